Context: an optimization exercise on an open-source flow, tuned for small area, a short achievable clock period and few clock cycles per item. The choices shown serve that exercise and are no tape-out recipe.
At most, simulation tests tie the RTL to the original design; equivalence was not proved.
Runs are listed by start time; runs that overlapped did not see each other's results, and the first one shown may already differ from the original design.
Some runs may be left out. An edit can pass the tests and still lose a function that they never use.
No functional check of the RTL was part of runs 9, 10 and 23.
The clock input has no modelled driver; a real chip could not lean on it and would need a root buffer or a full tree.

===== flow/config.mk =====
export PLATFORM = sky130hd
export DESIGN_NAME = fc_layer
export DESIGN_NICKNAME = fc_layer
export VERILOG_FILES = /design/flow/design.v
export SDC_FILE = /design/flow/constraint.sdc
export NUM_CORES = 4
export LEC_CHECK = 0
export CAP_MARGIN = 20
export CORE_MARGIN = 2
export CORE_UTILIZATION = 25
export PLACE_DENSITY = 0.35
export SLEW_MARGIN = 20
export SYNTH_MEMORY_MAX_BITS = 16384

===== flow/constraint.sdc =====
create_clock -name core_clock -period 15.0 [get_ports {clk}]
set_input_delay 3.0000 -clock core_clock [delete_from_list [all_inputs] [get_ports {clk}]]
set_output_delay 3.0000 -clock core_clock [all_outputs]
set_load 0.01 [all_outputs]

===== flow/design.v =====
`timescale 1ns / 1ps
module fc_layer #(
    parameter IN_SIZE = 75,
    parameter OUT_SIZE = 10,
    parameter DATA_WIDTH = 16
)(
    input  wire clk,
    input  wire reset_n,
    input  wire start_fc,
    input  wire data_valid,
    input  wire signed [DATA_WIDTH-1:0] map_in_serial,
    input  wire signed [DATA_WIDTH-1:0] weight_serial,
    input  wire signed [DATA_WIDTH-1:0] bias_serial,
    output reg finish_fc,
    output reg signed [DATA_WIDTH-1:0] predict_out,
    output reg predict_out_valid
);
    localparam IDLE = 2'd0, LD_X = 2'd1, LD_W = 2'd2, LD_B = 2'd3;
    reg [1:0] phase;
    reg [6:0] cnt_i;      
    reg [3:0] cnt_o;      
    reg ring_en;          
    reg ring_ld;          
    reg en;               
    reg first;            
    reg lastp;            
    reg push;             
    reg bv;               
    reg b9;               
    reg [15:0] d;         
    reg [15:0] w;         
    always @(posedge clk or negedge reset_n) begin
        if (!reset_n) begin
            phase <= IDLE;
            cnt_i <= 7'd0;
            cnt_o <= 4'd0;
            ring_en <= 1'b0;
            ring_ld <= 1'b0;
            en <= 1'b0;
            first <= 1'b0;
            lastp <= 1'b0;
            push <= 1'b0;
            bv <= 1'b0;
            b9 <= 1'b0;
            predict_out_valid <= 1'b0;
            finish_fc <= 1'b0;
        end else begin
            ring_en <= data_valid && (phase == LD_X || phase == LD_W);
            ring_ld <= (phase == LD_X);
            en <= data_valid && (phase == LD_W);
            first <= data_valid && (phase == LD_W) && (cnt_i == 7'd0);
            lastp <= data_valid && (phase == LD_W) && (cnt_i == IN_SIZE-1) && (cnt_o != OUT_SIZE-1);
            push <= lastp;
            bv <= data_valid && (phase == LD_B);
            b9 <= (cnt_o == OUT_SIZE-1);
            predict_out_valid <= bv;
            finish_fc <= bv && b9;
            if (start_fc) begin
                phase <= LD_X;
                cnt_i <= 7'd0;
                cnt_o <= 4'd0;
            end else if (data_valid) begin
                case (phase)
                    LD_X: begin
                        if (cnt_i == IN_SIZE-1) begin
                            cnt_i <= 7'd0;
                            phase <= LD_W;
                        end else
                            cnt_i <= cnt_i + 7'd1;
                    end
                    LD_W: begin
                        if (cnt_i == IN_SIZE-1) begin
                            cnt_i <= 7'd0;
                            if (cnt_o == OUT_SIZE-1) begin
                                cnt_o <= 4'd0;
                                phase <= LD_B;
                            end else
                                cnt_o <= cnt_o + 4'd1;
                        end else
                            cnt_i <= cnt_i + 7'd1;
                    end
                    LD_B: begin
                        if (cnt_o == OUT_SIZE-1) begin
                            cnt_o <= 4'd0;
                            phase <= IDLE;
                        end else
                            cnt_o <= cnt_o + 4'd1;
                    end
                    default: ;
                endcase
            end
        end
    end
    always @(posedge clk) begin
        d <= (phase == LD_X) ? map_in_serial : bias_serial;
        w <= (data_valid && phase == LD_W) ? weight_serial : 16'd0;
    end
    reg [16*IN_SIZE-1:0] ring;
    wire [15:0] x = ring[15:0];
    always @(posedge clk)
        if (ring_en)
            ring <= {ring_ld ? d : x, ring[16*IN_SIZE-1:16]};
    reg [28:0] acc_s, acc_c;
    wire [28:0] as_ = first ? 29'd4915200 : acc_s;
    wire [28:0] ac_ = first ? 29'd0 : acc_c;
    wire pp1;
    wire pp2;
    wire pp3;
    wire pp4;
    wire pp5;
    wire pp6;
    wire pp7;
    wire pp8;
    wire pp9;
    wire pp10;
    wire pp11;
    wire pp12;
    wire pp13;
    wire pp14;
    wire pp15;
    wire pp16;
    wire pp17;
    wire pp18;
    wire pp19;
    wire pp20;
    wire pp21;
    wire pp22;
    wire pp23;
    wire pp24;
    wire pp25;
    wire pp26;
    wire pp27;
    wire pp28;
    wire pp29;
    wire pp30;
    wire pp31;
    wire pp32;
    wire pp33;
    wire pp34;
    wire pp35;
    wire pp36;
    wire pp37;
    wire pp38;
    wire pp39;
    wire pp40;
    wire pp41;
    wire pp42;
    wire pp43;
    wire pp44;
    wire pp45;
    wire pp46;
    wire pp47;
    wire pp48;
    wire pp49;
    wire pp50;
    wire pp51;
    wire pp52;
    wire pp53;
    wire pp54;
    wire pp55;
    wire pp56;
    wire pp57;
    wire pp58;
    wire pp59;
    wire pp60;
    wire pp61;
    wire pp62;
    wire pp63;
    wire pp64;
    wire pp65;
    wire pp66;
    wire pp67;
    wire pp68;
    wire pp69;
    wire pp70;
    wire pp71;
    wire pp72;
    wire pp73;
    wire pp74;
    wire pp75;
    wire pp76;
    wire pp77;
    wire pp78;
    wire pp79;
    wire pp80;
    wire pp81;
    wire pp82;
    wire pp83;
    wire pp84;
    wire pp85;
    wire pp86;
    wire pp87;
    wire pp88;
    wire pp89;
    wire pp90;
    wire pp91;
    wire pp92;
    wire pp93;
    wire pp94;
    wire pp95;
    wire pp96;
    wire pp97;
    wire pp98;
    wire pp99;
    wire pp100;
    wire pp101;
    wire pp102;
    wire pp103;
    wire pp104;
    wire pp105;
    wire pp106;
    wire pp107;
    wire pp108;
    wire pp109;
    wire pp110;
    wire pp111;
    wire pp112;
    wire pp113;
    wire pp114;
    wire pp115;
    wire pp116;
    wire pp117;
    wire pp118;
    wire pp119;
    wire pp120;
    wire pp121;
    wire pp122;
    wire pp123;
    wire pp124;
    wire pp125;
    wire pp126;
    wire pp127;
    wire pp128;
    wire pp129;
    wire pp130;
    wire pp131;
    wire pp132;
    wire pp133;
    wire pp134;
    wire pp135;
    wire pp136;
    wire pp137;
    wire pp138;
    wire pp139;
    wire pp140;
    wire pp141;
    wire pp142;
    wire pp143;
    wire pp144;
    wire pp145;
    wire pp146;
    wire pp147;
    wire pp148;
    wire pp149;
    wire pp150;
    wire pp151;
    wire pp152;
    wire pp153;
    wire pp154;
    wire pp155;
    wire pp156;
    wire pp157;
    wire pp158;
    wire pp159;
    wire pp160;
    wire pp161;
    wire pp162;
    wire pp163;
    wire pp164;
    wire pp165;
    wire pp166;
    wire pp167;
    wire pp168;
    wire pp169;
    wire pp170;
    wire pp171;
    wire pp172;
    wire pp173;
    wire pp174;
    wire pp175;
    wire pp176;
    wire pp177;
    wire pp178;
    wire pp179;
    wire pp180;
    wire pp181;
    wire pp182;
    wire pp183;
    wire pp184;
    wire pp185;
    wire pp186;
    wire pp187;
    wire pp188;
    wire pp189;
    wire pp190;
    wire pp191;
    wire pp192;
    wire pp193;
    wire pp194;
    wire pp195;
    wire pp196;
    wire pp197;
    wire pp198;
    wire pp199;
    wire pp200;
    wire pp201;
    wire pp202;
    wire pp203;
    wire pp204;
    wire pp205;
    wire pp206;
    wire pp207;
    wire pp208;
    wire pp209;
    wire pp210;
    wire pp211;
    wire pp212;
    wire pp213;
    wire pp214;
    wire pp215;
    wire pp216;
    wire pp217;
    wire pp218;
    wire pp219;
    wire pp220;
    wire pp221;
    wire pp222;
    wire pp223;
    wire pp224;
    wire pp225;
    wire pp226;
    wire pp227;
    wire pp228;
    wire pp229;
    wire pp230;
    wire pp231;
    wire pp232;
    wire pp233;
    wire pp234;
    wire pp235;
    wire pp236;
    wire pp237;
    wire pp238;
    wire pp239;
    wire pp240;
    wire pp241;
    wire pp242;
    wire pp243;
    wire pp244;
    wire pp245;
    wire pp246;
    wire pp247;
    wire pp248;
    wire pp249;
    wire pp250;
    wire pp251;
    wire pp252;
    wire pp253;
    wire s254;
    wire c255;
    wire s256;
    wire c257;
    wire s258;
    wire c259;
    wire s260;
    wire c261;
    wire s262;
    wire c263;
    wire s264;
    wire c265;
    wire s266;
    wire c267;
    wire s268;
    wire c269;
    wire s270;
    wire c271;
    wire s272;
    wire c273;
    wire s274;
    wire c275;
    wire s276;
    wire c277;
    wire s278;
    wire c279;
    wire s280;
    wire c281;
    wire s282;
    wire c283;
    wire s284;
    wire c285;
    wire s286;
    wire c287;
    wire s288;
    wire c289;
    wire s290;
    wire c291;
    wire s292;
    wire c293;
    wire s294;
    wire c295;
    wire s296;
    wire c297;
    wire s298;
    wire c299;
    wire s300;
    wire c301;
    wire s302;
    wire c303;
    wire s304;
    wire c305;
    wire s306;
    wire c307;
    wire s308;
    wire c309;
    wire s310;
    wire c311;
    wire s312;
    wire c313;
    wire s314;
    wire c315;
    wire s316;
    wire c317;
    wire s318;
    wire c319;
    wire s320;
    wire c321;
    wire s322;
    wire c323;
    wire s324;
    wire c325;
    wire s326;
    wire c327;
    wire s328;
    wire c329;
    wire s330;
    wire c331;
    wire s332;
    wire c333;
    wire s334;
    wire c335;
    wire s336;
    wire c337;
    wire s338;
    wire c339;
    wire s340;
    wire c341;
    wire s342;
    wire c343;
    wire s344;
    wire c345;
    wire s346;
    wire c347;
    wire s348;
    wire c349;
    wire s350;
    wire c351;
    wire s352;
    wire c353;
    wire s354;
    wire c355;
    wire s356;
    wire c357;
    wire s358;
    wire c359;
    wire s360;
    wire c361;
    wire s362;
    wire c363;
    wire s364;
    wire c365;
    wire s366;
    wire c367;
    wire s368;
    wire c369;
    wire s370;
    wire c371;
    wire s372;
    wire c373;
    wire s374;
    wire c375;
    wire s376;
    wire c377;
    wire s378;
    wire c379;
    wire s380;
    wire c381;
    wire s382;
    wire c383;
    wire s384;
    wire c385;
    wire s386;
    wire c387;
    wire s388;
    wire c389;
    wire s390;
    wire c391;
    wire s392;
    wire c393;
    wire s394;
    wire c395;
    wire s396;
    wire c397;
    wire s398;
    wire c399;
    wire s400;
    wire c401;
    wire s402;
    wire c403;
    wire s404;
    wire c405;
    wire s406;
    wire c407;
    wire s408;
    wire c409;
    wire s410;
    wire c411;
    wire s412;
    wire c413;
    wire s414;
    wire c415;
    wire s416;
    wire c417;
    wire s418;
    wire c419;
    wire s420;
    wire c421;
    wire s422;
    wire c423;
    wire s424;
    wire c425;
    wire s426;
    wire c427;
    wire s428;
    wire c429;
    wire s430;
    wire c431;
    wire s432;
    wire c433;
    wire s434;
    wire c435;
    wire s436;
    wire c437;
    wire s438;
    wire c439;
    wire s440;
    wire c441;
    wire s442;
    wire c443;
    wire s444;
    wire c445;
    wire s446;
    wire c447;
    wire s448;
    wire c449;
    wire s450;
    wire c451;
    wire s452;
    wire c453;
    wire s454;
    wire c455;
    wire s456;
    wire c457;
    wire s458;
    wire c459;
    wire s460;
    wire c461;
    wire s462;
    wire c463;
    wire s464;
    wire c465;
    wire s466;
    wire c467;
    wire s468;
    wire c469;
    wire s470;
    wire c471;
    wire s472;
    wire c473;
    wire s474;
    wire c475;
    wire s476;
    wire c477;
    wire s478;
    wire c479;
    wire s480;
    wire c481;
    wire s482;
    wire c483;
    wire s484;
    wire c485;
    wire s486;
    wire c487;
    wire s488;
    wire c489;
    wire s490;
    wire c491;
    wire s492;
    wire c493;
    wire s494;
    wire c495;
    wire s496;
    wire c497;
    wire s498;
    wire c499;
    wire s500;
    wire c501;
    wire s502;
    wire c503;
    wire s504;
    wire c505;
    wire s506;
    wire c507;
    wire s508;
    wire c509;
    wire s510;
    wire c511;
    wire s512;
    wire c513;
    wire s514;
    wire c515;
    wire s516;
    wire c517;
    wire s518;
    wire c519;
    wire s520;
    wire c521;
    wire s522;
    wire c523;
    wire s524;
    wire c525;
    wire s526;
    wire c527;
    wire s528;
    wire c529;
    wire s530;
    wire c531;
    wire s532;
    wire c533;
    wire s534;
    wire c535;
    wire s536;
    wire c537;
    wire s538;
    wire c539;
    wire s540;
    wire c541;
    wire s542;
    wire c543;
    wire s544;
    wire c545;
    wire s546;
    wire c547;
    wire s548;
    wire c549;
    wire s550;
    wire c551;
    wire s552;
    wire c553;
    wire s554;
    wire c555;
    wire s556;
    wire c557;
    wire s558;
    wire c559;
    wire s560;
    wire c561;
    wire s562;
    wire c563;
    wire s564;
    wire c565;
    wire s566;
    wire c567;
    wire s568;
    wire c569;
    wire s570;
    wire c571;
    wire s572;
    wire c573;
    wire s574;
    wire c575;
    wire s576;
    wire c577;
    wire s578;
    wire c579;
    wire s580;
    wire c581;
    wire s582;
    wire c583;
    wire s584;
    wire c585;
    wire s586;
    wire c587;
    wire s588;
    wire c589;
    wire s590;
    wire c591;
    wire s592;
    wire c593;
    wire s594;
    wire c595;
    wire s596;
    wire c597;
    wire s598;
    wire c599;
    wire s600;
    wire c601;
    wire s602;
    wire c603;
    wire s604;
    wire c605;
    wire s606;
    wire c607;
    wire s608;
    wire c609;
    wire s610;
    wire c611;
    wire s612;
    wire c613;
    wire s614;
    wire c615;
    wire s616;
    wire c617;
    wire s618;
    wire c619;
    wire s620;
    wire c621;
    wire s622;
    wire c623;
    wire s624;
    wire c625;
    wire s626;
    wire c627;
    wire s628;
    wire c629;
    wire s630;
    wire c631;
    wire s632;
    wire c633;
    wire s634;
    wire c635;
    wire s636;
    wire c637;
    wire s638;
    wire c639;
    wire s640;
    wire c641;
    wire s642;
    wire c643;
    wire s644;
    wire c645;
    wire s646;
    wire c647;
    wire s648;
    wire c649;
    wire s650;
    wire c651;
    wire s652;
    wire c653;
    wire s654;
    wire c655;
    wire s656;
    wire c657;
    wire s658;
    wire c659;
    wire s660;
    wire c661;
    wire s662;
    wire c663;
    wire s664;
    wire c665;
    wire s666;
    wire c667;
    wire s668;
    wire c669;
    wire s670;
    wire c671;
    wire s672;
    wire c673;
    wire s674;
    wire c675;
    wire s676;
    wire c677;
    wire s678;
    wire c679;
    wire s680;
    wire c681;
    wire s682;
    wire c683;
    wire s684;
    wire c685;
    wire s686;
    wire c687;
    wire s688;
    wire c689;
    wire s690;
    wire c691;
    wire s692;
    wire c693;
    wire s694;
    wire c695;
    wire s696;
    wire c697;
    wire s698;
    wire c699;
    wire s700;
    wire c701;
    wire s702;
    wire c703;
    wire s704;
    wire c705;
    wire s706;
    wire c707;
    wire s708;
    wire c709;
    wire s710;
    wire c711;
    wire s712;
    wire c713;
    wire s714;
    wire c715;
    wire s716;
    wire c717;
    wire s718;
    wire c719;
    wire s720;
    wire c721;
    wire s722;
    wire c723;
    wire s724;
    wire c725;
    wire s726;
    wire c727;
    wire s728;
    wire c729;
    wire s730;
    wire c731;
    wire s732;
    wire c733;
    wire s734;
    wire c735;
    wire s736;
    wire c737;
    wire s738;
    wire c739;
    wire s740;
    wire c741;
    wire s742;
    wire c743;
    wire s744;
    wire c745;
    wire s746;
    wire c747;
    wire s748;
    wire c749;
    wire s750;
    wire c751;
    wire s752;
    wire c753;
    wire s754;
    wire c755;
    wire s756;
    wire c757;
    wire s758;
    wire c759;
    wire s760;
    wire c761;
    wire s762;
    wire c763;
    wire s764;
    wire c765;
    wire s766;
    wire c767;
    wire s768;
    wire c769;
    wire s770;
    wire c771;
    wire s772;
    wire c773;
    wire s774;
    wire c775;
    wire s776;
    wire c777;
    wire s778;
    wire c779;
    wire s780;
    wire c781;
    wire s782;
    wire c783;
    wire s784;
    wire c785;
    assign pp1 = (x[0] & w[0]);
    assign pp2 = (x[0] & w[1]);
    assign pp3 = (x[0] & w[2]);
    assign pp4 = (x[0] & w[3]);
    assign pp5 = (x[0] & w[4]);
    assign pp6 = (x[0] & w[5]);
    assign pp7 = (x[0] & w[6]);
    assign pp8 = (x[0] & w[7]);
    assign pp9 = (x[0] & w[8]);
    assign pp10 = (x[0] & w[9]);
    assign pp11 = (x[0] & w[10]);
    assign pp12 = (x[0] & w[11]);
    assign pp13 = (x[0] & w[12]);
    assign pp14 = (x[0] & w[13]);
    assign pp15 = (x[0] & w[14]);
    assign pp16 = (en & ~(x[0] & w[15]));
    assign pp17 = (x[1] & w[0]);
    assign pp18 = (x[1] & w[1]);
    assign pp19 = (x[1] & w[2]);
    assign pp20 = (x[1] & w[3]);
    assign pp21 = (x[1] & w[4]);
    assign pp22 = (x[1] & w[5]);
    assign pp23 = (x[1] & w[6]);
    assign pp24 = (x[1] & w[7]);
    assign pp25 = (x[1] & w[8]);
    assign pp26 = (x[1] & w[9]);
    assign pp27 = (x[1] & w[10]);
    assign pp28 = (x[1] & w[11]);
    assign pp29 = (x[1] & w[12]);
    assign pp30 = (x[1] & w[13]);
    assign pp31 = (x[1] & w[14]);
    assign pp32 = (en & ~(x[1] & w[15]));
    assign pp33 = (x[2] & w[0]);
    assign pp34 = (x[2] & w[1]);
    assign pp35 = (x[2] & w[2]);
    assign pp36 = (x[2] & w[3]);
    assign pp37 = (x[2] & w[4]);
    assign pp38 = (x[2] & w[5]);
    assign pp39 = (x[2] & w[6]);
    assign pp40 = (x[2] & w[7]);
    assign pp41 = (x[2] & w[8]);
    assign pp42 = (x[2] & w[9]);
    assign pp43 = (x[2] & w[10]);
    assign pp44 = (x[2] & w[11]);
    assign pp45 = (x[2] & w[12]);
    assign pp46 = (x[2] & w[13]);
    assign pp47 = (x[2] & w[14]);
    assign pp48 = (en & ~(x[2] & w[15]));
    assign pp49 = (x[3] & w[0]);
    assign pp50 = (x[3] & w[1]);
    assign pp51 = (x[3] & w[2]);
    assign pp52 = (x[3] & w[3]);
    assign pp53 = (x[3] & w[4]);
    assign pp54 = (x[3] & w[5]);
    assign pp55 = (x[3] & w[6]);
    assign pp56 = (x[3] & w[7]);
    assign pp57 = (x[3] & w[8]);
    assign pp58 = (x[3] & w[9]);
    assign pp59 = (x[3] & w[10]);
    assign pp60 = (x[3] & w[11]);
    assign pp61 = (x[3] & w[12]);
    assign pp62 = (x[3] & w[13]);
    assign pp63 = (x[3] & w[14]);
    assign pp64 = (en & ~(x[3] & w[15]));
    assign pp65 = (x[4] & w[0]);
    assign pp66 = (x[4] & w[1]);
    assign pp67 = (x[4] & w[2]);
    assign pp68 = (x[4] & w[3]);
    assign pp69 = (x[4] & w[4]);
    assign pp70 = (x[4] & w[5]);
    assign pp71 = (x[4] & w[6]);
    assign pp72 = (x[4] & w[7]);
    assign pp73 = (x[4] & w[8]);
    assign pp74 = (x[4] & w[9]);
    assign pp75 = (x[4] & w[10]);
    assign pp76 = (x[4] & w[11]);
    assign pp77 = (x[4] & w[12]);
    assign pp78 = (x[4] & w[13]);
    assign pp79 = (x[4] & w[14]);
    assign pp80 = (en & ~(x[4] & w[15]));
    assign pp81 = (x[5] & w[0]);
    assign pp82 = (x[5] & w[1]);
    assign pp83 = (x[5] & w[2]);
    assign pp84 = (x[5] & w[3]);
    assign pp85 = (x[5] & w[4]);
    assign pp86 = (x[5] & w[5]);
    assign pp87 = (x[5] & w[6]);
    assign pp88 = (x[5] & w[7]);
    assign pp89 = (x[5] & w[8]);
    assign pp90 = (x[5] & w[9]);
    assign pp91 = (x[5] & w[10]);
    assign pp92 = (x[5] & w[11]);
    assign pp93 = (x[5] & w[12]);
    assign pp94 = (x[5] & w[13]);
    assign pp95 = (x[5] & w[14]);
    assign pp96 = (en & ~(x[5] & w[15]));
    assign pp97 = (x[6] & w[0]);
    assign pp98 = (x[6] & w[1]);
    assign pp99 = (x[6] & w[2]);
    assign pp100 = (x[6] & w[3]);
    assign pp101 = (x[6] & w[4]);
    assign pp102 = (x[6] & w[5]);
    assign pp103 = (x[6] & w[6]);
    assign pp104 = (x[6] & w[7]);
    assign pp105 = (x[6] & w[8]);
    assign pp106 = (x[6] & w[9]);
    assign pp107 = (x[6] & w[10]);
    assign pp108 = (x[6] & w[11]);
    assign pp109 = (x[6] & w[12]);
    assign pp110 = (x[6] & w[13]);
    assign pp111 = (x[6] & w[14]);
    assign pp112 = (en & ~(x[6] & w[15]));
    assign pp113 = (x[7] & w[0]);
    assign pp114 = (x[7] & w[1]);
    assign pp115 = (x[7] & w[2]);
    assign pp116 = (x[7] & w[3]);
    assign pp117 = (x[7] & w[4]);
    assign pp118 = (x[7] & w[5]);
    assign pp119 = (x[7] & w[6]);
    assign pp120 = (x[7] & w[7]);
    assign pp121 = (x[7] & w[8]);
    assign pp122 = (x[7] & w[9]);
    assign pp123 = (x[7] & w[10]);
    assign pp124 = (x[7] & w[11]);
    assign pp125 = (x[7] & w[12]);
    assign pp126 = (x[7] & w[13]);
    assign pp127 = (x[7] & w[14]);
    assign pp128 = (en & ~(x[7] & w[15]));
    assign pp129 = (x[8] & w[0]);
    assign pp130 = (x[8] & w[1]);
    assign pp131 = (x[8] & w[2]);
    assign pp132 = (x[8] & w[3]);
    assign pp133 = (x[8] & w[4]);
    assign pp134 = (x[8] & w[5]);
    assign pp135 = (x[8] & w[6]);
    assign pp136 = (x[8] & w[7]);
    assign pp137 = (x[8] & w[8]);
    assign pp138 = (x[8] & w[9]);
    assign pp139 = (x[8] & w[10]);
    assign pp140 = (x[8] & w[11]);
    assign pp141 = (x[8] & w[12]);
    assign pp142 = (x[8] & w[13]);
    assign pp143 = (x[8] & w[14]);
    assign pp144 = (en & ~(x[8] & w[15]));
    assign pp145 = (x[9] & w[0]);
    assign pp146 = (x[9] & w[1]);
    assign pp147 = (x[9] & w[2]);
    assign pp148 = (x[9] & w[3]);
    assign pp149 = (x[9] & w[4]);
    assign pp150 = (x[9] & w[5]);
    assign pp151 = (x[9] & w[6]);
    assign pp152 = (x[9] & w[7]);
    assign pp153 = (x[9] & w[8]);
    assign pp154 = (x[9] & w[9]);
    assign pp155 = (x[9] & w[10]);
    assign pp156 = (x[9] & w[11]);
    assign pp157 = (x[9] & w[12]);
    assign pp158 = (x[9] & w[13]);
    assign pp159 = (x[9] & w[14]);
    assign pp160 = (en & ~(x[9] & w[15]));
    assign pp161 = (x[10] & w[0]);
    assign pp162 = (x[10] & w[1]);
    assign pp163 = (x[10] & w[2]);
    assign pp164 = (x[10] & w[3]);
    assign pp165 = (x[10] & w[4]);
    assign pp166 = (x[10] & w[5]);
    assign pp167 = (x[10] & w[6]);
    assign pp168 = (x[10] & w[7]);
    assign pp169 = (x[10] & w[8]);
    assign pp170 = (x[10] & w[9]);
    assign pp171 = (x[10] & w[10]);
    assign pp172 = (x[10] & w[11]);
    assign pp173 = (x[10] & w[12]);
    assign pp174 = (x[10] & w[13]);
    assign pp175 = (x[10] & w[14]);
    assign pp176 = (en & ~(x[10] & w[15]));
    assign pp177 = (x[11] & w[0]);
    assign pp178 = (x[11] & w[1]);
    assign pp179 = (x[11] & w[2]);
    assign pp180 = (x[11] & w[3]);
    assign pp181 = (x[11] & w[4]);
    assign pp182 = (x[11] & w[5]);
    assign pp183 = (x[11] & w[6]);
    assign pp184 = (x[11] & w[7]);
    assign pp185 = (x[11] & w[8]);
    assign pp186 = (x[11] & w[9]);
    assign pp187 = (x[11] & w[10]);
    assign pp188 = (x[11] & w[11]);
    assign pp189 = (x[11] & w[12]);
    assign pp190 = (x[11] & w[13]);
    assign pp191 = (x[11] & w[14]);
    assign pp192 = (en & ~(x[11] & w[15]));
    assign pp193 = (x[12] & w[0]);
    assign pp194 = (x[12] & w[1]);
    assign pp195 = (x[12] & w[2]);
    assign pp196 = (x[12] & w[3]);
    assign pp197 = (x[12] & w[4]);
    assign pp198 = (x[12] & w[5]);
    assign pp199 = (x[12] & w[6]);
    assign pp200 = (x[12] & w[7]);
    assign pp201 = (x[12] & w[8]);
    assign pp202 = (x[12] & w[9]);
    assign pp203 = (x[12] & w[10]);
    assign pp204 = (x[12] & w[11]);
    assign pp205 = (x[12] & w[12]);
    assign pp206 = (x[12] & w[13]);
    assign pp207 = (x[12] & w[14]);
    assign pp208 = (en & ~(x[12] & w[15]));
    assign pp209 = (x[13] & w[0]);
    assign pp210 = (x[13] & w[1]);
    assign pp211 = (x[13] & w[2]);
    assign pp212 = (x[13] & w[3]);
    assign pp213 = (x[13] & w[4]);
    assign pp214 = (x[13] & w[5]);
    assign pp215 = (x[13] & w[6]);
    assign pp216 = (x[13] & w[7]);
    assign pp217 = (x[13] & w[8]);
    assign pp218 = (x[13] & w[9]);
    assign pp219 = (x[13] & w[10]);
    assign pp220 = (x[13] & w[11]);
    assign pp221 = (x[13] & w[12]);
    assign pp222 = (x[13] & w[13]);
    assign pp223 = (x[13] & w[14]);
    assign pp224 = (en & ~(x[13] & w[15]));
    assign pp225 = (x[14] & w[0]);
    assign pp226 = (x[14] & w[1]);
    assign pp227 = (x[14] & w[2]);
    assign pp228 = (x[14] & w[3]);
    assign pp229 = (x[14] & w[4]);
    assign pp230 = (x[14] & w[5]);
    assign pp231 = (x[14] & w[6]);
    assign pp232 = (x[14] & w[7]);
    assign pp233 = (x[14] & w[8]);
    assign pp234 = (x[14] & w[9]);
    assign pp235 = (x[14] & w[10]);
    assign pp236 = (x[14] & w[11]);
    assign pp237 = (x[14] & w[12]);
    assign pp238 = (x[14] & w[13]);
    assign pp239 = (x[14] & w[14]);
    assign pp240 = (en & ~(x[15] & w[0]));
    assign pp241 = (en & ~(x[15] & w[1]));
    assign pp242 = (en & ~(x[15] & w[2]));
    assign pp243 = (en & ~(x[15] & w[3]));
    assign pp244 = (en & ~(x[15] & w[4]));
    assign pp245 = (en & ~(x[15] & w[5]));
    assign pp246 = (en & ~(x[15] & w[6]));
    assign pp247 = (en & ~(x[15] & w[7]));
    assign pp248 = (en & ~(x[15] & w[8]));
    assign pp249 = (en & ~(x[15] & w[9]));
    assign pp250 = (en & ~(x[15] & w[10]));
    assign pp251 = (en & ~(x[15] & w[11]));
    assign pp252 = (en & ~(x[15] & w[12]));
    assign pp253 = (en & ~(x[15] & w[13]));
    assign s254 = pp12 ^ pp27;
    assign c255 = pp12 & pp27;
    assign s256 = pp13 ^ pp28 ^ pp43;
    assign c257 = (pp13 & pp28) | (pp13 & pp43) | (pp28 & pp43);
    assign s258 = pp58 ^ pp73;
    assign c259 = pp58 & pp73;
    assign s260 = pp14 ^ pp29 ^ pp44;
    assign c261 = (pp14 & pp29) | (pp14 & pp44) | (pp29 & pp44);
    assign s262 = pp59 ^ pp74 ^ pp89;
    assign c263 = (pp59 & pp74) | (pp59 & pp89) | (pp74 & pp89);
    assign s264 = pp104 ^ pp119;
    assign c265 = pp104 & pp119;
    assign s266 = pp15 ^ pp30 ^ pp45;
    assign c267 = (pp15 & pp30) | (pp15 & pp45) | (pp30 & pp45);
    assign s268 = pp60 ^ pp75 ^ pp90;
    assign c269 = (pp60 & pp75) | (pp60 & pp90) | (pp75 & pp90);
    assign s270 = pp105 ^ pp120 ^ pp135;
    assign c271 = (pp105 & pp120) | (pp105 & pp135) | (pp120 & pp135);
    assign s272 = pp150 ^ pp165;
    assign c273 = pp150 & pp165;
    assign s274 = pp16 ^ pp31 ^ pp46;
    assign c275 = (pp16 & pp31) | (pp16 & pp46) | (pp31 & pp46);
    assign s276 = pp61 ^ pp76 ^ pp91;
    assign c277 = (pp61 & pp76) | (pp61 & pp91) | (pp76 & pp91);
    assign s278 = pp106 ^ pp121 ^ pp136;
    assign c279 = (pp106 & pp121) | (pp106 & pp136) | (pp121 & pp136);
    assign s280 = pp151 ^ pp166 ^ pp181;
    assign c281 = (pp151 & pp166) | (pp151 & pp181) | (pp166 & pp181);
    assign s282 = pp196 ^ pp211;
    assign c283 = pp196 & pp211;
    assign s284 = pp32 ^ pp47 ^ pp62;
    assign c285 = (pp32 & pp47) | (pp32 & pp62) | (pp47 & pp62);
    assign s286 = pp77 ^ pp92 ^ pp107;
    assign c287 = (pp77 & pp92) | (pp77 & pp107) | (pp92 & pp107);
    assign s288 = pp122 ^ pp137 ^ pp152;
    assign c289 = (pp122 & pp137) | (pp122 & pp152) | (pp137 & pp152);
    assign s290 = pp167 ^ pp182 ^ pp197;
    assign c291 = (pp167 & pp182) | (pp167 & pp197) | (pp182 & pp197);
    assign s292 = pp212 ^ pp227;
    assign c293 = pp212 & pp227;
    assign s294 = pp48 ^ pp63 ^ pp78;
    assign c295 = (pp48 & pp63) | (pp48 & pp78) | (pp63 & pp78);
    assign s296 = pp93 ^ pp108 ^ pp123;
    assign c297 = (pp93 & pp108) | (pp93 & pp123) | (pp108 & pp123);
    assign s298 = pp138 ^ pp153 ^ pp168;
    assign c299 = (pp138 & pp153) | (pp138 & pp168) | (pp153 & pp168);
    assign s300 = pp183 ^ pp198 ^ pp213;
    assign c301 = (pp183 & pp198) | (pp183 & pp213) | (pp198 & pp213);
    assign s302 = pp64 ^ pp79 ^ pp94;
    assign c303 = (pp64 & pp79) | (pp64 & pp94) | (pp79 & pp94);
    assign s304 = pp109 ^ pp124 ^ pp139;
    assign c305 = (pp109 & pp124) | (pp109 & pp139) | (pp124 & pp139);
    assign s306 = pp154 ^ pp169 ^ pp184;
    assign c307 = (pp154 & pp169) | (pp154 & pp184) | (pp169 & pp184);
    assign s308 = pp80 ^ pp95 ^ pp110;
    assign c309 = (pp80 & pp95) | (pp80 & pp110) | (pp95 & pp110);
    assign s310 = pp125 ^ pp140 ^ pp155;
    assign c311 = (pp125 & pp140) | (pp125 & pp155) | (pp140 & pp155);
    assign s312 = pp96 ^ pp111 ^ pp126;
    assign c313 = (pp96 & pp111) | (pp96 & pp126) | (pp111 & pp126);
    assign s314 = pp8 ^ pp23;
    assign c315 = pp8 & pp23;
    assign s316 = pp9 ^ pp24 ^ pp39;
    assign c317 = (pp9 & pp24) | (pp9 & pp39) | (pp24 & pp39);
    assign s318 = pp54 ^ pp69;
    assign c319 = pp54 & pp69;
    assign s320 = pp10 ^ pp25 ^ pp40;
    assign c321 = (pp10 & pp25) | (pp10 & pp40) | (pp25 & pp40);
    assign s322 = pp55 ^ pp70 ^ pp85;
    assign c323 = (pp55 & pp70) | (pp55 & pp85) | (pp70 & pp85);
    assign s324 = pp100 ^ pp115;
    assign c325 = pp100 & pp115;
    assign s326 = pp11 ^ pp26 ^ pp41;
    assign c327 = (pp11 & pp26) | (pp11 & pp41) | (pp26 & pp41);
    assign s328 = pp56 ^ pp71 ^ pp86;
    assign c329 = (pp56 & pp71) | (pp56 & pp86) | (pp71 & pp86);
    assign s330 = pp101 ^ pp116 ^ pp131;
    assign c331 = (pp101 & pp116) | (pp101 & pp131) | (pp116 & pp131);
    assign s332 = pp146 ^ pp161;
    assign c333 = pp146 & pp161;
    assign s334 = s254 ^ pp42 ^ pp57;
    assign c335 = (s254 & pp42) | (s254 & pp57) | (pp42 & pp57);
    assign s336 = pp72 ^ pp87 ^ pp102;
    assign c337 = (pp72 & pp87) | (pp72 & pp102) | (pp87 & pp102);
    assign s338 = pp117 ^ pp132 ^ pp147;
    assign c339 = (pp117 & pp132) | (pp117 & pp147) | (pp132 & pp147);
    assign s340 = pp162 ^ pp177 ^ as_[11];
    assign c341 = (pp162 & pp177) | (pp162 & as_[11]) | (pp177 & as_[11]);
    assign s342 = c255 ^ s256 ^ s258;
    assign c343 = (c255 & s256) | (c255 & s258) | (s256 & s258);
    assign s344 = pp88 ^ pp103 ^ pp118;
    assign c345 = (pp88 & pp103) | (pp88 & pp118) | (pp103 & pp118);
    assign s346 = pp133 ^ pp148 ^ pp163;
    assign c347 = (pp133 & pp148) | (pp133 & pp163) | (pp148 & pp163);
    assign s348 = pp178 ^ pp193 ^ as_[12];
    assign c349 = (pp178 & pp193) | (pp178 & as_[12]) | (pp193 & as_[12]);
    assign s350 = c257 ^ c259 ^ s260;
    assign c351 = (c257 & c259) | (c257 & s260) | (c259 & s260);
    assign s352 = s262 ^ s264 ^ pp134;
    assign c353 = (s262 & s264) | (s262 & pp134) | (s264 & pp134);
    assign s354 = pp149 ^ pp164 ^ pp179;
    assign c355 = (pp149 & pp164) | (pp149 & pp179) | (pp164 & pp179);
    assign s356 = pp194 ^ pp209 ^ as_[13];
    assign c357 = (pp194 & pp209) | (pp194 & as_[13]) | (pp209 & as_[13]);
    assign s358 = c261 ^ c263 ^ c265;
    assign c359 = (c261 & c263) | (c261 & c265) | (c263 & c265);
    assign s360 = s266 ^ s268 ^ s270;
    assign c361 = (s266 & s268) | (s266 & s270) | (s268 & s270);
    assign s362 = s272 ^ pp180 ^ pp195;
    assign c363 = (s272 & pp180) | (s272 & pp195) | (pp180 & pp195);
    assign s364 = pp210 ^ pp225 ^ as_[14];
    assign c365 = (pp210 & pp225) | (pp210 & as_[14]) | (pp225 & as_[14]);
    assign s366 = c267 ^ c269 ^ c271;
    assign c367 = (c267 & c269) | (c267 & c271) | (c269 & c271);
    assign s368 = c273 ^ s274 ^ s276;
    assign c369 = (c273 & s274) | (c273 & s276) | (s274 & s276);
    assign s370 = s278 ^ s280 ^ s282;
    assign c371 = (s278 & s280) | (s278 & s282) | (s280 & s282);
    assign s372 = pp226 ^ pp240 ^ as_[15];
    assign c373 = (pp226 & pp240) | (pp226 & as_[15]) | (pp240 & as_[15]);
    assign s374 = c275 ^ c277 ^ c279;
    assign c375 = (c275 & c277) | (c275 & c279) | (c277 & c279);
    assign s376 = c281 ^ c283 ^ s284;
    assign c377 = (c281 & c283) | (c281 & s284) | (c283 & s284);
    assign s378 = s286 ^ s288 ^ s290;
    assign c379 = (s286 & s288) | (s286 & s290) | (s288 & s290);
    assign s380 = s292 ^ pp241 ^ as_[16];
    assign c381 = (s292 & pp241) | (s292 & as_[16]) | (pp241 & as_[16]);
    assign s382 = c285 ^ c287 ^ c289;
    assign c383 = (c285 & c287) | (c285 & c289) | (c287 & c289);
    assign s384 = c291 ^ c293 ^ s294;
    assign c385 = (c291 & c293) | (c291 & s294) | (c293 & s294);
    assign s386 = s296 ^ s298 ^ s300;
    assign c387 = (s296 & s298) | (s296 & s300) | (s298 & s300);
    assign s388 = pp228 ^ pp242 ^ as_[17];
    assign c389 = (pp228 & pp242) | (pp228 & as_[17]) | (pp242 & as_[17]);
    assign s390 = c295 ^ c297 ^ c299;
    assign c391 = (c295 & c297) | (c295 & c299) | (c297 & c299);
    assign s392 = c301 ^ s302 ^ s304;
    assign c393 = (c301 & s302) | (c301 & s304) | (s302 & s304);
    assign s394 = s306 ^ pp199 ^ pp214;
    assign c395 = (s306 & pp199) | (s306 & pp214) | (pp199 & pp214);
    assign s396 = pp229 ^ pp243 ^ as_[18];
    assign c397 = (pp229 & pp243) | (pp229 & as_[18]) | (pp243 & as_[18]);
    assign s398 = c303 ^ c305 ^ c307;
    assign c399 = (c303 & c305) | (c303 & c307) | (c305 & c307);
    assign s400 = s308 ^ s310 ^ pp170;
    assign c401 = (s308 & s310) | (s308 & pp170) | (s310 & pp170);
    assign s402 = pp185 ^ pp200 ^ pp215;
    assign c403 = (pp185 & pp200) | (pp185 & pp215) | (pp200 & pp215);
    assign s404 = pp230 ^ pp244 ^ as_[19];
    assign c405 = (pp230 & pp244) | (pp230 & as_[19]) | (pp244 & as_[19]);
    assign s406 = c309 ^ c311 ^ s312;
    assign c407 = (c309 & c311) | (c309 & s312) | (c311 & s312);
    assign s408 = pp141 ^ pp156 ^ pp171;
    assign c409 = (pp141 & pp156) | (pp141 & pp171) | (pp156 & pp171);
    assign s410 = pp186 ^ pp201 ^ pp216;
    assign c411 = (pp186 & pp201) | (pp186 & pp216) | (pp201 & pp216);
    assign s412 = pp231 ^ pp245 ^ as_[20];
    assign c413 = (pp231 & pp245) | (pp231 & as_[20]) | (pp245 & as_[20]);
    assign s414 = c313 ^ pp112 ^ pp127;
    assign c415 = (c313 & pp112) | (c313 & pp127) | (pp112 & pp127);
    assign s416 = pp142 ^ pp157 ^ pp172;
    assign c417 = (pp142 & pp157) | (pp142 & pp172) | (pp157 & pp172);
    assign s418 = pp187 ^ pp202 ^ pp217;
    assign c419 = (pp187 & pp202) | (pp187 & pp217) | (pp202 & pp217);
    assign s420 = pp232 ^ pp246 ^ as_[21];
    assign c421 = (pp232 & pp246) | (pp232 & as_[21]) | (pp246 & as_[21]);
    assign s422 = pp128 ^ pp143 ^ pp158;
    assign c423 = (pp128 & pp143) | (pp128 & pp158) | (pp143 & pp158);
    assign s424 = pp173 ^ pp188 ^ pp203;
    assign c425 = (pp173 & pp188) | (pp173 & pp203) | (pp188 & pp203);
    assign s426 = pp218 ^ pp233 ^ pp247;
    assign c427 = (pp218 & pp233) | (pp218 & pp247) | (pp233 & pp247);
    assign s428 = pp144 ^ pp159 ^ pp174;
    assign c429 = (pp144 & pp159) | (pp144 & pp174) | (pp159 & pp174);
    assign s430 = pp189 ^ pp204 ^ pp219;
    assign c431 = (pp189 & pp204) | (pp189 & pp219) | (pp204 & pp219);
    assign s432 = pp160 ^ pp175 ^ pp190;
    assign c433 = (pp160 & pp175) | (pp160 & pp190) | (pp175 & pp190);
    assign s434 = pp5 ^ pp20;
    assign c435 = pp5 & pp20;
    assign s436 = pp6 ^ pp21 ^ pp36;
    assign c437 = (pp6 & pp21) | (pp6 & pp36) | (pp21 & pp36);
    assign s438 = pp51 ^ pp66;
    assign c439 = pp51 & pp66;
    assign s440 = pp7 ^ pp22 ^ pp37;
    assign c441 = (pp7 & pp22) | (pp7 & pp37) | (pp22 & pp37);
    assign s442 = pp52 ^ pp67 ^ pp82;
    assign c443 = (pp52 & pp67) | (pp52 & pp82) | (pp67 & pp82);
    assign s444 = pp97 ^ as_[6];
    assign c445 = pp97 & as_[6];
    assign s446 = s314 ^ pp38 ^ pp53;
    assign c447 = (s314 & pp38) | (s314 & pp53) | (pp38 & pp53);
    assign s448 = pp68 ^ pp83 ^ pp98;
    assign c449 = (pp68 & pp83) | (pp68 & pp98) | (pp83 & pp98);
    assign s450 = pp113 ^ as_[7] ^ ac_[7];
    assign c451 = (pp113 & as_[7]) | (pp113 & ac_[7]) | (as_[7] & ac_[7]);
    assign s452 = c315 ^ s316 ^ s318;
    assign c453 = (c315 & s316) | (c315 & s318) | (s316 & s318);
    assign s454 = pp84 ^ pp99 ^ pp114;
    assign c455 = (pp84 & pp99) | (pp84 & pp114) | (pp99 & pp114);
    assign s456 = pp129 ^ as_[8] ^ ac_[8];
    assign c457 = (pp129 & as_[8]) | (pp129 & ac_[8]) | (as_[8] & ac_[8]);
    assign s458 = c317 ^ c319 ^ s320;
    assign c459 = (c317 & c319) | (c317 & s320) | (c319 & s320);
    assign s460 = s322 ^ s324 ^ pp130;
    assign c461 = (s322 & s324) | (s322 & pp130) | (s324 & pp130);
    assign s462 = pp145 ^ as_[9] ^ ac_[9];
    assign c463 = (pp145 & as_[9]) | (pp145 & ac_[9]) | (as_[9] & ac_[9]);
    assign s464 = c321 ^ c323 ^ c325;
    assign c465 = (c321 & c323) | (c321 & c325) | (c323 & c325);
    assign s466 = s326 ^ s328 ^ s330;
    assign c467 = (s326 & s328) | (s326 & s330) | (s328 & s330);
    assign s468 = s332 ^ as_[10] ^ ac_[10];
    assign c469 = (s332 & as_[10]) | (s332 & ac_[10]) | (as_[10] & ac_[10]);
    assign s470 = c327 ^ c329 ^ c331;
    assign c471 = (c327 & c329) | (c327 & c331) | (c329 & c331);
    assign s472 = c333 ^ s334 ^ s336;
    assign c473 = (c333 & s334) | (c333 & s336) | (s334 & s336);
    assign s474 = s338 ^ s340 ^ ac_[11];
    assign c475 = (s338 & s340) | (s338 & ac_[11]) | (s340 & ac_[11]);
    assign s476 = c335 ^ c337 ^ c339;
    assign c477 = (c335 & c337) | (c335 & c339) | (c337 & c339);
    assign s478 = c341 ^ s342 ^ s344;
    assign c479 = (c341 & s342) | (c341 & s344) | (s342 & s344);
    assign s480 = s346 ^ s348 ^ ac_[12];
    assign c481 = (s346 & s348) | (s346 & ac_[12]) | (s348 & ac_[12]);
    assign s482 = c343 ^ c345 ^ c347;
    assign c483 = (c343 & c345) | (c343 & c347) | (c345 & c347);
    assign s484 = c349 ^ s350 ^ s352;
    assign c485 = (c349 & s350) | (c349 & s352) | (s350 & s352);
    assign s486 = s354 ^ s356 ^ ac_[13];
    assign c487 = (s354 & s356) | (s354 & ac_[13]) | (s356 & ac_[13]);
    assign s488 = c351 ^ c353 ^ c355;
    assign c489 = (c351 & c353) | (c351 & c355) | (c353 & c355);
    assign s490 = c357 ^ s358 ^ s360;
    assign c491 = (c357 & s358) | (c357 & s360) | (s358 & s360);
    assign s492 = s362 ^ s364 ^ ac_[14];
    assign c493 = (s362 & s364) | (s362 & ac_[14]) | (s364 & ac_[14]);
    assign s494 = c359 ^ c361 ^ c363;
    assign c495 = (c359 & c361) | (c359 & c363) | (c361 & c363);
    assign s496 = c365 ^ s366 ^ s368;
    assign c497 = (c365 & s366) | (c365 & s368) | (s366 & s368);
    assign s498 = s370 ^ s372 ^ ac_[15];
    assign c499 = (s370 & s372) | (s370 & ac_[15]) | (s372 & ac_[15]);
    assign s500 = c367 ^ c369 ^ c371;
    assign c501 = (c367 & c369) | (c367 & c371) | (c369 & c371);
    assign s502 = c373 ^ s374 ^ s376;
    assign c503 = (c373 & s374) | (c373 & s376) | (s374 & s376);
    assign s504 = s378 ^ s380 ^ ac_[16];
    assign c505 = (s378 & s380) | (s378 & ac_[16]) | (s380 & ac_[16]);
    assign s506 = c375 ^ c377 ^ c379;
    assign c507 = (c375 & c377) | (c375 & c379) | (c377 & c379);
    assign s508 = c381 ^ s382 ^ s384;
    assign c509 = (c381 & s382) | (c381 & s384) | (s382 & s384);
    assign s510 = s386 ^ s388 ^ ac_[17];
    assign c511 = (s386 & s388) | (s386 & ac_[17]) | (s388 & ac_[17]);
    assign s512 = c383 ^ c385 ^ c387;
    assign c513 = (c383 & c385) | (c383 & c387) | (c385 & c387);
    assign s514 = c389 ^ s390 ^ s392;
    assign c515 = (c389 & s390) | (c389 & s392) | (s390 & s392);
    assign s516 = s394 ^ s396 ^ ac_[18];
    assign c517 = (s394 & s396) | (s394 & ac_[18]) | (s396 & ac_[18]);
    assign s518 = c391 ^ c393 ^ c395;
    assign c519 = (c391 & c393) | (c391 & c395) | (c393 & c395);
    assign s520 = c397 ^ s398 ^ s400;
    assign c521 = (c397 & s398) | (c397 & s400) | (s398 & s400);
    assign s522 = s402 ^ s404 ^ ac_[19];
    assign c523 = (s402 & s404) | (s402 & ac_[19]) | (s404 & ac_[19]);
    assign s524 = c399 ^ c401 ^ c403;
    assign c525 = (c399 & c401) | (c399 & c403) | (c401 & c403);
    assign s526 = c405 ^ s406 ^ s408;
    assign c527 = (c405 & s406) | (c405 & s408) | (s406 & s408);
    assign s528 = s410 ^ s412 ^ ac_[20];
    assign c529 = (s410 & s412) | (s410 & ac_[20]) | (s412 & ac_[20]);
    assign s530 = c407 ^ c409 ^ c411;
    assign c531 = (c407 & c409) | (c407 & c411) | (c409 & c411);
    assign s532 = c413 ^ s414 ^ s416;
    assign c533 = (c413 & s414) | (c413 & s416) | (s414 & s416);
    assign s534 = s418 ^ s420 ^ ac_[21];
    assign c535 = (s418 & s420) | (s418 & ac_[21]) | (s420 & ac_[21]);
    assign s536 = c415 ^ c417 ^ c419;
    assign c537 = (c415 & c417) | (c415 & c419) | (c417 & c419);
    assign s538 = c421 ^ s422 ^ s424;
    assign c539 = (c421 & s422) | (c421 & s424) | (s422 & s424);
    assign s540 = s426 ^ as_[22] ^ ac_[22];
    assign c541 = (s426 & as_[22]) | (s426 & ac_[22]) | (as_[22] & ac_[22]);
    assign s542 = c423 ^ c425 ^ c427;
    assign c543 = (c423 & c425) | (c423 & c427) | (c425 & c427);
    assign s544 = s428 ^ s430 ^ pp234;
    assign c545 = (s428 & s430) | (s428 & pp234) | (s430 & pp234);
    assign s546 = pp248 ^ as_[23] ^ ac_[23];
    assign c547 = (pp248 & as_[23]) | (pp248 & ac_[23]) | (as_[23] & ac_[23]);
    assign s548 = c429 ^ c431 ^ s432;
    assign c549 = (c429 & c431) | (c429 & s432) | (c431 & s432);
    assign s550 = pp205 ^ pp220 ^ pp235;
    assign c551 = (pp205 & pp220) | (pp205 & pp235) | (pp220 & pp235);
    assign s552 = pp249 ^ as_[24] ^ ac_[24];
    assign c553 = (pp249 & as_[24]) | (pp249 & ac_[24]) | (as_[24] & ac_[24]);
    assign s554 = c433 ^ pp176 ^ pp191;
    assign c555 = (c433 & pp176) | (c433 & pp191) | (pp176 & pp191);
    assign s556 = pp206 ^ pp221 ^ pp236;
    assign c557 = (pp206 & pp221) | (pp206 & pp236) | (pp221 & pp236);
    assign s558 = pp250 ^ as_[25] ^ ac_[25];
    assign c559 = (pp250 & as_[25]) | (pp250 & ac_[25]) | (as_[25] & ac_[25]);
    assign s560 = pp192 ^ pp207 ^ pp222;
    assign c561 = (pp192 & pp207) | (pp192 & pp222) | (pp207 & pp222);
    assign s562 = pp237 ^ pp251 ^ as_[26];
    assign c563 = (pp237 & pp251) | (pp237 & as_[26]) | (pp251 & as_[26]);
    assign s564 = pp208 ^ pp223 ^ pp238;
    assign c565 = (pp208 & pp223) | (pp208 & pp238) | (pp223 & pp238);
    assign s566 = pp3 ^ pp18;
    assign c567 = pp3 & pp18;
    assign s568 = pp4 ^ pp19 ^ pp34;
    assign c569 = (pp4 & pp19) | (pp4 & pp34) | (pp19 & pp34);
    assign s570 = pp49 ^ as_[3];
    assign c571 = pp49 & as_[3];
    assign s572 = s434 ^ pp35 ^ pp50;
    assign c573 = (s434 & pp35) | (s434 & pp50) | (pp35 & pp50);
    assign s574 = pp65 ^ as_[4] ^ ac_[4];
    assign c575 = (pp65 & as_[4]) | (pp65 & ac_[4]) | (as_[4] & ac_[4]);
    assign s576 = c435 ^ s436 ^ s438;
    assign c577 = (c435 & s436) | (c435 & s438) | (s436 & s438);
    assign s578 = pp81 ^ as_[5] ^ ac_[5];
    assign c579 = (pp81 & as_[5]) | (pp81 & ac_[5]) | (as_[5] & ac_[5]);
    assign s580 = c437 ^ c439 ^ s440;
    assign c581 = (c437 & c439) | (c437 & s440) | (c439 & s440);
    assign s582 = s442 ^ s444 ^ ac_[6];
    assign c583 = (s442 & s444) | (s442 & ac_[6]) | (s444 & ac_[6]);
    assign s584 = c441 ^ c443 ^ c445;
    assign c585 = (c441 & c443) | (c441 & c445) | (c443 & c445);
    assign s586 = s446 ^ s448 ^ s450;
    assign c587 = (s446 & s448) | (s446 & s450) | (s448 & s450);
    assign s588 = c447 ^ c449 ^ c451;
    assign c589 = (c447 & c449) | (c447 & c451) | (c449 & c451);
    assign s590 = s452 ^ s454 ^ s456;
    assign c591 = (s452 & s454) | (s452 & s456) | (s454 & s456);
    assign s592 = c453 ^ c455 ^ c457;
    assign c593 = (c453 & c455) | (c453 & c457) | (c455 & c457);
    assign s594 = s458 ^ s460 ^ s462;
    assign c595 = (s458 & s460) | (s458 & s462) | (s460 & s462);
    assign s596 = c459 ^ c461 ^ c463;
    assign c597 = (c459 & c461) | (c459 & c463) | (c461 & c463);
    assign s598 = s464 ^ s466 ^ s468;
    assign c599 = (s464 & s466) | (s464 & s468) | (s466 & s468);
    assign s600 = c465 ^ c467 ^ c469;
    assign c601 = (c465 & c467) | (c465 & c469) | (c467 & c469);
    assign s602 = s470 ^ s472 ^ s474;
    assign c603 = (s470 & s472) | (s470 & s474) | (s472 & s474);
    assign s604 = c471 ^ c473 ^ c475;
    assign c605 = (c471 & c473) | (c471 & c475) | (c473 & c475);
    assign s606 = s476 ^ s478 ^ s480;
    assign c607 = (s476 & s478) | (s476 & s480) | (s478 & s480);
    assign s608 = c477 ^ c479 ^ c481;
    assign c609 = (c477 & c479) | (c477 & c481) | (c479 & c481);
    assign s610 = s482 ^ s484 ^ s486;
    assign c611 = (s482 & s484) | (s482 & s486) | (s484 & s486);
    assign s612 = c483 ^ c485 ^ c487;
    assign c613 = (c483 & c485) | (c483 & c487) | (c485 & c487);
    assign s614 = s488 ^ s490 ^ s492;
    assign c615 = (s488 & s490) | (s488 & s492) | (s490 & s492);
    assign s616 = c489 ^ c491 ^ c493;
    assign c617 = (c489 & c491) | (c489 & c493) | (c491 & c493);
    assign s618 = s494 ^ s496 ^ s498;
    assign c619 = (s494 & s496) | (s494 & s498) | (s496 & s498);
    assign s620 = c495 ^ c497 ^ c499;
    assign c621 = (c495 & c497) | (c495 & c499) | (c497 & c499);
    assign s622 = s500 ^ s502 ^ s504;
    assign c623 = (s500 & s502) | (s500 & s504) | (s502 & s504);
    assign s624 = c501 ^ c503 ^ c505;
    assign c625 = (c501 & c503) | (c501 & c505) | (c503 & c505);
    assign s626 = s506 ^ s508 ^ s510;
    assign c627 = (s506 & s508) | (s506 & s510) | (s508 & s510);
    assign s628 = c507 ^ c509 ^ c511;
    assign c629 = (c507 & c509) | (c507 & c511) | (c509 & c511);
    assign s630 = s512 ^ s514 ^ s516;
    assign c631 = (s512 & s514) | (s512 & s516) | (s514 & s516);
    assign s632 = c513 ^ c515 ^ c517;
    assign c633 = (c513 & c515) | (c513 & c517) | (c515 & c517);
    assign s634 = s518 ^ s520 ^ s522;
    assign c635 = (s518 & s520) | (s518 & s522) | (s520 & s522);
    assign s636 = c519 ^ c521 ^ c523;
    assign c637 = (c519 & c521) | (c519 & c523) | (c521 & c523);
    assign s638 = s524 ^ s526 ^ s528;
    assign c639 = (s524 & s526) | (s524 & s528) | (s526 & s528);
    assign s640 = c525 ^ c527 ^ c529;
    assign c641 = (c525 & c527) | (c525 & c529) | (c527 & c529);
    assign s642 = s530 ^ s532 ^ s534;
    assign c643 = (s530 & s532) | (s530 & s534) | (s532 & s534);
    assign s644 = c531 ^ c533 ^ c535;
    assign c645 = (c531 & c533) | (c531 & c535) | (c533 & c535);
    assign s646 = s536 ^ s538 ^ s540;
    assign c647 = (s536 & s538) | (s536 & s540) | (s538 & s540);
    assign s648 = c537 ^ c539 ^ c541;
    assign c649 = (c537 & c539) | (c537 & c541) | (c539 & c541);
    assign s650 = s542 ^ s544 ^ s546;
    assign c651 = (s542 & s544) | (s542 & s546) | (s544 & s546);
    assign s652 = c543 ^ c545 ^ c547;
    assign c653 = (c543 & c545) | (c543 & c547) | (c545 & c547);
    assign s654 = s548 ^ s550 ^ s552;
    assign c655 = (s548 & s550) | (s548 & s552) | (s550 & s552);
    assign s656 = c549 ^ c551 ^ c553;
    assign c657 = (c549 & c551) | (c549 & c553) | (c551 & c553);
    assign s658 = s554 ^ s556 ^ s558;
    assign c659 = (s554 & s556) | (s554 & s558) | (s556 & s558);
    assign s660 = c555 ^ c557 ^ c559;
    assign c661 = (c555 & c557) | (c555 & c559) | (c557 & c559);
    assign s662 = s560 ^ s562 ^ ac_[26];
    assign c663 = (s560 & s562) | (s560 & ac_[26]) | (s562 & ac_[26]);
    assign s664 = c561 ^ c563 ^ s564;
    assign c665 = (c561 & c563) | (c561 & s564) | (c563 & s564);
    assign s666 = pp252 ^ as_[27] ^ ac_[27];
    assign c667 = (pp252 & as_[27]) | (pp252 & ac_[27]) | (as_[27] & ac_[27]);
    assign s668 = c565 ^ pp224 ^ pp239;
    assign c669 = (c565 & pp224) | (c565 & pp239) | (pp224 & pp239);
    assign s670 = pp253 ^ as_[28] ^ ac_[28];
    assign c671 = (pp253 & as_[28]) | (pp253 & ac_[28]) | (as_[28] & ac_[28]);
    assign s672 = pp2 ^ pp17;
    assign c673 = pp2 & pp17;
    assign s674 = s566 ^ pp33 ^ as_[2];
    assign c675 = (s566 & pp33) | (s566 & as_[2]) | (pp33 & as_[2]);
    assign s676 = c567 ^ s568 ^ s570;
    assign c677 = (c567 & s568) | (c567 & s570) | (s568 & s570);
    assign s678 = c569 ^ c571 ^ s572;
    assign c679 = (c569 & c571) | (c569 & s572) | (c571 & s572);
    assign s680 = c573 ^ c575 ^ s576;
    assign c681 = (c573 & c575) | (c573 & s576) | (c575 & s576);
    assign s682 = c577 ^ c579 ^ s580;
    assign c683 = (c577 & c579) | (c577 & s580) | (c579 & s580);
    assign s684 = c581 ^ c583 ^ s584;
    assign c685 = (c581 & c583) | (c581 & s584) | (c583 & s584);
    assign s686 = c585 ^ c587 ^ s588;
    assign c687 = (c585 & c587) | (c585 & s588) | (c587 & s588);
    assign s688 = c589 ^ c591 ^ s592;
    assign c689 = (c589 & c591) | (c589 & s592) | (c591 & s592);
    assign s690 = c593 ^ c595 ^ s596;
    assign c691 = (c593 & c595) | (c593 & s596) | (c595 & s596);
    assign s692 = c597 ^ c599 ^ s600;
    assign c693 = (c597 & c599) | (c597 & s600) | (c599 & s600);
    assign s694 = c601 ^ c603 ^ s604;
    assign c695 = (c601 & c603) | (c601 & s604) | (c603 & s604);
    assign s696 = c605 ^ c607 ^ s608;
    assign c697 = (c605 & c607) | (c605 & s608) | (c607 & s608);
    assign s698 = c609 ^ c611 ^ s612;
    assign c699 = (c609 & c611) | (c609 & s612) | (c611 & s612);
    assign s700 = c613 ^ c615 ^ s616;
    assign c701 = (c613 & c615) | (c613 & s616) | (c615 & s616);
    assign s702 = c617 ^ c619 ^ s620;
    assign c703 = (c617 & c619) | (c617 & s620) | (c619 & s620);
    assign s704 = c621 ^ c623 ^ s624;
    assign c705 = (c621 & c623) | (c621 & s624) | (c623 & s624);
    assign s706 = c625 ^ c627 ^ s628;
    assign c707 = (c625 & c627) | (c625 & s628) | (c627 & s628);
    assign s708 = c629 ^ c631 ^ s632;
    assign c709 = (c629 & c631) | (c629 & s632) | (c631 & s632);
    assign s710 = c633 ^ c635 ^ s636;
    assign c711 = (c633 & c635) | (c633 & s636) | (c635 & s636);
    assign s712 = c637 ^ c639 ^ s640;
    assign c713 = (c637 & c639) | (c637 & s640) | (c639 & s640);
    assign s714 = c641 ^ c643 ^ s644;
    assign c715 = (c641 & c643) | (c641 & s644) | (c643 & s644);
    assign s716 = c645 ^ c647 ^ s648;
    assign c717 = (c645 & c647) | (c645 & s648) | (c647 & s648);
    assign s718 = c649 ^ c651 ^ s652;
    assign c719 = (c649 & c651) | (c649 & s652) | (c651 & s652);
    assign s720 = c653 ^ c655 ^ s656;
    assign c721 = (c653 & c655) | (c653 & s656) | (c655 & s656);
    assign s722 = c657 ^ c659 ^ s660;
    assign c723 = (c657 & c659) | (c657 & s660) | (c659 & s660);
    assign s724 = c661 ^ c663 ^ s664;
    assign c725 = (c661 & c663) | (c661 & s664) | (c663 & s664);
    assign s726 = c665 ^ c667 ^ s668;
    assign c727 = (c665 & c667) | (c665 & s668) | (c667 & s668);
    assign s728 = pp1 ^ as_[0];
    assign c729 = pp1 & as_[0];
    assign s730 = s672 ^ as_[1] ^ ac_[1];
    assign c731 = (s672 & as_[1]) | (s672 & ac_[1]) | (as_[1] & ac_[1]);
    assign s732 = c673 ^ s674 ^ ac_[2];
    assign c733 = (c673 & s674) | (c673 & ac_[2]) | (s674 & ac_[2]);
    assign s734 = c675 ^ s676 ^ ac_[3];
    assign c735 = (c675 & s676) | (c675 & ac_[3]) | (s676 & ac_[3]);
    assign s736 = c677 ^ s678 ^ s574;
    assign c737 = (c677 & s678) | (c677 & s574) | (s678 & s574);
    assign s738 = c679 ^ s680 ^ s578;
    assign c739 = (c679 & s680) | (c679 & s578) | (s680 & s578);
    assign s740 = c681 ^ s682 ^ s582;
    assign c741 = (c681 & s682) | (c681 & s582) | (s682 & s582);
    assign s742 = c683 ^ s684 ^ s586;
    assign c743 = (c683 & s684) | (c683 & s586) | (s684 & s586);
    assign s744 = c685 ^ s686 ^ s590;
    assign c745 = (c685 & s686) | (c685 & s590) | (s686 & s590);
    assign s746 = c687 ^ s688 ^ s594;
    assign c747 = (c687 & s688) | (c687 & s594) | (s688 & s594);
    assign s748 = c689 ^ s690 ^ s598;
    assign c749 = (c689 & s690) | (c689 & s598) | (s690 & s598);
    assign s750 = c691 ^ s692 ^ s602;
    assign c751 = (c691 & s692) | (c691 & s602) | (s692 & s602);
    assign s752 = c693 ^ s694 ^ s606;
    assign c753 = (c693 & s694) | (c693 & s606) | (s694 & s606);
    assign s754 = c695 ^ s696 ^ s610;
    assign c755 = (c695 & s696) | (c695 & s610) | (s696 & s610);
    assign s756 = c697 ^ s698 ^ s614;
    assign c757 = (c697 & s698) | (c697 & s614) | (s698 & s614);
    assign s758 = c699 ^ s700 ^ s618;
    assign c759 = (c699 & s700) | (c699 & s618) | (s700 & s618);
    assign s760 = c701 ^ s702 ^ s622;
    assign c761 = (c701 & s702) | (c701 & s622) | (s702 & s622);
    assign s762 = c703 ^ s704 ^ s626;
    assign c763 = (c703 & s704) | (c703 & s626) | (s704 & s626);
    assign s764 = c705 ^ s706 ^ s630;
    assign c765 = (c705 & s706) | (c705 & s630) | (s706 & s630);
    assign s766 = c707 ^ s708 ^ s634;
    assign c767 = (c707 & s708) | (c707 & s634) | (s708 & s634);
    assign s768 = c709 ^ s710 ^ s638;
    assign c769 = (c709 & s710) | (c709 & s638) | (s710 & s638);
    assign s770 = c711 ^ s712 ^ s642;
    assign c771 = (c711 & s712) | (c711 & s642) | (s712 & s642);
    assign s772 = c713 ^ s714 ^ s646;
    assign c773 = (c713 & s714) | (c713 & s646) | (s714 & s646);
    assign s774 = c715 ^ s716 ^ s650;
    assign c775 = (c715 & s716) | (c715 & s650) | (s716 & s650);
    assign s776 = c717 ^ s718 ^ s654;
    assign c777 = (c717 & s718) | (c717 & s654) | (s718 & s654);
    assign s778 = c719 ^ s720 ^ s658;
    assign c779 = (c719 & s720) | (c719 & s658) | (s720 & s658);
    assign s780 = c721 ^ s722 ^ s662;
    assign c781 = (c721 & s722) | (c721 & s662) | (s722 & s662);
    assign s782 = c723 ^ s724 ^ s666;
    assign c783 = (c723 & s724) | (c723 & s666) | (s724 & s666);
    assign s784 = c725 ^ s726 ^ s670;
    assign c785 = (c725 & s726) | (c725 & s670) | (s726 & s670);
    always @(posedge clk) begin
        acc_s <= {c783, c781, c779, c777, c775, c773, c771, c769, c767, c765, c763, c761, c759, c757, c755, c753, c751, c749, c747, c745, c743, c741, c739, c737, c735, c733, c731, c729, s728};
        acc_c <= {s784, s782, s780, s778, s776, s774, s772, s770, s768, s766, s764, s762, s760, s758, s756, s754, s752, s750, s748, s746, s744, s742, s740, s738, s736, s734, s732, s730, ac_[0]};
    end
    wire [28:0] sum = acc_s + acc_c;
    reg [16*(OUT_SIZE-1)-1:0] psum;
    always @(posedge clk)
        if (push || (bv && !b9))
            psum <= {sum[28:13], psum[16*(OUT_SIZE-1)-1:16]};
    always @(posedge clk)
        predict_out <= (b9 ? sum[28:13] : psum[15:0]) + d;
endmodule

===== flow/run.sh =====
#!/bin/bash
# synth_recipe.tcl (not shown) runs the flow's synth.tcl, then flattens the netlist and writes it again
# the make line also repeats each setting of config.mk as NAME=value (left out here)
make -C /OpenROAD-flow-scripts/flow DESIGN_CONFIG=/design/flow/config.mk WORK_HOME=/design/flow/orfs CLKGATE_MAP_FILE= SYNTH_SCRIPT=/design/flow/synth_recipe.tcl finish

==> results of run 1 <==
[Yosys cell counts (all sizes together), types with 20 or more instances]
cell / instances / area share
nor2b: 42 / 0.0049
xnor2: 23 / 0.0037
mux2: 45 / 0.0094
dfrtp: 23 / 0.011
ha: 67 / 0.015
a21oi: 42 / 0.0039
nor2: 27 / 0.0019
inv: 276 / 0.019
edfxtp: 1344 / 0.75
clkbuf: 51 / 0.0035
fa: 246 / 0.091
nand2: 115 / 0.0080
and3: 20 / 0.0023
and2: 159 / 0.018
dfxtp: 105 / 0.039
[state kept, by name, indices dropped and copies added, names as in the netlist, 2 cells and up]
register and count:
acc_c 28, acc_s 29, cnt_i 7, cnt_o 4, d 16, phase 2, predict_out 16, psum 144
ring 1200, w 16
[how the worst max path moves through the flow]
| stage | start | end | slack, ns | cells past startpoint |
|---|---|---|---|---|
| 2_1_floorplan | ring_en | ring[0] | 0.59 | 0 |
| 4_1_cts | predict_out[15] | predict_out[15] | 9.95 | 1 |
| 6_report | acc_s[5] | predict_out[15] | 10.13 | 18 |
| 3_5_place_dp | data_valid | cnt_o[2] | 9.84 | 4 |
| 3_3_place_gp | data_valid | cnt_i[2] | 9.92 | 7 |
| 5_1_grt | acc_c[5] | predict_out[14] | 9.74 | 18 |
[metrics by stage]
| stage | hold WS [ns] | setup slack, ns | cells |
|---|---|---|---|
| after floorplan | 0.331 | 0.591 | 2758 |
| after global placement | 0.400 | 9.92 | 5637 |
| after detailed placement | 0.405 | 9.84 | 5641 |
| after CTS | 0.384 | 9.95 | 5931 |
| after global routing | 0.387 | 9.74 | 5933 |
| final | 0.386 | 10.13 | 5934 |
[worst max-delay path: stages, from the launching register on]
cell	delay (ns)
dfxtp_1	0.31
ha_1	0.30
a21o_1	0.21
a211o_1	0.33
o221a_2	0.26
o21ai_0	0.27
nor2b_1	0.22
o21ai_0	0.12
xnor2_1	0.50
mux2_2	0.27
ha_1	0.14
a211oi_1	0.10
o211ai_1	0.33
nand2_1	0.18
a211o_1	0.33
o21ai_0	0.31
xor2_1	0.26
o21ai_0	0.12
o22ai_1	0.21
[per-layer routing]
metal | wire length [um] | track usage | up-vias | share of wire
met5 | 0 | 0 | - | 0
met2 | 44500 | 0.139 | 402 | 0.42
met3 | 4230 | 0.0210 | 198 | 0.040
li1 | - | - | 10265 | -
met4 | 3030 | 0.0355 | 0 | 0.029
met1 | 53100 | 0.142 | 12106 | 0.51
[area by class of cell]
type,count,share of cell area
well taps,2838,0.0558
multi-input cells,956,0.154
inverters,276,0.0163
flip-flops and latches,1472,0.676
diodes,1,0.0000393
clock inverters,86,0.0141
repair buffers,101,0.0164
clock buffers,204,0.0668
[cell families (layout without fill, tap and decap cells)]
group           count (synthesis)  count (layout)  synth area share
simple gates                  431             431            0.0430
buf+inv                       330             667            0.0229
fa+ha+maj                     313             313             0.107
compound gates                126             126            0.0158
flops                        1472            1472             0.796
xor+xnor                       38              38           0.00615
other cells                     0               1                 0
mux                            48              48           0.00992
==> results by group, run 1 <==
Synthesis
  – Post-synth EDFFs: 1344
  – Most used DFF post-synth: edfxtp_1
  – Post-Syn Area: 0.0541 mm^2
  – Seq/Total Area, Yosys: 0.796
  – Syn_nets: 3123
  – Synth Instances: 2758
  – Post-synthesis register bit count: 1472
  – YS warnings: 1
  – Synth cell types: 55
  – Post-synth ARST share: 0.0156
  – Syn_area_per_cell: 19.6 um^2

CTS
  – Clock root cell: clkbuf_16
  – H-tree levels: 4
  – Clk buf depth: 3
  – Worst-skew pair later-pin latency: 0.79 ns
  – Clk pin slew, worst setup/hold paths: 0.06 ns
  – Clk sink count: 1472
  – CTS Buf Count: 161
  – CTS resizes: 0
  – Post-CTS Setup Bufs: 0
  – Post-CTS Hold Buffers: 0
  – CTS tree: built

Floorplanning
  – Initial Util: 0.252
  – Num rows: 170
  – Die area: 0.220 mm^2
  – I/O pin total: 70
  – Die height: 469 um
  – Die width: 469 um
  – Placeable Area: 0.215 mm^2

Timing
  – Worst-Margin Slew: 1.23 ns
  – Final Hold Viols: 0
  – Slew margin rel.: 0.181
  – Tcrit/Tclk final: 0.325
  – RSZ-0062 raised after global routing: no
  – Finish-stage setup viols: 0
  – Min cycle time layout: 4.87 ns
  – FMAX: 0.205 GHz
  – Max-slew violation count: 0
  – Clk_skew: 0.0375 ns
  – Setup TNS: 0 ns

Final layout
  – Area of the multi-input gates: 0.00982 mm^2
  – Final nets: 3333
  – Design area: 0.0637 mm^2
  – Storage cell area: 0.0430 mm^2
  – Share of layout cells above drive strength 1: 0.102
  – Most common cell after layout, fill and taps aside: edfxtp_1
  – Commonest non-fill, non-tap cells in the layout: edfxtp_1 (1344), inv_1 (276), fa_1 (246), clkbuf_16 (164), and2_1 (159)
  – Fillers: 21037
  – Post-layout util: 0.296
  – Synth-to-layout area growth: 17.7%

Run
  – MaxCap Viol Count: 0

GRT
  – First-pass GRT wire length: 160 mm
  – Antenna violations before repair: 8
  – GRT overflow: 0
  – Vias in the first global route: 24821
  – GRT Total Usage: 0.0964
  – Pin count of the biggest net entering global routing: 176

Outcome
  – Status: finished clean

Placed design
  – Hpwl dp: 59.4 mm
  – Routability cong.: 0.764
  – Area after DPL: 0.0584 mm^2
  – Number of buffers added on ports: 69

Route
  – Post-DRT Antenna Nets: 0
  – DRT Pass-1 Iters: 5
  – WL final: 105 mm
  – DRT iter0 DRCs: 1869
  – Total DRC errors in the routed layout: 0
  – Vias per std cell: 3.87
  – Drt wl/cell: 17.7 um
  – Vias: 22971

Worst setup path
  – FF-to-FF End: predict_out[15]
  – Crit. End Element: flop
  – Crit path kind: reg2reg
  – Worst endpoint data arrival time: 5.55 ns
  – CP Max Fanout: 3
  – Worst r2r src: acc_s[5]
  – Register-to-Register Path Depth: 18
  – R2r setup slk: 10.13 ns
  – Startpoint types: flop
  – Crit path required time: 15.68 ns

Worst hold path
  – Worst Hold End: psum[103]
  – Worst Hold Launch: psum[119]
  – Hold Path Depth: 0
  – Hold crit path type: reg2reg
Testbench counts, summed over its fixed seeds: cycles 53,568, images 64.
Power of run 1 is not shown: the default activity estimate is doubtful for this run.
==> inputs of run 2 (changes only) <==
--- a/flow/config.mk
+++ b/flow/config.mk
@@ -7,6 +7,7 @@
 export LEC_CHECK = 0
+export ABC_CLOCK_PERIOD_IN_PS = 4000
 export CAP_MARGIN = 20
 export CORE_MARGIN = 2
-export CORE_UTILIZATION = 25
-export PLACE_DENSITY = 0.35
+export CORE_UTILIZATION = 50
+export PLACE_DENSITY = 0.6
 export SLEW_MARGIN = 20
==> run 2 against run 1 <==
Cell area shrank 3.8%. Still clean. Routed wire length shrank 21%. Critical path type unchanged. Global-route usage grew 5.7 points. Cell count shrank 25%.
==> results by group, run 2 <==
Outcome
  – Status: finished clean

Synthesis
  – Cell taking the most area after synthesis: edfxtp_1
  – Post-synthesis register bit count: 1472 (unchanged)
  – Synth top area share: 0.746 (unchanged)
  – Post-Syn Area: 0.0541 mm^2 (unchanged)
  – Post-synth EDFFs: 1344 (unchanged)
  – YS warnings: 1 (unchanged)
  – Top cells by area, synth: edfxtp_1 (75%), fa_1 (9.1%), dfxtp_1 (3.9%)
  – Seq/Total Area, Yosys: 0.796 (unchanged)
  – Most used DFF post-synth: edfxtp_1
  – Post-synth ARST share: 0.0156 (unchanged)
  – Syn_area_per_cell: 19.6 um^2 (unchanged)
  – Syn_nets: 3123 (unchanged)
  – Top post-synthesis cells by count: edfxtp_1 (1344), inv_1 (276), fa_1 (246)
  – Synth Instances: 2758 (unchanged)
  – Synth cell types: 55 (unchanged)
  – Cell with the most instances after synthesis: edfxtp_1

Timing
  – Clk_skew: 0.0332 ns (-0.00423 ns)
  – Setup TNS: 0 ns (unchanged)
  – Tcrit/Tclk final: 0.316 (-0.00911)
  – FMAX: 0.211 GHz (+2.9%)
  – Slew margin rel.: 0.267 (+0.0858)
  – Max-slew violation count: 0 (unchanged)
  – Final Hold Viols: 0 (unchanged)
  – RSZ-0062 raised after global routing: no
  – Min cycle time layout: 4.74 ns (-0.137 ns)
  – Worst-Margin Slew: 1.10 ns (-0.127 ns)
  – Finish-stage setup viols: 0 (unchanged)

CTS
  – Clock root cell: clkbuf_16
  – Clk sink count: 1472 (unchanged)
  – CTS resizes: 0 (unchanged)
  – Clk buf depth: 3 (unchanged)
  – Post-CTS Setup Bufs: 0 (unchanged)
  – Worst-skew pair later-pin latency: 0.74 ns (-0.05 ns)
  – CTS Buf Count: 146 (-9.3%)
  – CTS tree: built
  – Clk pin slew, worst setup/hold paths: 0.06 ns (about the same)
  – Post-CTS Hold Buffers: 0 (unchanged)
  – H-tree levels: 4 (unchanged)

Final layout
  – Commonest non-fill, non-tap cells in the layout: edfxtp_1 (1344), inv_1 (276), fa_1 (246), and2_1 (159), clkbuf_16 (149)
  – Most common cell after layout, fill and taps aside: edfxtp_1
  – Largest reg by FF count: ring
  – Largest registers: ring (1200), psum (144), acc_s (29)
  – Share of layout cells above drive strength 1: 0.0907 (-0.0110)
  – Fillers: 7949 (-62%)
  – Max reg flops: 1200 (unchanged)
  – Synth-to-layout area growth: 13.2%
  – Final nets: 3302 (-0.93%)
  – Inserted Diodes: 0 (-1)

Worst setup path
  – CP Max Fanout: 5 (+2)
  – Register-to-Register Path Depth: 18 (unchanged)
  – Crit path required time: 15.65 ns (-0.03 ns)
  – Worst endpoint data arrival time: 5.39 ns (-0.16 ns)
  – Worst r2r src: acc_s[5]
  – Startpoint types: flop
  – Crit. End Element: flop
  – R2r setup slk: 10.26 ns (+0.14 ns)
  – Crit path kind: reg2reg
  – FF-to-FF End: predict_out[15]

GRT
  – First-pass GRT wire length: 133 mm (-17%)
  – GRT Total Usage: 0.154 (+0.0572)
  – Antenna violations before repair: 7 (-1)
  – Pin count of the biggest net entering global routing: 221 (+26%)
  – Vias in the first global route: 23828 (-4.0%)
  – GRT overflow: 0 (unchanged)

Floorplanning
  – I/O pin total: 70 (unchanged)
  – Placeable Area: 0.107 mm^2 (-50%)
  – Die width: 333 um (-29%)
  – Die height: 333 um (-29%)
  – Die area: 0.111 mm^2 (-50%)
  – Num rows: 120 (-29%)
  – Initial Util: 0.505 (+0.253)

Placed design
  – Hpwl dp: 47.9 mm (-19%)
  – Routability cong.: 0.839 (+9.8%)
  – Number of buffers added on ports: 69 (unchanged)

Run
  – MaxCap Viol Count: 0 (unchanged)

Route
  – DRT Pass-1 Iters: 5 (unchanged)
  – Drt wl/cell: 18.6 um (+5.0%)
  – WL final: 82.7 mm (-21%)
  – Vias: 22667 (-1.3%)
  – DRT iter0 DRCs: 1791 (-4.2%)
  – Total DRC errors in the routed layout: 0 (unchanged)
  – Post-DRT Antenna Nets: 0 (unchanged)
  – Vias per std cell: 5.09 (+31%)

Worst hold path
  – Hold Path Depth: 0 (unchanged)
  – Worst Hold End: ring[101]
  – Worst Hold Launch: ring[117]
  – Hold crit path type: reg2reg
run 2: cell counts after synthesis:
Identical to the previous run, type by type.
run 2: worst max-delay path, stage by stage (launching register included):
cell      delay, ns
dfxtp_1        0.31
ha_1           0.30
a21o_1         0.18
a211o_1        0.32
o221ai_2       0.23
nand4_2        0.26
a31oi_4        0.39
o21ai_2        0.13
xor2_1         0.16
mux2_2         0.28
ha_1           0.35
and3_1         0.20
a221o_1        0.37
nor4_1         0.27
a211o_1        0.18
o21ai_0        0.21
xor2_1         0.21
a21o_1         0.18
o22ai_1        0.12
run 2: routing by layer:
layer	track usage	share of wire	wire length (um)
met5	0	0.00015	12
met4	0.0569	0.027	2240
met3	0.0345	0.052	4310
met2	0.218	0.44	36200
met1	0.234	0.48	39900
run 2: area by class of cell:
class,count,area (um^2),share of cell area
Clock inverter,81,757,0.0124
Timing Repair Buffer,85,900,0.0147
Tap cell,1403,1760,0.0287
Inverter,276,1040,0.0169
Multi-Input combinational cell,956,9820,0.160
Clock buffer,183,3900,0.0637
Sequential cell,1472,43000,0.703
run 2: how the worst max path moves through the flow:
stage                    start               to  slack [ns]  depth (start not counted)
floorplan              ring_en          ring[0]        0.59                          0
global placement    data_valid         cnt_o[2]        9.91                          4
detailed placement  data_valid         cnt_i[2]        9.74                          7
CTS                   acc_s[5]  predict_out[15]       10.22                         18
global route          acc_s[5]  predict_out[15]        9.91                         18
finish                acc_s[5]  predict_out[15]       10.26                         18
run 2: kinds of logic (layout without fill, tap and decap cells):
family                   after synthesis  count (layout)  share of synthesized area
AO/OA/AOI/OAI                        126             126                     0.0158
XOR/XNOR                              38              38                    0.00615
adder cells (fa/ha/maj)              313             313                      0.107
buffers and inverters                330             625                     0.0229
flip-flops                          1472            1472                      0.796
multiplexers                          48              48                    0.00992
AND/OR/NAND/NOR                      431             431                     0.0430
run 2: through the flow:
| step | instance area, um^2 | hold WS (ns) | utilization | setup WS [ns] | std cells |
|---|---|---|---|---|---|
| after floorplan | 54100 | 0.331 | - | 0.591 | 2758 |
| after global placement | 56500 | 0.393 | 0.527 | 9.91 | 4190 |
| after detailed placement | 56500 | 0.377 | 0.527 | 9.74 | 4190 |
| after CTS | 61100 | 0.406 | 0.570 | 10.22 | 4454 |
| after global routing | 61200 | 0.411 | 0.571 | 9.91 | 4456 |
| final | 61200 | 0.405 | 0.571 | 10.26 | 4456 |
Power of run 2 is not shown: the default activity estimate is doubtful for this run.
==> inputs of run 3 (changes only) <==
==> flow/flow/run.sh (new file) <==
#!/bin/bash
# Standard ORFS layout; the resizer is asked to aim below the clock period
# (setup margin), synthesis maps for a shorter period. Constraints unchanged.
set -euo pipefail
bash standard.sh SETUP_SLACK_MARGIN=10.8 ABC_CLOCK_PERIOD_IN_PS=4000 finish > standard_flow.log 2>&1
==> flow/standard.sh (new file) <==
#!/bin/bash
# synth_recipe.tcl (not shown) runs the flow's synth.tcl, then flattens the netlist and writes it again
# the make line also repeats each setting of config.mk as NAME=value (left out here)
make -C /OpenROAD-flow-scripts/flow DESIGN_CONFIG=/design/flow/config.mk WORK_HOME=/design/flow/orfs CLKGATE_MAP_FILE= SYNTH_SCRIPT=/design/flow/synth_recipe.tcl "${@:-finish}"
--- a/flow/config.mk
+++ b/flow/config.mk
@@ -7,3 +7,2 @@
 export LEC_CHECK = 0
-export ABC_CLOCK_PERIOD_IN_PS = 4000
 export CAP_MARGIN = 20
removed: flow/run.sh
==> run 3 against run 2 <==
Non-clock buffer count increased by 63. Global-route usage increased by 0.30 points. Routed wire length increased by 3.2%. First-iteration DRC count increased by 4.9%. Count of clock-buffer cells in the layout decreased by 4. Cell count increased by 1.5%. Critical endpoint is now predict_out_valid. Synthesized cell count unchanged. Die area unchanged. Core utilization increased by 0.90 points. Via count increased by 1.2%. Fmax increased by 12%. Setup slack improved by 0.51 ns.
==> results by group, run 3 <==
Outcome
  – Status: finished clean

Final layout
  – Largest reg by FF count: ring
  – Most common cell after layout, fill and taps aside: edfxtp_1
  – Commonest non-fill, non-tap cells in the layout: edfxtp_1 (1344), inv_1 (276), fa_1 (246), and2_1 (159), clkbuf_16 (150)
  – Synth-to-layout area growth: 14.9%
  – Largest registers: ring (1200), psum (144), acc_s (29)
  – Share of layout cells above drive strength 1: 0.139 (+0.0482)
  – Max reg flops: 1200 (unchanged)
  – Final nets: 3365 (+1.9%)

Worst setup path
  – Crit path largest cell delay: 0.38 ns (about the same)
  – CP max stage cell: dfrtp_1
  – CP Max Fanout: 1 (-4)
  – Worst endpoint data arrival time: 1.22 ns (-4.17 ns)
  – Cell family with most CP delay: flip-flops
  – Startpoint types: flop
  – Crit. End Element: primary output
  – Register-to-Register Path Depth: 18 (unchanged)
  – Crit. path cell count: 1 (-17)
  – Crit path required time: 12.00 ns (-3.65 ns)
  – Buf/Inv on CP: 1 (+1)
  – Worst path cell trace: buf_6
  – Crit path kind: reg2out

Synthesis
  – Post-Syn Area: 0.0541 mm^2 (unchanged)
  – Syn_area_per_cell: 19.6 um^2 (unchanged)
  – Synth cell types: 55 (unchanged)
  – YS warnings: 1 (unchanged)
  – Synth Instances: 2758 (unchanged)
  – Synth top area share: 0.746 (unchanged)
  – Most used DFF post-synth: edfxtp_1
  – Post-synth EDFFs: 1344 (unchanged)
  – Top post-synthesis cells by count: edfxtp_1 (1344), inv_1 (276), fa_1 (246)
  – Post-synth ARST share: 0.0156 (unchanged)
  – Cell with the most instances after synthesis: edfxtp_1
  – Cell taking the most area after synthesis: edfxtp_1
  – Top cells by area, synth: edfxtp_1 (75%), fa_1 (9.1%), dfxtp_1 (3.9%)
  – Seq/Total Area, Yosys: 0.796 (unchanged)
  – Post-synthesis register bit count: 1472 (unchanged)
  – Syn_nets: 3123 (unchanged)

Route
  – Vias per std cell: 5.07 (-0.29%)
  – Post-DRT Antenna Nets: 0 (unchanged)
  – Vias: 22932 (+1.2%)
  – DRT Pass-1 Iters: 5 (unchanged)
  – WL final: 85.4 mm (+3.2%)
  – DRT iter0 DRCs: 1879 (+4.9%)
  – Total DRC errors in the routed layout: 0 (unchanged)
  – Drt wl/cell: 18.9 um (+1.7%)

GRT
  – Grt met3 use: 0.0340 (-0.000525)
  – First-pass GRT wire length: 135 mm (+1.8%)
  – Met2 usage: 0.221 (+0.00346)
  – GRT Total Usage: 0.157 (+0.00299)
  – GRT overflow: 0 (unchanged)
  – GRT met1 Usage: 0.241 (+0.00646)
  – Antenna violations before repair: 4 (-3)
  – Vias in the first global route: 24125 (+1.2%)
  – Top Usage Layer GRT: met1
  – Pin count of the biggest net entering global routing: 219 (-0.90%)

Timing
  – Final Hold Viols: 0 (unchanged)
  – Finish-stage setup viols: 0 (unchanged)
  – Min cycle time layout: 4.22 ns (-0.513 ns)
  – Setup TNS: 0 ns (unchanged)
  – Tcrit/Tclk final: 0.282 (-0.0342)
  – FMAX: 0.237 GHz (+12%)
  – Clk_skew: 0.0212 ns (-0.0120 ns)
  – Slew margin rel.: 0.314 (+0.0468)
  – Max-slew violation count: 0 (unchanged)
  – Worst-Margin Slew: 1.03 ns (-0.0702 ns)
  – RSZ-0062 raised after global routing: yes

CTS
  – Clock root cell: clkbuf_16
  – Clk buf depth: 3 (unchanged)
  – Clk sink count: 1472 (unchanged)
  – CTS Buf Count: 146 (unchanged)
  – H-tree levels: 4 (unchanged)
  – Clk pin slew, worst setup/hold paths: 0.06 ns (about the same)
  – Worst-skew pair later-pin latency: 0.73 ns (about the same)
  – CTS tree: built

Placed design
  – Routability cong.: 0.828 (-1.4%)
  – Number of buffers added on ports: 69 (unchanged)
  – Hpwl dp: 48.2 mm (+0.73%)

Floorplanning
  – I/O pin total: 70 (unchanged)
  – Die height: 333 um (unchanged)
  – Initial Util: 0.505 (unchanged)
  – Num rows: 120 (unchanged)
  – Die width: 333 um (unchanged)
  – Placeable Area: 0.107 mm^2 (unchanged)
  – Die area: 0.111 mm^2 (unchanged)

Worst hold path
  – Hold crit path type: reg2reg
  – Hold Path Depth: 0 (unchanged)

Run
  – MaxCap Viol Count: 0 (unchanged)
run 3: cell counts after synthesis:
Identical to the previous run, type by type.
run 3: final timing paths:
check,from,end,slack (ns)
max,predict_out_valid,predict_out_valid,10.78
min,lastp,push,0.35
max reg2reg,acc_s[5],predict_out[15],10.78
min reg2reg,lastp,push,0.35
max in group asynchronous,reset_n,ring_en,12.35
min in group asynchronous,reset_n,cnt_o[3],2.25
run 3: metrics by stage:
| stage | hold slack [ns] | instances | utilization | area [um^2] | setup slack [ns] |
|---|---|---|---|---|---|
| after detailed placement | 0.343 | 4191 | 0.527 | 56500 | 9.75 |
| after CTS | 0.357 | 4502 | 0.576 | 61800 | 10.55 |
| after floorplan | 0.331 | 2758 | - | 54100 | 6.18 |
| after global routing | 0.370 | 4520 | 0.580 | 62200 | 10.58 |
| after global placement | 0.346 | 4191 | 0.527 | 56500 | 9.78 |
| final | 0.354 | 4521 | 0.580 | 62200 | 10.78 |
run 3: kinds of logic after synthesis:
logic type / count (synthesis) / share of synthesized area
compound gates: 126 / 0.0158
xor+xnor: 38 / 0.00615
fa+ha+maj: 313 / 0.107
buf+inv: 330 / 0.0229
flops: 1472 / 0.796
mux: 48 / 0.00992
simple gates: 431 / 0.0430
run 3: final cells by class:
cell class	instances	area [um^2]
fillers	7917	45000
clock buffers	179	3860
well taps	1403	1760
diodes	1	2.50
inverters	276	1040
flip-flops and latches	1472	43100
clock inverters	86	885
repair buffers	148	1420
multi-input cells	956	10100
run 3: repair_timing:
item,CTS,global route
endpoints found under the setup margin,59,53
hold buffers,0,0
gates resized for setup,135,45
setup buffers,46,15
cloned,0,0
pin swaps,24,22
run 3: metal layers:
metal  share of wire  vias to the layer above
met1            0.48                    11901
li1                -                    10327
met3           0.055                      172
met2            0.44                      532
met5               0                        -
met4           0.026                        0
Power of run 3 is not shown: the default activity estimate is doubtful for this run.
==> inputs of run 4 (changes only) <==
==> flow/design.v (replaced) <==
`timescale 1ns / 1ps
module fc_layer #(
    parameter IN_SIZE = 75,
    parameter OUT_SIZE = 10,
    parameter DATA_WIDTH = 16
)(
    input  wire clk,
    input  wire reset_n,
    input  wire start_fc,
    input  wire data_valid,
    input  wire signed [DATA_WIDTH-1:0] map_in_serial,
    input  wire signed [DATA_WIDTH-1:0] weight_serial,
    input  wire signed [DATA_WIDTH-1:0] bias_serial,
    output reg finish_fc,
    output reg signed [DATA_WIDTH-1:0] predict_out,
    output reg predict_out_valid
);
    localparam IDLE = 2'd0, LD_X = 2'd1, LD_W = 2'd2, LD_B = 2'd3;
    reg [1:0] phase;
    reg [6:0] cnt_i;      
    reg [3:0] cnt_o;      
    reg ring_en;          
    reg ring_ld;          
    reg en;               
    reg first;            
    reg lastp;            
    reg push;             
    reg push2;            
    reg bv;               
    reg b9;               
    reg [15:0] d;         
    reg [7:0] neg, one, two;
    always @(posedge clk or negedge reset_n) begin
        if (!reset_n) begin
            phase <= IDLE;
            cnt_i <= 7'd0;
            cnt_o <= 4'd0;
            ring_en <= 1'b0;
            ring_ld <= 1'b0;
            en <= 1'b0;
            first <= 1'b0;
            lastp <= 1'b0;
            push <= 1'b0;
            push2 <= 1'b0;
            bv <= 1'b0;
            b9 <= 1'b0;
            predict_out_valid <= 1'b0;
            finish_fc <= 1'b0;
        end else begin
            ring_en <= data_valid && (phase == LD_X || phase == LD_W);
            ring_ld <= (phase == LD_X);
            en <= data_valid && (phase == LD_W);
            first <= data_valid && (phase == LD_W) && (cnt_i == 7'd0);
            lastp <= data_valid && (phase == LD_W) && (cnt_i == IN_SIZE-1) && (cnt_o != OUT_SIZE-1);
            push <= lastp;
            push2 <= push;
            bv <= data_valid && (phase == LD_B);
            b9 <= (cnt_o == OUT_SIZE-1);
            predict_out_valid <= bv;
            finish_fc <= bv && b9;
            if (start_fc) begin
                phase <= LD_X;
                cnt_i <= 7'd0;
                cnt_o <= 4'd0;
            end else if (data_valid) begin
                case (phase)
                    LD_X: begin
                        if (cnt_i == IN_SIZE-1) begin
                            cnt_i <= 7'd0;
                            phase <= LD_W;
                        end else
                            cnt_i <= cnt_i + 7'd1;
                    end
                    LD_W: begin
                        if (cnt_i == IN_SIZE-1) begin
                            cnt_i <= 7'd0;
                            if (cnt_o == OUT_SIZE-1) begin
                                cnt_o <= 4'd0;
                                phase <= LD_B;
                            end else
                                cnt_o <= cnt_o + 4'd1;
                        end else
                            cnt_i <= cnt_i + 7'd1;
                    end
                    LD_B: begin
                        if (cnt_o == OUT_SIZE-1) begin
                            cnt_o <= 4'd0;
                            phase <= IDLE;
                        end else
                            cnt_o <= cnt_o + 4'd1;
                    end
                    default: ;
                endcase
            end
        end
    end
    always @(posedge clk) begin
        d <= (phase == LD_X) ? map_in_serial : bias_serial;
    end
    wire [15:0] wv = (data_valid && phase == LD_W) ? weight_serial : 16'd0;
    wire [16:0] wx = {wv, 1'b0};
    integer b;
    always @(posedge clk)
        for (b = 0; b < 8; b = b + 1) begin
            neg[b] <= wx[2*b+2];
            one[b] <= wx[2*b+1] ^ wx[2*b];
            two[b] <= (wx[2*b+2] & ~wx[2*b+1] & ~wx[2*b]) | (~wx[2*b+2] & wx[2*b+1] & wx[2*b]);
        end
    reg [16*IN_SIZE-1:0] ring;
    wire [15:0] x = ring[15:0];
    always @(posedge clk)
        if (ring_en)
            ring <= {ring_ld ? d : x, ring[16*IN_SIZE-1:16]};
    reg [28:0] acc_s, acc_c;
    wire [28:0] as_ = first ? 29'd1638400 : acc_s;
    wire [28:0] ac_ = first ? 29'd0 : acc_c;
    wire pp1;
    wire pp2;
    wire pp3;
    wire pp4;
    wire pp5;
    wire pp6;
    wire pp7;
    wire pp8;
    wire pp9;
    wire pp10;
    wire pp11;
    wire pp12;
    wire pp13;
    wire pp14;
    wire pp15;
    wire pp16;
    wire pp17;
    wire pp18;
    wire pp19;
    wire pp20;
    wire pp21;
    wire pp22;
    wire pp23;
    wire pp24;
    wire pp25;
    wire pp26;
    wire pp27;
    wire pp28;
    wire pp29;
    wire pp30;
    wire pp31;
    wire pp32;
    wire pp33;
    wire pp34;
    wire pp35;
    wire pp36;
    wire pp37;
    wire pp38;
    wire pp39;
    wire pp40;
    wire pp41;
    wire pp42;
    wire pp43;
    wire pp44;
    wire pp45;
    wire pp46;
    wire pp47;
    wire pp48;
    wire pp49;
    wire pp50;
    wire pp51;
    wire pp52;
    wire pp53;
    wire pp54;
    wire pp55;
    wire pp56;
    wire pp57;
    wire pp58;
    wire pp59;
    wire pp60;
    wire pp61;
    wire pp62;
    wire pp63;
    wire pp64;
    wire pp65;
    wire pp66;
    wire pp67;
    wire pp68;
    wire pp69;
    wire pp70;
    wire pp71;
    wire pp72;
    wire pp73;
    wire pp74;
    wire pp75;
    wire pp76;
    wire pp77;
    wire pp78;
    wire pp79;
    wire pp80;
    wire pp81;
    wire pp82;
    wire pp83;
    wire pp84;
    wire pp85;
    wire pp86;
    wire pp87;
    wire pp88;
    wire pp89;
    wire pp90;
    wire pp91;
    wire pp92;
    wire pp93;
    wire pp94;
    wire pp95;
    wire pp96;
    wire pp97;
    wire pp98;
    wire pp99;
    wire pp100;
    wire pp101;
    wire pp102;
    wire pp103;
    wire pp104;
    wire pp105;
    wire pp106;
    wire pp107;
    wire pp108;
    wire pp109;
    wire pp110;
    wire pp111;
    wire pp112;
    wire pp113;
    wire pp114;
    wire pp115;
    wire pp116;
    wire pp117;
    wire pp118;
    wire pp119;
    wire pp120;
    wire pp121;
    wire pp122;
    wire pp123;
    wire pp124;
    wire pp125;
    wire pp126;
    wire pp127;
    wire pp128;
    wire pp129;
    wire pp130;
    wire pp131;
    wire pp132;
    wire pp133;
    wire pp134;
    wire s135;
    wire c136;
    wire s137;
    wire c138;
    wire s139;
    wire c140;
    wire s141;
    wire c142;
    wire s143;
    wire c144;
    wire s145;
    wire c146;
    wire s147;
    wire c148;
    wire s149;
    wire c150;
    wire s151;
    wire c152;
    wire s153;
    wire c154;
    wire s155;
    wire c156;
    wire s157;
    wire c158;
    wire s159;
    wire c160;
    wire s161;
    wire c162;
    wire s163;
    wire c164;
    wire s165;
    wire c166;
    wire s167;
    wire c168;
    wire s169;
    wire c170;
    wire s171;
    wire c172;
    wire s173;
    wire c174;
    wire s175;
    wire c176;
    wire s177;
    wire c178;
    wire s179;
    wire c180;
    wire s181;
    wire c182;
    wire s183;
    wire c184;
    wire s185;
    wire c186;
    wire s187;
    wire c188;
    wire s189;
    wire c190;
    wire s191;
    wire c192;
    wire s193;
    wire c194;
    wire s195;
    wire c196;
    wire s197;
    wire c198;
    wire s199;
    wire c200;
    wire s201;
    wire c202;
    wire s203;
    wire c204;
    wire s205;
    wire c206;
    wire s207;
    wire c208;
    wire s209;
    wire c210;
    wire s211;
    wire c212;
    wire s213;
    wire c214;
    wire s215;
    wire c216;
    wire s217;
    wire c218;
    wire s219;
    wire c220;
    wire s221;
    wire c222;
    wire s223;
    wire c224;
    wire s225;
    wire c226;
    wire s227;
    wire c228;
    wire s229;
    wire c230;
    wire s231;
    wire c232;
    wire s233;
    wire c234;
    wire s235;
    wire c236;
    wire s237;
    wire c238;
    wire s239;
    wire c240;
    wire s241;
    wire c242;
    wire s243;
    wire c244;
    wire s245;
    wire c246;
    wire s247;
    wire c248;
    wire s249;
    wire c250;
    wire s251;
    wire c252;
    wire s253;
    wire c254;
    wire s255;
    wire c256;
    wire s257;
    wire c258;
    wire s259;
    wire c260;
    wire s261;
    wire c262;
    wire s263;
    wire c264;
    wire s265;
    wire c266;
    wire s267;
    wire c268;
    wire s269;
    wire c270;
    wire s271;
    wire c272;
    wire s273;
    wire c274;
    wire s275;
    wire c276;
    wire s277;
    wire c278;
    wire s279;
    wire c280;
    wire s281;
    wire c282;
    wire s283;
    wire c284;
    wire s285;
    wire c286;
    wire s287;
    wire c288;
    wire s289;
    wire c290;
    wire s291;
    wire c292;
    wire s293;
    wire c294;
    wire s295;
    wire c296;
    wire s297;
    wire c298;
    wire s299;
    wire c300;
    wire s301;
    wire c302;
    wire s303;
    wire c304;
    wire s305;
    wire c306;
    wire s307;
    wire c308;
    wire s309;
    wire c310;
    wire s311;
    wire c312;
    wire s313;
    wire c314;
    wire s315;
    wire c316;
    wire s317;
    wire c318;
    wire s319;
    wire c320;
    wire s321;
    wire c322;
    wire s323;
    wire c324;
    wire s325;
    wire c326;
    wire s327;
    wire c328;
    wire s329;
    wire c330;
    wire s331;
    wire c332;
    wire s333;
    wire c334;
    wire s335;
    wire c336;
    wire s337;
    wire c338;
    wire s339;
    wire c340;
    wire s341;
    wire c342;
    wire s343;
    wire c344;
    wire s345;
    wire c346;
    wire s347;
    wire c348;
    wire s349;
    wire c350;
    wire s351;
    wire c352;
    wire s353;
    wire c354;
    wire s355;
    wire c356;
    wire s357;
    wire c358;
    wire s359;
    wire c360;
    wire s361;
    wire c362;
    wire s363;
    wire c364;
    wire s365;
    wire c366;
    wire s367;
    wire c368;
    wire s369;
    wire c370;
    wire s371;
    wire c372;
    wire s373;
    wire c374;
    wire s375;
    wire c376;
    wire s377;
    wire c378;
    wire s379;
    wire c380;
    wire s381;
    wire c382;
    wire s383;
    wire c384;
    wire s385;
    wire c386;
    wire s387;
    wire c388;
    wire s389;
    wire c390;
    wire s391;
    wire c392;
    wire s393;
    wire c394;
    wire s395;
    wire c396;
    wire s397;
    wire c398;
    wire s399;
    wire c400;
    wire s401;
    wire c402;
    wire s403;
    wire c404;
    wire s405;
    wire c406;
    wire s407;
    wire c408;
    wire s409;
    wire c410;
    wire s411;
    wire c412;
    wire s413;
    wire c414;
    wire s415;
    wire c416;
    wire s417;
    wire c418;
    wire s419;
    wire c420;
    wire s421;
    wire c422;
    wire s423;
    wire c424;
    wire s425;
    wire c426;
    wire s427;
    wire c428;
    wire s429;
    wire c430;
    wire s431;
    wire c432;
    wire s433;
    wire c434;
    wire s435;
    wire c436;
    wire s437;
    wire c438;
    wire s439;
    wire c440;
    wire s441;
    wire c442;
    wire s443;
    wire c444;
    wire s445;
    wire c446;
    wire s447;
    wire c448;
    wire s449;
    wire c450;
    wire s451;
    wire c452;
    wire s453;
    wire c454;
    wire s455;
    wire c456;
    wire s457;
    wire c458;
    wire s459;
    wire c460;
    assign pp1 = ((one[0] & x[0])) ^ neg[0];
    assign pp2 = ((one[0] & x[1]) | (two[0] & x[0])) ^ neg[0];
    assign pp3 = ((one[0] & x[2]) | (two[0] & x[1])) ^ neg[0];
    assign pp4 = ((one[0] & x[3]) | (two[0] & x[2])) ^ neg[0];
    assign pp5 = ((one[0] & x[4]) | (two[0] & x[3])) ^ neg[0];
    assign pp6 = ((one[0] & x[5]) | (two[0] & x[4])) ^ neg[0];
    assign pp7 = ((one[0] & x[6]) | (two[0] & x[5])) ^ neg[0];
    assign pp8 = ((one[0] & x[7]) | (two[0] & x[6])) ^ neg[0];
    assign pp9 = ((one[0] & x[8]) | (two[0] & x[7])) ^ neg[0];
    assign pp10 = ((one[0] & x[9]) | (two[0] & x[8])) ^ neg[0];
    assign pp11 = ((one[0] & x[10]) | (two[0] & x[9])) ^ neg[0];
    assign pp12 = ((one[0] & x[11]) | (two[0] & x[10])) ^ neg[0];
    assign pp13 = ((one[0] & x[12]) | (two[0] & x[11])) ^ neg[0];
    assign pp14 = ((one[0] & x[13]) | (two[0] & x[12])) ^ neg[0];
    assign pp15 = ((one[0] & x[14]) | (two[0] & x[13])) ^ neg[0];
    assign pp16 = ((one[0] & x[15]) | (two[0] & x[14])) ^ neg[0];
    assign pp17 = en & ~(((one[0] & x[15]) | (two[0] & x[15])) ^ neg[0]);
    assign pp18 = ((one[1] & x[0])) ^ neg[1];
    assign pp19 = ((one[1] & x[1]) | (two[1] & x[0])) ^ neg[1];
    assign pp20 = ((one[1] & x[2]) | (two[1] & x[1])) ^ neg[1];
    assign pp21 = ((one[1] & x[3]) | (two[1] & x[2])) ^ neg[1];
    assign pp22 = ((one[1] & x[4]) | (two[1] & x[3])) ^ neg[1];
    assign pp23 = ((one[1] & x[5]) | (two[1] & x[4])) ^ neg[1];
    assign pp24 = ((one[1] & x[6]) | (two[1] & x[5])) ^ neg[1];
    assign pp25 = ((one[1] & x[7]) | (two[1] & x[6])) ^ neg[1];
    assign pp26 = ((one[1] & x[8]) | (two[1] & x[7])) ^ neg[1];
    assign pp27 = ((one[1] & x[9]) | (two[1] & x[8])) ^ neg[1];
    assign pp28 = ((one[1] & x[10]) | (two[1] & x[9])) ^ neg[1];
    assign pp29 = ((one[1] & x[11]) | (two[1] & x[10])) ^ neg[1];
    assign pp30 = ((one[1] & x[12]) | (two[1] & x[11])) ^ neg[1];
    assign pp31 = ((one[1] & x[13]) | (two[1] & x[12])) ^ neg[1];
    assign pp32 = ((one[1] & x[14]) | (two[1] & x[13])) ^ neg[1];
    assign pp33 = ((one[1] & x[15]) | (two[1] & x[14])) ^ neg[1];
    assign pp34 = en & ~(((one[1] & x[15]) | (two[1] & x[15])) ^ neg[1]);
    assign pp35 = ((one[2] & x[0])) ^ neg[2];
    assign pp36 = ((one[2] & x[1]) | (two[2] & x[0])) ^ neg[2];
    assign pp37 = ((one[2] & x[2]) | (two[2] & x[1])) ^ neg[2];
    assign pp38 = ((one[2] & x[3]) | (two[2] & x[2])) ^ neg[2];
    assign pp39 = ((one[2] & x[4]) | (two[2] & x[3])) ^ neg[2];
    assign pp40 = ((one[2] & x[5]) | (two[2] & x[4])) ^ neg[2];
    assign pp41 = ((one[2] & x[6]) | (two[2] & x[5])) ^ neg[2];
    assign pp42 = ((one[2] & x[7]) | (two[2] & x[6])) ^ neg[2];
    assign pp43 = ((one[2] & x[8]) | (two[2] & x[7])) ^ neg[2];
    assign pp44 = ((one[2] & x[9]) | (two[2] & x[8])) ^ neg[2];
    assign pp45 = ((one[2] & x[10]) | (two[2] & x[9])) ^ neg[2];
    assign pp46 = ((one[2] & x[11]) | (two[2] & x[10])) ^ neg[2];
    assign pp47 = ((one[2] & x[12]) | (two[2] & x[11])) ^ neg[2];
    assign pp48 = ((one[2] & x[13]) | (two[2] & x[12])) ^ neg[2];
    assign pp49 = ((one[2] & x[14]) | (two[2] & x[13])) ^ neg[2];
    assign pp50 = ((one[2] & x[15]) | (two[2] & x[14])) ^ neg[2];
    assign pp51 = en & ~(((one[2] & x[15]) | (two[2] & x[15])) ^ neg[2]);
    assign pp52 = ((one[3] & x[0])) ^ neg[3];
    assign pp53 = ((one[3] & x[1]) | (two[3] & x[0])) ^ neg[3];
    assign pp54 = ((one[3] & x[2]) | (two[3] & x[1])) ^ neg[3];
    assign pp55 = ((one[3] & x[3]) | (two[3] & x[2])) ^ neg[3];
    assign pp56 = ((one[3] & x[4]) | (two[3] & x[3])) ^ neg[3];
    assign pp57 = ((one[3] & x[5]) | (two[3] & x[4])) ^ neg[3];
    assign pp58 = ((one[3] & x[6]) | (two[3] & x[5])) ^ neg[3];
    assign pp59 = ((one[3] & x[7]) | (two[3] & x[6])) ^ neg[3];
    assign pp60 = ((one[3] & x[8]) | (two[3] & x[7])) ^ neg[3];
    assign pp61 = ((one[3] & x[9]) | (two[3] & x[8])) ^ neg[3];
    assign pp62 = ((one[3] & x[10]) | (two[3] & x[9])) ^ neg[3];
    assign pp63 = ((one[3] & x[11]) | (two[3] & x[10])) ^ neg[3];
    assign pp64 = ((one[3] & x[12]) | (two[3] & x[11])) ^ neg[3];
    assign pp65 = ((one[3] & x[13]) | (two[3] & x[12])) ^ neg[3];
    assign pp66 = ((one[3] & x[14]) | (two[3] & x[13])) ^ neg[3];
    assign pp67 = ((one[3] & x[15]) | (two[3] & x[14])) ^ neg[3];
    assign pp68 = en & ~(((one[3] & x[15]) | (two[3] & x[15])) ^ neg[3]);
    assign pp69 = ((one[4] & x[0])) ^ neg[4];
    assign pp70 = ((one[4] & x[1]) | (two[4] & x[0])) ^ neg[4];
    assign pp71 = ((one[4] & x[2]) | (two[4] & x[1])) ^ neg[4];
    assign pp72 = ((one[4] & x[3]) | (two[4] & x[2])) ^ neg[4];
    assign pp73 = ((one[4] & x[4]) | (two[4] & x[3])) ^ neg[4];
    assign pp74 = ((one[4] & x[5]) | (two[4] & x[4])) ^ neg[4];
    assign pp75 = ((one[4] & x[6]) | (two[4] & x[5])) ^ neg[4];
    assign pp76 = ((one[4] & x[7]) | (two[4] & x[6])) ^ neg[4];
    assign pp77 = ((one[4] & x[8]) | (two[4] & x[7])) ^ neg[4];
    assign pp78 = ((one[4] & x[9]) | (two[4] & x[8])) ^ neg[4];
    assign pp79 = ((one[4] & x[10]) | (two[4] & x[9])) ^ neg[4];
    assign pp80 = ((one[4] & x[11]) | (two[4] & x[10])) ^ neg[4];
    assign pp81 = ((one[4] & x[12]) | (two[4] & x[11])) ^ neg[4];
    assign pp82 = ((one[4] & x[13]) | (two[4] & x[12])) ^ neg[4];
    assign pp83 = ((one[4] & x[14]) | (two[4] & x[13])) ^ neg[4];
    assign pp84 = ((one[4] & x[15]) | (two[4] & x[14])) ^ neg[4];
    assign pp85 = en & ~(((one[4] & x[15]) | (two[4] & x[15])) ^ neg[4]);
    assign pp86 = ((one[5] & x[0])) ^ neg[5];
    assign pp87 = ((one[5] & x[1]) | (two[5] & x[0])) ^ neg[5];
    assign pp88 = ((one[5] & x[2]) | (two[5] & x[1])) ^ neg[5];
    assign pp89 = ((one[5] & x[3]) | (two[5] & x[2])) ^ neg[5];
    assign pp90 = ((one[5] & x[4]) | (two[5] & x[3])) ^ neg[5];
    assign pp91 = ((one[5] & x[5]) | (two[5] & x[4])) ^ neg[5];
    assign pp92 = ((one[5] & x[6]) | (two[5] & x[5])) ^ neg[5];
    assign pp93 = ((one[5] & x[7]) | (two[5] & x[6])) ^ neg[5];
    assign pp94 = ((one[5] & x[8]) | (two[5] & x[7])) ^ neg[5];
    assign pp95 = ((one[5] & x[9]) | (two[5] & x[8])) ^ neg[5];
    assign pp96 = ((one[5] & x[10]) | (two[5] & x[9])) ^ neg[5];
    assign pp97 = ((one[5] & x[11]) | (two[5] & x[10])) ^ neg[5];
    assign pp98 = ((one[5] & x[12]) | (two[5] & x[11])) ^ neg[5];
    assign pp99 = ((one[5] & x[13]) | (two[5] & x[12])) ^ neg[5];
    assign pp100 = ((one[5] & x[14]) | (two[5] & x[13])) ^ neg[5];
    assign pp101 = ((one[5] & x[15]) | (two[5] & x[14])) ^ neg[5];
    assign pp102 = en & ~(((one[5] & x[15]) | (two[5] & x[15])) ^ neg[5]);
    assign pp103 = ((one[6] & x[0])) ^ neg[6];
    assign pp104 = ((one[6] & x[1]) | (two[6] & x[0])) ^ neg[6];
    assign pp105 = ((one[6] & x[2]) | (two[6] & x[1])) ^ neg[6];
    assign pp106 = ((one[6] & x[3]) | (two[6] & x[2])) ^ neg[6];
    assign pp107 = ((one[6] & x[4]) | (two[6] & x[3])) ^ neg[6];
    assign pp108 = ((one[6] & x[5]) | (two[6] & x[4])) ^ neg[6];
    assign pp109 = ((one[6] & x[6]) | (two[6] & x[5])) ^ neg[6];
    assign pp110 = ((one[6] & x[7]) | (two[6] & x[6])) ^ neg[6];
    assign pp111 = ((one[6] & x[8]) | (two[6] & x[7])) ^ neg[6];
    assign pp112 = ((one[6] & x[9]) | (two[6] & x[8])) ^ neg[6];
    assign pp113 = ((one[6] & x[10]) | (two[6] & x[9])) ^ neg[6];
    assign pp114 = ((one[6] & x[11]) | (two[6] & x[10])) ^ neg[6];
    assign pp115 = ((one[6] & x[12]) | (two[6] & x[11])) ^ neg[6];
    assign pp116 = ((one[6] & x[13]) | (two[6] & x[12])) ^ neg[6];
    assign pp117 = ((one[6] & x[14]) | (two[6] & x[13])) ^ neg[6];
    assign pp118 = ((one[6] & x[15]) | (two[6] & x[14])) ^ neg[6];
    assign pp119 = en & ~(((one[6] & x[15]) | (two[6] & x[15])) ^ neg[6]);
    assign pp120 = ((one[7] & x[0])) ^ neg[7];
    assign pp121 = ((one[7] & x[1]) | (two[7] & x[0])) ^ neg[7];
    assign pp122 = ((one[7] & x[2]) | (two[7] & x[1])) ^ neg[7];
    assign pp123 = ((one[7] & x[3]) | (two[7] & x[2])) ^ neg[7];
    assign pp124 = ((one[7] & x[4]) | (two[7] & x[3])) ^ neg[7];
    assign pp125 = ((one[7] & x[5]) | (two[7] & x[4])) ^ neg[7];
    assign pp126 = ((one[7] & x[6]) | (two[7] & x[5])) ^ neg[7];
    assign pp127 = ((one[7] & x[7]) | (two[7] & x[6])) ^ neg[7];
    assign pp128 = ((one[7] & x[8]) | (two[7] & x[7])) ^ neg[7];
    assign pp129 = ((one[7] & x[9]) | (two[7] & x[8])) ^ neg[7];
    assign pp130 = ((one[7] & x[10]) | (two[7] & x[9])) ^ neg[7];
    assign pp131 = ((one[7] & x[11]) | (two[7] & x[10])) ^ neg[7];
    assign pp132 = ((one[7] & x[12]) | (two[7] & x[11])) ^ neg[7];
    assign pp133 = ((one[7] & x[13]) | (two[7] & x[12])) ^ neg[7];
    assign pp134 = ((one[7] & x[14]) | (two[7] & x[13])) ^ neg[7];
    assign s135 = pp13 ^ pp28;
    assign c136 = pp13 & pp28;
    assign s137 = pp14 ^ pp29;
    assign c138 = pp14 & pp29;
    assign s139 = pp15 ^ pp30 ^ pp45;
    assign c140 = (pp15 & pp30) | (pp15 & pp45) | (pp30 & pp45);
    assign s141 = pp60 ^ pp75;
    assign c142 = pp60 & pp75;
    assign s143 = pp16 ^ pp31 ^ pp46;
    assign c144 = (pp16 & pp31) | (pp16 & pp46) | (pp31 & pp46);
    assign s145 = pp61 ^ pp76;
    assign c146 = pp61 & pp76;
    assign s147 = pp17 ^ pp32 ^ pp47;
    assign c148 = (pp17 & pp32) | (pp17 & pp47) | (pp32 & pp47);
    assign s149 = pp62 ^ pp77;
    assign c150 = pp62 & pp77;
    assign s151 = pp33 ^ pp48 ^ pp63;
    assign c152 = (pp33 & pp48) | (pp33 & pp63) | (pp48 & pp63);
    assign s153 = pp34 ^ pp49;
    assign c154 = pp34 & pp49;
    assign s155 = pp7 ^ pp22;
    assign c156 = pp7 & pp22;
    assign s157 = pp8 ^ pp23;
    assign c158 = pp8 & pp23;
    assign s159 = pp9 ^ pp24 ^ pp39;
    assign c160 = (pp9 & pp24) | (pp9 & pp39) | (pp24 & pp39);
    assign s161 = pp54 ^ pp69;
    assign c162 = pp54 & pp69;
    assign s163 = pp10 ^ pp25 ^ pp40;
    assign c164 = (pp10 & pp25) | (pp10 & pp40) | (pp25 & pp40);
    assign s165 = pp55 ^ pp70;
    assign c166 = pp55 & pp70;
    assign s167 = pp11 ^ pp26 ^ pp41;
    assign c168 = (pp11 & pp26) | (pp11 & pp41) | (pp26 & pp41);
    assign s169 = pp56 ^ pp71 ^ pp86;
    assign c170 = (pp56 & pp71) | (pp56 & pp86) | (pp71 & pp86);
    assign s171 = neg[5] ^ as_[10];
    assign c172 = neg[5] & as_[10];
    assign s173 = pp12 ^ pp27 ^ pp42;
    assign c174 = (pp12 & pp27) | (pp12 & pp42) | (pp27 & pp42);
    assign s175 = pp57 ^ pp72 ^ pp87;
    assign c176 = (pp57 & pp72) | (pp57 & pp87) | (pp72 & pp87);
    assign s177 = as_[11] ^ ac_[11];
    assign c178 = as_[11] & ac_[11];
    assign s179 = s135 ^ pp43 ^ pp58;
    assign c180 = (s135 & pp43) | (s135 & pp58) | (pp43 & pp58);
    assign s181 = pp73 ^ pp88 ^ pp103;
    assign c182 = (pp73 & pp88) | (pp73 & pp103) | (pp88 & pp103);
    assign s183 = neg[6] ^ as_[12] ^ ac_[12];
    assign c184 = (neg[6] & as_[12]) | (neg[6] & ac_[12]) | (as_[12] & ac_[12]);
    assign s185 = c136 ^ s137 ^ pp44;
    assign c186 = (c136 & s137) | (c136 & pp44) | (s137 & pp44);
    assign s187 = pp59 ^ pp74 ^ pp89;
    assign c188 = (pp59 & pp74) | (pp59 & pp89) | (pp74 & pp89);
    assign s189 = pp104 ^ as_[13] ^ ac_[13];
    assign c190 = (pp104 & as_[13]) | (pp104 & ac_[13]) | (as_[13] & ac_[13]);
    assign s191 = c138 ^ s139 ^ s141;
    assign c192 = (c138 & s139) | (c138 & s141) | (s139 & s141);
    assign s193 = pp90 ^ pp105 ^ pp120;
    assign c194 = (pp90 & pp105) | (pp90 & pp120) | (pp105 & pp120);
    assign s195 = neg[7] ^ as_[14] ^ ac_[14];
    assign c196 = (neg[7] & as_[14]) | (neg[7] & ac_[14]) | (as_[14] & ac_[14]);
    assign s197 = c140 ^ c142 ^ s143;
    assign c198 = (c140 & c142) | (c140 & s143) | (c142 & s143);
    assign s199 = s145 ^ pp91 ^ pp106;
    assign c200 = (s145 & pp91) | (s145 & pp106) | (pp91 & pp106);
    assign s201 = pp121 ^ as_[15] ^ ac_[15];
    assign c202 = (pp121 & as_[15]) | (pp121 & ac_[15]) | (as_[15] & ac_[15]);
    assign s203 = c144 ^ c146 ^ s147;
    assign c204 = (c144 & c146) | (c144 & s147) | (c146 & s147);
    assign s205 = s149 ^ pp92 ^ pp107;
    assign c206 = (s149 & pp92) | (s149 & pp107) | (pp92 & pp107);
    assign s207 = pp122 ^ as_[16] ^ ac_[16];
    assign c208 = (pp122 & as_[16]) | (pp122 & ac_[16]) | (as_[16] & ac_[16]);
    assign s209 = c148 ^ c150 ^ s151;
    assign c210 = (c148 & c150) | (c148 & s151) | (c150 & s151);
    assign s211 = pp78 ^ pp93 ^ pp108;
    assign c212 = (pp78 & pp93) | (pp78 & pp108) | (pp93 & pp108);
    assign s213 = pp123 ^ as_[17] ^ ac_[17];
    assign c214 = (pp123 & as_[17]) | (pp123 & ac_[17]) | (as_[17] & ac_[17]);
    assign s215 = c152 ^ s153 ^ pp64;
    assign c216 = (c152 & s153) | (c152 & pp64) | (s153 & pp64);
    assign s217 = pp79 ^ pp94 ^ pp109;
    assign c218 = (pp79 & pp94) | (pp79 & pp109) | (pp94 & pp109);
    assign s219 = pp124 ^ as_[18] ^ ac_[18];
    assign c220 = (pp124 & as_[18]) | (pp124 & ac_[18]) | (as_[18] & ac_[18]);
    assign s221 = c154 ^ pp50 ^ pp65;
    assign c222 = (c154 & pp50) | (c154 & pp65) | (pp50 & pp65);
    assign s223 = pp80 ^ pp95 ^ pp110;
    assign c224 = (pp80 & pp95) | (pp80 & pp110) | (pp95 & pp110);
    assign s225 = pp125 ^ as_[19] ^ ac_[19];
    assign c226 = (pp125 & as_[19]) | (pp125 & ac_[19]) | (as_[19] & ac_[19]);
    assign s227 = pp51 ^ pp66 ^ pp81;
    assign c228 = (pp51 & pp66) | (pp51 & pp81) | (pp66 & pp81);
    assign s229 = pp96 ^ pp111 ^ pp126;
    assign c230 = (pp96 & pp111) | (pp96 & pp126) | (pp111 & pp126);
    assign s231 = as_[20] ^ ac_[20];
    assign c232 = as_[20] & ac_[20];
    assign s233 = pp67 ^ pp82 ^ pp97;
    assign c234 = (pp67 & pp82) | (pp67 & pp97) | (pp82 & pp97);
    assign s235 = pp112 ^ pp127 ^ as_[21];
    assign c236 = (pp112 & pp127) | (pp112 & as_[21]) | (pp127 & as_[21]);
    assign s237 = pp68 ^ pp83 ^ pp98;
    assign c238 = (pp68 & pp83) | (pp68 & pp98) | (pp83 & pp98);
    assign s239 = pp113 ^ pp128;
    assign c240 = pp113 & pp128;
    assign s241 = pp84 ^ pp99 ^ pp114;
    assign c242 = (pp84 & pp99) | (pp84 & pp114) | (pp99 & pp114);
    assign s243 = pp85 ^ pp100;
    assign c244 = pp85 & pp100;
    assign s245 = pp3 ^ pp18;
    assign c246 = pp3 & pp18;
    assign s247 = pp4 ^ pp19;
    assign c248 = pp4 & pp19;
    assign s249 = pp5 ^ pp20 ^ pp35;
    assign c250 = (pp5 & pp20) | (pp5 & pp35) | (pp20 & pp35);
    assign s251 = neg[2] ^ as_[4];
    assign c252 = neg[2] & as_[4];
    assign s253 = pp6 ^ pp21 ^ pp36;
    assign c254 = (pp6 & pp21) | (pp6 & pp36) | (pp21 & pp36);
    assign s255 = as_[5] ^ ac_[5];
    assign c256 = as_[5] & ac_[5];
    assign s257 = s155 ^ pp37 ^ pp52;
    assign c258 = (s155 & pp37) | (s155 & pp52) | (pp37 & pp52);
    assign s259 = neg[3] ^ as_[6] ^ ac_[6];
    assign c260 = (neg[3] & as_[6]) | (neg[3] & ac_[6]) | (as_[6] & ac_[6]);
    assign s261 = c156 ^ s157 ^ pp38;
    assign c262 = (c156 & s157) | (c156 & pp38) | (s157 & pp38);
    assign s263 = pp53 ^ as_[7] ^ ac_[7];
    assign c264 = (pp53 & as_[7]) | (pp53 & ac_[7]) | (as_[7] & ac_[7]);
    assign s265 = c158 ^ s159 ^ s161;
    assign c266 = (c158 & s159) | (c158 & s161) | (s159 & s161);
    assign s267 = neg[4] ^ as_[8] ^ ac_[8];
    assign c268 = (neg[4] & as_[8]) | (neg[4] & ac_[8]) | (as_[8] & ac_[8]);
    assign s269 = c160 ^ c162 ^ s163;
    assign c270 = (c160 & c162) | (c160 & s163) | (c162 & s163);
    assign s271 = s165 ^ as_[9] ^ ac_[9];
    assign c272 = (s165 & as_[9]) | (s165 & ac_[9]) | (as_[9] & ac_[9]);
    assign s273 = c164 ^ c166 ^ s167;
    assign c274 = (c164 & c166) | (c164 & s167) | (c166 & s167);
    assign s275 = s169 ^ s171 ^ ac_[10];
    assign c276 = (s169 & s171) | (s169 & ac_[10]) | (s171 & ac_[10]);
    assign s277 = c168 ^ c170 ^ c172;
    assign c278 = (c168 & c170) | (c168 & c172) | (c170 & c172);
    assign s279 = s173 ^ s175 ^ s177;
    assign c280 = (s173 & s175) | (s173 & s177) | (s175 & s177);
    assign s281 = c174 ^ c176 ^ c178;
    assign c282 = (c174 & c176) | (c174 & c178) | (c176 & c178);
    assign s283 = s179 ^ s181 ^ s183;
    assign c284 = (s179 & s181) | (s179 & s183) | (s181 & s183);
    assign s285 = c180 ^ c182 ^ c184;
    assign c286 = (c180 & c182) | (c180 & c184) | (c182 & c184);
    assign s287 = s185 ^ s187 ^ s189;
    assign c288 = (s185 & s187) | (s185 & s189) | (s187 & s189);
    assign s289 = c186 ^ c188 ^ c190;
    assign c290 = (c186 & c188) | (c186 & c190) | (c188 & c190);
    assign s291 = s191 ^ s193 ^ s195;
    assign c292 = (s191 & s193) | (s191 & s195) | (s193 & s195);
    assign s293 = c192 ^ c194 ^ c196;
    assign c294 = (c192 & c194) | (c192 & c196) | (c194 & c196);
    assign s295 = s197 ^ s199 ^ s201;
    assign c296 = (s197 & s199) | (s197 & s201) | (s199 & s201);
    assign s297 = c198 ^ c200 ^ c202;
    assign c298 = (c198 & c200) | (c198 & c202) | (c200 & c202);
    assign s299 = s203 ^ s205 ^ s207;
    assign c300 = (s203 & s205) | (s203 & s207) | (s205 & s207);
    assign s301 = c204 ^ c206 ^ c208;
    assign c302 = (c204 & c206) | (c204 & c208) | (c206 & c208);
    assign s303 = s209 ^ s211 ^ s213;
    assign c304 = (s209 & s211) | (s209 & s213) | (s211 & s213);
    assign s305 = c210 ^ c212 ^ c214;
    assign c306 = (c210 & c212) | (c210 & c214) | (c212 & c214);
    assign s307 = s215 ^ s217 ^ s219;
    assign c308 = (s215 & s217) | (s215 & s219) | (s217 & s219);
    assign s309 = c216 ^ c218 ^ c220;
    assign c310 = (c216 & c218) | (c216 & c220) | (c218 & c220);
    assign s311 = s221 ^ s223 ^ s225;
    assign c312 = (s221 & s223) | (s221 & s225) | (s223 & s225);
    assign s313 = c222 ^ c224 ^ c226;
    assign c314 = (c222 & c224) | (c222 & c226) | (c224 & c226);
    assign s315 = s227 ^ s229 ^ s231;
    assign c316 = (s227 & s229) | (s227 & s231) | (s229 & s231);
    assign s317 = c228 ^ c230 ^ c232;
    assign c318 = (c228 & c230) | (c228 & c232) | (c230 & c232);
    assign s319 = s233 ^ s235 ^ ac_[21];
    assign c320 = (s233 & s235) | (s233 & ac_[21]) | (s235 & ac_[21]);
    assign s321 = c234 ^ c236 ^ s237;
    assign c322 = (c234 & c236) | (c234 & s237) | (c236 & s237);
    assign s323 = s239 ^ as_[22] ^ ac_[22];
    assign c324 = (s239 & as_[22]) | (s239 & ac_[22]) | (as_[22] & ac_[22]);
    assign s325 = c238 ^ c240 ^ s241;
    assign c326 = (c238 & c240) | (c238 & s241) | (c240 & s241);
    assign s327 = pp129 ^ as_[23] ^ ac_[23];
    assign c328 = (pp129 & as_[23]) | (pp129 & ac_[23]) | (as_[23] & ac_[23]);
    assign s329 = c242 ^ s243 ^ pp115;
    assign c330 = (c242 & s243) | (c242 & pp115) | (s243 & pp115);
    assign s331 = pp130 ^ as_[24] ^ ac_[24];
    assign c332 = (pp130 & as_[24]) | (pp130 & ac_[24]) | (as_[24] & ac_[24]);
    assign s333 = c244 ^ pp101 ^ pp116;
    assign c334 = (c244 & pp101) | (c244 & pp116) | (pp101 & pp116);
    assign s335 = pp131 ^ as_[25] ^ ac_[25];
    assign c336 = (pp131 & as_[25]) | (pp131 & ac_[25]) | (as_[25] & ac_[25]);
    assign s337 = pp102 ^ pp117 ^ pp132;
    assign c338 = (pp102 & pp117) | (pp102 & pp132) | (pp117 & pp132);
    assign s339 = as_[26] ^ ac_[26];
    assign c340 = as_[26] & ac_[26];
    assign s341 = pp118 ^ pp133 ^ as_[27];
    assign c342 = (pp118 & pp133) | (pp118 & as_[27]) | (pp133 & as_[27]);
    assign s343 = pp119 ^ pp134;
    assign c344 = pp119 & pp134;
    assign s345 = pp1 ^ neg[0];
    assign c346 = pp1 & neg[0];
    assign s347 = pp2 ^ as_[1];
    assign c348 = pp2 & as_[1];
    assign s349 = s245 ^ neg[1] ^ as_[2];
    assign c350 = (s245 & neg[1]) | (s245 & as_[2]) | (neg[1] & as_[2]);
    assign s351 = c246 ^ s247 ^ as_[3];
    assign c352 = (c246 & s247) | (c246 & as_[3]) | (s247 & as_[3]);
    assign s353 = c248 ^ s249 ^ s251;
    assign c354 = (c248 & s249) | (c248 & s251) | (s249 & s251);
    assign s355 = c250 ^ c252 ^ s253;
    assign c356 = (c250 & c252) | (c250 & s253) | (c252 & s253);
    assign s357 = c254 ^ c256 ^ s257;
    assign c358 = (c254 & c256) | (c254 & s257) | (c256 & s257);
    assign s359 = c258 ^ c260 ^ s261;
    assign c360 = (c258 & c260) | (c258 & s261) | (c260 & s261);
    assign s361 = c262 ^ c264 ^ s265;
    assign c362 = (c262 & c264) | (c262 & s265) | (c264 & s265);
    assign s363 = c266 ^ c268 ^ s269;
    assign c364 = (c266 & c268) | (c266 & s269) | (c268 & s269);
    assign s365 = c270 ^ c272 ^ s273;
    assign c366 = (c270 & c272) | (c270 & s273) | (c272 & s273);
    assign s367 = c274 ^ c276 ^ s277;
    assign c368 = (c274 & c276) | (c274 & s277) | (c276 & s277);
    assign s369 = c278 ^ c280 ^ s281;
    assign c370 = (c278 & c280) | (c278 & s281) | (c280 & s281);
    assign s371 = c282 ^ c284 ^ s285;
    assign c372 = (c282 & c284) | (c282 & s285) | (c284 & s285);
    assign s373 = c286 ^ c288 ^ s289;
    assign c374 = (c286 & c288) | (c286 & s289) | (c288 & s289);
    assign s375 = c290 ^ c292 ^ s293;
    assign c376 = (c290 & c292) | (c290 & s293) | (c292 & s293);
    assign s377 = c294 ^ c296 ^ s297;
    assign c378 = (c294 & c296) | (c294 & s297) | (c296 & s297);
    assign s379 = c298 ^ c300 ^ s301;
    assign c380 = (c298 & c300) | (c298 & s301) | (c300 & s301);
    assign s381 = c302 ^ c304 ^ s305;
    assign c382 = (c302 & c304) | (c302 & s305) | (c304 & s305);
    assign s383 = c306 ^ c308 ^ s309;
    assign c384 = (c306 & c308) | (c306 & s309) | (c308 & s309);
    assign s385 = c310 ^ c312 ^ s313;
    assign c386 = (c310 & c312) | (c310 & s313) | (c312 & s313);
    assign s387 = c314 ^ c316 ^ s317;
    assign c388 = (c314 & c316) | (c314 & s317) | (c316 & s317);
    assign s389 = c318 ^ c320 ^ s321;
    assign c390 = (c318 & c320) | (c318 & s321) | (c320 & s321);
    assign s391 = c322 ^ c324 ^ s325;
    assign c392 = (c322 & c324) | (c322 & s325) | (c324 & s325);
    assign s393 = c326 ^ c328 ^ s329;
    assign c394 = (c326 & c328) | (c326 & s329) | (c328 & s329);
    assign s395 = c330 ^ c332 ^ s333;
    assign c396 = (c330 & c332) | (c330 & s333) | (c332 & s333);
    assign s397 = c334 ^ c336 ^ s337;
    assign c398 = (c334 & c336) | (c334 & s337) | (c336 & s337);
    assign s399 = c338 ^ c340 ^ s341;
    assign c400 = (c338 & c340) | (c338 & s341) | (c340 & s341);
    assign s401 = c342 ^ s343 ^ as_[28];
    assign c402 = (c342 & s343) | (c342 & as_[28]) | (s343 & as_[28]);
    assign s403 = s345 ^ as_[0];
    assign c404 = s345 & as_[0];
    assign s405 = c346 ^ s347 ^ ac_[1];
    assign c406 = (c346 & s347) | (c346 & ac_[1]) | (s347 & ac_[1]);
    assign s407 = c348 ^ s349 ^ ac_[2];
    assign c408 = (c348 & s349) | (c348 & ac_[2]) | (s349 & ac_[2]);
    assign s409 = c350 ^ s351 ^ ac_[3];
    assign c410 = (c350 & s351) | (c350 & ac_[3]) | (s351 & ac_[3]);
    assign s411 = c352 ^ s353 ^ ac_[4];
    assign c412 = (c352 & s353) | (c352 & ac_[4]) | (s353 & ac_[4]);
    assign s413 = c354 ^ s355 ^ s255;
    assign c414 = (c354 & s355) | (c354 & s255) | (s355 & s255);
    assign s415 = c356 ^ s357 ^ s259;
    assign c416 = (c356 & s357) | (c356 & s259) | (s357 & s259);
    assign s417 = c358 ^ s359 ^ s263;
    assign c418 = (c358 & s359) | (c358 & s263) | (s359 & s263);
    assign s419 = c360 ^ s361 ^ s267;
    assign c420 = (c360 & s361) | (c360 & s267) | (s361 & s267);
    assign s421 = c362 ^ s363 ^ s271;
    assign c422 = (c362 & s363) | (c362 & s271) | (s363 & s271);
    assign s423 = c364 ^ s365 ^ s275;
    assign c424 = (c364 & s365) | (c364 & s275) | (s365 & s275);
    assign s425 = c366 ^ s367 ^ s279;
    assign c426 = (c366 & s367) | (c366 & s279) | (s367 & s279);
    assign s427 = c368 ^ s369 ^ s283;
    assign c428 = (c368 & s369) | (c368 & s283) | (s369 & s283);
    assign s429 = c370 ^ s371 ^ s287;
    assign c430 = (c370 & s371) | (c370 & s287) | (s371 & s287);
    assign s431 = c372 ^ s373 ^ s291;
    assign c432 = (c372 & s373) | (c372 & s291) | (s373 & s291);
    assign s433 = c374 ^ s375 ^ s295;
    assign c434 = (c374 & s375) | (c374 & s295) | (s375 & s295);
    assign s435 = c376 ^ s377 ^ s299;
    assign c436 = (c376 & s377) | (c376 & s299) | (s377 & s299);
    assign s437 = c378 ^ s379 ^ s303;
    assign c438 = (c378 & s379) | (c378 & s303) | (s379 & s303);
    assign s439 = c380 ^ s381 ^ s307;
    assign c440 = (c380 & s381) | (c380 & s307) | (s381 & s307);
    assign s441 = c382 ^ s383 ^ s311;
    assign c442 = (c382 & s383) | (c382 & s311) | (s383 & s311);
    assign s443 = c384 ^ s385 ^ s315;
    assign c444 = (c384 & s385) | (c384 & s315) | (s385 & s315);
    assign s445 = c386 ^ s387 ^ s319;
    assign c446 = (c386 & s387) | (c386 & s319) | (s387 & s319);
    assign s447 = c388 ^ s389 ^ s323;
    assign c448 = (c388 & s389) | (c388 & s323) | (s389 & s323);
    assign s449 = c390 ^ s391 ^ s327;
    assign c450 = (c390 & s391) | (c390 & s327) | (s391 & s327);
    assign s451 = c392 ^ s393 ^ s331;
    assign c452 = (c392 & s393) | (c392 & s331) | (s393 & s331);
    assign s453 = c394 ^ s395 ^ s335;
    assign c454 = (c394 & s395) | (c394 & s335) | (s395 & s335);
    assign s455 = c396 ^ s397 ^ s339;
    assign c456 = (c396 & s397) | (c396 & s339) | (s397 & s339);
    assign s457 = c398 ^ s399 ^ ac_[27];
    assign c458 = (c398 & s399) | (c398 & ac_[27]) | (s399 & ac_[27]);
    assign s459 = c400 ^ s401 ^ ac_[28];
    assign c460 = (c400 & s401) | (c400 & ac_[28]) | (s401 & ac_[28]);
    always @(posedge clk) begin
        acc_s <= {c458, c456, c454, c452, c450, c448, c446, c444, c442, c440, c438, c436, c434, c432, c430, c428, c426, c424, c422, c420, c418, c416, c414, c412, c410, c408, c406, c404, s403};
        acc_c <= {s459, s457, s455, s453, s451, s449, s447, s445, s443, s441, s439, s437, s435, s433, s431, s429, s427, s425, s423, s421, s419, s417, s415, s413, s411, s409, s407, s405, ac_[0]};
    end
    wire [28:0] sum = acc_s + acc_c;
    reg [15:0] sum_r;     
    always @(posedge clk)
        sum_r <= sum[28:13];
    reg [16*(OUT_SIZE-1)-1:0] psum;
    always @(posedge clk)
        if (push2 || (bv && !b9))
            psum <= {sum_r, psum[16*(OUT_SIZE-1)-1:16]};
    always @(posedge clk)
        predict_out <= (b9 ? sum_r : psum[15:0]) + d;
endmodule
==> flow/flow/run.sh (replaced) <==
#!/bin/bash
# Standard ORFS layout (standard.sh, unchanged synthesis and steps).
# Only difference: the resizer's repair_timing is asked for a setup margin,
# so it works on paths well below the 15 ns period, and ABC maps for a
# shorter period. The SDC (period, I/O delays, loads) is not changed.
set -euo pipefail
bash standard.sh SETUP_SLACK_MARGIN=11.0 ABC_CLOCK_PERIOD_IN_PS=3800 finish > standard_flow.log 2>&1
==> run 4 against run 3 <==
Hold slack better by 0.0095 ns. Via count is 2.6% lower. Critical path depth stayed put. Global-route usage hardly changed. Count of clock-buffer cells in the layout is 14 higher. Sequential cell count is 25 higher.
==> results by group, run 4 <==
Timing
  – Final Hold Viols: 0 (unchanged)
  – Min cycle time layout: 4.24 ns (+0.0159 ns)
  – Slew margin rel.: 0.285 (-0.0282)
  – Hold_ws: 0.364 ns (+0.00951 ns)
  – Setup TNS: 0 ns (unchanged)
  – Clk_skew: 0.0258 ns (+0.00464 ns)
  – Worst-Margin Slew: 1.07 ns (+0.0424 ns)
  – Max-slew violation count: 0 (unchanged)
  – Tcrit/Tclk final: 0.283 (+0.00106)
  – Finish-stage setup viols: 0 (unchanged)
  – FMAX: 0.236 GHz (-0.38%)
  – RSZ-0062 raised after global routing: yes

Synthesis
  – Seq/Total Area, Yosys: 0.821 (+0.0250)
  – Synth top area share: 0.761 (+0.0145)
  – Syn_nets: 2895 (-7.3%)
  – Cell with the most instances after synthesis: edfxtp_1
  – Top cells by area, synth: edfxtp_1 (76%), fa_1 (5.2%), dfxtp_1 (4.9%)
  – Most used DFF post-synth: edfxtp_1
  – Post-synth EDFFs: 1344 (unchanged)
  – Synth Instances: 2634 (-4.5%)
  – Cell taking the most area after synthesis: edfxtp_1
  – YS warnings: 1 (unchanged)
  – Syn_area_per_cell: 20.1 um^2 (+2.7%)
  – Synth cell types: 60 (+9.1%)
  – Top post-synthesis cells by count: edfxtp_1 (1344), inv_1 (157), fa_1 (138)
  – Post-Syn Area: 0.0531 mm^2 (-1.9%)
  – Post-synthesis register bit count: 1497 (+1.7%)
  – Post-synth ARST share: 0.0160 (+0.000407)

Route
  – Post-DRT Antenna Nets: 0 (unchanged)
  – Vias per std cell: 5.18 (+2.1%)
  – WL final: 83.3 mm (-2.4%)
  – DRT iter0 DRCs: 1896 (+0.90%)
  – Total DRC errors in the routed layout: 0 (unchanged)
  – Vias: 22330 (-2.6%)
  – DRT Pass-1 Iters: 5 (unchanged)
  – Drt wl/cell: 19.3 um (+2.3%)

CTS
  – Clk sink count: 1497 (+1.7%)
  – Worst-skew pair later-pin latency: 0.75 ns (+0.02 ns)
  – Post-CTS Hold Buffers: 0 (unchanged)
  – H-tree levels: 4 (unchanged)
  – CTS Buf Count: 148 (+1.4%)
  – CTS tree: built
  – Clk buf depth: 3 (unchanged)
  – Clk pin slew, worst setup/hold paths: 0.06 ns (about the same)
  – Clock root cell: clkbuf_16

Placed design
  – Hpwl dp: 45.1 mm (-6.6%)
  – Routability cong.: 0.855 (+3.3%)
  – Number of buffers added on ports: 69 (unchanged)

Final layout
  – Commonest non-fill, non-tap cells in the layout: edfxtp_1 (1344), inv_1 (157), clkbuf_16 (151), fa_1 (138), a22oi_1 (120)
  – Fillers: 7676 (-3.0%)
  – Largest registers: ring (1200), psum (144), acc_s (29)
  – Synth-to-layout area growth: 13.6%
  – Final nets: 3068 (-8.8%)
  – Most common cell after layout, fill and taps aside: edfxtp_1
  – Inserted Diodes: 0 (-1)
  – Largest reg by FF count: ring
  – Share of layout cells above drive strength 1: 0.123 (-0.0163)
  – Max reg flops: 1200 (unchanged)

GRT
  – GRT overflow: 0 (unchanged)
  – GRT met1 Usage: 0.233 (-0.00775)
  – GRT Total Usage: 0.157 (about the same)
  – Vias in the first global route: 23261 (-3.6%)
  – Top Usage Layer GRT: met1
  – First-pass GRT wire length: 132 mm (-2.6%)
  – Met2 usage: 0.226 (+0.00482)
  – Grt met3 use: 0.0370 (+0.00300)
  – Pin count of the biggest net entering global routing: 206 (-5.9%)
  – Antenna violations before repair: 2 (-2)

Floorplanning
  – I/O pin total: 70 (unchanged)
  – Die height: 330 um (-0.95%)
  – Die area: 0.109 mm^2 (-1.9%)
  – Initial Util: 0.504 (-0.000529)
  – Num rows: 119 (-0.83%)
  – Die width: 330 um (-0.95%)
  – Placeable Area: 0.105 mm^2 (-1.8%)

Outcome
  – Status: finished clean

Worst setup path
  – CP max stage cell: dfrtp_1
  – Worst endpoint data arrival time: 1.24 ns (+0.02 ns)
  – CP Max Fanout: 1 (unchanged)
  – Crit. End Element: primary output
  – Startpoint types: flop
  – Crit path largest cell delay: 0.36 ns (-0.02 ns)
  – Crit path kind: reg2out
  – Crit path required time: 12.00 ns (about the same)
  – Worst path cell trace: buf_2
  – Cell family with most CP delay: flip-flops
  – Buf/Inv on CP: 1 (unchanged)

Run
  – MaxCap Viol Count: 0 (unchanged)

Worst hold path
  – Hold crit path type: reg2reg
## run 4: cell count changes after synthesis, sizes merged, moves of 32 or more
cell    before  now
xor2        15   59
clkbuf      51   83
xnor2       23  113
inv        276  157
nand2      115   41
a22oi        0  120
and2       159    9
fa         246  138
## run 4: per-layer routing
metal,vias up,wire [um],part of all wire
li1,10117,-,-
met1,11534,40300,0.48
met2,492,36600,0.44
met3,185,4080,0.049
met4,2,2240,0.027
met5,-,13,0.00016
## run 4: cell type report
class | instances | area (um^2) | area share
Clock buffer | 193 | 3980 | 0.0660
Tap cell | 1391 | 1740 | 0.0289
Timing Repair Buffer | 113 | 1040 | 0.0172
Inverter | 157 | 589 | 0.00978
Sequential cell | 1497 | 43600 | 0.723
Clock inverter | 69 | 772 | 0.0128
Multi-Input combinational cell | 890 | 8600 | 0.143
## run 4: path summary, 6_finish.rpt
check | slack [ns] | end | depth (start not counted) | from
setup / recovery | 10.76 | predict_out_valid | 1 | predict_out_valid
hold / removal | 0.36 | push2 | 0 | push
setup reg to reg | 11.15 | acc_c[17] | 9 | ring[8]
hold reg to reg | 0.36 | push2 | 0 | push
max in group asynchronous | 12.34 | ring_en | 1 | reset_n
min in group asynchronous | 2.24 | finish_fc | 1 | reset_n
## run 4: through the flow
step           setup WS, ns  instance area (um^2)  std cells  utilization
3_5_place_dp          10.11                 55400       4027        0.526
2_1_floorplan          6.18                 53100       2634            -
6_report              10.76                 60300       4310        0.573
3_3_place_gp          10.14                 55400       4027        0.526
5_1_grt               10.69                 60300       4310        0.573
4_1_cts               10.69                 60200       4301        0.571
## run 4: kinds of logic after synthesis
| group | after synthesis | share of synthesized area |
|---|---|---|
| compound gates | 234 | 0.0317 |
| xor+xnor | 172 | 0.0284 |
| fa+ha+maj | 209 | 0.0688 |
| buf+inv | 247 | 0.0175 |
| flops | 1497 | 0.821 |
| mux | 53 | 0.0112 |
| simple gates | 222 | 0.0217 |
## run 4: what timing repair did
item,in CTS,in global routing
endpoints found under the setup margin,106,111
gates resized for setup,89,23
setup buffers,12,9
Testbench counts for the RTL of run 4, summed over its fixed seeds: cycles 53,568, images 64.
Power of run 4 is not shown: the default activity estimate is doubtful for this run.
==> inputs of run 5 (changes only) <==
--- a/flow/config.mk
+++ b/flow/config.mk
@@ -10,2 +10,4 @@
 export CORE_UTILIZATION = 50
+export CTS_CLUSTER_DIAMETER = 100
+export CTS_CLUSTER_SIZE = 30
 export PLACE_DENSITY = 0.6
==> run 5 against run 4 <==
Die area stayed put. Global-route usage fell by 0.82 points. Cell area decreased by 4.9%. Routed wire length shrank 3.8%. Largest cell class unchanged. Sequential share of layout area rose by 3.8 points.
==> results by group, run 5 <==
Route
  – Total DRC errors in the routed layout: 0 (unchanged)
  – Drt wl/cell: 19.4 um (+0.22%)
  – Vias: 21626 (-3.2%)
  – WL final: 80.1 mm (-3.8%)
  – DRT Pass-1 Iters: 5 (unchanged)
  – Post-DRT Antenna Nets: 0 (unchanged)
  – DRT iter0 DRCs: 1803 (-4.9%)
  – Vias per std cell: 5.23 (+0.92%)

Timing
  – Min cycle time layout: 4.24 ns (+0.00470 ns)
  – Tcrit/Tclk final: 0.283 (+0.000313)
  – Worst-Margin Slew: 1.11 ns (+0.0379 ns)
  – Setup TNS: 0 ns (unchanged)
  – Max-slew violation count: 0 (unchanged)
  – Final Hold Viols: 0 (unchanged)
  – Clk_skew: 0.0483 ns (+0.0225 ns)
  – FMAX: 0.236 GHz (-0.11%)
  – RSZ-0062 raised after global routing: yes
  – Slew margin rel.: 0.260 (-0.0252)
  – Hold_ws: 0.364 ns (+0.000330 ns)
  – Finish-stage setup viols: 0 (unchanged)

Synthesis
  – Synth top area share: 0.761 (unchanged)
  – Post-synth ARST share: 0.0160 (unchanged)
  – Post-Syn Area: 0.0531 mm^2 (unchanged)
  – Syn_area_per_cell: 20.1 um^2 (unchanged)
  – Synth cell types: 60 (unchanged)
  – Top cells by area, synth: edfxtp_1 (76%), fa_1 (5.2%), dfxtp_1 (4.9%)
  – Syn_nets: 2895 (unchanged)
  – Seq/Total Area, Yosys: 0.821 (unchanged)
  – Top post-synthesis cells by count: edfxtp_1 (1344), inv_1 (157), fa_1 (138)
  – Cell taking the most area after synthesis: edfxtp_1
  – Synth Instances: 2634 (unchanged)
  – Post-synthesis register bit count: 1497 (unchanged)
  – Cell with the most instances after synthesis: edfxtp_1
  – YS warnings: 1 (unchanged)
  – Post-synth EDFFs: 1344 (unchanged)
  – Most used DFF post-synth: edfxtp_1

Worst setup path
  – Worst r2r src: ring[8]
  – Cell family with most CP delay: flip-flops
  – Worst endpoint data arrival time: 1.24 ns (about the same)
  – Crit path required time: 12.00 ns (about the same)
  – Crit path largest cell delay: 0.39 ns (+0.03 ns)
  – Buf/Inv on CP: 1 (unchanged)
  – Register-to-Register Path Depth: 9 (unchanged)
  – FF-to-FF End: acc_c[17]
  – CP max stage cell: dfrtp_1
  – Crit. End Element: primary output
  – Worst path cell trace: buf_2
  – R2r setup slk: 11.14 ns (about the same)
  – Startpoint types: flop
  – Crit path kind: reg2out
  – CP Max Fanout: 1 (unchanged)

Floorplanning
  – Die height: 330 um (unchanged)
  – Die width: 330 um (unchanged)
  – Die area: 0.109 mm^2 (unchanged)
  – Num rows: 119 (unchanged)
  – Placeable Area: 0.105 mm^2 (unchanged)
  – I/O pin total: 70 (unchanged)
  – Initial Util: 0.504 (unchanged)

Final layout
  – Post-layout util: 0.544 (-0.0283)
  – Fillers: 7933 (+3.3%)
  – Finished Layout Cells: 4136 (-4.0%)
  – Largest registers: ring (1200), psum (144), acc_s (29)
  – Area of the multi-input gates: 0.00860 mm^2 (unchanged)
  – Final nets: 2979 (-2.9%)
  – Commonest non-fill, non-tap cells in the layout: edfxtp_1 (1344), inv_1 (157), fa_1 (138), a22oi_1 (120), xnor2_1 (113)
  – Most common cell after layout, fill and taps aside: edfxtp_1
  – Largest reg by FF count: ring
  – Synth-to-layout area growth: 8.02%
  – Inserted Diodes: 0 (unchanged)
  – Share of layout cells above drive strength 1: 0.0827 (-0.0399)
  – Storage cell area: 0.0436 mm^2 (about the same)
  – Max reg flops: 1200 (unchanged)

Worst hold path
  – Hold crit path type: reg2reg
  – Worst Hold Launch: push
  – Worst Hold End: push2
  – Hold Path Depth: 0 (unchanged)

GRT
  – GRT Total Usage: 0.148 (-0.00820)
  – Pin count of the biggest net entering global routing: 206 (unchanged)
  – Vias in the first global route: 21930 (-5.7%)
  – First-pass GRT wire length: 126 mm (-4.2%)
  – Antenna violations before repair: 2 (unchanged)
  – GRT overflow: 0 (unchanged)

Outcome
  – Status: finished clean

CTS
  – CTS Buf Count: 59 (-60%)
  – CTS tree: built
  – Clk pin slew, worst setup/hold paths: 0.11 ns (+0.05 ns)
  – Clk sink count: 1497 (unchanged)
  – Clk buf depth: 3 (unchanged)
  – Clock root cell: clkbuf_16
  – Worst-skew pair later-pin latency: 0.72 ns (-0.03 ns)
  – H-tree levels: 2 (-2)
  – Post-CTS Hold Buffers: 0 (unchanged)

Placed design
  – Routability cong.: 0.855 (unchanged)
  – Post-Place Cells: 4027 (unchanged)
  – Hpwl dp: 45.1 mm (unchanged)
  – Number of buffers added on ports: 69 (unchanged)

Run
  – MaxCap Viol Count: 0 (unchanged)
==> run 5: cell counts after synthesis <==
Identical to the previous run, type by type.
==> run 5: worst max-delay path by stage <==
stage | from | to | slack, ns | cells past startpoint
final | predict_out_valid | predict_out_valid | 10.76 | 1
after floorplan | ring_en | ring[0] | 6.18 | 0
after CTS | predict_out_valid | predict_out_valid | 10.69 | 1
after global placement | data_valid | cnt_i[6] | 10.14 | 6
after global routing | predict_out_valid | predict_out_valid | 10.69 | 1
after detailed placement | data_valid | first | 10.11 | 4
==> run 5: metal layers <==
metal,vias to the layer above,track usage,share of wire
li1,9845,-,-
met1,11309,0.229,0.49
met2,353,0.220,0.45
met3,117,0.0270,0.042
met4,2,0.0373,0.020
met5,-,0,0.00016
==> run 5: kinds of logic (layout without fill, tap and decap cells) <==
group	count (synthesis)	after routing	share of synthesized area
flip-flops	1497	1497	0.821
AND/OR/NAND/NOR	222	222	0.0217
XOR/XNOR	172	172	0.0284
buffers and inverters	247	358	0.0175
multiplexers	53	53	0.0112
AO/OA/AOI/OAI	234	234	0.0317
adder cells (fa/ha/maj)	209	209	0.0688
==> run 5: area by class of cell <==
cell class / count / share of cell area
inverter: 157 / 0.0103
sequential: 1497 / 0.760
clock inverter: 12 / 0.00358
multi-input combinational: 890 / 0.150
timing repair buffer: 113 / 0.0182
clock buffer: 76 / 0.0272
tap: 1391 / 0.0304
==> run 5: stage by stage <==
stage	worst slack [ns]	instance area, um^2
6_report	10.76	57300
5_1_grt	10.69	57300
4_1_cts	10.69	57200
3_5_place_dp	10.11	55400
3_3_place_gp	10.14	55400
2_1_floorplan	6.18	53100
==> run 5: repair_timing <==
item,in CTS,in global routing
gates resized for setup,94,20
setup buffers,12,9
pin swaps,0,0
setup endpoints to repair,108,55
Power of run 5 is not shown: the default activity estimate is doubtful for this run.
==> inputs of run 6 (changes only) <==
--- a/flow/config.mk
+++ b/flow/config.mk
@@ -10,4 +10,4 @@
 export CORE_UTILIZATION = 50
-export CTS_CLUSTER_DIAMETER = 100
-export CTS_CLUSTER_SIZE = 30
+export CTS_CLUSTER_DIAMETER = 60
+export CTS_CLUSTER_SIZE = 25
 export PLACE_DENSITY = 0.6
==> run 6 against run 5 <==
Setup slack better by 0.042 ns. Routed wire length grew 1.4%. Hold slack improved by 0.011 ns. Synthesized area did not move. Cell area up 3.6%. Die area unchanged. Critical path depth is the same. Non-clock buffer count unchanged. Core utilization rose by 1.9 points. Via count increased by 2.0%. Synthesized cell count did not move. Critical endpoint unchanged.
==> results by group, run 6 <==
Worst setup path
  – Crit path required time: 12.00 ns (about the same)
  – CP max stage cell: dfrtp_1
  – Worst path cell trace: buf_2
  – CP Max Fanout: 1 (unchanged)
  – Crit path kind: reg2out
  – Crit path largest cell delay: 0.37 ns (-0.02 ns)
  – Startpoint types: flop
  – Crit. End Element: primary output
  – Buf/Inv on CP: 1 (unchanged)
  – Worst endpoint data arrival time: 1.20 ns (-0.04 ns)
  – Cell family with most CP delay: flip-flops

Route
  – Total DRC errors in the routed layout: 0 (unchanged)
  – WL final: 81.2 mm (+1.4%)
  – DRT iter0 DRCs: 2035 (+13%)
  – Drt wl/cell: 19.1 um (-1.3%)
  – Post-DRT Antenna Nets: 0 (unchanged)
  – Vias: 22054 (+2.0%)
  – Vias per std cell: 5.19 (-0.71%)
  – DRT Pass-1 Iters: 5 (unchanged)

Final layout
  – Largest registers: ring (1200), psum (144), acc_s (29)
  – Fillers: 7757 (-2.2%)
  – Commonest non-fill, non-tap cells in the layout: edfxtp_1 (1344), inv_1 (157), fa_1 (138), a22oi_1 (120), xnor2_1 (113)
  – Synth-to-layout area growth: 11.9%
  – Final nets: 3026 (+1.6%)
  – Most common cell after layout, fill and taps aside: edfxtp_1
  – Largest reg by FF count: ring
  – Max reg flops: 1200 (unchanged)
  – Share of layout cells above drive strength 1: 0.120 (+0.0371)

Synthesis
  – Cell taking the most area after synthesis: edfxtp_1
  – Syn_nets: 2895 (unchanged)
  – Synth cell types: 60 (unchanged)
  – Top post-synthesis cells by count: edfxtp_1 (1344), inv_1 (157), fa_1 (138)
  – Most used DFF post-synth: edfxtp_1
  – Syn_area_per_cell: 20.1 um^2 (unchanged)
  – Synth top area share: 0.761 (unchanged)
  – Post-synthesis register bit count: 1497 (unchanged)
  – Post-synth EDFFs: 1344 (unchanged)
  – YS warnings: 1 (unchanged)
  – Cell with the most instances after synthesis: edfxtp_1
  – Post-Syn Area: 0.0531 mm^2 (unchanged)
  – Post-synth ARST share: 0.0160 (unchanged)
  – Synth Instances: 2634 (unchanged)
  – Seq/Total Area, Yosys: 0.821 (unchanged)
  – Top cells by area, synth: edfxtp_1 (76%), fa_1 (5.2%), dfxtp_1 (4.9%)

Floorplanning
  – Initial Util: 0.504 (unchanged)
  – Die area: 0.109 mm^2 (unchanged)
  – Num rows: 119 (unchanged)
  – I/O pin total: 70 (unchanged)
  – Placeable Area: 0.105 mm^2 (unchanged)
  – Die height: 330 um (unchanged)
  – Die width: 330 um (unchanged)

Timing
  – FMAX: 0.238 GHz (+1.0%)
  – Worst-Margin Slew: 1.07 ns (-0.0425 ns)
  – Final Hold Viols: 0 (unchanged)
  – Tcrit/Tclk final: 0.280 (-0.00283)
  – Max-slew violation count: 0 (unchanged)
  – Finish-stage setup viols: 0 (unchanged)
  – Setup TNS: 0 ns (unchanged)
  – Hold_ws: 0.375 ns (+0.0106 ns)
  – Clk_skew: 0.0311 ns (-0.0172 ns)
  – Slew margin rel.: 0.288 (+0.0284)
  – RSZ-0062 raised after global routing: yes
  – Min cycle time layout: 4.20 ns (-0.0424 ns)

Placed design
  – Number of buffers added on ports: 69 (unchanged)
  – Routability cong.: 0.855 (unchanged)
  – Hpwl dp: 45.1 mm (unchanged)

CTS
  – Clock root cell: clkbuf_16
  – Clk buf depth: 3 (unchanged)
  – Worst-skew pair later-pin latency: 0.71 ns (about the same)
  – H-tree levels: 3 (+1)
  – CTS Buf Count: 106 (+80%)
  – Clk sink count: 1497 (unchanged)
  – CTS tree: built
  – Post-CTS Hold Buffers: 0 (unchanged)
  – Clk pin slew, worst setup/hold paths: 0.06 ns (-0.05 ns)

GRT
  – Antenna violations before repair: 2 (unchanged)
  – First-pass GRT wire length: 128 mm (+1.6%)
  – Pin count of the biggest net entering global routing: 206 (unchanged)
  – GRT overflow: 0 (unchanged)
  – GRT Total Usage: 0.151 (+0.00262)
  – Vias in the first global route: 22452 (+2.4%)

Outcome
  – Status: finished clean

Worst hold path
  – Hold crit path type: reg2reg

Run
  – MaxCap Viol Count: 0 (unchanged)
==> run 6: cells by family after synthesis <==
logic type	share of synthesized area
mux	0.0112
compound gates	0.0317
fa+ha+maj	0.0688
buf+inv	0.0175
xor+xnor	0.0284
simple gates	0.0217
flops	0.821
==> run 6: final timing paths <==
| check | start | endpoint | slack [ns] | cells after the start |
|---|---|---|---|---|
| worst max-delay path | predict_out_valid | predict_out_valid | 10.80 | 1 |
| worst min-delay path | push | push2 | 0.37 | 0 |
| worst max register to register | ring[8] | acc_c[17] | 11.12 | 9 |
| worst min register to register | push | push2 | 0.37 | 0 |
| max in group asynchronous | reset_n | ring_en | 12.30 | 1 |
| min in group asynchronous | reset_n | finish_fc | 2.28 | 1 |
==> run 6: final cells by class <==
class	count	area [um^2]	area share
clock inverters	88	1130	0.0191
diodes	1	2.50	0.0000422
repair buffers	113	1040	0.0175
well taps	1391	1740	0.0293
flip-flops and latches	1497	43600	0.734
inverters	157	589	0.00993
multi-input cells	890	8600	0.145
clock buffers	111	2680	0.0452
==> run 6: metal layers <==
layer | global-route usage | up-vias | share of wire | routed length (um)
met3 | 0.0310 | 156 | 0.045 | 3660
li1 | - | 10032 | - | -
met4 | 0.0463 | 4 | 0.026 | 2110
met1 | 0.231 | 11444 | 0.49 | 39700
met2 | 0.220 | 418 | 0.44 | 35700
met5 | 0 | - | 0.00033 | 27
==> run 6: metrics by stage <==
step                      instances  area, um^2   util  setup WS (ns)
after floorplan                2634       53100      -           6.18
after global placement         4027       55400  0.526          10.14
after detailed placement       4027       55400  0.526          10.11
after CTS                      4238       59200  0.563          10.74
after global routing           4247       59300  0.564          10.73
final                          4248       59400  0.564          10.80
==> run 6: timing repair <==
action / 4_1_cts / 5_1_grt
gates resized for setup: 89 / 23
endpoints found under the hold margin: 0 / 0
setup endpoints to repair: 110 / 115
buffers inserted: 12 / 9
Power of run 6 is not shown: the default activity estimate is doubtful for this run.
==> inputs of run 7 (changes only) <==
--- a/flow/design.v
+++ b/flow/design.v
@@ -21,4 +21,2 @@
     reg [3:0] cnt_o;      
-    reg ring_en;          
-    reg ring_ld;          
     reg en;               
@@ -28,5 +26,6 @@
     reg push2;            
-    reg bv;               
-    reg b9;               
-    reg [15:0] d;         
+    wire ld_x = data_valid && (phase == LD_X);
+    wire ld_w = data_valid && (phase == LD_W);
+    wire ld_b = data_valid && (phase == LD_B);
+    wire last_b = (cnt_o == OUT_SIZE-1);
     reg [7:0] neg, one, two;
@@ -37,4 +36,2 @@
             cnt_o <= 4'd0;
-            ring_en <= 1'b0;
-            ring_ld <= 1'b0;
             en <= 1'b0;
@@ -44,4 +41,2 @@
             push2 <= 1'b0;
-            bv <= 1'b0;
-            b9 <= 1'b0;
             predict_out_valid <= 1'b0;
@@ -49,13 +44,9 @@
         end else begin
-            ring_en <= data_valid && (phase == LD_X || phase == LD_W);
-            ring_ld <= (phase == LD_X);
-            en <= data_valid && (phase == LD_W);
-            first <= data_valid && (phase == LD_W) && (cnt_i == 7'd0);
-            lastp <= data_valid && (phase == LD_W) && (cnt_i == IN_SIZE-1) && (cnt_o != OUT_SIZE-1);
+            en <= ld_w;
+            first <= ld_w && (cnt_i == 7'd0);
+            lastp <= ld_w && (cnt_i == IN_SIZE-1) && (cnt_o != OUT_SIZE-1);
             push <= lastp;
             push2 <= push;
-            bv <= data_valid && (phase == LD_B);
-            b9 <= (cnt_o == OUT_SIZE-1);
-            predict_out_valid <= bv;
-            finish_fc <= bv && b9;
+            predict_out_valid <= ld_b;
+            finish_fc <= ld_b && last_b;
             if (start_fc) begin
@@ -96,6 +87,3 @@
     end
-    always @(posedge clk) begin
-        d <= (phase == LD_X) ? map_in_serial : bias_serial;
-    end
-    wire [15:0] wv = (data_valid && phase == LD_W) ? weight_serial : 16'd0;
+    wire [15:0] wv = ld_w ? weight_serial : 16'd0;
     wire [16:0] wx = {wv, 1'b0};
@@ -109,6 +97,6 @@
     reg [16*IN_SIZE-1:0] ring;
-    wire [15:0] x = ring[15:0];
+    wire [15:0] x = ring[16*IN_SIZE-1:16*IN_SIZE-16];
     always @(posedge clk)
-        if (ring_en)
-            ring <= {ring_ld ? d : x, ring[16*IN_SIZE-1:16]};
+        if (ld_x || ld_w)
+            ring <= {ld_x ? map_in_serial : ring[15:0], ring[16*IN_SIZE-1:16]};
     reg [28:0] acc_s, acc_c;
@@ -1046,6 +1034,6 @@
     always @(posedge clk)
-        if (push2 || (bv && !b9))
+        if (push2 || (ld_b && !last_b))
             psum <= {sum_r, psum[16*(OUT_SIZE-1)-1:16]};
     always @(posedge clk)
-        predict_out <= (b9 ? sum_r : psum[15:0]) + d;
+        predict_out <= (last_b ? sum_r : psum[15:0]) + bias_serial;
 endmodule
--- a/flow/config.mk
+++ b/flow/config.mk
@@ -10,4 +10,4 @@
 export CORE_UTILIZATION = 50
-export CTS_CLUSTER_DIAMETER = 60
-export CTS_CLUSTER_SIZE = 25
+export CTS_CLUSTER_DIAMETER = 100
+export CTS_CLUSTER_SIZE = 30
 export PLACE_DENSITY = 0.6
==> run 7 against run 6 <==
Register-to-register slack gained 0.05 ns. Count of clock-buffer cells in the layout shrank 25. Global-route usage rose by 0.24 points. Via count is 0.16% lower. Core utilization decreased by 0.19 points.
==> results by group, run 7 <==
Route
  – Vias per std cell: 5.26 (+1.3%)
  – Vias: 22019 (-0.16%)
  – Drt wl/cell: 19.9 um (+4.2%)
  – WL final: 83.4 mm (+2.7%)
  – DRT iter0 DRCs: 1930 (-5.2%)
  – DRT Pass-1 Iters: 5 (unchanged)
  – Total DRC errors in the routed layout: 0 (unchanged)
  – Post-DRT Antenna Nets: 0 (unchanged)

Final layout
  – Synth-to-layout area growth: 11.3%
  – Largest registers: ring (1200), psum (144), acc_s (29)
  – Fillers: 7658 (-1.3%)
  – Final nets: 3029 (+0.099%)
  – Max reg flops: 1200 (unchanged)
  – Commonest non-fill, non-tap cells in the layout: edfxtp_1 (1344), inv_1 (156), fa_1 (137), a22oi_1 (120), xnor2_1 (115)
  – Most common cell after layout, fill and taps aside: edfxtp_1
  – Largest reg by FF count: ring
  – Share of layout cells above drive strength 1: 0.102 (-0.0181)

Worst setup path
  – Crit path largest cell delay: 0.42 ns (+0.05 ns)
  – Crit path required time: 12.00 ns (about the same)
  – CP max stage cell: dfrtp_1
  – Register-to-Register Path Depth: 9 (unchanged)
  – CP Max Fanout: 1 (unchanged)
  – Startpoint types: flop
  – Worst path cell trace: buf_6
  – Cell family with most CP delay: flip-flops
  – Crit path kind: reg2out
  – Buf/Inv on CP: 1 (unchanged)
  – Crit. End Element: primary output
  – Worst endpoint data arrival time: 1.24 ns (+0.04 ns)
  – Crit. path cell count: 1 (unchanged)

Synthesis
  – Most used DFF post-synth: edfxtp_1
  – Largest family of logic cells by synthesized area: adder cells
  – Xor/xnor share of the synthesized area: 0.0292 (+0.000846)
  – Cell taking the most area after synthesis: edfxtp_1
  – Post-synthesis register bit count: 1477 (-1.3%)
  – Post-Syn Area: 0.0524 mm^2 (-1.2%)
  – Compound-gate portion of the synthesized area: 0.0316 (-0.000187)
  – Syn_area_per_cell: 20.0 um^2 (-0.63%)
  – Synth top area share: 0.770 (+0.00924)
  – Top post-synthesis cells by count: edfxtp_1 (1344), inv_1 (156), fa_1 (138)
  – Seq/Total Area, Yosys: 0.823 (+0.00195)
  – Top cells by area, synth: edfxtp_1 (77%), fa_1 (5.3%), dfxtp_1 (4.3%)
  – Simple-gate share of the synthesized area: 0.0256 (+0.00384)
  – YS warnings: 1 (unchanged)
  – Adder-Cell Fraction of Synth Area: 0.0697 (+0.000836)
  – Post-synth EDFFs: 1344 (unchanged)
  – Synth cell types: 66 (+10%)
  – Mux cell area share after synthesis: 0.00401 (-0.00714)
  – Cell with the most instances after synthesis: edfxtp_1
  – Syn_nets: 2880 (-0.52%)
  – Synth Instances: 2619 (-0.57%)
  – Post-synth ARST share: 0.0135 (-0.00249)

Floorplanning
  – I/O pin total: 70 (unchanged)
  – Num rows: 118 (-0.84%)
  – Die area: 0.107 mm^2 (-1.2%)
  – Die height: 328 um (-0.60%)
  – Die width: 328 um (-0.60%)
  – Initial Util: 0.505 (+0.00103)
  – Placeable Area: 0.104 mm^2 (-1.4%)

CTS
  – Clk buf depth: 3 (unchanged)
  – CTS Buf Count: 57 (-46%)
  – Worst-skew pair later-pin latency: 0.70 ns (about the same)
  – Post-CTS Hold Buffers: 0 (unchanged)
  – Clk pin slew, worst setup/hold paths: 0.12 ns (+0.06 ns)
  – Clk sink count: 1477 (-1.3%)
  – H-tree levels: 2 (-1)
  – Clock root cell: clkbuf_16
  – CTS tree: built

Timing
  – Min cycle time layout: 4.24 ns (+0.0375 ns)
  – FMAX: 0.236 GHz (-0.88%)
  – RSZ-0062 raised after global routing: yes
  – Clk_skew: 0.0343 ns (+0.00319 ns)
  – Slew margin rel.: 0.245 (-0.0434)
  – Setup TNS: 0 ns (unchanged)
  – Final Hold Viols: 0 (unchanged)
  – Max-slew violation count: 0 (unchanged)
  – Worst-Margin Slew: 1.13 ns (+0.0651 ns)
  – Tcrit/Tclk final: 0.283 (+0.00250)
  – Finish-stage setup viols: 0 (unchanged)

GRT
  – First-pass GRT wire length: 128 mm (about the same)
  – Antenna violations before repair: 2 (unchanged)
  – GRT overflow: 0 (unchanged)
  – Pin count of the biggest net entering global routing: 100 (-51%)
  – Vias in the first global route: 22227 (-1.0%)
  – GRT Total Usage: 0.153 (+0.00239)

Placed design
  – Hpwl dp: 44.9 mm (-0.42%)
  – Number of buffers added on ports: 69 (unchanged)
  – Routability cong.: 0.802 (-6.2%)

Run
  – MaxCap Viol Count: 0 (unchanged)

Worst hold path
  – Hold Path Depth: 0 (unchanged)
  – Hold crit path type: reg2reg

Outcome
  – Status: finished clean
## run 7: changes by cell type in the layout (fill, tap and decap cells not counted), sizes merged, moves of 15 or more
cell / delta
buf: +42
clkbuf: -15
dfxtp: -16
clkinv: -33
inv: -34
nand2: +47
mux2: -33
## run 7: logic make-up after synthesis
group                    after synthesis
flip-flops                          1477
multiplexers                          19
buffers and inverters                240
adder cells (fa/ha/maj)              209
XOR/XNOR                             175
AND/OR/NAND/NOR                      268
AO/OA/AOI/OAI                        231
## run 7: layer usage
layer  routed length, um  track usage  share of wire  vias to the layer above
met3                3300       0.0203          0.040                      108
met5                   0            0              0                        -
li1                    -            -              -                     9928
met1               41000        0.238           0.49                    11559
met2               37300        0.230           0.45                      424
met4                1840       0.0443          0.022                        0
## run 7: area by class of cell
type,instances,area [um^2],area share
Tap cell,1380,1730,0.0296
Antenna cell,3,7.51,0.000129
Timing Repair Buffer,171,2460,0.0422
Inverter,156,586,0.0100
Sequential cell,1477,43200,0.740
Clock inverter,9,139,0.00238
Multi-Input combinational cell,905,8690,0.149
Clock buffer,86,1560,0.0267
## run 7: per-stage QoR
stage	area, um^2	std cells	hold WS, ns	utilization	worst slack (ns)
floorplan	52500	2619	0.331	-	-6.53
CTS	57800	4158	0.382	0.557	10.69
detailed placement	54800	4013	0.344	0.528	7.64
global route	58300	4186	0.386	0.562	10.69
finish	58300	4187	0.377	0.562	10.76
global placement	54800	4013	0.333	0.528	7.83
## run 7: repair_timing
item / CTS / global route
pin swaps: 18 / 15
cloned: 25 / 15
setup endpoints to repair: 1387 / 758
setup buffers: 25 / 10
gates resized for setup: 193 / 43
## run 7: final timing paths
check / start / end / slack [ns]
worst max-delay path: predict_out_valid / predict_out_valid / 10.76
worst min-delay path: push / push2 / 0.38
worst max register to register: two[3] / acc_c[18] / 11.17
worst min register to register: push / push2 / 0.38
max in group asynchronous: reset_n / first / 12.38
min in group asynchronous: reset_n / lastp / 2.26
Testbench counts for the RTL of run 7, summed over its fixed seeds: cycles 53,504, images 64.
Power of run 7 is not shown: the default activity estimate is doubtful for this run.
==> inputs of run 8 (changes only) <==
--- a/flow/config.mk
+++ b/flow/config.mk
@@ -10,2 +10,3 @@
 export CORE_UTILIZATION = 50
+export CTS_BUF_LIST = sky130_fd_sc_hd__clkbuf_8 sky130_fd_sc_hd__clkbuf_16
 export CTS_CLUSTER_DIAMETER = 100
==> run 8 against run 7 <==
Core utilization decreased by 0.23 points. Count of clock-buffer cells in the layout decreased by 28. Setup slack got worse by 0.0022 ns. Non-clock buffer count decreased by 16. Die area unchanged. Highest routed layer unchanged.
==> results by group, run 8 <==
Worst hold path
  – Hold crit path type: reg2reg
  – Worst Hold Launch: push
  – Hold Path Depth: 0 (unchanged)

CTS
  – Clk sink count: 1477 (unchanged)
  – Worst-skew pair later-pin latency: 0.70 ns (about the same)
  – Clock root cell: clkbuf_16
  – Post-CTS Hold Buffers: 0 (unchanged)
  – CTS Buf Count: 57 (unchanged)
  – CTS tree: built
  – H-tree levels: 2 (unchanged)
  – Clk pin slew, worst setup/hold paths: 0.12 ns (about the same)
  – Clk buf depth: 3 (unchanged)

Timing
  – RSZ-0062 raised after global routing: yes
  – Worst setup margin: 10.76 ns (-0.00220 ns)
  – Slew margin rel.: 0.252 (+0.00677)
  – Clk_skew: 0.0392 ns (+0.00487 ns)
  – Final Hold Viols: 0 (unchanged)
  – Tcrit/Tclk final: 0.283 (about the same)
  – Max-slew violation count: 0 (unchanged)
  – Min cycle time layout: 4.24 ns (+0.00220 ns)
  – FMAX: 0.236 GHz (about the same)
  – Finish-stage setup viols: 0 (unchanged)
  – Hold_ws: 0.377 ns (-0.000166 ns)
  – Worst-Margin Slew: 1.12 ns (-0.0117 ns)

Route
  – Post-DRT Antenna Nets: 0 (unchanged)
  – DRT iter0 DRCs: 1886 (-2.3%)
  – DRT Pass-1 Iters: 5 (unchanged)
  – WL final: 82.4 mm (-1.3%)
  – Vias per std cell: 5.23 (-0.48%)
  – Vias: 21835 (-0.84%)
  – Total DRC errors in the routed layout: 0 (unchanged)
  – Drt wl/cell: 19.7 um (-0.91%)

Worst setup path
  – Register-to-Register Path Depth: 9 (unchanged)
  – Crit. End Element: primary output
  – Worst path cell trace: buf_6
  – Startpoint types: flop
  – Crit path largest cell delay: 0.42 ns (about the same)
  – Crit path kind: reg2out
  – CP Max Fanout: 1 (unchanged)
  – CP max stage cell: dfrtp_1
  – Crit path launch: predict_out_valid
  – Worst endpoint data arrival time: 1.24 ns (about the same)
  – Buf/Inv on CP: 1 (unchanged)
  – Crit. path cell count: 1 (unchanged)
  – Worst r2r src: one[4]
  – Cell family with most CP delay: flip-flops
  – Crit path required time: 12.00 ns (about the same)

Synthesis
  – Synth top area share: 0.770 (unchanged)
  – Syn_nets: 2880 (unchanged)
  – Cell with the most instances after synthesis: edfxtp_1
  – YS warnings: 1 (unchanged)
  – Post-synth ARST share: 0.0135 (unchanged)
  – Top cells by area, synth: edfxtp_1 (77%), fa_1 (5.3%), dfxtp_1 (4.3%)
  – Cell taking the most area after synthesis: edfxtp_1
  – Synth cell types: 66 (unchanged)
  – Post-Syn Area: 0.0524 mm^2 (unchanged)
  – Syn_area_per_cell: 20.0 um^2 (unchanged)
  – Synth Instances: 2619 (unchanged)
  – Post-synth EDFFs: 1344 (unchanged)
  – Top post-synthesis cells by count: edfxtp_1 (1344), inv_1 (156), fa_1 (138)
  – Seq/Total Area, Yosys: 0.823 (unchanged)
  – Post-synthesis register bit count: 1477 (unchanged)
  – Most used DFF post-synth: edfxtp_1

Final layout
  – Largest registers: ring (1200), psum (144), acc_s (29)
  – Share of layout cells above drive strength 1: 0.0965 (-0.00516)
  – Commonest non-fill, non-tap cells in the layout: edfxtp_1 (1344), inv_1 (184), fa_1 (137), a22oi_1 (120), xnor2_1 (115)
  – Synth-to-layout area growth: 10.8%
  – Largest reg by FF count: ring
  – Final nets: 3013 (-0.53%)
  – Most common cell after layout, fill and taps aside: edfxtp_1
  – Max reg flops: 1200 (unchanged)

Placed design
  – Pre-CTS setup slack: 7.64 ns (unchanged)
  – Routability cong.: 0.802 (unchanged)
  – Hpwl dp: 44.9 mm (unchanged)
  – Number of buffers added on ports: 69 (unchanged)

Outcome
  – Status: finished clean

GRT
  – First-pass GRT wire length: 128 mm (-0.17%)
  – Vias in the first global route: 22204 (-0.10%)
  – Antenna violations before repair: 3 (+1)
  – Pin count of the biggest net entering global routing: 99 (-1.0%)
  – GRT overflow: 0 (unchanged)
  – GRT Total Usage: 0.153 (-0.000216)

Run
  – MaxCap Viol Count: 0 (unchanged)

Floorplanning
  – Die height: 328 um (unchanged)
  – Initial Util: 0.505 (unchanged)
  – I/O pin total: 70 (unchanged)
  – Num rows: 118 (unchanged)
  – Placeable Area: 0.104 mm^2 (unchanged)
  – Die width: 328 um (unchanged)
  – Die area: 0.107 mm^2 (unchanged)
run 8: cell type report:
| class | instances | area (um^2) |
|---|---|---|
| fill | 7683 | 45700 |
| sequential | 1477 | 43200 |
| multi-input combinational | 905 | 8690 |
| timing repair buffer | 155 | 2220 |
| tap | 1380 | 1730 |
| clock buffer | 58 | 1450 |
| inverter | 156 | 586 |
| clock inverter | 37 | 244 |
| antenna | 4 | 10.0 |
run 8: logic make-up after synthesis:
group,synth area share
AOI/OAI and AO/OA,0.0316
xor gates and xnor gates,0.0292
adders and majority gates,0.0697
buffers and inverters,0.0174
DFF,0.823
muxes,0.00401
and+or+nand+nor,0.0256
run 8: path summary, 6_finish.rpt:
check,end,slack (ns)
worst max-delay path,predict_out_valid,10.76
worst min-delay path,push2,0.38
worst max register to register,acc_c[16],11.16
worst min register to register,push2,0.38
max in group asynchronous,first,12.38
min in group asynchronous,lastp,2.26
run 8: stage by stage:
stage               TNS (ns)  area [um^2]  instances  utilization
floorplan           -7840.46        52500       2619            -
global placement           0        54800       4013        0.528
detailed placement         0        54800       4013        0.528
CTS                        0        57800       4155        0.557
global route               0        58100       4170        0.560
finish                     0        58100       4172        0.560
run 8: repair_timing:
item,CTS,global route
setup endpoints to repair,1387,349
pin swaps,18,15
cloned,28,3
resized for setup,197,33
hold endpoints to repair,0,0
buffers inserted,19,9
run 8: worst reg2reg max path: stages (launching register included):
cell and delay, ns:
dfxtp_1 0.94, a22oi_1 0.24, xnor2_1 0.19, ha_1 0.33
fa_1 0.42, fa_1 0.52, inv_1 0.06, fa_1 0.54
inv_1 0.06, fa_1 0.46
run 8: metal layers:
layer | vias to the layer above | share of wire | GRT usage
li1 | 9896 | - | -
met1 | 11472 | 0.49 | 0.236
met2 | 363 | 0.45 | 0.231
met3 | 104 | 0.038 | 0.0203
met4 | 0 | 0.022 | 0.0444
met5 | - | 0 | 0
Power of run 8 is not shown: the default activity estimate is doubtful for this run.
==> inputs of run 9 (changes only) <==
--- a/flow/design.v
+++ b/flow/design.v
@@ -21,2 +21,4 @@
     reg [3:0] cnt_o;      
+    reg ring_en;          
+    reg ring_ld;          
     reg en;               
@@ -26,4 +28,3 @@
     reg push2;            
-    wire ld_x = data_valid && (phase == LD_X);
-    wire ld_w = data_valid && (phase == LD_W);
+    reg [15:0] d;         
     wire ld_b = data_valid && (phase == LD_B);
@@ -36,2 +37,4 @@
             cnt_o <= 4'd0;
+            ring_en <= 1'b0;
+            ring_ld <= 1'b0;
             en <= 1'b0;
@@ -44,5 +47,7 @@
         end else begin
-            en <= ld_w;
-            first <= ld_w && (cnt_i == 7'd0);
-            lastp <= ld_w && (cnt_i == IN_SIZE-1) && (cnt_o != OUT_SIZE-1);
+            ring_en <= data_valid && (phase == LD_X || phase == LD_W);
+            ring_ld <= (phase == LD_X);
+            en <= data_valid && (phase == LD_W);
+            first <= data_valid && (phase == LD_W) && (cnt_i == 7'd0);
+            lastp <= data_valid && (phase == LD_W) && (cnt_i == IN_SIZE-1) && (cnt_o != OUT_SIZE-1);
             push <= lastp;
@@ -87,3 +92,6 @@
     end
-    wire [15:0] wv = ld_w ? weight_serial : 16'd0;
+    always @(posedge clk) begin
+        d <= map_in_serial;
+    end
+    wire [15:0] wv = (data_valid && phase == LD_W) ? weight_serial : 16'd0;
     wire [16:0] wx = {wv, 1'b0};
@@ -97,6 +105,6 @@
     reg [16*IN_SIZE-1:0] ring;
-    wire [15:0] x = ring[16*IN_SIZE-1:16*IN_SIZE-16];
+    wire [15:0] x = ring[15:0];
     always @(posedge clk)
-        if (ld_x || ld_w)
-            ring <= {ld_x ? map_in_serial : ring[15:0], ring[16*IN_SIZE-1:16]};
+        if (ring_en)
+            ring <= {ring_ld ? d : x, ring[16*IN_SIZE-1:16]};
     reg [28:0] acc_s, acc_c;
--- a/flow/config.mk
+++ b/flow/config.mk
@@ -10,3 +10,2 @@
 export CORE_UTILIZATION = 50
-export CTS_BUF_LIST = sky130_fd_sc_hd__clkbuf_8 sky130_fd_sc_hd__clkbuf_16
 export CTS_CLUSTER_DIAMETER = 100
==> run 9 against run 8 <==
Register-to-register slack about the same. Global-route usage down 0.74 points. Setup slack worse by 0.21 ns. Synthesized cell count up 1.9%. Synthesized area up 0.79%. Fmax down 4.8%. Hold slack worse by 0.017 ns. Largest cell class unchanged.
==> results by group, run 9 <==
Placed design
  – Post-Place Cells: 4060 (+1.2%)
  – Number of buffers added on ports: 69 (unchanged)
  – Routability cong.: 0.833 (+3.8%)
  – Hpwl dp: 45.9 mm (+2.2%)

CTS
  – CTS tree: built
  – Worst-skew pair later-pin latency: 0.71 ns (about the same)
  – Clock root cell: clkbuf_16
  – Clk sink count: 1495 (+1.2%)
  – Clk buf depth: 3 (unchanged)
  – Clk pin slew, worst setup/hold paths: 0.12 ns (about the same)
  – Post-CTS Hold Buffers: 0 (unchanged)
  – CTS Buf Count: 58 (+1.8%)
  – H-tree levels: 2 (unchanged)

Worst hold path
  – Worst Hold Launch: lastp
  – Worst Hold End: push
  – Hold Path Depth: 0 (unchanged)
  – Hold crit path type: reg2reg

Worst setup path
  – R2r setup slk: 11.17 ns (about the same)
  – Crit path kind: in2reg
  – Crit. End Element: flop
  – CP Max Fanout: 2 (+1)
  – FF-to-FF End: acc_c[15]
  – CP max stage cell: or3_4
  – Worst path cell trace: buf_6 > ha_4 > fa_2 > a211oi_2 > nor2_2 > o31a_1 > o21a_1 > or3_4 > a21oi_4 > xnor2_2
  – Worst endpoint data arrival time: 5.09 ns (+3.85 ns)
  – Register-to-Register Path Depth: 9 (unchanged)
  – Crit path required time: 15.64 ns (+3.64 ns)
  – Startpoint types: primary input
  – Worst r2r src: two[2]
  – Crit path largest cell delay: 0.41 ns (about the same)

Synthesis
  – Top cells by area, synth: edfxtp_1 (76%), fa_1 (5.2%), dfxtp_1 (4.9%)
  – Top post-synthesis cells by count: edfxtp_1 (1344), inv_1 (153), fa_1 (138)
  – Cell taking the most area after synthesis: edfxtp_1
  – Post-synthesis register bit count: 1495 (+1.2%)
  – Syn_nets: 2930 (+1.7%)
  – YS warnings: 1 (unchanged)
  – Post-synth EDFFs: 1344 (unchanged)
  – Post-synth ARST share: 0.0147 (+0.00117)
  – Syn_area_per_cell: 19.8 um^2 (-1.1%)
  – Most used DFF post-synth: edfxtp_1
  – Seq/Total Area, Yosys: 0.823 (about the same)
  – Cell with the most instances after synthesis: edfxtp_1
  – Post-Syn Area: 0.0528 mm^2 (+0.79%)
  – Synth top area share: 0.764 (-0.00605)
  – Synth Instances: 2669 (+1.9%)
  – Synth cell types: 54 (-18%)

Floorplanning
  – Die area: 0.108 mm^2 (+0.78%)
  – Placeable Area: 0.105 mm^2 (+1.3%)
  – Die height: 329 um (+0.39%)
  – Initial Util: 0.503 (-0.00242)
  – Num rows: 119 (+0.85%)
  – I/O pin total: 70 (unchanged)
  – Die width: 329 um (+0.39%)

Route
  – DRT iter0 DRCs: 2452 (+30%)
  – DRT Pass-1 Iters: 7 (+2)
  – Vias per std cell: 5.19 (-0.84%)
  – Post-DRT Antenna Nets: 0 (unchanged)
  – Drt wl/cell: 18.9 um (-4.4%)
  – Total DRC errors in the routed layout: 0 (unchanged)
  – WL final: 79.5 mm (-3.4%)
  – Vias: 21880 (+0.21%)

Timing
  – Clk_skew: 0.0341 ns (-0.00508 ns)
  – Final Hold Viols: 0 (unchanged)
  – Hold_ws: 0.360 ns (-0.0165 ns)
  – Min cycle time layout: 4.46 ns (+0.214 ns)
  – Max-slew violation count: 0 (unchanged)
  – Setup TNS: 0 ns (unchanged)
  – Tcrit/Tclk final: 0.297 (+0.0143)
  – Finish-stage setup viols: 0 (unchanged)
  – FMAX: 0.224 GHz (-4.8%)
  – RSZ-0062 raised after global routing: yes
  – Slew margin rel.: 0.239 (-0.0131)
  – Worst-Margin Slew: 1.14 ns (+0.0196 ns)

Outcome
  – Status: finished clean

GRT
  – GRT Total Usage: 0.146 (-0.00740)
  – First-pass GRT wire length: 125 mm (-2.5%)
  – Pin count of the biggest net entering global routing: 203 (+110%)
  – GRT overflow: 0 (unchanged)
  – Vias in the first global route: 21716 (-2.2%)
  – Antenna violations before repair: 9 (+6)

Final layout
  – Max reg flops: 1200 (unchanged)
  – Final nets: 3033 (+0.66%)
  – Largest reg by FF count: ring
  – Finished Layout Cells: 4216 (+1.1%)
  – Share of layout cells above drive strength 1: 0.0822 (-0.0143)
  – Synth-to-layout area growth: 8.88%
  – Commonest non-fill, non-tap cells in the layout: edfxtp_1 (1344), inv_1 (153), fa_1 (137), a22oi_1 (121), dfxtp_1 (108)
  – Largest registers: ring (1200), psum (144), acc_s (29)
  – Most common cell after layout, fill and taps aside: edfxtp_1

Run
  – MaxCap Viol Count: 0 (unchanged)
run 9: metal layers:
metal | track usage | routed length [um] | share of wire | vias to the layer above
li1 | - | - | - | 10001
met5 | 0 | 59 | 0.00074 | -
met2 | 0.208 | 34500 | 0.43 | 407
met1 | 0.233 | 39800 | 0.50 | 11344
met3 | 0.0225 | 3420 | 0.043 | 118
met4 | 0.0444 | 1780 | 0.022 | 10
run 9: cell families (layout without fill, tap and decap cells):
group                    count (synthesis)  after routing  synth area share
AO/OA/AOI/OAI                          250            253            0.0326
XOR/XNOR                               171            171            0.0283
adder cells (fa/ha/maj)                209            209            0.0691
buffers and inverters                  245            395            0.0174
flip-flops                            1495           1495             0.823
multiplexers                            18             18           0.00379
other                                    0              3                 0
AND/OR/NAND/NOR                        281            281            0.0256
run 9: worst max-delay path by stage:
stage                   start         endpoint  slack, ns  depth (start not counted)
2_1_floorplan         ring_en          ring[0]       6.18                          0
3_3_place_gp       data_valid        psum[107]       8.94                          4
3_5_place_dp       data_valid          psum[9]       8.81                          4
4_1_cts        bias_serial[0]  predict_out[12]      10.55                         10
5_1_grt        bias_serial[0]  predict_out[12]      10.53                         10
6_report       bias_serial[0]  predict_out[12]      10.54                         10
run 9: cell type report:
| type | instances | area, um^2 |
|---|---|---|
| fillers | 8094 | 47600 |
| flip-flops and latches | 1495 | 43500 |
| multi-input cells | 932 | 8670 |
| well taps | 1391 | 1740 |
| clock buffers | 101 | 1640 |
| repair buffers | 131 | 1220 |
| inverters | 154 | 578 |
| clock inverters | 9 | 141 |
| diodes | 3 | 7.51 |
run 9: what timing repair did:
action,4_1_cts,5_1_grt
pin swaps,17,21
gates resized for setup,132,43
setup buffers,20,20
cloned,3,0
setup endpoints to repair,304,269
run 9: critical path: cells and delay by family:
kind | cells | cell delay (ns)
AO/OA/AOI/OAI | 4 | 0.86
XOR/XNOR | 1 | 0.12
adder cells (fa/ha/maj) | 2 | 0.53
buffers and inverters | 1 | 0.10
AND/OR/NAND/NOR | 2 | 0.49
run 9: stage by stage:
step / area, um^2 / util / worst slack [ns]
4_1_cts: 57200 / 0.545 / 10.55
2_1_floorplan: 52800 / - / 6.18
6_report: 57500 / 0.547 / 10.54
5_1_grt: 57500 / 0.547 / 10.53
3_3_place_gp: 55100 / 0.524 / 8.94
3_5_place_dp: 55100 / 0.524 / 8.81
Power of run 9 is not shown: the default activity estimate is doubtful for this run.
==> inputs of run 10 (changes only) <==
==> flow/flow/run.sh (replaced) <==
#!/bin/bash
# Standard ORFS layout (standard.sh, unchanged synthesis and steps).
# Differences: the resizer's repair_timing is asked for a setup margin, so it
# works on paths well below the 15 ns period; ABC maps for a shorter period;
# ports get buf_1 buffers (the resizer upsizes them where timing needs it).
# The SDC (period, I/O delays, loads) is not changed.
set -euo pipefail
bash standard.sh SETUP_SLACK_MARGIN=10.8 ABC_CLOCK_PERIOD_IN_PS=3800 \
  "BUFFER_PORTS_ARGS=-buffer_cell sky130_fd_sc_hd__buf_1" finish > standard_flow.log 2>&1
==> run 10 against run 9 <==
First-iteration DRC count down 17%. Setup slack gained 0.013 ns. Routed wire length shrank 0.53%. Global-route usage is 0.092 points lower. Non-clock buffer count is 27 lower. Sequential cell count is the same. Fmax up 0.29%.
==> results by group, run 10 <==
Synthesis
  – Top cells by area, synth: edfxtp_1 (76%), fa_1 (5.2%), dfxtp_1 (4.9%)
  – Seq/Total Area, Yosys: 0.823 (unchanged)
  – Post-synth ARST share: 0.0147 (unchanged)
  – Syn_area_per_cell: 19.8 um^2 (unchanged)
  – Synth top area share: 0.764 (unchanged)
  – Most used DFF post-synth: edfxtp_1
  – Post-synthesis register bit count: 1495 (unchanged)
  – Cell with the most instances after synthesis: edfxtp_1
  – Synth cell types: 54 (unchanged)
  – Post-Syn Area: 0.0528 mm^2 (unchanged)
  – Cell taking the most area after synthesis: edfxtp_1
  – Top post-synthesis cells by count: edfxtp_1 (1344), inv_1 (153), fa_1 (138)
  – Synth Instances: 2669 (unchanged)
  – YS warnings: 1 (unchanged)
  – Syn_nets: 2930 (unchanged)
  – Post-synth EDFFs: 1344 (unchanged)

Final layout
  – Final nets: 3005 (-0.92%)
  – Largest reg by FF count: ring
  – Post-layout util: 0.541 (-0.00593)
  – Most common cell after layout, fill and taps aside: edfxtp_1
  – Largest registers: ring (1200), psum (144), acc_s (29)
  – Max reg flops: 1200 (unchanged)
  – Inserted Diodes: 0 (-3)
  – Share of layout cells above drive strength 1: 0.0662 (-0.0160)
  – Finished Layout Cells: 4186 (-0.71%)
  – Commonest non-fill, non-tap cells in the layout: edfxtp_1 (1344), inv_1 (153), fa_1 (137), a22oi_1 (121), dfxtp_1 (114)
  – Synth-to-layout area growth: 7.70%

Floorplanning
  – I/O pin total: 70 (unchanged)
  – Die area: 0.108 mm^2 (unchanged)
  – Initial Util: 0.503 (unchanged)
  – Placeable Area: 0.105 mm^2 (unchanged)
  – Die height: 329 um (unchanged)
  – Num rows: 119 (unchanged)
  – Die width: 329 um (unchanged)

Placed design
  – Pre-CTS setup slack: 9.53 ns (+0.722 ns)
  – Hpwl dp: 46.3 mm (+0.97%)
  – Post-Place Cells: 4064 (+0.099%)
  – Routability cong.: 0.859 (+3.1%)
  – Number of buffers added on ports: 69 (unchanged)

Timing
  – RSZ-0062 raised after global routing: yes
  – FMAX: 0.225 GHz (+0.29%)
  – Finish-stage setup viols: 0 (unchanged)
  – Clk_skew: 0.0342 ns (+0.0000825 ns)
  – Max-slew violation count: 0 (unchanged)
  – Final Hold Viols: 0 (unchanged)
  – Tcrit/Tclk final: 0.296 (-0.000853)
  – Worst-Margin Slew: 1.09 ns (-0.0537 ns)
  – Setup TNS: 0 ns (unchanged)
  – Worst setup margin: 10.56 ns (+0.0128 ns)
  – Min cycle time layout: 4.44 ns (-0.0128 ns)
  – Slew margin rel.: 0.275 (+0.0358)

Worst hold path
  – Hold crit path type: reg2reg

Route
  – WL final: 79.1 mm (-0.53%)
  – Post-DRT Antenna Nets: 0 (unchanged)
  – Vias: 21785 (-0.43%)
  – DRT iter0 DRCs: 2024 (-17%)
  – Drt wl/cell: 18.9 um (+0.18%)
  – Total DRC errors in the routed layout: 0 (unchanged)
  – Vias per std cell: 5.20 (+0.28%)
  – DRT Pass-1 Iters: 5 (-2)

Worst setup path
  – FF-to-FF End: acc_c[17]
  – R2r setup slk: 11.01 ns (-0.16 ns)
  – Crit. End Element: flop
  – Crit path required time: 15.63 ns (about the same)
  – Worst endpoint data arrival time: 5.08 ns (about the same)
  – Critical path destination: predict_out[12]
  – CP Max Fanout: 3 (+1)
  – Crit path kind: in2reg
  – Register-to-Register Path Depth: 9 (unchanged)
  – Startpoint types: primary input
  – Worst r2r src: neg[0]
  – Crit path launch: bias_serial[0]

CTS
  – Clk buf depth: 3 (unchanged)
  – Post-CTS Hold Buffers: 0 (unchanged)
  – CTS tree: built
  – Clock root cell: clkbuf_16
  – H-tree levels: 2 (unchanged)
  – CTS Buf Count: 59 (+1.7%)
  – Clk sink count: 1495 (unchanged)
  – Worst-skew pair later-pin latency: 0.70 ns (about the same)
  – Clk pin slew, worst setup/hold paths: 0.11 ns (about the same)

Run
  – MaxCap Viol Count: 0 (unchanged)

GRT
  – GRT Total Usage: 0.145 (-0.000925)
  – GRT overflow: 0 (unchanged)
  – First-pass GRT wire length: 123 mm (-1.3%)
  – Pin count of the biggest net entering global routing: 204 (+0.49%)
  – Antenna violations before repair: 4 (-5)
  – Vias in the first global route: 21702 (-0.064%)

Outcome
  – Status: finished clean
==> run 10: cell counts after synthesis <==
Identical to the previous run, type by type.
==> run 10: through the flow <==
step	area [um^2]	hold WS, ns
6_report	56900	0.363
5_1_grt	56900	0.373
4_1_cts	56700	0.364
3_5_place_dp	54700	0.338
3_3_place_gp	54700	0.333
2_1_floorplan	52800	0.331
==> run 10: repair_timing <==
item	CTS	global route
gates cloned	1	0
pin swaps	7	10
setup buffers	6	2
resized for setup	46	24
endpoints found under the setup margin	176	175
==> run 10: worst min-delay path by stage <==
stage                from   end  cells past startpoint
floorplan           lastp  push                      0
global placement    lastp  push                      0
detailed placement  lastp  push                      0
CTS                 lastp  push                      0
global route        lastp  push                      0
finish              lastp  push                      0
==> run 10: worst max-delay path, cell delays in order <==
cell and delay, ns:
buf_1 0.07, ha_2 0.21, fa_2 0.42, a211oi_2 0.23, nor2_2 0.08, o31a_1 0.27, o21a_1 0.19, or3_1 0.33
a21oi_2 0.16, xnor2_1 0.12
==> run 10: logic make-up (layout without fill, tap and decap cells) <==
logic type / Yosys count / count (layout) / share of synthesized area
xor gates and xnor gates: 171 / 171 / 0.0283
AOI/OAI and AO/OA: 250 / 251 / 0.0326
muxes: 18 / 18 / 0.00379
adders and majority gates: 209 / 209 / 0.0691
and+or+nand+nor: 281 / 281 / 0.0256
buffers and inverters: 245 / 370 / 0.0174
DFF: 1495 / 1495 / 0.823
==> run 10: final cells by class <==
cell class,count,area [um^2]
clock buffer,101,1670
clock inverter,11,173
fill,8129,48200
inverter,154,578
multi-input combinational,930,8540
sequential,1495,43500
tap,1391,1740
timing repair buffer,104,694
==> run 10: per-layer routing <==
layer	vias to the layer above	routed length (um)	part of all wire	global-route usage
li1	9932	-	-	-
met1	11321	39300	0.50	0.227
met2	407	34600	0.44	0.212
met3	119	3330	0.042	0.0214
met4	6	1840	0.023	0.0451
met5	-	36	0.00046	0
Power of run 10 is not shown: the default activity estimate is doubtful for this run.
==> inputs of run 11 (changes only) <==
--- a/flow/design.v
+++ b/flow/design.v
@@ -28,5 +28,5 @@
     reg push2;            
+    reg bv;               
+    reg b9;               
     reg [15:0] d;         
-    wire ld_b = data_valid && (phase == LD_B);
-    wire last_b = (cnt_o == OUT_SIZE-1);
     reg [7:0] neg, one, two;
@@ -44,2 +44,4 @@
             push2 <= 1'b0;
+            bv <= 1'b0;
+            b9 <= 1'b0;
             predict_out_valid <= 1'b0;
@@ -54,4 +56,6 @@
             push2 <= push;
-            predict_out_valid <= ld_b;
-            finish_fc <= ld_b && last_b;
+            bv <= data_valid && (phase == LD_B);
+            b9 <= (cnt_o == OUT_SIZE-1);
+            predict_out_valid <= bv;
+            finish_fc <= bv && b9;
             if (start_fc) begin
@@ -93,3 +97,3 @@
     always @(posedge clk) begin
-        d <= map_in_serial;
+        d <= (phase == LD_X) ? map_in_serial : bias_serial;
     end
@@ -1042,6 +1046,6 @@
     always @(posedge clk)
-        if (push2 || (ld_b && !last_b))
+        if (push2 || (bv && !b9))
             psum <= {sum_r, psum[16*(OUT_SIZE-1)-1:16]};
     always @(posedge clk)
-        predict_out <= (last_b ? sum_r : psum[15:0]) + bias_serial;
+        predict_out <= (b9 ? sum_r : psum[15:0]) + d;
 endmodule
==> run 11 against run 10 <==
Cell area decreased by 0.27%. First-iteration DRC count fell by 2.5%. Sequential cell count grew 2. Non-clock buffer count fell by 9. Core utilization down 0.22 points. Still clean. Hold slack gained 0.028 ns.
==> results by group, run 11 <==
Timing
  – Worst-Margin Slew: 1.10 ns (+0.0122 ns)
  – Min cycle time layout: 4.20 ns (-0.238 ns)
  – FMAX: 0.238 GHz (+5.7%)
  – Tcrit/Tclk final: 0.280 (-0.0159)
  – Final Hold Viols: 0 (unchanged)
  – Slew margin rel.: 0.266 (-0.00814)
  – RSZ-0062 raised after global routing: yes
  – Clk_skew: 0.0272 ns (-0.00697 ns)
  – Hold_ws: 0.391 ns (+0.0279 ns)
  – Setup TNS: 0 ns (unchanged)
  – Finish-stage setup viols: 0 (unchanged)
  – Max-slew violation count: 0 (unchanged)

Route
  – Post-DRT Antenna Nets: 0 (unchanged)
  – WL final: 79.7 mm (+0.77%)
  – Vias: 21515 (-1.2%)
  – Total DRC errors in the routed layout: 0 (unchanged)
  – Vias per std cell: 5.21 (+0.20%)
  – DRT iter0 DRCs: 1973 (-2.5%)
  – DRT Pass-1 Iters: 5 (unchanged)
  – Drt wl/cell: 19.3 um (+2.2%)

Final layout
  – Final nets: 2959 (-1.5%)
  – Commonest non-fill, non-tap cells in the layout: edfxtp_1 (1344), inv_1 (158), fa_1 (138), a22oi_1 (120), dfxtp_1 (120)
  – Synth-to-layout area growth: 6.96%
  – Max reg flops: 1200 (unchanged)
  – Largest reg by FF count: ring
  – Fillers: 7991 (-1.7%)
  – Most common cell after layout, fill and taps aside: edfxtp_1
  – Finished Layout Cells: 4126 (-1.4%)
  – Largest registers: ring (1200), psum (144), acc_s (29)
  – Share of layout cells above drive strength 1: 0.0688 (+0.00260)

GRT
  – Antenna violations before repair: 3 (-1)
  – GRT overflow: 0 (unchanged)
  – GRT Total Usage: 0.147 (+0.00191)
  – Pin count of the biggest net entering global routing: 199 (-2.5%)
  – First-pass GRT wire length: 125 mm (+1.2%)
  – Vias in the first global route: 21676 (-0.12%)

Worst setup path
  – Crit path kind: reg2out
  – CP max stage cell: dfrtp_1
  – Worst r2r src: neg[0]
  – Crit. End Element: primary output
  – Crit path required time: 12.00 ns (-3.63 ns)
  – CP Max Fanout: 1 (-2)
  – Crit path launch: predict_out_valid
  – Worst endpoint data arrival time: 1.20 ns (-3.88 ns)
  – Cell family with most CP delay: flip-flops
  – Buf/Inv on CP: 1 (unchanged)
  – Crit path largest cell delay: 0.38 ns (-0.04 ns)
  – Worst path cell trace: clkbuf_2
  – Startpoint types: flop

Floorplanning
  – Initial Util: 0.504 (+0.00139)
  – I/O pin total: 70 (unchanged)
  – Num rows: 119 (unchanged)
  – Die width: 330 um (+0.21%)
  – Die height: 330 um (+0.21%)
  – Die area: 0.109 mm^2 (+0.42%)
  – Placeable Area: 0.105 mm^2 (+0.14%)

CTS
  – Clk pin slew, worst setup/hold paths: 0.12 ns (about the same)
  – Post-CTS Hold Buffers: 0 (unchanged)
  – Clk buf depth: 3 (unchanged)
  – CTS Buf Count: 57 (-3.4%)
  – CTS tree: built
  – H-tree levels: 2 (unchanged)
  – Clk sink count: 1497 (+0.13%)
  – Clock root cell: clkbuf_16
  – Worst-skew pair later-pin latency: 0.70 ns (about the same)

Placed design
  – Hpwl dp: 45.8 mm (-1.1%)
  – Number of buffers added on ports: 69 (unchanged)
  – Post-Place Cells: 4019 (-1.1%)
  – Routability cong.: 0.818 (-4.8%)

Synthesis
  – Post-synth EDFFs: 1344 (unchanged)
  – Synth top area share: 0.761 (-0.00319)
  – Syn_area_per_cell: 20.1 um^2 (+1.8%)
  – Most used DFF post-synth: edfxtp_1
  – Post-synth ARST share: 0.0160 (+0.00132)
  – Top post-synthesis cells by count: edfxtp_1 (1344), inv_1 (157), fa_1 (138)
  – Cell taking the most area after synthesis: edfxtp_1
  – Synth cell types: 60 (+11%)
  – Top cells by area, synth: edfxtp_1 (76%), fa_1 (5.2%), dfxtp_1 (4.9%)
  – Syn_nets: 2895 (-1.2%)
  – Post-Syn Area: 0.0531 mm^2 (+0.42%)
  – YS warnings: 1 (unchanged)
  – Synth Instances: 2634 (-1.3%)
  – Post-synthesis register bit count: 1497 (+0.13%)
  – Cell with the most instances after synthesis: edfxtp_1
  – Seq/Total Area, Yosys: 0.821 (-0.00249)

Outcome
  – Status: finished clean

Run
  – MaxCap Viol Count: 0 (unchanged)

Worst hold path
  – Worst Hold Launch: push
  – Hold crit path type: reg2reg
==> run 11: worst paths after layout <==
check	depth (start not counted)	endpoint	slack, ns
worst max-delay path	1	predict_out_valid	10.80
worst min-delay path	0	push2	0.39
worst max register to register	9	acc_c[17]	11.01
worst min register to register	0	push2	0.39
max in group asynchronous	2	ring_en	12.42
min in group asynchronous	2	finish_fc	2.27
==> run 11: routing by layer <==
metal  part of all wire  GRT usage  vias up
li1                   -          -     9809
met1               0.49      0.230    11246
met2               0.44      0.217      365
met3              0.044     0.0225       95
met4              0.018     0.0384        0
met5                  0          0        -
==> run 11: kinds of logic after synthesis <==
kind of cell             count (synthesis)  share of synthesized area
flip-flops                            1497                      0.821
buffers and inverters                  247                     0.0175
AO/OA/AOI/OAI                          234                     0.0317
AND/OR/NAND/NOR                        222                     0.0217
adder cells (fa/ha/maj)                209                     0.0688
XOR/XNOR                               172                     0.0284
multiplexers                            53                     0.0112
==> run 11: final cells by class <==
class | instances | area [um^2] | share of cell area
timing repair buffer | 95 | 582 | 0.0103
inverter | 157 | 589 | 0.0104
clock buffer | 86 | 1560 | 0.0274
sequential | 1497 | 43600 | 0.768
tap | 1391 | 1740 | 0.0307
clock inverter | 8 | 125 | 0.00220
antenna | 2 | 5.00 | 0.0000882
multi-input combinational | 890 | 8590 | 0.151
==> run 11: what timing repair did <==
action | in CTS | in global routing
resized for setup | 25 | 10
setup endpoints to repair | 18 | 443
pin swaps | 0 | 0
setup buffers | 0 | 11
==> run 11: through the flow <==
step	util	area (um^2)	setup slack, ns
5_1_grt	0.539	56700	10.74
3_5_place_dp	0.521	54900	10.29
2_1_floorplan	-	53100	6.18
6_report	0.539	56700	10.80
4_1_cts	0.538	56600	10.74
3_3_place_gp	0.521	54900	10.38
Testbench counts for the RTL of run 11, summed over its fixed seeds: cycles 53,568, images 64.
Power of run 11 is not shown: the default activity estimate is doubtful for this run.
==> inputs of run 12 (changes only) <==
==> flow/flow/run.sh (replaced) <==
#!/bin/bash
# Standard ORFS layout (standard.sh, unchanged synthesis and steps).
# Differences: the resizer's repair_timing is asked for a setup margin, so it
# works on paths well below the 15 ns period; ABC maps for a shorter period;
# ports get buf_1 buffers (the resizer upsizes them where timing needs it);
# CTS inserts no dummy loads. The SDC (period, I/O delays, loads) is not changed.
set -euo pipefail
bash standard.sh SETUP_SLACK_MARGIN=10.8 ABC_CLOCK_PERIOD_IN_PS=3800 \
  "BUFFER_PORTS_ARGS=-buffer_cell sky130_fd_sc_hd__buf_1" \
  "CTS_ARGS=-sink_clustering_enable -repair_clock_nets -sink_clustering_size 30 -sink_clustering_max_diameter 100 -dont_use_dummy_load" \
  finish > standard_flow.log 2>&1
==> run 12 against run 11 <==
Cell count shrank 0.92%. Sequential cell count is the same. First-iteration DRC count shrank 1.9%. Count of clock-buffer cells in the layout shrank 29. Clock skew grew 0.023 ns. Synthesized cell count is the same. Via count shrank 0.17%. Register-to-register slack is essentially flat. Non-clock buffer count is the same. Routed wire length shrank 0.26%. Hold slack lost 0.011 ns. Critical path type unchanged. Critical path depth is the same.
==> results by group, run 12 <==
Worst setup path
  – Crit. path cell count: 1 (unchanged)
  – R2r setup slk: 11.01 ns (about the same)
  – Startpoint types: flop
  – Crit path required time: 12.00 ns (about the same)
  – Buf/Inv on CP: 1 (unchanged)
  – Cell family with most CP delay: flip-flops
  – Critical path destination: predict_out_valid
  – CP max stage cell: dfrtp_1
  – Crit path largest cell delay: 0.38 ns (about the same)
  – CP Max Fanout: 1 (unchanged)
  – Crit path launch: predict_out_valid
  – Worst r2r src: neg[2]
  – Crit. End Element: primary output
  – Worst endpoint data arrival time: 1.18 ns (-0.02 ns)
  – Worst path cell trace: clkbuf_2
  – Register-to-Register Path Depth: 8 (-1)
  – Crit path kind: reg2out
  – FF-to-FF End: acc_c[18]

GRT
  – GRT Total Usage: 0.147 (about the same)
  – Vias in the first global route: 21688 (+0.055%)
  – Pin count of the biggest net entering global routing: 199 (unchanged)
  – GRT overflow: 0 (unchanged)
  – First-pass GRT wire length: 124 mm (-0.14%)
  – Antenna violations before repair: 3 (unchanged)

CTS
  – CTS Buf Count: 57 (unchanged)
  – CTS tree: built
  – Worst-skew pair later-pin latency: 0.68 ns (-0.02 ns)
  – Post-CTS Hold Buffers: 0 (unchanged)
  – Clock root cell: clkbuf_16
  – Clk sink count: 1497 (unchanged)
  – Clk pin slew, worst setup/hold paths: 0.12 ns (about the same)
  – H-tree levels: 2 (unchanged)
  – Clk buf depth: 3 (unchanged)

Timing
  – Min cycle time layout: 4.18 ns (-0.0280 ns)
  – FMAX: 0.239 GHz (+0.67%)
  – Setup TNS: 0 ns (unchanged)
  – Tcrit/Tclk final: 0.278 (-0.00187)
  – Slew margin rel.: 0.263 (-0.00306)
  – Finish-stage setup viols: 0 (unchanged)
  – Final Hold Viols: 0 (unchanged)
  – Clk_skew: 0.0499 ns (+0.0227 ns)
  – Worst-Margin Slew: 1.10 ns (+0.00459 ns)
  – RSZ-0062 raised after global routing: yes
  – Max-slew violation count: 0 (unchanged)
  – Hold_ws: 0.380 ns (-0.0109 ns)

Floorplanning
  – Placeable Area: 0.105 mm^2 (unchanged)
  – Initial Util: 0.504 (unchanged)
  – I/O pin total: 70 (unchanged)
  – Num rows: 119 (unchanged)
  – Die area: 0.109 mm^2 (unchanged)
  – Die height: 330 um (unchanged)
  – Die width: 330 um (unchanged)

Synthesis
  – Post-synth EDFFs: 1344 (unchanged)
  – Synth Instances: 2634 (unchanged)
  – Most used DFF post-synth: edfxtp_1
  – Seq/Total Area, Yosys: 0.821 (unchanged)
  – Syn_nets: 2895 (unchanged)
  – Post-Syn Area: 0.0531 mm^2 (unchanged)
  – Post-synthesis register bit count: 1497 (unchanged)
  – Top post-synthesis cells by count: edfxtp_1 (1344), inv_1 (157), fa_1 (138)
  – Synth top area share: 0.761 (unchanged)
  – Syn_area_per_cell: 20.1 um^2 (unchanged)
  – Top cells by area, synth: edfxtp_1 (76%), fa_1 (5.2%), dfxtp_1 (4.9%)
  – Cell with the most instances after synthesis: edfxtp_1
  – Cell taking the most area after synthesis: edfxtp_1
  – YS warnings: 1 (unchanged)
  – Synth cell types: 60 (unchanged)
  – Post-synth ARST share: 0.0160 (unchanged)

Final layout
  – Most common cell after layout, fill and taps aside: edfxtp_1
  – Largest registers: ring (1200), psum (144), acc_s (29)
  – Share of layout cells above drive strength 1: 0.0645 (-0.00425)
  – Largest reg by FF count: ring
  – Max reg flops: 1200 (unchanged)
  – Final nets: 2959 (unchanged)
  – Commonest non-fill, non-tap cells in the layout: edfxtp_1 (1344), inv_1 (157), fa_1 (138), dfxtp_1 (123), a22oi_1 (120)
  – Synth-to-layout area growth: 6.44%

Outcome
  – Status: finished clean

Placed design
  – Number of buffers added on ports: 69 (unchanged)
  – Hpwl dp: 45.8 mm (unchanged)
  – Routability cong.: 0.818 (unchanged)

Worst hold path
  – Hold crit path type: reg2reg

Route
  – Drt wl/cell: 19.5 um (+0.67%)
  – Total DRC errors in the routed layout: 0 (unchanged)
  – DRT Pass-1 Iters: 6 (+1)
  – DRT iter0 DRCs: 1935 (-1.9%)
  – WL final: 79.5 mm (-0.26%)
  – Post-DRT Antenna Nets: 0 (unchanged)
  – Vias: 21478 (-0.17%)
  – Vias per std cell: 5.25 (+0.76%)

Run
  – MaxCap Viol Count: 0 (unchanged)
==> run 12: cell counts after synthesis <==
No cell type changed its count.
==> run 12: worst min-delay path by stage <==
stage,slack [ns],startpoint,cells past startpoint,endpoint
2_1_floorplan,0.33,lastp,0,push
3_3_place_gp,0.34,push,0,push2
3_5_place_dp,0.34,push,0,push2
4_1_cts,0.37,push,0,push2
5_1_grt,0.39,ring[708],0,ring[692]
6_report,0.38,push,0,push2
==> run 12: layout make-up <==
class                      instances  area [um^2]
antenna                            1         2.50
clock buffer                      57         1430
multi-input combinational        890         8590
inverter                         157          589
tap                             1391         1740
timing repair buffer              95          568
fill                            7992        48800
sequential                      1497        43600
==> run 12: repair_timing <==
item,in CTS,in global routing
gates resized for setup,18,10
setup buffers,0,11
setup endpoints to repair,13,443
==> run 12: cell families after synthesis <==
logic type	count (synthesis)	share of synthesized area
DFF	1497	0.821
buffers and inverters	247	0.0175
AOI/OAI and AO/OA	234	0.0317
and+or+nand+nor	222	0.0217
adders and majority gates	209	0.0688
xor gates and xnor gates	172	0.0284
muxes	53	0.0112
==> run 12: metal layers <==
metal / routed length (um) / vias to the layer above / track usage
met5: 14 / - / 0
met4: 1640 / 2 / 0.0404
met3: 3610 / 94 / 0.0225
met2: 35300 / 387 / 0.217
met1: 39000 / 11223 / 0.229
li1: - / 9772 / -
==> run 12: stage by stage <==
| step | util | instances | setup WS (ns) | instance area, um^2 |
|---|---|---|---|---|
| global placement | 0.521 | 4019 | 10.38 | 54900 |
| detailed placement | 0.521 | 4019 | 10.29 | 54900 |
| global route | 0.536 | 4087 | 10.77 | 56500 |
| floorplan | - | 2634 | 6.18 | 53100 |
| CTS | 0.535 | 4076 | 10.76 | 56400 |
| finish | 0.536 | 4088 | 10.82 | 56500 |
Power of run 12 is not shown: the default activity estimate is doubtful for this run.
==> inputs of run 13 (changes only) <==
--- a/flow/config.mk
+++ b/flow/config.mk
@@ -9,6 +9,6 @@
 export CORE_MARGIN = 2
-export CORE_UTILIZATION = 50
+export CORE_UTILIZATION = 65
 export CTS_CLUSTER_DIAMETER = 100
 export CTS_CLUSTER_SIZE = 30
-export PLACE_DENSITY = 0.6
+export PLACE_DENSITY = 0.75
 export SLEW_MARGIN = 20
==> run 13 against run 12 <==
Still clean on timing, DRC and antenna. Critical path depth unchanged. Clock skew up 0.026 ns. Cell area shrank 0.90%. Setup slack better by 0.038 ns. Synthesized cell count did not move. Register-to-register slack got worse by 0.03 ns. Sequential cell count is the same. Count of clock-buffer cells in the layout decreased by 1. Synthesized area unchanged. First-iteration DRC count grew 16%. Routed wire length shrank 1.4%. Global-route usage rose by 4.3 points. Highest routed layer unchanged.
==> results by group, run 13 <==
Worst setup path
  – CP Max Fanout: 1 (unchanged)
  – CP max stage cell: dfrtp_1
  – Crit path largest cell delay: 0.39 ns (about the same)
  – R2r setup slk: 10.98 ns (-0.03 ns)
  – Worst endpoint data arrival time: 1.14 ns (-0.04 ns)
  – Worst path cell trace: buf_1
  – Cell family with most CP delay: flip-flops
  – Crit path kind: reg2out
  – Startpoint types: flop
  – Crit. End Element: primary output
  – Buf/Inv on CP: 1 (unchanged)
  – Crit path required time: 12.00 ns (about the same)

Timing
  – Max-slew violation count: 0 (unchanged)
  – Setup TNS: 0 ns (unchanged)
  – Clk_skew: 0.0759 ns (+0.0260 ns)
  – Final Hold Viols: 0 (unchanged)
  – FMAX: 0.242 GHz (+0.91%)
  – Tcrit/Tclk final: 0.276 (-0.00251)
  – Finish-stage setup viols: 0 (unchanged)
  – Min cycle time layout: 4.14 ns (-0.0377 ns)
  – Worst-Margin Slew: 1.11 ns (+0.00779 ns)
  – RSZ-0062 raised after global routing: no
  – Slew margin rel.: 0.259 (-0.00418)

Floorplanning
  – Die area: 0.0839 mm^2 (-23%)
  – Die height: 290 um (-12%)
  – Placeable Area: 0.0807 mm^2 (-23%)
  – Initial Util: 0.658 (+0.154)
  – Die width: 290 um (-12%)
  – I/O pin total: 70 (unchanged)
  – Num rows: 104 (-13%)

Synthesis
  – Synth cell types: 60 (unchanged)
  – Post-synth EDFFs: 1344 (unchanged)
  – Cell with the most instances after synthesis: edfxtp_1
  – Synth top area share: 0.761 (unchanged)
  – Post-Syn Area: 0.0531 mm^2 (unchanged)
  – Top cells by area, synth: edfxtp_1 (76%), fa_1 (5.2%), dfxtp_1 (4.9%)
  – Post-synth ARST share: 0.0160 (unchanged)
  – Cell taking the most area after synthesis: edfxtp_1
  – Post-synthesis register bit count: 1497 (unchanged)
  – YS warnings: 1 (unchanged)
  – Syn_nets: 2895 (unchanged)
  – Synth Instances: 2634 (unchanged)
  – Top post-synthesis cells by count: edfxtp_1 (1344), inv_1 (157), fa_1 (138)
  – Seq/Total Area, Yosys: 0.821 (unchanged)
  – Most used DFF post-synth: edfxtp_1
  – Syn_area_per_cell: 20.1 um^2 (unchanged)

CTS
  – Clk buf depth: 3 (unchanged)
  – CTS Buf Count: 56 (-1.8%)
  – Worst-skew pair later-pin latency: 0.67 ns (about the same)
  – Clk sink count: 1497 (unchanged)
  – Clock root cell: clkbuf_16
  – Post-CTS Setup Bufs: 0 (unchanged)
  – Clk pin slew, worst setup/hold paths: 0.11 ns (about the same)
  – CTS tree: built
  – H-tree levels: 2 (unchanged)
  – Post-CTS Hold Buffers: 0 (unchanged)

Outcome
  – Status: finished clean

Route
  – Drt wl/cell: 20.9 um (+7.6%)
  – Vias: 21459 (-0.088%)
  – Total DRC errors in the routed layout: 0 (unchanged)
  – Post-DRT Antenna Nets: 0 (unchanged)
  – DRT iter0 DRCs: 2246 (+16%)
  – DRT Pass-1 Iters: 5 (-1)
  – WL final: 78.4 mm (-1.4%)
  – Vias per std cell: 5.73 (+9.0%)

Final layout
  – Storage cell area: 0.0436 mm^2 (about the same)
  – Final nets: 2949 (-0.34%)
  – Synth-to-layout area growth: 5.49%
  – Fillers: 4951 (-38%)
  – Commonest non-fill, non-tap cells in the layout: edfxtp_1 (1344), inv_1 (157), fa_1 (138), dfxtp_1 (125), a22oi_1 (120)
  – Max reg flops: 1200 (unchanged)
  – Largest registers: ring (1200), psum (144), acc_s (29)
  – Inserted Diodes: 0 (-1)
  – Area of the multi-input gates: 0.00859 mm^2 (unchanged)
  – Most common cell after layout, fill and taps aside: edfxtp_1
  – Largest reg by FF count: ring
  – Share of layout cells above drive strength 1: 0.0551 (-0.00944)

GRT
  – First-pass GRT wire length: 122 mm (-2.3%)
  – Vias in the first global route: 21315 (-1.7%)
  – Pin count of the biggest net entering global routing: 217 (+9.0%)
  – Antenna violations before repair: 5 (+2)
  – GRT Total Usage: 0.190 (+0.0433)
  – GRT overflow: 0 (unchanged)

Placed design
  – Number of buffers added on ports: 69 (unchanged)
  – Hpwl dp: 45.0 mm (-1.8%)
  – Routability cong.: 0.881 (+7.7%)

Worst hold path
  – Hold crit path type: reg2reg

Run
  – MaxCap Viol Count: 0 (unchanged)
-- run 13: metrics by stage --
step           area, um^2  worst slack [ns]  instances  hold slack [ns]  utilization
3_3_place_gp        54500             10.51       3687            0.340        0.675
5_1_grt             56000             10.80       3746            0.378        0.694
6_report            56000             10.86       3746            0.376        0.694
3_5_place_dp        54500             10.38       3687            0.347        0.675
4_1_cts             55900             10.82       3743            0.380        0.693
2_1_floorplan       53100              6.18       2634            0.331            -
-- run 13: worst paths after layout --
| path | startpoint | endpoint | cells past startpoint |
|---|---|---|---|
| setup / recovery | finish_fc | finish_fc | 1 |
| hold / removal | ring[94] | ring[78] | 0 |
| setup reg to reg | ring[11] | acc_c[15] | 9 |
| hold reg to reg | ring[94] | ring[78] | 0 |
| max in group asynchronous | reset_n | ring_en | 2 |
| min in group asynchronous | reset_n | cnt_i[1] | 2 |
-- run 13: cells by family (layout without fill, tap and decap cells) --
| family | after synthesis | count (layout) | synth area share |
|---|---|---|---|
| AO/OA/AOI/OAI | 234 | 234 | 0.0317 |
| XOR/XNOR | 172 | 172 | 0.0284 |
| adder cells (fa/ha/maj) | 209 | 209 | 0.0688 |
| buffers and inverters | 247 | 299 | 0.0175 |
| flip-flops | 1497 | 1497 | 0.821 |
| multiplexers | 53 | 53 | 0.0112 |
| AND/OR/NAND/NOR | 222 | 222 | 0.0217 |
-- run 13: cell type report --
| class | instances | area share |
|---|---|---|
| Timing Repair Buffer | 86 | 0.00903 |
| Multi-Input combinational cell | 890 | 0.154 |
| Clock buffer | 56 | 0.0250 |
| Inverter | 157 | 0.0105 |
| Tap cell | 1060 | 0.0237 |
| Sequential cell | 1497 | 0.778 |
-- run 13: per-layer routing --
metal / track usage / routed length, um / part of all wire / vias up
li1: - / - / - / 9749
met1: 0.297 / 36000 / 0.46 / 11038
met2: 0.287 / 35900 / 0.46 / 554
met3: 0.0286 / 4450 / 0.057 / 116
met4: 0.0519 / 1960 / 0.025 / 2
met5: 0 / 13 / 0.00017 / -
-- run 13: repair_timing --
| item | CTS | global route |
|---|---|---|
| endpoints found under the setup margin | 1 | 234 |
| cloned | 0 | 0 |
| gates resized for setup | 2 | 3 |
| pin swaps | 0 | 0 |
Power of run 13 is not shown: the default activity estimate is doubtful for this run.
==> inputs of run 14 (changes only) <==
--- a/flow/design.v
+++ b/flow/design.v
@@ -710,328 +710,165 @@
     assign pp134 = ((one[7] & x[14]) | (two[7] & x[13])) ^ neg[7];
-    assign s135 = pp13 ^ pp28;
-    assign c136 = pp13 & pp28;
-    assign s137 = pp14 ^ pp29;
-    assign c138 = pp14 & pp29;
-    assign s139 = pp15 ^ pp30 ^ pp45;
-    assign c140 = (pp15 & pp30) | (pp15 & pp45) | (pp30 & pp45);
-    assign s141 = pp60 ^ pp75;
-    assign c142 = pp60 & pp75;
-    assign s143 = pp16 ^ pp31 ^ pp46;
-    assign c144 = (pp16 & pp31) | (pp16 & pp46) | (pp31 & pp46);
-    assign s145 = pp61 ^ pp76;
-    assign c146 = pp61 & pp76;
-    assign s147 = pp17 ^ pp32 ^ pp47;
-    assign c148 = (pp17 & pp32) | (pp17 & pp47) | (pp32 & pp47);
-    assign s149 = pp62 ^ pp77;
-    assign c150 = pp62 & pp77;
-    assign s151 = pp33 ^ pp48 ^ pp63;
-    assign c152 = (pp33 & pp48) | (pp33 & pp63) | (pp48 & pp63);
-    assign s153 = pp34 ^ pp49;
-    assign c154 = pp34 & pp49;
-    assign s155 = pp7 ^ pp22;
-    assign c156 = pp7 & pp22;
-    assign s157 = pp8 ^ pp23;
-    assign c158 = pp8 & pp23;
-    assign s159 = pp9 ^ pp24 ^ pp39;
-    assign c160 = (pp9 & pp24) | (pp9 & pp39) | (pp24 & pp39);
-    assign s161 = pp54 ^ pp69;
-    assign c162 = pp54 & pp69;
-    assign s163 = pp10 ^ pp25 ^ pp40;
-    assign c164 = (pp10 & pp25) | (pp10 & pp40) | (pp25 & pp40);
-    assign s165 = pp55 ^ pp70;
-    assign c166 = pp55 & pp70;
-    assign s167 = pp11 ^ pp26 ^ pp41;
-    assign c168 = (pp11 & pp26) | (pp11 & pp41) | (pp26 & pp41);
-    assign s169 = pp56 ^ pp71 ^ pp86;
-    assign c170 = (pp56 & pp71) | (pp56 & pp86) | (pp71 & pp86);
-    assign s171 = neg[5] ^ as_[10];
-    assign c172 = neg[5] & as_[10];
-    assign s173 = pp12 ^ pp27 ^ pp42;
-    assign c174 = (pp12 & pp27) | (pp12 & pp42) | (pp27 & pp42);
-    assign s175 = pp57 ^ pp72 ^ pp87;
-    assign c176 = (pp57 & pp72) | (pp57 & pp87) | (pp72 & pp87);
-    assign s177 = as_[11] ^ ac_[11];
-    assign c178 = as_[11] & ac_[11];
-    assign s179 = s135 ^ pp43 ^ pp58;
-    assign c180 = (s135 & pp43) | (s135 & pp58) | (pp43 & pp58);
-    assign s181 = pp73 ^ pp88 ^ pp103;
-    assign c182 = (pp73 & pp88) | (pp73 & pp103) | (pp88 & pp103);
-    assign s183 = neg[6] ^ as_[12] ^ ac_[12];
-    assign c184 = (neg[6] & as_[12]) | (neg[6] & ac_[12]) | (as_[12] & ac_[12]);
-    assign s185 = c136 ^ s137 ^ pp44;
-    assign c186 = (c136 & s137) | (c136 & pp44) | (s137 & pp44);
-    assign s187 = pp59 ^ pp74 ^ pp89;
-    assign c188 = (pp59 & pp74) | (pp59 & pp89) | (pp74 & pp89);
-    assign s189 = pp104 ^ as_[13] ^ ac_[13];
-    assign c190 = (pp104 & as_[13]) | (pp104 & ac_[13]) | (as_[13] & ac_[13]);
-    assign s191 = c138 ^ s139 ^ s141;
-    assign c192 = (c138 & s139) | (c138 & s141) | (s139 & s141);
-    assign s193 = pp90 ^ pp105 ^ pp120;
-    assign c194 = (pp90 & pp105) | (pp90 & pp120) | (pp105 & pp120);
-    assign s195 = neg[7] ^ as_[14] ^ ac_[14];
-    assign c196 = (neg[7] & as_[14]) | (neg[7] & ac_[14]) | (as_[14] & ac_[14]);
-    assign s197 = c140 ^ c142 ^ s143;
-    assign c198 = (c140 & c142) | (c140 & s143) | (c142 & s143);
-    assign s199 = s145 ^ pp91 ^ pp106;
-    assign c200 = (s145 & pp91) | (s145 & pp106) | (pp91 & pp106);
-    assign s201 = pp121 ^ as_[15] ^ ac_[15];
-    assign c202 = (pp121 & as_[15]) | (pp121 & ac_[15]) | (as_[15] & ac_[15]);
-    assign s203 = c144 ^ c146 ^ s147;
-    assign c204 = (c144 & c146) | (c144 & s147) | (c146 & s147);
-    assign s205 = s149 ^ pp92 ^ pp107;
-    assign c206 = (s149 & pp92) | (s149 & pp107) | (pp92 & pp107);
-    assign s207 = pp122 ^ as_[16] ^ ac_[16];
-    assign c208 = (pp122 & as_[16]) | (pp122 & ac_[16]) | (as_[16] & ac_[16]);
-    assign s209 = c148 ^ c150 ^ s151;
-    assign c210 = (c148 & c150) | (c148 & s151) | (c150 & s151);
-    assign s211 = pp78 ^ pp93 ^ pp108;
-    assign c212 = (pp78 & pp93) | (pp78 & pp108) | (pp93 & pp108);
-    assign s213 = pp123 ^ as_[17] ^ ac_[17];
-    assign c214 = (pp123 & as_[17]) | (pp123 & ac_[17]) | (as_[17] & ac_[17]);
-    assign s215 = c152 ^ s153 ^ pp64;
-    assign c216 = (c152 & s153) | (c152 & pp64) | (s153 & pp64);
-    assign s217 = pp79 ^ pp94 ^ pp109;
-    assign c218 = (pp79 & pp94) | (pp79 & pp109) | (pp94 & pp109);
-    assign s219 = pp124 ^ as_[18] ^ ac_[18];
-    assign c220 = (pp124 & as_[18]) | (pp124 & ac_[18]) | (as_[18] & ac_[18]);
-    assign s221 = c154 ^ pp50 ^ pp65;
-    assign c222 = (c154 & pp50) | (c154 & pp65) | (pp50 & pp65);
-    assign s223 = pp80 ^ pp95 ^ pp110;
-    assign c224 = (pp80 & pp95) | (pp80 & pp110) | (pp95 & pp110);
-    assign s225 = pp125 ^ as_[19] ^ ac_[19];
-    assign c226 = (pp125 & as_[19]) | (pp125 & ac_[19]) | (as_[19] & ac_[19]);
-    assign s227 = pp51 ^ pp66 ^ pp81;
-    assign c228 = (pp51 & pp66) | (pp51 & pp81) | (pp66 & pp81);
-    assign s229 = pp96 ^ pp111 ^ pp126;
-    assign c230 = (pp96 & pp111) | (pp96 & pp126) | (pp111 & pp126);
-    assign s231 = as_[20] ^ ac_[20];
-    assign c232 = as_[20] & ac_[20];
-    assign s233 = pp67 ^ pp82 ^ pp97;
-    assign c234 = (pp67 & pp82) | (pp67 & pp97) | (pp82 & pp97);
-    assign s235 = pp112 ^ pp127 ^ as_[21];
-    assign c236 = (pp112 & pp127) | (pp112 & as_[21]) | (pp127 & as_[21]);
-    assign s237 = pp68 ^ pp83 ^ pp98;
-    assign c238 = (pp68 & pp83) | (pp68 & pp98) | (pp83 & pp98);
-    assign s239 = pp113 ^ pp128;
-    assign c240 = pp113 & pp128;
-    assign s241 = pp84 ^ pp99 ^ pp114;
-    assign c242 = (pp84 & pp99) | (pp84 & pp114) | (pp99 & pp114);
-    assign s243 = pp85 ^ pp100;
-    assign c244 = pp85 & pp100;
-    assign s245 = pp3 ^ pp18;
-    assign c246 = pp3 & pp18;
-    assign s247 = pp4 ^ pp19;
-    assign c248 = pp4 & pp19;
-    assign s249 = pp5 ^ pp20 ^ pp35;
-    assign c250 = (pp5 & pp20) | (pp5 & pp35) | (pp20 & pp35);
-    assign s251 = neg[2] ^ as_[4];
-    assign c252 = neg[2] & as_[4];
-    assign s253 = pp6 ^ pp21 ^ pp36;
-    assign c254 = (pp6 & pp21) | (pp6 & pp36) | (pp21 & pp36);
-    assign s255 = as_[5] ^ ac_[5];
-    assign c256 = as_[5] & ac_[5];
-    assign s257 = s155 ^ pp37 ^ pp52;
-    assign c258 = (s155 & pp37) | (s155 & pp52) | (pp37 & pp52);
-    assign s259 = neg[3] ^ as_[6] ^ ac_[6];
-    assign c260 = (neg[3] & as_[6]) | (neg[3] & ac_[6]) | (as_[6] & ac_[6]);
-    assign s261 = c156 ^ s157 ^ pp38;
-    assign c262 = (c156 & s157) | (c156 & pp38) | (s157 & pp38);
-    assign s263 = pp53 ^ as_[7] ^ ac_[7];
-    assign c264 = (pp53 & as_[7]) | (pp53 & ac_[7]) | (as_[7] & ac_[7]);
-    assign s265 = c158 ^ s159 ^ s161;
-    assign c266 = (c158 & s159) | (c158 & s161) | (s159 & s161);
-    assign s267 = neg[4] ^ as_[8] ^ ac_[8];
-    assign c268 = (neg[4] & as_[8]) | (neg[4] & ac_[8]) | (as_[8] & ac_[8]);
-    assign s269 = c160 ^ c162 ^ s163;
-    assign c270 = (c160 & c162) | (c160 & s163) | (c162 & s163);
-    assign s271 = s165 ^ as_[9] ^ ac_[9];
-    assign c272 = (s165 & as_[9]) | (s165 & ac_[9]) | (as_[9] & ac_[9]);
-    assign s273 = c164 ^ c166 ^ s167;
-    assign c274 = (c164 & c166) | (c164 & s167) | (c166 & s167);
-    assign s275 = s169 ^ s171 ^ ac_[10];
-    assign c276 = (s169 & s171) | (s169 & ac_[10]) | (s171 & ac_[10]);
-    assign s277 = c168 ^ c170 ^ c172;
-    assign c278 = (c168 & c170) | (c168 & c172) | (c170 & c172);
-    assign s279 = s173 ^ s175 ^ s177;
-    assign c280 = (s173 & s175) | (s173 & s177) | (s175 & s177);
-    assign s281 = c174 ^ c176 ^ c178;
-    assign c282 = (c174 & c176) | (c174 & c178) | (c176 & c178);
-    assign s283 = s179 ^ s181 ^ s183;
-    assign c284 = (s179 & s181) | (s179 & s183) | (s181 & s183);
-    assign s285 = c180 ^ c182 ^ c184;
-    assign c286 = (c180 & c182) | (c180 & c184) | (c182 & c184);
-    assign s287 = s185 ^ s187 ^ s189;
-    assign c288 = (s185 & s187) | (s185 & s189) | (s187 & s189);
-    assign s289 = c186 ^ c188 ^ c190;
-    assign c290 = (c186 & c188) | (c186 & c190) | (c188 & c190);
-    assign s291 = s191 ^ s193 ^ s195;
-    assign c292 = (s191 & s193) | (s191 & s195) | (s193 & s195);
-    assign s293 = c192 ^ c194 ^ c196;
-    assign c294 = (c192 & c194) | (c192 & c196) | (c194 & c196);
-    assign s295 = s197 ^ s199 ^ s201;
-    assign c296 = (s197 & s199) | (s197 & s201) | (s199 & s201);
-    assign s297 = c198 ^ c200 ^ c202;
-    assign c298 = (c198 & c200) | (c198 & c202) | (c200 & c202);
-    assign s299 = s203 ^ s205 ^ s207;
-    assign c300 = (s203 & s205) | (s203 & s207) | (s205 & s207);
-    assign s301 = c204 ^ c206 ^ c208;
-    assign c302 = (c204 & c206) | (c204 & c208) | (c206 & c208);
-    assign s303 = s209 ^ s211 ^ s213;
-    assign c304 = (s209 & s211) | (s209 & s213) | (s211 & s213);
-    assign s305 = c210 ^ c212 ^ c214;
-    assign c306 = (c210 & c212) | (c210 & c214) | (c212 & c214);
-    assign s307 = s215 ^ s217 ^ s219;
-    assign c308 = (s215 & s217) | (s215 & s219) | (s217 & s219);
-    assign s309 = c216 ^ c218 ^ c220;
-    assign c310 = (c216 & c218) | (c216 & c220) | (c218 & c220);
-    assign s311 = s221 ^ s223 ^ s225;
-    assign c312 = (s221 & s223) | (s221 & s225) | (s223 & s225);
-    assign s313 = c222 ^ c224 ^ c226;
-    assign c314 = (c222 & c224) | (c222 & c226) | (c224 & c226);
-    assign s315 = s227 ^ s229 ^ s231;
-    assign c316 = (s227 & s229) | (s227 & s231) | (s229 & s231);
-    assign s317 = c228 ^ c230 ^ c232;
-    assign c318 = (c228 & c230) | (c228 & c232) | (c230 & c232);
-    assign s319 = s233 ^ s235 ^ ac_[21];
-    assign c320 = (s233 & s235) | (s233 & ac_[21]) | (s235 & ac_[21]);
-    assign s321 = c234 ^ c236 ^ s237;
-    assign c322 = (c234 & c236) | (c234 & s237) | (c236 & s237);
-    assign s323 = s239 ^ as_[22] ^ ac_[22];
-    assign c324 = (s239 & as_[22]) | (s239 & ac_[22]) | (as_[22] & ac_[22]);
-    assign s325 = c238 ^ c240 ^ s241;
-    assign c326 = (c238 & c240) | (c238 & s241) | (c240 & s241);
-    assign s327 = pp129 ^ as_[23] ^ ac_[23];
-    assign c328 = (pp129 & as_[23]) | (pp129 & ac_[23]) | (as_[23] & ac_[23]);
-    assign s329 = c242 ^ s243 ^ pp115;
-    assign c330 = (c242 & s243) | (c242 & pp115) | (s243 & pp115);
-    assign s331 = pp130 ^ as_[24] ^ ac_[24];
-    assign c332 = (pp130 & as_[24]) | (pp130 & ac_[24]) | (as_[24] & ac_[24]);
-    assign s333 = c244 ^ pp101 ^ pp116;
-    assign c334 = (c244 & pp101) | (c244 & pp116) | (pp101 & pp116);
-    assign s335 = pp131 ^ as_[25] ^ ac_[25];
-    assign c336 = (pp131 & as_[25]) | (pp131 & ac_[25]) | (as_[25] & ac_[25]);
-    assign s337 = pp102 ^ pp117 ^ pp132;
-    assign c338 = (pp102 & pp117) | (pp102 & pp132) | (pp117 & pp132);
-    assign s339 = as_[26] ^ ac_[26];
-    assign c340 = as_[26] & ac_[26];
-    assign s341 = pp118 ^ pp133 ^ as_[27];
-    assign c342 = (pp118 & pp133) | (pp118 & as_[27]) | (pp133 & as_[27]);
-    assign s343 = pp119 ^ pp134;
-    assign c344 = pp119 & pp134;
-    assign s345 = pp1 ^ neg[0];
-    assign c346 = pp1 & neg[0];
-    assign s347 = pp2 ^ as_[1];
-    assign c348 = pp2 & as_[1];
-    assign s349 = s245 ^ neg[1] ^ as_[2];
-    assign c350 = (s245 & neg[1]) | (s245 & as_[2]) | (neg[1] & as_[2]);
-    assign s351 = c246 ^ s247 ^ as_[3];
-    assign c352 = (c246 & s247) | (c246 & as_[3]) | (s247 & as_[3]);
-    assign s353 = c248 ^ s249 ^ s251;
-    assign c354 = (c248 & s249) | (c248 & s251) | (s249 & s251);
-    assign s355 = c250 ^ c252 ^ s253;
-    assign c356 = (c250 & c252) | (c250 & s253) | (c252 & s253);
-    assign s357 = c254 ^ c256 ^ s257;
-    assign c358 = (c254 & c256) | (c254 & s257) | (c256 & s257);
-    assign s359 = c258 ^ c260 ^ s261;
-    assign c360 = (c258 & c260) | (c258 & s261) | (c260 & s261);
-    assign s361 = c262 ^ c264 ^ s265;
-    assign c362 = (c262 & c264) | (c262 & s265) | (c264 & s265);
-    assign s363 = c266 ^ c268 ^ s269;
-    assign c364 = (c266 & c268) | (c266 & s269) | (c268 & s269);
-    assign s365 = c270 ^ c272 ^ s273;
-    assign c366 = (c270 & c272) | (c270 & s273) | (c272 & s273);
-    assign s367 = c274 ^ c276 ^ s277;
-    assign c368 = (c274 & c276) | (c274 & s277) | (c276 & s277);
-    assign s369 = c278 ^ c280 ^ s281;
-    assign c370 = (c278 & c280) | (c278 & s281) | (c280 & s281);
-    assign s371 = c282 ^ c284 ^ s285;
-    assign c372 = (c282 & c284) | (c282 & s285) | (c284 & s285);
-    assign s373 = c286 ^ c288 ^ s289;
-    assign c374 = (c286 & c288) | (c286 & s289) | (c288 & s289);
-    assign s375 = c290 ^ c292 ^ s293;
-    assign c376 = (c290 & c292) | (c290 & s293) | (c292 & s293);
-    assign s377 = c294 ^ c296 ^ s297;
-    assign c378 = (c294 & c296) | (c294 & s297) | (c296 & s297);
-    assign s379 = c298 ^ c300 ^ s301;
-    assign c380 = (c298 & c300) | (c298 & s301) | (c300 & s301);
-    assign s381 = c302 ^ c304 ^ s305;
-    assign c382 = (c302 & c304) | (c302 & s305) | (c304 & s305);
-    assign s383 = c306 ^ c308 ^ s309;
-    assign c384 = (c306 & c308) | (c306 & s309) | (c308 & s309);
-    assign s385 = c310 ^ c312 ^ s313;
-    assign c386 = (c310 & c312) | (c310 & s313) | (c312 & s313);
-    assign s387 = c314 ^ c316 ^ s317;
-    assign c388 = (c314 & c316) | (c314 & s317) | (c316 & s317);
-    assign s389 = c318 ^ c320 ^ s321;
-    assign c390 = (c318 & c320) | (c318 & s321) | (c320 & s321);
-    assign s391 = c322 ^ c324 ^ s325;
-    assign c392 = (c322 & c324) | (c322 & s325) | (c324 & s325);
-    assign s393 = c326 ^ c328 ^ s329;
-    assign c394 = (c326 & c328) | (c326 & s329) | (c328 & s329);
-    assign s395 = c330 ^ c332 ^ s333;
-    assign c396 = (c330 & c332) | (c330 & s333) | (c332 & s333);
-    assign s397 = c334 ^ c336 ^ s337;
-    assign c398 = (c334 & c336) | (c334 & s337) | (c336 & s337);
-    assign s399 = c338 ^ c340 ^ s341;
-    assign c400 = (c338 & c340) | (c338 & s341) | (c340 & s341);
-    assign s401 = c342 ^ s343 ^ as_[28];
-    assign c402 = (c342 & s343) | (c342 & as_[28]) | (s343 & as_[28]);
-    assign s403 = s345 ^ as_[0];
-    assign c404 = s345 & as_[0];
-    assign s405 = c346 ^ s347 ^ ac_[1];
-    assign c406 = (c346 & s347) | (c346 & ac_[1]) | (s347 & ac_[1]);
-    assign s407 = c348 ^ s349 ^ ac_[2];
-    assign c408 = (c348 & s349) | (c348 & ac_[2]) | (s349 & ac_[2]);
-    assign s409 = c350 ^ s351 ^ ac_[3];
-    assign c410 = (c350 & s351) | (c350 & ac_[3]) | (s351 & ac_[3]);
-    assign s411 = c352 ^ s353 ^ ac_[4];
-    assign c412 = (c352 & s353) | (c352 & ac_[4]) | (s353 & ac_[4]);
-    assign s413 = c354 ^ s355 ^ s255;
-    assign c414 = (c354 & s355) | (c354 & s255) | (s355 & s255);
-    assign s415 = c356 ^ s357 ^ s259;
-    assign c416 = (c356 & s357) | (c356 & s259) | (s357 & s259);
-    assign s417 = c358 ^ s359 ^ s263;
-    assign c418 = (c358 & s359) | (c358 & s263) | (s359 & s263);
-    assign s419 = c360 ^ s361 ^ s267;
-    assign c420 = (c360 & s361) | (c360 & s267) | (s361 & s267);
-    assign s421 = c362 ^ s363 ^ s271;
-    assign c422 = (c362 & s363) | (c362 & s271) | (s363 & s271);
-    assign s423 = c364 ^ s365 ^ s275;
-    assign c424 = (c364 & s365) | (c364 & s275) | (s365 & s275);
-    assign s425 = c366 ^ s367 ^ s279;
-    assign c426 = (c366 & s367) | (c366 & s279) | (s367 & s279);
-    assign s427 = c368 ^ s369 ^ s283;
-    assign c428 = (c368 & s369) | (c368 & s283) | (s369 & s283);
-    assign s429 = c370 ^ s371 ^ s287;
-    assign c430 = (c370 & s371) | (c370 & s287) | (s371 & s287);
-    assign s431 = c372 ^ s373 ^ s291;
-    assign c432 = (c372 & s373) | (c372 & s291) | (s373 & s291);
-    assign s433 = c374 ^ s375 ^ s295;
-    assign c434 = (c374 & s375) | (c374 & s295) | (s375 & s295);
-    assign s435 = c376 ^ s377 ^ s299;
-    assign c436 = (c376 & s377) | (c376 & s299) | (s377 & s299);
-    assign s437 = c378 ^ s379 ^ s303;
-    assign c438 = (c378 & s379) | (c378 & s303) | (s379 & s303);
-    assign s439 = c380 ^ s381 ^ s307;
-    assign c440 = (c380 & s381) | (c380 & s307) | (s381 & s307);
-    assign s441 = c382 ^ s383 ^ s311;
-    assign c442 = (c382 & s383) | (c382 & s311) | (s383 & s311);
-    assign s443 = c384 ^ s385 ^ s315;
-    assign c444 = (c384 & s385) | (c384 & s315) | (s385 & s315);
-    assign s445 = c386 ^ s387 ^ s319;
-    assign c446 = (c386 & s387) | (c386 & s319) | (s387 & s319);
-    assign s447 = c388 ^ s389 ^ s323;
-    assign c448 = (c388 & s389) | (c388 & s323) | (s389 & s323);
-    assign s449 = c390 ^ s391 ^ s327;
-    assign c450 = (c390 & s391) | (c390 & s327) | (s391 & s327);
-    assign s451 = c392 ^ s393 ^ s331;
-    assign c452 = (c392 & s393) | (c392 & s331) | (s393 & s331);
-    assign s453 = c394 ^ s395 ^ s335;
-    assign c454 = (c394 & s395) | (c394 & s335) | (s395 & s335);
-    assign s455 = c396 ^ s397 ^ s339;
-    assign c456 = (c396 & s397) | (c396 & s339) | (s397 & s339);
-    assign s457 = c398 ^ s399 ^ ac_[27];
-    assign c458 = (c398 & s399) | (c398 & ac_[27]) | (s399 & ac_[27]);
-    assign s459 = c400 ^ s401 ^ ac_[28];
-    assign c460 = (c400 & s401) | (c400 & ac_[28]) | (s401 & ac_[28]);
+    assign {c136, s135} = pp13 + pp28;
+    assign {c138, s137} = pp14 + pp29;
+    assign {c140, s139} = pp15 + pp30 + pp45;
+    assign {c142, s141} = pp60 + pp75;
+    assign {c144, s143} = pp16 + pp31 + pp46;
+    assign {c146, s145} = pp61 + pp76;
+    assign {c148, s147} = pp17 + pp32 + pp47;
+    assign {c150, s149} = pp62 + pp77;
+    assign {c152, s151} = pp33 + pp48 + pp63;
+    assign {c154, s153} = pp34 + pp49;
+    assign {c156, s155} = pp7 + pp22;
+    assign {c158, s157} = pp8 + pp23;
+    assign {c160, s159} = pp9 + pp24 + pp39;
+    assign {c162, s161} = pp54 + pp69;
+    assign {c164, s163} = pp10 + pp25 + pp40;
+    assign {c166, s165} = pp55 + pp70;
+    assign {c168, s167} = pp11 + pp26 + pp41;
+    assign {c170, s169} = pp56 + pp71 + pp86;
+    assign {c172, s171} = neg[5] + as_[10];
+    assign {c174, s173} = pp12 + pp27 + pp42;
+    assign {c176, s175} = pp57 + pp72 + pp87;
+    assign {c178, s177} = as_[11] + ac_[11];
+    assign {c180, s179} = s135 + pp43 + pp58;
+    assign {c182, s181} = pp73 + pp88 + pp103;
+    assign {c184, s183} = neg[6] + as_[12] + ac_[12];
+    assign {c186, s185} = c136 + s137 + pp44;
+    assign {c188, s187} = pp59 + pp74 + pp89;
+    assign {c190, s189} = pp104 + as_[13] + ac_[13];
+    assign {c192, s191} = c138 + s139 + s141;
+    assign {c194, s193} = pp90 + pp105 + pp120;
+    assign {c196, s195} = neg[7] + as_[14] + ac_[14];
+    assign {c198, s197} = c140 + c142 + s143;
+    assign {c200, s199} = s145 + pp91 + pp106;
+    assign {c202, s201} = pp121 + as_[15] + ac_[15];
+    assign {c204, s203} = c144 + c146 + s147;
+    assign {c206, s205} = s149 + pp92 + pp107;
+    assign {c208, s207} = pp122 + as_[16] + ac_[16];
+    assign {c210, s209} = c148 + c150 + s151;
+    assign {c212, s211} = pp78 + pp93 + pp108;
+    assign {c214, s213} = pp123 + as_[17] + ac_[17];
+    assign {c216, s215} = c152 + s153 + pp64;
+    assign {c218, s217} = pp79 + pp94 + pp109;
+    assign {c220, s219} = pp124 + as_[18] + ac_[18];
+    assign {c222, s221} = c154 + pp50 + pp65;
+    assign {c224, s223} = pp80 + pp95 + pp110;
+    assign {c226, s225} = pp125 + as_[19] + ac_[19];
+    assign {c228, s227} = pp51 + pp66 + pp81;
+    assign {c230, s229} = pp96 + pp111 + pp126;
+    assign {c232, s231} = as_[20] + ac_[20];
+    assign {c234, s233} = pp67 + pp82 + pp97;
+    assign {c236, s235} = pp112 + pp127 + as_[21];
+    assign {c238, s237} = pp68 + pp83 + pp98;
+    assign {c240, s239} = pp113 + pp128;
+    assign {c242, s241} = pp84 + pp99 + pp114;
+    assign {c244, s243} = pp85 + pp100;
+    assign {c246, s245} = pp3 + pp18;
+    assign {c248, s247} = pp4 + pp19;
+    assign {c250, s249} = pp5 + pp20 + pp35;
+    assign {c252, s251} = neg[2] + as_[4];
+    assign {c254, s253} = pp6 + pp21 + pp36;
+    assign {c256, s255} = as_[5] + ac_[5];
+    assign {c258, s257} = s155 + pp37 + pp52;
+    assign {c260, s259} = neg[3] + as_[6] + ac_[6];
+    assign {c262, s261} = c156 + s157 + pp38;
+    assign {c264, s263} = pp53 + as_[7] + ac_[7];
+    assign {c266, s265} = c158 + s159 + s161;
+    assign {c268, s267} = neg[4] + as_[8] + ac_[8];
+    assign {c270, s269} = c160 + c162 + s163;
+    assign {c272, s271} = s165 + as_[9] + ac_[9];
+    assign {c274, s273} = c164 + c166 + s167;
+    assign {c276, s275} = s169 + s171 + ac_[10];
+    assign {c278, s277} = c168 + c170 + c172;
+    assign {c280, s279} = s173 + s175 + s177;
+    assign {c282, s281} = c174 + c176 + c178;
+    assign {c284, s283} = s179 + s181 + s183;
+    assign {c286, s285} = c180 + c182 + c184;
+    assign {c288, s287} = s185 + s187 + s189;
+    assign {c290, s289} = c186 + c188 + c190;
+    assign {c292, s291} = s191 + s193 + s195;
+    assign {c294, s293} = c192 + c194 + c196;
+    assign {c296, s295} = s197 + s199 + s201;
+    assign {c298, s297} = c198 + c200 + c202;
+    assign {c300, s299} = s203 + s205 + s207;
+    assign {c302, s301} = c204 + c206 + c208;
+    assign {c304, s303} = s209 + s211 + s213;
+    assign {c306, s305} = c210 + c212 + c214;
+    assign {c308, s307} = s215 + s217 + s219;
+    assign {c310, s309} = c216 + c218 + c220;
+    assign {c312, s311} = s221 + s223 + s225;
+    assign {c314, s313} = c222 + c224 + c226;
+    assign {c316, s315} = s227 + s229 + s231;
+    assign {c318, s317} = c228 + c230 + c232;
+    assign {c320, s319} = s233 + s235 + ac_[21];
+    assign {c322, s321} = c234 + c236 + s237;
+    assign {c324, s323} = s239 + as_[22] + ac_[22];
+    assign {c326, s325} = c238 + c240 + s241;
+    assign {c328, s327} = pp129 + as_[23] + ac_[23];
+    assign {c330, s329} = c242 + s243 + pp115;
+    assign {c332, s331} = pp130 + as_[24] + ac_[24];
+    assign {c334, s333} = c244 + pp101 + pp116;
+    assign {c336, s335} = pp131 + as_[25] + ac_[25];
+    assign {c338, s337} = pp102 + pp117 + pp132;
+    assign {c340, s339} = as_[26] + ac_[26];
+    assign {c342, s341} = pp118 + pp133 + as_[27];
+    assign {c344, s343} = pp119 + pp134;
+    assign {c346, s345} = pp1 + neg[0];
+    assign {c348, s347} = pp2 + as_[1];
+    assign {c350, s349} = s245 + neg[1] + as_[2];
+    assign {c352, s351} = c246 + s247 + as_[3];
+    assign {c354, s353} = c248 + s249 + s251;
+    assign {c356, s355} = c250 + c252 + s253;
+    assign {c358, s357} = c254 + c256 + s257;
+    assign {c360, s359} = c258 + c260 + s261;
+    assign {c362, s361} = c262 + c264 + s265;
+    assign {c364, s363} = c266 + c268 + s269;
+    assign {c366, s365} = c270 + c272 + s273;
+    assign {c368, s367} = c274 + c276 + s277;
+    assign {c370, s369} = c278 + c280 + s281;
+    assign {c372, s371} = c282 + c284 + s285;
+    assign {c374, s373} = c286 + c288 + s289;
+    assign {c376, s375} = c290 + c292 + s293;
+    assign {c378, s377} = c294 + c296 + s297;
+    assign {c380, s379} = c298 + c300 + s301;
+    assign {c382, s381} = c302 + c304 + s305;
+    assign {c384, s383} = c306 + c308 + s309;
+    assign {c386, s385} = c310 + c312 + s313;
+    assign {c388, s387} = c314 + c316 + s317;
+    assign {c390, s389} = c318 + c320 + s321;
+    assign {c392, s391} = c322 + c324 + s325;
+    assign {c394, s393} = c326 + c328 + s329;
+    assign {c396, s395} = c330 + c332 + s333;
+    assign {c398, s397} = c334 + c336 + s337;
+    assign {c400, s399} = c338 + c340 + s341;
+    assign {c402, s401} = c342 + s343 + as_[28];
+    assign {c404, s403} = s345 + as_[0];
+    assign {c406, s405} = c346 + s347 + ac_[1];
+    assign {c408, s407} = c348 + s349 + ac_[2];
+    assign {c410, s409} = c350 + s351 + ac_[3];
+    assign {c412, s411} = c352 + s353 + ac_[4];
+    assign {c414, s413} = c354 + s355 + s255;
+    assign {c416, s415} = c356 + s357 + s259;
+    assign {c418, s417} = c358 + s359 + s263;
+    assign {c420, s419} = c360 + s361 + s267;
+    assign {c422, s421} = c362 + s363 + s271;
+    assign {c424, s423} = c364 + s365 + s275;
+    assign {c426, s425} = c366 + s367 + s279;
+    assign {c428, s427} = c368 + s369 + s283;
+    assign {c430, s429} = c370 + s371 + s287;
+    assign {c432, s431} = c372 + s373 + s291;
+    assign {c434, s433} = c374 + s375 + s295;
+    assign {c436, s435} = c376 + s377 + s299;
+    assign {c438, s437} = c378 + s379 + s303;
+    assign {c440, s439} = c380 + s381 + s307;
+    assign {c442, s441} = c382 + s383 + s311;
+    assign {c444, s443} = c384 + s385 + s315;
+    assign {c446, s445} = c386 + s387 + s319;
+    assign {c448, s447} = c388 + s389 + s323;
+    assign {c450, s449} = c390 + s391 + s327;
+    assign {c452, s451} = c392 + s393 + s331;
+    assign {c454, s453} = c394 + s395 + s335;
+    assign {c456, s455} = c396 + s397 + s339;
+    assign {c458, s457} = c398 + s399 + ac_[27];
+    assign {c460, s459} = c400 + s401 + ac_[28];
     always @(posedge clk) begin
--- a/flow/config.mk
+++ b/flow/config.mk
@@ -9,6 +9,6 @@
 export CORE_MARGIN = 2
-export CORE_UTILIZATION = 65
+export CORE_UTILIZATION = 75
 export CTS_CLUSTER_DIAMETER = 100
 export CTS_CLUSTER_SIZE = 30
-export PLACE_DENSITY = 0.75
+export PLACE_DENSITY = 0.85
 export SLEW_MARGIN = 20
==> run 14 against run 13 <==
Sequential cell count unchanged. Sequential share of layout area up 0.10 points. Routed wire length up 18%. Register-to-register slack worse by 0.15 ns. Die area down 13%. First-iteration DRC count up 29%. Cell count down 2.6%. Critical endpoint is now acc_c[18]. Largest cell class unchanged. Highest routed layer unchanged.
==> results by group, run 14 <==
Floorplanning
  – Initial Util: 0.758 (+0.100)
  – Die height: 270 um (-6.8%)
  – I/O pin total: 70 (unchanged)
  – Num rows: 97 (-6.7%)
  – Placeable Area: 0.0700 mm^2 (-13%)
  – Die width: 270 um (-6.8%)
  – Die area: 0.0729 mm^2 (-13%)

CTS
  – Clk pin slew, worst setup/hold paths: 0.12 ns (about the same)
  – CTS tree: built
  – Worst-skew pair later-pin latency: 0.70 ns (+0.03 ns)
  – Clk sink count: 1497 (unchanged)
  – CTS Buf Count: 55 (-1.8%)
  – Clk buf depth: 3 (unchanged)
  – Clock root cell: clkbuf_16
  – H-tree levels: 2 (unchanged)
  – Post-CTS Hold Buffers: 0 (unchanged)

Synthesis
  – Syn_area_per_cell: 20.1 um^2 (-0.23%)
  – Post-synth EDFFs: 1344 (unchanged)
  – Top cells by area, synth: edfxtp_1 (76%), fa_1 (5.2%), dfxtp_1 (4.9%)
  – Post-synth ARST share: 0.0160 (unchanged)
  – Top post-synthesis cells by count: edfxtp_1 (1344), inv_1 (155), fa_1 (138)
  – Post-synthesis register bit count: 1497 (unchanged)
  – Most used DFF post-synth: edfxtp_1
  – Synth cell types: 57 (-5.0%)
  – Seq/Total Area, Yosys: 0.821 (unchanged)
  – Syn_nets: 2902 (+0.24%)
  – Cell taking the most area after synthesis: edfxtp_1
  – Synth top area share: 0.761 (unchanged)
  – Cell with the most instances after synthesis: edfxtp_1
  – Synth Instances: 2640 (+0.23%)
  – Post-Syn Area: 0.0531 mm^2 (unchanged)
  – YS warnings: 1 (unchanged)

Run
  – MaxCap Viol Count: 0 (unchanged)

Placed design
  – Routability cong.: 0.896 (+1.7%)
  – Area after DPL: 0.0543 mm^2 (-0.29%)
  – Number of buffers added on ports: 69 (unchanged)
  – Hpwl dp: 51.6 mm (+15%)

Timing
  – Slew margin rel.: 0.212 (-0.0475)
  – FMAX: 0.240 GHz (-0.85%)
  – Clk_skew: 0.0639 ns (-0.0120 ns)
  – Finish-stage setup viols: 0 (unchanged)
  – Hold_ws: 0.351 ns (-0.0253 ns)
  – Max-slew violation count: 0 (unchanged)
  – Tcrit/Tclk final: 0.278 (+0.00237)
  – RSZ-0062 raised after global routing: no
  – Final Hold Viols: 0 (unchanged)
  – Setup TNS: 0 ns (unchanged)
  – Worst-Margin Slew: 1.18 ns (+0.0712 ns)
  – Min cycle time layout: 4.17 ns (+0.0356 ns)

Worst hold path
  – Hold crit path type: reg2reg
  – Worst Hold End: push2
  – Worst Hold Launch: push
  – Hold Path Depth: 0 (unchanged)

Final layout
  – Final nets: 2969 (+0.68%)
  – Max reg flops: 1200 (unchanged)
  – Largest registers: ring (1200), psum (144), acc_s (29)
  – Fillers: 3286 (-34%)
  – Design area: 0.0559 mm^2 (-0.14%)
  – Area of the multi-input gates: 0.00860 mm^2 (+0.12%)
  – Synth-to-layout area growth: 5.34%
  – Storage cell area: 0.0436 mm^2 (about the same)
  – Commonest non-fill, non-tap cells in the layout: edfxtp_1 (1344), inv_1 (155), fa_1 (138), dfxtp_1 (125), a22oi_1 (121)
  – Most common cell after layout, fill and taps aside: edfxtp_1
  – Largest reg by FF count: ring
  – Share of layout cells above drive strength 1: 0.0566 (+0.00146)

Worst setup path
  – CP Max Fanout: 17 (+16)
  – Startpoint types: flop
  – Crit path kind: reg2reg
  – Crit path launch: ring[12]
  – R2r setup slk: 10.83 ns (-0.15 ns)
  – Worst endpoint data arrival time: 4.73 ns (+3.59 ns)
  – FF-to-FF End: acc_c[18]
  – Register-to-Register Path Depth: 8 (-1)
  – Crit path required time: 15.56 ns (+3.56 ns)
  – Crit. End Element: flop
  – Worst r2r src: ring[12]

GRT
  – GRT Total Usage: 0.253 (+0.0630)
  – Antenna violations before repair: 7 (+2)
  – Pin count of the biggest net entering global routing: 239 (+10%)
  – GRT overflow: 0 (unchanged)
  – First-pass GRT wire length: 138 mm (+13%)
  – Vias in the first global route: 23094 (+8.3%)

Outcome
  – Status: finished clean

Route
  – Total DRC errors in the routed layout: 0 (unchanged)
  – Vias: 22850 (+6.5%)
  – DRT iter0 DRCs: 2897 (+29%)
  – WL final: 92.3 mm (+18%)
  – DRT Pass-1 Iters: 7 (+2)
  – Drt wl/cell: 25.3 um (+21%)
  – Vias per std cell: 6.26 (+9.3%)
  – Post-DRT Antenna Nets: 0 (unchanged)
## run 14: changes by cell type after synthesis, moves of 4 or more
cell and delta:
o21ai_0 +6, a21o_1 +5, a31oi_1 -4, nor2_1 +5, xnor2_1 -35, xor2_1 +36, nor2b_1 -8, nand2b_1 +4
## run 14: layout make-up
type | count | share of cell area
Multi-Input combinational cell | 897 | 0.154
Tap cell | 940 | 0.0210
Sequential cell | 1497 | 0.779
Clock buffer | 55 | 0.0246
Timing Repair Buffer | 100 | 0.0105
Antenna cell | 4 | 0.000179
Inverter | 156 | 0.0105
## run 14: how the worst max path moves through the flow
stage | endpoint | slack (ns) | depth (start not counted)
global route | acc_c[18] | 10.80 | 8
global placement | first | 10.36 | 4
finish | acc_c[18] | 10.83 | 8
floorplan | ring[0] | 6.18 | 0
detailed placement | first | 10.24 | 4
CTS | first | 10.81 | 4
## run 14: logic make-up (layout without fill, tap and decap cells)
logic type	count (synthesis)	in the layout	synth area share
buffers and inverters	246	311	0.0174
flip-flops	1497	1497	0.821
multiplexers	51	51	0.0107
AND/OR/NAND/NOR	212	212	0.0202
adder cells (fa/ha/maj)	210	210	0.0691
XOR/XNOR	173	173	0.0286
other	0	4	0
AO/OA/AOI/OAI	251	251	0.0334
## run 14: repair_timing
| item | in CTS | in global routing |
|---|---|---|
| endpoints found under the hold margin | 0 | 0 |
| resized for setup | 2 | 7 |
| buffers inserted | 0 | 12 |
| setup endpoints to repair | 70 | 11 |
## run 14: stage by stage
stage                     utilization  worst slack [ns]  cells
after detailed placement        0.776             10.24   3575
final                           0.798             10.83   3649
after CTS                       0.795             10.81   3630
after global placement          0.776             10.36   3575
after floorplan                     -              6.18   2640
after global routing            0.798             10.80   3645
## run 14: layer usage
metal / track usage / part of all wire / vias to the layer above
met1: 0.358 / 0.39 / 11508
met2: 0.404 / 0.48 / 1234
met5: 0 / 0.00057 / -
li1: - / - / 9798
met3: 0.0510 / 0.091 / 300
met4: 0.0895 / 0.039 / 10
## run 14: critical path, stage by stage, from the launching register on
cell,delay [ns]
edfxtp_1,0.94
a22oi_1,0.25
xor2_1,0.30
fa_1,0.50
fa_1,0.47
fa_1,0.61
fa_1,0.44
fa_1,0.51
inv_1,0.05
Testbench counts for the RTL of run 14, summed over its fixed seeds: cycles 53,568, images 64.
Power of run 14 is not shown: the default activity estimate is doubtful for this run.
==> inputs of run 15 (changes only) <==
--- a/flow/config.mk
+++ b/flow/config.mk
@@ -9,6 +9,6 @@
 export CORE_MARGIN = 2
-export CORE_UTILIZATION = 75
+export CORE_UTILIZATION = 65
 export CTS_CLUSTER_DIAMETER = 100
 export CTS_CLUSTER_SIZE = 30
-export PLACE_DENSITY = 0.85
+export PLACE_DENSITY = 0.75
 export SLEW_MARGIN = 20
==> run 15 against run 14 <==
Still clean. Die area is 15% higher. Synthesized cell count stayed put. Setup slack better by 0.021 ns. Non-clock buffer count is 13 lower. Via count is 5.1% lower. Core utilization is 10 points lower. Clock skew is 0.019 ns higher. Sequential cell count stayed put. Hold slack worse by 0.042 ns. Largest cell class unchanged. Sequential share of layout area is 0.13 points lower. Cell count is 2.9% higher. Count of clock-buffer cells in the layout is 2 higher.
==> results by group, run 15 <==
CTS
  – Worst-skew pair later-pin latency: 0.68 ns (-0.02 ns)
  – H-tree levels: 2 (unchanged)
  – Clock root cell: clkbuf_16
  – Post-CTS Hold Buffers: 0 (unchanged)
  – CTS Buf Count: 57 (+3.6%)
  – Clk sink count: 1497 (unchanged)
  – CTS tree: built
  – Clk buf depth: 3 (unchanged)
  – Clk pin slew, worst setup/hold paths: 0.11 ns (about the same)

Floorplanning
  – Die area: 0.0839 mm^2 (+15%)
  – Placeable Area: 0.0807 mm^2 (+15%)
  – Initial Util: 0.658 (-0.100)
  – Die height: 290 um (+7.3%)
  – Die width: 290 um (+7.3%)
  – Num rows: 104 (+7.2%)
  – I/O pin total: 70 (unchanged)

Synthesis
  – Synth Instances: 2640 (unchanged)
  – Cell with the most instances after synthesis: edfxtp_1
  – Syn_nets: 2902 (unchanged)
  – Syn_area_per_cell: 20.1 um^2 (unchanged)
  – Cell taking the most area after synthesis: edfxtp_1
  – Top cells by area, synth: edfxtp_1 (76%), fa_1 (5.2%), dfxtp_1 (4.9%)
  – Post-synthesis register bit count: 1497 (unchanged)
  – Most used DFF post-synth: edfxtp_1
  – Post-Syn Area: 0.0531 mm^2 (unchanged)
  – Synth top area share: 0.761 (unchanged)
  – Synth cell types: 57 (unchanged)
  – Post-synth ARST share: 0.0160 (unchanged)
  – YS warnings: 1 (unchanged)
  – Top post-synthesis cells by count: edfxtp_1 (1344), inv_1 (155), fa_1 (138)
  – Post-synth EDFFs: 1344 (unchanged)
  – Seq/Total Area, Yosys: 0.821 (unchanged)

Timing
  – Final Hold Viols: 0 (unchanged)
  – FMAX: 0.241 GHz (+0.49%)
  – Worst setup margin: 10.85 ns (+0.0205 ns)
  – Setup TNS: 0 ns (unchanged)
  – Max-slew violation count: 0 (unchanged)
  – Finish-stage setup viols: 0 (unchanged)
  – Worst-Margin Slew: 1.10 ns (-0.0777 ns)
  – Clk_skew: 0.0827 ns (+0.0188 ns)
  – Slew margin rel.: 0.263 (+0.0518)
  – Min cycle time layout: 4.15 ns (-0.0205 ns)
  – RSZ-0062 raised after global routing: yes
  – Tcrit/Tclk final: 0.277 (-0.00137)

Worst setup path
  – Crit path largest cell delay: 0.39 ns (-0.55 ns)
  – Worst r2r src: one[0]
  – Crit. End Element: primary output
  – Crit path launch: predict_out_valid
  – CP Max Fanout: 1 (-16)
  – CP max stage cell: dfrtp_1
  – Crit path required time: 12.00 ns (-3.56 ns)
  – Crit path kind: reg2out
  – Buf/Inv on CP: 1 (unchanged)
  – Cell family with most CP delay: flip-flops
  – Worst path cell trace: clkbuf_2
  – Startpoint types: flop
  – Worst endpoint data arrival time: 1.15 ns (-3.58 ns)

Final layout
  – Final nets: 2958 (-0.37%)
  – Commonest non-fill, non-tap cells in the layout: edfxtp_1 (1344), inv_1 (155), fa_1 (138), dfxtp_1 (128), a22oi_1 (121)
  – Largest reg by FF count: ring
  – Largest registers: ring (1200), psum (144), acc_s (29)
  – Design area: 0.0560 mm^2 (+0.16%)
  – Synth-to-layout area growth: 5.52%
  – Share of layout cells above drive strength 1: 0.0535 (-0.00311)
  – Post-layout util: 0.694 (-0.104)
  – Max reg flops: 1200 (unchanged)
  – Most common cell after layout, fill and taps aside: edfxtp_1

GRT
  – Vias in the first global route: 21374 (-7.4%)
  – First-pass GRT wire length: 120 mm (-13%)
  – Antenna violations before repair: 2 (-5)
  – Pin count of the biggest net entering global routing: 221 (-7.5%)
  – GRT Total Usage: 0.186 (-0.0666)
  – GRT overflow: 0 (unchanged)

Worst hold path
  – Hold crit path type: reg2reg
  – Worst Hold Launch: lastp

Route
  – DRT Pass-1 Iters: 6 (-1)
  – Post-DRT Antenna Nets: 0 (unchanged)
  – Vias: 21678 (-5.1%)
  – Total DRC errors in the routed layout: 0 (unchanged)
  – Vias per std cell: 5.77 (-7.8%)
  – DRT iter0 DRCs: 1968 (-32%)
  – Drt wl/cell: 20.6 um (-18%)
  – WL final: 77.5 mm (-16%)

Placed design
  – Area after DPL: 0.0545 mm^2 (+0.34%)
  – Pre-CTS setup slack: 10.40 ns (+0.164 ns)
  – Routability cong.: 0.870 (-2.8%)
  – Hpwl dp: 45.0 mm (-13%)
  – Number of buffers added on ports: 69 (unchanged)

Outcome
  – Status: finished clean

Run
  – MaxCap Viol Count: 0 (unchanged)
-- run 15: worst paths after layout --
check,end,slack [ns],depth (start not counted)
max in group asynchronous,ring_en,11.82,1
hold reg to reg,push,0.31,0
setup / recovery,predict_out_valid,10.85,1
setup reg to reg,acc_c[17],11.10,9
min in group asynchronous,ring_ld,2.47,1
hold / removal,push,0.31,0
-- run 15: repair_timing --
item                                    CTS  global route
endpoints found under the setup margin    1            24
gates cloned                              0             0
gates resized for setup                   2             8
pin swaps                                 0             0
setup buffers                             0             0
-- run 15: routing by layer --
layer  track usage  routed length [um]  vias to the layer above  part of all wire
met1         0.293               35700                    11225              0.46
met2         0.284               36000                      574              0.46
met3        0.0283                4370                       93             0.056
li1              -                   -                     9784                 -
met5             0                  11                        -           0.00014
met4        0.0422                1380                        2             0.018
-- run 15: per-stage QoR --
step,hold slack [ns],cells
6_report,0.309,3755
5_1_grt,0.310,3754
4_1_cts,0.312,3753
3_5_place_dp,0.343,3696
3_3_place_gp,0.361,3696
2_1_floorplan,0.331,2640
-- run 15: area by class of cell --
class | instances | area (um^2)
flip-flops and latches | 1497 | 43500
multi-input cells | 897 | 8600
clock buffers | 57 | 1430
repair buffers | 87 | 494
diodes | 1 | 2.50
fillers | 4889 | 24700
well taps | 1060 | 1330
inverters | 156 | 586
-- run 15: cell families (layout without fill, tap and decap cells) --
| group | Yosys count | after routing | synth area share |
|---|---|---|---|
| flops | 1497 | 1497 | 0.821 |
| compound gates | 251 | 251 | 0.0334 |
| buf+inv | 246 | 300 | 0.0174 |
| simple gates | 212 | 212 | 0.0202 |
| fa+ha+maj | 210 | 210 | 0.0691 |
| xor+xnor | 173 | 173 | 0.0286 |
| mux | 51 | 51 | 0.0107 |
| other cells | 0 | 1 | 0 |
Power of run 15 is not shown: the default activity estimate is doubtful for this run.
==> inputs of run 16 (changes only) <==
==> flow/flow/run.sh (replaced) <==
#!/bin/bash
# Standard ORFS layout (standard.sh: ORFS synthesis and steps).
# Differences:
# - synthesis skips Yosys's early "abc -fast" (SYNTH_ARGS=-noabc), so the
#   full adders written out in the RTL are extracted without inverters
#   between them; registers (names and cells) are the same as the standard
#   synthesis, and ORFS's own ABC mapping still runs;
# - the resizer's repair_timing is asked for a setup margin, so it works on
#   paths well below the 15 ns period; ABC maps for a shorter period;
# - ports get buf_1 buffers (the resizer upsizes them where timing needs it);
# - CTS inserts no dummy loads.
# The SDC (period, I/O delays, loads) is not changed.
set -euo pipefail
bash standard.sh SYNTH_ARGS=-noabc SETUP_SLACK_MARGIN=10.8 ABC_CLOCK_PERIOD_IN_PS=3800 \
  "BUFFER_PORTS_ARGS=-buffer_cell sky130_fd_sc_hd__buf_1" \
  "CTS_ARGS=-sink_clustering_enable -repair_clock_nets -sink_clustering_size 30 -sink_clustering_max_diameter 100 -dont_use_dummy_load" \
  finish > standard_flow.log 2>&1
==> run 16 against run 15 <==
Still clean. Critical path depth is the same. Sequential share of layout area is 0.48 points higher. Clock skew shrank 0.021 ns.
==> results by group, run 16 <==
Outcome
  – Status: finished clean

Timing
  – Clk_skew: 0.0616 ns (-0.0211 ns)
  – RSZ-0062 raised after global routing: no
  – FMAX: 0.242 GHz (+0.61%)
  – Setup TNS: 0 ns (unchanged)
  – Max-slew violation count: 0 (unchanged)
  – Final Hold Viols: 0 (unchanged)
  – Worst-Margin Slew: 1.08 ns (-0.0260 ns)
  – Min cycle time layout: 4.13 ns (-0.0251 ns)
  – Tcrit/Tclk final: 0.275 (-0.00167)
  – Finish-stage setup viols: 0 (unchanged)
  – Slew margin rel.: 0.281 (+0.0173)

CTS
  – CTS Buf Count: 57 (unchanged)
  – H-tree levels: 2 (unchanged)
  – Post-CTS Hold Buffers: 0 (unchanged)
  – Clk pin slew, worst setup/hold paths: 0.11 ns (about the same)
  – Post-CTS Setup Bufs: 0 (unchanged)
  – Clock root cell: clkbuf_16
  – CTS tree: built
  – Clk buf depth: 3 (unchanged)
  – Clk sink count: 1497 (unchanged)
  – Worst-skew pair later-pin latency: 0.65 ns (-0.03 ns)

Floorplanning
  – Placeable Area: 0.0804 mm^2 (-0.32%)
  – Num rows: 104 (unchanged)
  – Initial Util: 0.656 (-0.00173)
  – Die width: 289 um (-0.29%)
  – Die height: 289 um (-0.29%)
  – Die area: 0.0834 mm^2 (-0.58%)
  – I/O pin total: 70 (unchanged)

Final layout
  – Most common cell after layout, fill and taps aside: edfxtp_1
  – Synth-to-layout area growth: 5.49% (about the same)
  – Post-layout util: 0.692 (-0.00202)
  – Largest registers: ring (1200), psum (144), acc_s (29)
  – Commonest non-fill, non-tap cells in the layout: edfxtp_1 (1344), xnor2_1 (155), fa_1 (138), dfxtp_1 (126), a22oi_1 (119)
  – Finished Layout Cells: 3658 (-2.6%)
  – Design area: 0.0556 mm^2 (-0.61%)
  – Share of layout cells above drive strength 1: 0.0563 (+0.00281)
  – Max reg flops: 1200 (unchanged)
  – Largest reg by FF count: ring
  – Final nets: 2861 (-3.3%)

Worst setup path
  – Buf/Inv on CP: 1 (unchanged)
  – Crit path largest cell delay: 0.38 ns (about the same)
  – CP Max Fanout: 1 (unchanged)
  – Worst endpoint data arrival time: 1.13 ns (-0.02 ns)
  – Crit. End Element: primary output
  – Startpoint types: flop
  – CP max stage cell: dfrtp_1
  – Cell family with most CP delay: flip-flops
  – Worst path cell trace: buf_1
  – Crit path kind: reg2out
  – Crit path required time: 12.00 ns (about the same)

Synthesis
  – Post-synth EDFFs: 1344 (unchanged)
  – Post-synth ARST share: 0.0160 (unchanged)
  – Top post-synthesis cells by count: edfxtp_1 (1344), xnor2_1 (155), fa_1 (138)
  – Top cells by area, synth: edfxtp_1 (77%), fa_1 (5.2%), dfxtp_1 (4.9%)
  – YS warnings: 1 (unchanged)
  – Syn_area_per_cell: 20.8 um^2 (+3.3%)
  – Synth cell types: 62 (+8.8%)
  – Post-synthesis register bit count: 1497 (unchanged)
  – Seq/Total Area, Yosys: 0.826 (+0.00483)
  – Cell taking the most area after synthesis: edfxtp_1
  – Cell with the most instances after synthesis: edfxtp_1
  – Post-Syn Area: 0.0527 mm^2 (-0.58%)
  – Synth top area share: 0.765 (+0.00448)
  – Most used DFF post-synth: edfxtp_1
  – Syn_nets: 2805 (-3.3%)
  – Synth Instances: 2541 (-3.8%)

Route
  – Post-DRT Antenna Nets: 0 (unchanged)
  – WL final: 80.4 mm (+3.7%)
  – Total DRC errors in the routed layout: 0 (unchanged)
  – Vias: 21309 (-1.7%)
  – DRT iter0 DRCs: 2009 (+2.1%)
  – DRT Pass-1 Iters: 6 (unchanged)
  – Vias per std cell: 5.83 (+0.90%)
  – Drt wl/cell: 22.0 um (+6.5%)

GRT
  – Antenna violations before repair: 4 (+2)
  – GRT overflow: 0 (unchanged)
  – First-pass GRT wire length: 123 mm (+1.8%)
  – GRT Total Usage: 0.194 (+0.00785)
  – Pin count of the biggest net entering global routing: 208 (-5.9%)
  – Vias in the first global route: 21029 (-1.6%)

Worst hold path
  – Hold crit path type: reg2reg

Placed design
  – Routability cong.: 0.878 (+0.86%)
  – Number of buffers added on ports: 69 (unchanged)
  – Post-Place Cells: 3597 (-2.7%)
  – Area after DPL: 0.0541 mm^2 (-0.64%)
  – Hpwl dp: 46.8 mm (+4.0%)

Run
  – MaxCap Viol Count: 0 (unchanged)
run 16: cell types whose count changed after synthesis, moves of 9 or more:
| cell | change |
|---|---|
| a21oi_1 | +10 |
| nand3_1 | +10 |
| nand2_1 | +17 |
| nand2b_1 | -27 |
| xor2_1 | -79 |
| xnor2_1 | +77 |
| buf_2 | +9 |
| inv_1 | -139 |
| nor2b_1 | +30 |
run 16: final cells by class:
class / count / area, um^2
flip-flops and latches: 1497 / 43500
fillers: 4828 / 24800
multi-input cells: 935 / 8790
clock buffers: 57 / 1430
well taps: 1060 / 1330
repair buffers: 90 / 479
inverters: 16 / 60.1
diodes: 3 / 7.51
run 16: per-stage QoR:
stage	hold slack [ns]	setup WS [ns]
6_report	0.358	10.87
5_1_grt	0.374	10.80
4_1_cts	0.359	10.81
3_5_place_dp	0.337	10.74
3_3_place_gp	0.341	10.76
2_1_floorplan	0.331	6.18
run 16: per-layer routing:
layer  vias up  part of all wire  routed length [um]  GRT usage
met5         -           0.00062                  50          0
met4         8             0.025                2030     0.0541
met3       119             0.054                4350     0.0320
met2       552              0.47               37400      0.297
met1     11004              0.45               36600      0.298
li1       9626                 -                   -          -
run 16: kinds of logic after synthesis:
family                   share of synthesized area
buffers and inverters                      0.00797
multiplexers                                0.0104
AND/OR/NAND/NOR                             0.0245
adder cells (fa/ha/maj)                     0.0699
flip-flops                                   0.826
AO/OA/AOI/OAI                               0.0333
XOR/XNOR                                    0.0284
run 16: repair_timing:
item,CTS,global route
gates resized for setup,2,3
pin swaps,0,0
setup endpoints to repair,90,346
run 16: final timing paths:
check | to | cells past startpoint | slack (ns) | from
max in group asynchronous | predict_out_valid | 2 | 12.33 | reset_n
worst max-delay path | finish_fc | 1 | 10.87 | finish_fc
worst min-delay path | ring[800] | 0 | 0.36 | ring[816]
worst min register to register | ring[800] | 0 | 0.36 | ring[816]
min in group asynchronous | cnt_i[3] | 2 | 2.34 | reset_n
worst max register to register | acc_c[18] | 8 | 11.10 | one[0]
Power of run 16 is not shown: the default activity estimate is doubtful for this run.
==> inputs of run 17 (changes only) <==
--- a/flow/flow/run.sh
+++ b/flow/flow/run.sh
@@ -13,3 +13,3 @@
 set -euo pipefail
-bash standard.sh SYNTH_ARGS=-noabc SETUP_SLACK_MARGIN=10.8 ABC_CLOCK_PERIOD_IN_PS=3800 \
+bash standard.sh SYNTH_ARGS=-noabc SETUP_SLACK_MARGIN=10.95 ABC_CLOCK_PERIOD_IN_PS=3800 \
   "BUFFER_PORTS_ARGS=-buffer_cell sky130_fd_sc_hd__buf_1" \
==> run 17 against run 16 <==
Still clean. Count of clock-buffer cells in the layout did not move. Sequential share of layout area shrank 0.13 points. Register-to-register slack better by 0.02 ns. Hold slack lost 0.0017 ns. Clock skew increased by 0.0044 ns. Core utilization up 0.14 points. Fmax about the same. Cell area increased by 0.20%. Sequential cell count is the same. Setup slack got worse by 0.0013 ns. Critical path type unchanged. Largest cell class unchanged. Highest routed layer unchanged.
==> results by group, run 17 <==
Route
  – DRT Pass-1 Iters: 8 (+2)
  – WL final: 80.8 mm (+0.53%)
  – Drt wl/cell: 22.1 um (+0.56%)
  – Vias per std cell: 5.85 (+0.38%)
  – Vias: 21384 (+0.35%)
  – Post-DRT Antenna Nets: 0 (unchanged)
  – Total DRC errors in the routed layout: 0 (unchanged)
  – DRT iter0 DRCs: 2024 (+0.75%)

Synthesis
  – Seq/Total Area, Yosys: 0.826 (unchanged)
  – Post-Syn Area: 0.0527 mm^2 (unchanged)
  – Xor/xnor share of the synthesized area: 0.0284 (unchanged)
  – Compound-gate portion of the synthesized area: 0.0333 (unchanged)
  – Cell taking the most area after synthesis: edfxtp_1
  – Synth Instances: 2541 (unchanged)
  – Mux cell area share after synthesis: 0.0104 (unchanged)
  – Most used DFF post-synth: edfxtp_1
  – YS warnings: 1 (unchanged)
  – Synth cell types: 62 (unchanged)
  – Post-synthesis register bit count: 1497 (unchanged)
  – Largest family of logic cells by synthesized area: adder cells
  – Synth top area share: 0.765 (unchanged)
  – Cell with the most instances after synthesis: edfxtp_1
  – Simple-gate share of the synthesized area: 0.0245 (unchanged)
  – Adder-Cell Fraction of Synth Area: 0.0699 (unchanged)
  – Top cells by area, synth: edfxtp_1 (77%), fa_1 (5.2%), dfxtp_1 (4.9%)
  – Top post-synthesis cells by count: edfxtp_1 (1344), xnor2_1 (155), fa_1 (138)
  – Post-synth EDFFs: 1344 (unchanged)
  – Syn_area_per_cell: 20.8 um^2 (unchanged)
  – Syn_nets: 2805 (unchanged)
  – Post-synth ARST share: 0.0160 (unchanged)

CTS
  – CTS Buf Count: 57 (unchanged)
  – H-tree levels: 2 (unchanged)
  – Worst-skew pair later-pin latency: 0.66 ns (about the same)
  – Post-CTS Setup Bufs: 0 (unchanged)
  – Clk pin slew, worst setup/hold paths: 0.11 ns (about the same)
  – Clock root cell: clkbuf_16
  – CTS tree: built
  – Clk sink count: 1497 (unchanged)
  – Post-CTS Hold Buffers: 0 (unchanged)
  – Clk buf depth: 3 (unchanged)

Worst setup path
  – Buf/Inv on CP: 1 (unchanged)
  – Worst endpoint data arrival time: 1.13 ns (about the same)
  – Cell family with most CP delay: flip-flops
  – CP Max Fanout: 1 (unchanged)
  – Crit path required time: 12.00 ns (about the same)
  – Crit path kind: reg2out
  – Worst path cell trace: clkbuf_2
  – Crit. End Element: primary output
  – Startpoint types: flop
  – CP max stage cell: dfrtp_1
  – Crit path largest cell delay: 0.38 ns (about the same)

Timing
  – Min cycle time layout: 4.13 ns (+0.00130 ns)
  – Setup TNS: 0 ns (unchanged)
  – RSZ-0062 raised after global routing: yes
  – Tcrit/Tclk final: 0.275 (about the same)
  – Max-slew violation count: 0 (unchanged)
  – Finish-stage setup viols: 0 (unchanged)
  – Slew margin rel.: 0.274 (-0.00650)
  – Final Hold Viols: 0 (unchanged)
  – Worst-Margin Slew: 1.09 ns (+0.00827 ns)
  – Clk_skew: 0.0660 ns (+0.00439 ns)
  – FMAX: 0.242 GHz (about the same)

Final layout
  – Storage cell area: 0.0436 mm^2 (about the same)
  – Fillers: 4810 (-0.37%)
  – Largest registers: ring (1200), psum (144), acc_s (29)
  – Area of the multi-input gates: 0.00879 mm^2 (unchanged)
  – Commonest non-fill, non-tap cells in the layout: edfxtp_1 (1344), xnor2_1 (155), fa_1 (138), a22oi_1 (119), dfxtp_1 (114)
  – Max reg flops: 1200 (unchanged)
  – Synth-to-layout area growth: 5.70%
  – Final nets: 2861 (unchanged)
  – Share of layout cells above drive strength 1: 0.0678 (+0.0116)
  – Largest reg by FF count: ring
  – Most common cell after layout, fill and taps aside: edfxtp_1

Worst hold path
  – Hold crit path type: reg2reg

GRT
  – GRT Total Usage: 0.194 (about the same)
  – GRT overflow: 0 (unchanged)
  – First-pass GRT wire length: 123 mm (about the same)
  – Antenna violations before repair: 4 (unchanged)
  – Vias in the first global route: 21058 (+0.14%)
  – Pin count of the biggest net entering global routing: 208 (unchanged)

Run
  – MaxCap Viol Count: 0 (unchanged)

Floorplanning
  – Die width: 289 um (unchanged)
  – Die area: 0.0834 mm^2 (unchanged)
  – Die height: 289 um (unchanged)
  – Initial Util: 0.656 (unchanged)
  – Num rows: 104 (unchanged)
  – Placeable Area: 0.0804 mm^2 (unchanged)
  – I/O pin total: 70 (unchanged)

Placed design
  – Hpwl dp: 46.8 mm (unchanged)
  – Routability cong.: 0.878 (unchanged)
  – Number of buffers added on ports: 69 (unchanged)

Outcome
  – Status: finished clean
[run 17: cell counts after synthesis]
Identical to the previous run, type by type.
[run 17: through the flow]
stage / hold WS (ns) / instance area (um^2) / setup WS [ns] / util / instances
floorplan: 0.331 / 52700 / 6.18 / - / 2541
global placement: 0.341 / 54100 / 10.76 / 0.673 / 3597
detailed placement: 0.337 / 54100 / 10.74 / 0.673 / 3597
CTS: 0.359 / 55600 / 10.83 / 0.692 / 3654
global route: 0.374 / 55700 / 10.82 / 0.693 / 3655
finish: 0.357 / 55800 / 10.87 / 0.693 / 3657
[run 17: cell families after synthesis]
group,Yosys count
buffers and inverters,109
adder cells (fa/ha/maj),212
AO/OA/AOI/OAI,249
XOR/XNOR,171
flip-flops,1497
multiplexers,49
AND/OR/NAND/NOR,254
[run 17: path summary, 6_finish.rpt]
check | end | cells past startpoint | start | slack, ns
max in group asynchronous | predict_out_valid | 2 | reset_n | 12.34
max | finish_fc | 1 | finish_fc | 10.87
min in group asynchronous | cnt_i[2] | 2 | reset_n | 2.34
min | ring[800] | 0 | ring[816] | 0.36
min reg2reg | ring[800] | 0 | ring[816] | 0.36
max reg2reg | acc_c[15] | 7 | ring[10] | 11.12
[run 17: area by class of cell]
cell class,count,share of cell area
sequential,1497,0.781
multi-input combinational,935,0.158
clock buffer,57,0.0256
tap,1060,0.0238
timing repair buffer,90,0.0104
inverter,16,0.00108
antenna,2,0.0000898
[run 17: routing by layer]
layer / up-vias / share of wire / global-route usage
met5: - / 0.00079 / 0
met4: 8 / 0.027 / 0.0544
met2: 615 / 0.47 / 0.298
li1: 9629 / - / -
met3: 127 / 0.058 / 0.0320
met1: 11005 / 0.45 / 0.297
[run 17: worst reg2reg max path: cells and delay by family, from the launching register on]
kind                     cells  cell delay, ns
adder cells (fa/ha/maj)      5            2.42
flip-flops                   1            0.90
AO/OA/AOI/OAI                1            0.23
XOR/XNOR                     1            0.23
[run 17: repair_timing]
item                                    CTS  global route
gates resized for setup                  31            17
hold endpoints to repair                  0             0
endpoints found under the setup margin  409           430
Power of run 17 is not shown: the default activity estimate is doubtful for this run.
==> inputs of run 18 (changes only) <==
--- a/flow/design.v
+++ b/flow/design.v
@@ -27,3 +27,2 @@
     reg push;             
-    reg push2;            
     reg bv;               
@@ -43,3 +42,2 @@
             push <= 1'b0;
-            push2 <= 1'b0;
             bv <= 1'b0;
@@ -55,3 +53,2 @@
             push <= lastp;
-            push2 <= push;
             bv <= data_valid && (phase == LD_B);
@@ -878,11 +875,8 @@
     wire [28:0] sum = acc_s + acc_c;
-    reg [15:0] sum_r;     
-    always @(posedge clk)
-        sum_r <= sum[28:13];
     reg [16*(OUT_SIZE-1)-1:0] psum;
     always @(posedge clk)
-        if (push2 || (bv && !b9))
-            psum <= {sum_r, psum[16*(OUT_SIZE-1)-1:16]};
+        if (push || bv)
+            psum <= {sum[28:13], psum[16*(OUT_SIZE-1)-1:16]};
     always @(posedge clk)
-        predict_out <= (b9 ? sum_r : psum[15:0]) + d;
+        predict_out <= psum[15:0] + d;
 endmodule
--- a/flow/flow/run.sh
+++ b/flow/flow/run.sh
@@ -13,3 +13,3 @@
 set -euo pipefail
-bash standard.sh SYNTH_ARGS=-noabc SETUP_SLACK_MARGIN=10.95 ABC_CLOCK_PERIOD_IN_PS=3800 \
+bash standard.sh SYNTH_ARGS=-noabc SETUP_SLACK_MARGIN=10.8 ABC_CLOCK_PERIOD_IN_PS=3800 \
   "BUFFER_PORTS_ARGS=-buffer_cell sky130_fd_sc_hd__buf_1" \
==> run 18 against run 17 <==
Global-route usage increased by 0.87 points. Via count is 2.5% lower. Critical path type unchanged. Sequential cell count decreased by 17. Critical path depth unchanged. Still clean on timing, DRC and antenna. Count of clock-buffer cells in the layout unchanged. Fmax about the same. Sequential share of layout area increased by 0.56 points.
==> results by group, run 18 <==
Synthesis
  – Syn_nets: 2726 (-2.8%)
  – Top post-synthesis cells by count: edfxtp_1 (1344), xnor2_1 (157), fa_1 (138)
  – YS warnings: 1 (unchanged)
  – Cell taking the most area after synthesis: edfxtp_1
  – Post-synth EDFFs: 1344 (unchanged)
  – Post-synth ARST share: 0.0155 (-0.000492)
  – Post-synthesis register bit count: 1480 (-1.1%)
  – Synth cell types: 52 (-16%)
  – Syn_area_per_cell: 21.1 um^2 (+1.6%)
  – Seq/Total Area, Yosys: 0.832 (+0.00604)
  – Most used DFF post-synth: edfxtp_1
  – Synth Instances: 2462 (-3.1%)
  – Post-Syn Area: 0.0519 mm^2 (-1.5%)
  – Top cells by area, synth: edfxtp_1 (78%), fa_1 (5.3%), dfxtp_1 (4.4%)
  – Synth top area share: 0.777 (+0.0118)
  – Cell with the most instances after synthesis: edfxtp_1

Final layout
  – Most common cell after layout, fill and taps aside: edfxtp_1
  – Commonest non-fill, non-tap cells in the layout: edfxtp_1 (1344), xnor2_1 (157), fa_1 (138), a22oi_1 (121), dfxtp_1 (113)
  – Max reg flops: 1200 (unchanged)
  – Final nets: 2795 (-2.3%)
  – Largest registers: ring (1200), psum (144), acc_s (29)
  – Finished Layout Cells: 3580 (-2.1%)
  – Largest reg by FF count: ring
  – Share of layout cells above drive strength 1: 0.0546 (-0.0133)
  – Synth-to-layout area growth: 5.67% (about the same)

CTS
  – Clock root cell: clkbuf_16
  – Clk sink count: 1480 (-1.1%)
  – Clk buf depth: 3 (unchanged)
  – Worst-skew pair later-pin latency: 0.63 ns (-0.03 ns)
  – Post-CTS Hold Buffers: 0 (unchanged)
  – Clk pin slew, worst setup/hold paths: 0.11 ns (about the same)
  – CTS tree: built
  – CTS Buf Count: 57 (unchanged)
  – H-tree levels: 2 (unchanged)

Run
  – MaxCap Viol Count: 0 (unchanged)

Worst setup path
  – FF-to-FF End: acc_c[16]
  – Crit path largest cell delay: 0.38 ns (about the same)
  – Startpoint types: flop
  – Crit. End Element: primary output
  – Worst r2r src: neg[0]
  – Crit. path cell count: 1 (unchanged)
  – Buf/Inv on CP: 1 (unchanged)
  – Worst endpoint data arrival time: 1.13 ns (about the same)
  – Worst path cell trace: buf_1
  – CP Max Fanout: 1 (unchanged)
  – CP max stage cell: dfrtp_1
  – Register-to-Register Path Depth: 6 (-1)
  – Crit path kind: reg2out
  – Cell family with most CP delay: flip-flops
  – R2r setup slk: 10.96 ns (-0.16 ns)
  – Crit path required time: 12.00 ns (about the same)

Route
  – DRT iter0 DRCs: 1968 (-2.8%)
  – Vias: 20851 (-2.5%)
  – Post-DRT Antenna Nets: 0 (unchanged)
  – WL final: 82.2 mm (+1.7%)
  – Vias per std cell: 5.82 (-0.40%)
  – Total DRC errors in the routed layout: 0 (unchanged)
  – Drt wl/cell: 23.0 um (+3.9%)
  – DRT Pass-1 Iters: 7 (-1)

GRT
  – Vias in the first global route: 21378 (+1.5%)
  – Pin count of the biggest net entering global routing: 208 (unchanged)
  – GRT Total Usage: 0.203 (+0.00872)
  – GRT overflow: 0 (unchanged)
  – Antenna violations before repair: 3 (-1)
  – First-pass GRT wire length: 126 mm (+2.7%)

Floorplanning
  – Die height: 287 um (-0.75%)
  – Initial Util: 0.658 (+0.00167)
  – Die area: 0.0822 mm^2 (-1.5%)
  – Num rows: 103 (-0.96%)
  – I/O pin total: 70 (unchanged)
  – Placeable Area: 0.0790 mm^2 (-1.8%)
  – Die width: 287 um (-0.75%)

Timing
  – Final Hold Viols: 0 (unchanged)
  – RSZ-0062 raised after global routing: no
  – Setup TNS: 0 ns (unchanged)
  – Slew margin rel.: 0.221 (-0.0530)
  – Max-slew violation count: 0 (unchanged)
  – Min cycle time layout: 4.13 ns (-0.00120 ns)
  – Finish-stage setup viols: 0 (unchanged)
  – Worst-Margin Slew: 1.17 ns (+0.0795 ns)
  – Hold_ws: 0.345 ns (-0.0121 ns)
  – Tcrit/Tclk final: 0.275 (about the same)
  – Clk_skew: 0.0614 ns (-0.00461 ns)
  – FMAX: 0.242 GHz (about the same)

Worst hold path
  – Worst Hold End: push
  – Hold Path Depth: 0 (unchanged)
  – Hold crit path type: reg2reg
  – Worst Hold Launch: lastp

Placed design
  – Routability cong.: 0.889 (+1.3%)
  – Number of buffers added on ports: 69 (unchanged)
  – Post-Place Cells: 3520 (-2.1%)
  – Hpwl dp: 44.6 mm (-4.7%)

Outcome
  – Status: finished clean
run 18: cell count changes after synthesis, moves of 5 or more:
cell      before  now
buf_2          9    0
a21oi_1       47   39
nand2_1       57   43
mux2_2        48   35
a211oi_1       9    2
dfxtp_1      129  113
o21ai_0       24   29
nand3_1       17   11
or3_1          7    2
run 18: layout make-up:
class	count	area, um^2
repair buffers	97	523
multi-input cells	877	8360
diodes	1	2.50
well taps	1050	1310
fillers	4677	24100
flip-flops and latches	1480	43200
clock buffers	57	1430
inverters	18	67.6
run 18: timing repair:
| item | CTS | global route |
|---|---|---|
| endpoints found under the setup margin | 302 | 269 |
| gates resized for setup | 2 | 5 |
| pin swaps | 0 | 0 |
| setup buffers | 0 | 2 |
run 18: worst reg2reg max path, delay by kind of cell (launching register included):
| family | cells | cell delay [ns] |
|---|---|---|
| flops | 1 | 1.11 |
| fa+ha+maj | 5 | 2.52 |
| xor+xnor | 1 | 0.25 |
run 18: how the worst max path moves through the flow:
stage                           start           endpoint
detailed placement         data_valid           cnt_i[4]
CTS                    predict_out[9]     predict_out[9]
floorplan                     ring_en            ring[0]
finish              predict_out_valid  predict_out_valid
global route          predict_out[10]    predict_out[10]
global placement           data_valid           cnt_i[4]
run 18: kinds of logic after synthesis:
logic type,share of synthesized area
fa+ha+maj,0.0710
flops,0.832
simple gates,0.0223
mux,0.00759
buf+inv,0.00761
xor+xnor,0.0293
compound gates,0.0306
run 18: layer usage:
layer	wire (um)	track usage
met1	36600	0.303
met2	39800	0.328
met3	4170	0.0292
met4	1540	0.0449
met5	13	0
run 18: per-stage QoR:
step	cell area, um^2	setup slack [ns]	utilization
4_1_cts	54800	10.82	0.694
5_1_grt	54900	10.80	0.695
3_5_place_dp	53400	10.27	0.676
3_3_place_gp	53400	10.31	0.676
6_report	54900	10.87	0.695
2_1_floorplan	52000	6.18	-
Testbench counts for the RTL of run 18, summed over its fixed seeds: cycles 53,568, images 64.
Power of run 18 is not shown: the default activity estimate is doubtful for this run.
==> inputs of run 19 (changes only) <==
--- a/flow/flow/run.sh
+++ b/flow/flow/run.sh
@@ -13,3 +13,3 @@
 set -euo pipefail
-bash standard.sh SYNTH_ARGS=-noabc SETUP_SLACK_MARGIN=10.8 ABC_CLOCK_PERIOD_IN_PS=3800 \
+bash standard.sh SYNTH_ARGS=-noabc SETUP_SLACK_MARGIN=10.95 ABC_CLOCK_PERIOD_IN_PS=3800 \
   "BUFFER_PORTS_ARGS=-buffer_cell sky130_fd_sc_hd__buf_1" \
==> run 19 against run 18 <==
Cell count grew 0.39%. Non-clock buffer count is 15 higher. Global-route usage is essentially flat. Critical path type unchanged. Critical endpoint unchanged.
==> results by group, run 19 <==
Final layout
  – Inserted Diodes: 0 (-1)
  – Final nets: 2810 (+0.54%)
  – Largest reg by FF count: ring
  – Largest registers: ring (1200), psum (144), acc_s (29)
  – Max reg flops: 1200 (unchanged)
  – Most common cell after layout, fill and taps aside: edfxtp_1
  – Commonest non-fill, non-tap cells in the layout: edfxtp_1 (1344), xnor2_1 (157), fa_1 (138), a22oi_1 (121), dfxtp_1 (95)
  – Share of layout cells above drive strength 1: 0.0735 (+0.0189)
  – Synth-to-layout area growth: 6.13%
  – Finished Layout Cells: 3594 (+0.39%)

CTS
  – Worst-skew pair later-pin latency: 0.63 ns (about the same)
  – CTS tree: built
  – Clk pin slew, worst setup/hold paths: 0.11 ns (about the same)
  – Post-CTS Hold Buffers: 0 (unchanged)
  – Clock root cell: clkbuf_16
  – H-tree levels: 2 (unchanged)
  – Clk buf depth: 3 (unchanged)
  – Clk sink count: 1480 (unchanged)
  – CTS Buf Count: 57 (unchanged)

Synthesis
  – Cell taking the most area after synthesis: edfxtp_1
  – Syn_area_per_cell: 21.1 um^2 (unchanged)
  – Synth cell types: 52 (unchanged)
  – Top post-synthesis cells by count: edfxtp_1 (1344), xnor2_1 (157), fa_1 (138)
  – Post-synthesis register bit count: 1480 (unchanged)
  – Synth Instances: 2462 (unchanged)
  – Cell with the most instances after synthesis: edfxtp_1
  – Adder-Cell Fraction of Synth Area: 0.0710 (unchanged)
  – Largest family of logic cells by synthesized area: adder cells
  – Syn_nets: 2726 (unchanged)
  – Compound-gate portion of the synthesized area: 0.0306 (unchanged)
  – Top cells by area, synth: edfxtp_1 (78%), fa_1 (5.3%), dfxtp_1 (4.4%)
  – Xor/xnor share of the synthesized area: 0.0293 (unchanged)
  – Synth top area share: 0.777 (unchanged)
  – Mux cell area share after synthesis: 0.00759 (unchanged)
  – Simple-gate share of the synthesized area: 0.0223 (unchanged)
  – Post-synth ARST share: 0.0155 (unchanged)
  – Post-synth EDFFs: 1344 (unchanged)
  – Most used DFF post-synth: edfxtp_1
  – Post-Syn Area: 0.0519 mm^2 (unchanged)
  – Seq/Total Area, Yosys: 0.832 (unchanged)
  – YS warnings: 1 (unchanged)

GRT
  – Pin count of the biggest net entering global routing: 208 (unchanged)
  – GRT overflow: 0 (unchanged)
  – Antenna violations before repair: 3 (unchanged)
  – GRT Total Usage: 0.203 (+0.000253)
  – Vias in the first global route: 21391 (+0.061%)
  – First-pass GRT wire length: 126 mm (+0.12%)

Timing
  – Worst setup margin: 10.87 ns (+0.00120 ns)
  – Setup TNS: 0 ns (unchanged)
  – Min cycle time layout: 4.13 ns (-0.00120 ns)
  – Worst-Margin Slew: 1.11 ns (-0.0583 ns)
  – Clk_skew: 0.0621 ns (+0.000714 ns)
  – Finish-stage setup viols: 0 (unchanged)
  – Max-slew violation count: 0 (unchanged)
  – Hold_ws: 0.345 ns (+0.000552 ns)
  – Final Hold Viols: 0 (unchanged)
  – RSZ-0062 raised after global routing: yes
  – FMAX: 0.242 GHz (about the same)
  – Tcrit/Tclk final: 0.275 (about the same)
  – Slew margin rel.: 0.261 (+0.0400)

Route
  – Vias: 20901 (+0.24%)
  – Met2 wire length: 40.2 mm (+0.98%)
  – Top sig layer: met5
  – Vias per std cell: 5.82 (-0.15%)
  – DRT Pass-1 Iters: 5 (-2)
  – DRT iter0 DRCs: 2101 (+6.8%)
  – DRT met1 WL: 36.7 mm (+0.14%)
  – Met3 WL post-DR: 4.15 mm (-0.48%)
  – Post-DRT Antenna Nets: 0 (unchanged)
  – Total DRC errors in the routed layout: 0 (unchanged)
  – Drt wl/cell: 23.0 um (+0.19%)
  – WL final: 82.6 mm (+0.59%)

Worst setup path
  – Worst endpoint data arrival time: 1.13 ns (about the same)
  – Crit. End Element: primary output
  – R2r setup slk: 11.09 ns (+0.13 ns)
  – FF-to-FF End: acc_c[19]
  – Startpoint types: flop
  – Register-to-Register Path Depth: 7 (+1)
  – Cell family with most CP delay: flip-flops
  – Crit path required time: 12.00 ns (about the same)
  – Worst r2r src: one[1]
  – CP Max Fanout: 1 (unchanged)
  – Crit path largest cell delay: 0.37 ns (about the same)
  – CP max stage cell: dfrtp_1
  – Crit path kind: reg2out
  – Buf/Inv on CP: 1 (unchanged)
  – Worst path cell trace: clkbuf_2

Placed design
  – Number of buffers added on ports: 69 (unchanged)
  – Pre-CTS setup slack: 10.27 ns (unchanged)
  – Hpwl dp: 44.6 mm (unchanged)
  – Post-Place Cells: 3520 (unchanged)
  – Routability cong.: 0.889 (unchanged)

Floorplanning
  – Die width: 287 um (unchanged)
  – Die height: 287 um (unchanged)
  – Initial Util: 0.658 (unchanged)
  – I/O pin total: 70 (unchanged)
  – Die area: 0.0822 mm^2 (unchanged)
  – Num rows: 103 (unchanged)
  – Placeable Area: 0.0790 mm^2 (unchanged)

Worst hold path
  – Hold crit path type: reg2reg
  – Worst Hold Launch: lastp
  – Hold Path Depth: 0 (unchanged)
  – Worst Hold End: push

Outcome
  – Status: finished clean

Run
  – MaxCap Viol Count: 0 (unchanged)
[run 19: cell counts after synthesis]
No cell type changed its count.
[run 19: cell families after synthesis]
| logic type | Yosys count |
|---|---|
| AO/OA/AOI/OAI | 231 |
| XOR/XNOR | 174 |
| AND/OR/NAND/NOR | 225 |
| adder cells (fa/ha/maj) | 212 |
| multiplexers | 35 |
| flip-flops | 1480 |
| buffers and inverters | 105 |
[run 19: area by class of cell]
cell class / instances / area (um^2)
repair buffers: 112 / 743
clock buffers: 57 / 1430
inverters: 18 / 67.6
well taps: 1050 / 1310
flip-flops and latches: 1480 / 43200
multi-input cells: 877 / 8360
fillers: 4657 / 23900
[run 19: worst max path at each step]
stage,start,end,slack [ns],cells past startpoint
2_1_floorplan,ring_en,ring[0],6.18,0
4_1_cts,predict_out_valid,predict_out_valid,10.84,1
3_3_place_gp,data_valid,cnt_i[4],10.31,6
5_1_grt,predict_out_valid,predict_out_valid,10.82,1
3_5_place_dp,data_valid,cnt_i[4],10.27,6
6_report,predict_out_valid,predict_out_valid,10.87,1
[run 19: routing by layer]
metal / vias up / GRT usage
li1: 9391 / -
met1: 10819 / 0.303
met2: 579 / 0.328
met3: 110 / 0.0295
met4: 2 / 0.0449
met5: - / 0
[run 19: timing repair]
action | CTS | global route
hold endpoints to repair | 0 | 0
buffers inserted | 0 | 17
resized for setup | 33 | 22
endpoints found under the setup margin | 471 | 482
[run 19: metrics by stage]
stage,util,cell area [um^2]
after floorplan,-,52000
after global placement,0.676,53400
after detailed placement,0.676,53400
after CTS,0.695,54900
after global routing,0.698,55100
final,0.698,55100
Power of run 19 is not shown: the default activity estimate is doubtful for this run.
==> inputs of run 20 (changes only) <==
--- a/flow/flow/run.sh
+++ b/flow/flow/run.sh
@@ -13,3 +13,3 @@
 set -euo pipefail
-bash standard.sh SYNTH_ARGS=-noabc SETUP_SLACK_MARGIN=10.95 ABC_CLOCK_PERIOD_IN_PS=3800 \
+bash standard.sh SYNTH_ARGS=-noabc SETUP_SLACK_MARGIN=10.8 ABC_CLOCK_PERIOD_IN_PS=3800 \
   "BUFFER_PORTS_ARGS=-buffer_cell sky130_fd_sc_hd__buf_1" \
--- a/flow/config.mk
+++ b/flow/config.mk
@@ -9,6 +9,6 @@
 export CORE_MARGIN = 2
-export CORE_UTILIZATION = 65
+export CORE_UTILIZATION = 60.0
 export CTS_CLUSTER_DIAMETER = 100
 export CTS_CLUSTER_SIZE = 30
-export PLACE_DENSITY = 0.75
+export PLACE_DENSITY = 0.7
 export SLEW_MARGIN = 20
==> run 20 against run 19 <==
Still clean on timing, DRC and antenna. Sequential cell count is the same. Fmax shrank 0.29%. Sequential share of layout area grew 0.22 points. Hold slack gained 0.020 ns. Critical endpoint is now predict_out[1].
==> results by group, run 20 <==
Worst setup path
  – Worst path cell trace: buf_1
  – Startpoint types: flop
  – Crit. End Element: primary output
  – Crit path required time: 12.00 ns (about the same)
  – Cell family with most CP delay: flip-flops
  – Register-to-Register Path Depth: 7 (unchanged)
  – Crit. path cell count: 1 (unchanged)
  – Worst endpoint data arrival time: 1.14 ns (about the same)
  – Crit path largest cell delay: 0.34 ns (-0.03 ns)
  – Crit path kind: reg2out
  – CP max stage cell: dfxtp_1
  – CP Max Fanout: 1 (unchanged)
  – Buf/Inv on CP: 1 (unchanged)

Route
  – Total DRC errors in the routed layout: 0 (unchanged)
  – DRT Pass-1 Iters: 5 (unchanged)
  – Met2 wire length: 32.3 mm (-20%)
  – DRT met1 WL: 35.0 mm (-4.7%)
  – Vias per std cell: 5.62 (-3.3%)
  – Vias: 20599 (-1.4%)
  – Top sig layer: met4
  – Post-DRT Antenna Nets: 0 (unchanged)
  – DRT iter0 DRCs: 1953 (-7.0%)
  – Drt wl/cell: 19.7 um (-14%)
  – Met3 WL post-DR: 3.24 mm (-22%)
  – WL final: 72.1 mm (-13%)

Synthesis
  – Simple-gate share of the synthesized area: 0.0223 (unchanged)
  – Xor/xnor share of the synthesized area: 0.0293 (unchanged)
  – Post-Syn Area: 0.0519 mm^2 (unchanged)
  – Mux cell area share after synthesis: 0.00759 (unchanged)
  – Post-synth ARST share: 0.0155 (unchanged)
  – Top post-synthesis cells by count: edfxtp_1 (1344), xnor2_1 (157), fa_1 (138)
  – Synth top area share: 0.777 (unchanged)
  – Post-synth EDFFs: 1344 (unchanged)
  – Adder-Cell Fraction of Synth Area: 0.0710 (unchanged)
  – Post-synthesis register bit count: 1480 (unchanged)
  – Synth Instances: 2462 (unchanged)
  – Compound-gate portion of the synthesized area: 0.0306 (unchanged)
  – Synth cell types: 52 (unchanged)
  – Seq/Total Area, Yosys: 0.832 (unchanged)
  – Cell with the most instances after synthesis: edfxtp_1
  – Cell taking the most area after synthesis: edfxtp_1
  – Syn_area_per_cell: 21.1 um^2 (unchanged)
  – Syn_nets: 2726 (unchanged)
  – YS warnings: 1 (unchanged)
  – Most used DFF post-synth: edfxtp_1
  – Largest family of logic cells by synthesized area: adder cells
  – Top cells by area, synth: edfxtp_1 (78%), fa_1 (5.3%), dfxtp_1 (4.4%)

Floorplanning
  – Initial Util: 0.607 (-0.0503)
  – Die area: 0.0889 mm^2 (+8.2%)
  – Placeable Area: 0.0855 mm^2 (+8.3%)
  – I/O pin total: 70 (unchanged)
  – Num rows: 107 (+3.9%)
  – Die height: 298 um (+4.0%)
  – Die width: 298 um (+4.0%)

Final layout
  – Share of layout cells above drive strength 1: 0.0552 (-0.0183)
  – Commonest non-fill, non-tap cells in the layout: edfxtp_1 (1344), xnor2_1 (157), fa_1 (138), a22oi_1 (121), dfxtp_1 (110)
  – Largest reg by FF count: ring
  – Max reg flops: 1200 (unchanged)
  – Synth-to-layout area growth: 5.78%
  – Final nets: 2786 (-0.85%)
  – Fillers: 5608 (+20%)
  – Largest registers: ring (1200), psum (144), acc_s (29)
  – Inserted Diodes: 0 (unchanged)
  – Most common cell after layout, fill and taps aside: edfxtp_1

Timing
  – Clk_skew: 0.0570 ns (-0.00512 ns)
  – Min cycle time layout: 4.14 ns (+0.0120 ns)
  – Worst-Margin Slew: 1.15 ns (+0.0428 ns)
  – Finish-stage setup viols: 0 (unchanged)
  – Slew margin rel.: 0.232 (-0.0296)
  – RSZ-0062 raised after global routing: no
  – FMAX: 0.242 GHz (-0.29%)
  – Setup TNS: 0 ns (unchanged)
  – Max-slew violation count: 0 (unchanged)
  – Tcrit/Tclk final: 0.276 (+0.000800)
  – Final Hold Viols: 0 (unchanged)

GRT
  – GRT overflow: 0 (unchanged)
  – Pin count of the biggest net entering global routing: 213 (+2.4%)
  – First-pass GRT wire length: 114 mm (-9.8%)
  – GRT Total Usage: 0.163 (-0.0404)
  – Vias in the first global route: 20182 (-5.7%)
  – Antenna violations before repair: 1 (-2)

Placed design
  – Hpwl dp: 41.7 mm (-6.5%)
  – Number of buffers added on ports: 69 (unchanged)
  – Routability cong.: 0.858 (-3.5%)

CTS
  – CTS Buf Count: 57 (unchanged)
  – Clock root cell: clkbuf_16
  – H-tree levels: 2 (unchanged)
  – Worst-skew pair later-pin latency: 0.66 ns (+0.03 ns)
  – CTS tree: built
  – Clk pin slew, worst setup/hold paths: 0.11 ns (about the same)
  – Post-CTS Hold Buffers: 0 (unchanged)
  – Clk buf depth: 3 (unchanged)
  – Clk sink count: 1480 (unchanged)

Worst hold path
  – Hold Path Depth: 0 (unchanged)
  – Hold crit path type: reg2reg

Run
  – MaxCap Viol Count: 0 (unchanged)

Outcome
  – Status: finished clean
run 20: cell types whose count changed in the layout (fill, tap and decap cells not counted):
cell,previous run,this run
buf_1,50,59
dfxtp_1,95,110
buf_2,3,8
dfxtp_2,18,3
buf_12,1,3
buf_6,22,3
buf_4,33,13
buf_8,1,0
run 20: cells by family after synthesis:
logic type      Yosys count
flops                  1480
compound gates          231
simple gates            225
fa+ha+maj               212
xor+xnor                174
buf+inv                 105
mux                      35
run 20: routing by layer:
layer | vias to the layer above | GRT usage
li1 | 9342 | -
met1 | 10689 | 0.259
met2 | 468 | 0.242
met3 | 100 | 0.0227
met4 | 0 | 0.0414
met5 | - | 0
run 20: what timing repair did:
action / CTS / global route
endpoints found under the setup margin: 101 / 5
pin swaps: 0 / 0
gates resized for setup: 9 / 3
setup buffers: 0 / 2
run 20: worst paths after layout:
check / start / to / slack [ns]
hold reg to reg: ring[1007] / ring[991] / 0.37
setup reg to reg: ring[14] / acc_c[15] / 10.95
setup / recovery: predict_out[1] / predict_out[1] / 10.86
min in group asynchronous: reset_n / cnt_i[1] / 2.33
hold / removal: ring[1007] / ring[991] / 0.37
max in group asynchronous: reset_n / ring_en / 12.38
run 20: area by class of cell:
cell class | instances | area [um^2] | share of cell area
sequential | 1480 | 43200 | 0.786
multi-input combinational | 877 | 8360 | 0.152
tap | 1144 | 1430 | 0.0260
inverter | 18 | 67.6 | 0.00123
timing repair buffer | 88 | 463 | 0.00842
clock buffer | 57 | 1430 | 0.0260
run 20: stage by stage:
step,cell area (um^2),hold WS (ns),utilization,instances,setup slack [ns]
detailed placement,53500,0.347,0.625,3605,10.37
floorplan,52000,0.331,-,2462,6.18
global placement,53500,0.340,0.625,3605,10.45
finish,55000,0.365,0.642,3664,10.86
global route,55000,0.363,0.642,3664,10.80
CTS,54900,0.359,0.642,3662,10.80
Power of run 20 is not shown: the default activity estimate is doubtful for this run.
==> inputs of run 21 (changes only) <==
--- a/flow/config.mk
+++ b/flow/config.mk
@@ -9,6 +9,6 @@
 export CORE_MARGIN = 2
-export CORE_UTILIZATION = 60.0
+export CORE_UTILIZATION = 70.0
 export CTS_CLUSTER_DIAMETER = 100
 export CTS_CLUSTER_SIZE = 30
-export PLACE_DENSITY = 0.7
+export PLACE_DENSITY = 0.8
 export SLEW_MARGIN = 20
==> run 21 against run 20 <==
Still clean on timing, DRC and antenna. Fmax down 0.59%. Cell area down 0.28%. Cell count down 4.9%. Setup slack worse by 0.025 ns. Via count up 3.1%. Clock skew up 0.010 ns. Global-route usage up 5.6 points. Critical path depth unchanged. Routed wire length up 16%. Die area down 14%. First-iteration DRC count up 7.5%. Highest routed layer is now met5.
==> results by group, run 21 <==
Outcome
  – Status: finished clean

CTS
  – Clk buf depth: 3 (unchanged)
  – CTS tree: built
  – Clk pin slew, worst setup/hold paths: 0.11 ns (about the same)
  – CTS Buf Count: 56 (-1.8%)
  – Worst-skew pair later-pin latency: 0.67 ns (about the same)
  – H-tree levels: 2 (unchanged)
  – Clock root cell: clkbuf_16
  – Clk sink count: 1480 (unchanged)

Floorplanning
  – Placeable Area: 0.0732 mm^2 (-14%)
  – Die height: 276 um (-7.3%)
  – Die area: 0.0764 mm^2 (-14%)
  – Initial Util: 0.710 (+0.102)
  – I/O pin total: 70 (unchanged)
  – Num rows: 99 (-7.5%)
  – Die width: 276 um (-7.3%)

Synthesis
  – Seq/Total Area, Yosys: 0.832 (unchanged)
  – Xor/xnor share of the synthesized area: 0.0293 (unchanged)
  – Syn_area_per_cell: 21.1 um^2 (unchanged)
  – Simple-gate share of the synthesized area: 0.0223 (unchanged)
  – Post-Syn Area: 0.0519 mm^2 (unchanged)
  – YS warnings: 1 (unchanged)
  – Most used DFF post-synth: edfxtp_1
  – Syn_nets: 2726 (unchanged)
  – Synth top area share: 0.777 (unchanged)
  – Top post-synthesis cells by count: edfxtp_1 (1344), xnor2_1 (157), fa_1 (138)
  – Mux cell area share after synthesis: 0.00759 (unchanged)
  – Cell with the most instances after synthesis: edfxtp_1
  – Cell taking the most area after synthesis: edfxtp_1
  – Compound-gate portion of the synthesized area: 0.0306 (unchanged)
  – Post-synthesis register bit count: 1480 (unchanged)
  – Synth cell types: 52 (unchanged)
  – Largest family of logic cells by synthesized area: adder cells
  – Synth Instances: 2462 (unchanged)
  – Post-synth ARST share: 0.0155 (unchanged)
  – Top cells by area, synth: edfxtp_1 (78%), fa_1 (5.3%), dfxtp_1 (4.4%)
  – Adder-Cell Fraction of Synth Area: 0.0710 (unchanged)
  – Post-synth EDFFs: 1344 (unchanged)

GRT
  – Pin count of the biggest net entering global routing: 237 (+11%)
  – First-pass GRT wire length: 127 mm (+12%)
  – GRT overflow: 0 (unchanged)
  – Vias in the first global route: 21607 (+7.1%)
  – Antenna violations before repair: 3 (+2)
  – GRT Total Usage: 0.219 (+0.0557)

Route
  – Vias per std cell: 6.10 (+8.5%)
  – DRT Pass-1 Iters: 7 (+2)
  – Vias: 21242 (+3.1%)
  – Total DRC errors in the routed layout: 0 (unchanged)
  – DRT iter0 DRCs: 2100 (+7.5%)
  – Drt wl/cell: 24.1 um (+22%)
  – WL final: 83.8 mm (+16%)
  – Post-DRT Antenna Nets: 0 (unchanged)

Timing
  – Slew margin rel.: 0.237 (+0.00562)
  – Min cycle time layout: 4.16 ns (+0.0247 ns)
  – Clk_skew: 0.0671 ns (+0.0102 ns)
  – Final Hold Viols: 0 (unchanged)
  – Worst-Margin Slew: 1.14 ns (-0.00685 ns)
  – FMAX: 0.240 GHz (-0.59%)
  – Hold_ws: 0.366 ns (+0.00104 ns)
  – Tcrit/Tclk final: 0.278 (+0.00165)
  – RSZ-0062 raised after global routing: yes
  – Finish-stage setup viols: 0 (unchanged)
  – Worst setup margin: 10.84 ns (-0.0247 ns)
  – Max-slew violation count: 0 (unchanged)
  – Setup TNS: 0 ns (unchanged)

Final layout
  – Largest reg by FF count: ring
  – Max reg flops: 1200 (unchanged)
  – Share of layout cells above drive strength 1: 0.0603 (+0.00511)
  – Synth-to-layout area growth: 5.48%
  – Commonest non-fill, non-tap cells in the layout: edfxtp_1 (1344), xnor2_1 (157), fa_1 (138), a22oi_1 (121), dfxtp_1 (104)
  – Post-layout util: 0.749 (+0.106)
  – Final nets: 2788 (+0.072%)
  – Largest registers: ring (1200), psum (144), acc_s (29)
  – Most common cell after layout, fill and taps aside: edfxtp_1
  – Fillers: 3874 (-31%)

Worst setup path
  – Cell family with most CP delay: flip-flops
  – Crit path kind: reg2out
  – Worst path cell trace: clkbuf_2
  – CP max stage cell: dfrtp_1
  – Buf/Inv on CP: 1 (unchanged)
  – Crit. End Element: primary output
  – R2r setup slk: 10.93 ns (-0.02 ns)
  – Startpoint types: flop
  – Crit path largest cell delay: 0.40 ns (+0.06 ns)
  – CP Max Fanout: 1 (unchanged)
  – Worst endpoint data arrival time: 1.16 ns (+0.02 ns)
  – Crit path required time: 12.00 ns (about the same)

Run
  – MaxCap Viol Count: 0 (unchanged)

Placed design
  – Hpwl dp: 45.7 mm (+9.6%)
  – Number of buffers added on ports: 69 (unchanged)
  – Routability cong.: 0.875 (+1.9%)
  – Pre-CTS setup slack: 10.39 ns (+0.0233 ns)

Worst hold path
  – Hold crit path type: reg2reg
==> run 21: repair_timing <==
action,in CTS,in global routing
cloned,0,0
hold buffers,0,0
endpoints found under the setup margin,7,12
resized for setup,7,13
hold endpoints to repair,0,0
buffers inserted,0,5
==> run 21: per-layer routing <==
metal	vias up	GRT usage	wire, um
met3	134	0.0300	5340
li1	9342	-	-
met2	777	0.365	41500
met4	2	0.0548	1750
met1	10987	0.314	35200
met5	-	0	7
==> run 21: stage by stage <==
stage | area, um^2 | std cells
6_report | 54800 | 3483
5_1_grt | 54800 | 3481
4_1_cts | 54600 | 3473
3_5_place_dp | 53200 | 3417
3_3_place_gp | 53200 | 3417
2_1_floorplan | 52000 | 2462
==> run 21: worst paths after layout <==
path,cells after the start,endpoint,from
min in group asynchronous,2,cnt_o[1],reset_n
max reg2reg,7,acc_c[19],ring[12]
min,0,psum[115],psum[131]
max,1,finish_fc,finish_fc
max in group asynchronous,2,ring_en,reset_n
min reg2reg,0,psum[115],psum[131]
==> run 21: kinds of logic (layout without fill, tap and decap cells) <==
group / count (synthesis) / count (layout)
simple gates: 225 / 225
flops: 1480 / 1480
other cells: 0 / 2
fa+ha+maj: 212 / 212
xor+xnor: 174 / 174
buf+inv: 105 / 165
compound gates: 231 / 231
mux: 35 / 35
==> run 21: cell type report <==
type	instances	area (um^2)	share of cell area
Timing Repair Buffer	91	552	0.0101
Tap cell	959	1200	0.0219
Multi-Input combinational cell	877	8360	0.153
Antenna cell	2	5.00	0.0000913
Sequential cell	1480	43200	0.789
Inverter	18	67.6	0.00123
Clock buffer	56	1400	0.0256
Power of run 21 is not shown: the default activity estimate is doubtful for this run.
==> inputs of run 22 (changes only) <==
--- a/flow/flow/run.sh
+++ b/flow/flow/run.sh
@@ -10,8 +10,10 @@
 # - ports get buf_1 buffers (the resizer upsizes them where timing needs it);
-# - CTS inserts no dummy loads.
-# The SDC (period, I/O delays, loads) is not changed.
+# - CTS inserts no dummy loads;
 set -euo pipefail
-bash standard.sh SYNTH_ARGS=-noabc SETUP_SLACK_MARGIN=10.8 ABC_CLOCK_PERIOD_IN_PS=3800 \
-  "BUFFER_PORTS_ARGS=-buffer_cell sky130_fd_sc_hd__buf_1" \
-  "CTS_ARGS=-sink_clustering_enable -repair_clock_nets -sink_clustering_size 30 -sink_clustering_max_diameter 100 -dont_use_dummy_load" \
-  finish > standard_flow.log 2>&1
+VARS=(SYNTH_ARGS=-noabc SETUP_SLACK_MARGIN=10.95 ABC_CLOCK_PERIOD_IN_PS=3800
+  "BUFFER_PORTS_ARGS=-buffer_cell sky130_fd_sc_hd__buf_1"
+  "CTS_ARGS=-sink_clustering_enable -repair_clock_nets -sink_clustering_size 30 -sink_clustering_max_diameter 100 -dont_use_dummy_load")
+bash standard.sh "${VARS[@]}" cts > standard_flow_cts.log 2>&1
+ODB=orfs/results/sky130hd/fc_layer/base/4_cts.odb CLK_PORT=clk \
+  openroad -no_init -exit flow/noroot.tcl > noroot.log 2>&1
+bash standard.sh "${VARS[@]}" finish > standard_flow_finish.log 2>&1
==> flow/flow/noroot.tcl (new file) <==
read_db $::env(ODB)
set block [ord::get_db_block]
set clkport [$block findBTerm $::env(CLK_PORT)]
set clknet [$clkport getNet]
set its [$clknet getITerms]
puts "noroot: clock port net [$clknet getName] has [llength $its] cell pins"
if {[llength $its] != 1} { puts "noroot: unexpected, leaving the tree as it is"; exit 0 }
set rootA [lindex $its 0]
set root [$rootA getInst]
set master [[$root getMaster] getName]
if {![string match "sky130_fd_sc_hd__clkbuf_*" $master]} { puts "noroot: root is $master, leaving"; exit 0 }
set rootX [$root findITerm X]
set net0 [$rootX getNet]
set sinks {}
foreach it [$net0 getITerms] {
  if {[$it getInst] ne $root} { lappend sinks $it }
}
puts "noroot: root [$root getName] ($master) drives [llength $sinks] pins"
if {[llength $sinks] > 4 || [llength [$net0 getBTerms]] > 0} { puts "noroot: too many, leaving"; exit 0 }
foreach it $sinks {
  set m [[[$it getInst] getMaster] getName]
  if {![string match "sky130_fd_sc_hd__clkbuf_*" $m]} { puts "noroot: sink is $m, leaving"; exit 0 }
}
foreach it $sinks {
  $it disconnect
  $it connect $clknet
}
$rootA disconnect
$rootX disconnect
odb::dbInst_destroy $root
odb::dbNet_destroy $net0
puts "noroot: clock port now drives [llength [$clknet getITerms]] pins"
write_db $::env(ODB)
--- a/flow/config.mk
+++ b/flow/config.mk
@@ -9,6 +9,6 @@
 export CORE_MARGIN = 2
-export CORE_UTILIZATION = 70.0
+export CORE_UTILIZATION = 65
 export CTS_CLUSTER_DIAMETER = 100
 export CTS_CLUSTER_SIZE = 30
-export PLACE_DENSITY = 0.8
+export PLACE_DENSITY = 0.75
 export SLEW_MARGIN = 20
==> run 22 against run 21 <==
Cell count grew 3.2%. Routed wire length shrank 1.8%. Synthesized cell count is the same. Core utilization shrank 5.2 points. Cell area grew 0.47%. First-iteration DRC count shrank 2.2%. Sequential share of layout area shrank 0.37 points. Sequential cell count is the same. Register-to-register slack gained 0.15 ns. Non-clock buffer count grew 21. Clock skew shrank 0.0045 ns. Largest cell class unchanged.
==> results by group, run 22 <==
Outcome
  – Status: finished clean

Worst setup path
  – Startpoint types: flop
  – Worst r2r src: one[1]
  – Worst path cell trace: buf_1
  – Buf/Inv on CP: 1 (unchanged)
  – Crit path kind: reg2out
  – Critical path destination: predict_out_valid
  – Crit path required time: 12.00 ns (about the same)
  – Worst endpoint data arrival time: 0.94 ns (-0.22 ns)
  – CP Max Fanout: 1 (unchanged)
  – Crit. End Element: primary output
  – R2r setup slk: 11.08 ns (+0.15 ns)
  – Crit path largest cell delay: 0.37 ns (-0.03 ns)
  – Crit path launch: predict_out_valid
  – Register-to-Register Path Depth: 7 (unchanged)
  – Crit. path cell count: 1 (unchanged)
  – Cell family with most CP delay: flip-flops
  – FF-to-FF End: acc_c[19]
  – CP max stage cell: dfrtp_1

Synthesis
  – Syn_area_per_cell: 21.1 um^2 (unchanged)
  – Syn_nets: 2726 (unchanged)
  – Synth Instances: 2462 (unchanged)
  – Seq/Total Area, Yosys: 0.832 (unchanged)
  – Top cells by area, synth: edfxtp_1 (78%), fa_1 (5.3%), dfxtp_1 (4.4%)
  – Synth cell types: 52 (unchanged)
  – Cell with the most instances after synthesis: edfxtp_1
  – Post-synth EDFFs: 1344 (unchanged)
  – Synth top area share: 0.777 (unchanged)
  – Post-Syn Area: 0.0519 mm^2 (unchanged)
  – Most used DFF post-synth: edfxtp_1
  – Cell taking the most area after synthesis: edfxtp_1
  – Top post-synthesis cells by count: edfxtp_1 (1344), xnor2_1 (157), fa_1 (138)
  – Post-synth ARST share: 0.0155 (unchanged)
  – YS warnings: 1 (unchanged)
  – Post-synthesis register bit count: 1480 (unchanged)

Floorplanning
  – Die area: 0.0822 mm^2 (+7.6%)
  – Num rows: 103 (+4.0%)
  – I/O pin total: 70 (unchanged)
  – Initial Util: 0.658 (-0.0520)
  – Die width: 287 um (+3.7%)
  – Die height: 287 um (+3.7%)
  – Placeable Area: 0.0790 mm^2 (+7.9%)

Final layout
  – Fillers: 4667 (+20%)
  – Largest reg by FF count: ring
  – Finished Layout Cells: 3593 (+3.2%)
  – Synth-to-layout area growth: 5.98%
  – Max reg flops: 1200 (unchanged)
  – Largest registers: ring (1200), psum (144), acc_s (29)
  – Commonest non-fill, non-tap cells in the layout: edfxtp_1 (1344), xnor2_1 (157), fa_1 (138), a22oi_1 (121), dfxtp_1 (102)
  – Final nets: 2809 (+0.75%)
  – Most common cell after layout, fill and taps aside: edfxtp_1
  – Share of layout cells above drive strength 1: 0.0700 (+0.00973)
  – Inserted Diodes: 0 (-2)

Timing
  – RSZ-0062 raised after global routing: no
  – Worst-Margin Slew: 1.13 ns (-0.00944 ns)
  – Finish-stage setup viols: 0 (unchanged)
  – Max-slew violation count: 0 (unchanged)
  – Slew margin rel.: 0.243 (+0.00629)
  – Min cycle time layout: 3.94 ns (-0.221 ns)
  – Hold_ws: 0.345 ns (-0.0209 ns)
  – FMAX: 0.254 GHz (+5.6%)
  – Setup TNS: 0 ns (unchanged)
  – Clk_skew: 0.0627 ns (-0.00448 ns)
  – Tcrit/Tclk final: 0.263 (-0.0147)
  – Final Hold Viols: 0 (unchanged)

GRT
  – GRT Total Usage: 0.202 (-0.0162)
  – First-pass GRT wire length: 126 mm (-0.65%)
  – GRT overflow: 0 (unchanged)
  – Vias in the first global route: 21388 (-1.0%)
  – Pin count of the biggest net entering global routing: 208 (-12%)
  – Antenna violations before repair: 3 (unchanged)

Route
  – Drt wl/cell: 22.9 um (-4.8%)
  – WL final: 82.3 mm (-1.8%)
  – Vias per std cell: 5.82 (-4.6%)
  – DRT Pass-1 Iters: 7 (unchanged)
  – Post-DRT Antenna Nets: 0 (unchanged)
  – Total DRC errors in the routed layout: 0 (unchanged)
  – DRT iter0 DRCs: 2054 (-2.2%)
  – Vias: 20897 (-1.6%)

CTS
  – Clk pin slew, worst setup/hold paths: 0.11 ns (about the same)
  – Worst-skew pair later-pin latency: 0.45 ns (-0.22 ns)
  – Clk sink count: 1480 (unchanged)

Placed design
  – Post-Place Cells: 3520 (+3.0%)
  – Routability cong.: 0.889 (+1.6%)
  – Number of buffers added on ports: 69 (unchanged)
  – Hpwl dp: 44.6 mm (-2.4%)

Run
  – MaxCap Viol Count: 0 (unchanged)

Worst hold path
  – Hold crit path type: reg2reg
run 22: cell counts after synthesis:
Identical to the previous run, type by type.
run 22: layer usage:
layer,up-vias,routed length (um),global-route usage
met5,-,13,0
met4,2,1570,0.0435
met3,102,3960,0.0276
met2,577,39900,0.328
met1,10832,36900,0.302
li1,9384,-,-
run 22: cells by family after synthesis:
family / synth area share
multiplexers: 0.00759
AO/OA/AOI/OAI: 0.0306
adder cells (fa/ha/maj): 0.0710
AND/OR/NAND/NOR: 0.0223
flip-flops: 0.832
XOR/XNOR: 0.0293
buffers and inverters: 0.00761
run 22: worst min-delay path by stage:
stage / slack (ns) / start / cells after the start / endpoint
after floorplan: 0.33 / lastp / 0 / push
after global placement: 0.34 / lastp / 0 / push
after detailed placement: 0.34 / lastp / 0 / push
after CTS: 0.35 / lastp / 0 / push
after global routing: 0.37 / ring[1087] / 0 / ring[1071]
final: 0.35 / lastp / 0 / push
run 22: area by class of cell:
| class | count | area [um^2] | share of cell area |
|---|---|---|---|
| clock buffers | 56 | 1400 | 0.0255 |
| inverters | 18 | 67.6 | 0.00123 |
| multi-input cells | 877 | 8360 | 0.152 |
| flip-flops and latches | 1480 | 43200 | 0.785 |
| well taps | 1050 | 1310 | 0.0239 |
| repair buffers | 112 | 697 | 0.0127 |
run 22: through the flow:
step,area [um^2],utilization,worst slack (ns)
floorplan,52000,-,6.18
global placement,53400,0.676,10.31
detailed placement,53400,0.676,10.27
CTS,54900,0.695,10.84
global route,55100,0.697,10.96
finish,55100,0.697,11.06
run 22: timing repair:
item,in CTS,in global routing
setup endpoints to repair,471,465
hold buffers,0,0
resized for setup,33,7
buffers inserted,0,17
Power of run 22 is not shown: the default activity estimate is doubtful for this run.
==> inputs of run 23 (changes only) <==
--- a/flow/design.v
+++ b/flow/design.v
@@ -25,2 +25,3 @@
     reg first;            
+    reg first_d;          
     reg lastp;            
@@ -40,2 +41,3 @@
             first <= 1'b0;
+            first_d <= 1'b0;
             lastp <= 1'b0;
@@ -53,2 +55,3 @@
             push <= lastp;
+            first_d <= first;
             bv <= data_valid && (phase == LD_B);
@@ -110,5 +113,2 @@
             ring <= {ring_ld ? d : x, ring[16*IN_SIZE-1:16]};
-    reg [28:0] acc_s, acc_c;
-    wire [28:0] as_ = first ? 29'd1638400 : acc_s;
-    wire [28:0] ac_ = first ? 29'd0 : acc_c;
     wire pp1;
@@ -457,118 +457,2 @@
     wire c344;
-    wire s345;
-    wire c346;
-    wire s347;
-    wire c348;
-    wire s349;
-    wire c350;
-    wire s351;
-    wire c352;
-    wire s353;
-    wire c354;
-    wire s355;
-    wire c356;
-    wire s357;
-    wire c358;
-    wire s359;
-    wire c360;
-    wire s361;
-    wire c362;
-    wire s363;
-    wire c364;
-    wire s365;
-    wire c366;
-    wire s367;
-    wire c368;
-    wire s369;
-    wire c370;
-    wire s371;
-    wire c372;
-    wire s373;
-    wire c374;
-    wire s375;
-    wire c376;
-    wire s377;
-    wire c378;
-    wire s379;
-    wire c380;
-    wire s381;
-    wire c382;
-    wire s383;
-    wire c384;
-    wire s385;
-    wire c386;
-    wire s387;
-    wire c388;
-    wire s389;
-    wire c390;
-    wire s391;
-    wire c392;
-    wire s393;
-    wire c394;
-    wire s395;
-    wire c396;
-    wire s397;
-    wire c398;
-    wire s399;
-    wire c400;
-    wire s401;
-    wire c402;
-    wire s403;
-    wire c404;
-    wire s405;
-    wire c406;
-    wire s407;
-    wire c408;
-    wire s409;
-    wire c410;
-    wire s411;
-    wire c412;
-    wire s413;
-    wire c414;
-    wire s415;
-    wire c416;
-    wire s417;
-    wire c418;
-    wire s419;
-    wire c420;
-    wire s421;
-    wire c422;
-    wire s423;
-    wire c424;
-    wire s425;
-    wire c426;
-    wire s427;
-    wire c428;
-    wire s429;
-    wire c430;
-    wire s431;
-    wire c432;
-    wire s433;
-    wire c434;
-    wire s435;
-    wire c436;
-    wire s437;
-    wire c438;
-    wire s439;
-    wire c440;
-    wire s441;
-    wire c442;
-    wire s443;
-    wire c444;
-    wire s445;
-    wire c446;
-    wire s447;
-    wire c448;
-    wire s449;
-    wire c450;
-    wire s451;
-    wire c452;
-    wire s453;
-    wire c454;
-    wire s455;
-    wire c456;
-    wire s457;
-    wire c458;
-    wire s459;
-    wire c460;
     assign pp1 = ((one[0] & x[0])) ^ neg[0];
@@ -707,53 +591,53 @@
     assign pp134 = ((one[7] & x[14]) | (two[7] & x[13])) ^ neg[7];
-    assign {c136, s135} = pp13 + pp28;
-    assign {c138, s137} = pp14 + pp29;
-    assign {c140, s139} = pp15 + pp30 + pp45;
-    assign {c142, s141} = pp60 + pp75;
-    assign {c144, s143} = pp16 + pp31 + pp46;
-    assign {c146, s145} = pp61 + pp76;
-    assign {c148, s147} = pp17 + pp32 + pp47;
-    assign {c150, s149} = pp62 + pp77;
-    assign {c152, s151} = pp33 + pp48 + pp63;
-    assign {c154, s153} = pp34 + pp49;
-    assign {c156, s155} = pp7 + pp22;
-    assign {c158, s157} = pp8 + pp23;
-    assign {c160, s159} = pp9 + pp24 + pp39;
-    assign {c162, s161} = pp54 + pp69;
-    assign {c164, s163} = pp10 + pp25 + pp40;
-    assign {c166, s165} = pp55 + pp70;
-    assign {c168, s167} = pp11 + pp26 + pp41;
-    assign {c170, s169} = pp56 + pp71 + pp86;
-    assign {c172, s171} = neg[5] + as_[10];
-    assign {c174, s173} = pp12 + pp27 + pp42;
-    assign {c176, s175} = pp57 + pp72 + pp87;
-    assign {c178, s177} = as_[11] + ac_[11];
-    assign {c180, s179} = s135 + pp43 + pp58;
-    assign {c182, s181} = pp73 + pp88 + pp103;
-    assign {c184, s183} = neg[6] + as_[12] + ac_[12];
-    assign {c186, s185} = c136 + s137 + pp44;
-    assign {c188, s187} = pp59 + pp74 + pp89;
-    assign {c190, s189} = pp104 + as_[13] + ac_[13];
-    assign {c192, s191} = c138 + s139 + s141;
-    assign {c194, s193} = pp90 + pp105 + pp120;
-    assign {c196, s195} = neg[7] + as_[14] + ac_[14];
-    assign {c198, s197} = c140 + c142 + s143;
-    assign {c200, s199} = s145 + pp91 + pp106;
-    assign {c202, s201} = pp121 + as_[15] + ac_[15];
-    assign {c204, s203} = c144 + c146 + s147;
-    assign {c206, s205} = s149 + pp92 + pp107;
-    assign {c208, s207} = pp122 + as_[16] + ac_[16];
-    assign {c210, s209} = c148 + c150 + s151;
-    assign {c212, s211} = pp78 + pp93 + pp108;
-    assign {c214, s213} = pp123 + as_[17] + ac_[17];
-    assign {c216, s215} = c152 + s153 + pp64;
-    assign {c218, s217} = pp79 + pp94 + pp109;
-    assign {c220, s219} = pp124 + as_[18] + ac_[18];
-    assign {c222, s221} = c154 + pp50 + pp65;
-    assign {c224, s223} = pp80 + pp95 + pp110;
-    assign {c226, s225} = pp125 + as_[19] + ac_[19];
-    assign {c228, s227} = pp51 + pp66 + pp81;
-    assign {c230, s229} = pp96 + pp111 + pp126;
-    assign {c232, s231} = as_[20] + ac_[20];
-    assign {c234, s233} = pp67 + pp82 + pp97;
-    assign {c236, s235} = pp112 + pp127 + as_[21];
+    assign {c136, s135} = pp11 + pp26;
+    assign {c138, s137} = pp12 + pp27;
+    assign {c140, s139} = pp13 + pp28 + pp43;
+    assign {c142, s141} = pp58 + pp73;
+    assign {c144, s143} = pp14 + pp29 + pp44;
+    assign {c146, s145} = pp59 + pp74;
+    assign {c148, s147} = pp15 + pp30 + pp45;
+    assign {c150, s149} = pp60 + pp75 + pp90;
+    assign {c152, s151} = pp105 + pp120;
+    assign {c154, s153} = pp16 + pp31 + pp46;
+    assign {c156, s155} = pp61 + pp76 + pp91;
+    assign {c158, s157} = pp106 + pp121;
+    assign {c160, s159} = pp17 + pp32 + pp47;
+    assign {c162, s161} = pp62 + pp77 + pp92;
+    assign {c164, s163} = pp107 + pp122;
+    assign {c166, s165} = pp33 + pp48 + pp63;
+    assign {c168, s167} = pp78 + pp93 + pp108;
+    assign {c170, s169} = pp34 + pp49 + pp64;
+    assign {c172, s171} = pp79 + pp94;
+    assign {c174, s173} = pp50 + pp65 + pp80;
+    assign {c176, s175} = pp51 + pp66;
+    assign {c178, s177} = pp7 + pp22;
+    assign {c180, s179} = pp8 + pp23;
+    assign {c182, s181} = pp9 + pp24 + pp39;
+    assign {c184, s183} = pp54 + pp69;
+    assign {c186, s185} = pp10 + pp25 + pp40;
+    assign {c188, s187} = pp55 + pp70;
+    assign {c190, s189} = s135 + pp41 + pp56;
+    assign {c192, s191} = pp71 + pp86 + neg[5];
+    assign {c194, s193} = c136 + s137 + pp42;
+    assign {c196, s195} = pp57 + pp72 + pp87;
+    assign {c198, s197} = c138 + s139 + s141;
+    assign {c200, s199} = pp88 + pp103 + neg[6];
+    assign {c202, s201} = c140 + c142 + s143;
+    assign {c204, s203} = s145 + pp89 + pp104;
+    assign {c206, s205} = c144 + c146 + s147;
+    assign {c208, s207} = s149 + s151 + neg[7];
+    assign {c210, s209} = c148 + c150 + c152;
+    assign {c212, s211} = s153 + s155 + s157;
+    assign {c214, s213} = c154 + c156 + c158;
+    assign {c216, s215} = s159 + s161 + s163;
+    assign {c218, s217} = c160 + c162 + c164;
+    assign {c220, s219} = s165 + s167 + pp123;
+    assign {c222, s221} = c166 + c168 + s169;
+    assign {c224, s223} = s171 + pp109 + pp124;
+    assign {c226, s225} = c170 + c172 + s173;
+    assign {c228, s227} = pp95 + pp110 + pp125;
+    assign {c230, s229} = c174 + s175 + pp81;
+    assign {c232, s231} = pp96 + pp111 + pp126;
+    assign {c234, s233} = c176 + pp67 + pp82;
+    assign {c236, s235} = pp97 + pp112 + pp127;
     assign {c238, s237} = pp68 + pp83 + pp98;
@@ -762,115 +646,64 @@
     assign {c244, s243} = pp85 + pp100;
-    assign {c246, s245} = pp3 + pp18;
-    assign {c248, s247} = pp4 + pp19;
-    assign {c250, s249} = pp5 + pp20 + pp35;
-    assign {c252, s251} = neg[2] + as_[4];
-    assign {c254, s253} = pp6 + pp21 + pp36;
-    assign {c256, s255} = as_[5] + ac_[5];
-    assign {c258, s257} = s155 + pp37 + pp52;
-    assign {c260, s259} = neg[3] + as_[6] + ac_[6];
-    assign {c262, s261} = c156 + s157 + pp38;
-    assign {c264, s263} = pp53 + as_[7] + ac_[7];
-    assign {c266, s265} = c158 + s159 + s161;
-    assign {c268, s267} = neg[4] + as_[8] + ac_[8];
-    assign {c270, s269} = c160 + c162 + s163;
-    assign {c272, s271} = s165 + as_[9] + ac_[9];
-    assign {c274, s273} = c164 + c166 + s167;
-    assign {c276, s275} = s169 + s171 + ac_[10];
-    assign {c278, s277} = c168 + c170 + c172;
-    assign {c280, s279} = s173 + s175 + s177;
-    assign {c282, s281} = c174 + c176 + c178;
-    assign {c284, s283} = s179 + s181 + s183;
-    assign {c286, s285} = c180 + c182 + c184;
-    assign {c288, s287} = s185 + s187 + s189;
-    assign {c290, s289} = c186 + c188 + c190;
-    assign {c292, s291} = s191 + s193 + s195;
-    assign {c294, s293} = c192 + c194 + c196;
-    assign {c296, s295} = s197 + s199 + s201;
-    assign {c298, s297} = c198 + c200 + c202;
-    assign {c300, s299} = s203 + s205 + s207;
-    assign {c302, s301} = c204 + c206 + c208;
-    assign {c304, s303} = s209 + s211 + s213;
-    assign {c306, s305} = c210 + c212 + c214;
-    assign {c308, s307} = s215 + s217 + s219;
-    assign {c310, s309} = c216 + c218 + c220;
-    assign {c312, s311} = s221 + s223 + s225;
-    assign {c314, s313} = c222 + c224 + c226;
-    assign {c316, s315} = s227 + s229 + s231;
-    assign {c318, s317} = c228 + c230 + c232;
-    assign {c320, s319} = s233 + s235 + ac_[21];
-    assign {c322, s321} = c234 + c236 + s237;
-    assign {c324, s323} = s239 + as_[22] + ac_[22];
-    assign {c326, s325} = c238 + c240 + s241;
-    assign {c328, s327} = pp129 + as_[23] + ac_[23];
-    assign {c330, s329} = c242 + s243 + pp115;
-    assign {c332, s331} = pp130 + as_[24] + ac_[24];
-    assign {c334, s333} = c244 + pp101 + pp116;
-    assign {c336, s335} = pp131 + as_[25] + ac_[25];
-    assign {c338, s337} = pp102 + pp117 + pp132;
-    assign {c340, s339} = as_[26] + ac_[26];
-    assign {c342, s341} = pp118 + pp133 + as_[27];
+    assign {c246, s245} = pp5 + pp20;
+    assign {c248, s247} = pp6 + pp21;
+    assign {c250, s249} = s177 + pp37 + pp52;
+    assign {c252, s251} = c178 + s179 + pp38;
+    assign {c254, s253} = c180 + s181 + s183;
+    assign {c256, s255} = c182 + c184 + s185;
+    assign {c258, s257} = c186 + c188 + s189;
+    assign {c260, s259} = c190 + c192 + s193;
+    assign {c262, s261} = c194 + c196 + s197;
+    assign {c264, s263} = c198 + c200 + s201;
+    assign {c266, s265} = c202 + c204 + s205;
+    assign {c268, s267} = c206 + c208 + s209;
+    assign {c270, s269} = c210 + c212 + s213;
+    assign {c272, s271} = c214 + c216 + s217;
+    assign {c274, s273} = c218 + c220 + s221;
+    assign {c276, s275} = c222 + c224 + s225;
+    assign {c278, s277} = c226 + c228 + s229;
+    assign {c280, s279} = c230 + c232 + s233;
+    assign {c282, s281} = c234 + c236 + s237;
+    assign {c284, s283} = c238 + c240 + s241;
+    assign {c286, s285} = c242 + s243 + pp115;
+    assign {c288, s287} = c244 + pp101 + pp116;
+    assign {c290, s289} = pp102 + pp117;
+    assign {c292, s291} = pp3 + pp18;
+    assign {c294, s293} = pp4 + pp19;
+    assign {c296, s295} = s245 + pp35 + neg[2];
+    assign {c298, s297} = c246 + s247 + pp36;
+    assign {c300, s299} = c248 + s249 + neg[3];
+    assign {c302, s301} = c250 + s251 + pp53;
+    assign {c304, s303} = c252 + s253 + neg[4];
+    assign {c306, s305} = c254 + s255 + s187;
+    assign {c308, s307} = c256 + s257 + s191;
+    assign {c310, s309} = c258 + s259 + s195;
+    assign {c312, s311} = c260 + s261 + s199;
+    assign {c314, s313} = c262 + s263 + s203;
+    assign {c316, s315} = c264 + s265 + s207;
+    assign {c318, s317} = c266 + s267 + s211;
+    assign {c320, s319} = c268 + s269 + s215;
+    assign {c322, s321} = c270 + s271 + s219;
+    assign {c324, s323} = c272 + s273 + s223;
+    assign {c326, s325} = c274 + s275 + s227;
+    assign {c328, s327} = c276 + s277 + s231;
+    assign {c330, s329} = c278 + s279 + s235;
+    assign {c332, s331} = c280 + s281 + s239;
+    assign {c334, s333} = c282 + s283 + pp129;
+    assign {c336, s335} = c284 + s285 + pp130;
+    assign {c338, s337} = c286 + s287 + pp131;
+    assign {c340, s339} = c288 + s289 + pp132;
+    assign {c342, s341} = c290 + pp118 + pp133;
     assign {c344, s343} = pp119 + pp134;
-    assign {c346, s345} = pp1 + neg[0];
-    assign {c348, s347} = pp2 + as_[1];
-    assign {c350, s349} = s245 + neg[1] + as_[2];
-    assign {c352, s351} = c246 + s247 + as_[3];
-    assign {c354, s353} = c248 + s249 + s251;
-    assign {c356, s355} = c250 + c252 + s253;
-    assign {c358, s357} = c254 + c256 + s257;
-    assign {c360, s359} = c258 + c260 + s261;
-    assign {c362, s361} = c262 + c264 + s265;
-    assign {c364, s363} = c266 + c268 + s269;
-    assign {c366, s365} = c270 + c272 + s273;
-    assign {c368, s367} = c274 + c276 + s277;
-    assign {c370, s369} = c278 + c280 + s281;
-    assign {c372, s371} = c282 + c284 + s285;
-    assign {c374, s373} = c286 + c288 + s289;
-    assign {c376, s375} = c290 + c292 + s293;
-    assign {c378, s377} = c294 + c296 + s297;
-    assign {c380, s379} = c298 + c300 + s301;
-    assign {c382, s381} = c302 + c304 + s305;
-    assign {c384, s383} = c306 + c308 + s309;
-    assign {c386, s385} = c310 + c312 + s313;
-    assign {c388, s387} = c314 + c316 + s317;
-    assign {c390, s389} = c318 + c320 + s321;
-    assign {c392, s391} = c322 + c324 + s325;
-    assign {c394, s393} = c326 + c328 + s329;
-    assign {c396, s395} = c330 + c332 + s333;
-    assign {c398, s397} = c334 + c336 + s337;
-    assign {c400, s399} = c338 + c340 + s341;
-    assign {c402, s401} = c342 + s343 + as_[28];
-    assign {c404, s403} = s345 + as_[0];
-    assign {c406, s405} = c346 + s347 + ac_[1];
-    assign {c408, s407} = c348 + s349 + ac_[2];
-    assign {c410, s409} = c350 + s351 + ac_[3];
-    assign {c412, s411} = c352 + s353 + ac_[4];
-    assign {c414, s413} = c354 + s355 + s255;
-    assign {c416, s415} = c356 + s357 + s259;
-    assign {c418, s417} = c358 + s359 + s263;
-    assign {c420, s419} = c360 + s361 + s267;
-    assign {c422, s421} = c362 + s363 + s271;
-    assign {c424, s423} = c364 + s365 + s275;
-    assign {c426, s425} = c366 + s367 + s279;
-    assign {c428, s427} = c368 + s369 + s283;
-    assign {c430, s429} = c370 + s371 + s287;
-    assign {c432, s431} = c372 + s373 + s291;
-    assign {c434, s433} = c374 + s375 + s295;
-    assign {c436, s435} = c376 + s377 + s299;
-    assign {c438, s437} = c378 + s379 + s303;
-    assign {c440, s439} = c380 + s381 + s307;
-    assign {c442, s441} = c382 + s383 + s311;
-    assign {c444, s443} = c384 + s385 + s315;
-    assign {c446, s445} = c386 + s387 + s319;
-    assign {c448, s447} = c388 + s389 + s323;
-    assign {c450, s449} = c390 + s391 + s327;
-    assign {c452, s451} = c392 + s393 + s331;
-    assign {c454, s453} = c394 + s395 + s335;
-    assign {c456, s455} = c396 + s397 + s339;
-    assign {c458, s457} = c398 + s399 + ac_[27];
-    assign {c460, s459} = c400 + s401 + ac_[28];
+    reg [28:0] pp_s, pp_c;
     always @(posedge clk) begin
-        acc_s <= {c458, c456, c454, c452, c450, c448, c446, c444, c442, c440, c438, c436, c434, c432, c430, c428, c426, c424, c422, c420, c418, c416, c414, c412, c410, c408, c406, c404, s403};
-        acc_c <= {s459, s457, s455, s453, s451, s449, s447, s445, s443, s441, s439, s437, s435, s433, s431, s429, s427, s425, s423, s421, s419, s417, s415, s413, s411, s409, s407, s405, ac_[0]};
+        pp_s <= {c342, c340, c338, c336, c334, c332, c330, c328, c326, c324, c322, c320, c318, c316, c314, c312, c310, c308, c306, c304, c302, c300, c298, c296, c294, c292, s291, pp2, pp1};
+        pp_c <= {s343, s341, s339, s337, s335, s333, s331, s329, s327, s325, s323, s321, s319, s317, s315, s313, s311, s309, s307, s305, s303, s301, s299, s297, s295, s293, neg[1], 1'b0, neg[0]};
     end
-    wire [28:0] sum = acc_s + acc_c;
+    reg [28:0] acc;
+    wire [28:0] acc_in = first_d ? 29'd1638400 : acc;
+    wire [28:0] t_s = acc_in ^ pp_s ^ pp_c;
+    wire [28:0] t_c = (acc_in & pp_s) | (acc_in & pp_c) | (pp_s & pp_c);
+    wire [28:0] sum = t_s + {t_c[27:0], 1'b0};    
+    always @(posedge clk)
+        acc <= sum;
     reg [16*(OUT_SIZE-1)-1:0] psum;
--- a/flow/flow/run.sh
+++ b/flow/flow/run.sh
@@ -12,3 +12,3 @@
 set -euo pipefail
-VARS=(SYNTH_ARGS=-noabc SETUP_SLACK_MARGIN=10.95 ABC_CLOCK_PERIOD_IN_PS=3800
+VARS=(SYNTH_ARGS=-noabc SETUP_SLACK_MARGIN=11.05 ABC_CLOCK_PERIOD_IN_PS=3800
   "BUFFER_PORTS_ARGS=-buffer_cell sky130_fd_sc_hd__buf_1"
==> run 23 against run 22 <==
Fmax is 0.75% lower. Via count is 0.79% higher. Setup slack worse by 0.030 ns. Sequential share of layout area is 0.80 points higher. Still clean. Routed wire length is 5.9% lower. Synthesized cell count is 1.6% higher. Count of clock-buffer cells in the layout stayed put. Sequential cell count is 30 higher. Clock skew is 0.0067 ns higher. Synthesized area is 0.62% higher. Critical path type unchanged.
==> results by group, run 23 <==
Floorplanning
  – Num rows: 103 (unchanged)
  – I/O pin total: 70 (unchanged)
  – Placeable Area: 0.0793 mm^2 (+0.33%)
  – Die area: 0.0827 mm^2 (+0.61%)
  – Die height: 288 um (+0.31%)
  – Initial Util: 0.659 (+0.00192)
  – Die width: 288 um (+0.31%)

Timing
  – FMAX: 0.252 GHz (-0.75%)
  – Slew margin rel.: 0.278 (+0.0345)
  – Worst-Margin Slew: 1.08 ns (-0.0532 ns)
  – Setup TNS: 0 ns (unchanged)
  – Final Hold Viols: 0 (unchanged)
  – Finish-stage setup viols: 0 (unchanged)
  – Clk_skew: 0.0694 ns (+0.00671 ns)
  – Max-slew violation count: 0 (unchanged)
  – RSZ-0062 raised after global routing: yes
  – Min cycle time layout: 3.97 ns (+0.0296 ns)
  – Tcrit/Tclk final: 0.265 (+0.00197)

Worst setup path
  – Worst endpoint data arrival time: 0.97 ns (+0.03 ns)
  – Cell family with most CP delay: flip-flops
  – Crit. End Element: primary output
  – CP max stage cell: dfrtp_1
  – CP Max Fanout: 1 (unchanged)
  – Buf/Inv on CP: 1 (unchanged)
  – Startpoint types: flop
  – Crit path required time: 12.00 ns (about the same)
  – Worst path cell trace: clkbuf_2
  – Crit path kind: reg2out
  – Crit path largest cell delay: 0.38 ns (about the same)

GRT
  – GRT overflow: 0 (unchanged)
  – First-pass GRT wire length: 119 mm (-5.6%)
  – Pin count of the biggest net entering global routing: 200 (-3.8%)
  – Vias in the first global route: 20790 (-2.8%)
  – GRT Total Usage: 0.187 (-0.0153)
  – Antenna violations before repair: 6 (+3)

Run
  – MaxCap Viol Count: 0 (unchanged)

Route
  – WL final: 77.5 mm (-5.9%)
  – DRT Pass-1 Iters: 5 (-2)
  – Post-DRT Antenna Nets: 0 (unchanged)
  – Vias: 21063 (+0.79%)
  – Vias per std cell: 5.82 (about the same)
  – Total DRC errors in the routed layout: 0 (unchanged)
  – Drt wl/cell: 21.4 um (-6.7%)
  – DRT iter0 DRCs: 1986 (-3.3%)

CTS
  – Clk sink count: 1510 (+2.0%)
  – Clk pin slew, worst setup/hold paths: 0.11 ns (about the same)
  – Worst-skew pair later-pin latency: 0.48 ns (+0.03 ns)

Final layout
  – Commonest non-fill, non-tap cells in the layout: edfxtp_1 (1344), xnor2_1 (159), dfxtp_1 (134), a22oi_1 (120), fa_1 (113)
  – Max reg flops: 1200 (unchanged)
  – Largest reg by FF count: ring
  – Share of layout cells above drive strength 1: 0.0624 (-0.00757)
  – Most common cell after layout, fill and taps aside: edfxtp_1
  – Largest registers: ring (1200), psum (144)
  – Final nets: 2802 (-0.25%)
  – Synth-to-layout area growth: 5.72%

Synthesis
  – Post-synth ARST share: 0.0159 (+0.000353)
  – Synth top area share: 0.772 (-0.00478)
  – Top cells by area, synth: edfxtp_1 (77%), dfxtp_1 (5.4%), fa_1 (4.3%)
  – Cell with the most instances after synthesis: edfxtp_1
  – Synth Instances: 2501 (+1.6%)
  – Syn_area_per_cell: 20.9 um^2 (-0.95%)
  – YS warnings: 1 (unchanged)
  – Most used DFF post-synth: edfxtp_1
  – Syn_nets: 2738 (+0.44%)
  – Top post-synthesis cells by count: edfxtp_1 (1344), xnor2_1 (159), dfxtp_1 (142)
  – Seq/Total Area, Yosys: 0.838 (+0.00647)
  – Post-Syn Area: 0.0523 mm^2 (+0.62%)
  – Cell taking the most area after synthesis: edfxtp_1
  – Synth cell types: 60 (+15%)
  – Post-synthesis register bit count: 1510 (+2.0%)
  – Post-synth EDFFs: 1344 (unchanged)

Placed design
  – Routability cong.: 0.846 (-4.8%)
  – Number of buffers added on ports: 69 (unchanged)
  – Hpwl dp: 44.4 mm (-0.51%)

Worst hold path
  – Hold crit path type: reg2reg

Outcome
  – Status: finished clean
-- run 23: changes by cell type in the layout (fill, tap and decap cells not counted), sizes merged, moves of 5 or more --
cell / delta
a21oi: +7
nand2b: +6
buf: -23
nor2b: -20
a31oi: -5
o21ai: +13
fa: -25
xor2: +5
diode: +8
dfxtp: +29
nor2: +9
-- run 23: final cells by class --
class | count | area [um^2]
Antenna cell | 8 | 20.0
Clock buffer | 56 | 1400
Fill cell | 4771 | 24000
Inverter | 14 | 52.6
Multi-Input combinational cell | 892 | 8110
Sequential cell | 1510 | 43800
Tap cell | 1050 | 1310
Timing Repair Buffer | 91 | 539
-- run 23: logic make-up (layout without fill, tap and decap cells) --
logic type / Yosys count / in the layout / share of synthesized area
adder cells (fa/ha/maj): 185 / 185 / 0.0605
other: 0 / 8 / 0
buffers and inverters: 99 / 161 / 0.00716
flip-flops: 1510 / 1510 / 0.838
AO/OA/AOI/OAI: 261 / 261 / 0.0342
AND/OR/NAND/NOR: 228 / 228 / 0.0219
multiplexers: 37 / 37 / 0.00792
XOR/XNOR: 181 / 181 / 0.0303
-- run 23: layer usage --
metal	routed length, um	up-vias	part of all wire	global-route usage
met5	13	-	0.00017	0
met4	1800	2	0.023	0.0484
met3	4390	106	0.057	0.0227
met2	35900	523	0.46	0.289
met1	35300	10897	0.46	0.291
li1	-	9535	-	-
-- run 23: final timing paths --
kind / start / slack (ns) / cells after the start / endpoint
min reg2reg: ring[1108] / 0.38 / 0 / ring[1092]
max reg2reg: first_d / 11.28 / 11 / psum[141]
min in group asynchronous: reset_n / 2.50 / 2 / b9
max in group asynchronous: reset_n / 12.21 / 2 / ring_ld
max: finish_fc / 11.03 / 1 / finish_fc
min: ring[1108] / 0.38 / 0 / ring[1092]
-- run 23: what timing repair did --
item / 4_1_cts / 5_1_grt
hold buffers: 0 / 0
endpoints found under the setup margin: 445 / 441
gates resized for setup: 29 / 12
hold endpoints to repair: 0 / 0
setup buffers: 0 / 1
-- run 23: through the flow --
step	hold WS [ns]	setup WS [ns]	util	cell area (um^2)	std cells
floorplan	0.329	6.18	-	52300	2501
global placement	0.338	10.68	0.678	53700	3556
detailed placement	0.363	10.54	0.678	53700	3556
CTS	0.382	10.78	0.697	55200	3613
global route	0.372	10.98	0.697	55200	3613
finish	0.380	11.03	0.697	55300	3621
Power of run 23 is not shown: the default activity estimate is doubtful for this run.
==> inputs of run 24 (changes only) <==
--- a/flow/design.v
+++ b/flow/design.v
@@ -32,2 +32,30 @@
     reg [7:0] neg, one, two;
+    reg [1:0] phase_nx;
+    reg [6:0] cnt_i_nx;
+    reg [3:0] cnt_o_nx;
+    wire last_i = (cnt_i == IN_SIZE-1);
+    wire last_o = (cnt_o == OUT_SIZE-1);
+    always @(*) begin
+        phase_nx = phase;
+        cnt_i_nx = cnt_i;
+        cnt_o_nx = cnt_o;
+        case (phase)
+            LD_X: begin
+                cnt_i_nx = last_i ? 7'd0 : cnt_i + 7'd1;
+                if (last_i) phase_nx = LD_W;
+            end
+            LD_W: begin
+                cnt_i_nx = last_i ? 7'd0 : cnt_i + 7'd1;
+                if (last_i) begin
+                    cnt_o_nx = last_o ? 4'd0 : cnt_o + 4'd1;
+                    if (last_o) phase_nx = LD_B;
+                end
+            end
+            LD_B: begin
+                cnt_o_nx = last_o ? 4'd0 : cnt_o + 4'd1;
+                if (last_o) phase_nx = IDLE;
+            end
+            default: ;
+        endcase
+    end
     always @(posedge clk or negedge reset_n) begin
@@ -46,4 +74,2 @@
             b9 <= 1'b0;
-            predict_out_valid <= 1'b0;
-            finish_fc <= 1'b0;
         end else begin
@@ -53,3 +79,3 @@
             first <= data_valid && (phase == LD_W) && (cnt_i == 7'd0);
-            lastp <= data_valid && (phase == LD_W) && (cnt_i == IN_SIZE-1) && (cnt_o != OUT_SIZE-1);
+            lastp <= data_valid && (phase == LD_W) && last_i && !last_o;
             push <= lastp;
@@ -57,5 +83,3 @@
             bv <= data_valid && (phase == LD_B);
-            b9 <= (cnt_o == OUT_SIZE-1);
-            predict_out_valid <= bv;
-            finish_fc <= bv && b9;
+            b9 <= last_o;
             if (start_fc) begin
@@ -65,30 +89,5 @@
             end else if (data_valid) begin
-                case (phase)
-                    LD_X: begin
-                        if (cnt_i == IN_SIZE-1) begin
-                            cnt_i <= 7'd0;
-                            phase <= LD_W;
-                        end else
-                            cnt_i <= cnt_i + 7'd1;
-                    end
-                    LD_W: begin
-                        if (cnt_i == IN_SIZE-1) begin
-                            cnt_i <= 7'd0;
-                            if (cnt_o == OUT_SIZE-1) begin
-                                cnt_o <= 4'd0;
-                                phase <= LD_B;
-                            end else
-                                cnt_o <= cnt_o + 4'd1;
-                        end else
-                            cnt_i <= cnt_i + 7'd1;
-                    end
-                    LD_B: begin
-                        if (cnt_o == OUT_SIZE-1) begin
-                            cnt_o <= 4'd0;
-                            phase <= IDLE;
-                        end else
-                            cnt_o <= cnt_o + 4'd1;
-                    end
-                    default: ;
-                endcase
+                phase <= phase_nx;
+                cnt_i <= cnt_i_nx;
+                cnt_o <= cnt_o_nx;
             end
@@ -97,6 +96,10 @@
     always @(posedge clk) begin
+        predict_out_valid <= bv;
+        finish_fc <= bv && b9;
+    end
+    always @(posedge clk) begin
         d <= (phase == LD_X) ? map_in_serial : bias_serial;
     end
-    wire [15:0] wv = (data_valid && phase == LD_W) ? weight_serial : 16'd0;
-    wire [16:0] wx = {wv, 1'b0};
+    wire ld_w = data_valid && (phase == LD_W);
+    wire [16:0] wx = {weight_serial, 1'b0};
     integer b;
@@ -104,5 +107,5 @@
         for (b = 0; b < 8; b = b + 1) begin
-            neg[b] <= wx[2*b+2];
-            one[b] <= wx[2*b+1] ^ wx[2*b];
-            two[b] <= (wx[2*b+2] & ~wx[2*b+1] & ~wx[2*b]) | (~wx[2*b+2] & wx[2*b+1] & wx[2*b]);
+            neg[b] <= ld_w & wx[2*b+2];
+            one[b] <= ld_w & (wx[2*b+1] ^ wx[2*b]);
+            two[b] <= ld_w & ((wx[2*b+2] & ~wx[2*b+1] & ~wx[2*b]) | (~wx[2*b+2] & wx[2*b+1] & wx[2*b]));
         end
--- a/flow/flow/run.sh
+++ b/flow/flow/run.sh
@@ -12,3 +12,3 @@
 set -euo pipefail
-VARS=(SYNTH_ARGS=-noabc SETUP_SLACK_MARGIN=11.05 ABC_CLOCK_PERIOD_IN_PS=3800
+VARS=(SYNTH_ARGS=-noabc SETUP_SLACK_MARGIN=11.0 ABC_CLOCK_PERIOD_IN_PS=3800
   "BUFFER_PORTS_ARGS=-buffer_cell sky130_fd_sc_hd__buf_1"
==> run 24 against run 23 <==
Die area up 0.27%. Global-route usage up 0.44 points. Cell count about the same. Critical path depth up 7. Non-clock buffer count down 8.
==> results by group, run 24 <==
Timing
  – Worst-Margin Slew: 1.18 ns (+0.102 ns)
  – RSZ-0062 raised after global routing: yes
  – Worst setup margin: 11.03 ns (+0.00190 ns)
  – Tcrit/Tclk final: 0.265 (about the same)
  – FMAX: 0.252 GHz (about the same)
  – Clk_skew: 0.0503 ns (-0.0190 ns)
  – Finish-stage setup viols: 0 (unchanged)
  – Setup TNS: 0 ns (unchanged)
  – Final Hold Viols: 0 (unchanged)
  – Slew margin rel.: 0.210 (-0.0680)
  – Min cycle time layout: 3.97 ns (-0.00190 ns)
  – Max-slew violation count: 0 (unchanged)

Worst setup path
  – Crit path kind: in2reg
  – Crit. End Element: flop
  – CP Max Fanout: 16 (+15)
  – Crit path required time: 15.32 ns (+3.32 ns)
  – Crit path launch: data_valid
  – Startpoint types: primary input
  – Worst r2r src: first_d
  – Worst endpoint data arrival time: 4.29 ns (+3.32 ns)

Route
  – Total DRC errors in the routed layout: 0 (unchanged)
  – Post-DRT Antenna Nets: 0 (unchanged)
  – Drt wl/cell: 21.8 um (+2.1%)
  – WL final: 79.0 mm (+2.0%)
  – DRT Pass-1 Iters: 5 (unchanged)
  – Vias per std cell: 5.87 (+0.99%)
  – Vias: 21253 (+0.90%)
  – DRT iter0 DRCs: 2046 (+3.0%)

Floorplanning
  – Die area: 0.0829 mm^2 (+0.27%)
  – Placeable Area: 0.0802 mm^2 (+1.1%)
  – I/O pin total: 70 (unchanged)
  – Num rows: 104 (+0.97%)
  – Die height: 288 um (+0.14%)
  – Die width: 288 um (+0.14%)
  – Initial Util: 0.654 (-0.00561)

Synthesis
  – Post-Syn Area: 0.0524 mm^2 (+0.28%)
  – Syn_area_per_cell: 20.9 um^2 (about the same)
  – Most used DFF post-synth: edfxtp_1
  – YS warnings: 1 (unchanged)
  – Synth cell types: 61 (+1.7%)
  – Post-synthesis register bit count: 1510 (unchanged)
  – Syn_nets: 2744 (+0.22%)
  – Synth top area share: 0.770 (-0.00212)
  – Top post-synthesis cells by count: edfxtp_1 (1344), xnor2_1 (159), dfxtp_1 (144)
  – Post-synth ARST share: 0.0146 (-0.00132)
  – Cell with the most instances after synthesis: edfxtp_1
  – Seq/Total Area, Yosys: 0.836 (-0.00249)
  – Post-synth EDFFs: 1344 (unchanged)
  – Top cells by area, synth: edfxtp_1 (77%), dfxtp_1 (5.5%), fa_1 (4.3%)
  – Synth Instances: 2507 (+0.24%)
  – Cell taking the most area after synthesis: edfxtp_1

Final layout
  – Commonest non-fill, non-tap cells in the layout: edfxtp_1 (1344), xnor2_1 (159), dfxtp_1 (131), a22oi_1 (120), fa_1 (113)
  – Final nets: 2796 (-0.21%)
  – Largest reg by FF count: ring
  – Synth-to-layout area growth: 5.60%
  – Max reg flops: 1200 (unchanged)
  – Fillers: 4907 (+2.9%)
  – Largest registers: ring (1200), psum (144)
  – Most common cell after layout, fill and taps aside: edfxtp_1
  – Share of layout cells above drive strength 1: 0.0634 (+0.000929)

Placed design
  – Routability cong.: 0.945 (+12%)
  – Pre-CTS setup slack: 10.21 ns (-0.328 ns)
  – Number of buffers added on ports: 69 (unchanged)
  – Hpwl dp: 45.5 mm (+2.6%)

Outcome
  – Status: finished clean

CTS
  – Clk pin slew, worst setup/hold paths: 0.11 ns (about the same)
  – Clk sink count: 1510 (unchanged)
  – Post-CTS Setup Bufs: 0 (unchanged)
  – Worst-skew pair later-pin latency: 0.47 ns (about the same)

GRT
  – Vias in the first global route: 21370 (+2.8%)
  – GRT overflow: 0 (unchanged)
  – Pin count of the biggest net entering global routing: 226 (+13%)
  – GRT Total Usage: 0.192 (+0.00439)
  – First-pass GRT wire length: 121 mm (+1.8%)
  – Antenna violations before repair: 6 (unchanged)

Worst hold path
  – Hold crit path type: reg2reg
  – Worst Hold Launch: lastp

Run
  – MaxCap Viol Count: 0 (unchanged)
[run 24: cell types whose count changed in the layout (fill, tap and decap cells not counted), sizes merged, moves of 6 or more]
cell,delta
nor2,-24
o21ai,-11
nand3b,+9
buf,-8
a21oi,+7
diode,-7
or3b,+7
nor2b,-6
nor3,+6
[run 24: path summary, 6_finish.rpt]
path,endpoint,slack (ns),cells after the start
worst max-delay path,cnt_i[5],11.03,8
worst min-delay path,push,0.35,0
worst max register to register,psum[141],11.21,9
worst min register to register,push,0.35,0
max in group asynchronous,ring_en,12.17,2
min in group asynchronous,push,2.53,2
[run 24: final cells by class]
class,instances,area [um^2],area share
flip-flops and latches,1510,43800,0.792
multi-input cells,891,8240,0.149
clock buffers,55,1380,0.0249
well taps,1060,1330,0.0240
repair buffers,83,522,0.00943
inverters,18,67.6,0.00122
diodes,1,2.50,0.0000452
[run 24: timing repair]
action	in CTS	in global routing
endpoints found under the hold margin	0	0
pin swaps	0	1
hold buffers	0	0
gates cloned	0	0
endpoints found under the setup margin	127	108
resized for setup	35	11
[run 24: cells by family (layout without fill, tap and decap cells)]
family,count (synthesis),count (layout),share of synthesized area
compound gates,273,273,0.0366
xor+xnor,180,180,0.0301
fa+ha+maj,185,185,0.0603
mux,37,37,0.00788
simple gates,216,216,0.0219
flops,1510,1510,0.836
other cells,0,1,0
buf+inv,106,156,0.00764
[run 24: metal layers]
metal | wire [um] | part of all wire | vias to the layer above | GRT usage
met4 | 1710 | 0.022 | 0 | 0.0449
met2 | 37200 | 0.47 | 610 | 0.303
met1 | 36100 | 0.46 | 10955 | 0.291
met5 | 0 | 0 | - | 0
met3 | 4000 | 0.051 | 126 | 0.0268
li1 | - | - | 9562 | -
[run 24: critical path: stages]
cell,delay (ns)
clkbuf_4,0.21
nand2b_1,0.14
inv_2,0.13
o21ai_0,0.11
nor3_2,0.30
nand3_1,0.16
xor2_1,0.17
nor2_1,0.06
[run 24: stage by stage]
| step | area, um^2 | hold slack (ns) | cells | utilization |
|---|---|---|---|---|
| global route | 55300 | 0.359 | 3617 | 0.690 |
| CTS | 55300 | 0.360 | 3617 | 0.690 |
| floorplan | 52400 | 0.329 | 2507 | - |
| finish | 55300 | 0.351 | 3618 | 0.691 |
| detailed placement | 53800 | 0.344 | 3561 | 0.671 |
| global placement | 53800 | 0.343 | 3561 | 0.671 |
Testbench counts for the RTL of run 24, summed over its fixed seeds: cycles 53,568, images 64.
Power of run 24 is not shown: the default activity estimate is doubtful for this run.
==> inputs of run 25 (changes only) <==
--- a/flow/flow/run.sh
+++ b/flow/flow/run.sh
@@ -12,3 +12,3 @@
 set -euo pipefail
-VARS=(SYNTH_ARGS=-noabc SETUP_SLACK_MARGIN=11.0 ABC_CLOCK_PERIOD_IN_PS=3800
+VARS=(SYNTH_ARGS=-noabc SETUP_SLACK_MARGIN=11.12 ABC_CLOCK_PERIOD_IN_PS=3800
   "BUFFER_PORTS_ARGS=-buffer_cell sky130_fd_sc_hd__buf_1"
==> run 25 against run 24 <==
Routed wire length up 0.16%. Via count rose by 0.23%. Count of clock-buffer cells in the layout did not move. Fmax rose by 0.80%. Critical path depth down 7. Cell count about the same. Sequential share of layout area shrank 0.080 points. Still clean on timing, DRC and antenna.
==> results by group, run 25 <==
Floorplanning
  – Initial Util: 0.654 (unchanged)
  – Die height: 288 um (unchanged)
  – Num rows: 104 (unchanged)
  – Die area: 0.0829 mm^2 (unchanged)
  – Placeable Area: 0.0802 mm^2 (unchanged)
  – Die width: 288 um (unchanged)
  – I/O pin total: 70 (unchanged)

Synthesis
  – Seq/Total Area, Yosys: 0.836 (unchanged)
  – Post-synth EDFFs: 1344 (unchanged)
  – Cell with the most instances after synthesis: edfxtp_1
  – Most used DFF post-synth: edfxtp_1
  – Post-Syn Area: 0.0524 mm^2 (unchanged)
  – Synth cell types: 61 (unchanged)
  – Synth Instances: 2507 (unchanged)
  – Syn_nets: 2744 (unchanged)
  – Post-synthesis register bit count: 1510 (unchanged)
  – Post-synth ARST share: 0.0146 (unchanged)
  – YS warnings: 1 (unchanged)
  – Top cells by area, synth: edfxtp_1 (77%), dfxtp_1 (5.5%), fa_1 (4.3%)
  – Synth top area share: 0.770 (unchanged)
  – Cell taking the most area after synthesis: edfxtp_1
  – Syn_area_per_cell: 20.9 um^2 (unchanged)
  – Top post-synthesis cells by count: edfxtp_1 (1344), xnor2_1 (159), dfxtp_1 (144)

Final layout
  – Max reg flops: 1200 (unchanged)
  – Post-layout util: 0.691 (+0.000796)
  – Most common cell after layout, fill and taps aside: edfxtp_1
  – Largest registers: ring (1200), psum (144)
  – Share of layout cells above drive strength 1: 0.0665 (+0.00310)
  – Largest reg by FF count: ring
  – Synth-to-layout area growth: 5.72%
  – Commonest non-fill, non-tap cells in the layout: edfxtp_1 (1344), xnor2_1 (159), dfxtp_1 (126), a22oi_1 (120), fa_1 (113)
  – Final nets: 2797 (+0.036%)
  – Finished Layout Cells: 3619 (+0.028%)

Timing
  – Setup TNS: 0 ns (unchanged)
  – Max-slew violation count: 0 (unchanged)
  – Worst setup margin: 11.06 ns (+0.0315 ns)
  – Clk_skew: 0.0510 ns (+0.000672 ns)
  – FMAX: 0.254 GHz (+0.80%)
  – Finish-stage setup viols: 0 (unchanged)
  – Worst-Margin Slew: 1.17 ns (-0.00930 ns)
  – Min cycle time layout: 3.94 ns (-0.0315 ns)
  – Tcrit/Tclk final: 0.263 (-0.00210)
  – Final Hold Viols: 0 (unchanged)
  – RSZ-0062 raised after global routing: yes
  – Slew margin rel.: 0.216 (+0.00621)

Route
  – Vias per std cell: 5.89 (+0.20%)
  – DRT met1 WL: 36.1 mm (+0.11%)
  – WL final: 79.1 mm (+0.16%)
  – DRT iter0 DRCs: 2158 (+5.5%)
  – Drt wl/cell: 21.9 um (+0.13%)
  – Top sig layer: met4
  – Met3 WL post-DR: 3.99 mm (about the same)
  – Total DRC errors in the routed layout: 0 (unchanged)
  – Vias: 21301 (+0.23%)
  – DRT Pass-1 Iters: 5 (unchanged)
  – Post-DRT Antenna Nets: 0 (unchanged)
  – Met2 wire length: 37.3 mm (+0.29%)

Outcome
  – Status: finished clean

Worst setup path
  – Crit path largest cell delay: 0.37 ns (+0.07 ns)
  – Cell family with most CP delay: flip-flops
  – Startpoint types: flop
  – Crit path required time: 12.00 ns (-3.32 ns)
  – Worst path cell trace: buf_6
  – Buf/Inv on CP: 1 (-1)
  – Worst endpoint data arrival time: 0.94 ns (-3.35 ns)
  – CP Max Fanout: 1 (-15)
  – Crit path kind: reg2out
  – Crit. End Element: primary output
  – CP max stage cell: dfxtp_2

Worst hold path
  – Hold crit path type: reg2reg

Placed design
  – Routability cong.: 0.945 (unchanged)
  – Hpwl dp: 45.5 mm (unchanged)
  – Pre-CTS setup slack: 10.21 ns (unchanged)
  – Post-Place Cells: 3561 (unchanged)
  – Number of buffers added on ports: 69 (unchanged)

GRT
  – GRT Total Usage: 0.191 (about the same)
  – GRT overflow: 0 (unchanged)
  – Antenna violations before repair: 6 (unchanged)
  – Vias in the first global route: 21370 (unchanged)
  – First-pass GRT wire length: 121 mm (about the same)
  – Pin count of the biggest net entering global routing: 226 (unchanged)

Run
  – MaxCap Viol Count: 0 (unchanged)

CTS
  – Clk sink count: 1510 (unchanged)
  – Clk pin slew, worst setup/hold paths: 0.11 ns (about the same)
  – Post-CTS Hold Buffers: 0 (unchanged)
  – Worst-skew pair later-pin latency: 0.47 ns (about the same)
-- run 25: what timing repair did --
item | in CTS | in global routing
pin swaps | 0 | 2
setup buffers | 0 | 1
endpoints found under the setup margin | 135 | 127
gates resized for setup | 39 | 22
-- run 25: area by class of cell --
cell class              instances  area [um^2]
diodes                          1         2.50
clock buffers                  55         1380
fillers                      4907        24700
inverters                      18         67.6
multi-input cells             891         8250
flip-flops and latches       1510        43800
well taps                    1060         1330
repair buffers                 84          564
-- run 25: path summary, 6_finish.rpt --
check	slack, ns	startpoint	cells past startpoint	to
max in group asynchronous	12.18	reset_n	2	ring_en
worst min-delay path	0.35	lastp	0	push
min in group asynchronous	2.53	reset_n	2	push
worst min register to register	0.35	lastp	0	push
worst max register to register	11.33	first_d	9	psum[142]
worst max-delay path	11.06	predict_out[13]	1	predict_out[13]
-- run 25: cells by family after synthesis --
kind of cell / after synthesis / share of synthesized area
AOI/OAI and AO/OA: 273 / 0.0366
xor gates and xnor gates: 180 / 0.0301
adders and majority gates: 185 / 0.0603
buffers and inverters: 106 / 0.00764
DFF: 1510 / 0.836
muxes: 37 / 0.00788
and+or+nand+nor: 216 / 0.0219
-- run 25: metrics by stage --
step / hold slack, ns / area [um^2]
after floorplan: 0.329 / 52400
after CTS: 0.360 / 55300
after detailed placement: 0.344 / 53800
after global routing: 0.359 / 55400
after global placement: 0.343 / 53800
final: 0.350 / 55400
-- run 25: layer usage --
metal | vias to the layer above | GRT usage
li1 | 9557 | -
met5 | - | 0
met2 | 614 | 0.303
met1 | 11011 | 0.290
met3 | 119 | 0.0268
met4 | 0 | 0.0449
Power of run 25 is not shown: the default activity estimate is doubtful for this run.
==> inputs of run 26 (changes only) <==
--- a/flow/design.v
+++ b/flow/design.v
@@ -32,5 +32,6 @@
     reg [7:0] neg, one, two;
-    reg [1:0] phase_nx;
-    reg [6:0] cnt_i_nx;
-    reg [3:0] cnt_o_nx;
+    reg v_r;
+    reg [1:0] ph_now;
+    reg [6:0] ci_now;
+    reg [3:0] co_now;
     wire last_i = (cnt_i == IN_SIZE-1);
@@ -38,24 +39,29 @@
     always @(*) begin
-        phase_nx = phase;
-        cnt_i_nx = cnt_i;
-        cnt_o_nx = cnt_o;
-        case (phase)
-            LD_X: begin
-                cnt_i_nx = last_i ? 7'd0 : cnt_i + 7'd1;
-                if (last_i) phase_nx = LD_W;
-            end
-            LD_W: begin
-                cnt_i_nx = last_i ? 7'd0 : cnt_i + 7'd1;
-                if (last_i) begin
-                    cnt_o_nx = last_o ? 4'd0 : cnt_o + 4'd1;
-                    if (last_o) phase_nx = LD_B;
+        ph_now = phase;
+        ci_now = cnt_i;
+        co_now = cnt_o;
+        if (v_r) begin
+            case (phase)
+                LD_X: begin
+                    ci_now = last_i ? 7'd0 : cnt_i + 7'd1;
+                    if (last_i) ph_now = LD_W;
                 end
-            end
-            LD_B: begin
-                cnt_o_nx = last_o ? 4'd0 : cnt_o + 4'd1;
-                if (last_o) phase_nx = IDLE;
-            end
-            default: ;
-        endcase
+                LD_W: begin
+                    ci_now = last_i ? 7'd0 : cnt_i + 7'd1;
+                    if (last_i) begin
+                        co_now = last_o ? 4'd0 : cnt_o + 4'd1;
+                        if (last_o) ph_now = LD_B;
+                    end
+                end
+                LD_B: begin
+                    co_now = last_o ? 4'd0 : cnt_o + 4'd1;
+                    if (last_o) ph_now = IDLE;
+                end
+                default: ;
+            endcase
+        end
     end
+    wire is_x = (ph_now == LD_X);
+    wire is_w = (ph_now == LD_W);
+    wire is_b = (ph_now == LD_B);
     always @(posedge clk or negedge reset_n) begin
@@ -65,2 +71,3 @@
             cnt_o <= 4'd0;
+            v_r <= 1'b0;
             ring_en <= 1'b0;
@@ -75,11 +82,11 @@
         end else begin
-            ring_en <= data_valid && (phase == LD_X || phase == LD_W);
-            ring_ld <= (phase == LD_X);
-            en <= data_valid && (phase == LD_W);
-            first <= data_valid && (phase == LD_W) && (cnt_i == 7'd0);
-            lastp <= data_valid && (phase == LD_W) && last_i && !last_o;
+            ring_en <= data_valid && (is_x || is_w);
+            ring_ld <= is_x;
+            en <= data_valid && is_w;
+            first <= data_valid && is_w && (ci_now == 7'd0);
+            lastp <= data_valid && is_w && (ci_now == IN_SIZE-1) && (co_now != OUT_SIZE-1);
             push <= lastp;
             first_d <= first;
-            bv <= data_valid && (phase == LD_B);
-            b9 <= last_o;
+            bv <= data_valid && is_b;
+            b9 <= (co_now == OUT_SIZE-1);
             if (start_fc) begin
@@ -88,6 +95,8 @@
                 cnt_o <= 4'd0;
-            end else if (data_valid) begin
-                phase <= phase_nx;
-                cnt_i <= cnt_i_nx;
-                cnt_o <= cnt_o_nx;
+                v_r <= 1'b0;
+            end else begin
+                phase <= ph_now;
+                cnt_i <= ci_now;
+                cnt_o <= co_now;
+                v_r <= data_valid && (ph_now != IDLE);
             end
@@ -100,5 +109,5 @@
     always @(posedge clk) begin
-        d <= (phase == LD_X) ? map_in_serial : bias_serial;
+        d <= is_x ? map_in_serial : bias_serial;
     end
-    wire ld_w = data_valid && (phase == LD_W);
+    wire ld_w = data_valid && is_w;
     wire [16:0] wx = {weight_serial, 1'b0};
--- a/flow/flow/run.sh
+++ b/flow/flow/run.sh
@@ -12,3 +12,3 @@
 set -euo pipefail
-VARS=(SYNTH_ARGS=-noabc SETUP_SLACK_MARGIN=11.12 ABC_CLOCK_PERIOD_IN_PS=3800
+VARS=(SYNTH_ARGS=-noabc SETUP_SLACK_MARGIN=11.2 ABC_CLOCK_PERIOD_IN_PS=3800
   "BUFFER_PORTS_ARGS=-buffer_cell sky130_fd_sc_hd__buf_1"
==> run 26 against run 25 <==
Setup slack better by 0.030 ns. Sequential cell count is 1 higher. Synthesized cell count fell by 0.52%.
==> results by group, run 26 <==
Worst setup path
  – CP Max Fanout: 1 (unchanged)
  – Worst endpoint data arrival time: 0.91 ns (-0.03 ns)
  – Crit path kind: reg2out
  – Worst path cell trace: buf_6
  – Cell family with most CP delay: flip-flops
  – Startpoint types: flop
  – Crit path largest cell delay: 0.33 ns (-0.04 ns)
  – Crit path required time: 12.00 ns (about the same)
  – Crit. End Element: primary output
  – CP max stage cell: dfxtp_2
  – Buf/Inv on CP: 1 (unchanged)

Route
  – Post-DRT Antenna Nets: 0 (unchanged)
  – DRT Pass-1 Iters: 6 (+1)
  – Vias: 21165 (-0.64%)
  – Drt wl/cell: 21.3 um (-2.6%)
  – Total DRC errors in the routed layout: 0 (unchanged)
  – DRT iter0 DRCs: 2103 (-2.5%)
  – WL final: 77.2 mm (-2.4%)
  – Vias per std cell: 5.84 (-0.86%)

Final layout
  – Fillers: 4895 (-0.24%)
  – Synth-to-layout area growth: 6.04%
  – Share of layout cells above drive strength 1: 0.0737 (+0.00720)
  – Storage cell area: 0.0438 mm^2 (about the same)
  – Largest reg by FF count: ring
  – Largest registers: ring (1200), psum (144)
  – Area of the multi-input gates: 0.00822 mm^2 (-0.36%)
  – Max reg flops: 1200 (unchanged)
  – Commonest non-fill, non-tap cells in the layout: edfxtp_1 (1344), xnor2_1 (165), dfxtp_1 (136), a22oi_1 (120), fa_1 (111)
  – Most common cell after layout, fill and taps aside: edfxtp_1
  – Final nets: 2808 (+0.39%)

Timing
  – FMAX: 0.256 GHz (+0.77%)
  – Worst setup margin: 11.09 ns (+0.0300 ns)
  – Clk_skew: 0.0911 ns (+0.0401 ns)
  – RSZ-0062 raised after global routing: yes
  – Tcrit/Tclk final: 0.261 (-0.00200)
  – Setup TNS: 0 ns (unchanged)
  – Slew margin rel.: 0.294 (+0.0778)
  – Final Hold Viols: 0 (unchanged)
  – Worst-Margin Slew: 1.06 ns (-0.115 ns)
  – Finish-stage setup viols: 0 (unchanged)
  – Min cycle time layout: 3.91 ns (-0.0300 ns)
  – Max-slew violation count: 0 (unchanged)

Placed design
  – Number of buffers added on ports: 69 (unchanged)
  – Hpwl dp: 44.4 mm (-2.4%)
  – Pre-CTS setup slack: 10.27 ns (+0.0636 ns)
  – Routability cong.: 0.880 (-6.9%)

Synthesis
  – YS warnings: 1 (unchanged)
  – Adder-Cell Fraction of Synth Area: 0.0612 (+0.000804)
  – Largest family of logic cells by synthesized area: adder cells
  – Syn_area_per_cell: 21.0 um^2 (+0.38%)
  – Xor/xnor share of the synthesized area: 0.0313 (+0.00121)
  – Synth Instances: 2494 (-0.52%)
  – Simple-gate share of the synthesized area: 0.0211 (-0.000805)
  – Seq/Total Area, Yosys: 0.837 (+0.00168)
  – Post-synth EDFFs: 1344 (unchanged)
  – Compound-gate portion of the synthesized area: 0.0347 (-0.00193)
  – Cell taking the most area after synthesis: edfxtp_1
  – Post-Syn Area: 0.0523 mm^2 (-0.14%)
  – Cell with the most instances after synthesis: edfxtp_1
  – Synth top area share: 0.771 (+0.00110)
  – Post-synth ARST share: 0.0152 (+0.000652)
  – Top post-synthesis cells by count: edfxtp_1 (1344), xnor2_1 (165), dfxtp_1 (144)
  – Post-synthesis register bit count: 1511 (+0.066%)
  – Most used DFF post-synth: edfxtp_1
  – Mux cell area share after synthesis: 0.00710 (-0.000778)
  – Syn_nets: 2734 (-0.36%)
  – Synth cell types: 55 (-9.8%)
  – Top cells by area, synth: edfxtp_1 (77%), dfxtp_1 (5.5%), fa_1 (4.3%)

Outcome
  – Status: finished clean

CTS
  – Clk sink count: 1511 (+0.066%)
  – Worst-skew pair later-pin latency: 0.48 ns (about the same)
  – Clk pin slew, worst setup/hold paths: 0.11 ns (about the same)
  – Post-CTS Hold Buffers: 0 (unchanged)

Floorplanning
  – I/O pin total: 70 (unchanged)
  – Placeable Area: 0.0802 mm^2 (unchanged)
  – Die height: 288 um (about the same)
  – Num rows: 104 (unchanged)
  – Initial Util: 0.653 (-0.000937)
  – Die area: 0.0828 mm^2 (-0.14%)
  – Die width: 288 um (about the same)

GRT
  – GRT Total Usage: 0.184 (-0.00710)
  – Antenna violations before repair: 8 (+2)
  – Vias in the first global route: 20934 (-2.0%)
  – GRT overflow: 0 (unchanged)
  – Pin count of the biggest net entering global routing: 230 (+1.8%)
  – First-pass GRT wire length: 118 mm (-2.9%)

Run
  – MaxCap Viol Count: 0 (unchanged)

Worst hold path
  – Hold crit path type: reg2reg
[run 26: worst register-to-register path: cells and delay by family, from the launching register on]
family	cells	cell delay, ns
adders and majority gates	2	0.75
and+or+nand+nor	3	1.05
AOI/OAI and AO/OA	4	0.82
buffers and inverters	1	0.19
DFF	1	0.49
xor gates and xnor gates	1	0.11
[run 26: kinds of logic after synthesis]
| group | count (synthesis) |
|---|---|
| flip-flops | 1511 |
| AO/OA/AOI/OAI | 267 |
| AND/OR/NAND/NOR | 204 |
| adder cells (fa/ha/maj) | 188 |
| XOR/XNOR | 187 |
| buffers and inverters | 104 |
| multiplexers | 33 |
[run 26: cell type report]
cell class | count | area share
antenna | 1 | 0.0000451
clock buffer | 55 | 0.0248
inverter | 18 | 0.00122
multi-input combinational | 879 | 0.148
sequential | 1511 | 0.790
tap | 1060 | 0.0239
timing repair buffer | 103 | 0.0121
[run 26: metal layers]
| metal | share of wire | vias up | global-route usage |
|---|---|---|---|
| li1 | - | 9525 | - |
| met1 | 0.46 | 10922 | 0.289 |
| met2 | 0.45 | 613 | 0.276 |
| met3 | 0.067 | 105 | 0.0345 |
| met4 | 0.021 | 0 | 0.0421 |
| met5 | 0 | - | 0 |
[run 26: metrics by stage]
step	instance area, um^2	utilization	cells	hold slack, ns
global route	55500	0.692	3626	0.375
global placement	53800	0.672	3565	0.350
floorplan	52300	-	2494	0.329
detailed placement	53800	0.672	3565	0.337
finish	55500	0.692	3627	0.361
CTS	55300	0.690	3621	0.362
[run 26: path summary, 6_finish.rpt]
kind	depth (start not counted)	end	slack, ns	from
max in group asynchronous	2	first_d	12.18	reset_n
max	1	finish_fc	11.09	finish_fc
max reg2reg	11	psum[143]	11.33	first_d
min reg2reg	0	push	0.36	lastp
min	0	push	0.36	lastp
min in group asynchronous	2	b9	2.50	reset_n
[run 26: timing repair]
item | in CTS | in global routing
pin swaps | 0 | 4
gates resized for setup | 30 | 36
setup endpoints to repair | 311 | 232
buffers inserted | 0 | 5
Testbench counts for the RTL of run 26, summed over its fixed seeds: cycles 53,568, images 64.
Power of run 26 is not shown: the default activity estimate is doubtful for this run.
==> inputs of run 27 (changes only) <==
--- a/flow/flow/run.sh
+++ b/flow/flow/run.sh
@@ -12,3 +12,3 @@
 set -euo pipefail
-VARS=(SYNTH_ARGS=-noabc SETUP_SLACK_MARGIN=11.2 ABC_CLOCK_PERIOD_IN_PS=3800
+VARS=(SYNTH_ARGS=-noabc SETUP_SLACK_MARGIN=11.1 ABC_CLOCK_PERIOD_IN_PS=3800
   "BUFFER_PORTS_ARGS=-buffer_cell sky130_fd_sc_hd__buf_1"
==> run 27 against run 26 <==
Synthesized area stayed put. Die area stayed put. Clock skew is 0.0011 ns higher. Register-to-register slack worse by 0.18 ns. Cell count is 0.11% lower. Sequential share of layout area is 0.14 points higher.
==> results by group, run 27 <==
Outcome
  – Status: finished clean

Timing
  – Min cycle time layout: 3.91 ns (-0.00100 ns)
  – Worst-Margin Slew: 1.06 ns (+0.00495 ns)
  – Finish-stage setup viols: 0 (unchanged)
  – Tcrit/Tclk final: 0.261 (about the same)
  – RSZ-0062 raised after global routing: yes
  – Setup TNS: 0 ns (unchanged)
  – Slew margin rel.: 0.291 (-0.00330)
  – Max-slew violation count: 0 (unchanged)
  – Final Hold Viols: 0 (unchanged)
  – Clk_skew: 0.0922 ns (+0.00108 ns)
  – FMAX: 0.256 GHz (about the same)
  – Hold_ws: 0.359 ns (-0.00176 ns)

GRT
  – GRT overflow: 0 (unchanged)
  – First-pass GRT wire length: 118 mm (unchanged)
  – Vias in the first global route: 20934 (unchanged)
  – Pin count of the biggest net entering global routing: 230 (unchanged)
  – Antenna violations before repair: 8 (unchanged)
  – GRT Total Usage: 0.184 (unchanged)

Synthesis
  – Cell taking the most area after synthesis: edfxtp_1
  – Cell with the most instances after synthesis: edfxtp_1
  – Syn_area_per_cell: 21.0 um^2 (unchanged)
  – Post-synth EDFFs: 1344 (unchanged)
  – Most used DFF post-synth: edfxtp_1
  – Post-synthesis register bit count: 1511 (unchanged)
  – Syn_nets: 2734 (unchanged)
  – Synth top area share: 0.771 (unchanged)
  – Top post-synthesis cells by count: edfxtp_1 (1344), xnor2_1 (165), dfxtp_1 (144)
  – Synth cell types: 55 (unchanged)
  – Post-synth ARST share: 0.0152 (unchanged)
  – YS warnings: 1 (unchanged)
  – Synth Instances: 2494 (unchanged)
  – Post-Syn Area: 0.0523 mm^2 (unchanged)
  – Top cells by area, synth: edfxtp_1 (77%), dfxtp_1 (5.5%), fa_1 (4.3%)
  – Seq/Total Area, Yosys: 0.837 (unchanged)

Final layout
  – Largest reg by FF count: ring
  – Most common cell after layout, fill and taps aside: edfxtp_1
  – Final nets: 2804 (-0.14%)
  – Commonest non-fill, non-tap cells in the layout: edfxtp_1 (1344), xnor2_1 (165), dfxtp_1 (136), a22oi_1 (120), fa_1 (113)
  – Max reg flops: 1200 (unchanged)
  – Largest registers: ring (1200), psum (144)
  – Synth-to-layout area growth: 5.85%
  – Share of layout cells above drive strength 1: 0.0664 (-0.00730)

Worst setup path
  – Startpoint types: flop
  – Buf/Inv on CP: 1 (unchanged)
  – CP Max Fanout: 1 (unchanged)
  – Cell family with most CP delay: flip-flops
  – Crit. End Element: primary output
  – CP max stage cell: dfxtp_2
  – Worst path cell trace: buf_6
  – Crit path kind: reg2out
  – Crit path required time: 12.00 ns (about the same)
  – Worst endpoint data arrival time: 0.91 ns (about the same)
  – Crit path largest cell delay: 0.33 ns (about the same)

Route
  – DRT iter0 DRCs: 2016 (-4.1%)
  – DRT Pass-1 Iters: 6 (unchanged)
  – Drt wl/cell: 21.1 um (-0.67%)
  – Vias: 21071 (-0.44%)
  – WL final: 76.6 mm (-0.78%)
  – Vias per std cell: 5.82 (-0.33%)
  – Total DRC errors in the routed layout: 0 (unchanged)
  – Post-DRT Antenna Nets: 0 (unchanged)

CTS
  – Worst-skew pair later-pin latency: 0.48 ns (about the same)
  – Clk sink count: 1511 (unchanged)
  – Post-CTS Hold Buffers: 0 (unchanged)
  – Clk pin slew, worst setup/hold paths: 0.11 ns (about the same)

Floorplanning
  – I/O pin total: 70 (unchanged)
  – Placeable Area: 0.0802 mm^2 (unchanged)
  – Die height: 288 um (unchanged)
  – Num rows: 104 (unchanged)
  – Die area: 0.0828 mm^2 (unchanged)
  – Die width: 288 um (unchanged)
  – Initial Util: 0.653 (unchanged)

Worst hold path
  – Hold crit path type: reg2reg

Placed design
  – Routability cong.: 0.880 (unchanged)
  – Number of buffers added on ports: 69 (unchanged)
  – Hpwl dp: 44.4 mm (unchanged)

Run
  – MaxCap Viol Count: 0 (unchanged)
-- run 27: changes by cell type in the layout (fill, tap and decap cells not counted), sizes merged --
| cell | previous run | this run |
|---|---|---|
| clkbuf | 56 | 55 |
| buf | 102 | 99 |
-- run 27: through the flow --
| step | worst slack [ns] | cells | area, um^2 | utilization |
|---|---|---|---|---|
| 2_1_floorplan | 6.18 | 2494 | 52300 | - |
| 3_3_place_gp | 10.45 | 3565 | 53800 | 0.672 |
| 3_5_place_dp | 10.27 | 3565 | 53800 | 0.672 |
| 4_1_cts | 10.84 | 3621 | 55300 | 0.690 |
| 5_1_grt | 10.95 | 3622 | 55400 | 0.691 |
| 6_report | 11.09 | 3623 | 55400 | 0.691 |
-- run 27: path summary, 6_finish.rpt --
check                           depth (start not counted)       from  slack [ns]        end
worst max-delay path                                    1  finish_fc       11.09  finish_fc
worst min-delay path                                    0      lastp        0.36       push
worst max register to register                         13    first_d       11.15  psum[142]
worst min register to register                          0      lastp        0.36       push
max in group asynchronous                               2    reset_n       12.18    first_d
min in group asynchronous                               2    reset_n        2.50   cnt_i[5]
-- run 27: cells by family after synthesis --
group	after synthesis	share of synthesized area
DFF	1511	0.837
xor gates and xnor gates	187	0.0313
AOI/OAI and AO/OA	267	0.0347
adders and majority gates	188	0.0612
and+or+nand+nor	204	0.0211
buffers and inverters	104	0.00746
muxes	33	0.00710
-- run 27: cell type report --
cell class | instances | area, um^2
clock buffer | 55 | 1380
multi-input combinational | 879 | 8150
antenna | 1 | 2.50
timing repair buffer | 99 | 641
fill | 4907 | 24800
inverter | 18 | 67.6
tap | 1060 | 1330
sequential | 1511 | 43800
-- run 27: worst register-to-register path, delay by kind of cell (launching register included) --
family,cells,cell delay [ns]
buffers and inverters,2,0.40
AOI/OAI and AO/OA,6,1.36
adders and majority gates,3,1.05
and+or+nand+nor,1,0.09
DFF,1,0.57
xor gates and xnor gates,1,0.16
-- run 27: layer usage --
metal  GRT usage  wire length [um]  up-vias  part of all wire
met1       0.289             35100    10875              0.46
met3      0.0345              5190       95             0.068
met5           0                 0        -                 0
met2       0.276             34900      588              0.45
met4      0.0421              1520        0             0.020
li1            -                 -     9513                 -
-- run 27: what timing repair did --
action	in CTS	in global routing
setup endpoints to repair	281	529
pin swaps	0	1
buffers inserted	0	1
resized for setup	27	22
Power of run 27 is not shown: the default activity estimate is doubtful for this run.
==> inputs of run 28 (changes only) <==
--- a/flow/flow/run.sh
+++ b/flow/flow/run.sh
@@ -12,3 +12,3 @@
 set -euo pipefail
-VARS=(SYNTH_ARGS=-noabc SETUP_SLACK_MARGIN=11.1 ABC_CLOCK_PERIOD_IN_PS=3800
+VARS=(SYNTH_ARGS=-noabc SETUP_SLACK_MARGIN=11.15 ABC_CLOCK_PERIOD_IN_PS=3800
   "BUFFER_PORTS_ARGS=-buffer_cell sky130_fd_sc_hd__buf_1"
--- a/flow/config.mk
+++ b/flow/config.mk
@@ -9,6 +9,6 @@
 export CORE_MARGIN = 2
-export CORE_UTILIZATION = 65
+export CORE_UTILIZATION = 60.0
 export CTS_CLUSTER_DIAMETER = 100
 export CTS_CLUSTER_SIZE = 30
-export PLACE_DENSITY = 0.75
+export PLACE_DENSITY = 0.7
 export SLEW_MARGIN = 20
==> run 28 against run 27 <==
Critical path depth is the same. Sequential cell count unchanged. Cell area rose by 0.34%. Synthesized cell count unchanged. Non-clock buffer count shrank 1. Fmax is 0.49% lower. Register-to-register slack improved by 0.19 ns. Hold slack got worse by 0.0022 ns. Via count shrank 0.14%. Cell count is 2.6% higher. Sequential share of layout area decreased by 0.27 points. Critical path type unchanged. Critical endpoint unchanged. Highest routed layer unchanged.
==> results by group, run 28 <==
Outcome
  – Status: finished clean

Floorplanning
  – Initial Util: 0.604 (-0.0487)
  – Placeable Area: 0.0866 mm^2 (+8.1%)
  – Die width: 299 um (+4.0%)
  – I/O pin total: 70 (unchanged)
  – Die height: 299 um (+4.0%)
  – Num rows: 108 (+3.8%)
  – Die area: 0.0896 mm^2 (+8.2%)

Route
  – DRT Pass-1 Iters: 6 (unchanged)
  – WL final: 74.6 mm (-2.7%)
  – Post-DRT Antenna Nets: 0 (unchanged)
  – Vias: 21042 (-0.14%)
  – Drt wl/cell: 20.1 um (-5.1%)
  – Vias per std cell: 5.66 (-2.6%)
  – Total DRC errors in the routed layout: 0 (unchanged)
  – DRT iter0 DRCs: 2203 (+9.3%)

Synthesis
  – Top cells by area, synth: edfxtp_1 (77%), dfxtp_1 (5.5%), fa_1 (4.3%)
  – Top post-synthesis cells by count: edfxtp_1 (1344), xnor2_1 (165), dfxtp_1 (144)
  – Cell taking the most area after synthesis: edfxtp_1
  – Most used DFF post-synth: edfxtp_1
  – Post-Syn Area: 0.0523 mm^2 (unchanged)
  – YS warnings: 1 (unchanged)
  – Seq/Total Area, Yosys: 0.837 (unchanged)
  – Post-synthesis register bit count: 1511 (unchanged)
  – Synth Instances: 2494 (unchanged)
  – Syn_nets: 2734 (unchanged)
  – Post-synth ARST share: 0.0152 (unchanged)
  – Syn_area_per_cell: 21.0 um^2 (unchanged)
  – Synth top area share: 0.771 (unchanged)
  – Synth cell types: 55 (unchanged)
  – Post-synth EDFFs: 1344 (unchanged)
  – Cell with the most instances after synthesis: edfxtp_1

Final layout
  – Area of the multi-input gates: 0.00819 mm^2 (+0.40%)
  – Finished Layout Cells: 3716 (+2.6%)
  – Final nets: 2803 (-0.036%)
  – Most common cell after layout, fill and taps aside: edfxtp_1
  – Inserted Diodes: 0 (-1)
  – Max reg flops: 1200 (unchanged)
  – Largest registers: ring (1200), psum (144)
  – Commonest non-fill, non-tap cells in the layout: edfxtp_1 (1344), xnor2_1 (165), dfxtp_1 (132), a22oi_1 (120), fa_1 (113)
  – Largest reg by FF count: ring
  – Share of layout cells above drive strength 1: 0.0703 (+0.00393)
  – Fillers: 5778 (+18%)
  – Storage cell area: 0.0438 mm^2 (about the same)
  – Synth-to-layout area growth: 6.22%

GRT
  – GRT Total Usage: 0.164 (-0.0204)
  – Pin count of the biggest net entering global routing: 233 (+1.3%)
  – Antenna violations before repair: 6 (-2)
  – First-pass GRT wire length: 116 mm (-1.7%)
  – GRT overflow: 0 (unchanged)
  – Vias in the first global route: 20412 (-2.5%)

Timing
  – Final Hold Viols: 0 (unchanged)
  – FMAX: 0.255 GHz (-0.49%)
  – Clk_skew: 0.0590 ns (-0.0332 ns)
  – Finish-stage setup viols: 0 (unchanged)
  – Slew margin rel.: 0.289 (-0.00150)
  – Setup TNS: 0 ns (unchanged)
  – RSZ-0062 raised after global routing: yes
  – Min cycle time layout: 3.93 ns (+0.0191 ns)
  – Worst-Margin Slew: 1.07 ns (+0.00226 ns)
  – Tcrit/Tclk final: 0.262 (+0.00127)
  – Max-slew violation count: 0 (unchanged)

Worst setup path
  – Cell family with most CP delay: flip-flops
  – Crit path kind: reg2out
  – CP max stage cell: dfxtp_2
  – Register-to-Register Path Depth: 11 (-2)
  – Buf/Inv on CP: 1 (unchanged)
  – CP Max Fanout: 1 (unchanged)
  – Worst path cell trace: buf_6
  – Crit path launch: finish_fc
  – Crit path largest cell delay: 0.34 ns (about the same)
  – FF-to-FF End: psum[143]
  – Worst r2r src: first_d
  – Worst endpoint data arrival time: 0.93 ns (+0.02 ns)
  – Crit path required time: 12.00 ns (about the same)
  – Crit. End Element: primary output
  – Critical path destination: finish_fc
  – Crit. path cell count: 1 (unchanged)
  – R2r setup slk: 11.34 ns (+0.19 ns)
  – Startpoint types: flop

Worst hold path
  – Hold crit path type: reg2reg
  – Hold Path Depth: 0 (unchanged)
  – Worst Hold Launch: lastp

Placed design
  – Post-Place Cells: 3658 (+2.6%)
  – Number of buffers added on ports: 69 (unchanged)
  – Routability cong.: 0.831 (-5.6%)
  – Hpwl dp: 43.7 mm (-1.6%)

CTS
  – Worst-skew pair later-pin latency: 0.48 ns (about the same)
  – Clk pin slew, worst setup/hold paths: 0.11 ns (about the same)
  – Clk sink count: 1511 (unchanged)

Run
  – MaxCap Viol Count: 0 (unchanged)
==> run 28: cell types whose count changed in the layout (fill, tap and decap cells not counted), sizes merged <==
cell   before  now
buf        99   98
diode       1    0
==> run 28: kinds of logic after synthesis <==
logic type      Yosys count  share of synthesized area
compound gates          267                     0.0347
buf+inv                 104                    0.00746
simple gates            204                     0.0211
fa+ha+maj               188                     0.0612
xor+xnor                187                     0.0313
mux                      33                    0.00710
flops                  1511                      0.837
==> run 28: stage by stage <==
stage / area (um^2) / worst slack [ns] / hold WS [ns] / utilization
6_report: 55600 / 11.07 / 0.357 / 0.642
5_1_grt: 55600 / 11.03 / 0.367 / 0.642
4_1_cts: 55500 / 10.82 / 0.360 / 0.640
3_5_place_dp: 54000 / 10.38 / 0.336 / 0.623
3_3_place_gp: 54000 / 10.42 / 0.337 / 0.623
2_1_floorplan: 52300 / 6.18 / 0.329 / -
==> run 28: timing repair <==
action,CTS,global route
setup endpoints to repair,107,243
gates resized for setup,38,21
buffers inserted,0,1
cloned,0,0
pin swaps,0,2
hold buffers,0,0
==> run 28: worst min-delay path by stage <==
stage	end
2_1_floorplan	pp_c[0]
3_3_place_gp	push
3_5_place_dp	push
4_1_cts	push
5_1_grt	push
6_report	push
==> run 28: layer usage <==
metal | up-vias | share of wire | track usage
li1 | 9511 | - | -
met2 | 496 | 0.43 | 0.229
met3 | 85 | 0.053 | 0.0207
met5 | - | 0 | 0
met4 | 0 | 0.021 | 0.0395
met1 | 10950 | 0.50 | 0.278
==> run 28: final cells by class <==
class	instances	share of cell area
flip-flops and latches	1511	0.789
multi-input cells	879	0.147
well taps	1155	0.0260
clock buffers	55	0.0248
repair buffers	98	0.0122
inverters	18	0.00122
Power of run 28 is not shown: the default activity estimate is doubtful for this run.
==> inputs of run 29 (changes only) <==
--- a/flow/config.mk
+++ b/flow/config.mk
@@ -9,6 +9,6 @@
 export CORE_MARGIN = 2
-export CORE_UTILIZATION = 60.0
+export CORE_UTILIZATION = 68.0
 export CTS_CLUSTER_DIAMETER = 100
 export CTS_CLUSTER_SIZE = 30
-export PLACE_DENSITY = 0.7
+export PLACE_DENSITY = 0.78
 export SLEW_MARGIN = 20
==> run 29 against run 28 <==
Die area is 12% lower. Critical path depth did not move. Still clean on timing, DRC and antenna. Hold slack is essentially flat. Routed wire length increased by 5.5%. Cell count shrank 3.6%.
==> results by group, run 29 <==
Worst hold path
  – Hold crit path type: reg2reg

Worst setup path
  – Startpoint types: flop
  – Crit. End Element: primary output
  – Crit path largest cell delay: 0.34 ns (about the same)
  – Crit path kind: reg2out
  – Buf/Inv on CP: 1 (unchanged)
  – Worst path cell trace: buf_6
  – Register-to-Register Path Depth: 7 (-4)
  – Worst endpoint data arrival time: 0.94 ns (about the same)
  – Crit path required time: 12.00 ns (about the same)
  – Crit. path cell count: 1 (unchanged)
  – CP max stage cell: dfxtp_2
  – Critical path destination: predict_out[7]
  – CP Max Fanout: 1 (unchanged)
  – FF-to-FF End: pp_c[17]
  – R2r setup slk: 11.26 ns (-0.08 ns)
  – Worst r2r src: ring[15]
  – Crit path launch: predict_out[7]
  – Cell family with most CP delay: flip-flops

Synthesis
  – Post-synthesis register bit count: 1511 (unchanged)
  – Top cells by area, synth: edfxtp_1 (77%), dfxtp_1 (5.5%), fa_1 (4.3%)
  – Cell with the most instances after synthesis: edfxtp_1
  – Most used DFF post-synth: edfxtp_1
  – Post-synth EDFFs: 1344 (unchanged)
  – YS warnings: 1 (unchanged)
  – Syn_nets: 2734 (unchanged)
  – Post-Syn Area: 0.0523 mm^2 (unchanged)
  – Synth Instances: 2494 (unchanged)
  – Seq/Total Area, Yosys: 0.837 (unchanged)
  – Cell taking the most area after synthesis: edfxtp_1
  – Post-synth ARST share: 0.0152 (unchanged)
  – Synth top area share: 0.771 (unchanged)
  – Top post-synthesis cells by count: edfxtp_1 (1344), xnor2_1 (165), dfxtp_1 (144)
  – Synth cell types: 55 (unchanged)
  – Syn_area_per_cell: 21.0 um^2 (unchanged)

CTS
  – Clk sink count: 1511 (unchanged)
  – Post-CTS Hold Buffers: 0 (unchanged)
  – Worst-skew pair later-pin latency: 0.48 ns (about the same)
  – Clk pin slew, worst setup/hold paths: 0.11 ns (about the same)

Route
  – DRT Pass-1 Iters: 6 (unchanged)
  – Drt wl/cell: 22.0 um (+9.4%)
  – WL final: 78.7 mm (+5.5%)
  – Vias: 21042 (unchanged)
  – DRT iter0 DRCs: 2092 (-5.0%)
  – Total DRC errors in the routed layout: 0 (unchanged)
  – Vias per std cell: 5.87 (+3.7%)
  – Post-DRT Antenna Nets: 0 (unchanged)

Final layout
  – Fillers: 4389 (-24%)
  – Finished Layout Cells: 3584 (-3.6%)
  – Area of the multi-input gates: 0.00818 mm^2 (about the same)
  – Most common cell after layout, fill and taps aside: edfxtp_1
  – Largest registers: ring (1200), psum (144)
  – Commonest non-fill, non-tap cells in the layout: edfxtp_1 (1344), xnor2_1 (165), dfxtp_1 (129), a22oi_1 (120), fa_1 (113)
  – Largest reg by FF count: ring
  – Storage cell area: 0.0438 mm^2 (about the same)
  – Max reg flops: 1200 (unchanged)
  – Synth-to-layout area growth: 5.84%
  – Share of layout cells above drive strength 1: 0.0678 (-0.00252)
  – Final nets: 2795 (-0.29%)

Timing
  – FMAX: 0.254 GHz (-0.36%)
  – Final Hold Viols: 0 (unchanged)
  – Tcrit/Tclk final: 0.263 (+0.000940)
  – Slew margin rel.: 0.299 (+0.0101)
  – RSZ-0062 raised after global routing: yes
  – Hold_ws: 0.356 ns (-0.000190 ns)
  – Finish-stage setup viols: 0 (unchanged)
  – Max-slew violation count: 0 (unchanged)
  – Worst-Margin Slew: 1.05 ns (-0.0152 ns)
  – Setup TNS: 0 ns (unchanged)
  – Clk_skew: 0.0608 ns (+0.00182 ns)
  – Min cycle time layout: 3.94 ns (+0.0141 ns)

GRT
  – Top Usage Layer GRT: met1
  – GRT Total Usage: 0.199 (+0.0352)
  – GRT overflow: 0 (unchanged)
  – GRT met1 Usage: 0.307 (+0.0287)
  – Vias in the first global route: 20809 (+1.9%)
  – First-pass GRT wire length: 120 mm (+3.6%)
  – Antenna violations before repair: 6 (unchanged)
  – Pin count of the biggest net entering global routing: 216 (-7.3%)
  – Met2 usage: 0.303 (+0.0740)
  – Grt met3 use: 0.0388 (+0.0181)

Floorplanning
  – Die width: 281 um (-6.0%)
  – Initial Util: 0.688 (+0.0837)
  – I/O pin total: 70 (unchanged)
  – Die height: 281 um (-6.0%)
  – Num rows: 101 (-6.5%)
  – Die area: 0.0792 mm^2 (-12%)
  – Placeable Area: 0.0761 mm^2 (-12%)

Placed design
  – Hpwl dp: 44.1 mm (+0.77%)
  – Routability cong.: 0.874 (+5.2%)
  – Post-Place Cells: 3525 (-3.6%)
  – Number of buffers added on ports: 69 (unchanged)

Run
  – MaxCap Viol Count: 0 (unchanged)

Outcome
  – Status: finished clean
run 29: cell counts after synthesis:
No cell type changed its count.
run 29: what timing repair did:
| action | CTS | global route |
|---|---|---|
| buffers inserted | 1 | 0 |
| gates resized for setup | 34 | 30 |
| setup endpoints to repair | 687 | 191 |
run 29: per-stage QoR:
| stage | setup WS, ns | cell area, um^2 | util |
|---|---|---|---|
| after floorplan | 6.18 | 52300 | - |
| after global placement | 10.33 | 53700 | 0.706 |
| after detailed placement | 10.17 | 53700 | 0.706 |
| after CTS | 10.82 | 55300 | 0.726 |
| after global routing | 11.01 | 55400 | 0.728 |
| final | 11.06 | 55400 | 0.728 |
run 29: layout make-up:
type                            count  share of cell area
Antenna cell                        1           0.0000452
Clock buffer                       56              0.0253
Inverter                           18             0.00122
Multi-Input combinational cell    879               0.148
Sequential cell                  1511               0.791
Tap cell                         1030              0.0233
Timing Repair Buffer               89              0.0110
run 29: cells by family after synthesis:
logic type / count (synthesis) / share of synthesized area
simple gates: 204 / 0.0211
buf+inv: 104 / 0.00746
flops: 1511 / 0.837
xor+xnor: 187 / 0.0313
fa+ha+maj: 188 / 0.0612
compound gates: 267 / 0.0347
mux: 33 / 0.00710
run 29: worst min-delay path by stage:
stage | cells after the start | to | slack (ns) | startpoint
after floorplan | 0 | pp_c[0] | 0.33 | neg[0]
after global placement | 0 | push | 0.34 | lastp
after detailed placement | 0 | push | 0.34 | lastp
after CTS | 0 | first_d | 0.36 | first
after global routing | 0 | first_d | 0.36 | first
final | 0 | first_d | 0.36 | first
run 29: per-layer routing:
layer | share of wire | up-vias | wire (um)
met4 | 0.021 | 4 | 1620
met3 | 0.071 | 120 | 5590
li1 | - | 9487 | -
met2 | 0.46 | 635 | 36100
met1 | 0.45 | 10796 | 35400
met5 | 0.00034 | - | 27
Power of run 29 is not shown: the default activity estimate is doubtful for this run.
==> inputs of run 30 (changes only) <==
--- a/flow/design.v
+++ b/flow/design.v
@@ -63,5 +63,11 @@
     end
-    wire is_x = (ph_now == LD_X);
-    wire is_w = (ph_now == LD_W);
-    wire is_b = (ph_now == LD_B);
+    wire p_x = (phase == LD_X);
+    wire p_w = (phase == LD_W);
+    wire p_b = (phase == LD_B);
+    wire is_x = p_x & ~(v_r & last_i);
+    wire is_w = (p_w & ~(v_r & last_i & last_o)) | (p_x & v_r & last_i);
+    wire is_b = (p_b & ~(v_r & last_o)) | (p_w & v_r & last_i & last_o);
+    wire first_now = is_w & (v_r ? last_i : (cnt_i == 7'd0));
+    wire last_now = is_w & (v_r ? (cnt_i == IN_SIZE-2) : last_i) & ~last_o;
+    wire b9_now = (v_r & ((p_w & last_i) | p_b)) ? (cnt_o == OUT_SIZE-2) : last_o;
     always @(posedge clk or negedge reset_n) begin
@@ -85,4 +91,4 @@
             en <= data_valid && is_w;
-            first <= data_valid && is_w && (ci_now == 7'd0);
-            lastp <= data_valid && is_w && (ci_now == IN_SIZE-1) && (co_now != OUT_SIZE-1);
+            first <= data_valid && first_now;
+            lastp <= data_valid && last_now;
             push <= lastp;
@@ -90,3 +96,3 @@
             bv <= data_valid && is_b;
-            b9 <= (co_now == OUT_SIZE-1);
+            b9 <= b9_now;
             if (start_fc) begin
--- a/flow/flow/run.sh
+++ b/flow/flow/run.sh
@@ -12,3 +12,3 @@
 set -euo pipefail
-VARS=(SYNTH_ARGS=-noabc SETUP_SLACK_MARGIN=11.15 ABC_CLOCK_PERIOD_IN_PS=3800
+VARS=(SYNTH_ARGS=-noabc SETUP_SLACK_MARGIN=11.2 ABC_CLOCK_PERIOD_IN_PS=3800
   "BUFFER_PORTS_ARGS=-buffer_cell sky130_fd_sc_hd__buf_1"
--- a/flow/config.mk
+++ b/flow/config.mk
@@ -9,6 +9,6 @@
 export CORE_MARGIN = 2
-export CORE_UTILIZATION = 68.0
+export CORE_UTILIZATION = 65
 export CTS_CLUSTER_DIAMETER = 100
 export CTS_CLUSTER_SIZE = 30
-export PLACE_DENSITY = 0.78
+export PLACE_DENSITY = 0.75
 export SLEW_MARGIN = 20
==> run 30 against run 29 <==
Cell area up 0.61%. Via count up 1.8%. Core utilization down 3.4 points. Highest routed layer is now met4. Die area up 5.0%. Fmax about the same. Sequential cell count unchanged. Critical endpoint is now predict_out[12]. Clock skew up 0.023 ns. Setup slack better by 0.0038 ns.
==> results by group, run 30 <==
Worst setup path
  – Buf/Inv on CP: 1 (unchanged)
  – Worst r2r src: ring[11]
  – Crit path largest cell delay: 0.34 ns (about the same)
  – Crit path kind: reg2out
  – Critical path destination: predict_out[12]
  – R2r setup slk: 11.35 ns (+0.09 ns)
  – Crit path required time: 12.00 ns (about the same)
  – Crit path launch: predict_out[12]
  – Worst path cell trace: buf_6
  – FF-to-FF End: pp_c[14]
  – CP max stage cell: dfxtp_2
  – Worst endpoint data arrival time: 0.94 ns (about the same)
  – Startpoint types: flop
  – CP Max Fanout: 1 (unchanged)
  – Cell family with most CP delay: flip-flops
  – Crit. path cell count: 1 (unchanged)
  – Register-to-Register Path Depth: 6 (-1)
  – Crit. End Element: primary output

Route
  – WL final: 80.7 mm (+2.6%)
  – Vias per std cell: 5.88 (+0.17%)
  – Total DRC errors in the routed layout: 0 (unchanged)
  – Drt wl/cell: 22.2 um (+0.95%)
  – Vias: 21412 (+1.8%)
  – Post-DRT Antenna Nets: 0 (unchanged)
  – DRT Pass-1 Iters: 6 (unchanged)
  – DRT iter0 DRCs: 1988 (-5.0%)

CTS
  – Post-CTS Hold Buffers: 0 (unchanged)
  – Clk pin slew, worst setup/hold paths: 0.10 ns (about the same)
  – Clk sink count: 1511 (unchanged)
  – Worst-skew pair later-pin latency: 0.49 ns (about the same)

Final layout
  – Largest reg by FF count: ring
  – Commonest non-fill, non-tap cells in the layout: edfxtp_1 (1344), xnor2_1 (164), dfxtp_1 (126), a22oi_1 (120), fa_1 (113)
  – Inserted Diodes: 0 (-1)
  – Share of layout cells above drive strength 1: 0.0717 (+0.00391)
  – Largest registers: ring (1200), psum (144)
  – Area of the multi-input gates: 0.00838 mm^2 (+2.4%)
  – Synth-to-layout area growth: 6.03%
  – Fillers: 4804 (+9.5%)
  – Max reg flops: 1200 (unchanged)
  – Most common cell after layout, fill and taps aside: edfxtp_1
  – Final nets: 2822 (+0.97%)
  – Storage cell area: 0.0438 mm^2 (about the same)

Timing
  – FMAX: 0.254 GHz (about the same)
  – Max-slew violation count: 0 (unchanged)
  – Clk_skew: 0.0839 ns (+0.0231 ns)
  – Slew margin rel.: 0.233 (-0.0658)
  – Final Hold Viols: 0 (unchanged)
  – Worst-Margin Slew: 1.15 ns (+0.0987 ns)
  – Min cycle time layout: 3.94 ns (-0.00380 ns)
  – Tcrit/Tclk final: 0.263 (about the same)
  – RSZ-0062 raised after global routing: yes
  – Finish-stage setup viols: 0 (unchanged)
  – Setup TNS: 0 ns (unchanged)

Run
  – MaxCap Viol Count: 0 (unchanged)

Synthesis
  – Top post-synthesis cells by count: edfxtp_1 (1344), xnor2_1 (164), dfxtp_1 (144)
  – Syn_area_per_cell: 20.9 um^2 (-0.49%)
  – YS warnings: 1 (unchanged)
  – Syn_nets: 2756 (+0.80%)
  – Synth Instances: 2517 (+0.92%)
  – Synth top area share: 0.768 (-0.00332)
  – Synth cell types: 63 (+15%)
  – Most used DFF post-synth: edfxtp_1
  – Cell taking the most area after synthesis: edfxtp_1
  – Post-synth ARST share: 0.0152 (unchanged)
  – Seq/Total Area, Yosys: 0.834 (-0.00361)
  – Cell with the most instances after synthesis: edfxtp_1
  – Top cells by area, synth: edfxtp_1 (77%), dfxtp_1 (5.5%), fa_1 (4.3%)
  – Post-synthesis register bit count: 1511 (unchanged)
  – Post-synth EDFFs: 1344 (unchanged)
  – Post-Syn Area: 0.0526 mm^2 (+0.43%)

Placed design
  – Number of buffers added on ports: 69 (unchanged)
  – Routability cong.: 0.861 (-1.5%)
  – Hpwl dp: 46.0 mm (+4.2%)

GRT
  – Vias in the first global route: 21258 (+2.2%)
  – First-pass GRT wire length: 123 mm (+2.9%)
  – GRT Total Usage: 0.195 (-0.00411)
  – Pin count of the biggest net entering global routing: 221 (+2.3%)
  – Antenna violations before repair: 4 (-2)
  – GRT overflow: 0 (unchanged)

Outcome
  – Status: finished clean

Floorplanning
  – Die height: 288 um (+2.5%)
  – Die width: 288 um (+2.5%)
  – Num rows: 104 (+3.0%)
  – Placeable Area: 0.0803 mm^2 (+5.5%)
  – Die area: 0.0832 mm^2 (+5.0%)
  – I/O pin total: 70 (unchanged)
  – Initial Util: 0.655 (-0.0333)

Worst hold path
  – Worst Hold Launch: lastp
  – Hold crit path type: reg2reg
run 30: changes by cell type after synthesis, sizes merged, moves of 9 or more:
cell and change:
nor2 -10, nand3 +9, and2 +9, nand2 +13
and3 -13, o21ai -10
run 30: per-layer routing:
layer,up-vias,GRT usage,share of wire
met5,-,0,0
met1,11013,0.295,0.44
met3,110,0.0260,0.055
met2,660,0.311,0.48
met4,0,0.0435,0.018
li1,9629,-,-
run 30: kinds of logic after synthesis:
family / count (synthesis) / share of synthesized area
mux: 35 / 0.00743
fa+ha+maj: 187 / 0.0607
simple gates: 209 / 0.0211
compound gates: 286 / 0.0390
xor+xnor: 183 / 0.0305
buf+inv: 106 / 0.00766
flops: 1511 / 0.834
run 30: per-stage QoR:
step,util,setup WS [ns],cells,hold slack (ns),instance area [um^2]
2_1_floorplan,-,6.18,2517,0.329,52600
3_3_place_gp,0.673,10.63,3573,0.343,54000
3_5_place_dp,0.673,10.63,3573,0.342,54000
4_1_cts,0.692,10.83,3631,0.358,55500
5_1_grt,0.694,11.01,3641,0.379,55700
6_report,0.694,11.06,3641,0.355,55700
run 30: how the worst min path moves through the flow:
stage                     endpoint  slack [ns]  depth (start not counted)
after floorplan            pp_c[0]        0.33                          0
after global placement        push        0.34                          0
after detailed placement      push        0.34                          0
after CTS                     push        0.36                          0
after global routing          push        0.38                          0
final                         push        0.36                          0
run 30: repair_timing:
action | CTS | global route
cloned | 0 | 1
resized for setup | 38 | 20
setup buffers | 0 | 9
setup endpoints to repair | 127 | 349
run 30: final cells by class:
class / instances / share of cell area
flip-flops and latches: 1511 / 0.787
multi-input cells: 900 / 0.150
clock buffers: 57 / 0.0256
well taps: 1060 / 0.0238
repair buffers: 97 / 0.0125
inverters: 16 / 0.00108
run 30: worst reg2reg max path: cells and delay by family (launching register included):
kind	cells	cell delay [ns]
adder cells (fa/ha/maj)	4	1.88
AO/OA/AOI/OAI	1	0.27
XOR/XNOR	1	0.26
flip-flops	1	1.06
Testbench counts for the RTL of run 30, summed over its fixed seeds: cycles 53,568, images 64.
Power of run 30 is not shown: the default activity estimate is doubtful for this run.
==> inputs of run 31 (changes only) <==
--- a/flow/flow/run.sh
+++ b/flow/flow/run.sh
@@ -12,3 +12,3 @@
 set -euo pipefail
-VARS=(SYNTH_ARGS=-noabc SETUP_SLACK_MARGIN=11.2 ABC_CLOCK_PERIOD_IN_PS=3800
+VARS=(SYNTH_ARGS=-noabc SETUP_SLACK_MARGIN=11.1 ABC_CLOCK_PERIOD_IN_PS=3800
   "BUFFER_PORTS_ARGS=-buffer_cell sky130_fd_sc_hd__buf_1"
==> run 31 against run 30 <==
Critical path type unchanged. Count of clock-buffer cells in the layout stayed put. Core utilization is 0.16 points lower. Largest cell class unchanged. Cell area is 0.23% lower. Still clean. Synthesized cell count stayed put. Synthesized area stayed put. Clock skew hardly changed. Highest routed layer is now met5. Setup slack worse by 0.0020 ns. Sequential cell count stayed put.
==> results by group, run 31 <==
Outcome
  – Status: finished clean

Synthesis
  – Cell with the most instances after synthesis: edfxtp_1
  – Top cells by area, synth: edfxtp_1 (77%), dfxtp_1 (5.5%), fa_1 (4.3%)
  – Post-synth ARST share: 0.0152 (unchanged)
  – Seq/Total Area, Yosys: 0.834 (unchanged)
  – Synth Instances: 2517 (unchanged)
  – Syn_nets: 2756 (unchanged)
  – Post-synthesis register bit count: 1511 (unchanged)
  – Post-Syn Area: 0.0526 mm^2 (unchanged)
  – Syn_area_per_cell: 20.9 um^2 (unchanged)
  – Synth top area share: 0.768 (unchanged)
  – Synth cell types: 63 (unchanged)
  – Cell taking the most area after synthesis: edfxtp_1
  – Most used DFF post-synth: edfxtp_1
  – Post-synth EDFFs: 1344 (unchanged)
  – YS warnings: 1 (unchanged)
  – Top post-synthesis cells by count: edfxtp_1 (1344), xnor2_1 (164), dfxtp_1 (144)

Floorplanning
  – Placeable Area: 0.0803 mm^2 (unchanged)
  – Num rows: 104 (unchanged)
  – I/O pin total: 70 (unchanged)
  – Die width: 288 um (unchanged)
  – Die area: 0.0832 mm^2 (unchanged)
  – Die height: 288 um (unchanged)
  – Initial Util: 0.655 (unchanged)

Route
  – DRT Pass-1 Iters: 6 (unchanged)
  – WL final: 80.5 mm (-0.34%)
  – Total DRC errors in the routed layout: 0 (unchanged)
  – Vias per std cell: 5.85 (-0.44%)
  – Post-DRT Antenna Nets: 0 (unchanged)
  – Vias: 21259 (-0.71%)
  – Drt wl/cell: 22.2 um (about the same)
  – DRT iter0 DRCs: 2113 (+6.3%)

Timing
  – Clk_skew: 0.0839 ns (+0.00000200 ns)
  – Setup TNS: 0 ns (unchanged)
  – Max-slew violation count: 0 (unchanged)
  – Worst-Margin Slew: 1.09 ns (-0.0557 ns)
  – Min cycle time layout: 3.94 ns (+0.00200 ns)
  – RSZ-0062 raised after global routing: yes
  – Final Hold Viols: 0 (unchanged)
  – FMAX: 0.254 GHz (about the same)
  – Finish-stage setup viols: 0 (unchanged)
  – Tcrit/Tclk final: 0.263 (about the same)
  – Slew margin rel.: 0.270 (+0.0362)

Final layout
  – Synth-to-layout area growth: 5.78%
  – Share of layout cells above drive strength 1: 0.0669 (-0.00478)
  – Largest registers: ring (1200), psum (144)
  – Final nets: 2812 (-0.35%)
  – Inserted Diodes: 0 (unchanged)
  – Largest reg by FF count: ring
  – Max reg flops: 1200 (unchanged)
  – Commonest non-fill, non-tap cells in the layout: edfxtp_1 (1344), xnor2_1 (164), dfxtp_1 (126), a22oi_1 (120), fa_1 (113)
  – Most common cell after layout, fill and taps aside: edfxtp_1

Placed design
  – Hpwl dp: 46.0 mm (unchanged)
  – Number of buffers added on ports: 69 (unchanged)
  – Routability cong.: 0.861 (unchanged)

CTS
  – Post-CTS Setup Bufs: 0 (unchanged)
  – Clk sink count: 1511 (unchanged)
  – Post-CTS Hold Buffers: 0 (unchanged)
  – Clk pin slew, worst setup/hold paths: 0.10 ns (about the same)
  – Worst-skew pair later-pin latency: 0.49 ns (about the same)

GRT
  – GRT Total Usage: 0.195 (about the same)
  – Pin count of the biggest net entering global routing: 221 (unchanged)
  – Vias in the first global route: 21256 (-0.0094%)
  – First-pass GRT wire length: 123 mm (about the same)
  – Antenna violations before repair: 4 (unchanged)
  – GRT overflow: 0 (unchanged)

Worst setup path
  – Crit path kind: reg2out
  – Worst endpoint data arrival time: 0.94 ns (about the same)
  – Buf/Inv on CP: 1 (unchanged)
  – CP max stage cell: dfxtp_2
  – Startpoint types: flop
  – Worst path cell trace: buf_6
  – Crit path required time: 12.00 ns (about the same)
  – Worst r2r src: ring[10]
  – CP Max Fanout: 1 (unchanged)
  – Crit path largest cell delay: 0.34 ns (about the same)
  – Crit path launch: predict_out[13]
  – Crit. End Element: primary output
  – Cell family with most CP delay: flip-flops

Worst hold path
  – Hold crit path type: reg2reg
  – Worst Hold Launch: lastp

Run
  – MaxCap Viol Count: 0 (unchanged)
run 31: cell count changes in the layout (fill, tap and decap cells not counted), sizes merged:
cell    change
clkbuf      -1
buf         -9
run 31: final timing paths:
| check | endpoint | slack (ns) | cells after the start |
|---|---|---|---|
| worst max-delay path | predict_out[13] | 11.06 | 1 |
| worst min-delay path | push | 0.36 | 0 |
| worst max register to register | pp_c[17] | 11.28 | 6 |
| worst min register to register | push | 0.36 | 0 |
| max in group asynchronous | ring_en | 12.11 | 2 |
| min in group asynchronous | ring_ld | 2.49 | 2 |
run 31: area by class of cell:
type | instances | area, um^2
clock buffer | 57 | 1430
fill | 4806 | 24700
inverter | 16 | 60.1
multi-input combinational | 900 | 8360
sequential | 1511 | 43800
tap | 1060 | 1330
timing repair buffer | 87 | 582
run 31: worst reg2reg max path, delay by kind of cell (launching register included):
kind            cells  cell delay [ns]
compound gates      1             0.29
fa+ha+maj           4             1.96
flops               1             1.06
xor+xnor            1             0.22
run 31: routing by layer:
metal | track usage | wire [um] | vias up
met1 | 0.295 | 35800 | 10947
met3 | 0.0260 | 4470 | 110
li1 | - | - | 9611
met5 | 0 | 13 | -
met4 | 0.0435 | 1590 | 2
met2 | 0.311 | 38600 | 589
run 31: kinds of logic (layout without fill, tap and decap cells):
family	after synthesis	in the layout	share of synthesized area
flip-flops	1511	1511	0.834
AO/OA/AOI/OAI	286	286	0.0390
AND/OR/NAND/NOR	209	209	0.0211
adder cells (fa/ha/maj)	187	187	0.0607
XOR/XNOR	183	183	0.0305
buffers and inverters	106	160	0.00766
multiplexers	35	35	0.00743
run 31: per-stage QoR:
step	util	instance area, um^2	std cells	hold WS [ns]	setup WS, ns
2_1_floorplan	-	52600	2517	0.329	6.18
3_3_place_gp	0.673	54000	3573	0.343	10.63
3_5_place_dp	0.673	54000	3573	0.342	10.63
4_1_cts	0.692	55500	3631	0.358	10.83
5_1_grt	0.693	55600	3631	0.379	11.02
6_report	0.693	55600	3631	0.355	11.06
run 31: repair_timing:
item / CTS / global route
endpoints found under the setup margin: 23 / 226
endpoints found under the hold margin: 0 / 0
resized for setup: 37 / 18
Power of run 31 is not shown: the default activity estimate is doubtful for this run.
==> inputs of run 32 (changes only) <==
--- a/flow/design.v
+++ b/flow/design.v
@@ -63,11 +63,5 @@
     end
-    wire p_x = (phase == LD_X);
-    wire p_w = (phase == LD_W);
-    wire p_b = (phase == LD_B);
-    wire is_x = p_x & ~(v_r & last_i);
-    wire is_w = (p_w & ~(v_r & last_i & last_o)) | (p_x & v_r & last_i);
-    wire is_b = (p_b & ~(v_r & last_o)) | (p_w & v_r & last_i & last_o);
-    wire first_now = is_w & (v_r ? last_i : (cnt_i == 7'd0));
-    wire last_now = is_w & (v_r ? (cnt_i == IN_SIZE-2) : last_i) & ~last_o;
-    wire b9_now = (v_r & ((p_w & last_i) | p_b)) ? (cnt_o == OUT_SIZE-2) : last_o;
+    wire is_x = (ph_now == LD_X);
+    wire is_w = (ph_now == LD_W);
+    wire is_b = (ph_now == LD_B);
     always @(posedge clk or negedge reset_n) begin
@@ -91,4 +85,4 @@
             en <= data_valid && is_w;
-            first <= data_valid && first_now;
-            lastp <= data_valid && last_now;
+            first <= data_valid && is_w && (ci_now == 7'd0);
+            lastp <= data_valid && is_w && (ci_now == IN_SIZE-1) && (co_now != OUT_SIZE-1);
             push <= lastp;
@@ -96,3 +90,3 @@
             bv <= data_valid && is_b;
-            b9 <= b9_now;
+            b9 <= (co_now == OUT_SIZE-1);
             if (start_fc) begin
--- a/flow/flow/run.sh
+++ b/flow/flow/run.sh
@@ -9,7 +9,7 @@
 #   paths well below the 15 ns period; ABC maps for a shorter period;
-# - ports get buf_1 buffers (the resizer upsizes them where timing needs it);
+# - ports get buf_2 buffers (the resizer upsizes them where timing needs it);
 # - CTS inserts no dummy loads;
 set -euo pipefail
-VARS=(SYNTH_ARGS=-noabc SETUP_SLACK_MARGIN=11.1 ABC_CLOCK_PERIOD_IN_PS=3800
-  "BUFFER_PORTS_ARGS=-buffer_cell sky130_fd_sc_hd__buf_1"
+VARS=(SYNTH_ARGS=-noabc SETUP_SLACK_MARGIN=11.2 ABC_CLOCK_PERIOD_IN_PS=3800
+  "BUFFER_PORTS_ARGS=-buffer_cell sky130_fd_sc_hd__buf_2"
   "CTS_ARGS=-sink_clustering_enable -repair_clock_nets -sink_clustering_size 30 -sink_clustering_max_diameter 100 -dont_use_dummy_load")
==> run 32 against run 31 <==
Still clean on timing, DRC and antenna. Highest routed layer is now met4. Die area fell by 0.42%. Critical path type unchanged. Cell area did not move. Via count barely moved. Synthesized cell count fell by 0.91%. Critical endpoint is now predict_out_valid.
==> results by group, run 32 <==
Outcome
  – Status: finished clean

Timing
  – Tcrit/Tclk final: 0.263 (+0.000327)
  – Setup TNS: 0 ns (unchanged)
  – Max-slew violation count: 0 (unchanged)
  – Min cycle time layout: 3.95 ns (+0.00490 ns)
  – Worst-Margin Slew: 1.07 ns (-0.0226 ns)
  – Slew margin rel.: 0.285 (+0.0151)
  – Final Hold Viols: 0 (unchanged)
  – Clk_skew: 0.0845 ns (+0.000538 ns)
  – RSZ-0062 raised after global routing: yes
  – FMAX: 0.253 GHz (-0.12%)
  – Finish-stage setup viols: 0 (unchanged)

Route
  – DRT Pass-1 Iters: 6 (unchanged)
  – Vias: 21245 (-0.066%)
  – Total DRC errors in the routed layout: 0 (unchanged)
  – WL final: 80.8 mm (+0.49%)
  – Post-DRT Antenna Nets: 0 (unchanged)
  – Vias per std cell: 5.86 (about the same)
  – Drt wl/cell: 22.3 um (+0.60%)
  – DRT iter0 DRCs: 2419 (+14%)

GRT
  – Pin count of the biggest net entering global routing: 212 (-4.1%)
  – GRT Total Usage: 0.194 (-0.00156)
  – Vias in the first global route: 21213 (-0.20%)
  – Antenna violations before repair: 0 (-4)
  – Met2 usage: 0.301 (-0.0102)
  – GRT met1 Usage: 0.300 (+0.00504)
  – Grt met3 use: 0.0231 (-0.00285)
  – First-pass GRT wire length: 122 mm (-0.73%)
  – Top Usage Layer GRT: met2
  – GRT overflow: 0 (unchanged)

Worst setup path
  – CP max stage cell: dfxtp_1
  – Crit. path cell count: 1 (unchanged)
  – Buf/Inv on CP: 1 (unchanged)
  – Crit path required time: 12.00 ns (about the same)
  – Startpoint types: flop
  – Crit path kind: reg2out
  – Crit. End Element: primary output
  – R2r setup slk: 11.28 ns (about the same)
  – CP Max Fanout: 1 (unchanged)
  – Cell family with most CP delay: flip-flops
  – Worst path cell trace: buf_2
  – Crit path largest cell delay: 0.33 ns (about the same)
  – Register-to-Register Path Depth: 7 (+1)
  – Worst endpoint data arrival time: 0.95 ns (about the same)

Final layout
  – Fillers: 4921 (+2.4%)
  – Post-layout util: 0.694 (+0.00112)
  – Max reg flops: 1200 (unchanged)
  – Synth-to-layout area growth: 6.24%
  – Most common cell after layout, fill and taps aside: edfxtp_1
  – Storage cell area: 0.0438 mm^2 (about the same)
  – Largest reg by FF count: ring
  – Largest registers: ring (1200), psum (144)
  – Commonest non-fill, non-tap cells in the layout: edfxtp_1 (1344), xnor2_1 (165), dfxtp_1 (132), a22oi_1 (120), fa_1 (113)
  – Final nets: 2805 (-0.25%)
  – Area of the multi-input gates: 0.00820 mm^2 (-2.0%)
  – Share of layout cells above drive strength 1: 0.0909 (+0.0240)

Synthesis
  – YS warnings: 1 (unchanged)
  – Syn_area_per_cell: 21.0 um^2 (+0.49%)
  – Cell with the most instances after synthesis: edfxtp_1
  – Cell taking the most area after synthesis: edfxtp_1
  – Seq/Total Area, Yosys: 0.837 (+0.00361)
  – Top cells by area, synth: edfxtp_1 (77%), dfxtp_1 (5.5%), fa_1 (4.3%)
  – Top post-synthesis cells by count: edfxtp_1 (1344), xnor2_1 (165), dfxtp_1 (144)
  – Synth cell types: 55 (-13%)
  – Post-Syn Area: 0.0523 mm^2 (-0.43%)
  – Post-synth ARST share: 0.0152 (unchanged)
  – Post-synth EDFFs: 1344 (unchanged)
  – Synth top area share: 0.771 (+0.00332)
  – Syn_nets: 2734 (-0.80%)
  – Synth Instances: 2494 (-0.91%)
  – Most used DFF post-synth: edfxtp_1
  – Post-synthesis register bit count: 1511 (unchanged)

Worst hold path
  – Hold crit path type: reg2reg
  – Hold Path Depth: 0 (unchanged)

Floorplanning
  – Placeable Area: 0.0802 mm^2 (-0.16%)
  – I/O pin total: 70 (unchanged)
  – Die height: 288 um (-0.21%)
  – Initial Util: 0.653 (-0.00176)
  – Die area: 0.0828 mm^2 (-0.42%)
  – Die width: 288 um (-0.21%)
  – Num rows: 104 (unchanged)

Run
  – MaxCap Viol Count: 0 (unchanged)

Placed design
  – Number of buffers added on ports: 69 (unchanged)
  – Routability cong.: 0.826 (-4.1%)
  – Hpwl dp: 45.9 mm (-0.19%)

CTS
  – Worst-skew pair later-pin latency: 0.49 ns (about the same)
  – Clk sink count: 1511 (unchanged)
  – Clk pin slew, worst setup/hold paths: 0.11 ns (about the same)
-- run 32: cell count changes after synthesis, sizes merged, moves of 9 or more --
cell / delta
and2: -9
and3: +13
nand2: -13
nand3: -9
nor2: +10
o21ai: +10
-- run 32: what timing repair did --
action	in CTS	in global routing
setup buffers	0	3
endpoints found under the setup margin	342	214
hold buffers	0	0
gates cloned	1	0
gates resized for setup	24	23
pin swaps	0	1
-- run 32: cells by family (layout without fill, tap and decap cells) --
logic type | Yosys count | in the layout | synth area share
AOI/OAI and AO/OA | 267 | 267 | 0.0347
xor gates and xnor gates | 187 | 187 | 0.0313
adders and majority gates | 188 | 188 | 0.0612
buffers and inverters | 104 | 173 | 0.00746
DFF | 1511 | 1511 | 0.837
muxes | 33 | 33 | 0.00710
other | 0 | 4 | 0
and+or+nand+nor | 204 | 204 | 0.0211
-- run 32: layout make-up --
type                       instances  area share
antenna                            4    0.000180
clock buffer                      57      0.0257
inverter                          18     0.00122
multi-input combinational        879       0.147
sequential                      1511       0.788
tap                             1060      0.0239
timing repair buffer              98      0.0133
-- run 32: final timing paths --
check / from / end
setup reg to reg: two[1] / pp_c[18]
max in group asynchronous: reset_n / first_d
min in group asynchronous: reset_n / b9
hold / removal: first / first_d
setup / recovery: predict_out_valid / predict_out_valid
hold reg to reg: first / first_d
-- run 32: stage by stage --
| stage | hold slack, ns | instance area [um^2] | cells | setup slack [ns] |
|---|---|---|---|---|
| 5_1_grt | 0.348 | 55600 | 3623 | 11.01 |
| 4_1_cts | 0.354 | 55500 | 3621 | 10.83 |
| 6_report | 0.357 | 55600 | 3627 | 11.05 |
| 3_3_place_gp | 0.338 | 53900 | 3562 | 10.54 |
| 3_5_place_dp | 0.339 | 53900 | 3562 | 10.45 |
| 2_1_floorplan | 0.329 | 52300 | 2494 | 6.18 |
-- run 32: routing by layer --
layer,share of wire,up-vias
li1,-,9523
met1,0.45,10976
met5,0,-
met3,0.054,116
met4,0.023,0
met2,0.47,630
Testbench counts for the RTL of run 32, summed over its fixed seeds: cycles 53,568, images 64.
Power of run 32 is not shown: the default activity estimate is doubtful for this run.
==> inputs of run 33 (changes only) <==
--- a/flow/flow/run.sh
+++ b/flow/flow/run.sh
@@ -9,3 +9,3 @@
 #   paths well below the 15 ns period; ABC maps for a shorter period;
-# - ports get buf_2 buffers (the resizer upsizes them where timing needs it);
+# - ports get buf_1 buffers (the resizer upsizes them where timing needs it);
 # - CTS inserts no dummy loads;
@@ -13,4 +13,4 @@
 VARS=(SYNTH_ARGS=-noabc SETUP_SLACK_MARGIN=11.2 ABC_CLOCK_PERIOD_IN_PS=3800
-  "BUFFER_PORTS_ARGS=-buffer_cell sky130_fd_sc_hd__buf_2"
-  "CTS_ARGS=-sink_clustering_enable -repair_clock_nets -sink_clustering_size 30 -sink_clustering_max_diameter 100 -dont_use_dummy_load")
+  "BUFFER_PORTS_ARGS=-buffer_cell sky130_fd_sc_hd__buf_1"
+  "CTS_ARGS=-sink_clustering_enable -repair_clock_nets -sink_clustering_size 26 -sink_clustering_max_diameter 90 -dont_use_dummy_load")
 bash standard.sh "${VARS[@]}" cts > standard_flow_cts.log 2>&1
--- a/flow/config.mk
+++ b/flow/config.mk
@@ -10,4 +10,4 @@
 export CORE_UTILIZATION = 65
-export CTS_CLUSTER_DIAMETER = 100
-export CTS_CLUSTER_SIZE = 30
+export CTS_CLUSTER_DIAMETER = 90
+export CTS_CLUSTER_SIZE = 26
 export PLACE_DENSITY = 0.75
==> run 33 against run 32 <==
Clock skew shrank 0.0098 ns. Routed wire length shrank 2.9%. Still clean on timing, DRC and antenna. Critical path depth unchanged. Via count grew 0.27%. Fmax down 2.7%. Highest routed layer is now met5. Core utilization increased by 0.30 points.
==> results by group, run 33 <==
Outcome
  – Status: finished clean

Synthesis
  – Seq/Total Area, Yosys: 0.837 (unchanged)
  – Cell with the most instances after synthesis: edfxtp_1
  – Synth cell types: 55 (unchanged)
  – Synth top area share: 0.771 (unchanged)
  – Post-synthesis register bit count: 1511 (unchanged)
  – Top post-synthesis cells by count: edfxtp_1 (1344), xnor2_1 (165), dfxtp_1 (144)
  – Post-synth ARST share: 0.0152 (unchanged)
  – Post-synth EDFFs: 1344 (unchanged)
  – Synth Instances: 2494 (unchanged)
  – Cell taking the most area after synthesis: edfxtp_1
  – YS warnings: 1 (unchanged)
  – Syn_nets: 2734 (unchanged)
  – Most used DFF post-synth: edfxtp_1
  – Post-Syn Area: 0.0523 mm^2 (unchanged)
  – Syn_area_per_cell: 21.0 um^2 (unchanged)
  – Top cells by area, synth: edfxtp_1 (77%), dfxtp_1 (5.5%), fa_1 (4.3%)

Final layout
  – Share of layout cells above drive strength 1: 0.0783 (-0.0126)
  – Max reg flops: 1200 (unchanged)
  – Synth-to-layout area growth: 6.70%
  – Commonest non-fill, non-tap cells in the layout: edfxtp_1 (1344), xnor2_1 (165), dfxtp_1 (136), a22oi_1 (120), fa_1 (112)
  – Largest registers: ring (1200), psum (144)
  – Most common cell after layout, fill and taps aside: edfxtp_1
  – Final nets: 2822 (+0.61%)
  – Inserted Diodes: 0 (-4)
  – Largest reg by FF count: ring

Route
  – Total DRC errors in the routed layout: 0 (unchanged)
  – DRT iter0 DRCs: 1984 (-18%)
  – Vias: 21303 (+0.27%)
  – Post-DRT Antenna Nets: 0 (unchanged)
  – Vias per std cell: 5.85 (about the same)
  – DRT Pass-1 Iters: 6 (unchanged)
  – WL final: 78.5 mm (-2.9%)
  – Drt wl/cell: 21.6 um (-3.3%)

GRT
  – Vias in the first global route: 21283 (+0.33%)
  – First-pass GRT wire length: 120 mm (-1.7%)
  – Pin count of the biggest net entering global routing: 230 (+8.5%)
  – Antenna violations before repair: 8 (+8)
  – GRT Total Usage: 0.190 (-0.00329)
  – GRT overflow: 0 (unchanged)

Worst setup path
  – Crit path largest cell delay: 0.33 ns (about the same)
  – Crit. End Element: primary output
  – Startpoint types: flop
  – Buf/Inv on CP: 1 (unchanged)
  – Crit path required time: 12.00 ns (about the same)
  – Crit path kind: reg2out
  – Worst endpoint data arrival time: 1.05 ns (+0.10 ns)
  – Cell family with most CP delay: flip-flops
  – Worst path cell trace: buf_6
  – CP Max Fanout: 1 (unchanged)
  – CP max stage cell: dfxtp_2

Timing
  – Clk_skew: 0.0746 ns (-0.00983 ns)
  – FMAX: 0.247 GHz (-2.7%)
  – Min cycle time layout: 4.05 ns (+0.110 ns)
  – Slew margin rel.: 0.297 (+0.0123)
  – RSZ-0062 raised after global routing: yes
  – Worst setup margin: 10.95 ns (-0.110 ns)
  – Finish-stage setup viols: 0 (unchanged)
  – Max-slew violation count: 0 (unchanged)
  – Hold_ws: 0.357 ns (+0.000166 ns)
  – Final Hold Viols: 0 (unchanged)
  – Tcrit/Tclk final: 0.270 (+0.00730)
  – Worst-Margin Slew: 1.05 ns (-0.0170 ns)
  – Setup TNS: 0 ns (unchanged)

Placed design
  – Pre-CTS setup slack: 10.27 ns (-0.178 ns)
  – Hpwl dp: 44.4 mm (-3.1%)
  – Routability cong.: 0.880 (+6.6%)
  – Number of buffers added on ports: 69 (unchanged)

Run
  – MaxCap Viol Count: 0 (unchanged)

Floorplanning
  – Num rows: 104 (unchanged)
  – I/O pin total: 70 (unchanged)
  – Initial Util: 0.653 (unchanged)
  – Die area: 0.0828 mm^2 (unchanged)
  – Die height: 288 um (unchanged)
  – Placeable Area: 0.0802 mm^2 (unchanged)
  – Die width: 288 um (unchanged)

CTS
  – Clock root cell: clkbuf_16
  – CTS Buf Count: 69
  – H-tree levels: 3
  – Clk pin slew, worst setup/hold paths: 0.10 ns (about the same)
  – Clk buf depth: 3
  – Worst-skew pair later-pin latency: 0.63 ns (+0.14 ns)
  – CTS tree: built
  – Clk sink count: 1511 (unchanged)

Worst hold path
  – Hold crit path type: reg2reg
[run 33: cell counts after synthesis]
No cell type changed its count.
[run 33: stage by stage]
stage / utilization / instance area (um^2) / instances
3_3_place_gp: 0.672 / 53800 / 3565
3_5_place_dp: 0.672 / 53800 / 3565
2_1_floorplan: - / 52300 / 2494
6_report: 0.697 / 55800 / 3640
5_1_grt: 0.697 / 55800 / 3640
4_1_cts: 0.694 / 55600 / 3634
[run 33: metal layers]
metal / up-vias / GRT usage / share of wire
met1: 10972 / 0.293 / 0.45
met2: 657 / 0.280 / 0.45
met4: 2 / 0.0492 / 0.023
li1: 9556 / - / -
met3: 116 / 0.0457 / 0.073
met5: - / 0 / 0.00017
[run 33: layout make-up]
cell class / instances / area [um^2]
well taps: 1060 / 1330
inverters: 18 / 67.6
clock buffers: 69 / 1730
repair buffers: 103 / 669
multi-input cells: 879 / 8220
flip-flops and latches: 1511 / 43800
fillers: 4858 / 24300
[run 33: worst register-to-register path, stage by stage, from the launching register on]
cell and delay [ns]:
dfrtp_4 0.51, buf_12 0.15, nor2b_2 0.19, fa_2 0.50
ha_1 0.36, a211oi_2 0.27, nor2_2 0.12, o2111ai_4 0.23
buf_4 0.16, a21oi_2 0.08, or4b_4 0.57, a31oi_4 0.19
xnor2_1 0.10
[run 33: worst paths after layout]
path                       cells past startpoint  slack (ns)             end      startpoint
max                                            1       10.95  predict_out[6]  predict_out[6]
min                                            0        0.36            push           lastp
max reg2reg                                   12       11.32       psum[143]         first_d
min reg2reg                                    0        0.36            push           lastp
max in group asynchronous                      2       12.37         first_d         reset_n
min in group asynchronous                      2        2.35           lastp         reset_n
[run 33: cell families (layout without fill, tap and decap cells)]
family	Yosys count	count (layout)	share of synthesized area
XOR/XNOR	187	187	0.0313
AO/OA/AOI/OAI	267	267	0.0347
multiplexers	33	33	0.00710
buffers and inverters	104	190	0.00746
flip-flops	1511	1511	0.837
adder cells (fa/ha/maj)	188	188	0.0612
AND/OR/NAND/NOR	204	204	0.0211
[run 33: what timing repair did]
item | in CTS | in global routing
hold endpoints to repair | 0 | 0
endpoints found under the setup margin | 342 | 241
pin swaps | 0 | 4
buffers inserted | 0 | 5
hold buffers | 0 | 0
gates resized for setup | 30 | 32
Power of run 33 is not shown: the default activity estimate is doubtful for this run.
==> inputs of run 34 (changes only) <==
--- a/flow/flow/run.sh
+++ b/flow/flow/run.sh
@@ -14,3 +14,3 @@
   "BUFFER_PORTS_ARGS=-buffer_cell sky130_fd_sc_hd__buf_1"
-  "CTS_ARGS=-sink_clustering_enable -repair_clock_nets -sink_clustering_size 26 -sink_clustering_max_diameter 90 -dont_use_dummy_load")
+  "CTS_ARGS=-sink_clustering_enable -repair_clock_nets -sink_clustering_size 30 -sink_clustering_max_diameter 100 -dont_use_dummy_load")
 bash standard.sh "${VARS[@]}" cts > standard_flow_cts.log 2>&1
--- a/flow/config.mk
+++ b/flow/config.mk
@@ -10,5 +10,5 @@
 export CORE_UTILIZATION = 65
-export CTS_CLUSTER_DIAMETER = 90
-export CTS_CLUSTER_SIZE = 26
-export PLACE_DENSITY = 0.75
+export CTS_CLUSTER_DIAMETER = 100
+export CTS_CLUSTER_SIZE = 30
+export PLACE_DENSITY = 0.7
 export SLEW_MARGIN = 20
==> run 34 against run 33 <==
Still clean on timing, DRC and antenna. Global-route usage decreased by 0.47 points. Non-clock buffer count is 8 lower. Fmax increased by 3.6%. Register-to-register slack got worse by 0.02 ns. Clock skew rose by 0.0048 ns. Core utilization shrank 0.43 points. Routed wire length down 2.3%. Sequential cell count unchanged. Cell area fell by 0.61%. Setup slack improved by 0.14 ns. Critical path type unchanged. Largest cell class unchanged.
==> results by group, run 34 <==
Outcome
  – Status: finished clean

Synthesis
  – Syn_area_per_cell: 21.0 um^2 (unchanged)
  – Seq/Total Area, Yosys: 0.837 (unchanged)
  – Post-synthesis register bit count: 1511 (unchanged)
  – Post-Syn Area: 0.0523 mm^2 (unchanged)
  – Synth Instances: 2494 (unchanged)
  – Most used DFF post-synth: edfxtp_1
  – Cell taking the most area after synthesis: edfxtp_1
  – Syn_nets: 2734 (unchanged)
  – YS warnings: 1 (unchanged)
  – Post-synth ARST share: 0.0152 (unchanged)
  – Synth cell types: 55 (unchanged)
  – Post-synth EDFFs: 1344 (unchanged)
  – Synth top area share: 0.771 (unchanged)
  – Cell with the most instances after synthesis: edfxtp_1
  – Top post-synthesis cells by count: edfxtp_1 (1344), xnor2_1 (165), dfxtp_1 (144)
  – Top cells by area, synth: edfxtp_1 (77%), dfxtp_1 (5.5%), fa_1 (4.3%)

GRT
  – GRT overflow: 0 (unchanged)
  – Pin count of the biggest net entering global routing: 221 (-3.9%)
  – Antenna violations before repair: 2 (-6)
  – First-pass GRT wire length: 118 mm (-2.0%)
  – Vias in the first global route: 20764 (-2.4%)
  – GRT Total Usage: 0.186 (-0.00471)

Final layout
  – Inserted Diodes: 0 (unchanged)
  – Fillers: 4972 (+2.3%)
  – Largest reg by FF count: ring
  – Share of layout cells above drive strength 1: 0.0703 (-0.00795)
  – Largest registers: ring (1200), psum (144)
  – Most common cell after layout, fill and taps aside: edfxtp_1
  – Synth-to-layout area growth: 6.05%
  – Max reg flops: 1200 (unchanged)
  – Final nets: 2801 (-0.74%)
  – Commonest non-fill, non-tap cells in the layout: edfxtp_1 (1344), xnor2_1 (165), dfxtp_1 (129), a22oi_1 (120), fa_1 (113)

Worst setup path
  – Worst path cell trace: buf_2
  – Crit path kind: reg2out
  – Buf/Inv on CP: 1 (unchanged)
  – Crit path largest cell delay: 0.32 ns (about the same)
  – Crit. End Element: primary output
  – Worst endpoint data arrival time: 0.91 ns (-0.14 ns)
  – Cell family with most CP delay: flip-flops
  – CP Max Fanout: 1 (unchanged)
  – CP max stage cell: dfxtp_1
  – Crit path required time: 12.00 ns (about the same)
  – Startpoint types: flop

Timing
  – Min cycle time layout: 3.91 ns (-0.142 ns)
  – Worst-Margin Slew: 1.08 ns (+0.0229 ns)
  – RSZ-0062 raised after global routing: yes
  – Final Hold Viols: 0 (unchanged)
  – Hold_ws: 0.349 ns (-0.00810 ns)
  – Finish-stage setup viols: 0 (unchanged)
  – Setup TNS: 0 ns (unchanged)
  – Clk_skew: 0.0794 ns (+0.00480 ns)
  – Max-slew violation count: 0 (unchanged)
  – Slew margin rel.: 0.282 (-0.0153)
  – FMAX: 0.256 GHz (+3.6%)
  – Tcrit/Tclk final: 0.261 (-0.00943)

Floorplanning
  – Num rows: 104 (unchanged)
  – Die area: 0.0828 mm^2 (unchanged)
  – I/O pin total: 70 (unchanged)
  – Placeable Area: 0.0802 mm^2 (unchanged)
  – Initial Util: 0.653 (unchanged)
  – Die width: 288 um (unchanged)
  – Die height: 288 um (unchanged)

CTS
  – Worst-skew pair later-pin latency: 0.48 ns (-0.15 ns)
  – Post-CTS Hold Buffers: 0 (unchanged)
  – Clk sink count: 1511 (unchanged)
  – Clk pin slew, worst setup/hold paths: 0.10 ns (about the same)

Route
  – Total DRC errors in the routed layout: 0 (unchanged)
  – Post-DRT Antenna Nets: 0 (unchanged)
  – DRT iter0 DRCs: 1970 (-0.71%)
  – Vias: 21085 (-1.0%)
  – WL final: 76.7 mm (-2.3%)
  – Drt wl/cell: 21.2 um (-1.7%)
  – Vias per std cell: 5.83 (-0.45%)
  – DRT Pass-1 Iters: 6 (unchanged)

Placed design
  – Routability cong.: 0.850 (-3.4%)
  – Hpwl dp: 44.9 mm (+1.0%)
  – Number of buffers added on ports: 69 (unchanged)

Run
  – MaxCap Viol Count: 0 (unchanged)

Worst hold path
  – Hold crit path type: reg2reg
run 34: cell counts after synthesis:
Identical to the previous run, type by type.
run 34: path summary, 6_finish.rpt:
| check | from | to | slack, ns | cells after the start |
|---|---|---|---|---|
| min in group asynchronous | reset_n | cnt_i[0] | 2.50 | 2 |
| worst min-delay path | ring[261] | ring[245] | 0.35 | 0 |
| worst max register to register | one[1] | pp_c[18] | 11.30 | 7 |
| max in group asynchronous | reset_n | ring_ld | 12.21 | 2 |
| worst max-delay path | finish_fc | finish_fc | 11.09 | 1 |
| worst min register to register | ring[261] | ring[245] | 0.35 | 0 |
run 34: cell families after synthesis:
logic type | synth area share
compound gates | 0.0347
simple gates | 0.0211
buf+inv | 0.00746
flops | 0.837
fa+ha+maj | 0.0612
mux | 0.00710
xor+xnor | 0.0313
run 34: area by class of cell:
class,instances,area [um^2],share of cell area
Timing Repair Buffer,95,669,0.0121
Inverter,18,67.6,0.00122
Multi-Input combinational cell,879,8200,0.148
Sequential cell,1511,43800,0.790
Tap cell,1060,1330,0.0239
Clock buffer,56,1400,0.0252
run 34: repair_timing:
item,in CTS,in global routing
resized for setup,42,19
buffers inserted,1,0
pin swaps,0,0
setup endpoints to repair,222,219
run 34: worst register-to-register path, cell delays in order (launching register included):
cell and delay [ns]:
dfxtp_1 0.90, o21ai_0 0.27, xor2_1 0.20, and2_1 0.20, fa_1 0.57, fa_1 0.46, fa_1 0.51, fa_1 0.40
run 34: per-layer routing:
metal | GRT usage | up-vias | wire length (um)
li1 | - | 9510 | -
met1 | 0.297 | 10905 | 36200
met2 | 0.275 | 548 | 34500
met3 | 0.0261 | 122 | 4010
met4 | 0.0499 | 0 | 2030
met5 | 0 | - | 0
run 34: stage by stage:
step | instances | instance area [um^2] | util | setup slack (ns)
after global routing | 3619 | 55500 | 0.692 | 11.04
after CTS | 3618 | 55400 | 0.691 | 10.84
after global placement | 3560 | 53800 | 0.671 | 10.48
after detailed placement | 3560 | 53800 | 0.671 | 10.39
after floorplan | 2494 | 52300 | - | 6.18
final | 3619 | 55500 | 0.692 | 11.09
Power of run 34 is not shown: the default activity estimate is doubtful for this run.
==> inputs of run 35 (changes only) <==
--- a/flow/config.mk
+++ b/flow/config.mk
@@ -12,3 +12,3 @@
 export CTS_CLUSTER_SIZE = 30
-export PLACE_DENSITY = 0.7
+export PLACE_DENSITY = 0.82
 export SLEW_MARGIN = 20
==> run 35 against run 34 <==
Clock skew up 0.012 ns. Global-route usage grew 0.43 points. Highest routed layer unchanged. Sequential cell count unchanged. Cell area about the same. Via count up 0.95%. Setup slack worse by 0.020 ns. Non-clock buffer count unchanged. Critical path depth did not move. Routed wire length increased by 3.8%. Critical endpoint unchanged. Still clean. Synthesized cell count did not move. Cell count about the same.
==> results by group, run 35 <==
Worst setup path
  – Buf/Inv on CP: 1 (unchanged)
  – Register-to-Register Path Depth: 7 (unchanged)
  – Worst endpoint data arrival time: 0.93 ns (+0.02 ns)
  – Crit path kind: reg2out
  – CP Max Fanout: 1 (unchanged)
  – Crit path largest cell delay: 0.34 ns (+0.02 ns)
  – CP max stage cell: dfxtp_2
  – Crit. path cell count: 1 (unchanged)
  – Crit. End Element: primary output
  – Cell family with most CP delay: flip-flops
  – Crit path required time: 12.00 ns (about the same)
  – Worst r2r src: one[1]
  – R2r setup slk: 11.21 ns (-0.09 ns)
  – FF-to-FF End: pp_c[18]
  – Startpoint types: flop
  – Worst path cell trace: buf_6

Placed design
  – Number of buffers added on ports: 69 (unchanged)
  – Routability cong.: 0.857 (+0.81%)
  – Area after DPL: 0.0538 mm^2 (about the same)
  – Hpwl dp: 45.7 mm (+1.7%)

Worst hold path
  – Worst Hold End: first_d
  – Hold Path Depth: 0 (unchanged)
  – Worst Hold Launch: first
  – Hold crit path type: reg2reg

Final layout
  – Commonest non-fill, non-tap cells in the layout: edfxtp_1 (1344), xnor2_1 (165), dfxtp_1 (136), a22oi_1 (120), fa_1 (112)
  – Largest registers: ring (1200), psum (144)
  – Most common cell after layout, fill and taps aside: edfxtp_1
  – Final nets: 2800 (-0.036%)
  – Share of layout cells above drive strength 1: 0.0692 (-0.00115)
  – Largest reg by FF count: ring
  – Synth-to-layout area growth: 6.00% (about the same)
  – Design area: 0.0555 mm^2 (about the same)
  – Inserted Diodes: 0 (unchanged)
  – Max reg flops: 1200 (unchanged)

Floorplanning
  – Die area: 0.0828 mm^2 (unchanged)
  – Die width: 288 um (unchanged)
  – I/O pin total: 70 (unchanged)
  – Placeable Area: 0.0802 mm^2 (unchanged)
  – Initial Util: 0.653 (unchanged)
  – Die height: 288 um (unchanged)
  – Num rows: 104 (unchanged)

Route
  – Vias: 21286 (+0.95%)
  – Total DRC errors in the routed layout: 0 (unchanged)
  – Vias per std cell: 5.88 (+0.98%)
  – DRT Pass-1 Iters: 7 (+1)
  – Post-DRT Antenna Nets: 0 (unchanged)
  – Drt wl/cell: 22.0 um (+3.9%)
  – DRT iter0 DRCs: 2345 (+19%)
  – WL final: 79.6 mm (+3.8%)

Synthesis
  – Synth Instances: 2494 (unchanged)
  – Syn_nets: 2734 (unchanged)
  – Top post-synthesis cells by count: edfxtp_1 (1344), xnor2_1 (165), dfxtp_1 (144)
  – Post-Syn Area: 0.0523 mm^2 (unchanged)
  – Post-synth EDFFs: 1344 (unchanged)
  – Cell taking the most area after synthesis: edfxtp_1
  – YS warnings: 1 (unchanged)
  – Top cells by area, synth: edfxtp_1 (77%), dfxtp_1 (5.5%), fa_1 (4.3%)
  – Post-synthesis register bit count: 1511 (unchanged)
  – Synth cell types: 55 (unchanged)
  – Seq/Total Area, Yosys: 0.837 (unchanged)
  – Synth top area share: 0.771 (unchanged)
  – Syn_area_per_cell: 21.0 um^2 (unchanged)
  – Post-synth ARST share: 0.0152 (unchanged)
  – Cell with the most instances after synthesis: edfxtp_1
  – Most used DFF post-synth: edfxtp_1

GRT
  – GRT overflow: 0 (unchanged)
  – First-pass GRT wire length: 120 mm (+1.6%)
  – Vias in the first global route: 21075 (+1.5%)
  – GRT Total Usage: 0.190 (+0.00430)
  – Antenna violations before repair: 3 (+1)
  – Pin count of the biggest net entering global routing: 227 (+2.7%)

Timing
  – Setup TNS: 0 ns (unchanged)
  – FMAX: 0.254 GHz (-0.50%)
  – Max-slew violation count: 0 (unchanged)
  – Clk_skew: 0.0918 ns (+0.0124 ns)
  – Slew margin rel.: 0.264 (-0.0174)
  – RSZ-0062 raised after global routing: yes
  – Tcrit/Tclk final: 0.262 (+0.00130)
  – Final Hold Viols: 0 (unchanged)
  – Finish-stage setup viols: 0 (unchanged)
  – Worst-Margin Slew: 1.10 ns (+0.0261 ns)
  – Min cycle time layout: 3.93 ns (+0.0195 ns)

Outcome
  – Status: finished clean

Run
  – MaxCap Viol Count: 0 (unchanged)

CTS
  – Clk pin slew, worst setup/hold paths: 0.11 ns (about the same)
  – Worst-skew pair later-pin latency: 0.48 ns (about the same)
  – Clk sink count: 1511 (unchanged)
==> run 35: cell counts after synthesis <==
No cell type changed its count.
==> run 35: cell families after synthesis <==
group,Yosys count,share of synthesized area
buffers and inverters,104,0.00746
adder cells (fa/ha/maj),188,0.0612
XOR/XNOR,187,0.0313
multiplexers,33,0.00710
flip-flops,1511,0.837
AND/OR/NAND/NOR,204,0.0211
AO/OA/AOI/OAI,267,0.0347
==> run 35: metrics by stage <==
| stage | hold WS (ns) | setup WS (ns) | util | instances |
|---|---|---|---|---|
| global route | 0.387 | 11.02 | 0.692 | 3618 |
| floorplan | 0.329 | 6.18 | - | 2494 |
| global placement | 0.343 | 10.15 | 0.672 | 3560 |
| finish | 0.371 | 11.07 | 0.692 | 3618 |
| detailed placement | 0.350 | 10.08 | 0.672 | 3560 |
| CTS | 0.376 | 10.82 | 0.691 | 3617 |
==> run 35: layout make-up <==
class / count / area [um^2]
sequential: 1511 / 43800
fill: 4861 / 24700
multi-input combinational: 879 / 8210
clock buffer: 55 / 1380
tap: 1060 / 1330
timing repair buffer: 95 / 669
inverter: 18 / 67.6
==> run 35: how the worst max path moves through the flow <==
stage / slack, ns / to / startpoint
finish: 11.07 / finish_fc / finish_fc
CTS: 10.82 / finish_fc / finish_fc
global placement: 10.15 / lastp / data_valid
floorplan: 6.18 / ring[0] / ring_en
global route: 11.02 / finish_fc / finish_fc
detailed placement: 10.08 / lastp / data_valid
==> run 35: what timing repair did <==
| item | CTS | global route |
|---|---|---|
| cloned | 1 | 1 |
| resized for setup | 35 | 23 |
| pin swaps | 0 | 1 |
| hold buffers | 0 | 0 |
| endpoints found under the setup margin | 277 | 283 |
| setup buffers | 0 | 1 |
==> run 35: per-layer routing <==
layer / vias up / part of all wire / global-route usage
met5: - / 0 / 0
met4: 0 / 0.021 / 0.0431
met1: 10941 / 0.44 / 0.287
met2: 721 / 0.47 / 0.293
li1: 9502 / - / -
met3: 122 / 0.073 / 0.0386
Power of run 35 is not shown: the default activity estimate is doubtful for this run.

-- what the ideal ports hide --
No port has a modelled driver above. Below, the same layouts with a new extraction and two added sets of constraints. Step 1: set_driving_cell puts a clkbuf_16 on clk and a buf_2 on each other input, an assumption about the parent block. Step 2 also shifts input and output timing later by t, the mid clock arrival at the registers, as if the neighbouring blocks saw the same clock. a / b / c = ideal ports / drivers / drivers and shift; a / b = the first two.
run	t (ns)	setup slack, ns	worst data-port slew with drivers (ns)
run 1	0.848	10.127 / 10.066 / 9.854	0.05
run 2	0.788	10.263 / 10.263 / 9.673	0.14
run 3	0.784	10.777 / 10.710 / 10.456	0.20
run 4	0.803	10.761 / 10.692 / 10.658	0.16
run 5	0.765	10.756 / 10.688 / 10.673	0.17
run 6	0.758	10.798 / 10.732 / 10.683	0.15
run 7	0.751	10.761 / 10.690 / 10.258	0.13
run 8	0.751	10.759 / 10.688 / 10.255	0.13
run 9	0.762	10.544 / 10.583 / 9.821	0.10
run 10	0.754	10.557 / 10.605 / 9.851	0.10
run 11	0.748	10.795 / 10.726 / 10.258	0.17
run 12	0.726	10.823 / 10.756 / 10.254	0.16
run 13	0.695	10.861 / 10.797 / 10.306	0.15
run 14	0.730	10.825 / 10.764 / 10.510	0.15
run 15	0.688	10.846 / 10.782 / 10.550	0.12
run 16	0.694	10.871 / 10.806 / 10.631	0.11
run 17	0.693	10.870 / 10.805 / 10.594	0.12
run 18	0.676	10.871 / 10.805 / 10.564	0.04
run 19	0.679	10.872 / 10.803 / 10.578	0.03
run 20	0.682	10.860 / 10.797 / 10.296	0.04
run 21	0.682	10.835 / 10.774 / 10.375	0.03
run 22	0.540	11.056 / 10.941 / 10.660	0.03
run 23	0.569	11.026 / 10.905 / 10.637	0.16
run 24	0.567	11.028 / 10.937 / 10.561	0.04
run 25	0.568	11.060 / 10.938 / 10.687	0.04
run 26	0.557	11.090 / 10.965 / 10.803	0.14
run 27	0.555	11.091 / 10.966 / 10.680	0.14
run 28	0.574	11.072 / 10.946 / 10.740	0.10
run 29	0.567	11.058 / 10.931 / 10.796	0.08
run 30	0.562	11.062 / 10.945 / 10.820	0.07
run 31	0.561	11.059 / 10.944 / 10.824	0.07
run 32	0.580	11.055 / 10.929 / 10.787	0.07
run 33	0.660	10.945 / 10.880 / 10.699	0.13
run 34	0.557	11.087 / 10.966 / 10.752	0.10
run 35	0.569	11.067 / 10.936 / 10.883	0.04
After both steps every run listed still meets setup and hold. For run 9, which loses most, drivers alone change the setup slack by +0.039 ns; drivers and shift together by -0.723 ns.
